Background: an optimization exercise with open tools, aiming at small area, a short achievable clock period and few clock cycles per item. Do not read the settings as production practice.
RTL that was checked went through simulation tests only; none was proved equivalent to the original.
The runs stand in the order in which they began. Some may have run side by side, so a run need not build on the results above it, and the first need not be the original design.
Not every run is shown, and edits may drop behaviour that the tests do not exercise.
The RTL of runs 6, 7, 12 to 16, 21 and 22 was laid out without a check of its function.

## design/flow/design.v

```verilog
module nr_div (
    input rstn,
    input clk,
    input [MANTISSA_W+EXP_W-1:0] d,
    input in_valid,
    output reg in_ready,
    output reg [MANTISSA_W+EXP_W-1:0] out,
    output reg out_valid,
    input out_ready
);
    localparam MANTISSA_W = 16;
    localparam EXP_W = 8;
    localparam ITERATION_COUNT = 4;
    localparam ITERATION_CNT_W = 2;
    localparam MANTISSA_W_CLOG2 = 4;
    localparam STATE_W = 2;
    localparam STATE_IDLE = 0;
    localparam STATE_APPROXIMATE = 1;
    localparam STATE_ITTERATING = 2;
    localparam STATE_DONE = 3;
    localparam FIX_POINT_LOCATION = 15;
    localparam CONST_48_OVER_17 = 32'd3031741621;  
    localparam CONST_32_OVER_17 = 16'd61681;  
    localparam CONST_2 = 32'h80000000;  
    reg [MANTISSA_W-1:0] d_man;  
    reg [31:FIX_POINT_LOCATION] z;  
    reg [31:FIX_POINT_LOCATION] ztemp;  
    wire [31:0] z_approx = CONST_48_OVER_17 - (CONST_32_OVER_17 * d_man);
    wire [31:0] ztemp_next = CONST_2-(d_man * z);
    wire [31:0] z_next = z * ztemp;
    reg signed [EXP_W-1:0] d_exp;  
    reg d_sign;
    reg [ITERATION_CNT_W-1:0] i;
    reg [STATE_W-1:0] state;
    always @(posedge clk) begin
        if (!rstn) begin
            i <= 0;
            state <= STATE_IDLE;
            in_ready <= 1;
            out_valid <= 0;
        end else begin
            if (state == STATE_IDLE) begin
                if (in_ready && in_valid) begin
                    d_man <= ({(MANTISSA_W){d[MANTISSA_W+EXP_W-1]}} ^ d[MANTISSA_W+EXP_W-1:EXP_W]) + d[MANTISSA_W+EXP_W-1];
                    d_exp <= d[EXP_W-1:0];
                    d_sign <= d[MANTISSA_W+EXP_W-1];
                    state <= STATE_APPROXIMATE;
                    in_ready <= 0;
                end
            end else if (state == STATE_APPROXIMATE) begin
                z <= z_approx[31:FIX_POINT_LOCATION];
                state <= STATE_ITTERATING;
            end else if (state == STATE_ITTERATING) begin
                i <= i+1;
                if (i[0] == 1'b0) begin
                    ztemp <= ztemp_next[31:FIX_POINT_LOCATION];
                end else begin
                    z <= z_next[31:FIX_POINT_LOCATION];
                end
                if (i == ITERATION_COUNT-1) begin
                    i <= 0;
                    state <= STATE_DONE;
                end
            end else if (state == STATE_DONE) begin
                if (!out_valid) begin
                    out_valid <= 1;
                    out[MANTISSA_W+EXP_W-1:EXP_W] <= ({MANTISSA_W{d_sign}} ^ (z[31:31-MANTISSA_W+1])) + d_sign;
                    out[EXP_W-1:0] <= -d_exp + 1'b1;
                end else if (out_ready) begin
                    out_valid <= 0;
                    state <= STATE_IDLE;
                    in_ready <= 1;
                end
            end
        end
    end
endmodule
```

## design/flow/run.sh

```bash
#!/bin/bash
# synth_recipe.tcl (not shown) runs the flow's synth.tcl, then flattens the netlist and writes it again
# the make line also repeats each setting of config.mk as NAME=value (left out here)
make -C /OpenROAD-flow-scripts/flow DESIGN_CONFIG=/design/flow/config.mk WORK_HOME=/design/flow/orfs CLKGATE_MAP_FILE= SYNTH_SCRIPT=/design/flow/synth_recipe.tcl finish
```

## design/flow/constraint.sdc

```tcl
create_clock -name core_clock -period 8.0 [get_ports {clk}]
set_input_delay 1.6000 -clock core_clock [delete_from_list [all_inputs] [get_ports {clk}]]
set_output_delay 1.6000 -clock core_clock [all_outputs]
set_load 0.01 [all_outputs]
```

## design/flow/config.mk

```make
export PLATFORM = sky130hd
export DESIGN_NAME = nr_div
export DESIGN_NICKNAME = nr_div
export VERILOG_FILES = /design/flow/design.v
export SDC_FILE = /design/flow/constraint.sdc
export NUM_CORES = 4
export LEC_CHECK = 0
export CAP_MARGIN = 20
export CORE_MARGIN = 2
export CORE_UTILIZATION = 40
export SLEW_MARGIN = 20
```

==> results of run 1 <==
-- metal layers --
layer / global-route usage, % / share of wire, % / vias to the layer above
met5: 0 / 0 / -
met4: 4.77 / 2.4 / 0
met3: 1.98 / 4.9 / 67
met2: 35.3 / 48 / 477
met1: 28.4 / 45 / 9480
li1: - / - / 8768
-- stage by stage --
step | utilization (%) | cells | setup WS (ns)
floorplan | - | 2923 | 1.68
global placement | 42.9 | 3781 | 1.04
detailed placement | 42.9 | 3781 | 0.978
CTS | 43.3 | 3797 | 0.946
global route | 43.3 | 3797 | 0.602
finish | 43.3 | 3797 | 0.939
-- registers in the layout, summed over array words and instances (netlist names) --
| register | flops |
|---|---|
| d_exp | 8 |
| d_man | 16 |
| d_sign | 1 |
| i | 2 |
| in_ready | 1 |
| out | 24 |
| out_valid | 1 |
| state | 2 |
| z | 17 |
| ztemp | 17 |
-- worst max-delay path: cells and delay by family (launching register included) --
kind	cells	cell delay (ns)
AO/OA/AOI/OAI	6	1.67
XOR/XNOR	1	0.14
adder cells (fa/ha/maj)	7	3.27
buffers and inverters	4	0.52
flip-flops	1	0.78
multiplexers	1	0.10
AND/OR/NAND/NOR	2	0.31
-- logic make-up after synthesis --
| family | after synthesis |
|---|---|
| AO/OA/AOI/OAI | 226 |
| XOR/XNOR | 109 |
| adder cells (fa/ha/maj) | 853 |
| buffers and inverters | 860 |
| flip-flops | 89 |
| multiplexers | 7 |
| AND/OR/NAND/NOR | 779 |
-- layout make-up --
class	instances	area (um^2)
Inverter	748	2810
Sequential cell	89	2610
Clock buffer	11	254
Tap cell	864	1080
Multi-Input combinational cell	1974	20800
Timing Repair Buffer	106	941
Clock inverter	5	35.0
Fill cell	6495	37300
-- how the worst min path moves through the flow --
stage	start	end	slack, ns	depth (start not counted)
2_1_floorplan	d_exp[1]$_DFFE_PP_	out[1]$_DFFE_PP_	0.45	0
3_3_place_gp	d_exp[1]$_DFFE_PP_	out[1]$_DFFE_PP_	0.49	0
3_5_place_dp	d_exp[1]$_DFFE_PP_	out[1]$_DFFE_PP_	0.51	0
4_1_cts	d_exp[0]$_DFFE_PP_	out[0]$_DFFE_PP_	0.52	1
5_1_grt	d_exp[0]$_DFFE_PP_	out[0]$_DFFE_PP_	0.53	1
6_report	d_exp[1]$_DFFE_PP_	out[1]$_DFFE_PP_	0.51	0
-- cell usage after synthesis, types with 3 or more instances --
| cell | number |
|---|---|
| and2_1 | 225 |
| a21oi_2 | 4 |
| o22ai_1 | 3 |
| ha_1 | 337 |
| o21a_1 | 11 |
| nand3_1 | 14 |
| xor2_1 | 46 |
| nand2_1 | 325 |
| and4_1 | 4 |
| mux2i_1 | 7 |
| a221oi_1 | 3 |
| nor2b_1 | 8 |
| nor4_1 | 4 |
| dfxtp_1 | 6 |
| buf_1 | 5 |
| nand4_1 | 13 |
| o21ai_1 | 10 |
| fa_1 | 516 |
| edfxtp_1 | 83 |
| inv_1 | 747 |
| a31oi_1 | 11 |
| o221ai_1 | 3 |
| a21oi_1 | 69 |
| xnor2_1 | 63 |
| a21o_1 | 18 |
| or3_1 | 3 |
| nor3_1 | 19 |
| o21bai_1 | 5 |
| and3_1 | 7 |
| a211oi_1 | 9 |
| o21ai_0 | 42 |
| or4b_1 | 4 |
| o211ai_1 | 7 |
| clkbuf_1 | 104 |
| o31ai_1 | 6 |
| nand2b_1 | 14 |
| nor2_1 | 126 |
==> impl_results.md, run 1 <==
* Crit-path max FO at 17
* Startpoint Class: register
* Setup TNS Final at 0 ns
* # Max-Cap Violations at 0
* DIE HEIGHT at 262 um
* I/O pins at 54
* Vias in the first global route at 19.9k
* DR DRC count at 0
* DR vias/cell at 4.95
* Worst Setup End Kind: register
* Worst reg2reg path startpoint: z[23]$_DFFE_PP_
* Sink Count at 89
* Diode count at 0
* Commonest register cell after synthesis: edfxtp_1
* Final instance area at 28500 um^2
* Num CTS Buffers at 9
* Root buf cell: clkbuf_16
* Initial antenna violation count at 1
* Pin count of the biggest net entering global routing at 37
* XOR/XNOR Fraction of Synth Area at 3.58%
* EDFF count, synth at 83
* Final period utilization at 88.3%
* Simple-Gate Fraction of Synth Area at 14.1%
* CP arrival at 7.16 ns
* Area growth syn-to-layout at 7.09%
* HPWL after DPL at 54100 um
* Ranking of synthesized cells by area: fa_1 39%, ha_1 16%, inv_1 11%, edfxtp_1 9.4%, and2_1 5.3%
* Combinational family with the most area after synthesis: adder cells
* Hold Crit Class: reg -> reg
* Critical path's most frequent cell: fa_1
* CTS tree: built
* Yosys top cell by area: fa_1
* Maximum clock frequency at 142 MHz
* Post-synthesis adder-cell area fraction at 54.6%
* Max Root-Sink Buffers at 2
* Reg2reg path depth at 21
* Final setup fails at 0
* Port bufs at 53
* Skew-Pair Late Insertion Delay at 0.38 ns
* Worst-margin pin slew at 0.994 ns
* Compound-cell area share of the yosys netlist at 5.49%
* Reg2Reg Setup Slack at 0.94 ns
* Global route total overflow at 0
* Cell area after synthesis at 26600 um^2
* Initial Util at 40.4%
* RSZ-0062 raised after global routing: no
* Kind of critical path: reg -> reg
* Hold_buf cts at 0
* Mean Syn Cell Area at 9.11 um^2
* Final ANT Viol Nets at 0
* Worst Path Required at 8.10 ns
* Synth Register Bits at 89
* Post-synthesis sequential area ratio at 9.81%
* Reg clk slew, reported paths at 0.07 ns
* Std-Cell Rows at 94
* Post-CTS Setup Inserts at 0
* Post_cts resized at 0
* Via Count at 18.8k
* Gr usage total at 20.7%
* Final wirelength at 66800 um
* Hold Slack at 0.510 ns
* Final Hold Fails at 0
* CTS H-tree depth at 3
* Post-layout min period at 7.06 ns
* Drt wl/cell at 17.6 um
* First-pass GRT wire length at 109000 um
* Ys async rst share at 0%
* DR iter-0 viols at 887
* Layout cells sized above 1 at 3.00%
* Max-slew violations at 0
* GP Congestion at 0.865
* Commonest non-fill, non-tap cell in the layout: inv_1
* Core outline area at 65900 um^2
* Endpoint of the worst register-to-register path: z[30]$_DFFE_PP_
* Drt first pass iters at 7
* Ys Warns at 1
* Synth top area share at 38.8%
* Full die area at 68700 um^2
* CP peak stage delay at 0.78 ns
* Relative slew slack at 33.7%
* Worst setup path endpoint: z[30]$_DFFE_PP_
* Mux share of post-synthesis cell area at 0.263%
* Commonest non-fill, non-tap cells in the layout: 747 x inv_1, 516 x fa_1, 337 x ha_1, 325 x nand2_1, 225 x and2_1
* Final Skew at 0.0180 ns
* Worst path cell trace: buf_4 > nand2_1 > fa_1 > inv_1 > fa_1 > fa_1 > fa_1 > fa_1 > inv_1 > fa_1 > inv_1 > ha_1 > and2_1 > a221oi_1 > o21ai_0 > a31oi_1 > o211ai_1 > a21oi_1 > o221a_2 > xor2_1 > mux2i_1
* Outcome: finished clean
* Post-DP Area at 28200 um^2
* Synth unique cells at 70
* CP max-delay cell: edfxtp_1
* Syn Inst Count at 2923
* CP Launch Point: z[23]$_DFFE_PP_
* Nets at 3809
* Width of the die at 262 um
* Synthesized Nets at 3804
Testbench counts, summed over its fixed seeds: cycles 16,384, items 2,048.
Power of run 1 is not shown: default switching activity piles up to over one toggle a cycle in this logic, so the estimate is an artifact.
==> run 2: changes to the inputs <==
==> design/flow/design.v (replaced) <==
module nr_div (
    input rstn,
    input clk,
    input [23:0] d,
    input in_valid,
    output reg in_ready,
    output reg [23:0] out,
    output reg out_valid,
    input out_ready
);
    localparam [31:0] C48 = 32'd3031741621;
    localparam [31:0] C32 = 32'd61681;
    localparam [31:0] C2  = 32'h80000000;
    wire en = in_ready;              
    reg        v1;
    reg [23:0] d1;
    reg        v2, s2;
    reg [7:0]  e2;
    reg [15:0] m2;
    reg [16:0] z2;
    reg        v3, s3;
    reg [7:0]  e3;
    reg [15:0] m3;
    reg [16:0] z3, t3;
    reg        v4, s4;
    reg [7:0]  e4;
    reg [15:0] m4;
    reg [16:0] z4;
    reg        v5, s5;
    reg [7:0]  e5;
    reg [16:0] z5, t5;
    reg [23:0] sk;
    wire        s1 = d1[23];
    wire [15:0] m1 = s1 ? (~d1[23:8] + 16'd1) : d1[23:8];
    wire [31:0] za = C48 - C32 * m1;
    wire [31:0] ta = C2 - m2 * z2;
    wire [31:0] zb = z3 * t3;
    wire [31:0] tb = C2 - m4 * z4;
    wire [31:0] zc = z5 * t5;
    wire [15:0] om = s5 ? (~zc[31:16] + 16'd1) : zc[31:16];
    wire [23:0] r5 = {om, e5};
    always @(posedge clk) begin
        if (en) begin
            d1 <= d;
            s2 <= s1; e2 <= 8'd1 - d1[7:0]; m2 <= m1; z2 <= za[31:15];
            s3 <= s2; e3 <= e2; m3 <= m2; z3 <= z2; t3 <= ta[31:15];
            s4 <= s3; e4 <= e3; m4 <= m3; z4 <= zb[31:15];
            s5 <= s4; e5 <= e4; z5 <= z4; t5 <= tb[31:15];
        end
    end
    wire push = en & v5;
    wire pop  = out_valid & out_ready;
    always @(posedge clk) begin
        if (!rstn) begin
            v1 <= 0; v2 <= 0; v3 <= 0; v4 <= 0; v5 <= 0;
            out_valid <= 0;
            in_ready <= 1;
        end else begin
            if (en) begin
                v1 <= in_valid; v2 <= v1; v3 <= v2; v4 <= v3; v5 <= v4;
            end
            if (pop) begin
                out_valid <= !in_ready | push;
                in_ready <= 1;
            end else if (push) begin
                out_valid <= 1;
                in_ready <= !out_valid;
            end
        end
    end
    always @(posedge clk) begin
        if (pop) begin
            out <= in_ready ? r5 : sk;
        end else if (push & !out_valid) begin
            out <= r5;
        end
        if (push & (pop ? !in_ready : out_valid)) sk <= r5;
    end
endmodule
==> run 2 against run 1 <==
  * Still clean
  * Sequential cell count rose by 176
  * Global-route usage fell by 2.2 points
  * Wire length rose by 63%
  * Sequential share of layout area rose by 5.8 points
  * Non-clock buffer count rose by 4
  * Critical path depth rose by 4
  * Via count rose by 69%
  * Worst setup slack got worse by 0.40 ns
  * First-iteration DRC count rose by 69%
  * Clock-buffer cell count rose by 31
  * Core utilization fell by 0.096 points
  * Critical path type unchanged
  * Largest cell class unchanged
==> impl_results.md, run 2 <==
* Final setup fails at 0 (unchanged)
* Kind of critical path: reg -> reg
* DR iter-0 viols at 1496 (+69%)
* Via Count at 31.8k (+69%)
* Final Skew at 0.0305 ns (+0.0125 ns)
* First-pass GRT wire length at 186000 um (+70%)
* Core outline area at 122000 um^2 (+85%)
* CTS H-tree depth at 2 (-1)
* Cell area after synthesis at 49100 um^2 (+84%)
* Nets at 6459 (+70%)
* CP arrival at 7.79 ns (+0.63 ns)
* CP max-delay cell: fa_1
* Syn Inst Count at 4968 (+70%)
* Worst-margin pin slew at 1.05 ns (+0.0597 ns)
* Max Root-Sink Buffers at 3 (+1)
* DIE HEIGHT at 354 um (+35%)
* Max-slew violations at 0 (unchanged)
* Vias in the first global route at 35.5k (+79%)
* HPWL after DPL at 88000 um (+63%)
* Ys Warns at 1 (unchanged)
* Std-Cell Rows at 128 (+36%)
* Num CTS Buffers at 36 (+27)
* Relative slew slack at 29.7% (-4.0 points)
* Setup TNS Final at 0 ns (unchanged)
* EDFF count, synth at 258 (+210%)
* Outcome: finished clean
* CTS tree: built
* # Max-Cap Violations at 0 (unchanged)
* RSZ-0062 raised after global routing: no
* DR vias/cell at 4.82 (-2.5%)
* Width of the die at 354 um (+35%)
* Worst Setup End Kind: register
* Commonest non-fill, non-tap cell in the layout: inv_1
* Gr usage total at 18.4% (-2.2 points)
* Sink Count at 265 (+200%)
* Critical path's most frequent cell: fa_1
* Final ANT Viol Nets at 0 (unchanged)
* Top-count cell post-synth: inv_1
* Worst Path Required at 8.33 ns (+0.23 ns)
* Layout cells sized above 1 at 3.30% (+0.30 points)
* Initial Util at 40.3% (-0.13 points)
* I/O pins at 54 (unchanged)
* Ys async rst share at 0% (unchanged)
* Hold Crit Class: reg -> reg
* Commonest register cell after synthesis: edfxtp_1
* Post-synth top cells: 1240 x inv_1, 951 x fa_1, 606 x nand2_1
* Pin count of the biggest net entering global routing at 74 (+100%)
* Initial antenna violation count at 1 (unchanged)
* Synth unique cells at 75 (+7.1%)
* Crit-path max FO at 8 (-9)
* Port bufs at 53 (unchanged)
* Synthesized Nets at 6476 (+70%)
* Final wirelength at 109000 um (+63%)
* Synth top area share at 38.7% (about the same)
* Root buf cell: clkbuf_16
* CP peak stage delay at 0.50 ns (-0.28 ns)
* Startpoint Class: register
* Post-synthesis sequential area ratio at 16.1% (+6.2 points)
* Global route total overflow at 0 (unchanged)
* Full die area at 126000 um^2 (+83%)
* GP Congestion at 0.894 (+3.3%)
* Post-layout min period at 7.46 ns (+0.398 ns)
* Mean Syn Cell Area at 9.89 um^2 (+8.5%)
* Post-layout util at 43.2% (-0.096 points)
* Bufs and invs on worst path at 4 (unchanged)
* Final period utilization at 93.2% (+5.0 points)
* Drt wl/cell at 16.5 um (-6.1%)
* DR DRC count at 0 (unchanged)
* Skew-Pair Late Insertion Delay at 0.59 ns (+0.21 ns)
* Final Hold Fails at 0 (unchanged)
* Drt first pass iters at 5 (-2)
* Yosys top cell by area: fa_1
* Diode count at 0 (unchanged)
* Commonest non-fill, non-tap cells in the layout: 1240 x inv_1, 951 x fa_1, 606 x nand2_1, 599 x and2_1, 529 x ha_1
* Area growth syn-to-layout at 7.21%
* Synth Register Bits at 265 (+200%)
* Reg clk slew, reported paths at 0.07 ns (about the same)
* Maximum clock frequency at 134 MHz (-5.3%)
* Post-CTS Setup Inserts at 0 (unchanged)
* Ranking of synthesized cells by area: fa_1 39%, edfxtp_1 16%, ha_1 13%, inv_1 9.5%, and2_1 7.6%
* Top flop regs: d1 (24), out (24), sk (24)
* Crit path max-delay family: adder cells
-- run 2: final timing paths --
check,from,to,slack [ns],cells past startpoint
max reg2reg,d1[8]$_DFFE_PP_,z2[16]$_DFFE_PP_,0.54,25
min reg2reg,m3[3]$_DFFE_PP_,m4[3]$_DFFE_PP_,0.41,0
min,m3[3]$_DFFE_PP_,m4[3]$_DFFE_PP_,0.41,0
max,d1[8]$_DFFE_PP_,z2[16]$_DFFE_PP_,0.54,25
-- run 2: area by class of cell --
cell class	count	area (um^2)
Clock buffer	42	923
Clock inverter	21	226
Fill cell	11800	69200
Inverter	1240	4650
Multi-Input combinational cell	3298	36000
Sequential cell	265	7890
Tap cell	1625	2030
Timing Repair Buffer	110	958
-- run 2: metal layers --
metal / GRT usage (%) / share of wire (%) / vias to the layer above
li1: - / - / 14800
met1: 24.5 / 45 / 16400
met2: 31.7 / 48 / 551
met3: 2.83 / 4.6 / 119
met4: 3.85 / 1.8 / 0
met5: 0 / 0 / -
-- run 2: kinds of logic after synthesis --
logic type                 count (synthesis)  share of synthesized area, %
AOI/OAI and AO/OA                        245                          3.50
xor gates and xnor gates                 125                          2.24
adders and majority gates               1480                          52.2
buffers and inverters                   1405                          10.7
DFF                                      265                          16.1
muxes                                     21                         0.469
and+or+nand+nor                         1427                          14.8
-- run 2: worst register-to-register path, cell delays in order, from the launching register on --
cell and delay [ns]:
edfxtp_1 0.38, buf_4 0.19, or3_1 0.40, or4_1 0.48, o41ai_1 0.47, xnor2_2 0.25, inv_1 0.16, fa_1 0.50
inv_1 0.04, ha_1 0.29, fa_1 0.50, fa_1 0.43, fa_1 0.50, inv_1 0.05, fa_1 0.44, ha_1 0.34
o21a_1 0.13, o21ai_0 0.06, nand2b_1 0.10, nand2_1 0.08, o21ai_0 0.34, a31o_2 0.26, nand3_1 0.09, a21boi_1 0.30
nor4_1 0.10, a311o_1 0.33
-- run 2: timing repair --
action	in CTS	in global routing
endpoints found under the setup margin	0	1
hold buffers	0	0
resized for setup	0	2
-- run 2: stage by stage --
stage / instance area [um^2] / hold WS [ns] / std cells / setup slack (ns)
2_1_floorplan: 49100 / 0.400 / 4968 / 0.133
3_3_place_gp: 51500 / 0.402 / 6538 / 0.615
3_5_place_dp: 51500 / 0.405 / 6538 / 0.399
4_1_cts: 52700 / 0.406 / 6601 / 0.399
5_1_grt: 52700 / 0.422 / 6601 / 0.0518
6_report: 52700 / 0.412 / 6601 / 0.540
Testbench counts for the RTL of run 2, summed over its fixed seeds: cycles 2,096, items 2,048.
Power of run 2 is left out for the same reason.
==> run 3: too many edits to list; what changed since run 2 <==
design/flow/design.v: 79 -> 1557 lines; modules unchanged: 0
  nr_div: edited, 79 -> 1557 lines, shown in part
==> module nr_div, changes in run 3, first 56 of 1592 lines <==
@@ -9,71 +9,1549 @@
     input out_ready
 );
-    localparam [31:0] C48 = 32'd3031741621;
-    localparam [31:0] C32 = 32'd61681;
-    localparam [31:0] C2  = 32'h80000000;
-    wire en = in_ready;              
-    reg        v1;
+    wire in_norm = d[23] ? ((d[22] == 1'b0 && d[21:8] != 14'd0) || d[22:8] == 15'h4000)
+                         : d[22];
+    wire acc = in_valid & in_ready;
+    reg        v1, v2, v3, v4, v5;
+    reg        f1, f2, f3, f4, f5;       
     reg [23:0] d1;
-    reg        v2, s2;
-    reg [7:0]  e2;
-    reg [15:0] m2;
-    reg [16:0] z2;
-    reg        v3, s3;
-    reg [7:0]  e3;
-    reg [15:0] m3;
-    reg [16:0] z3, t3;
-    reg        v4, s4;
-    reg [7:0]  e4;
-    reg [15:0] m4;
-    reg [16:0] z4;
-    reg        v5, s5;
-    reg [7:0]  e5;
-    reg [16:0] z5, t5;
+    reg        s2, s3, s4, s5;
+    reg [7:0]  ex2, ex3, ex4, ex5;
+    reg [15:0] z2, z3, z4, z5;
+    reg [13:0] mp2, mp3, mp4;
+    reg [11:0] ea3;
+    reg [6:0]  eb5;
+    reg        skv;                      
     reg [23:0] sk;
+    reg        sbusy;                    
+    reg [2:0]  ph;                       
+    reg [4:0]  cnt;
+    reg [15:0] sM;
+    reg [16:0] sZ, sB, sA;
+    wire sdone = (ph == 3'd0);
+    wire en = !skv & !(v5 & f5 & !sdone);
     wire        s1 = d1[23];
-    wire [15:0] m1 = s1 ? (~d1[23:8] + 16'd1) : d1[23:8];
-    wire [31:0] za = C48 - C32 * m1;
-    wire [31:0] ta = C2 - m2 * z2;
-    wire [31:0] zb = z3 * t3;
-    wire [31:0] tb = C2 - m4 * z4;
-    wire [31:0] zc = z5 * t5;
-    wire [15:0] om = s5 ? (~zc[31:16] + 16'd1) : zc[31:16];
-    wire [23:0] r5 = {om, e5};
+    wire [15:0] x1 = d1[23:8] ^ {16{s1}};
+    wire [15:0] m1 = x1 + {15'd0, s1};
+    wire za_s1 = x1[0] ^ s1 ^ ~x1[4];
==> run 3 against run 2 <==
  * Register-to-register slack improved by 0.59 ns
  * Worst setup slack gained 0.59 ns
  * Area after synthesis decreased by 24%
  * Synthesized cell count is 24% lower
  * Core utilization grew 0.53 points
  * First-iteration DRC count increased by 5.9%
  * Final cell count shrank 23%
  * Die area fell by 23%
  * Global-route usage up 1.2 points
  * Highest routed layer is now met5
==> impl_results.md, run 3 <==
* Outcome: finished clean
* Diode count at 0 (unchanged)
* Final setup fails at 0 (unchanged)
* Ys Warns at 1 (unchanged)
* Max Root-Sink Buffers at 3 (unchanged)
* Final wirelength at 90800 um (-17%)
* M3 GR Usage at 1.69% (-1.1 points)
* Worst path cell trace: nand2_1 > fa_1 > fa_1 > inv_1 > fa_1 > fa_1 > fa_1 > fa_1 > ha_1 > a2111oi_0 > o21ai_0 > a211oi_1 > o31ai_1 > a211oi_1 > o311ai_0 > a31oi_1 > o21bai_1 > xnor2_1
* Full die area at 96200 um^2 (-23%)
* Crit-path max FO at 16 (+8)
* Routing usage on met2 at 34.4% (+2.6 points)
* Port bufs at 53 (unchanged)
* Vias in the first global route at 26.1k (-26%)
* Hold_buf cts at 0 (unchanged)
* Core outline area at 93200 um^2 (-24%)
* DIE HEIGHT at 310 um (-12%)
* Grt peak-use layer: met2
* First-pass GRT wire length at 146000 um (-21%)
* Syn Inst Count at 3776 (-24%)
* Gr usage total at 19.6% (+1.2 points)
* Initial antenna violation count at 1 (unchanged)
* Synthesized Nets at 4639 (-28%)
* Hold Crit Class: reg -> reg
* Pin count of the biggest net entering global routing at 74 (unchanged)
* Bufs and invs on worst path at 1 (-3)
* Worst-margin pin slew at 1.02 ns (-0.0367 ns)
* Via Count at 25.0k (-21%)
* Final Hold Fails at 0 (unchanged)
* Commonest register cell after synthesis: edfxtp_1
* Pre-CTS setup slack at 1.01 ns (+0.613 ns)
* Drt wl/cell at 17.9 um (+8.6%)
* DR vias/cell at 4.94 (+2.4%)
* Max-slew violations at 0 (unchanged)
* Mean Syn Cell Area at 9.93 um^2 (+0.43%)
* Maximum clock frequency at 145 MHz (+8.5%)
* Area growth syn-to-layout at 8.69%
* Worst Setup End Kind: register
* Root buf cell: clkbuf_16
* DR DRC count at 0 (unchanged)
* Routing usage on met1 at 26.4% (+1.9 points)
* Setup ws final at 1.13 ns (+0.586 ns)
* RSZ-0062 raised after global routing: no
* Synth top area share at 30.3% (-8.5 points)
* Setup TNS Final at 0 ns (unchanged)
* Post-layout min period at 6.87 ns (-0.586 ns)
* CTS tree: built
* Final period utilization at 85.9% (-7.3 points)
* HPWL after DPL at 70700 um (-20%)
* Layout fillers at 8977 (-24%)
* Top-count cell post-synth: inv_1
* I/O pins at 54 (unchanged)
* Hold Slack at 0.398 ns (-0.0137 ns)
* Sink Count at 322 (+22%)
* Synth unique cells at 77 (+2.7%)
* Cell area after synthesis at 37500 um^2 (-24%)
* Post-synthesis sequential area ratio at 24.8% (+8.8 points)
* CP peak stage delay at 0.65 ns (+0.15 ns)
* Yosys top cell by area: fa_1
* Final instance area at 40800 um^2 (-23%)
* Final Skew at 0.0281 ns (-0.00237 ns)
* Relative slew slack at 32.1% (+2.4 points)
* Worst Path Required at 8.28 ns (-0.05 ns)
* Kind of critical path: reg -> reg
* GP Congestion at 0.843 (-5.7%)
* Initial Util at 40.2% (-0.068 points)
* EDFF count, synth at 287 (+11%)
* Final ANT Viol Nets at 0 (unchanged)
* Std-Cell Rows at 112 (-13%)
* Startpoint Class: register
* Ranking of synthesized cells by area: fa_1 30%, edfxtp_1 23%, ha_1 8.9%, and2_1 8.6%, inv_1 8.0%
* CP max-delay cell: edfxtp_1
* CP arrival at 7.16 ns (-0.63 ns)
* Skew-Pair Late Insertion Delay at 0.56 ns (-0.03 ns)
* # Max-Cap Violations at 0 (unchanged)
* CTS H-tree depth at 2 (unchanged)
* Layout cells sized above 1 at 3.86% (+0.56 points)
* Post-DP Area at 39400 um^2 (-24%)
* Commonest non-fill, non-tap cells in the layout: 798 x inv_1, 567 x fa_1, 517 x and2_1, 356 x nand2_1, 287 x edfxtp_1
* Post_cts resized at 0 (unchanged)
* Post-synth top cells: 799 x inv_1, 567 x fa_1, 517 x and2_1
* Synth Register Bits at 322 (+22%)
* Top flop regs: d1 (24), out (24), sk (24)
* DR iter-0 viols at 1584 (+5.9%)
* Num CTS Buffers at 40 (+11%)
* Width of the die at 310 um (-12%)
* Nets at 4639 (-28%)
* Ys async rst share at 0% (unchanged)
* Commonest non-fill, non-tap cell in the layout: inv_1
* Global route total overflow at 0 (unchanged)
* Post-CTS Setup Inserts at 0 (unchanged)
* Reg clk slew, reported paths at 0.06 ns (about the same)
* Drt first pass iters at 8 (+3)
* Critical path's most frequent cell: fa_1
* Crit path max-delay family: adder cells
run 3: changes by cell type after synthesis, moves of 36 or more:
cell      delta
and2_1      -82
clkbuf_1    -36
fa_1       -384
ha_1       -261
inv_1      -441
nand2_1    -250
o21ai_0     +53
run 3: final timing paths:
path	slack, ns	startpoint	cells past startpoint	endpoint
worst max-delay path	1.13	z2[12]$_DFFE_PP_	18	ea3[11]$_DFFE_PP_
worst min-delay path	0.40	mp3[10]$_DFFE_PP_	0	mp4[10]$_DFFE_PP_
worst max register to register	1.13	z2[12]$_DFFE_PP_	18	ea3[11]$_DFFE_PP_
worst min register to register	0.40	mp3[10]$_DFFE_PP_	0	mp4[10]$_DFFE_PP_
run 3: through the flow:
stage / std cells / utilization (%)
3_5_place_dp: 4988 / 42.3
4_1_cts: 5062 / 43.7
3_3_place_gp: 4988 / 42.3
5_1_grt: 5062 / 43.7
6_report: 5062 / 43.7
2_1_floorplan: 3776 / -
run 3: logic make-up (layout without fill, tap and decap cells):
kind of cell / count (synthesis) / in the layout / synth area share (%)
flops: 322 / 322 / 24.8
compound gates: 331 / 331 / 5.75
fa+ha+maj: 835 / 835 / 39.2
mux: 35 / 35 / 0.997
buf+inv: 932 / 964 / 9.34
simple gates: 1170 / 1170 / 16.3
xor+xnor: 151 / 151 / 3.53
run 3: final cells by class:
class / count / area, um^2 / area share [%]
flip-flops and latches: 322 / 9320 / 22.9
clock buffers: 48 / 1070 / 2.63
repair buffers: 90 / 808 / 1.98
inverters: 800 / 3000 / 7.37
multi-input cells: 2522 / 24700 / 60.6
clock inverters: 26 / 288 / 0.706
well taps: 1254 / 1570 / 3.85
run 3: routing by layer:
layer	vias to the layer above	share of wire, %
met1	12700	45
li1	11700	-
met4	2	1.9
met5	-	0.014
met2	450	49
met3	98	3.4
Testbench counts for the RTL of run 3, summed over its fixed seeds: cycles 2,096, items 2,048.
Power of run 3 is left out for the same reason.
==> run 4: changes to the inputs <==
--- a/design/flow/config.mk
+++ b/design/flow/config.mk
@@ -9,3 +9,4 @@
 export CORE_MARGIN = 2
 export CORE_UTILIZATION = 40
+export SETUP_SLACK_MARGIN = 4.5
 export SLEW_MARGIN = 20
==> run 4 against run 3 <==
  * Area after synthesis unchanged
  * Clock-buffer cell count up 2
  * Core utilization up 5.8 points
  * Hold slack better by 0.013 ns
  * Largest cell class unchanged
  * Highest routed layer is now met4
==> impl_results.md, run 4 <==
* Ys async rst share at 0% (unchanged)
* EDFF count, synth at 287 (unchanged)
* Startpoint Class: register
* DR vias/cell at 4.97 (+0.61%)
* Synth Register Bits at 322 (unchanged)
* RSZ-0062 raised after global routing: yes
* Max-slew violations at 0 (unchanged)
* Maximum clock frequency at 168 MHz (+15%)
* Syn Inst Count at 3776 (unchanged)
* Worst Path Required at 8.41 ns (+0.13 ns)
* Skew-Pair Late Insertion Delay at 0.57 ns (about the same)
* Hold_buf cts at 0 (unchanged)
* Max Root-Sink Buffers at 3 (unchanged)
* DR iter-0 viols at 1423 (-10%)
* Post-synthesis sequential area ratio at 24.8% (unchanged)
* Post-layout min period at 5.96 ns (-0.919 ns)
* Kind of critical path: reg -> reg
* Final period utilization at 74.4% (-11 points)
* Global route total overflow at 0 (unchanged)
* CTS H-tree depth at 2 (unchanged)
* Crit path max-delay family: adder cells
* Worst-margin pin slew at 0.997 ns (-0.0206 ns)
* Mean Syn Cell Area at 9.93 um^2 (unchanged)
* Full die area at 96200 um^2 (unchanged)
* Ranking of synthesized cells by area: fa_1 30%, edfxtp_1 23%, ha_1 8.9%, and2_1 8.6%, inv_1 8.0%
* Commonest non-fill, non-tap cell in the layout: inv_1
* Port bufs at 53 (unchanged)
* GP Congestion at 0.854 (+1.3%)
* Worst path cell trace: buf_6 > and2_4 > fa_1 > inv_1 > fa_1 > inv_1 > fa_1 > inv_1 > fa_1 > inv_2 > ha_4 > or3_4 > o21ai_4 > a21oi_4 > o211a_4 > o31a_1 > or4_4 > a211oi_4 > nand4_1 > buf_4 > or4_1 > nand3_1
* HPWL after DPL at 64200 um (-9.2%)
* Initial Util at 40.2% (unchanged)
* Commonest register cell after synthesis: edfxtp_1
* Top flop regs: d1 (24), out (24), sk (24)
* First-pass GRT wire length at 153000 um (+4.5%)
* Std-Cell Rows at 112 (unchanged)
* Final setup fails at 0 (unchanged)
* Top-count cell post-synth: inv_1
* Gr usage total at 20.1% (+0.55 points)
* Initial antenna violation count at 2 (+1)
* Root buf cell: clkbuf_16
* Final Skew at 0.0293 ns (+0.00121 ns)
* Area growth syn-to-layout at 23.1%
* Synth unique cells at 77 (unchanged)
* Worst Setup End Kind: register
* DR DRC count at 0 (unchanged)
* Critical path's most frequent cell: fa_1
* Ys Warns at 1 (unchanged)
* Synth top area share at 30.3% (unchanged)
* Width of the die at 310 um (unchanged)
* Commonest non-fill, non-tap cells in the layout: 757 x inv_1, 518 x fa_1, 486 x and2_1, 346 x nand2_1, 287 x edfxtp_1
* Bufs and invs on worst path at 6 (+5)
* Relative slew slack at 32.7% (+0.56 points)
* Num CTS Buffers at 38 (-5.0%)
* Final Hold Fails at 0 (unchanged)
* Drt first pass iters at 7 (-1)
* CP peak stage delay at 0.52 ns (-0.13 ns)
* Final wirelength at 95300 um (+4.9%)
* Crit-path max FO at 5 (-11)
* Vias in the first global route at 28.0k (+7.2%)
* Nets at 4984 (+7.4%)
* DIE HEIGHT at 310 um (unchanged)
* Post-synth top cells: 799 x inv_1, 567 x fa_1, 517 x and2_1
* Synthesized Nets at 4639 (unchanged)
* CP arrival at 6.37 ns (-0.79 ns)
* I/O pins at 54 (unchanged)
* CP max-delay cell: fa_1
* Yosys top cell by area: fa_1
* Reg clk slew, reported paths at 0.06 ns (about the same)
* Final ANT Viol Nets at 0 (unchanged)
* Layout cells sized above 1 at 20.1% (+16 points)
* Hold Crit Class: reg -> reg
* Via Count at 26.9k (+7.4%)
* Outcome: finished clean
* Pin count of the biggest net entering global routing at 63 (-15%)
* Setup TNS Final at 0 ns (unchanged)
* Drt wl/cell at 17.6 um (-1.7%)
* Sink Count at 322 (unchanged)
* # Max-Cap Violations at 0 (unchanged)
* Cell area after synthesis at 37500 um^2 (unchanged)
* Diode count at 0 (unchanged)
* CTS tree: built
* Hold Slack at 0.411 ns (+0.0126 ns)
* Core outline area at 93200 um^2 (unchanged)
-- run 4: cell counts after synthesis --
Identical to the previous run, type by type.
-- run 4: worst paths after layout --
check                     from                 to  slack, ns  cells past startpoint
max           eb5[0]$_DFFE_PP_  out[20]$_DFFE_PP_       2.04                     22
min          mp3[13]$_DFFE_PP_  mp4[13]$_DFFE_PP_       0.41                      0
max reg2reg   eb5[0]$_DFFE_PP_  out[20]$_DFFE_PP_       2.04                     22
min reg2reg  mp3[13]$_DFFE_PP_  mp4[13]$_DFFE_PP_       0.41                      0
-- run 4: cell families after synthesis --
logic type | after synthesis | synth area share (%)
fa+ha+maj | 835 | 39.2
xor+xnor | 151 | 3.53
flops | 322 | 24.8
simple gates | 1170 | 16.3
compound gates | 331 | 5.75
mux | 35 | 0.997
buf+inv | 932 | 9.34
-- run 4: final cells by class --
cell class / count / area (um^2)
clock buffer: 50 / 1060
clock inverter: 18 / 170
fill: 8306 / 47000
inverter: 800 / 3020
multi-input combinational: 2523 / 27100
sequential: 322 / 9320
tap: 1254 / 1570
timing repair buffer: 436 / 3910
-- run 4: worst register-to-register path, cell delays in order (launching register included) --
cell	delay [ns]
edfxtp_1	0.40
buf_6	0.15
and2_4	0.15
fa_1	0.52
inv_1	0.05
fa_1	0.47
inv_1	0.05
fa_1	0.47
inv_1	0.05
fa_1	0.51
inv_2	0.05
ha_4	0.23
or3_4	0.40
o21ai_4	0.08
a21oi_4	0.06
o211a_4	0.25
o31a_1	0.31
or4_4	0.44
a211oi_4	0.26
nand4_1	0.22
buf_4	0.20
or4_1	0.40
nand3_1	0.10
-- run 4: through the flow --
stage,std cells,setup slack (ns),area (um^2),utilization [%]
5_1_grt,5403,1.88,46200,49.5
3_3_place_gp,4972,1.76,39900,42.8
3_5_place_dp,4972,1.71,39900,42.8
4_1_cts,5346,2.12,44900,48.1
6_report,5403,2.04,46200,49.5
2_1_floorplan,3776,2.25,38400,-
-- run 4: what timing repair did --
item | 4_1_cts | 5_1_grt
pin swaps | 146 | 130
hold endpoints to repair | 0 | 0
gates cloned | 3 | 0
endpoints found under the setup margin | 408 | 208
buffers inserted | 303 | 57
resized for setup | 257 | 182
-- run 4: routing by layer --
| layer | global-route usage, % | wire length (um) | vias up |
|---|---|---|---|
| met4 | 5.38 | 2810 | 0 |
| met3 | 1.66 | 3990 | 170 |
| met2 | 34.1 | 45900 | 576 |
| met1 | 27.9 | 42500 | 13700 |
| met5 | 0 | 0 | - |
| li1 | - | - | 12400 |
Power of run 4 is left out for the same reason.
==> run 5: changes to the inputs <==
--- a/design/flow/config.mk
+++ b/design/flow/config.mk
@@ -9,4 +9,4 @@
 export CORE_MARGIN = 2
 export CORE_UTILIZATION = 40
-export SETUP_SLACK_MARGIN = 4.5
+export SETUP_SLACK_MARGIN = 3
 export SLEW_MARGIN = 20
==> run 5 against run 4 <==
  * Clock-buffer cell count shrank 6
  * Register-to-register slack lost 0.099 ns
  * Wire length grew 4.4%
  * Sequential cell count is the same
  * Hold slack lost 0.0075 ns
  * Area after synthesis is the same
  * Highest routed layer unchanged
==> impl_results.md, run 5 <==
* Kind of critical path: reg -> reg
* Mean Syn Cell Area at 9.93 um^2 (unchanged)
* Final wirelength at 99400 um (+4.4%)
* DR iter-0 viols at 1612 (+13%)
* CTS tree: built
* Synth Register Bits at 322 (unchanged)
* Final setup fails at 0 (unchanged)
* Final Skew at 0.0380 ns (+0.00871 ns)
* Relative slew slack at 31.3% (-1.4 points)
* Reg clk slew, reported paths at 0.07 ns (about the same)
* EDFF count, synth at 287 (unchanged)
* Nets at 4927 (-1.1%)
* Std-Cell Rows at 112 (unchanged)
* Simple-Gate Fraction of Synth Area at 16.3% (unchanged)
* Final Hold Fails at 0 (unchanged)
* CTS H-tree depth at 2 (unchanged)
* Mux share of post-synthesis cell area at 0.997% (unchanged)
* Max Root-Sink Buffers at 3 (unchanged)
* Initial Util at 40.2% (unchanged)
* Commonest non-fill, non-tap cells in the layout: 763 x inv_1, 529 x fa_1, 493 x and2_1, 344 x nand2_1, 287 x edfxtp_1
* Worst Path Required at 8.32 ns (-0.09 ns)
* Crit-path max FO at 7 (+2)
* Num CTS Buffers at 37 (-2.6%)
* First-pass GRT wire length at 159000 um (+4.0%)
* Post-synthesis sequential area ratio at 24.8% (unchanged)
* Post-synth top cells: 799 x inv_1, 567 x fa_1, 517 x and2_1
* Gr usage total at 21.3% (+1.1 points)
* Initial antenna violation count at 1 (-1)
* Sink Count at 322 (unchanged)
* Compound-cell area share of the yosys netlist at 5.75% (unchanged)
* RSZ-0062 raised after global routing: yes
* Vias in the first global route at 28.2k (+0.70%)
* Skew-Pair Late Insertion Delay at 0.57 ns (about the same)
* Area growth syn-to-layout at 20.6%
* Register Area at 9320 um^2 (about the same)
* Outcome: finished clean
* CP arrival at 6.37 ns (about the same)
* Final instance area at 45200 um^2 (-2.0%)
* HPWL after DPL at 69400 um (+8.1%)
* Commonest non-fill, non-tap cell in the layout: inv_1
* Syn Inst Count at 3776 (unchanged)
* Core outline area at 93200 um^2 (unchanged)
* Synthesized Nets at 4639 (unchanged)
* XOR/XNOR Fraction of Synth Area at 3.53% (unchanged)
* Worst-margin pin slew at 1.03 ns (+0.0346 ns)
* # Max-Cap Violations at 0 (unchanged)
* DR vias/cell at 4.99 (+0.36%)
* Ys async rst share at 0% (unchanged)
* Ranking of synthesized cells by area: fa_1 30%, edfxtp_1 23%, ha_1 8.9%, and2_1 8.6%, inv_1 8.0%
* Cell area after synthesis at 37500 um^2 (unchanged)
* Worst Setup End Kind: register
* Final ANT Viol Nets at 0 (unchanged)
* Post-DP Area at 39700 um^2 (-0.40%)
* Port bufs at 53 (unchanged)
* DIE HEIGHT at 310 um (unchanged)
* Pin count of the biggest net entering global routing at 81 (+29%)
* Diode count at 0 (unchanged)
* Root buf cell: clkbuf_16
* Multi-input logic area at 26600 um^2 (-2.0%)
* Max-slew violations at 0 (unchanged)
* Drt wl/cell at 18.6 um (+5.5%)
* Startpoint Class: register
* Combinational family with the most area after synthesis: adder cells
* Top flop regs: d1 (24), out (24), sk (24)
* Hold Crit Class: reg -> reg
* Top-count cell post-synth: inv_1
* Reg2reg path depth at 23 (+4.5%)
* Final period utilization at 75.7% (+1.2 points)
* Hold Path Depth at 0 (unchanged)
* Via Count at 26.7k (-0.70%)
* Width of the die at 310 um (unchanged)
* Yosys top cell by area: fa_1
* Ys Warns at 1 (unchanged)
* Post-layout min period at 6.05 ns (+0.0986 ns)
* Global route total overflow at 0 (unchanged)
* I/O pins at 54 (unchanged)
* Full die area at 96200 um^2 (unchanged)
* Layout fillers at 8559 (+3.0%)
* GP Congestion at 0.858 (+0.48%)
* Drt first pass iters at 5 (-2)
* DR DRC count at 0 (unchanged)
* Post-synthesis adder-cell area fraction at 39.2% (unchanged)
* Synth unique cells at 77 (unchanged)
* Synth top area share at 30.3% (unchanged)
* Layout cells sized above 1 at 17.6% (-2.5 points)
* Maximum clock frequency at 165 MHz (-1.6%)
* Commonest register cell after synthesis: edfxtp_1
* Setup TNS Final at 0 ns (unchanged)
## run 5: final timing paths
path | start | end | slack, ns
worst max-delay path | eb5[1]$_DFFE_PP_ | out[18]$_DFFE_PP_ | 1.95
worst min-delay path | ex2[6]$_DFFE_PP_ | ex3[6]$_DFFE_PP_ | 0.40
worst min register to register | ex2[6]$_DFFE_PP_ | ex3[6]$_DFFE_PP_ | 0.40
worst max register to register | eb5[1]$_DFFE_PP_ | out[18]$_DFFE_PP_ | 1.95
## run 5: layout make-up
| type | instances | share of cell area, % |
|---|---|---|
| Multi-Input combinational cell | 2522 | 58.7 |
| Sequential cell | 322 | 20.6 |
| Timing Repair Buffer | 381 | 7.56 |
| Inverter | 800 | 6.64 |
| Tap cell | 1254 | 3.47 |
| Clock buffer | 44 | 2.20 |
| Clock inverter | 23 | 0.808 |
## run 5: logic make-up after synthesis
group	Yosys count
AND/OR/NAND/NOR	1170
buffers and inverters	932
adder cells (fa/ha/maj)	835
AO/OA/AOI/OAI	331
flip-flops	322
XOR/XNOR	151
multiplexers	35
## run 5: critical path, stage by stage, from the launching register on
cell	delay, ns
edfxtp_1	0.42
buf_6	0.16
and2_4	0.15
fa_1	0.49
inv_1	0.05
fa_1	0.49
inv_2	0.04
fa_1	0.47
inv_1	0.05
fa_1	0.51
inv_2	0.05
ha_4	0.24
or3_1	0.38
o21ai_2	0.09
a21oi_4	0.08
o211a_4	0.26
o31a_1	0.32
or4_4	0.44
a211oi_4	0.28
buf_6	0.15
buf_4	0.12
a31oi_1	0.10
xnor2_1	0.18
mux2_2	0.27
## run 5: repair_timing
item,CTS,global route
cloned,0,1
hold buffers,0,0
pin swaps,116,153
endpoints found under the hold margin,0,0
resized for setup,200,196
buffers inserted,225,63
setup endpoints to repair,98,90
## run 5: stage by stage
step           cells  hold slack (ns)  util [%]  setup WS [ns]
6_report        5346            0.403      48.5           1.95
3_5_place_dp    4990            0.405      42.6           1.52
2_1_floorplan   3776            0.400         -           2.25
4_1_cts         5282            0.405      47.1           2.08
5_1_grt         5346            0.409      48.5           1.76
3_3_place_gp    4989            0.400      42.6           1.69
## run 5: per-layer routing
| layer | track usage [%] | share of wire, % |
|---|---|---|
| met4 | 5.57 | 2.9 |
| met5 | 0 | 0 |
| met2 | 35.7 | 48 |
| met1 | 29.3 | 44 |
| met3 | 2.38 | 5.1 |
Power of run 5 is left out for the same reason.
--- run 6: outline of the changes from run 5 ---
design/flow/design.v: 1557 -> 1483 lines; modules unchanged: 0
  nr_div: edited, 1557 -> 1483 lines, shown in part
==> module nr_div, changes in run 6, first 45 of 2652 lines <==
@@ -12,13 +12,19 @@
                          : d[22];
     wire acc = in_valid & in_ready;
-    reg        v1, v2, v3, v4, v5;
-    reg        f1, f2, f3, f4, f5;       
+    reg        v1, v2, v3, v4, v5, v6, v7, v8, v9;
+    reg        f1, f2, f3, f4, f5, f6, f7, f8, f9;    
     reg [23:0] d1;
-    reg        s2, s3, s4, s5;
-    reg [7:0]  ex2, ex3, ex4, ex5;
-    reg [15:0] z2, z3, z4, z5;
-    reg [13:0] mp2, mp3, mp4;
-    reg [11:0] ea3;
-    reg [6:0]  eb5;
+    reg        s2, s3, s4, s5, s6, s7, s8, s9;
+    reg [7:0]  ex2, ex3, ex4, ex5, ex6, ex7, ex8, ex9;
+    reg [15:0] z2, z3, z4, z5, z6, z7, z8;
+    reg [13:0] mp2, mp3, mp4, mp5, mp6;
+    reg [19:0] pa3;
+    reg [11:0] ea4;
+    reg [5:0]  ea5h;
+    reg [24:0] qa5;
+    reg [6:0]  mp7h;
+    reg [14:0] pc7;
+    reg [6:0]  eb8;
+    reg [15:0] mg9;
     reg        skv;                      
     reg [23:0] sk;
@@ -29,5 +35,5 @@
     reg [16:0] sZ, sB, sA;
     wire sdone = (ph == 3'd0);
-    wire en = !skv & !(v5 & f5 & !sdone);
+    wire en = !skv & !(v9 & f9 & !sdone);
     wire        s1 = d1[23];
     wire [15:0] x1 = d1[23:8] ^ {16{s1}};
@@ -155,1345 +161,1265 @@
     wire [31:0] za = za_a + za_b;
     wire [16:0] z1 = za[31:15];
-    wire pa_s119 = (z2[12] & mp2[0]) ^ (z2[11] & mp2[1]);
-    wire pa_c120 = (z2[12] & mp2[0]) & (z2[11] & mp2[1]);
-    wire pa_s121 = (z2[13] & mp2[0]) ^ (z2[12] & mp2[1]) ^ (z2[11] & mp2[2]);
-    wire pa_c122 = ((z2[13] & mp2[0]) & (z2[12] & mp2[1])) | ((z2[13] & mp2[0]) & (z2[11] & mp2[2])) | ((z2[12] & mp2[1]) & (z2[11] & mp2[2]));
-    wire pa_s123 = (z2[10] & mp2[3]) ^ (z2[9] & mp2[4]);
-    wire pa_c124 = (z2[10] & mp2[3]) & (z2[9] & mp2[4]);
-    wire pa_s125 = (z2[14] & mp2[0]) ^ (z2[13] & mp2[1]) ^ (z2[12] & mp2[2]);
==> run 6 against run 5 <==
  * Register-to-register slack improved by 0.85 ns
  * Die area increased by 17%
  * First-iteration DRC count decreased by 11%
  * Critical path depth decreased by 1
  * Still clean
  * Worst setup slack improved by 0.85 ns
  * Sequential share of layout area increased by 10 points
  * Area after synthesis increased by 17%
  * Clock-buffer cell count increased by 28
  * Core utilization decreased by 2.6 points
  * Sequential cell count increased by 207
  * Synthesized cell count increased by 8.4%
==> impl_results.md, run 6 <==
* Skew-Pair Late Insertion Delay at 0.66 ns (+0.09 ns)
* CTS tree: built
* Commonest non-fill, non-tap cell in the layout: inv_1
* First-pass GRT wire length at 153000 um (-3.4%)
* Via Count at 28.0k (+4.9%)
* Routing usage on met2 at 28.7% (-7.0 points)
* Drt wl/cell at 16.5 um (-12%)
* Reg clk slew, reported paths at 0.06 ns (about the same)
* Post-synthesis sequential area ratio at 35.4% (+11 points)
* HPWL after DPL at 69700 um (+0.52%)
* Reg2reg path depth at 22 (-4.3%)
* Setup TNS Final at 0 ns (unchanged)
* Synth Register Bits at 529 (+64%)
* Startpoint Class: register
* GP Congestion at 0.822 (-4.2%)
* Yosys top cell by area: edfxtp_1
* Routing usage on met1 at 23.7% (-5.7 points)
* CTS H-tree depth at 2 (unchanged)
* Reg2Reg Setup Slack at 2.80 ns (+0.85 ns)
* Max-slew violations at 0 (unchanged)
* EDFF count, synth at 490 (+71%)
* Worst-margin pin slew at 1.05 ns (+0.0225 ns)
* Endpoint of the worst register-to-register path: z6[12]$_DFFE_PP_
* Crit path max-delay family: adder cells
* Port bufs at 53 (unchanged)
* Relative slew slack at 29.8% (-1.5 points)
* Maximum clock frequency at 192 MHz (+16%)
* Max Root-Sink Buffers at 3 (unchanged)
* RSZ-0062 raised after global routing: yes
* CP arrival at 5.61 ns (-0.76 ns)
* I/O pins at 54 (unchanged)
* M3 GR Usage at 1.89% (-0.49 points)
* DR DRC count at 0 (unchanged)
* Max FFs per register at 25
* Drt first pass iters at 5 (unchanged)
* Worst Setup End Kind: register
* Hold Crit Class: reg -> reg
* Final ANT Viol Nets at 0 (unchanged)
* Final Skew at 0.0800 ns (+0.0420 ns)
* Ys Warns at 1 (unchanged)
* Syn Inst Count at 4095 (+8.4%)
* Cell area after synthesis at 43800 um^2 (+17%)
* Core outline area at 109000 um^2 (+17%)
* Synthesized Nets at 4951 (+6.7%)
* Post-layout min period at 5.20 ns (-0.850 ns)
* Area growth syn-to-layout at 13.9%
* Final period utilization at 65.0% (-11 points)
* Bufs and invs on worst path at 7 (unchanged)
* Post-synth top cells: 831 x inv_1, 526 x fa_1, 490 x edfxtp_1
* Outcome: finished clean
* Crit-path max FO at 13 (+6)
* CP peak stage delay at 0.54 ns (+0.03 ns)
* Commonest register cell after synthesis: edfxtp_1
* Critical path's most frequent cell: fa_1
* Width of the die at 335 um (+8.0%)
* Pin count of the biggest net entering global routing at 164 (+100%)
* Top-count cell post-synth: inv_1
* Hold Path Sink: ex8[5]$_DFFE_PP_
* Mean Syn Cell Area at 10.7 um^2 (+7.7%)
* Gr usage total at 17.1% (-4.2 points)
* Worst path cell trace: buf_6 > and2_4 > fa_1 > inv_1 > fa_1 > inv_1 > fa_1 > inv_1 > fa_1 > inv_2 > ha_4 > a21o_1 > a21o_1 > a211oi_2 > o21ai_2 > o211ai_1 > a31oi_2 > buf_4 > o41ai_4 > o21bai_1 > buf_4 > xor2_1
* # Max-Cap Violations at 0 (unchanged)
* Num CTS Buffers at 57 (+54%)
* Vias in the first global route at 28.6k (+1.2%)
* CP max-delay cell: fa_1
* Root buf cell: clkbuf_16
* Synth top area share at 33.6% (+3.3 points)
* Worst reg2reg path startpoint: ea5h[0]$_DFFE_PP_
* Ys async rst share at 0% (unchanged)
* Initial Util at 40.3% (+0.064 points)
* Final wirelength at 94800 um (-4.6%)
* Kind of critical path: reg -> reg
* Hold Startpoint: ex7[5]$_DFFE_PP_
* Biggest register: qa5
* Std-Cell Rows at 121 (+8.0%)
* Final Hold Fails at 0 (unchanged)
* DIE HEIGHT at 335 um (+8.0%)
* Initial antenna violation count at 0 (-1)
* Grt peak-use layer: met2
* Final setup fails at 0 (unchanged)
* Global route total overflow at 0 (unchanged)
* Hold Path Depth at 0 (unchanged)
* Commonest non-fill, non-tap cells in the layout: 820 x inv_1, 523 x fa_1, 490 x edfxtp_1, 466 x nand2_1, 405 x and2_1
* Full die area at 112000 um^2 (+17%)
* DR vias/cell at 4.86 (-2.6%)
* Sink Count at 529 (+64%)
* Synth unique cells at 73 (-5.2%)
* Worst Path Required at 8.40 ns (+0.08 ns)
* Ranking of synthesized cells by area: edfxtp_1 34%, fa_1 24%, ha_1 8.6%, inv_1 7.1%, and2_1 5.9%
* Nets at 5157 (+4.7%)
* DR iter-0 viols at 1434 (-11%)
* Diode count at 0 (unchanged)
* Layout cells sized above 1 at 9.66% (-7.9 points)
* CP Launch Point: ea5h[0]$_DFFE_PP_
-- run 6: layout make-up --
class,instances,area (um^2)
well taps,1414,1770
repair buffers,240,2060
clock buffers,72,1500
fillers,10100,58800
flip-flops and latches,529,15500
multi-input cells,2641,25700
clock inverters,35,324
inverters,832,3120
-- run 6: cell families after synthesis --
group / after synthesis / synth area share, %
simple gates: 1225 / 13.9
buf+inv: 925 / 7.94
fa+ha+maj: 828 / 32.7
flops: 529 / 35.4
compound gates: 338 / 4.93
xor+xnor: 200 / 4.01
mux: 50 / 1.19
-- run 6: timing repair --
| item | 4_1_cts | 5_1_grt |
|---|---|---|
| gates resized for setup | 51 | 100 |
| gates cloned | 0 | 1 |
| pin swaps | 39 | 45 |
| buffers inserted | 113 | 55 |
| hold buffers | 0 | 0 |
| endpoints found under the setup margin | 87 | 156 |
-- run 6: worst max-delay path by stage --
stage,to,slack [ns],cells after the start
after global routing,z6[12]$_DFFE_PP_,2.53,22
after floorplan,z6[15]$_DFFE_PP_,2.93,21
final,z6[12]$_DFFE_PP_,2.80,22
after global placement,sZ[4]$_DFFE_PP_,2.43,19
after detailed placement,sZ[4]$_DFFE_PP_,2.33,19
after CTS,z6[15]$_DFFE_PP_,2.79,22
-- run 6: routing by layer --
layer	wire length (um)	share of wire [%]
met3	3390	3.6
met1	43200	46
met4	2180	2.3
met2	46100	49
met5	0	0
-- run 6: metrics by stage --
| step | instances | cell area, um^2 | setup slack (ns) | utilization [%] | hold WS [ns] |
|---|---|---|---|---|---|
| 2_1_floorplan | 4095 | 44000 | 2.93 | - | 0.400 |
| 3_3_place_gp | 5487 | 46000 | 2.43 | 42.3 | 0.400 |
| 3_5_place_dp | 5487 | 46000 | 2.33 | 42.3 | 0.405 |
| 4_1_cts | 5707 | 48900 | 2.79 | 45.0 | 0.402 |
| 5_1_grt | 5763 | 49900 | 2.53 | 45.9 | 0.413 |
| 6_report | 5763 | 49900 | 2.80 | 45.9 | 0.415 |
Power of run 6 is left out for the same reason.
==> run 7: changes to the inputs <==
--- a/design/flow/config.mk
+++ b/design/flow/config.mk
@@ -9,4 +9,3 @@
 export CORE_MARGIN = 2
 export CORE_UTILIZATION = 40
-export SETUP_SLACK_MARGIN = 3
 export SLEW_MARGIN = 20
==> run 7 against run 6 <==
  * Global-route usage shrank 0.21 points
  * Sequential share of layout area grew 1.3 points
  * Wire length shrank 2.8%
  * Via count shrank 3.0%
  * Non-clock buffer count shrank 172
  * Hold slack lost 0.0066 ns
  * Fmax shrank 13%
  * Synthesized cell count is the same
  * Sequential cell count is the same
  * Clock-buffer cell count shrank 8
==> impl_results.md, run 7 <==
* Commonest register cell after synthesis: edfxtp_1
* Biggest register: qa5
* CP Launch Point: mp2[2]$_DFFE_PP_
* Layout fillers at 10.2k (+0.88%)
* Via Count at 27.2k (-3.0%)
* Final Skew at 0.0773 ns (-0.00270 ns)
* Global route total overflow at 0 (unchanged)
* Hold Crit Class: reg -> reg
* Post-synth top cells: 831 x inv_1, 526 x fa_1, 490 x edfxtp_1
* Final setup fails at 0 (unchanged)
* Final period utilization at 75.1% (+10 points)
* CP peak stage delay at 0.79 ns (+0.25 ns)
* Initial Util at 40.3% (unchanged)
* DR DRC count at 0 (unchanged)
* GP Congestion at 0.837 (+1.8%)
* Worst Path Required at 8.38 ns (-0.02 ns)
* Critical path's most frequent cell: fa_1
* Std-Cell Rows at 121 (unchanged)
* Max Root-Sink Buffers at 3 (unchanged)
* Vias in the first global route at 28.1k (-1.7%)
* Outcome: finished clean
* Port bufs at 53 (unchanged)
* DIE HEIGHT at 335 um (unchanged)
* HPWL after DPL at 69900 um (+0.25%)
* Post-CTS Setup Inserts at 0 (-100%)
* Hold Startpoint: mp2[9]$_DFFE_PP_
* Post_cts resized at 0 (-100%)
* Final wirelength at 92200 um (-2.8%)
* Mean Syn Cell Area at 10.7 um^2 (unchanged)
* Core outline area at 109000 um^2 (unchanged)
* Post-layout min period at 6.01 ns (+0.804 ns)
* RSZ-0062 raised after global routing: no
* Final Hold Fails at 0 (unchanged)
* Nets at 4985 (-3.3%)
* Max FFs per register at 25 (unchanged)
* Worst reg2reg path startpoint: mp2[2]$_DFFE_PP_
* CP max-delay cell: edfxtp_1
* Worst-margin pin slew at 1.04 ns (-0.0125 ns)
* CP arrival at 6.38 ns (+0.77 ns)
* Num CTS Buffers at 57 (unchanged)
* Max-slew violations at 0 (unchanged)
* DR iter-0 viols at 1562 (+8.9%)
* Maximum clock frequency at 166 MHz (-13%)
* EDFF count, synth at 490 (unchanged)
* Top-count cell post-synth: inv_1
* Width of the die at 335 um (unchanged)
* DR vias/cell at 4.86 (about the same)
* Synth top area share at 33.6% (unchanged)
* Final ANT Viol Nets at 0 (unchanged)
* # Max-Cap Violations at 0 (unchanged)
* Gr usage total at 16.9% (-0.21 points)
* Synth unique cells at 73 (unchanged)
* Skew-Pair Late Insertion Delay at 0.66 ns (about the same)
* I/O pins at 54 (unchanged)
* Sink Count at 529 (unchanged)
* Worst path cell trace: nand2_1 > fa_1 > fa_1 > inv_1 > fa_1 > fa_1 > ha_1 > nor2_1 > a21oi_1 > a311oi_1 > o21bai_1 > a21oi_1 > o31ai_1 > o41ai_1 > o21ba_2 > and2_1
* Syn Inst Count at 4095 (unchanged)
* CTS tree: built
* Area growth syn-to-layout at 9.27%
* Worst Setup End Kind: register
* Commonest non-fill, non-tap cells in the layout: 830 x inv_1, 526 x fa_1, 490 x edfxtp_1, 470 x nand2_1, 414 x and2_1
* Yosys top cell by area: edfxtp_1
* Layout cells sized above 1 at 3.59% (-6.1 points)
* Crit-path max FO at 17 (+4)
* Diode count at 0 (unchanged)
* Synth Register Bits at 529 (unchanged)
* Startpoint Class: register
* Hold_buf cts at 0 (unchanged)
* Post-synthesis sequential area ratio at 35.4% (unchanged)
* Ys async rst share at 0% (unchanged)
* Reg clk slew, reported paths at 0.06 ns (about the same)
* Commonest non-fill, non-tap cell in the layout: inv_1
* Bufs and invs on worst path at 1 (-6)
* Root buf cell: clkbuf_16
* CTS H-tree depth at 2 (unchanged)
* Pin count of the biggest net entering global routing at 177 (+7.9%)
* First-pass GRT wire length at 151000 um (-1.4%)
* Drt first pass iters at 7 (+2)
* Full die area at 112000 um^2 (unchanged)
* Crit path max-delay family: adder cells
* Drt wl/cell at 16.5 um (+0.20%)
* Ys Warns at 1 (unchanged)
* Kind of critical path: reg -> reg
* Ranking of synthesized cells by area: edfxtp_1 34%, fa_1 24%, ha_1 8.6%, inv_1 7.1%, and2_1 5.9%
* Synthesized Nets at 4951 (unchanged)
* Setup TNS Final at 0 ns (unchanged)
* Initial antenna violation count at 0 (unchanged)
* Relative slew slack at 30.5% (+0.74 points)
* Cell area after synthesis at 43800 um^2 (unchanged)
-- run 7: metal layers --
| layer | track usage [%] | up-vias | share of wire, % |
|---|---|---|---|
| met2 | 28.1 | 387 | 48 |
| met3 | 1.90 | 108 | 3.2 |
| li1 | - | 13000 | - |
| met5 | 0 | - | 0 |
| met1 | 23.7 | 13600 | 46 |
| met4 | 4.01 | 0 | 2.2 |
-- run 7: per-stage QoR --
step | util [%] | instance area (um^2) | hold WS, ns | instances | setup slack, ns
after floorplan | - | 43800 | 0.400 | 4095 | 0.990
after global placement | 42.2 | 45900 | 0.401 | 5484 | 1.95
after CTS | 44.0 | 47900 | 0.407 | 5592 | 1.94
after detailed placement | 42.2 | 45900 | 0.405 | 5484 | 1.93
final | 44.0 | 47900 | 0.409 | 5592 | 1.99
after global routing | 44.0 | 47900 | 0.420 | 5592 | 1.47
-- run 7: worst paths after layout --
| check | end | slack, ns | depth (start not counted) |
|---|---|---|---|
| max | pa3[18]$_DFFE_PP_ | 1.99 | 16 |
| max reg2reg | pa3[18]$_DFFE_PP_ | 1.99 | 16 |
| min reg2reg | mp3[9]$_DFFE_PP_ | 0.41 | 0 |
| min | mp3[9]$_DFFE_PP_ | 0.41 | 0 |
-- run 7: layout make-up --
cell class              count  area [um^2]  share of cell area (%)
flip-flops and latches    529        15500                    32.4
clock buffers              64         1470                    3.08
inverters                 832         3120                    6.52
repair buffers             68          668                    1.40
multi-input cells        2641        24900                    51.9
well taps                1414         1770                    3.69
clock inverters            44          484                    1.01
-- run 7: cells by family (layout without fill, tap and decap cells) --
logic type / count (synthesis) / count (layout) / share of synthesized area (%)
buffers and inverters: 925 / 1008 / 7.94
and+or+nand+nor: 1225 / 1225 / 13.9
adders and majority gates: 828 / 828 / 32.7
AOI/OAI and AO/OA: 338 / 338 / 4.93
xor gates and xnor gates: 200 / 200 / 4.01
muxes: 50 / 50 / 1.19
DFF: 529 / 529 / 35.4
Power of run 7 is left out for the same reason.
--- run 8: outline of the changes from run 7 ---
design/flow/design.v: 1483 -> 1674 lines; modules unchanged: 0
  nr_div: edited, 1483 -> 1674 lines, shown in part
==> module nr_div, changes in run 8, first 43 of 2730 lines <==
@@ -14,17 +14,16 @@
     reg        v1, v2, v3, v4, v5, v6, v7, v8, v9;
     reg        f1, f2, f3, f4, f5, f6, f7, f8, f9;    
-    reg [23:0] d1;
-    reg        s2, s3, s4, s5, s6, s7, s8, s9;
+    reg        s1, s2, s3, s4, s5, s6, s7, s8, s9;
+    reg [15:0] x1;
+    reg [7:0]  dl1;
     reg [7:0]  ex2, ex3, ex4, ex5, ex6, ex7, ex8, ex9;
-    reg [15:0] z2, z3, z4, z5, z6, z7, z8;
+    reg [15:0] z2, z3, z4, z6, z7, zz8;
     reg [13:0] mp2, mp3, mp4, mp5, mp6;
-    reg [19:0] pa3;
+    reg [26:0] pa3_a, pa3_b;
     reg [11:0] ea4;
-    reg [5:0]  ea5h;
-    reg [24:0] qa5;
-    reg [6:0]  mp7h;
-    reg [14:0] pc7;
+    reg [30:0] qb5_a, qb5_b;
+    reg [21:0] pb7_a, pb7_b;
     reg [6:0]  eb8;
-    reg [15:0] mg9;
+    reg [31:0] zc9_a, zc9_b;
     reg        skv;                      
     reg [23:0] sk;
@@ -36,6 +35,4 @@
     wire sdone = (ph == 3'd0);
     wire en = !skv & !(v9 & f9 & !sdone);
-    wire        s1 = d1[23];
-    wire [15:0] x1 = d1[23:8] ^ {16{s1}};
     wire [15:0] m1 = x1 + {15'd0, s1};
     wire za_s1 = x1[0] ^ s1 ^ ~x1[4];
@@ -161,1256 +158,1450 @@
     wire [31:0] za = za_a + za_b;
     wire [16:0] z1 = za[31:15];
-    wire pa_s119 = (z2[5] & mp2[0]) ^ (z2[4] & mp2[1]);
-    wire pa_c120 = (z2[5] & mp2[0]) & (z2[4] & mp2[1]);
-    wire pa_s121 = (z2[6] & mp2[0]) ^ (z2[5] & mp2[1]) ^ (z2[4] & mp2[2]);
-    wire pa_c122 = ((z2[6] & mp2[0]) & (z2[5] & mp2[1])) | ((z2[6] & mp2[0]) & (z2[4] & mp2[2])) | ((z2[5] & mp2[1]) & (z2[4] & mp2[2]));
-    wire pa_s123 = (z2[3] & mp2[3]) ^ (z2[2] & mp2[4]);
-    wire pa_c124 = (z2[3] & mp2[3]) & (z2[2] & mp2[4]);
-    wire pa_s125 = (z2[7] & mp2[0]) ^ (z2[6] & mp2[1]) ^ (z2[5] & mp2[2]);
==> run 8 against run 7 <==
  * Non-clock buffer count up 6
  * Sequential cell count up 114
  * Clock skew down 0.031 ns
  * First-iteration DRC count down 6.4%
  * Critical path depth down 8
  * Core utilization up 0.49 points
  * Fmax up 8.8%
  * Final cell count up 4.4%
  * Worst setup slack better by 0.48 ns
  * Critical path type unchanged
  * Hold slack better by 0.0069 ns
  * Global-route usage up 0.053 points
  * Sequential share of layout area up 3.5 points
==> impl_results.md, run 8 <==
* Critical path's most frequent cell: buf_4
* Drt first pass iters at 5 (-2)
* Reg clk slew, reported paths at 0.06 ns (about the same)
* Width of the die at 350 um (+4.5%)
* Yosys top cell by area: edfxtp_1
* Final ANT Viol Nets at 0 (unchanged)
* Core outline area at 118000 um^2 (+8.9%)
* CP arrival at 5.76 ns (-0.62 ns)
* Endpoint of the worst register-to-register path: qb5_a[6]$_DFFE_PP_
* Commonest non-fill, non-tap cells in the layout: 885 x inv_1, 604 x edfxtp_1, 590 x fa_1, 486 x and2_1, 371 x nand2_1
* Final Hold Fails at 0 (unchanged)
* Hold Crit Class: reg -> reg
* EDFF count, synth at 604 (+23%)
* Setup ws final at 2.48 ns (+0.483 ns)
* Kind of critical path: reg -> reg
* CTS tree: built
* Full die area at 122000 um^2 (+9.1%)
* Worst path cell trace: clkinv_1 > ha_1 > nand2b_1 > a31oi_4 > buf_4 > buf_12 > buf_4 > buf_4
* Port bufs at 53 (unchanged)
* CP peak stage delay at 0.88 ns (+0.09 ns)
* CP Launch Point: ph[0]$_SDFFE_PN0P_
* Pre-CTS setup slack at 2.59 ns (+0.663 ns)
* Initial antenna violation count at 1 (+1)
* Initial Util at 40.4% (+0.12 points)
* Relative slew slack at 26.3% (-4.2 points)
* Final period utilization at 69.1% (-6.0 points)
* Startpoint Class: register
* Global route total overflow at 0 (unchanged)
* DR iter-0 viols at 1462 (-6.4%)
* # Max-Cap Violations at 0 (unchanged)
* Setup TNS Final at 0 ns (unchanged)
* Ranking of synthesized cells by area: edfxtp_1 38%, fa_1 25%, ha_1 7.6%, inv_1 6.9%, and2_1 6.4%
* Syn Inst Count at 4155 (+1.5%)
* GP Congestion at 0.835 (-0.24%)
* Worst-margin pin slew at 1.11 ns (+0.0648 ns)
* Biggest register: zc9_a
* Worst reg2reg path startpoint: ph[0]$_SDFFE_PN0P_
* HPWL after DPL at 73000 um (+4.3%)
* Max-slew violations at 0 (unchanged)
* Layout cells sized above 1 at 4.56% (+0.96 points)
* Post-synthesis sequential area ratio at 39.5% (+4.2 points)
* Num CTS Buffers at 73 (+28%)
* I/O pins at 54 (unchanged)
* Worst Path Required at 8.24 ns (-0.14 ns)
* Worst Setup End Kind: register
* Drt wl/cell at 17.1 um (+4.0%)
* Std-Cell Rows at 126 (+4.1%)
* Root buf cell: clkbuf_16
* Vias in the first global route at 29.9k (+6.3%)
* Top-count cell post-synth: inv_1
* Maximum clock frequency at 181 MHz (+8.8%)
* Sink Count at 643 (+22%)
* Commonest register cell after synthesis: edfxtp_1
* Worst setup path endpoint: qb5_a[6]$_DFFE_PP_
* Top flop regs: zc9_a (32), zc9_b (31)
* RSZ-0062 raised after global routing: no
* Post-layout min period at 5.52 ns (-0.483 ns)
* Reg2reg path depth at 8 (-8)
* Synth top area share at 37.9% (+4.3 points)
* Ys Warns at 1 (unchanged)
* Nets at 5089 (+2.1%)
* Mean Syn Cell Area at 11.5 um^2 (+7.7%)
* Skew-Pair Late Insertion Delay at 0.65 ns (about the same)
* First-pass GRT wire length at 163000 um (+7.7%)
* Synth Register Bits at 643 (+22%)
* Post-layout util at 44.5% (+0.49 points)
* Gr usage total at 16.9% (+0.053 points)
* Final setup fails at 0 (unchanged)
* Cells after DPL at 5705 (+4.0%)
* Commonest non-fill, non-tap cell in the layout: inv_1
* Post-CTS Setup Inserts at 0 (unchanged)
* DIE HEIGHT at 350 um (+4.5%)
* Synthesized Nets at 5064 (+2.3%)
* Outcome: finished clean
* Crit-path max FO at 181 (+164)
* Cell area after synthesis at 47900 um^2 (+9.2%)
* DR vias/cell at 4.79 (-1.4%)
* DR DRC count at 0 (unchanged)
* Reg2Reg Setup Slack at 2.48 ns (+0.48 ns)
* Post_cts resized at 0 (unchanged)
* Pin count of the biggest net entering global routing at 182 (+2.8%)
* Post-synth top cells: 886 x inv_1, 604 x edfxtp_1, 590 x fa_1
* Max FFs per register at 32 (+28%)
* Final Skew at 0.0467 ns (-0.0306 ns)
* Ys async rst share at 0% (unchanged)
* CP max-delay cell: buf_4
* Final Instance Count excl. Fillers at 5838 (+4.4%)
* Hold_buf cts at 0 (unchanged)
* Synth unique cells at 65 (-11%)
* Max Root-Sink Buffers at 3 (unchanged)
* Final wirelength at 100000 um (+8.6%)
* CTS H-tree depth at 3 (+1)
* Area growth syn-to-layout at 10.1%
* Via Count at 27.9k (+2.9%)
==> run 8: cell types whose count changed after synthesis, moves of 27 or more <==
cell,delta
clkbuf_1,+29
inv_1,+55
and2_1,+72
a21oi_1,-31
edfxtp_1,+114
nand2_1,-99
nor2_1,-64
xnor2_1,-27
fa_1,+64
==> run 8: critical path, delay by kind of cell, from the launching register on <==
family	cells	cell delay [ns]
AOI/OAI and AO/OA	1	0.26
adders and majority gates	1	0.24
buffers and inverters	5	3.37
DFF	1	0.62
and+or+nand+nor	1	0.23
==> run 8: worst min path at each step <==
stage,from,to,cells past startpoint
2_1_floorplan,ex2[0]$_DFFE_PP_,ex3[0]$_DFFE_PP_,0
5_1_grt,z3[6]$_DFFE_PP_,z4[6]$_DFFE_PP_,0
6_report,mp3[4]$_DFFE_PP_,mp4[4]$_DFFE_PP_,0
4_1_cts,mp3[12]$_DFFE_PP_,mp4[12]$_DFFE_PP_,0
3_3_place_gp,ex4[1]$_DFFE_PP_,ex5[1]$_DFFE_PP_,0
3_5_place_dp,ex2[1]$_DFFE_PP_,ex3[1]$_DFFE_PP_,0
==> run 8: per-stage QoR <==
step | hold slack (ns) | instance area [um^2]
after floorplan | 0.400 | 47900
after global placement | 0.400 | 50100
after detailed placement | 0.405 | 50100
after CTS | 0.409 | 52700
after global routing | 0.421 | 52700
final | 0.416 | 52700
==> run 8: final cells by class <==
type                            instances  area (um^2)
Inverter                              887         3330
Clock buffer                           83         1860
Timing Repair Buffer                   74          701
Tap cell                             1600         2000
Clock inverter                         49          723
Sequential cell                       643        18900
Fill cell                           10900        65700
Multi-Input combinational cell       2501        25200
Antenna cell                            1         2.50
==> run 8: routing by layer <==
| layer | track usage (%) | up-vias | share of wire (%) |
|---|---|---|---|
| li1 | - | 13100 | - |
| met1 | 23.4 | 14200 | 46 |
| met2 | 28.3 | 466 | 48 |
| met3 | 1.93 | 132 | 3.8 |
| met4 | 4.75 | 0 | 2.0 |
| met5 | 0 | - | 0 |
==> run 8: cell families (layout without fill, tap and decap cells) <==
family,Yosys count,after routing,share of synthesized area [%]
other,0,1,0
xor gates and xnor gates,181,181,3.31
muxes,52,52,1.17
adders and majority gates,881,881,32.3
buffers and inverters,1011,1093,7.94
and+or+nand+nor,1094,1094,11.9
AOI/OAI and AO/OA,293,293,3.93
DFF,643,643,39.5
Testbench counts for the RTL of run 8, summed over its fixed seeds: cycles 2,128, items 2,048.
Power of run 8 is left out for the same reason.
==> run 9: changes to the inputs <==
--- a/design/flow/config.mk
+++ b/design/flow/config.mk
@@ -9,3 +9,4 @@
 export CORE_MARGIN = 2
 export CORE_UTILIZATION = 40
+export SETUP_SLACK_MARGIN = 5
 export SLEW_MARGIN = 20
==> run 9 against run 8 <==
  * Still clean on timing, DRC and antenna
  * Core utilization increased by 5.5 points
  * Via count rose by 8.0%
  * Non-clock buffer count is 395 higher
  * Worst setup slack gained 1.4 ns
  * Clock skew rose by 0.0075 ns
  * Sequential share of layout area shrank 3.9 points
  * First-iteration DRC count up 31%
  * Hold slack worse by 0.0069 ns
  * Fmax is 33% higher
  * Final area increased by 12%
  * Register-to-register slack gained 1.4 ns
  * Highest routed layer unchanged
==> impl_results.md, run 9 <==
* Setup TNS Final at 0 ns (unchanged)
* Post-layout min period at 4.15 ns (-1.38 ns)
* # Max-Cap Violations at 0 (unchanged)
* Final setup fails at 0 (unchanged)
* Final Instance Count excl. Fillers at 6242 (+6.9%)
* Outcome: finished clean
* Pin count of the biggest net entering global routing at 84 (-54%)
* EDFF count, synth at 604 (unchanged)
* HPWL after DPL at 74400 um (+2.0%)
* Commonest non-fill, non-tap cells in the layout: 674 x inv_1, 604 x edfxtp_1, 392 x and2_1, 329 x nand2_1, 328 x fa_1
* Worst Setup End Kind: register
* Diode count at 0 (-1)
* Max-slew violations at 0 (unchanged)
* Final period utilization at 51.8% (-17 points)
* Final ANT Viol Nets at 0 (unchanged)
* Ranking of synthesized cells by area: edfxtp_1 38%, fa_1 25%, ha_1 7.6%, inv_1 6.9%, and2_1 6.4%
* Synth top area share at 37.9% (unchanged)
* Global route total overflow at 0 (unchanged)
* Maximum clock frequency at 241 MHz (+33%)
* GP Congestion at 0.855 (+2.4%)
* Simple-Gate Fraction of Synth Area at 11.9% (unchanged)
* Sink Count at 643 (unchanged)
* Width of the die at 350 um (unchanged)
* Mux share of post-synthesis cell area at 1.17% (unchanged)
* Root buf cell: clkbuf_16
* Mean Syn Cell Area at 11.5 um^2 (unchanged)
* Kind of critical path: reg -> reg
* Post-DP Area at 50500 um^2 (+0.78%)
* Max FFs per register at 32 (unchanged)
* Nets at 5489 (+7.9%)
* Port bufs at 53 (unchanged)
* Full die area at 122000 um^2 (unchanged)
* Std-Cell Rows at 126 (unchanged)
* Syn Inst Count at 4155 (unchanged)
* Startpoint Class: register
* Final Skew at 0.0543 ns (+0.00751 ns)
* RSZ-0062 raised after global routing: yes
* XOR/XNOR Fraction of Synth Area at 3.31% (unchanged)
* Cells after DPL at 5698 (-0.12%)
* Setup ws final at 3.85 ns (+1.38 ns)
* Synth unique cells at 65 (unchanged)
* Initial Util at 40.4% (unchanged)
* Synth Register Bits at 643 (unchanged)
* Vias in the first global route at 31.8k (+6.3%)
* DR DRC count at 0 (unchanged)
* Hold Crit Class: reg -> reg
* Top flop regs: zc9_a (32), zc9_b (31)
* Biggest register: zc9_a
* Initial antenna violation count at 3 (+2)
* CTS tree: built
* CP arrival at 4.60 ns (-1.16 ns)
* Post-synthesis adder-cell area fraction at 32.3% (unchanged)
* Commonest non-fill, non-tap cell in the layout: inv_1
* First-pass GRT wire length at 178000 um (+9.0%)
* Num CTS Buffers at 77 (+5.5%)
* Post-synth top cells: 886 x inv_1, 604 x edfxtp_1, 590 x fa_1
* Synthesized Nets at 5064 (unchanged)
* Commonest register cell after synthesis: edfxtp_1
* Final Hold Fails at 0 (unchanged)
* DR iter-0 viols at 1910 (+31%)
* Pre-CTS setup slack at 3.61 ns (+1.02 ns)
* Worst-margin pin slew at 0.942 ns (-0.163 ns)
* Final instance area at 59300 um^2 (+12%)
* Cell area after synthesis at 47900 um^2 (unchanged)
* Layout cells sized above 1 at 29.2% (+25 points)
* Drt first pass iters at 5 (unchanged)
* Ys async rst share at 0% (unchanged)
* DR vias/cell at 4.83 (+0.97%)
* Final wirelength at 112000 um (+12%)
* Skew-Pair Late Insertion Delay at 0.69 ns (+0.04 ns)
* Reg clk slew, reported paths at 0.07 ns (about the same)
* Relative slew slack at 37.2% (+11 points)
* Via Count at 30.2k (+8.0%)
* Compound-cell area share of the yosys netlist at 3.93% (unchanged)
* Yosys top cell by area: edfxtp_1
* DIE HEIGHT at 350 um (unchanged)
* CTS H-tree depth at 3 (unchanged)
* Area growth syn-to-layout at 23.8%
* Gr usage total at 18.7% (+1.7 points)
* Worst Path Required at 8.45 ns (+0.21 ns)
* Max Root-Sink Buffers at 3 (unchanged)
* I/O pins at 54 (unchanged)
* Drt wl/cell at 18.0 um (+5.1%)
* Combinational family with the most area after synthesis: adder cells
* Crit-path max FO at 5 (-97%)
* Top-count cell post-synth: inv_1
* Core outline area at 118000 um^2 (unchanged)
* Post-synthesis sequential area ratio at 39.5% (unchanged)
* Ys Warns at 1 (unchanged)
-- run 9: repair_timing --
item / 4_1_cts / 5_1_grt
setup buffers: 327 / 66
cloned: 8 / 2
pin swaps: 314 / 177
endpoints found under the setup margin: 781 / 394
hold buffers: 0 / 0
gates resized for setup: 575 / 296
-- run 9: worst paths after layout --
| kind | to | slack (ns) | from | cells past startpoint |
|---|---|---|---|---|
| hold reg to reg | mp6[7]$_DFFE_PP_ | 0.41 | mp5[7]$_DFFE_PP_ | 0 |
| hold / removal | mp6[7]$_DFFE_PP_ | 0.41 | mp5[7]$_DFFE_PP_ | 0 |
| setup / recovery | sZ[15]$_DFFE_PP_ | 3.85 | x1[0]$_DFFE_PP_ | 18 |
| setup reg to reg | sZ[15]$_DFFE_PP_ | 3.85 | x1[0]$_DFFE_PP_ | 18 |
-- run 9: layer usage --
metal,vias up,track usage [%],share of wire (%)
met5,-,0,0
met4,0,5.40,2.6
met3,160,2.27,4.1
met2,570,31.2,49
met1,15500,25.6,45
li1,13900,-,-
-- run 9: through the flow --
step | hold WS [ns] | util (%)
CTS | 0.404 | 48.7
global placement | 0.400 | 42.7
detailed placement | 0.405 | 42.7
floorplan | 0.400 | -
finish | 0.409 | 50.1
global route | 0.422 | 50.1
-- run 9: cell type report --
cell class                      count  area (um^2)
Clock inverter                     45          546
Timing Repair inverter              1         7.51
Sequential cell                   643        18900
Inverter                          887         3350
Fill cell                       10300        59100
Tap cell                         1600         2000
Timing Repair Buffer              469         4770
Clock buffer                       96         2040
Multi-Input combinational cell   2501        27600
-- run 9: worst max-delay path: stages, from the launching register on --
cell,delay [ns]
edfxtp_1,0.36
inv_2,0.06
fa_1,0.54
inv_2,0.05
fa_1,0.47
inv_1,0.04
ha_1,0.28
inv_2,0.04
ha_4,0.25
nand4_1,0.08
or3_1,0.38
a21oi_2,0.17
nor3_2,0.08
o21a_2,0.25
o211ai_1,0.17
buf_4,0.17
a31oi_2,0.09
xnor2_1,0.16
mux2_2,0.27
-- run 9: logic make-up (layout without fill, tap and decap cells) --
family,Yosys count,in the layout
buffers and inverters,1011,1498
AOI/OAI and AO/OA,293,293
DFF,643,643
and+or+nand+nor,1094,1094
muxes,52,52
xor gates and xnor gates,181,181
adders and majority gates,881,881
Power of run 9 is left out for the same reason.
==> run 10: changes to the inputs <==
--- a/design/flow/config.mk
+++ b/design/flow/config.mk
@@ -9,4 +9,4 @@
 export CORE_MARGIN = 2
 export CORE_UTILIZATION = 40
-export SETUP_SLACK_MARGIN = 5
+export SETUP_SLACK_MARGIN = 4.3
 export SLEW_MARGIN = 20
==> run 10 against run 9 <==
  * Worst setup slack got worse by 0.13 ns
  * Synthesized cell count unchanged
  * Global-route usage decreased by 0.79 points
  * Fmax decreased by 2.9%
  * Area after synthesis unchanged
  * Wire length decreased by 5.6%
  * Core utilization decreased by 3.1 points
  * Register-to-register slack got worse by 0.13 ns
  * Largest cell class unchanged
  * Highest routed layer is now met5
==> impl_results.md, run 10 <==
* Outcome: finished clean
* Syn Inst Count at 4155 (unchanged)
* Startpoint Class: register
* Synth Register Bits at 643 (unchanged)
* Global route total overflow at 0 (unchanged)
* Final period utilization at 53.4% (+1.6 points)
* EDFF count, synth at 604 (unchanged)
* Reg clk slew, reported paths at 0.06 ns (about the same)
* Post-synthesis sequential area ratio at 39.5% (unchanged)
* Commonest register cell after synthesis: edfxtp_1
* Endpoint of the worst register-to-register path: sZ[9]$_DFFE_PP_
* HPWL after DPL at 74700 um (+0.37%)
* Simple-Gate Fraction of Synth Area at 11.9% (unchanged)
* Post-synthesis adder-cell area fraction at 32.3% (unchanged)
* Hold Crit Class: reg -> reg
* Kind of critical path: reg -> reg
* Relative slew slack at 31.2% (-5.9 points)
* Via Count at 29.1k (-3.4%)
* CTS H-tree depth at 3 (unchanged)
* Mux share of post-synthesis cell area at 1.17% (unchanged)
* Post-synth top cells: 886 x inv_1, 604 x edfxtp_1, 590 x fa_1
* Vias in the first global route at 31.0k (-2.5%)
* Max FFs per register at 32 (unchanged)
* RSZ-0062 raised after global routing: yes
* Commonest non-fill, non-tap cells in the layout: 800 x inv_1, 604 x edfxtp_1, 493 x fa_1, 452 x and2_1, 362 x nand2_1
* Setup TNS Final at 0 ns (unchanged)
* Reg2reg path depth at 18 (unchanged)
* Skew-Pair Late Insertion Delay at 0.67 ns (-0.02 ns)
* Final wirelength at 106000 um (-5.6%)
* Commonest non-fill, non-tap cell in the layout: inv_1
* Final setup fails at 0 (unchanged)
* Hold Path Depth at 0 (unchanged)
* Final Skew at 0.0437 ns (-0.0105 ns)
* CTS tree: built
* Diode count at 0 (unchanged)
* Worst Path Required at 8.42 ns (-0.03 ns)
* Initial Util at 40.4% (unchanged)
* Hold Slack at 0.405 ns (-0.00392 ns)
* Pin count of the biggest net entering global routing at 169 (+100%)
* CP arrival at 4.69 ns (+0.09 ns)
* Initial antenna violation count at 2 (-1)
* Root buf cell: clkbuf_16
* Drt first pass iters at 5 (unchanged)
* # Max-Cap Violations at 0 (unchanged)
* Ys Warns at 1 (unchanged)
* Worst Setup End Kind: register
* DR vias/cell at 4.79 (-0.82%)
* DIE HEIGHT at 350 um (unchanged)
* Biggest register: zc9_a
* Setup ws final at 3.73 ns (-0.125 ns)
* Synth top area share at 37.9% (unchanged)
* Maximum clock frequency at 234 MHz (-2.9%)
* Port bufs at 53 (unchanged)
* I/O pins at 54 (unchanged)
* Worst-margin pin slew at 1.03 ns (+0.0889 ns)
* Synth unique cells at 65 (unchanged)
* Max Root-Sink Buffers at 3 (unchanged)
* Full die area at 122000 um^2 (unchanged)
* Layout cells sized above 1 at 15.6% (-14 points)
* Final instance area at 55600 um^2 (-6.2%)
* Final ANT Viol Nets at 0 (unchanged)
* Drt wl/cell at 17.5 um (-3.1%)
* Ys async rst share at 0% (unchanged)
* Nets at 5324 (-3.0%)
* First-pass GRT wire length at 171000 um (-3.9%)
* Hold Startpoint: mp3[6]$_DFFE_PP_
* GP Congestion at 0.847 (-0.96%)
* Synthesized Nets at 5064 (unchanged)
* Width of the die at 350 um (unchanged)
* Yosys top cell by area: edfxtp_1
* Crit-path max FO at 4 (-1)
* Std-Cell Rows at 126 (unchanged)
* Worst reg2reg path startpoint: x1[9]$_DFFE_PP_
* Compound-cell area share of the yosys netlist at 3.93% (unchanged)
* DR iter-0 viols at 1639 (-14%)
* Hold Path Sink: mp4[6]$_DFFE_PP_
* Core outline area at 118000 um^2 (unchanged)
* Final Hold Fails at 0 (unchanged)
* Post-DP Area at 50300 um^2 (-0.37%)
* Pre-CTS setup slack at 3.60 ns (-0.00256 ns)
* Top-count cell post-synth: inv_1
* Sink Count at 643 (unchanged)
* Num CTS Buffers at 77 (unchanged)
* Top flop regs: zc9_a (32), zc9_b (31)
* Ranking of synthesized cells by area: edfxtp_1 38%, fa_1 25%, ha_1 7.6%, inv_1 6.9%, and2_1 6.4%
* XOR/XNOR Fraction of Synth Area at 3.31% (unchanged)
* Max-slew violations at 0 (unchanged)
* Reg2Reg Setup Slack at 3.73 ns (-0.13 ns)
* DR DRC count at 0 (unchanged)
* Gr usage total at 17.9% (-0.79 points)
* Combinational family with the most area after synthesis: adder cells
* Area growth syn-to-layout at 16.2%
* Mean Syn Cell Area at 11.5 um^2 (unchanged)
* Cell area after synthesis at 47900 um^2 (unchanged)
* Post-layout min period at 4.27 ns (+0.125 ns)
==> run 10: stage by stage <==
stage	cells	util, %
2_1_floorplan	4155	-
3_5_place_dp	5699	42.5
6_report	6079	47.0
5_1_grt	6079	47.0
3_3_place_gp	5699	42.5
4_1_cts	6036	46.4
==> run 10: timing repair <==
action                     4_1_cts  5_1_grt
setup endpoints to repair      399      260
gates resized for setup        139      108
gates cloned                     2        1
setup buffers                  192       42
hold buffers                     0        0
pin swaps                       74       77
==> run 10: worst max-delay path, cell delays in order (launching register included) <==
cell	delay, ns
edfxtp_1	0.38
inv_2	0.06
fa_2	0.57
inv_2	0.05
fa_2	0.53
inv_2	0.05
ha_4	0.25
inv_2	0.04
ha_4	0.25
nand4_1	0.06
or3_4	0.38
a21oi_4	0.17
nor3_4	0.06
o21a_4	0.24
buf_4	0.14
nor3_4	0.21
o31ai_1	0.12
xnor2_1	0.17
mux2_2	0.28
==> run 10: routing by layer <==
layer | vias up | wire [um] | global-route usage [%]
met5 | - | 11 | 0
met4 | 2 | 2390 | 5.10
met3 | 139 | 4230 | 2.26
met2 | 489 | 51900 | 30.3
met1 | 14900 | 47500 | 24.1
li1 | 13600 | - | -
==> run 10: logic make-up (layout without fill, tap and decap cells) <==
kind of cell	count (synthesis)	count (layout)
buffers and inverters	1011	1335
adders and majority gates	881	881
muxes	52	52
DFF	643	643
xor gates and xnor gates	181	181
AOI/OAI and AO/OA	293	293
and+or+nand+nor	1094	1094
==> run 10: worst max path at each step <==
| stage | end | cells after the start | start |
|---|---|---|---|
| detailed placement | sB[3]$_DFFE_PP_ | 9 | ph[0]$_SDFFE_PN0P_ |
| CTS | sZ[14]$_DFFE_PP_ | 17 | x1[9]$_DFFE_PP_ |
| global placement | sZ[15]$_DFFE_PP_ | 17 | s1$_DFFE_PP_ |
| floorplan | sZ[15]$_DFFE_PP_ | 16 | x1[2]$_DFFE_PP_ |
| finish | sZ[9]$_DFFE_PP_ | 18 | x1[9]$_DFFE_PP_ |
| global route | sZ[9]$_DFFE_PP_ | 18 | x1[6]$_DFFE_PP_ |
==> run 10: cell type report <==
class	count	area [um^2]
fillers	10700	62800
multi-input cells	2501	26000
flip-flops and latches	643	18900
inverters	887	3350
repair buffers	304	2820
well taps	1600	2000
clock buffers	89	1970
clock inverters	54	608
repair inverters	1	7.51
Power of run 10 is left out for the same reason.
==> run 11: changes to the inputs <==
--- a/design/flow/config.mk
+++ b/design/flow/config.mk
@@ -9,4 +9,4 @@
 export CORE_MARGIN = 2
 export CORE_UTILIZATION = 40
-export SETUP_SLACK_MARGIN = 4.3
+export SETUP_SLACK_MARGIN = 3.7
 export SLEW_MARGIN = 20
==> run 11 against run 10 <==
  * Worst setup slack better by 0.026 ns
  * First-iteration DRC count is 4.9% lower
  * Core utilization is 1.6 points lower
  * Non-clock buffer count is 150 lower
  * Critical endpoint is now sZ[14]$_DFFE_PP_
==> impl_results.md, run 11 <==
* Synthesized Nets at 5064 (unchanged)
* Nets at 5173 (-2.8%)
* Worst-margin pin slew at 0.990 ns (-0.0410 ns)
* Worst path cell trace: inv_2 > fa_2 > inv_2 > fa_1 > inv_1 > ha_4 > inv_2 > ha_4 > nand4_1 > or3_1 > a21oi_2 > nor3_2 > o21a_2 > o211ai_1 > buf_4 > buf_6 > nand3_4 > xnor2_2 > mux2_4
* HPWL after DPL at 71700 um (-4.0%)
* Critical path's most frequent cell: inv_2
* Hold Path Depth at 0 (unchanged)
* Setup TNS Final at 0 ns (unchanged)
* Reg clk slew, reported paths at 0.06 ns (about the same)
* Initial antenna violation count at 3 (+1)
* Final Hold Fails at 0 (unchanged)
* Biggest register: zc9_a
* Core outline area at 118000 um^2 (unchanged)
* EDFF count, synth at 604 (unchanged)
* Final setup fails at 0 (unchanged)
* Ranking of synthesized cells by area: edfxtp_1 38%, fa_1 25%, ha_1 7.6%, inv_1 6.9%, and2_1 6.4%
* Yosys top cell by area: edfxtp_1
* Diode count at 0 (unchanged)
* Full die area at 122000 um^2 (unchanged)
* Final period utilization at 53.1% (-0.33 points)
* Global route total overflow at 0 (unchanged)
* DIE HEIGHT at 350 um (unchanged)
* Hold_buf cts at 0 (unchanged)
* Final ANT Viol Nets at 0 (unchanged)
* Worst Setup End Kind: register
* Ys Warns at 1 (unchanged)
* Drt first pass iters at 5 (unchanged)
* CP peak stage delay at 0.57 ns (about the same)
* Area growth syn-to-layout at 12.2%
* DR iter-0 viols at 1558 (-4.9%)
* Max Root-Sink Buffers at 3 (unchanged)
* RSZ-0062 raised after global routing: yes
* Post-synth top cells: 886 x inv_1, 604 x edfxtp_1, 590 x fa_1
* Final Skew at 0.0672 ns (+0.0235 ns)
* Initial Util at 40.4% (unchanged)
* Commonest non-fill, non-tap cells in the layout: 871 x inv_1, 604 x edfxtp_1, 589 x fa_1, 486 x and2_1, 371 x nand2_1
* Synth top area share at 37.9% (unchanged)
* Post-layout min period at 4.25 ns (-0.0261 ns)
* Pin count of the biggest net entering global routing at 200 (+18%)
* Relative slew slack at 34.0% (+2.7 points)
* First-pass GRT wire length at 161000 um (-5.4%)
* CP max-delay cell: fa_2
* Cell area after synthesis at 47900 um^2 (unchanged)
* Port bufs at 53 (unchanged)
* Via Count at 28.3k (-2.8%)
* CTS H-tree depth at 3 (unchanged)
* Top flop regs: zc9_a (32), zc9_b (31)
* Commonest non-fill, non-tap cell in the layout: inv_1
* Syn Inst Count at 4155 (unchanged)
* Crit-path max FO at 5 (+1)
* I/O pins at 54 (unchanged)
* Layout cells sized above 1 at 7.17% (-8.4 points)
* Kind of critical path: reg -> reg
* Synth Register Bits at 643 (unchanged)
* Skew-Pair Late Insertion Delay at 0.66 ns (about the same)
* Drt wl/cell at 16.7 um (-4.6%)
* Std-Cell Rows at 126 (unchanged)
* GP Congestion at 0.819 (-3.3%)
* Ys async rst share at 0% (unchanged)
* Worst Path Required at 8.41 ns (about the same)
* Post-synthesis sequential area ratio at 39.5% (unchanged)
* Sink Count at 643 (unchanged)
* Hold Crit Class: reg -> reg
* Width of the die at 350 um (unchanged)
* Commonest register cell after synthesis: edfxtp_1
* Outcome: finished clean
* Top-count cell post-synth: inv_1
* Final wirelength at 98700 um (-7.0%)
* Root buf cell: clkbuf_16
* DR vias/cell at 4.78 (-0.32%)
* Maximum clock frequency at 235 MHz (+0.61%)
* Synth unique cells at 65 (unchanged)
* Mean Syn Cell Area at 11.5 um^2 (unchanged)
* Num CTS Buffers at 77 (unchanged)
* Max-slew violations at 0 (unchanged)
* DR DRC count at 0 (unchanged)
* CP arrival at 4.66 ns (-0.03 ns)
* Reg2reg path depth at 19 (+1)
* # Max-Cap Violations at 0 (unchanged)
* CTS tree: built
* Startpoint Class: register
* Max FFs per register at 32 (unchanged)
* Gr usage total at 16.6% (-1.2 points)
* Vias in the first global route at 29.7k (-4.0%)
==> run 11: changes by cell type in the layout (fill, tap and decap cells not counted), moves of 34 or more <==
| cell | delta |
|---|---|
| buf_4 | -102 |
| fa_1 | +96 |
| fa_2 | -96 |
| inv_1 | +71 |
| inv_2 | -71 |
| and2_1 | +34 |
| and2_4 | -34 |
==> run 11: logic make-up (layout without fill, tap and decap cells) <==
logic type	after synthesis	after routing	share of synthesized area, %
AOI/OAI and AO/OA	293	293	3.93
xor gates and xnor gates	181	181	3.31
adders and majority gates	881	881	32.3
buffers and inverters	1011	1182	7.94
DFF	643	643	39.5
muxes	52	52	1.17
and+or+nand+nor	1094	1094	11.9
==> run 11: cell type report <==
class                   instances  area (um^2)
multi-input cells            2501        25400
clock inverters                45          692
fillers                     10800        64700
repair buffers                154         1410
clock buffers                  96         2020
well taps                    1600         2000
flip-flops and latches        643        18900
inverters                     887         3330
==> run 11: critical path: cells and delay by family, from the launching register on <==
kind | cells | cell delay [ns]
buf+inv | 6 | 0.50
fa+ha+maj | 4 | 1.57
mux | 1 | 0.26
flops | 1 | 0.37
simple gates | 4 | 0.55
compound gates | 3 | 0.59
xor+xnor | 1 | 0.16
==> run 11: final timing paths <==
kind	start	slack [ns]	to
max	x1[1]$_DFFE_PP_	3.75	sZ[14]$_DFFE_PP_
min	mp5[1]$_DFFE_PP_	0.41	mp6[1]$_DFFE_PP_
max reg2reg	x1[1]$_DFFE_PP_	3.75	sZ[14]$_DFFE_PP_
min reg2reg	mp5[1]$_DFFE_PP_	0.41	mp6[1]$_DFFE_PP_
==> run 11: through the flow <==
stage	instance area, um^2	instances	utilization, %	worst slack, ns	hold slack, ns
finish	53700	5926	45.4	3.75	0.408
global route	53700	5926	45.4	3.57	0.421
CTS	53100	5870	44.8	3.70	0.412
detailed placement	50100	5696	42.3	3.20	0.405
global placement	50100	5696	42.3	3.35	0.400
floorplan	47900	4155	-	3.88	0.400
==> run 11: per-layer routing <==
layer	GRT usage [%]	routed length (um)
met1	22.9	44900
met2	28.0	48000
met3	2.01	4040
met4	4.15	1800
met5	0	0
==> run 11: what timing repair did <==
item                       in CTS  in global routing
pin swaps                       1                 14
gates cloned                    0                  0
setup endpoints to repair      42                 29
setup buffers                  33                 54
gates resized for setup         7                 34
Power of run 11 is left out for the same reason.
==> run 12: too many edits to list; what changed since run 11 <==
design/flow/design.v: 1674 -> 1395 lines; modules unchanged: 0
  nr_div: edited, 1674 -> 1395 lines, shown in part
==> module nr_div as of run 12, first 51 of 1395 lines <==
module nr_div (
    input rstn,
    input clk,
    input [23:0] d,
    input in_valid,
    output reg in_ready,
    output reg [23:0] out,
    output reg out_valid,
    input out_ready
);
    wire in_norm = d[23] ? ((d[22] == 1'b0 && d[21:8] != 14'd0) || d[22:8] == 15'h4000)
                         : d[22];
    wire acc = in_valid & in_ready;
    reg        v1, v2, v3, v4, v5, v6, v7, v8, v9;
    reg        f1, f2, f3, f4, f5, f6, f7, f8, f9;    
    reg        s1, s2, s3, s4, s5, s6, s7, s8, s9;
    reg [15:0] x1;
    reg [7:0]  dl1;
    reg [7:0]  ex2, ex3, ex4, ex5, ex6, ex7, ex8, ex9;
    reg [15:0] z2, z3, z4, z6, z7, zz8;
    reg        z2h;                      
    reg [1:0]  m2h;
    reg [13:0] mp2, mp3, mp4, mp5, mp6;
    reg [26:0] pa3_a, pa3_b;
    reg [11:0] ea4;
    reg [30:0] qb5_a, qb5_b;
    reg [21:0] pb7_a, pb7_b;
    reg [6:0]  eb8;
    reg [31:0] zc9_a, zc9_b;
    reg        skv;                      
    reg [23:0] sk;
    reg        sbusy;                    
    reg [2:0]  ph;                       
    reg [4:0]  cnt;
    reg [15:0] sM;
    reg [16:0] sZ, sB, sA;
    wire sdone = (ph == 3'd0);
    wire en = !skv & !(v9 & f9 & !sdone);
    wire [15:0] m1 = x1 + {15'd0, s1};
    wire za_s1 = x1[0] ^ s1 ^ ~x1[4];
    wire za_c2 = (x1[0] & s1) | (x1[0] & ~x1[4]) | (s1 & ~x1[4]);
    wire za_s3 = x1[1] ^ ~x1[5] ^ x1[9];
    wire za_c4 = (x1[1] & ~x1[5]) | (x1[1] & x1[9]) | (~x1[5] & x1[9]);
    wire za_s5 = x1[2] ^ ~x1[6];
    wire za_c6 = x1[2] & ~x1[6];
    wire za_s7 = x1[3] ^ ~x1[7] ^ x1[11];
    wire za_c8 = (x1[3] & ~x1[7]) | (x1[3] & x1[11]) | (~x1[7] & x1[11]);
    wire za_s9 = ~x1[0] ^ ~s1 ^ x1[4];
    wire za_c10 = (~x1[0] & ~s1) | (~x1[0] & x1[4]) | (~s1 & x1[4]);
    wire za_s11 = ~x1[8] ^ x1[12];
    wire za_c12 = ~x1[8] & x1[12];
==> run 12 against run 11 <==
  * Core utilization down 0.96 points
  * Area after synthesis up 4.0%
  * Final cell count up 9.9%
  * Still clean on timing, DRC and antenna
  * Critical path type unchanged
==> impl_results.md, run 12 <==
* Sink Count at 648 (+0.78%)
* Area growth syn-to-layout at 10.3%
* First-pass GRT wire length at 188000 um (+16%)
* CP max-delay cell: fa_1
* DR iter-0 viols at 2780 (+78%)
* Relative slew slack at 28.8% (-5.2 points)
* Synth top area share at 36.7% (-1.2 points)
* Maximum clock frequency at 241 MHz (+2.4%)
* Initial Util at 40.3% (-0.15 points)
* EDFF count, synth at 609 (+0.83%)
* Via Count at 34.6k (+22%)
* Pin count of the biggest net entering global routing at 188 (-6.0%)
* Ys Warns at 1 (unchanged)
* Crit-path max FO at 29 (+24)
* Worst path cell trace: buf_4 > clkinv_1 > nor2_2 > nand2_1 > o211ai_1 > o21ai_0 > o21ai_0 > fa_1 > fa_1 > fa_1 > inv_1 > fa_1
* Hold Crit Class: reg -> reg
* Yosys top cell by area: edfxtp_1
* Diode count at 0 (unchanged)
* Worst Setup End Kind: register
* Startpoint Class: register
* Num CTS Buffers at 77 (unchanged)
* Full die area at 127000 um^2 (+4.0%)
* Reg clk slew, reported paths at 0.06 ns (about the same)
* Syn Inst Count at 4877 (+17%)
* DIE HEIGHT at 357 um (+2.0%)
* CTS tree: built
* Final Hold Fails at 0 (unchanged)
* Post-layout min period at 4.15 ns (-0.0977 ns)
* Global route total overflow at 0 (unchanged)
* CP arrival at 4.54 ns (-0.12 ns)
* Std-Cell Rows at 129 (+2.4%)
* Synthesized Nets at 5612 (+11%)
* Hold Path Depth at 0 (unchanged)
* Core outline area at 124000 um^2 (+4.4%)
* Crit path max-delay family: adder cells
* Skew-Pair Late Insertion Delay at 0.68 ns (+0.02 ns)
* Final Instance Count excl. Fillers at 6512 (+9.9%)
* Gr usage total at 18.5% (+1.9 points)
* Final wirelength at 118000 um (+20%)
* Commonest non-fill, non-tap cell in the layout: inv_1
* Final ANT Viol Nets at 0 (unchanged)
* DR DRC count at 0 (unchanged)
* Post-synth top cells: 640 x inv_1, 609 x edfxtp_1, 458 x nand2_1
* Reg2Reg Setup Slack at 3.85 ns (+0.10 ns)
* Drt wl/cell at 18.1 um (+8.8%)
* Max Root-Sink Buffers at 3 (unchanged)
* RSZ-0062 raised after global routing: yes
* Top-count cell post-synth: inv_1
* Final Skew at 0.0323 ns (-0.0350 ns)
* Synth unique cells at 69 (+6.2%)
* DR vias/cell at 5.31 (+11%)
* Mean Syn Cell Area at 10.2 um^2 (-11%)
* CP peak stage delay at 0.51 ns (-0.06 ns)
* Ranking of synthesized cells by area: edfxtp_1 37%, fa_1 17%, ha_1 7.0%, inv_1 4.8%, nand2_1 3.5%
* HPWL after DPL at 80900 um (+13%)
* Bufs and invs on worst path at 3 (-3)
* Synth Register Bits at 648 (+0.78%)
* Crit path depth at 12 (-7)
* Critical path's most frequent cell: fa_1
* Width of the die at 357 um (+2.0%)
* Biggest register: zc9_a
* Cells after DPL at 6319 (+11%)
* Cell area after synthesis at 49800 um^2 (+4.0%)
* Root buf cell: clkbuf_16
* Port bufs at 53 (unchanged)
* Pre-CTS setup slack at 3.30 ns (+0.103 ns)
* Setup ws final at 3.85 ns (+0.0977 ns)
* Vias in the first global route at 33.9k (+14%)
* Post-synthesis sequential area ratio at 38.3% (-1.2 points)
* Final setup fails at 0 (unchanged)
* Initial antenna violation count at 1 (-2)
* # Max-Cap Violations at 0 (unchanged)
* GP Congestion at 0.888 (+8.3%)
* Layout cells sized above 1 at 5.97% (-1.2 points)
* I/O pins at 54 (unchanged)
* Top flop regs: zc9_a (32), zc9_b (31)
* Final period utilization at 51.9% (-1.2 points)
* Drt first pass iters at 6 (+1)
* Worst-margin pin slew at 1.07 ns (+0.0775 ns)
* Worst Path Required at 8.39 ns (-0.02 ns)
* Commonest non-fill, non-tap cells in the layout: 633 x inv_1, 609 x edfxtp_1, 458 x nand2_1, 429 x fa_1, 295 x o21ai_0
* Reg2reg path depth at 12 (-7)
* Setup TNS Final at 0 ns (unchanged)
* Max-slew violations at 0 (unchanged)
* CTS H-tree depth at 3 (unchanged)
* Nets at 5551 (+7.3%)
* Commonest register cell after synthesis: edfxtp_1
* Kind of critical path: reg -> reg
* Ys async rst share at 0% (unchanged)
* Max FFs per register at 32 (unchanged)
* Outcome: finished clean
==> run 12: cell types whose count changed in the layout (fill, tap and decap cells not counted), sizes merged, moves of 68 or more <==
| cell | previous run | this run |
|---|---|---|
| and2 | 486 | 235 |
| inv | 890 | 639 |
| a21oi | 72 | 290 |
| o21ai | 91 | 301 |
| nor2 | 74 | 245 |
| fa | 590 | 429 |
| nand2 | 371 | 458 |
| o22ai | 4 | 75 |
| maj3 | 0 | 68 |
==> run 12: metrics by stage <==
| step | utilization (%) | hold WS [ns] | area, um^2 |
|---|---|---|---|
| final | 44.4 | 0.410 | 54900 |
| after global routing | 44.4 | 0.407 | 54900 |
| after CTS | 44.0 | 0.406 | 54400 |
| after detailed placement | 41.8 | 0.405 | 51700 |
| after global placement | 41.8 | 0.400 | 51700 |
| after floorplan | - | 0.400 | 49900 |
==> run 12: repair_timing <==
| item | CTS | global route |
|---|---|---|
| pin swaps | 1 | 5 |
| setup endpoints to repair | 152 | 141 |
| buffers inserted | 13 | 38 |
| hold endpoints to repair | 0 | 0 |
| hold buffers | 0 | 0 |
| gates resized for setup | 18 | 39 |
| gates cloned | 1 | 2 |
==> run 12: final cells by class <==
class,count,area [um^2]
repair buffers,161,1470
repair inverters,2,10.0
multi-input cells,3271,27300
fillers,11600,68700
well taps,1637,2050
flip-flops and latches,648,19100
inverters,655,2490
clock inverters,40,449
clock buffers,98,2090
==> run 12: per-layer routing <==
layer	wire, um	GRT usage [%]	vias to the layer above	share of wire [%]
li1	-	-	16500	-
met1	52900	25.7	17000	45
met2	55400	30.1	936	47
met3	6330	2.72	212	5.4
met4	3240	5.34	0	2.7
met5	0	0	-	0
==> run 12: cells by family (layout without fill, tap and decap cells) <==
logic type / after synthesis / after routing / share of synthesized area, %
AO/OA/AOI/OAI: 1034 / 1034 / 12.6
XOR/XNOR: 221 / 221 / 3.89
adder cells (fa/ha/maj): 775 / 775 / 25.6
buffers and inverters: 958 / 956 / 7.22
flip-flops: 648 / 648 / 38.3
multiplexers: 59 / 59 / 1.24
AND/OR/NAND/NOR: 1182 / 1182 / 11.1
==> run 12: path summary, 6_finish.rpt <==
check | start | end
max | mp6[9]$_DFFE_PP_ | pb7_b[17]$_DFFE_PP_
min | mp3[10]$_DFFE_PP_ | mp4[10]$_DFFE_PP_
max reg2reg | mp6[9]$_DFFE_PP_ | pb7_b[17]$_DFFE_PP_
min reg2reg | mp3[10]$_DFFE_PP_ | mp4[10]$_DFFE_PP_
Power of run 12 is left out for the same reason.
--- run 13: outline of the changes from run 12 ---
design/flow/design.v: 1395 -> 1666 lines; modules unchanged: 0
  nr_div: edited, 1395 -> 1666 lines, shown in part
==> module nr_div as of run 13, first 49 of 1666 lines <==
module nr_div (
    input rstn,
    input clk,
    input [23:0] d,
    input in_valid,
    output in_ready,
    output reg [23:0] out,
    output reg out_valid,
    input out_ready
);
    wire in_norm = d[23] ? ((d[22] == 1'b0 && d[21:8] != 14'd0) || d[22:8] == 15'h4000)
                         : d[22];
    wire acc = in_valid & in_ready;
    reg        v1, v2, v3, v4, v5, v6, v7, v8, v9;
    reg        f1, f2, f3, f4, f5, f6, f7, f8, f9;    
    reg        s1, s2, s3, s4, s5, s6, s7, s8, s9;
    reg [15:0] x1;
    reg [7:0]  dl1;
    reg [7:0]  ex2, ex3, ex4, ex5, ex6, ex7, ex8, ex9;
    reg [15:0] z2, z3, z4, z6, z7, zz8;
    reg        z2h;                      
    reg [1:0]  m2h;
    reg [13:0] mp2, mp3, mp4, mp5, mp6;
    reg [26:0] pa3_a, pa3_b;
    reg [11:0] ea4;
    reg [30:0] qb5_a, qb5_b;
    reg [21:0] pb7_a, pb7_b;
    reg [6:0]  eb8;
    reg [31:0] zc9_a, zc9_b;
    reg        sbusy;                    
    reg [2:0]  ph;                       
    reg [4:0]  cnt;
    reg [15:0] sM;
    reg [16:0] sZ, sB, sA;
    wire sdone = (ph == 3'd0);
    wire en = (!out_valid | out_ready) & !(v9 & f9 & !sdone);
    assign in_ready = (!out_valid | out_ready) & !sbusy;
    wire [15:0] m1 = x1 + {15'd0, s1};
    wire za_s1 = x1[0] ^ s1 ^ ~x1[4];
    wire za_c2 = (x1[0] & s1) | (x1[0] & ~x1[4]) | (s1 & ~x1[4]);
    wire za_s3 = x1[1] ^ ~x1[5] ^ x1[9];
    wire za_c4 = (x1[1] & ~x1[5]) | (x1[1] & x1[9]) | (~x1[5] & x1[9]);
    wire za_s5 = x1[2] ^ ~x1[6];
    wire za_c6 = x1[2] & ~x1[6];
    wire za_s7 = x1[3] ^ ~x1[7] ^ x1[11];
    wire za_c8 = (x1[3] & ~x1[7]) | (x1[3] & x1[11]) | (~x1[7] & x1[11]);
    wire za_s9 = ~x1[0] ^ ~s1 ^ x1[4];
    wire za_c10 = (~x1[0] & ~s1) | (~x1[0] & x1[4]) | (~s1 & x1[4]);
    wire za_s11 = ~x1[8] ^ x1[12];
==> run 13 against run 12 <==
  * Clock skew shrank 0.0074 ns
  * Global-route usage shrank 2.3 points
  * Still clean
  * Critical path depth grew 2
  * Final area shrank 4.8%
  * Synthesized cell count shrank 16%
  * Largest cell class unchanged
  * Via count shrank 20%
==> impl_results.md, run 13 <==
* CP peak stage delay at 0.55 ns (+0.04 ns)
* Met2 wire len at 45400 um (-18%)
* Drt wl/cell at 16.3 um (-10%)
* Final Skew at 0.0248 ns (-0.00743 ns)
* Hold Crit Class: reg -> reg
* Drt first pass iters at 5 (-1)
* Final period utilization at 52.8% (+0.89 points)
* Setup TNS Final at 0 ns (unchanged)
* Outcome: finished clean
* CTS tree: built
* Sink Count at 620 (-4.3%)
* Crit-path max FO at 3 (-90%)
* Worst reg2reg path startpoint: x1[6]$_DFFE_PP_
* Post-DP Area at 48800 um^2 (-5.6%)
* Maximum clock frequency at 237 MHz (-1.7%)
* Synth top area share at 37.5% (+0.79 points)
* CP max-delay cell: fa_1
* Ys async rst share at 0% (unchanged)
* HPWL after DPL at 67300 um (-17%)
* Post-synthesis sequential area ratio at 39.1% (+0.81 points)
* Relative slew slack at 29.7% (+0.92 points)
* Area growth syn-to-layout at 12.0%
* Mean Syn Cell Area at 11.4 um^2 (+12%)
* Met1 Routed Length at 42500 um (-20%)
* Top-count cell post-synth: inv_1
* Top flop regs: zc9_a (32), zc9_b (31)
* Commonest non-fill, non-tap cell in the layout: inv_1
* DR DRC count at 0 (unchanged)
* Hold_buf cts at 0 (unchanged)
* CTS H-tree depth at 3 (unchanged)
* Max-slew violations at 0 (unchanged)
* Via Count at 27.8k (-20%)
* Top layer in use: met4
* Diode count at 0 (unchanged)
* CP Launch Point: x1[6]$_DFFE_PP_
* Pin count of the biggest net entering global routing at 107 (-43%)
* Full die area at 119000 um^2 (-6.2%)
* Syn Inst Count at 4088 (-16%)
* Max Root-Sink Buffers at 3 (unchanged)
* Post-layout min period at 4.22 ns (+0.0715 ns)
* Final instance area at 52300 um^2 (-4.8%)
* Final ANT Viol Nets at 0 (unchanged)
* Num CTS Buffers at 73 (-5.2%)
* Commonest non-fill, non-tap cells in the layout: 818 x inv_1, 589 x fa_1, 583 x edfxtp_1, 465 x and2_1, 436 x nand2_1
* Synth unique cells at 71 (+2.9%)
* Biggest register: zc9_a
* GP Congestion at 0.819 (-7.7%)
* Vias in the first global route at 29.0k (-14%)
* # Max-Cap Violations at 0 (unchanged)
* CP arrival at 4.61 ns (+0.07 ns)
* EDFF count, synth at 583 (-4.3%)
* Final wirelength at 94500 um (-20%)
* Post-synth top cells: 828 x inv_1, 590 x fa_1, 583 x edfxtp_1
* Initial Util at 40.3% (about the same)
* Startpoint Class: register
* Ranking of synthesized cells by area: edfxtp_1 38%, fa_1 25%, ha_1 7.8%, inv_1 6.7%, and2_1 6.2%
* Reg clk slew, reported paths at 0.06 ns (about the same)
* Layout cells sized above 1 at 6.68% (+0.71 points)
* Core outline area at 116000 um^2 (-6.3%)
* DIE HEIGHT at 346 um (-3.2%)
* Std-Cell Rows at 125 (-3.1%)
* Ys Warns at 1 (unchanged)
* Width of the die at 346 um (-3.2%)
* First-pass GRT wire length at 156000 um (-17%)
* Worst Setup End Kind: register
* Port bufs at 53 (unchanged)
* Nets at 5133 (-7.5%)
* Root buf cell: clkbuf_16
* Cell area after synthesis at 46700 um^2 (-6.3%)
* Worst Path Required at 8.39 ns (about the same)
* I/O pins at 54 (unchanged)
* WL met3 at 4210 um (-33%)
* Skew-Pair Late Insertion Delay at 0.64 ns (-0.04 ns)
* Hold Startpoint: mp4[3]$_DFFE_PP_
* Final setup fails at 0 (unchanged)
* Gr usage total at 16.2% (-2.3 points)
* Kind of critical path: reg -> reg
* Initial antenna violation count at 1 (unchanged)
* Final Hold Fails at 0 (unchanged)
* Worst path cell trace: fa_1 > inv_2 > fa_1 > inv_1 > fa_1 > ha_4 > or4_4 > a21oi_4 > o21ai_2 > o211ai_1 > a31oi_2 > o21a_1 > o21ai_2 > xnor2_1
* Synthesized Nets at 4998 (-11%)
* DR iter-0 viols at 1439 (-48%)
* Critical path's most frequent cell: fa_1
* Yosys top cell by area: edfxtp_1
* Synth Register Bits at 620 (-4.3%)
* RSZ-0062 raised after global routing: yes
* DR vias/cell at 4.79 (-9.9%)
* Max FFs per register at 32 (unchanged)
* Worst-margin pin slew at 1.05 ns (-0.0138 ns)
* Global route total overflow at 0 (unchanged)
* Commonest register cell after synthesis: edfxtp_1
[run 13: cell count changes in the layout (fill, tap and decap cells not counted), sizes merged, moves of 68 or more]
cell,delta
inv,+193
nor2,-165
and2,+231
fa,+161
a21oi,-190
o22ai,-72
o21ai,-204
a211oi,-74
maj3,-68
[run 13: metal layers]
| layer | up-vias | GRT usage [%] |
|---|---|---|
| li1 | 13100 | - |
| met1 | 14000 | 21.7 |
| met2 | 477 | 27.2 |
| met3 | 153 | 2.82 |
| met4 | 0 | 4.43 |
| met5 | - | 0 |
[run 13: cell type report]
class,count,area [um^2]
clock inverters,49,587
multi-input cells,2521,25000
inverters,829,3120
clock buffers,84,1930
fillers,10700,63600
well taps,1524,1910
flip-flops and latches,620,18200
repair buffers,178,1490
[run 13: final timing paths]
kind,slack [ns],end,cells past startpoint
setup / recovery,3.78,z2[14]$_DFFE_PP_,14
hold / removal,0.41,mp5[3]$_DFFE_PP_,0
setup reg to reg,3.78,z2[14]$_DFFE_PP_,14
hold reg to reg,0.41,mp5[3]$_DFFE_PP_,0
[run 13: per-stage QoR]
stage	instances	util, %	setup WS (ns)	hold slack, ns
after floorplan	4088	-	3.76	0.400
after global placement	5566	42.1	2.57	0.400
after detailed placement	5566	42.1	2.47	0.405
after CTS	5759	44.7	3.70	0.410
after global routing	5805	45.1	3.62	0.419
final	5805	45.1	3.78	0.410
[run 13: critical path, delay by kind of cell, from the launching register on]
| kind | cells | cell delay [ns] |
|---|---|---|
| AO/OA/AOI/OAI | 6 | 1.11 |
| XOR/XNOR | 1 | 0.09 |
| flip-flops | 1 | 0.45 |
| buffers and inverters | 2 | 0.10 |
| AND/OR/NAND/NOR | 1 | 0.52 |
| adder cells (fa/ha/maj) | 4 | 1.71 |
[run 13: cell families after synthesis]
family	after synthesis	synth area share, %
simple gates	1129	12.3
buf+inv	947	7.64
fa+ha+maj	882	33.1
flops	620	39.1
compound gates	320	4.24
xor+xnor	176	3.30
mux	14	0.300
[run 13: timing repair]
item,in CTS,in global routing
setup buffers,60,46
setup endpoints to repair,156,119
resized for setup,12,19
pin swaps,3,20
Power of run 13 is left out for the same reason.
==> run 14: changes to the inputs <==
==> design/flow/flow/run.sh (new file) <==
#!/bin/bash
# Standard layout, with one extra step between synthesis and floorplan:
# invopt.py re-polarises full adders (a full adder is self-dual) so that the
# netlist needs fewer inverters around them.  Registers are untouched.
set -euo pipefail
R=orfs/results/${FLOW_PLATFORM}/nr_div/base
bash standard.sh synth > synth.log 2>&1
cp "$R/1_2_yosys.v" "$R/1_2_yosys.std.v"
python3 flow/invopt.py "$R/1_2_yosys.std.v" "$R/1_2_yosys.v" > invopt.log 2>&1
rm -f "$R/1_synth.odb" "$R/1_synth.sdc"
bash standard.sh > layout.log 2>&1
==> design/flow/flow/invopt.py (new file) <==
#!/usr/bin/env python3
"""Remove inverters around full adders in a Yosys gate netlist.
A full adder is self-dual: complementing its three inputs complements both
outputs.  Each fa cell may therefore be 'flipped' (fed complemented inputs,
its outputs read as complemented); this pass picks flips that need the
fewest inverters and rewrites the netlist.  Usage: invopt.py in.v out.v"""
import re, sys, random
from collections import defaultdict

src = open(sys.argv[1]).read()
INV = re.compile(r'sky130_fd_sc_hd__(inv|clkinv)_\d+$')
cell_re = re.compile(r'^(\s*)(sky130_fd_sc_hd__\w+)\s+(\S+)\s*\((.*?)\);', re.S | re.M)
pin_re = re.compile(r'\.(\w+)\(\s*(.*?)\s*\)\s*(?:,|$)', re.S)
OUTPINS = {'X', 'Y', 'Q', 'Q_N', 'SUM', 'COUT', 'HI', 'LO'}

cells = []
for m in cell_re.finditer(src):
    pins = [(p, n.strip()) for p, n in pin_re.findall(m.group(4))]
    cells.append(dict(span=m.span(), indent=m.group(1), type=m.group(2), name=m.group(3), pins=pins))

driver = {}
loads = defaultdict(list)           # net -> [(cell idx, pin)]
for i, c in enumerate(cells):
    for p, n in c['pins']:
        if p in OUTPINS:
            driver[n] = (i, p)
        else:
            loads[n].append((i, p))

def is_inv(i):
    return bool(INV.match(cells[i]['type']))
def is_fa(i):
    return re.match(r'sky130_fd_sc_hd__fa_\d+$', cells[i]['type']) is not None

# base signal of each net: follow inverter chains back to a non-inverter driver
def base(n):
    par = 0
    seen = 0
    while n in driver and is_inv(driver[n][0]) and seen < 50:
        i = driver[n][0]
        n = dict(cells[i]['pins'])['A']
        par ^= 1
        seen += 1
    return n, par

# groups: base net -> list of consumer pins with their polarity relative to base
groups = defaultdict(list)
inv_cells = set()
for i, c in enumerate(cells):
    if is_inv(i):
        inv_cells.add(i)
        continue
    for p, n in c['pins']:
        if p in OUTPINS:
            continue
        b, par = base(n)
        groups[b].append((i, p, par))
# nets used by module ports / assigns outside cells: keep their polarity fixed
other = src
for c in reversed(cells):
    s, e = c['span']
    other = other[:s] + other[e:]
extern = defaultdict(int)
for line in other.split(";"):
    l = line.strip()
    if l.startswith("assign") or l.startswith("output") or l.startswith("input"):
        for tok in re.findall(r'\\\S+|[A-Za-z_][\w$]*(?:\[\d+\])?', l):
            extern[tok] += 1
# inverter output nets referenced outside cells (e.g. output ports)
ext_need = defaultdict(set)
for n in list(driver):
    if n in extern and driver[n][0] in inv_cells:
        b, par = base(n)
        ext_need[b].add(par)
for n in extern:
    if n in driver and driver[n][0] not in inv_cells:
        ext_need[n].add(0)

fixed = set(driver[n][0] for n in extern if n in driver)
fa_idx = [i for i in range(len(cells)) if is_fa(i) and i not in fixed]
flip = defaultdict(int)
def drv_pol(b):
    if b in driver and is_fa(driver[b][0]):
        return flip[driver[b][0]]
    return 0
def group_cost(b):
    need = set(ext_need.get(b, ()))
    for i, p, par in groups[b]:
        need.add(par ^ (flip[i] if is_fa(i) else 0))
    dp = drv_pol(b)
    return 1 if any(x != dp for x in need) else 0

# groups touched by each fa
touch = defaultdict(set)
for b, lst in groups.items():
    for i, p, par in lst:
        if is_fa(i):
            touch[i].add(b)
    if b in driver and is_fa(driver[b][0]):
        touch[driver[b][0]].add(b)
for b in ext_need:
    if b in driver and is_fa(driver[b][0]):
        touch[driver[b][0]].add(b)

allg = set(groups) | set(ext_need)
before = sum(1 for b in allg if any(True for _ in [0]) and group_cost(b))
import math
random.seed(1)
cur = sum(group_cost(b) for b in allg)
best = cur; bestflip = dict(flip)
T = 2.0
steps = 400 * max(1, len(fa_idx))
for k in range(steps):
    i = random.choice(fa_idx)
    gs = touch[i]
    c0 = sum(group_cost(b) for b in gs)
    flip[i] ^= 1
    c1 = sum(group_cost(b) for b in gs)
    d = c1 - c0
    if d <= 0 or random.random() < math.exp(-d / T):
        cur += d
        if cur < best:
            best = cur; bestflip = dict(flip)
    else:
        flip[i] ^= 1
    T = max(0.05, 2.0 * (1 - k / steps))
flip.clear(); flip.update(bestflip)
after = sum(group_cost(b) for b in allg)
nflip = sum(flip[i] for i in fa_idx)
sys.stderr.write(f"inverters: {len(inv_cells)} cells; groups needing one before {before}, after {after}; flipped {nflip} of {len(fa_idx)} fa\n")

if len(sys.argv) < 3:
    sys.exit(0)

# rewrite: one inverter per group that needs the other polarity
newnets = []
edits = {}                          # cell idx -> new pin list
repl_inv = []
cnt = 0
def pin_set(i, p, n):
    pl = edits.get(i, list(cells[i]['pins']))
    pl = [(pp, n if pp == p else nn) for pp, nn in pl]
    edits[i] = pl
for b in allg:
    dp = drv_pol(b)
    consumers = groups.get(b, [])
    need_inv = any((par ^ (flip[i] if is_fa(i) else 0)) != dp for i, p, par in consumers) or any(x != dp for x in ext_need.get(b, ()))
    invnet = None
    if need_inv:
        cnt += 1
        invnet = f"_invopt_{cnt}_"
        newnets.append(invnet)
        repl_inv.append((b, invnet))
    for i, p, par in consumers:
        want = par ^ (flip[i] if is_fa(i) else 0)
        pin_set(i, p, b if want == dp else invnet)
    # external references to inverted copies: keep via assigns

# external nets that were inverter outputs: drive them from the new structure
assigns = []
for n in list(driver):
    if n in extern and driver[n][0] in inv_cells:
        b, par = base(n)
        dp = drv_pol(b)
        src_net = b if par == dp else [x for bb, x in repl_inv if bb == b][0]
        assigns.append((n, src_net))
for n in extern:
    if n in driver and driver[n][0] not in inv_cells and drv_pol(n) == 1:
        # a flipped fa output drives a port/assign directly: not handled
        raise SystemExit("flipped fa output referenced outside cells: " + n)

out = []
pos = 0
for i, c in enumerate(cells):
    s, e = c['span']
    out.append(src[pos:s])
    pos = e
    if i in inv_cells:
        continue
    pl = edits.get(i, c['pins'])
    body = ",\n".join(f"    .{p}({n}{' ' if n.startswith(chr(92)) else ''})" for p, n in pl)
    out.append(f"{c['indent']}{c['type']} {c['name']} (\n{body}\n  );")
out.append(src[pos:])
txt = "".join(out)
decl = "".join(f"  wire {n};\n" for n in newnets)
sp = lambda n: n + (' ' if n.startswith(chr(92)) else '')
insts = "".join(f"  sky130_fd_sc_hd__inv_1 _invopt_cell_{k}_ (\n    .A({sp(b)}),\n    .Y({x})\n  );\n" for k, (b, x) in enumerate(repl_inv))
asg = "".join(f"  assign {sp(n)} = {sp(s)};\n" for n, s in assigns)
# wires of removed inverter outputs stay declared (unused) - harmless
txt = txt.replace("endmodule", decl + insts + asg + "endmodule", 1)
open(sys.argv[2], "w").write(txt)
sys.stderr.write(f"wrote {sys.argv[2]}: {len(repl_inv)} inverters\n")
==> design/flow/standard.sh (new file) <==
#!/bin/bash
# synth_recipe.tcl (not shown) runs the flow's synth.tcl, then flattens the netlist and writes it again
# the make line also repeats each setting of config.mk as NAME=value (left out here)
make -C /OpenROAD-flow-scripts/flow DESIGN_CONFIG=/design/flow/config.mk WORK_HOME=/design/flow/orfs CLKGATE_MAP_FILE= SYNTH_SCRIPT=/design/flow/synth_recipe.tcl "${@:-finish}"
removed: design/flow/run.sh
==> run 14 against run 13 <==
  * Fmax down 0.33%
  * Wire length decreased by 1.6%
  * First-iteration DRC count grew 11%
  * Critical path depth decreased by 1
  * Core utilization down 0.073 points
  * Worst setup slack lost 0.014 ns
  * Sequential cell count is the same
  * Hold slack got worse by 0.0068 ns
  * Final cell count fell by 7.2%
  * Critical endpoint is now z2h$_DFFE_PP_
  * Largest cell class unchanged
==> impl_results.md, run 14 <==
* Outcome: finished clean
* Top flop regs: zc9_a (32), zc9_b (31)
* Synthesized Nets at 4627 (-7.4%)
* Skew-Pair Late Insertion Delay at 0.64 ns (about the same)
* Bufs and invs on worst path at 1 (-1)
* Port bufs at 53 (unchanged)
* Kind of critical path: reg -> reg
* Worst Setup End Kind: register
* Post-layout util at 45.0% (-0.073 points)
* Crit path depth at 13 (-1)
* Relative slew slack at 35.1% (+5.3 points)
* Commonest non-fill, non-tap cell in the layout: fa_1
* Startpoint Class: register
* Global route total overflow at 0 (unchanged)
* Width of the die at 340 um (-1.5%)
* Hold Crit Class: reg -> reg
* Vias in the first global route at 28.1k (-3.3%)
* Full die area at 116000 um^2 (-2.9%)
* Reg2reg path depth at 13 (-1)
* RSZ-0062 raised after global routing: yes
* Max-slew violations at 0 (unchanged)
* Ys Warns at 1 (unchanged)
* Gr usage total at 16.5% (+0.28 points)
* Max FFs per register at 32 (unchanged)
* Drt wl/cell at 17.3 um (+6.0%)
* Commonest non-fill, non-tap cells in the layout: 588 x fa_1, 583 x edfxtp_1, 465 x and2_1, 449 x inv_1, 436 x nand2_1
* Final wirelength at 93000 um (-1.6%)
* Sink Count at 620 (unchanged)
* Maximum clock frequency at 236 MHz (-0.33%)
* Final Instance Count excl. Fillers at 5386 (-7.2%)
* Mean Syn Cell Area at 12.2 um^2 (+6.7%)
* Core outline area at 112000 um^2 (-3.1%)
* Drt first pass iters at 5 (unchanged)
* Layout cells sized above 1 at 6.54% (-0.14 points)
* Cell area after synthesis at 45300 um^2 (-3.0%)
* Final Hold Fails at 0 (unchanged)
* DR iter-0 viols at 1601 (+11%)
* Via Count at 26.5k (-4.6%)
* CP max-delay cell: fa_1
* Critical path's most frequent cell: fa_1
* Pin count of the biggest net entering global routing at 178 (+66%)
* Setup ws final at 3.77 ns (-0.0141 ns)
* Worst Path Required at 8.39 ns (about the same)
* Final period utilization at 52.9% (+0.18 points)
* Initial Util at 40.3% (about the same)
* Crit-path max FO at 3 (unchanged)
* First-pass GRT wire length at 152000 um (-2.1%)
* GP Congestion at 0.831 (+1.5%)
* Syn Inst Count at 3717 (-9.1%)
* CP arrival at 4.62 ns (about the same)
* Final Skew at 0.0404 ns (+0.0156 ns)
* CTS tree: built
* CTS H-tree depth at 3 (unchanged)
* Root buf cell: clkbuf_16
* Post-layout min period at 4.23 ns (+0.0141 ns)
* Worst path cell trace: inv_2 > fa_1 > fa_1 > fa_1 > ha_2 > or4_4 > a21oi_4 > o21ai_2 > o211ai_1 > a31oi_2 > o21a_1 > o21ai_2 > o21ai_1
* Biggest register: zc9_a
* CP peak stage delay at 0.58 ns (+0.03 ns)
* Initial antenna violation count at 0 (-1)
* Crit path max-delay family: adder cells
* Cells after DPL at 5171 (-7.1%)
* Setup TNS Final at 0 ns (unchanged)
* HPWL after DPL at 65900 um (-2.1%)
* Final setup fails at 0 (unchanged)
* Area growth syn-to-layout at 11.7%
* Max Root-Sink Buffers at 3 (unchanged)
* Pre-CTS setup slack at 2.49 ns (+0.0144 ns)
* DIE HEIGHT at 340 um (-1.5%)
* Final ANT Viol Nets at 0 (unchanged)
* Std-Cell Rows at 123 (-1.6%)
* Hold Path Depth at 0 (unchanged)
* Nets at 4737 (-7.7%)
* Diode count at 0 (unchanged)
* DR vias/cell at 4.92 (+2.8%)
* Reg clk slew, reported paths at 0.06 ns (about the same)
* # Max-Cap Violations at 0 (unchanged)
* I/O pins at 54 (unchanged)
* Hold_buf cts at 0 (unchanged)
* Worst-margin pin slew at 0.974 ns (-0.0799 ns)
* Num CTS Buffers at 72 (-1.4%)
* DR DRC count at 0 (unchanged)
run 14: cell count changes in the layout (fill, tap and decap cells not counted), moves of 2 or more:
cell / delta
clkinv_1: +2
inv_1: -369
clkbuf_8: -5
clkbuf_1: +6
clkinv_8: -2
inv_6: -2
clkinv_4: -3
inv_16: +3
buf_4: -24
run 14: layer usage:
metal / share of wire, % / up-vias / global-route usage (%)
li1: - / 12400 / -
met1: 46 / 13600 / 22.7
met2: 48 / 426 / 27.4
met3: 3.7 / 130 / 2.53
met4: 2.2 / 0 / 4.10
met5: 0 / - / 0
run 14: stage by stage:
step	instance area [um^2]	hold WS, ns
after floorplan	45300	0.400
after global placement	47400	0.400
after detailed placement	47400	0.405
after CTS	50100	0.399
after global routing	50600	0.406
final	50600	0.403
run 14: worst paths after layout:
kind | startpoint | end | slack (ns)
setup / recovery | x1[10]$_DFFE_PP_ | z2h$_DFFE_PP_ | 3.77
hold / removal | z3[9]$_DFFE_PP_ | z4[9]$_DFFE_PP_ | 0.40
setup reg to reg | x1[10]$_DFFE_PP_ | z2h$_DFFE_PP_ | 3.77
hold reg to reg | z3[9]$_DFFE_PP_ | z4[9]$_DFFE_PP_ | 0.40
run 14: what timing repair did:
item / in CTS / in global routing
setup endpoints to repair: 330 / 77
pin swaps: 3 / 16
resized for setup: 17 / 14
buffers inserted: 32 / 50
endpoints found under the hold margin: 0 / 0
run 14: cell type report:
cell class | instances | area (um^2)
fillers | 10300 | 61800
multi-input cells | 2521 | 25000
flip-flops and latches | 620 | 18200
clock buffers | 85 | 1880
well taps | 1500 | 1880
inverters | 458 | 1730
repair buffers | 154 | 1330
clock inverters | 48 | 538
run 14: worst register-to-register path, stage by stage, from the launching register on:
cell and delay, ns:
edfxtp_1 0.41, inv_2 0.09, fa_1 0.58, fa_1 0.43
fa_1 0.47, ha_2 0.21, or4_4 0.54, a21oi_4 0.16
o21ai_2 0.08, o211ai_1 0.31, a31oi_2 0.18, o21a_1 0.26
o21ai_2 0.17, o21ai_1 0.10
Power of run 14 is left out for the same reason.
==> run 15: changes to the inputs <==
--- a/design/flow/design.v
+++ b/design/flow/design.v
@@ -31,5 +31,4 @@
     reg [2:0]  ph;                       
     reg [4:0]  cnt;
-    reg [15:0] sM;
     reg [16:0] sZ, sB, sA;
     wire sdone = (ph == 3'd0);
@@ -1595,6 +1594,10 @@
     wire [23:0] r9  = {om, ex9};
     always @(posedge clk) begin
-        if (en) begin
+        if (acc) begin
             s1 <= d[23]; x1 <= d[23:8] ^ {16{d[23]}}; dl1 <= d[7:0];
+        end
+    end
+    always @(posedge clk) begin
+        if (en) begin
             s2 <= s1; ex2 <= 8'd1 - dl1; z2 <= z1[15:0]; mp2 <= m1[13:0]; z2h <= z1[16]; m2h <= m1[15:14];
             s3 <= s2; ex3 <= ex2; z3 <= z2; mp3 <= mp2; pa3_a <= pa_a; pa3_b <= pa_b;
@@ -1646,5 +1649,5 @@
     always @(posedge clk) begin
         if (sstart) begin
-            sM <= m2; sZ <= {z2h, z2}; sB <= {1'b0, m2}; sA <= 0; cnt <= 0;
+            sZ <= {z2h, z2}; sB <= {1'b0, m2}; sA <= 0; cnt <= 0;
         end else if (ph != 0) begin
             if (cnt == 5'd17) begin
@@ -1655,5 +1658,5 @@
                 end else begin
                     sZ <= sH;
-                    sB <= {1'b0, sM};
+                    sB <= {1'b0, m2};
                 end
             end else begin
--- a/design/flow/config.mk
+++ b/design/flow/config.mk
@@ -9,4 +9,4 @@
 export CORE_MARGIN = 2
 export CORE_UTILIZATION = 40
-export SETUP_SLACK_MARGIN = 3.7
+export SETUP_SLACK_MARGIN = 4.0
 export SLEW_MARGIN = 20
==> run 15 against run 14 <==
  * Worst setup slack gained 0.28 ns
  * Still clean on timing, DRC and antenna
  * Sequential cell count shrank 16
  * Critical path depth shrank 3
  * Register-to-register slack gained 0.28 ns
  * Critical path type unchanged
  * Synthesized cell count shrank 0.13%
  * Final area grew 0.42%
  * Core utilization grew 0.31 points
  * Sequential share of layout area shrank 1.1 points
  * Final cell count grew 0.50%
  * Fmax grew 7.0%
  * Hold slack gained 0.0022 ns
  * Via count grew 1.6%
==> impl_results.md, run 15 <==
* Sink Count at 604 (-2.6%)
* Pre-CTS setup slack at 3.13 ns (+0.639 ns)
* Biggest register: zc9_a
* Ys Warns at 1 (unchanged)
* Kind of critical path: reg -> reg
* Diode count at 0 (unchanged)
* Commonest non-fill, non-tap cell in the layout: edfxtp_1
* Max Root-Sink Buffers at 3 (unchanged)
* GP Congestion at 0.838 (+0.83%)
* Final setup fails at 0 (unchanged)
* DR iter-0 viols at 1688 (+5.4%)
* Endpoint of the worst register-to-register path: z2[13]$_DFFE_PP_
* Worst setup path endpoint: z2[13]$_DFFE_PP_
* Maximum clock frequency at 253 MHz (+7.0%)
* Setup TNS Final at 0 ns (unchanged)
* CTS H-tree depth at 3 (unchanged)
* Final Skew at 0.0446 ns (+0.00424 ns)
* Via Count at 26.9k (+1.6%)
* Synthesized Nets at 4621 (-0.13%)
* Worst Path Required at 8.39 ns (about the same)
* Drt wl/cell at 17.6 um (+2.1%)
* CP Launch Point: x1[6]$_DFFE_PP_
* Reg2Reg Setup Slack at 4.04 ns (+0.28 ns)
* Pin count of the biggest net entering global routing at 166 (-6.7%)
* HPWL after DPL at 67400 um (+2.3%)
* # Max-Cap Violations at 0 (unchanged)
* First-pass GRT wire length at 156000 um (+2.2%)
* Initial antenna violation count at 1 (+1)
* Skew-Pair Late Insertion Delay at 0.65 ns (about the same)
* Final Hold Fails at 0 (unchanged)
* Top flop regs: zc9_a (32), zc9_b (31)
* Root buf cell: clkbuf_16
* Final wirelength at 95400 um (+2.6%)
* Reg clk slew, reported paths at 0.06 ns (about the same)
* Final period utilization at 49.5% (-3.5 points)
* Core outline area at 112000 um^2 (-0.27%)
* Std-Cell Rows at 123 (unchanged)
* Setup ws final at 4.04 ns (+0.278 ns)
* Width of the die at 339 um (-0.30%)
* Initial Util at 40.2% (-0.13 points)
* Mean Syn Cell Area at 12.1 um^2 (-0.46%)
* Post-layout util at 45.3% (+0.31 points)
* CP arrival at 4.35 ns (-0.27 ns)
* Max-slew violations at 0 (unchanged)
* DR DRC count at 0 (unchanged)
* Crit-path max FO at 4 (+1)
* Post-layout min period at 3.96 ns (-0.278 ns)
* DIE HEIGHT at 339 um (-0.30%)
* Worst Setup End Kind: register
* Full die area at 115000 um^2 (-0.59%)
* Gr usage total at 16.9% (+0.44 points)
* Final ANT Viol Nets at 0 (unchanged)
* CTS tree: built
* Outcome: finished clean
* Num CTS Buffers at 71 (-1.4%)
* Reg2reg path depth at 10 (-3)
* Global route total overflow at 0 (unchanged)
* Nets at 4763 (+0.55%)
* Commonest non-fill, non-tap cells in the layout: 567 x edfxtp_1, 526 x fa_1, 450 x and2_1, 436 x inv_1, 410 x nand2_1
* Worst reg2reg path startpoint: x1[6]$_DFFE_PP_
* DR vias/cell at 4.97 (+1.1%)
* Max FFs per register at 32 (unchanged)
* I/O pins at 54 (unchanged)
* RSZ-0062 raised after global routing: yes
* Startpoint Class: register
* Drt first pass iters at 5 (unchanged)
* Hold_buf cts at 0 (unchanged)
* Area growth syn-to-layout at 12.8%
* Relative slew slack at 36.6% (+1.5 points)
* Cell area after synthesis at 45000 um^2 (-0.60%)
* Layout cells sized above 1 at 10.1% (+3.5 points)
* Syn Inst Count at 3712 (-0.13%)
* Hold Slack at 0.405 ns (+0.00218 ns)
* Port bufs at 53 (unchanged)
* Vias in the first global route at 28.7k (+2.2%)
* Worst-margin pin slew at 0.952 ns (-0.0225 ns)
* Hold Crit Class: reg -> reg
run 15: changes by cell type in the layout (fill, tap and decap cells not counted), moves of 20 or more:
cell     change
fa_1        -62
buf_4       +31
a21o_1      +20
o21ai_0     -20
fa_2        +62
nand2_1     -26
run 15: area by class of cell:
| class | instances | area (um^2) |
|---|---|---|
| multi-input cells | 2538 | 25500 |
| clock buffers | 87 | 1890 |
| inverters | 450 | 1710 |
| repair buffers | 189 | 1600 |
| well taps | 1500 | 1880 |
| fillers | 10300 | 61300 |
| clock inverters | 45 | 489 |
| flip-flops and latches | 604 | 17800 |
run 15: through the flow:
| stage | area, um^2 | instances |
|---|---|---|
| floorplan | 45100 | 3712 |
| global placement | 47100 | 5157 |
| detailed placement | 47100 | 5157 |
| CTS | 50300 | 5379 |
| global route | 50800 | 5413 |
| finish | 50800 | 5413 |
run 15: worst min-delay path by stage:
stage	end	slack, ns	startpoint	cells past startpoint
after CTS	z4[15]$_DFFE_PP_	0.41	z3[15]$_DFFE_PP_	0
after detailed placement	ex3[3]$_DFFE_PP_	0.40	ex2[3]$_DFFE_PP_	0
final	z4[15]$_DFFE_PP_	0.40	z3[15]$_DFFE_PP_	0
after global placement	out[5]$_DFFE_PP_	0.40	ex9[5]$_DFFE_PP_	0
after global routing	z4[15]$_DFFE_PP_	0.41	z3[15]$_DFFE_PP_	0
after floorplan	ex3[0]$_DFFE_PP_	0.40	ex2[0]$_DFFE_PP_	0
run 15: metal layers:
layer,vias up,track usage [%],part of all wire [%]
li1,12500,-,-
met1,13700,22.3,44
met2,515,28.9,49
met3,181,2.56,4.0
met4,2,5.13,3.0
met5,-,0,0.021
run 15: repair_timing:
item,in CTS,in global routing
setup endpoints to repair,232,102
pin swaps,11,65
resized for setup,36,90
buffers inserted,90,34
run 15: critical path, stage by stage (launching register included):
cell and delay (ns):
edfxtp_1 0.43, buf_4 0.17, fa_1 0.57, fa_1 0.43, fa_1 0.40, ha_1 0.37
o211a_1 0.24, a221o_1 0.38, o2111ai_4 0.29, a31oi_4 0.14, o31a_1 0.29
Power of run 15 is left out for the same reason.
==> run 16: changes to the inputs <==
--- a/design/flow/config.mk
+++ b/design/flow/config.mk
@@ -9,4 +9,4 @@
 export CORE_MARGIN = 2
 export CORE_UTILIZATION = 40
-export SETUP_SLACK_MARGIN = 4.0
+export SETUP_SLACK_MARGIN = 3.7
 export SLEW_MARGIN = 20
==> run 16 against run 15 <==
  * Highest routed layer is now met4
  * Wire length down 1.1%
  * Still clean on timing, DRC and antenna
  * Die area unchanged
  * Critical path type unchanged
  * Clock skew up 0.012 ns
  * Sequential share of layout area up 0.39 points
==> impl_results.md, run 16 <==
* Outcome: finished clean
* CP max-delay cell: fa_1
* Hold_buf cts at 0 (unchanged)
* Initial Util at 40.2% (unchanged)
* DR DRC count at 0 (unchanged)
* Reg2Reg Setup Slack at 3.81 ns (-0.24 ns)
* Relative slew slack at 33.7% (-2.9 points)
* I/O pins at 54 (unchanged)
* Worst-margin pin slew at 0.995 ns (+0.0433 ns)
* DIE HEIGHT at 339 um (unchanged)
* Max Root-Sink Buffers at 3 (unchanged)
* CP arrival at 4.57 ns (+0.22 ns)
* Bufs and invs on worst path at 2 (+1)
* Vias in the first global route at 28.6k (-0.20%)
* Worst reg2reg path startpoint: x1[1]$_DFFE_PP_
* Initial antenna violation count at 0 (-1)
* Final period utilization at 52.4% (+3.0 points)
* Num CTS Buffers at 71 (unchanged)
* Final setup fails at 0 (unchanged)
* Diode count at 0 (unchanged)
* Worst Setup End Kind: register
* Final Skew at 0.0570 ns (+0.0123 ns)
* Ys Warns at 1 (unchanged)
* Max-slew violations at 0 (unchanged)
* Hold Startpoint: f4$_DFFE_PP_
* Top flop regs: zc9_a (32), zc9_b (31)
* Post-layout min period at 4.19 ns (+0.236 ns)
* Area growth syn-to-layout at 11.6%
* HPWL after DPL at 67500 um (+0.17%)
* Final ANT Viol Nets at 0 (unchanged)
* Pin count of the biggest net entering global routing at 117 (-30%)
* Port bufs at 53 (unchanged)
* First-pass GRT wire length at 155000 um (-0.22%)
* Full die area at 115000 um^2 (unchanged)
* Biggest register: zc9_a
* Max FFs per register at 32 (unchanged)
* Width of the die at 339 um (unchanged)
* Drt first pass iters at 7 (+2)
* Layout cells sized above 1 at 6.30% (-3.8 points)
* Crit-path max FO at 4 (unchanged)
* Gr usage total at 16.8% (-0.094 points)
* Sink Count at 604 (unchanged)
* CP peak stage delay at 0.49 ns (-0.08 ns)
* Cell area after synthesis at 45000 um^2 (unchanged)
* Startpoint Class: register
* Reg2reg path depth at 14 (+4)
* Crit path max-delay family: compound AO/OA/AOI/OAI gates
* Commonest non-fill, non-tap cell in the layout: fa_1
* Worst Path Required at 8.38 ns (about the same)
* Final wirelength at 94300 um (-1.1%)
* Worst path cell trace: inv_2 > fa_2 > fa_1 > fa_1 > inv_1 > ha_1 > a21o_1 > a21o_1 > a21oi_1 > o21ai_0 > a221o_1 > o2111ai_4 > a31oi_4 > o31a_1
* GP Congestion at 0.805 (-3.9%)
* Core outline area at 112000 um^2 (unchanged)
* Nets at 4708 (-1.2%)
* Setup TNS Final at 0 ns (unchanged)
* DR iter-0 viols at 1705 (+1.0%)
* CTS tree: built
* Kind of critical path: reg -> reg
* Commonest non-fill, non-tap cells in the layout: 588 x fa_1, 567 x edfxtp_1, 466 x and2_1, 445 x inv_1, 414 x nand2_1
* Root buf cell: clkbuf_16
* Mean Syn Cell Area at 12.1 um^2 (unchanged)
* Hold Path Sink: f5$_DFFE_PP_
* Drt wl/cell at 17.6 um (about the same)
* Final Hold Fails at 0 (unchanged)
* Skew-Pair Late Insertion Delay at 0.65 ns (about the same)
* Std-Cell Rows at 123 (unchanged)
* DR vias/cell at 5.01 (+0.83%)
* # Max-Cap Violations at 0 (unchanged)
* Maximum clock frequency at 238 MHz (-5.6%)
* Hold Crit Class: reg -> reg
* Via Count at 26.9k (-0.22%)
* Endpoint of the worst register-to-register path: z2[13]$_DFFE_PP_
* Syn Inst Count at 3712 (unchanged)
* Reg clk slew, reported paths at 0.06 ns (about the same)
* Hold Path Depth at 0 (unchanged)
* Global route total overflow at 0 (unchanged)
* RSZ-0062 raised after global routing: yes
* CTS H-tree depth at 3 (unchanged)
* Synthesized Nets at 4621 (unchanged)
==> run 16: cell types whose count changed in the layout (fill, tap and decap cells not counted), moves of 9 or more <==
cell    before  now
fa_1       526  588
fa_2        64    2
buf_4      128   79
and2_1     450  466
and2_4      16    0
inv_1      436  445
inv_2       12    3
==> run 16: worst max path at each step <==
| stage | startpoint | end | slack, ns | cells past startpoint |
|---|---|---|---|---|
| detailed placement | out_ready | sB[0]$_DFFE_PP_ | 2.78 | 7 |
| global route | x1[1]$_DFFE_PP_ | z2[13]$_DFFE_PP_ | 3.66 | 14 |
| finish | x1[1]$_DFFE_PP_ | z2[13]$_DFFE_PP_ | 3.81 | 14 |
| floorplan | out_ready | sZ[0]$_DFFE_PP_ | 3.72 | 8 |
| CTS | x1[9]$_DFFE_PP_ | z2h$_DFFE_PP_ | 3.70 | 14 |
| global placement | out_ready | sB[0]$_DFFE_PP_ | 2.88 | 7 |
==> run 16: final cells by class <==
cell class / count / area, um^2
Multi-Input combinational cell: 2538 / 25200
Tap cell: 1500 / 1880
Clock inverter: 43 / 598
Sequential cell: 604 / 17800
Inverter: 450 / 1710
Fill cell: 10300 / 61800
Clock buffer: 88 / 1940
Timing Repair Buffer: 134 / 1150
==> run 16: stage by stage <==
stage	hold slack (ns)	instances	area, um^2	setup slack, ns	utilization (%)
final	0.414	5357	50200	3.81	44.8
after CTS	0.416	5311	49800	3.70	44.5
after global placement	0.401	5153	47000	2.88	42.0
after detailed placement	0.405	5153	47000	2.78	42.0
after global routing	0.419	5357	50200	3.66	44.8
after floorplan	0.400	3712	45100	3.72	-
==> run 16: layer usage <==
| metal | GRT usage, % | wire length, um | vias to the layer above | part of all wire (%) |
|---|---|---|---|---|
| met5 | 0 | 0 | - | 0 |
| met1 | 22.8 | 42200 | 13700 | 45 |
| met4 | 4.11 | 2190 | 0 | 2.3 |
| met3 | 2.37 | 4130 | 163 | 4.4 |
| li1 | - | - | 12400 | - |
| met2 | 28.7 | 45900 | 603 | 49 |
==> run 16: what timing repair did <==
action | in CTS | in global routing
gates resized for setup | 9 | 9
pin swaps | 0 | 2
buffers inserted | 27 | 46
endpoints found under the setup margin | 91 | 45
Power of run 16 is left out for the same reason.
==> run 17: changes to the inputs <==
--- a/design/flow/design.v
+++ b/design/flow/design.v
@@ -1641,4 +1641,5 @@
         if (!rstn) begin
             ph <= 0;
+            cnt <= 0;
         end else if (sstart) begin
             ph <= 1;
@@ -1646,11 +1647,16 @@
             ph <= (ph == 3'd4) ? 3'd0 : ph + 3'd1;
         end
+        if (rstn) begin
+            if (sstart) cnt <= 0;
+            else if (ph != 0) cnt <= (cnt == 5'd17) ? 5'd0 : cnt + 5'd1;
+        end
     end
     always @(posedge clk) begin
-        if (sstart) begin
-            sZ <= {z2h, z2}; sB <= {1'b0, m2}; sA <= 0; cnt <= 0;
+        if (!rstn) begin
+            sA <= 0;                     
+        end else if (sstart) begin
+            sZ <= {z2h, z2}; sB <= {1'b0, m2}; sA <= 0;
         end else if (ph != 0) begin
             if (cnt == 5'd17) begin
-                cnt <= 0;
                 sA <= 0;
                 if (ph[0]) begin
@@ -1661,5 +1667,4 @@
                 end
             end else begin
-                cnt <= cnt + 5'd1;
                 sA <= ssum[17:1];
                 sB <= {ssum[0], sB[16:1]};
--- a/design/flow/flow/invopt.py
+++ b/design/flow/flow/invopt.py
@@ -32,4 +32,6 @@
 def is_fa(i):
     return re.match(r'sky130_fd_sc_hd__fa_\d+$', cells[i]['type']) is not None
+def is_ha(i):
+    return re.match(r'sky130_fd_sc_hd__ha_\d+$', cells[i]['type']) is not None
 
 # base signal of each net: follow inverter chains back to a non-inverter driver
@@ -80,12 +82,36 @@
 fa_idx = [i for i in range(len(cells)) if is_fa(i) and i not in fixed]
 flip = defaultdict(int)
+def drv_free(b):
+    return b in driver and is_ha(driver[b][0])
 def drv_pol(b):
     if b in driver and is_fa(driver[b][0]):
         return flip[driver[b][0]]
     return 0
-def group_cost(b):
+def needs(b):
     need = set(ext_need.get(b, ()))
     for i, p, par in groups[b]:
+        if is_ha(i):
+            continue
         need.add(par ^ (flip[i] if is_fa(i) else 0))
+    return need
+def out_pol(b):
+    """physical polarity of the driver's net after the rewrite"""
+    if drv_free(b):
+        need = needs(b)
+        if len(need) == 1:
+            return next(iter(need))
+        if not need:
+            return 0
+        # mixed: majority
+        cnt = [0, 0]
+        for i, p, par in groups[b]:
+            if not is_ha(i):
+                cnt[par ^ (flip[i] if is_fa(i) else 0)] += 1
+        return 0 if cnt[0] >= cnt[1] else 1
+    return drv_pol(b)
+def group_cost(b):
+    need = needs(b)
+    if drv_free(b):
+        return 1 if len(need) > 1 else 0
     dp = drv_pol(b)
     return 1 if any(x != dp for x in need) else 0
@@ -142,8 +168,9 @@
     pl = [(pp, n if pp == p else nn) for pp, nn in pl]
     edits[i] = pl
+hapol = {}                          # (ha idx, pin) -> physical polarity of the net it reads
 for b in allg:
-    dp = drv_pol(b)
+    dp = out_pol(b)
     consumers = groups.get(b, [])
-    need_inv = any((par ^ (flip[i] if is_fa(i) else 0)) != dp for i, p, par in consumers) or any(x != dp for x in ext_need.get(b, ()))
+    need_inv = any((par ^ (flip[i] if is_fa(i) else 0)) != dp for i, p, par in consumers if not is_ha(i)) or any(x != dp for x in ext_need.get(b, ()))
     invnet = None
     if need_inv:
@@ -153,7 +180,17 @@
         repl_inv.append((b, invnet))
     for i, p, par in consumers:
+        if is_ha(i):
+            # reads the driver's net as it is; the HA is rebuilt for that polarity
+            hapol[(i, p)] = dp ^ par
+            pin_set(i, p, b)
+            continue
         want = par ^ (flip[i] if is_fa(i) else 0)
         pin_set(i, p, b if want == dp else invnet)
-    # external references to inverted copies: keep via assigns
+# output polarity of each HA output net
+for i in range(len(cells)):
+    if is_ha(i):
+        for p, n in cells[i]['pins']:
+            if p in OUTPINS:
+                hapol[(i, p)] = out_pol(n) if n in allg else 0
 
 # external nets that were inverter outputs: drive them from the new structure
@@ -163,8 +200,9 @@
         b, par = base(n)
         dp = drv_pol(b)
+        dp = out_pol(b)
         src_net = b if par == dp else [x for bb, x in repl_inv if bb == b][0]
         assigns.append((n, src_net))
 for n in extern:
-    if n in driver and driver[n][0] not in inv_cells and drv_pol(n) == 1:
+    if n in driver and driver[n][0] not in inv_cells and out_pol(n) == 1:
         # a flipped fa output drives a port/assign directly: not handled
         raise SystemExit("flipped fa output referenced outside cells: " + n)
@@ -179,4 +217,25 @@
         continue
     pl = edits.get(i, c['pins'])
+    sp1 = lambda n: n + (' ' if n.startswith(chr(92)) else '')
+    if is_ha(i):
+        d = dict(pl)
+        pa, pb = hapol[(i, 'A')], hapol[(i, 'B')]
+        ps, pc = hapol[(i, 'SUM')], hapol[(i, 'COUT')]
+        a, bb = d['A'], d['B']
+        if 'SUM' in d:
+            t = 'xor2_1' if (pa ^ pb ^ ps) == 0 else 'xnor2_1'
+            o = 'X' if t == 'xor2_1' else 'Y'
+            out.append(f"{c['indent']}sky130_fd_sc_hd__{t} {c['name']}_s (\n    .A({sp1(a)}),\n    .B({sp1(bb)}),\n    .{o}({sp1(d['SUM'])})\n  );")
+        if 'COUT' in d:
+            if pa == 0 and pb == 0:
+                t, pins = ('and2_1', 'X') if pc == 0 else ('nand2_1', 'Y'), (('A', a), ('B', bb))
+            elif pa == 1 and pb == 1:
+                t, pins = ('nor2_1', 'Y') if pc == 0 else ('or2_1', 'X'), (('A', a), ('B', bb))
+            else:
+                an, bp = (a, bb) if pa == 1 else (bb, a)
+                t, pins = ('and2b_1', 'X') if pc == 0 else ('nand2b_1', 'Y'), (('A_N', an), ('B', bp))
+            body = "".join(f"    .{p}({sp1(n)}),\n" for p, n in pins)
+            out.append(f"\n{c['indent']}sky130_fd_sc_hd__{t[0]} {c['name']}_c (\n{body}    .{t[1]}({sp1(d['COUT'])})\n  );")
+        continue
     body = ",\n".join(f"    .{p}({n}{' ' if n.startswith(chr(92)) else ''})" for p, n in pl)
     out.append(f"{c['indent']}{c['type']} {c['name']} (\n{body}\n  );")
--- a/design/flow/config.mk
+++ b/design/flow/config.mk
@@ -9,4 +9,4 @@
 export CORE_MARGIN = 2
 export CORE_UTILIZATION = 40
-export SETUP_SLACK_MARGIN = 3.7
+export SETUP_SLACK_MARGIN = 4.0
 export SLEW_MARGIN = 20
==> run 17 against run 16 <==
  * Register-to-register slack gained 0.21 ns
  * Fmax grew 5.3%
  * Still clean
  * Non-clock buffer count grew 41
  * Clock-buffer cell count grew 1
  * Critical path type unchanged
  * Wire length grew 2.4%
  * Synthesized cell count grew 2.4%
  * Clock skew grew 0.0073 ns
==> impl_results.md, run 17 <==
* Diode count at 0 (unchanged)
* Skew-Pair Late Insertion Delay at 0.67 ns (+0.02 ns)
* Layout cells sized above 1 at 8.47% (+2.2 points)
* Core outline area at 111000 um^2 (-0.95%)
* Relative slew slack at 30.2% (-3.4 points)
* I/O pins at 54 (unchanged)
* HPWL after DPL at 66800 um (-1.1%)
* Vias in the first global route at 28.6k (-0.27%)
* Max FFs per register at 32 (unchanged)
* First-pass GRT wire length at 158000 um (+1.6%)
* Crit-path max FO at 4 (unchanged)
* Worst-margin pin slew at 1.05 ns (+0.0513 ns)
* Post-layout min period at 3.98 ns (-0.212 ns)
* # Max-Cap Violations at 0 (unchanged)
* Final ANT Viol Nets at 0 (unchanged)
* Startpoint Class: register
* Initial antenna violation count at 2 (+2)
* Drt first pass iters at 6 (-1)
* Hold_buf cts at 0 (unchanged)
* Final period utilization at 49.8% (-2.7 points)
* Kind of critical path: reg -> reg
* GP Congestion at 0.801 (-0.57%)
* Final wirelength at 96600 um (+2.4%)
* Area growth syn-to-layout at 12.7%
* Std-Cell Rows at 122 (-0.81%)
* Full die area at 115000 um^2 (-0.40%)
* Commonest non-fill, non-tap cell in the layout: and2_1
* Setup TNS Final at 0 ns (unchanged)
* Initial Util at 40.4% (+0.22 points)
* Worst Setup End Kind: register
* Drt wl/cell at 17.6 um (about the same)
* Num CTS Buffers at 74 (+4.2%)
* Gr usage total at 17.3% (+0.42 points)
* DR vias/cell at 4.98 (-0.74%)
* Final setup fails at 0 (unchanged)
* Final Skew at 0.0642 ns (+0.00726 ns)
* CTS tree: built
* Max Root-Sink Buffers at 3 (unchanged)
* Biggest register: zc9_a
* Commonest non-fill, non-tap cells in the layout: 630 x and2_1, 568 x edfxtp_1, 541 x fa_1, 439 x nand2_1, 281 x xor2_1
* Sink Count at 604 (unchanged)
* Ys Warns at 1 (unchanged)
* CTS H-tree depth at 3 (unchanged)
* Pin count of the biggest net entering global routing at 160 (+37%)
* Worst Path Required at 8.39 ns (about the same)
* Hold Crit Class: reg -> reg
* Cell area after synthesis at 44800 um^2 (-0.41%)
* Max-slew violations at 0 (unchanged)
* DIE HEIGHT at 339 um (-0.20%)
* Top flop regs: zc9_a (32), zc9_b (31)
* DR DRC count at 0 (unchanged)
* Nets at 4550 (-3.4%)
* Maximum clock frequency at 251 MHz (+5.3%)
* RSZ-0062 raised after global routing: yes
* Global route total overflow at 0 (unchanged)
* Width of the die at 339 um (-0.20%)
* Mean Syn Cell Area at 11.8 um^2 (-2.7%)
* Final Hold Fails at 0 (unchanged)
* Root buf cell: clkbuf_16
* Syn Inst Count at 3801 (+2.4%)
* Via Count at 27.3k (+1.5%)
* CP arrival at 4.37 ns (-0.20 ns)
* Reg clk slew, reported paths at 0.06 ns (about the same)
* DR iter-0 viols at 1556 (-8.7%)
* Port bufs at 53 (unchanged)
* Outcome: finished clean
* Synthesized Nets at 4419 (-4.4%)
## run 17: layout make-up
cell class / instances / area [um^2]
multi-input cells: 2843 / 26000
fillers: 10100 / 60400
flip-flops and latches: 604 / 17800
repair buffers: 175 / 1520
clock inverters: 46 / 562
inverters: 234 / 897
well taps: 1488 / 1860
clock buffers: 89 / 1940
## run 17: path summary, 6_finish.rpt
kind	slack [ns]	startpoint	depth (start not counted)	to
min reg2reg	0.41	ex8[0]$_DFFE_PP_	0	ex9[0]$_DFFE_PP_
min	0.41	ex8[0]$_DFFE_PP_	0	ex9[0]$_DFFE_PP_
max	4.02	z6[15]$_DFFE_PP_	10	pb7_b[16]$_DFFE_PP_
max reg2reg	4.02	z6[15]$_DFFE_PP_	10	pb7_b[16]$_DFFE_PP_
## run 17: metal layers
metal	global-route usage, %	routed length [um]	up-vias
met2	28.6	46600	558
met4	5.06	2260	2
met5	0	13	-
met1	23.8	43500	13800
met3	2.29	4180	147
li1	-	-	12700
## run 17: timing repair
| item | 4_1_cts | 5_1_grt |
|---|---|---|
| endpoints found under the setup margin | 212 | 36 |
| pin swaps | 6 | 36 |
| resized for setup | 30 | 71 |
| setup buffers | 75 | 25 |
## run 17: stage by stage
stage | setup slack, ns | hold slack (ns) | instances | util (%) | instance area [um^2]
finish | 4.02 | 0.414 | 5479 | 45.5 | 50500
global route | 3.89 | 0.421 | 5479 | 45.5 | 50500
CTS | 4.00 | 0.414 | 5454 | 45.2 | 50100
detailed placement | 2.78 | 0.405 | 5244 | 42.3 | 47000
global placement | 2.85 | 0.400 | 5244 | 42.3 | 47000
floorplan | 3.90 | 0.400 | 3801 | - | 44900
## run 17: critical path: stages (launching register included)
cell	delay, ns
edfxtp_1	0.44
buf_4	0.14
buf_4	0.10
nand2_1	0.07
fa_1	0.54
inv_1	0.06
fa_1	0.51
fa_2	0.46
fa_2	0.42
fa_2	0.56
fa_1	0.41
Testbench counts for the RTL of run 17, summed over its fixed seeds: cycles 2,128, items 2,048.
Power of run 17 is left out for the same reason.
==> run 18: changes to the inputs <==
--- a/design/flow/config.mk
+++ b/design/flow/config.mk
@@ -9,4 +9,4 @@
 export CORE_MARGIN = 2
 export CORE_UTILIZATION = 40
-export SETUP_SLACK_MARGIN = 4.0
+export SETUP_SLACK_MARGIN = 4.4
 export SLEW_MARGIN = 20
==> run 18 against run 17 <==
  * Still clean on timing, DRC and antenna
  * Final area is 4.3% higher
  * Wire length increased by 3.4%
  * Sequential share of layout area is 1.5 points lower
  * Critical path type unchanged
==> impl_results.md, run 18 <==
* Outcome: finished clean
* Startpoint Class: register
* I/O pins at 54 (unchanged)
* Biggest register: zc9_a
* DR iter-0 viols at 1685 (+8.3%)
* Final period utilization at 48.8% (-0.99 points)
* Reg clk slew, reported paths at 0.06 ns (about the same)
* Post-layout min period at 3.90 ns (-0.0788 ns)
* Synthesized Nets at 4419 (unchanged)
* Mean Syn Cell Area at 11.8 um^2 (unchanged)
* Maximum clock frequency at 256 MHz (+2.0%)
* CP arrival at 4.28 ns (-0.09 ns)
* RSZ-0062 raised after global routing: yes
* Final setup fails at 0 (unchanged)
* Via Count at 27.9k (+2.3%)
* Layout cells sized above 1 at 16.9% (+8.5 points)
* Pin count of the biggest net entering global routing at 92 (-43%)
* Vias in the first global route at 29.6k (+3.6%)
* Layout fillers at 9896 (-2.3%)
* Width of the die at 339 um (unchanged)
* Syn Inst Count at 3801 (unchanged)
* Commonest non-fill, non-tap cells in the layout: 606 x and2_1, 568 x edfxtp_1, 430 x nand2_1, 411 x fa_1, 279 x xor2_1
* GP Congestion at 0.815 (+1.8%)
* Initial Util at 40.4% (unchanged)
* Area growth syn-to-layout at 17.6%
* DR vias/cell at 4.94 (-0.71%)
* Max-slew violations at 0 (unchanged)
* Full die area at 115000 um^2 (unchanged)
* Final instance area at 52700 um^2 (+4.3%)
* Drt first pass iters at 8 (+2)
* Reg2Reg Setup Slack at 4.10 ns (+0.08 ns)
* Cell area after synthesis at 44800 um^2 (unchanged)
* CTS H-tree depth at 3 (unchanged)
* Global route total overflow at 0 (unchanged)
* Final wirelength at 99900 um (+3.4%)
* Gr usage total at 17.8% (+0.53 points)
* Post-DP Area at 47300 um^2 (+0.68%)
* Port bufs at 53 (unchanged)
* Num CTS Buffers at 73 (-1.4%)
* Final Skew at 0.0476 ns (-0.0166 ns)
* Post-layout util at 47.5% (+2.0 points)
* Ys Warns at 1 (unchanged)
* Max FFs per register at 32 (unchanged)
* Skew-Pair Late Insertion Delay at 0.66 ns (about the same)
* Root buf cell: clkbuf_16
* CTS tree: built
* Relative slew slack at 31.7% (+1.5 points)
* Kind of critical path: reg -> reg
* Worst Path Required at 8.38 ns (about the same)
* Worst Setup End Kind: register
* Top flop regs: zc9_a (32), zc9_b (31)
* Hold Crit Class: reg -> reg
* Final ANT Viol Nets at 0 (unchanged)
* First-pass GRT wire length at 162000 um (+2.7%)
* DR DRC count at 0 (unchanged)
* Commonest non-fill, non-tap cell in the layout: and2_1
* DIE HEIGHT at 339 um (unchanged)
* HPWL after DPL at 66600 um (-0.31%)
* Std-Cell Rows at 122 (unchanged)
* Sink Count at 604 (unchanged)
* Nets at 4716 (+3.6%)
* Core outline area at 111000 um^2 (unchanged)
* Setup TNS Final at 0 ns (unchanged)
* # Max-Cap Violations at 0 (unchanged)
* Crit-path max FO at 7 (+3)
* Initial antenna violation count at 1 (-1)
* Worst-margin pin slew at 1.02 ns (-0.0220 ns)
* Max Root-Sink Buffers at 3 (unchanged)
* Drt wl/cell at 17.7 um (+0.34%)
* Final Hold Fails at 0 (unchanged)
run 18: cell count changes in the layout (fill, tap and decap cells not counted), moves of 7 or more:
cell,previous run,this run
fa_1,541,411
fa_2,49,179
buf_4,110,208
buf_6,8,56
and2_1,630,606
and2_4,10,34
buf_12,3,20
inv_1,231,217
inv_2,1,15
nand2_1,439,430
clkinv_2,8,15
xnor2_1,173,166
run 18: repair_timing:
action	4_1_cts	5_1_grt
hold buffers	0	0
resized for setup	135	124
cloned	2	1
pin swaps	99	69
hold endpoints to repair	0	0
endpoints found under the setup margin	247	107
buffers inserted	230	39
run 18: final timing paths:
path | from | cells after the start | endpoint
max | z6[12]$_DFFE_PP_ | 7 | pb7_b[17]$_DFFE_PP_
min | mp5[13]$_DFFE_PP_ | 0 | mp6[13]$_DFFE_PP_
max reg2reg | z6[12]$_DFFE_PP_ | 7 | pb7_b[17]$_DFFE_PP_
min reg2reg | mp5[13]$_DFFE_PP_ | 0 | mp6[13]$_DFFE_PP_
run 18: metal layers:
metal	wire [um]	GRT usage, %	vias to the layer above
met5	11	0	-
met4	2500	5.27	2
met3	4340	2.52	173
met2	49300	30.4	558
met1	43700	23.6	14100
li1	-	-	13000
run 18: final cells by class:
class                      instances  area [um^2]  area share, %
sequential                       604        17800           33.7
clock inverter                    48          444          0.843
clock buffer                      87         1900           3.60
inverter                         234          898           1.70
timing repair inverter             1         8.76         0.0166
multi-input combinational       2843        26600           50.5
tap                             1488         1860           3.53
timing repair buffer             341         3220           6.11
antenna                            1         2.50        0.00475
run 18: through the flow:
stage	instances	worst slack (ns)	hold slack (ns)
floorplan	3801	3.90	0.400
global placement	5239	3.02	0.400
detailed placement	5239	2.96	0.405
CTS	5606	4.09	0.408
global route	5646	4.00	0.412
finish	5647	4.10	0.407
run 18: critical path, stage by stage, from the launching register on:
cell      delay [ns]
edfxtp_1        0.53
and2_4          0.23
fa_2            0.47
fa_2            0.56
fa_2            0.45
fa_2            0.40
fa_2            0.55
fa_2            0.43
Power of run 18 is left out for the same reason.
==> run 19: changes to the inputs <==
--- a/design/flow/flow/run.sh
+++ b/design/flow/flow/run.sh
@@ -1,5 +1,5 @@
 #!/bin/bash
 # Standard layout, with one extra step between synthesis and floorplan:
-# invopt.py re-polarises full adders (a full adder is self-dual) so that the
+# invopt.py re-polarises full and half adders so that the
 # netlist needs fewer inverters around them.  Registers are untouched.
 set -euo pipefail
--- a/design/flow/flow/invopt.py
+++ b/design/flow/flow/invopt.py
@@ -1,8 +1,11 @@
 #!/usr/bin/env python3
-"""Remove inverters around full adders in a Yosys gate netlist.
+"""Remove inverters around full and half adders in a Yosys gate netlist.
 A full adder is self-dual: complementing its three inputs complements both
 outputs.  Each fa cell may therefore be 'flipped' (fed complemented inputs,
-its outputs read as complemented); this pass picks flips that need the
-fewest inverters and rewrites the netlist.  Usage: invopt.py in.v out.v"""
+its outputs read as complemented).  A half adder is rebuilt from an xor/xnor
+and an and/nand/nor/or/and2b/nand2b cell of the same area, so it can read
+and produce either polarity.  This pass picks the flips that need the fewest
+inverters and rewrites the netlist; registers are untouched.
+Usage: invopt.py in.v out.v"""
 import re, sys, random
 from collections import defaultdict
--- a/design/flow/config.mk
+++ b/design/flow/config.mk
@@ -9,4 +9,4 @@
 export CORE_MARGIN = 2
 export CORE_UTILIZATION = 40
-export SETUP_SLACK_MARGIN = 4.4
+export SETUP_SLACK_MARGIN = 4.0
 export SLEW_MARGIN = 20
==> run 19 against run 18 <==
  * Clock-buffer cell count is 10 lower
  * Sequential share of layout area is 1.5 points higher
  * Hold slack lost 0.012 ns
  * Register-to-register slack got worse by 0.03 ns
  * Die area stayed put
  * Critical path depth is 1 higher
  * Wire length decreased by 3.4%
  * Final area shrank 4.4%
  * Area after synthesis stayed put
==> impl_results.md, run 19 <==
* Final Skew at 0.0425 ns (-0.00509 ns)
* Width of the die at 339 um (unchanged)
* Final Hold Fails at 0 (unchanged)
* Cell area after synthesis at 44800 um^2 (unchanged)
* Skew-Pair Late Insertion Delay at 0.66 ns (about the same)
* Final instance area at 50400 um^2 (-4.4%)
* Syn Inst Count at 3801 (unchanged)
* HPWL after DPL at 66600 um (about the same)
* Endpoint of the worst register-to-register path: pb7_b[14]$_DFFE_PP_
* Synthesized Nets at 4419 (unchanged)
* Initial antenna violation count at 0 (-1)
* Num CTS Buffers at 72 (-1.4%)
* Hold Startpoint: z3[6]$_DFFE_PP_
* Ys Warns at 1 (unchanged)
* RSZ-0062 raised after global routing: yes
* Top flop regs: zc9_a (32), zc9_b (31)
* Nets at 4552 (-3.5%)
* Area growth syn-to-layout at 12.5%
* Root buf cell: clkbuf_16
* Startpoint Class: register
* Worst reg2reg path startpoint: z6[12]$_DFFE_PP_
* Vias in the first global route at 28.6k (-3.2%)
* Layout cells sized above 1 at 8.39% (-8.5 points)
* DR vias/cell at 4.95 (+0.13%)
* DIE HEIGHT at 339 um (unchanged)
* Hold Slack at 0.395 ns (-0.0115 ns)
* Max-slew violations at 0 (unchanged)
* Post-layout min period at 3.93 ns (+0.0271 ns)
* Outcome: finished clean
* Gr usage total at 17.2% (-0.62 points)
* CP peak stage delay at 0.58 ns (+0.02 ns)
* Post-DP Area at 47000 um^2 (-0.66%)
* Reg2Reg Setup Slack at 4.07 ns (-0.03 ns)
* Max FFs per register at 32 (unchanged)
* CTS H-tree depth at 3 (unchanged)
* Biggest register: zc9_a
* CP max-delay cell: fa_2
* Worst path cell trace: buf_4 > and2_1 > fa_1 > fa_2 > fa_2 > fa_2 > fa_1 > fa_1
* Mean Syn Cell Area at 11.8 um^2 (unchanged)
* Global route total overflow at 0 (unchanged)
* DR DRC count at 0 (unchanged)
* Crit path max-delay family: adder cells
* Commonest non-fill, non-tap cells in the layout: 634 x and2_1, 568 x edfxtp_1, 546 x fa_1, 442 x nand2_1, 281 x xor2_1
* I/O pins at 54 (unchanged)
* Max Root-Sink Buffers at 3 (unchanged)
* Hold Crit Class: reg -> reg
* Relative slew slack at 27.9% (-3.9 points)
* DR iter-0 viols at 1612 (-4.3%)
* Worst Path Required at 8.39 ns (about the same)
* Pin count of the biggest net entering global routing at 179 (+95%)
* Std-Cell Rows at 122 (unchanged)
* Port bufs at 53 (unchanged)
* Drt first pass iters at 5 (-3)
* Hold Path Sink: z4[6]$_DFFE_PP_
* Final ANT Viol Nets at 0 (unchanged)
* Final wirelength at 96500 um (-3.4%)
* CTS tree: built
* Core outline area at 111000 um^2 (unchanged)
* CP arrival at 4.32 ns (+0.04 ns)
* Reg clk slew, reported paths at 0.07 ns (about the same)
* GP Congestion at 0.815 (about the same)
* Initial Util at 40.4% (unchanged)
* # Max-Cap Violations at 0 (unchanged)
* Maximum clock frequency at 255 MHz (-0.69%)
* Final setup fails at 0 (unchanged)
* Worst-margin pin slew at 1.08 ns (+0.0578 ns)
* Final period utilization at 49.1% (+0.34 points)
* Setup TNS Final at 0 ns (unchanged)
* Via Count at 27.1k (-2.8%)
* Hold Path Depth at 0 (unchanged)
* Layout fillers at 10.1k (+2.2%)
* Commonest non-fill, non-tap cell in the layout: and2_1
* Diode count at 0 (-1)
* Worst Setup End Kind: register
* First-pass GRT wire length at 157000 um (-3.1%)
* Drt wl/cell at 17.6 um (-0.49%)
* Reg2reg path depth at 8 (+1)
* Kind of critical path: reg -> reg
* Crit-path max FO at 6 (-1)
* Sink Count at 604 (unchanged)
* Bufs and invs on worst path at 1 (+1)
* Full die area at 115000 um^2 (unchanged)
[run 19: per-stage QoR]
stage	util, %	std cells	setup WS [ns]
5_1_grt	45.4	5481	3.94
4_1_cts	45.1	5456	4.00
2_1_floorplan	-	3801	3.90
6_report	45.4	5481	4.07
3_5_place_dp	42.3	5242	2.66
3_3_place_gp	42.3	5241	2.72
[run 19: metal layers]
metal	up-vias	GRT usage, %	wire length, um	part of all wire (%)
li1	12700	-	-	-
met1	13700	23.3	42900	44
met2	536	29.0	47300	49
met3	144	2.22	4190	4.3
met4	0	4.76	2080	2.2
met5	-	0	0	0
[run 19: repair_timing]
| item | CTS | global route |
|---|---|---|
| resized for setup | 26 | 58 |
| cloned | 0 | 0 |
| pin swaps | 4 | 28 |
| hold endpoints to repair | 0 | 0 |
| buffers inserted | 81 | 25 |
| endpoints found under the setup margin | 107 | 26 |
| hold buffers | 0 | 0 |
[run 19: worst register-to-register path: cells and delay by family, from the launching register on]
family	cells	cell delay (ns)
simple gates	1	0.16
flops	1	0.50
buf+inv	1	0.19
fa+ha+maj	6	2.82
[run 19: worst max path at each step]
stage / end / depth (start not counted) / slack, ns / from
after floorplan: out[0]$_DFFE_PP_ / 5 / 3.90 / out_ready
after global placement: sZ[11]$_DFFE_PP_ / 8 / 2.72 / out_ready
after detailed placement: sZ[11]$_DFFE_PP_ / 8 / 2.66 / out_ready
after CTS: pa3_b[15]$_DFFE_PP_ / 8 / 4.00 / mp2[0]$_DFFE_PP_
after global routing: z2[13]$_DFFE_PP_ / 11 / 3.94 / x1[0]$_DFFE_PP_
final: pb7_b[14]$_DFFE_PP_ / 8 / 4.07 / z6[12]$_DFFE_PP_
[run 19: cell type report]
class / instances / area, um^2 / share of cell area (%)
Multi-Input combinational cell: 2843 / 26000 / 51.5
Sequential cell: 604 / 17800 / 35.3
Tap cell: 1488 / 1860 / 3.69
Clock buffer: 77 / 1820 / 3.61
Timing Repair Buffer: 179 / 1530 / 3.04
Inverter: 234 / 897 / 1.78
Clock inverter: 56 / 559 / 1.11
Power of run 19 is left out for the same reason.
==> run 20: changes to the inputs <==
--- a/design/flow/config.mk
+++ b/design/flow/config.mk
@@ -9,4 +9,6 @@
 export CORE_MARGIN = 2
 export CORE_UTILIZATION = 40
+export CTS_BUF_LIST = sky130_fd_sc_hd__clkbuf_8
+export CTS_CLUSTER_SIZE = 30
 export SETUP_SLACK_MARGIN = 4.0
 export SLEW_MARGIN = 20
==> run 20 against run 19 <==
  * Global-route usage rose by 0.23 points
  * Critical path depth unchanged
  * Critical path type unchanged
  * Still clean
  * Worst setup slack got worse by 0.085 ns
  * Fmax fell by 2.1%
  * Area after synthesis unchanged
  * Final cell count rose by 1.4%
  * Clock skew increased by 0.018 ns
  * Non-clock buffer count increased by 15
==> impl_results.md, run 20 <==
* Cells after DPL at 5241 (-0.019%)
* Port bufs at 53 (unchanged)
* CTS H-tree depth at 3 (unchanged)
* Initial Util at 40.4% (unchanged)
* Maximum clock frequency at 249 MHz (-2.1%)
* Worst setup path endpoint: pa3_b[14]$_DFFE_PP_
* Area growth syn-to-layout at 12.3%
* Drt wl/cell at 17.6 um (-0.14%)
* First-pass GRT wire length at 160000 um (+1.6%)
* DR vias/cell at 4.93 (-0.43%)
* Max FFs per register at 32 (unchanged)
* Skew-Pair Late Insertion Delay at 0.79 ns (+0.13 ns)
* DIE HEIGHT at 339 um (unchanged)
* Sink Count at 604 (unchanged)
* Startpoint Class: register
* I/O pins at 54 (unchanged)
* Max Root-Sink Buffers at 3 (unchanged)
* Layout fillers at 10.2k (+0.70%)
* CP Launch Point: mp2[0]$_DFFE_PP_
* Register Area at 17800 um^2 (unchanged)
* Multi-input logic area at 26100 um^2 (+0.35%)
* Ys Warns at 1 (unchanged)
* Worst reg2reg path startpoint: mp2[0]$_DFFE_PP_
* Width of the die at 339 um (unchanged)
* Relative slew slack at 34.4% (+6.6 points)
* RSZ-0062 raised after global routing: yes
* Num CTS Buffers at 106 (+47%)
* CP arrival at 4.50 ns (+0.18 ns)
* Final Skew at 0.0604 ns (+0.0179 ns)
* Gr usage total at 17.4% (+0.23 points)
* Outcome: finished clean
* Syn Inst Count at 3801 (unchanged)
* Worst Path Required at 8.49 ns (+0.10 ns)
* DR iter-0 viols at 1733 (+7.5%)
* Kind of critical path: reg -> reg
* # Max-Cap Violations at 0 (unchanged)
* Reg2reg path depth at 8 (unchanged)
* Synthesized Nets at 4419 (unchanged)
* Pin count of the biggest net entering global routing at 147 (-18%)
* Initial antenna violation count at 2 (+2)
* Cell area after synthesis at 44800 um^2 (unchanged)
* Worst Setup End Kind: register
* Vias in the first global route at 29.3k (+2.2%)
* Full die area at 115000 um^2 (unchanged)
* Final wirelength at 97700 um (+1.3%)
* Commonest non-fill, non-tap cell in the layout: and2_1
* GP Congestion at 0.813 (-0.29%)
* Layout cells sized above 1 at 10.0% (+1.6 points)
* Setup ws final at 3.99 ns (-0.0849 ns)
* Reg2Reg Setup Slack at 3.99 ns (-0.08 ns)
* Setup TNS Final at 0 ns (unchanged)
* Mean Syn Cell Area at 11.8 um^2 (unchanged)
* Biggest register: zc9_a
* Core outline area at 111000 um^2 (unchanged)
* Std-Cell Rows at 122 (unchanged)
* Post-layout min period at 4.01 ns (+0.0849 ns)
* CTS tree: built
* Global route total overflow at 0 (unchanged)
* Max-slew violations at 0 (unchanged)
* HPWL after DPL at 67100 um (+0.74%)
* Top flop regs: zc9_a (32), zc9_b (31)
* Reg clk slew, reported paths at 0.06 ns (about the same)
* Commonest non-fill, non-tap cells in the layout: 629 x and2_1, 568 x edfxtp_1, 525 x fa_1, 440 x nand2_1, 280 x xor2_1
* Crit-path max FO at 3 (-3)
* Drt first pass iters at 5 (unchanged)
* Final period utilization at 50.2% (+1.1 points)
* Final Instance Count excl. Fillers at 5560 (+1.4%)
* Pre-CTS setup slack at 2.78 ns (+0.120 ns)
* Hold Crit Class: reg -> reg
* Final setup fails at 0 (unchanged)
* Worst-margin pin slew at 0.983 ns (-0.0988 ns)
* Endpoint of the worst register-to-register path: pa3_b[14]$_DFFE_PP_
* Hold Slack at 0.409 ns (+0.0141 ns)
* Nets at 4601 (+1.1%)
* Root buf cell: clkbuf_8
* Via Count at 27.4k (+1.0%)
* Final Hold Fails at 0 (unchanged)
* Final ANT Viol Nets at 0 (unchanged)
* DR DRC count at 0 (unchanged)
-- run 20: cell type report --
| class | count | area share [%] |
|---|---|---|
| sequential | 604 | 35.3 |
| tap | 1488 | 3.70 |
| timing repair buffer | 194 | 3.36 |
| multi-input combinational | 2843 | 51.8 |
| clock inverter | 90 | 1.18 |
| inverter | 234 | 1.78 |
| antenna | 1 | 0.00497 |
| clock buffer | 106 | 2.90 |
-- run 20: worst min-delay path by stage --
stage / slack (ns) / start / cells after the start / end
finish: 0.41 / ex8[1]$_DFFE_PP_ / 0 / ex9[1]$_DFFE_PP_
floorplan: 0.40 / ex2[0]$_DFFE_PP_ / 0 / ex3[0]$_DFFE_PP_
global placement: 0.40 / ex6[0]$_DFFE_PP_ / 0 / ex7[0]$_DFFE_PP_
detailed placement: 0.40 / ex2[7]$_DFFE_PP_ / 0 / ex3[7]$_DFFE_PP_
CTS: 0.41 / z3[0]$_DFFE_PP_ / 0 / z4[0]$_DFFE_PP_
global route: 0.42 / ex2[7]$_DFFE_PP_ / 0 / ex3[7]$_DFFE_PP_
-- run 20: per-stage QoR --
step                util [%]  cell area, um^2
CTS                     44.9            49800
global route            45.4            50300
floorplan                  -            44900
finish                  45.4            50300
global placement        42.3            47000
detailed placement      42.3            47000
-- run 20: layer usage --
| layer | track usage (%) | wire [um] | up-vias |
|---|---|---|---|
| li1 | - | - | 12800 |
| met1 | 23.5 | 43700 | 13900 |
| met2 | 29.4 | 47600 | 499 |
| met3 | 2.39 | 4160 | 142 |
| met4 | 4.69 | 2230 | 0 |
| met5 | 0 | 0 | - |
-- run 20: critical path, stage by stage (launching register included) --
cell,delay (ns)
edfxtp_1,0.53
buf_6,0.18
and2_1,0.15
fa_2,0.58
fa_2,0.45
fa_2,0.36
fa_2,0.55
fa_2,0.44
fa_1,0.46
-- run 20: what timing repair did --
item,in CTS,in global routing
endpoints found under the hold margin,0,0
setup buffers,92,30
resized for setup,33,91
hold buffers,0,0
pin swaps,12,48
setup endpoints to repair,265,273
Power of run 20 is left out for the same reason.
==> run 21: changes to the inputs <==
--- a/design/flow/design.v
+++ b/design/flow/design.v
@@ -22,10 +22,14 @@
     reg [1:0]  m2h;
     reg [13:0] mp2, mp3, mp4, mp5, mp6;
-    reg [26:0] pa3_a, pa3_b;
+    reg [26:8] pa3_a, pa3_b;
+    reg        pa3_c;
     reg [11:0] ea4;
-    reg [30:0] qb5_a, qb5_b;
-    reg [21:0] pb7_a, pb7_b;
+    reg [30:8] qb5_a, qb5_b;
+    reg        qb5_c;
+    reg [21:8] pb7_a, pb7_b;
+    reg        pb7_c;
     reg [6:0]  eb8;
-    reg [31:0] zc9_a, zc9_b;
+    reg [31:7] zc9_a, zc9_b;
+    reg        zc9_c;
     reg        sbusy;                    
     reg [2:0]  ph;                       
@@ -596,5 +600,6 @@
     wire [26:0] pa_a = {pa_c552, pa_c550, pa_c548, pa_c546, pa_c544, pa_c542, pa_c540, pa_c538, pa_c536, pa_c534, pa_c532, pa_c530, pa_c528, pa_c526, pa_c524, pa_c522, pa_c520, pa_c518, pa_c516, pa_c514, pa_c512, pa_c510, pa_c508, pa_c506, pa_c504, pa_s503, (z2[0] & mp2[0])};
     wire [26:0] pa_b = {pa_s553, pa_s551, pa_s549, pa_s547, pa_s545, pa_s543, pa_s541, pa_s539, pa_s537, pa_s535, pa_s533, pa_s531, pa_s529, pa_s527, pa_s525, pa_s523, pa_s521, pa_s519, pa_s517, pa_s515, pa_s513, pa_s511, pa_s509, pa_s507, pa_s505, 1'b1, 1'b1};
-    wire [26:0] pa3 = pa3_a + pa3_b;
+    wire [8:0]  pa_lo = pa_a[7:0] + pa_b[7:0];    
+    wire [26:8] pa3 = pa3_a + pa3_b + {18'd0, pa3_c};
     wire [11:0] e1n = ~pa3[26:15];
     wire qb_s555 = (z4[9] & ea4[0]) ^ (z4[8] & ea4[1]);
@@ -932,5 +937,6 @@
     wire [30:0] qb_a = {qb_c884, qb_c882, qb_c880, qb_c878, qb_c876, qb_c874, qb_c872, qb_c870, qb_c868, qb_c866, qb_c864, qb_c862, qb_c860, qb_c858, qb_c856, qb_c854, qb_c852, qb_c850, qb_c848, qb_c846, qb_c844, qb_c842, qb_c840, qb_c838, qb_c836, qb_c834, qb_c832, qb_c830, qb_s829, (z4[1] & ea4[0]), (z4[0] & ea4[0])};
     wire [30:0] qb_b = {qb_s885, qb_s883, qb_s881, qb_s879, qb_s877, qb_s875, qb_s873, qb_s871, qb_s869, qb_s867, qb_s865, qb_s863, qb_s861, qb_s859, qb_s857, qb_s855, qb_s853, qb_s851, qb_s849, qb_s847, qb_s845, qb_s843, qb_s841, qb_s839, qb_s837, qb_s835, qb_s833, qb_s831, (z4[0] & ea4[2]), (z4[0] & ea4[1]), 1'b0};
-    wire [30:0] qb5 = qb5_a + qb5_b;
+    wire [8:0]  qb_lo = qb_a[7:0] + qb_b[7:0];
+    wire [30:8] qb5 = qb5_a + qb5_b + {22'd0, qb5_c};
     wire pb_s887 = (z6[12] & mp6[0]) ^ (z6[11] & mp6[1]);
     wire pb_c888 = (z6[12] & mp6[0]) & (z6[11] & mp6[1]);
@@ -1311,5 +1317,6 @@
     wire [21:0] pb_a = {pb_c1260, pb_c1258, pb_c1256, pb_c1254, pb_c1252, pb_c1250, pb_c1248, pb_c1246, pb_c1244, pb_c1242, pb_c1240, pb_c1238, pb_c1236, pb_c1234, pb_c1232, pb_c1230, pb_c1228, pb_c1226, pb_c1224, pb_c1222, pb_s1221, (z6[0] & mp6[0])};
     wire [21:0] pb_b = {pb_s1261, pb_s1259, pb_s1257, pb_s1255, pb_s1253, pb_s1251, pb_s1249, pb_s1247, pb_s1245, pb_s1243, pb_s1241, pb_s1239, pb_s1237, pb_s1235, pb_s1233, pb_s1231, pb_s1229, pb_s1227, pb_s1225, pb_s1223, 1'b1, 1'b1};
-    wire [21:0] pb7 = pb7_a + pb7_b;
+    wire [8:0]  pb_lo = pb_a[7:0] + pb_b[7:0];
+    wire [21:8] pb7 = pb7_a + pb7_b + {13'd0, pb7_c};
     wire [6:0]  e2n = ~pb7[21:15];
     wire zc_s1263 = (zz8[15] & eb8[0]) ^ (zz8[14] & eb8[1]);
@@ -1589,5 +1596,6 @@
     wire [31:0] zc_a = {zc_c1534, zc_c1532, zc_c1530, zc_c1528, zc_c1526, zc_c1524, zc_c1522, zc_c1520, zc_c1518, zc_c1516, zc_c1514, zc_c1512, zc_c1510, zc_c1508, zc_c1506, zc_c1504, zc_c1502, zc_c1500, zc_c1498, zc_c1496, zc_c1494, zc_c1492, zc_c1490, zc_c1488, zc_c1486, zc_c1484, zc_c1482, zc_c1480, zc_c1478, zc_c1476, zc_c1474, zc_s1473};
     wire [31:0] zc_b = {zc_s1535, zc_s1533, zc_s1531, zc_s1529, zc_s1527, zc_s1525, zc_s1523, zc_s1521, zc_s1519, zc_s1517, zc_s1515, zc_s1513, zc_s1511, zc_s1509, zc_s1507, zc_s1505, zc_s1503, zc_s1501, zc_s1499, zc_s1497, zc_s1495, zc_s1493, zc_s1491, zc_s1489, zc_s1487, zc_s1485, zc_s1483, zc_s1481, zc_s1479, zc_s1477, zc_s1475, 1'b1};
-    wire [31:0] zc9 = zc9_a + zc9_b;
+    wire [7:0]  zc_lo = zc_a[6:0] + zc_b[6:0];
+    wire [31:7] zc9 = zc9_a + zc9_b + {24'd0, zc9_c};
     wire [15:0] sm  = s9 ? (~sZ[16:1] + 16'd1) : sZ[16:1];
     wire [15:0] om  = f9 ? sm : zc9[31:16];
@@ -1601,11 +1609,11 @@
         if (en) begin
             s2 <= s1; ex2 <= 8'd1 - dl1; z2 <= z1[15:0]; mp2 <= m1[13:0]; z2h <= z1[16]; m2h <= m1[15:14];
-            s3 <= s2; ex3 <= ex2; z3 <= z2; mp3 <= mp2; pa3_a <= pa_a; pa3_b <= pa_b;
+            s3 <= s2; ex3 <= ex2; z3 <= z2; mp3 <= mp2; pa3_a <= pa_a[26:8]; pa3_b <= pa_b[26:8]; pa3_c <= pa_lo[8];
             s4 <= s3; ex4 <= ex3; z4 <= z3; mp4 <= mp3; ea4 <= e1n;
-            s5 <= s4; ex5 <= ex4; mp5 <= mp4; qb5_a <= qb_a; qb5_b <= qb_b;
+            s5 <= s4; ex5 <= ex4; mp5 <= mp4; qb5_a <= qb_a[30:8]; qb5_b <= qb_b[30:8]; qb5_c <= qb_lo[8];
             s6 <= s5; ex6 <= ex5; z6 <= qb5[30:15]; mp6 <= mp5;
-            s7 <= s6; ex7 <= ex6; z7 <= z6; pb7_a <= pb_a; pb7_b <= pb_b;
+            s7 <= s6; ex7 <= ex6; z7 <= z6; pb7_a <= pb_a[21:8]; pb7_b <= pb_b[21:8]; pb7_c <= pb_lo[8];
             s8 <= s7; ex8 <= ex7; zz8 <= z7 ^ {16{s7}}; eb8 <= e2n;
-            s9 <= s8; ex9 <= ex8; zc9_a <= zc_a; zc9_b <= zc_b;
+            s9 <= s8; ex9 <= ex8; zc9_a <= zc_a[31:7]; zc9_b <= zc_b[31:7]; zc9_c <= zc_lo[7];
         end
     end
--- a/design/flow/config.mk
+++ b/design/flow/config.mk
@@ -9,6 +9,4 @@
 export CORE_MARGIN = 2
 export CORE_UTILIZATION = 40
-export CTS_BUF_LIST = sky130_fd_sc_hd__clkbuf_8
-export CTS_CLUSTER_SIZE = 30
 export SETUP_SLACK_MARGIN = 4.0
 export SLEW_MARGIN = 20
==> run 21 against run 20 <==
  * First-iteration DRC count fell by 14%
  * Register-to-register slack gained 0.02 ns
  * Non-clock buffer count grew 12
  * Final cell count decreased by 5.4%
  * Area after synthesis decreased by 4.3%
  * Clock-buffer cell count fell by 25
  * Clock skew shrank 0.023 ns
  * Sequential cell count down 51
  * Global-route usage decreased by 0.62 points
  * Wire length down 7.5%
  * Critical path depth up 1
  * Synthesized cell count shrank 4.1%
  * Highest routed layer is now met5
==> impl_results.md, run 21 <==
* Final Hold Fails at 0 (unchanged)
* Syn Inst Count at 3646 (-4.1%)
* Register Area at 16200 um^2 (-8.6%)
* Worst path cell trace: buf_4 > nand2_2 > fa_1 > inv_1 > fa_1 > fa_2 > fa_2 > fa_2 > fa_1
* Post-DP Area at 45000 um^2 (-4.1%)
* Gr usage total at 16.8% (-0.62 points)
* Layout fillers at 9666 (-5.1%)
* CP max-delay cell: edfxtp_1
* Maximum clock frequency at 250 MHz (+0.55%)
* Endpoint of the worst register-to-register path: pa3_b[17]$_DFFE_PP_
* Final Skew at 0.0372 ns (-0.0232 ns)
* Drt first pass iters at 7 (+2)
* Outcome: finished clean
* Drt wl/cell at 17.2 um (-2.2%)
* DR iter-0 viols at 1487 (-14%)
* Kind of critical path: reg -> reg
* Hold Slack at 0.407 ns (-0.00193 ns)
* Global route total overflow at 0 (unchanged)
* Reg2Reg Setup Slack at 4.01 ns (+0.02 ns)
* Max-slew violations at 0 (unchanged)
* Relative slew slack at 31.4% (-3.0 points)
* Final setup fails at 0 (unchanged)
* Final ANT Viol Nets at 0 (unchanged)
* CTS H-tree depth at 3 (unchanged)
* Initial Util at 40.2% (-0.19 points)
* Root buf cell: clkbuf_16
* DIE HEIGHT at 332 um (-2.1%)
* Width of the die at 332 um (-2.1%)
* Ys Warns at 1 (unchanged)
* Worst setup path endpoint: pa3_b[17]$_DFFE_PP_
* Startpoint Class: register
* Commonest non-fill, non-tap cell in the layout: and2_1
* Top flop regs: zc9_a (25), zc9_b (25), out (24)
* Mean Syn Cell Area at 11.8 um^2 (-0.18%)
* Nets at 4422 (-3.9%)
* CTS tree: built
* CP arrival at 4.34 ns (-0.16 ns)
* CP peak stage delay at 0.58 ns (about the same)
* Num CTS Buffers at 67 (-37%)
* Layout cells sized above 1 at 9.91% (-0.11 points)
* Initial antenna violation count at 2 (unchanged)
* Vias in the first global route at 27.6k (-5.9%)
* Synthesized Nets at 4264 (-3.5%)
* Pin count of the biggest net entering global routing at 191 (+30%)
* Area growth syn-to-layout at 13.4%
* HPWL after DPL at 62800 um (-6.4%)
* Full die area at 110000 um^2 (-4.2%)
* GP Congestion at 0.819 (+0.73%)
* CP Launch Point: z2[14]$_DFFE_PP_
* Post-layout min period at 3.99 ns (-0.0218 ns)
* Reg2reg path depth at 9 (+1)
* Worst-margin pin slew at 1.02 ns (+0.0321 ns)
* Final wirelength at 90400 um (-7.5%)
* Commonest non-fill, non-tap cells in the layout: 620 x and2_1, 545 x fa_1, 517 x edfxtp_1, 386 x nand2_1, 264 x xor2_1
* Worst Setup End Kind: register
* Hold_buf cts at 0 (unchanged)
* Crit-path max FO at 6 (+3)
* Std-Cell Rows at 120 (-1.6%)
* I/O pins at 54 (unchanged)
* Max Root-Sink Buffers at 3 (unchanged)
* Reg clk slew, reported paths at 0.06 ns (about the same)
* Skew-Pair Late Insertion Delay at 0.63 ns (-0.16 ns)
* Diode count at 0 (-1)
* Worst Path Required at 8.34 ns (-0.15 ns)
* First-pass GRT wire length at 148000 um (-7.1%)
* Core outline area at 107000 um^2 (-3.8%)
* Sink Count at 553 (-8.4%)
* Worst reg2reg path startpoint: z2[14]$_DFFE_PP_
* Via Count at 26.0k (-5.2%)
* Final instance area at 48700 um^2 (-3.4%)
* Hold Crit Class: reg -> reg
* # Max-Cap Violations at 0 (unchanged)
* DR DRC count at 0 (unchanged)
* Multi-input logic area at 25700 um^2 (-1.3%)
* Port bufs at 53 (unchanged)
* RSZ-0062 raised after global routing: yes
* DR vias/cell at 4.94 (+0.24%)
* Cell area after synthesis at 42900 um^2 (-4.3%)
* Final period utilization at 49.9% (-0.27 points)
run 21: metal layers:
layer,vias to the layer above,share of wire (%),GRT usage [%]
met1,13200,45,22.3
met2,429,49,28.6
met4,4,2.3,4.39
met5,-,0.034,0
li1,12200,-,-
met3,123,3.7,2.62
run 21: worst max-delay path: cells and delay by family (launching register included):
kind / cells / cell delay (ns)
buffers and inverters: 2 / 0.23
adders and majority gates: 6 / 2.84
and+or+nand+nor: 1 / 0.05
DFF: 1 / 0.58
run 21: what timing repair did:
action / CTS / global route
pin swaps: 1 / 50
gates resized for setup: 20 / 87
buffers inserted: 80 / 49
cloned: 1 / 3
endpoints found under the setup margin: 426 / 57
run 21: worst min-delay path by stage:
stage | startpoint | end | cells past startpoint
after global routing | z3[14]$_DFFE_PP_ | z4[14]$_DFFE_PP_ | 0
after detailed placement | ex2[6]$_DFFE_PP_ | ex3[6]$_DFFE_PP_ | 0
after global placement | f1$_DFFE_PP_ | f2$_DFFE_PP_ | 0
after floorplan | ex2[0]$_DFFE_PP_ | ex3[0]$_DFFE_PP_ | 0
final | z3[14]$_DFFE_PP_ | z4[14]$_DFFE_PP_ | 0
after CTS | z3[14]$_DFFE_PP_ | z4[14]$_DFFE_PP_ | 0
run 21: layout make-up:
type / count / share of cell area [%]
timing repair inverter: 1 / 0.0103
clock inverter: 39 / 0.885
tap: 1403 / 3.61
timing repair buffer: 206 / 3.86
clock buffer: 81 / 3.60
inverter: 230 / 1.78
multi-input combinational: 2745 / 52.9
sequential: 553 / 33.4
run 21: per-stage QoR:
stage	worst slack (ns)	instances	util [%]	TNS, ns
finish	4.01	5258	45.6	0
global route	3.95	5258	45.6	0
CTS	3.88	5206	44.9	0
detailed placement	3.01	5005	42.2	0
global placement	3.06	5005	42.2	0
floorplan	-1.63	3646	-	-543.45
Power of run 21 is left out for the same reason.
==> run 22: changes to the inputs <==
--- a/design/flow/config.mk
+++ b/design/flow/config.mk
@@ -8,5 +8,5 @@
 export CAP_MARGIN = 20
 export CORE_MARGIN = 2
-export CORE_UTILIZATION = 40
+export CORE_UTILIZATION = 60
 export SETUP_SLACK_MARGIN = 4.0
 export SLEW_MARGIN = 20
==> run 22 against run 21 <==
  * Non-clock buffer count shrank 12
  * Clock skew is 0.016 ns higher
  * Register-to-register slack improved by 0.06 ns
  * Clock-buffer cell count decreased by 1
  * Critical path depth fell by 1
  * Still clean on timing, DRC and antenna
  * Via count is 2.1% higher
  * Die area is 33% lower
  * Final cell count down 9.0%
==> impl_results.md, run 22 <==
* GP Congestion at 0.863 (+5.4%)
* Final wirelength at 92700 um (+2.6%)
* I/O pins at 54 (unchanged)
* DR iter-0 viols at 1738 (+17%)
* Drt first pass iters at 5 (-2)
* CP peak stage delay at 0.57 ns (about the same)
* Port bufs at 53 (unchanged)
* CTS H-tree depth at 2 (-1)
* Gr usage total at 26.2% (+9.5 points)
* Syn Inst Count at 3646 (unchanged)
* Pin count of the biggest net entering global routing at 189 (-1.0%)
* Commonest non-fill, non-tap cell in the layout: and2_1
* Worst-margin pin slew at 1.06 ns (+0.0403 ns)
* Crit path max-delay family: adder cells
* Ys Warns at 1 (unchanged)
* Num CTS Buffers at 61 (-9.0%)
* Max Root-Sink Buffers at 3 (unchanged)
* HPWL after DPL at 64600 um (+3.0%)
* RSZ-0062 raised after global routing: yes
* Worst Setup End Kind: register
* Outcome: finished clean
* Post-layout util at 67.1% (+22 points)
* DR DRC count at 0 (unchanged)
* Top flop regs: zc9_a (25), zc9_b (25), out (24)
* Std-Cell Rows at 98 (-18%)
* # Max-Cap Violations at 0 (unchanged)
* Skew-Pair Late Insertion Delay at 0.66 ns (+0.03 ns)
* Layout cells sized above 1 at 9.49% (-0.42 points)
* Area growth syn-to-layout at 11.2%
* CP arrival at 4.32 ns (-0.02 ns)
* Via Count at 26.5k (+2.1%)
* Startpoint Class: register
* Hold_buf cts at 0 (unchanged)
* Cell area after synthesis at 42900 um^2 (unchanged)
* Layout fillers at 5351 (-45%)
* Sink Count at 553 (unchanged)
* Initial Util at 60.4% (+20 points)
* Cells after DPL at 4545 (-9.2%)
* Synthesized Nets at 4264 (unchanged)
* CTS tree: built
* Bufs and invs on worst path at 1 (-1)
* Commonest non-fill, non-tap cells in the layout: 620 x and2_1, 548 x fa_1, 517 x edfxtp_1, 388 x nand2_1, 263 x xor2_1
* Post-layout min period at 3.93 ns (-0.0607 ns)
* Maximum clock frequency at 254 MHz (+1.5%)
* Max-slew violations at 0 (unchanged)
* Critical path's most frequent cell: fa_1
* Hold Crit Class: reg -> reg
* Final Hold Fails at 0 (unchanged)
* Full die area at 73700 um^2 (-33%)
* Crit-path max FO at 4 (-2)
* Root buf cell: clkbuf_16
* Final ANT Viol Nets at 0 (unchanged)
* Register Area at 16200 um^2 (unchanged)
* Initial antenna violation count at 3 (+1)
* Multi-input logic area at 25700 um^2 (-0.12%)
* Diode count at 0 (unchanged)
* Final Instance Count excl. Fillers at 4787 (-9.0%)
* DIE HEIGHT at 271 um (-18%)
* Final instance area at 47700 um^2 (-1.9%)
* Mean Syn Cell Area at 11.8 um^2 (unchanged)
* Hold Slack at 0.417 ns (+0.00966 ns)
* Worst Path Required at 8.39 ns (+0.05 ns)
* DR vias/cell at 5.54 (+12%)
* Worst path cell trace: buf_4 > and2_1 > fa_1 > fa_2 > fa_1 > fa_1 > fa_2 > fa_1
* Kind of critical path: reg -> reg
* Width of the die at 271 um (-18%)
* Final setup fails at 0 (unchanged)
* Relative slew slack at 29.6% (-1.8 points)
* First-pass GRT wire length at 152000 um (+2.7%)
* Final Skew at 0.0528 ns (+0.0156 ns)
* Reg clk slew, reported paths at 0.06 ns (about the same)
* Final period utilization at 49.1% (-0.76 points)
* Post-DP Area at 44400 um^2 (-1.4%)
* Core outline area at 71100 um^2 (-33%)
* Vias in the first global route at 29.0k (+5.2%)
* Global route total overflow at 0 (unchanged)
* Nets at 4404 (-0.41%)
* CP max-delay cell: fa_1
* Drt wl/cell at 19.4 um (+13%)
-- run 22: cell types whose count changed in the layout (fill, tap and decap cells not counted), sizes merged --
| cell | delta |
|---|---|
| clkinvlp | -4 |
| buf | -10 |
| inv | +3 |
| bufinv | +1 |
| clkbuf | -4 |
| clkdlybuf4s15 | +1 |
| clkinv | -5 |
-- run 22: final timing paths --
path / startpoint / to / slack, ns / cells past startpoint
max: z6[14]$_DFFE_PP_ / pb7_b[15]$_DFFE_PP_ / 4.07 / 8
min: f1$_DFFE_PP_ / f2$_DFFE_PP_ / 0.42 / 0
max reg2reg: z6[14]$_DFFE_PP_ / pb7_b[15]$_DFFE_PP_ / 4.07 / 8
min reg2reg: f1$_DFFE_PP_ / f2$_DFFE_PP_ / 0.42 / 0
-- run 22: metal layers --
metal	vias to the layer above	global-route usage, %	part of all wire, %
met5	-	0	0.024
li1	12100	-	-
met3	216	3.72	5.3
met4	4	9.30	3.4
met2	728	43.2	49
met1	13500	36.1	43
-- run 22: worst reg2reg max path, cell delays in order, from the launching register on --
cell	delay (ns)
edfxtp_1	0.46
buf_4	0.18
and2_1	0.16
fa_1	0.57
fa_2	0.48
fa_1	0.42
fa_1	0.48
fa_2	0.55
fa_1	0.41
-- run 22: what timing repair did --
action,CTS,global route
resized for setup,15,67
cloned,0,1
endpoints found under the setup margin,219,222
hold endpoints to repair,0,0
setup buffers,87,40
pin swaps,1,32
-- run 22: cell type report --
type,count,area share (%)
Clock inverter,34,0.892
Timing Repair Buffer,194,3.44
Tap cell,950,2.49
Timing Repair inverter,1,0.0105
Multi-Input combinational cell,2745,53.8
Inverter,230,1.82
Clock buffer,80,3.46
Sequential cell,553,34.0
-- run 22: per-stage QoR --
step           TNS, ns  worst slack (ns)
3_5_place_dp         0              3.19
3_3_place_gp         0              3.30
2_1_floorplan  -543.45             -1.63
6_report             0              4.07
4_1_cts              0              3.87
5_1_grt              0              3.96
Power of run 22 is left out for the same reason.
==> run 23: changes to the inputs <==
--- a/design/flow/design.v
+++ b/design/flow/design.v
@@ -35,6 +35,9 @@
     reg [2:0]  ph;                       
     reg [4:0]  cnt;
-    reg [16:0] sZ, sB, sA;
-    wire sdone = (ph == 3'd0);
+    wire [16:0] sZ = {mp3[0], z3};
+    wire [16:0] sB = {mp3[1], z4};
+    wire [16:0] sA = {mp3[4:2], mp4};
+    reg  [16:0] sZ_n, sB_n, sA_n;
+    wire sdone = (ph == 3'd5);
     wire en = (!out_valid | out_ready) & !(v9 & f9 & !sdone);
     assign in_ready = (!out_valid | out_ready) & !sbusy;
@@ -1616,4 +1619,8 @@
             s8 <= s7; ex8 <= ex7; zz8 <= z7 ^ {16{s7}}; eb8 <= e2n;
             s9 <= s8; ex9 <= ex8; zc9_a <= zc_a[31:7]; zc9_b <= zc_b[31:7]; zc9_c <= zc_lo[7];
+        end else if (srun) begin
+            {mp3[0], z3} <= sZ_n;
+            {mp3[1], z4} <= sB_n;
+            {mp3[4:2], mp4} <= sA_n;
         end
     end
@@ -1641,9 +1648,24 @@
         if (push) out <= r9;
     end
-    wire        sstart = en & v2 & f2;
+    wire        sstart = v9 & f9 & (ph == 3'd0);
+    wire        srun = sstart | (ph != 3'd0 && ph != 3'd5);
     wire [15:0] m2 = {m2h, mp2};
     wire [17:0] ssum = {1'b0, sA} + (sB[0] ? {1'b0, sZ} : 18'd0);
     wire [16:0] sH = {sA[14:0], sB[16:15]};
     wire [16:0] sT = (~sH + {16'd0, ~|sB[14:0]}) ^ 17'h10000;
+    always @(*) begin
+        sZ_n = sZ; sB_n = {ssum[0], sB[16:1]}; sA_n = ssum[17:1];
+        if (sstart) begin
+            sZ_n = {z2h, z2}; sB_n = {1'b0, m2}; sA_n = 17'd0;
+        end else if (cnt == 5'd17) begin
+            sA_n = 17'd0;
+            if (ph[0]) begin
+                sB_n = sT;
+            end else begin
+                sZ_n = sH;
+                sB_n = {1'b0, m2};
+            end
+        end
+    end
     always @(posedge clk) begin
         if (!rstn) begin
@@ -1652,30 +1674,10 @@
         end else if (sstart) begin
             ph <= 1;
-        end else if (ph != 0 && cnt == 5'd17) begin
-            ph <= (ph == 3'd4) ? 3'd0 : ph + 3'd1;
-        end
-        if (rstn) begin
-            if (sstart) cnt <= 0;
-            else if (ph != 0) cnt <= (cnt == 5'd17) ? 5'd0 : cnt + 5'd1;
-        end
-    end
-    always @(posedge clk) begin
-        if (!rstn) begin
-            sA <= 0;                     
-        end else if (sstart) begin
-            sZ <= {z2h, z2}; sB <= {1'b0, m2}; sA <= 0;
-        end else if (ph != 0) begin
-            if (cnt == 5'd17) begin
-                sA <= 0;
-                if (ph[0]) begin
-                    sB <= sT;
-                end else begin
-                    sZ <= sH;
-                    sB <= {1'b0, m2};
-                end
-            end else begin
-                sA <= ssum[17:1];
-                sB <= {ssum[0], sB[16:1]};
-            end
+            cnt <= 0;
+        end else if (srun) begin
+            cnt <= (cnt == 5'd17) ? 5'd0 : cnt + 5'd1;
+            if (cnt == 5'd17) ph <= ph + 3'd1;
+        end else if (sdone & push) begin
+            ph <= 0;
         end
     end
--- a/design/flow/config.mk
+++ b/design/flow/config.mk
@@ -8,5 +8,5 @@
 export CAP_MARGIN = 20
 export CORE_MARGIN = 2
-export CORE_UTILIZATION = 60
+export CORE_UTILIZATION = 72
 export SETUP_SLACK_MARGIN = 4.0
 export SLEW_MARGIN = 20
==> run 23 against run 22 <==
  * Synthesized cell count decreased by 0.71%
  * Register-to-register slack got worse by 0.18 ns
  * Worst setup slack got worse by 0.18 ns
  * Clock-buffer cell count decreased by 15
  * Final area decreased by 3.5%
  * Wire length increased by 5.6%
  * Clock skew decreased by 0.030 ns
  * Sequential cell count decreased by 51
  * Largest cell class unchanged
  * Highest routed layer is now met4
==> impl_results.md, run 23 <==
* Initial Util at 72.5% (+12 points)
* Via Count at 27.5k (+3.8%)
* Worst Setup End Kind: register
* Skew-Pair Late Insertion Delay at 0.62 ns (-0.04 ns)
* CTS tree: built
* Kind of critical path: reg -> reg
* Core outline area at 57400 um^2 (-19%)
* Final setup fails at 0 (unchanged)
* Hold Crit Class: reg -> reg
* Commonest non-fill, non-tap cell in the layout: and2_1
* Ys Warns at 1 (unchanged)
* I/O pins at 54 (unchanged)
* Worst-margin pin slew at 1.03 ns (-0.0306 ns)
* Outcome: finished clean
* Register Area at 14900 um^2 (-8.4%)
* DR iter-0 viols at 2369 (+36%)
* CP peak stage delay at 0.58 ns (about the same)
* Crit-path max FO at 3 (-1)
* Drt first pass iters at 7 (+2)
* Std-Cell Rows at 88 (-10%)
* Drt wl/cell at 21.5 um (+11%)
* Worst path cell trace: inv_2 > fa_2 > fa_2 > fa_2 > xor2_2 > nand4_1 > nor3_2 > nor2_2 > a41oi_2 > a21boi_2 > a21oi_2 > a221o_1 > nand2_2 > xnor2_1
* Layout fillers at 3328 (-38%)
* DIE HEIGHT at 244 um (-10%)
* DR DRC count at 0 (unchanged)
* CP max-delay cell: fa_2
* Cell area after synthesis at 41600 um^2 (-3.1%)
* Relative slew slack at 31.7% (+2.0 points)
* Final ANT Viol Nets at 0 (unchanged)
* Final Skew at 0.0231 ns (-0.0298 ns)
* GP Congestion at 0.937 (+8.6%)
* Synthesized Nets at 4238 (-0.61%)
* Final Hold Fails at 0 (unchanged)
* Root buf cell: clkbuf_16
* Setup ws final at 3.89 ns (-0.183 ns)
* Commonest non-fill, non-tap cells in the layout: 620 x and2_1, 542 x fa_1, 483 x edfxtp_1, 437 x nand2_1, 271 x xor2_1
* RSZ-0062 raised after global routing: yes
* Nets at 4370 (-0.77%)
* Mean Syn Cell Area at 11.5 um^2 (-2.4%)
* HPWL after DPL at 66500 um (+2.9%)
* CP arrival at 4.47 ns (+0.15 ns)
* First-pass GRT wire length at 154000 um (+1.3%)
* Global route total overflow at 0 (unchanged)
* Critical path's most frequent cell: fa_2
* Max Root-Sink Buffers at 3 (unchanged)
* Syn Inst Count at 3620 (-0.71%)
* Max-slew violations at 0 (unchanged)
* Maximum clock frequency at 243 MHz (-4.4%)
* Num CTS Buffers at 54 (-11%)
* Initial antenna violation count at 1 (-2)
* # Max-Cap Violations at 0 (unchanged)
* Pin count of the biggest net entering global routing at 175 (-7.4%)
* Setup TNS Final at 0 ns (unchanged)
* Worst Path Required at 8.36 ns (-0.03 ns)
* Reg clk slew, reported paths at 0.06 ns (about the same)
* CTS H-tree depth at 2 (unchanged)
* DR vias/cell at 6.03 (+8.8%)
* Startpoint Class: register
* Pre-CTS setup slack at 2.48 ns (-0.714 ns)
* Layout cells sized above 1 at 9.22% (-0.27 points)
* Full die area at 59700 um^2 (-19%)
* Post-layout min period at 4.11 ns (+0.183 ns)
* Multi-input logic area at 25700 um^2 (about the same)
* Area growth syn-to-layout at 10.7%
* Final period utilization at 51.4% (+2.3 points)
* Gr usage total at 33.3% (+7.0 points)
* Top flop regs: zc9_a (25), zc9_b (25), out (24)
* Port bufs at 53 (unchanged)
* Sink Count at 502 (-9.2%)
* Width of the die at 244 um (-10%)
* Final wirelength at 97900 um (+5.6%)
* Vias in the first global route at 29.9k (+3.3%)
-- run 23: path summary, 6_finish.rpt --
| kind | start | endpoint | slack (ns) | cells past startpoint |
|---|---|---|---|---|
| worst max register to register | x1[9]$_DFFE_PP_ | z2[14]$_DFFE_PP_ | 3.89 | 14 |
| worst max-delay path | x1[9]$_DFFE_PP_ | z2[14]$_DFFE_PP_ | 3.89 | 14 |
| worst min-delay path | mp5[8]$_DFFE_PP_ | mp6[8]$_DFFE_PP_ | 0.40 | 0 |
| worst min register to register | mp5[8]$_DFFE_PP_ | mp6[8]$_DFFE_PP_ | 0.40 | 0 |
-- run 23: worst max-delay path, delay by kind of cell (launching register included) --
family / cells / cell delay [ns]
adders and majority gates: 3 / 1.43
and+or+nand+nor: 4 / 0.71
DFF: 1 / 0.41
buffers and inverters: 1 / 0.11
AOI/OAI and AO/OA: 4 / 0.88
xor gates and xnor gates: 2 / 0.33
-- run 23: metrics by stage --
| stage | std cells | utilization [%] | hold WS (ns) | cell area (um^2) |
|---|---|---|---|---|
| 2_1_floorplan | 3620 | - | 0.400 | 41600 |
| 3_3_place_gp | 4331 | 74.6 | 0.400 | 42800 |
| 3_5_place_dp | 4332 | 74.6 | 0.405 | 42800 |
| 4_1_cts | 4527 | 79.3 | 0.395 | 45500 |
| 5_1_grt | 4563 | 80.3 | 0.419 | 46100 |
| 6_report | 4564 | 80.3 | 0.401 | 46100 |
-- run 23: layer usage --
layer / share of wire [%] / GRT usage, %
met1: 37 / 41.7
met2: 51 / 58.0
met3: 7.6 / 5.20
met4: 4.7 / 14.0
met5: 0 / 0
-- run 23: what timing repair did --
action,in CTS,in global routing
setup endpoints to repair,429,71
hold buffers,0,0
hold endpoints to repair,0,0
cloned,1,0
pin swaps,13,49
setup buffers,92,36
gates resized for setup,36,80
-- run 23: cell type report --
type | count | share of cell area, %
multi-input combinational | 2766 | 55.8
sequential | 502 | 32.3
timing repair buffer | 197 | 3.74
clock buffer | 65 | 3.09
tap | 765 | 2.08
inverter | 230 | 1.94
clock inverter | 37 | 1.05
timing repair inverter | 1 | 0.0190
antenna | 1 | 0.00543
Testbench counts for the RTL of run 23, summed over its fixed seeds: cycles 2,128, items 2,048.
Power of run 23 is left out for the same reason.
==> run 24: changes to the inputs <==
--- a/design/flow/config.mk
+++ b/design/flow/config.mk
@@ -8,5 +8,5 @@
 export CAP_MARGIN = 20
 export CORE_MARGIN = 2
-export CORE_UTILIZATION = 72
+export CORE_UTILIZATION = 60
 export SETUP_SLACK_MARGIN = 4.0
 export SLEW_MARGIN = 20
==> run 24 against run 23 <==
  * Core utilization decreased by 13 points
  * Die area is 20% higher
  * Highest routed layer unchanged
  * Fmax increased by 1.6%
==> impl_results.md, run 24 <==
* Syn Inst Count at 3620 (unchanged)
* Diode count at 0 (-1)
* Layout cells sized above 1 at 10.3% (+1.1 points)
* Startpoint Class: register
* Hold Crit Class: reg -> reg
* Core outline area at 68600 um^2 (+20%)
* Nets at 4389 (+0.43%)
* Final period utilization at 50.6% (-0.83 points)
* Grt peak-use layer: met2
* Width of the die at 267 um (+9.4%)
* Global route total overflow at 0 (unchanged)
* Crit-path max FO at 4 (+1)
* Num CTS Buffers at 55 (+1.9%)
* I/O pins at 54 (unchanged)
* Gr usage total at 27.9% (-5.3 points)
* Top flop regs: zc9_a (25), zc9_b (25), out (24)
* Final wirelength at 97000 um (-0.92%)
* DR DRC count at 0 (unchanged)
* Routing usage on met2 at 49.0% (-9.0 points)
* Kind of critical path: reg -> reg
* Pin count of the biggest net entering global routing at 164 (-6.3%)
* Port bufs at 53 (unchanged)
* CTS tree: built
* Max-slew violations at 0 (unchanged)
* Ys Warns at 1 (unchanged)
* DR vias/cell at 5.62 (-6.8%)
* Setup TNS Final at 0 ns (unchanged)
* Final Hold Fails at 0 (unchanged)
* HPWL after DPL at 67300 um (+1.2%)
* Vias in the first global route at 28.5k (-4.7%)
* Root buf cell: clkbuf_16
* Commonest non-fill, non-tap cells in the layout: 617 x and2_1, 519 x fa_1, 483 x edfxtp_1, 437 x nand2_1, 270 x xor2_1
* Mean Syn Cell Area at 11.5 um^2 (unchanged)
* First-pass GRT wire length at 154000 um (-0.37%)
* Layout fillers at 5207 (+56%)
* Final Skew at 0.0521 ns (+0.0291 ns)
* CP arrival at 4.45 ns (-0.02 ns)
* Initial antenna violation count at 1 (unchanged)
* Drt wl/cell at 20.4 um (-4.7%)
* DIE HEIGHT at 267 um (+9.4%)
* Hold_buf cts at 0 (unchanged)
* Relative slew slack at 33.1% (+1.4 points)
* Worst-margin pin slew at 0.978 ns (-0.0466 ns)
* Reg clk slew, reported paths at 0.06 ns (about the same)
* Via Count at 26.7k (-3.1%)
* Area growth syn-to-layout at 11.7%
* Sink Count at 502 (unchanged)
* Max Root-Sink Buffers at 3 (unchanged)
* Initial Util at 60.7% (-12 points)
* Maximum clock frequency at 247 MHz (+1.6%)
* Final setup fails at 0 (unchanged)
* CTS H-tree depth at 2 (unchanged)
* DR iter-0 viols at 1820 (-23%)
* Commonest non-fill, non-tap cell in the layout: and2_1
* Full die area at 71500 um^2 (+20%)
* Cell area after synthesis at 41600 um^2 (unchanged)
* Post-layout min period at 4.05 ns (-0.0661 ns)
* M3 GR Usage at 3.52% (-1.7 points)
* GP Congestion at 0.889 (-5.1%)
* Routing usage on met1 at 36.1% (-5.5 points)
* Final ANT Viol Nets at 0 (unchanged)
* Std-Cell Rows at 96 (+9.1%)
* Synthesized Nets at 4238 (unchanged)
* Post-layout util at 67.7% (-13 points)
* Worst Setup End Kind: register
* # Max-Cap Violations at 0 (unchanged)
* RSZ-0062 raised after global routing: yes
* Outcome: finished clean
* Worst Path Required at 8.40 ns (+0.04 ns)
* Drt first pass iters at 5 (-2)
* Skew-Pair Late Insertion Delay at 0.66 ns (+0.04 ns)
==> run 24: cell type report <==
class,count,area [um^2],area share [%]
timing repair inverter,1,8.76,0.0189
tap,931,1160,2.51
clock inverter,38,445,0.959
sequential,502,14900,32.0
timing repair buffer,215,1880,4.05
inverter,230,892,1.92
multi-input combinational,2766,25800,55.5
clock buffer,63,1410,3.03
==> run 24: final timing paths <==
path,start,end,slack [ns],cells past startpoint
hold reg to reg,mp5[11]$_DFFE_PP_,mp6[11]$_DFFE_PP_,0.41,0
hold / removal,mp5[11]$_DFFE_PP_,mp6[11]$_DFFE_PP_,0.41,0
setup reg to reg,x1[4]$_DFFE_PP_,z2[15]$_DFFE_PP_,3.95,14
setup / recovery,x1[4]$_DFFE_PP_,z2[15]$_DFFE_PP_,3.95,14
==> run 24: timing repair <==
action	in CTS	in global routing
gates resized for setup	42	107
buffers inserted	92	52
pin swaps	10	82
cloned	1	1
setup endpoints to repair	438	265
==> run 24: critical path, cell delays in order (launching register included) <==
cell and delay (ns):
edfxtp_1 0.41, inv_2 0.08, fa_1 0.59, fa_1 0.48, xor2_2 0.18, xnor2_1 0.17, a211oi_1 0.35, o22ai_2 0.15
nor2_2 0.18, a41oi_4 0.18, a21boi_2 0.21, a21oi_2 0.08, a221o_1 0.46, a21oi_2 0.19, xnor2_1 0.09
==> run 24: metal layers <==
metal | up-vias | share of wire [%]
met4 | 0 | 2.7
met5 | - | 0
met3 | 174 | 5.1
li1 | 12000 | -
met2 | 762 | 52
met1 | 13700 | 40
==> run 24: through the flow <==
| stage | worst slack (ns) | hold slack [ns] | instance area (um^2) | std cells |
|---|---|---|---|---|
| 5_1_grt | 3.79 | 0.422 | 46500 | 4746 |
| 4_1_cts | 3.97 | 0.413 | 45700 | 4693 |
| 6_report | 3.95 | 0.413 | 46500 | 4746 |
| 3_3_place_gp | 2.73 | 0.401 | 43000 | 4499 |
| 2_1_floorplan | 4.02 | 0.400 | 41600 | 3620 |
| 3_5_place_dp | 2.61 | 0.405 | 43000 | 4499 |
Power of run 24 is left out for the same reason.
==> run 25: changes to the inputs <==
--- a/design/flow/flow/run.sh
+++ b/design/flow/flow/run.sh
@@ -1,5 +1,5 @@
 #!/bin/bash
 # Standard layout, with one extra step between synthesis and floorplan:
-# invopt.py re-polarises full and half adders so that the
+# invopt.py re-polarises full and half adders and simple gates so that the
 # netlist needs fewer inverters around them.  Registers are untouched.
 set -euo pipefail
--- a/design/flow/flow/invopt.py
+++ b/design/flow/flow/invopt.py
@@ -5,6 +5,7 @@
 its outputs read as complemented).  A half adder is rebuilt from an xor/xnor
 and an and/nand/nor/or/and2b/nand2b cell of the same area, so it can read
-and produce either polarity.  This pass picks the flips that need the fewest
-inverters and rewrites the netlist; registers are untouched.
+and produce either polarity, and a two-input and/nand/or/nor/xor/xnor gate
+may be swapped for its complement.  This pass picks the flips that need the
+least inverter and gate area and rewrites the netlist; registers are untouched.
 Usage: invopt.py in.v out.v"""
 import re, sys, random
@@ -85,6 +86,16 @@
 fa_idx = [i for i in range(len(cells)) if is_fa(i) and i not in fixed]
 flip = defaultdict(int)
+COMPL = {'and2_1': ('nand2_1', 'X', 'Y'), 'nand2_1': ('and2_1', 'Y', 'X'),
+         'or2_1': ('nor2_1', 'X', 'Y'), 'nor2_1': ('or2_1', 'Y', 'X'),
+         'xor2_1': ('xnor2_1', 'X', 'Y'), 'xnor2_1': ('xor2_1', 'Y', 'X')}
+AREA = {'and2_1': 6.256, 'nand2_1': 3.7536, 'or2_1': 6.256, 'nor2_1': 3.7536,
+        'xor2_1': 8.7584, 'xnor2_1': 8.7584}
+INVA = 3.7536
+def gtype(i):
+    return cells[i]['type'][len('sky130_fd_sc_hd__'):]
+def is_g2(i):
+    return gtype(i) in COMPL and i not in fixed
 def drv_free(b):
-    return b in driver and is_ha(driver[b][0])
+    return b in driver and (is_ha(driver[b][0]) or is_g2(driver[b][0]))
 def drv_pol(b):
     if b in driver and is_fa(driver[b][0]):
@@ -98,25 +109,24 @@
         need.add(par ^ (flip[i] if is_fa(i) else 0))
     return need
+def free_cost(b, q, need):
+    c = INVA if any(x != q for x in need) else 0.0
+    i = driver[b][0]
+    if is_g2(i):
+        t = gtype(i)
+        c += AREA[t] if q == 0 else AREA[COMPL[t][0]]
+    return c
 def out_pol(b):
     """physical polarity of the driver's net after the rewrite"""
     if drv_free(b):
         need = needs(b)
-        if len(need) == 1:
-            return next(iter(need))
-        if not need:
-            return 0
-        # mixed: majority
-        cnt = [0, 0]
-        for i, p, par in groups[b]:
-            if not is_ha(i):
-                cnt[par ^ (flip[i] if is_fa(i) else 0)] += 1
-        return 0 if cnt[0] >= cnt[1] else 1
+        c0, c1 = free_cost(b, 0, need), free_cost(b, 1, need)
+        return 0 if c0 <= c1 else 1
     return drv_pol(b)
 def group_cost(b):
     need = needs(b)
     if drv_free(b):
-        return 1 if len(need) > 1 else 0
+        return min(free_cost(b, 0, need), free_cost(b, 1, need))
     dp = drv_pol(b)
-    return 1 if any(x != dp for x in need) else 0
+    return INVA if any(x != dp for x in need) else 0.0
 
 # groups touched by each fa
@@ -133,5 +143,5 @@
 
 allg = set(groups) | set(ext_need)
-before = sum(1 for b in allg if any(True for _ in [0]) and group_cost(b))
+before = sum(group_cost(b) for b in allg)
 import math
 random.seed(1)
@@ -147,5 +157,5 @@
     c1 = sum(group_cost(b) for b in gs)
     d = c1 - c0
-    if d <= 0 or random.random() < math.exp(-d / T):
+    if d <= 0 or random.random() < math.exp(-d / (INVA * T)):
         cur += d
         if cur < best:
@@ -157,5 +167,5 @@
 after = sum(group_cost(b) for b in allg)
 nflip = sum(flip[i] for i in fa_idx)
-sys.stderr.write(f"inverters: {len(inv_cells)} cells; groups needing one before {before}, after {after}; flipped {nflip} of {len(fa_idx)} fa\n")
+sys.stderr.write(f"inverters: {len(inv_cells)} cells; cost before {before:.1f}, after {after:.1f}; flipped {nflip} of {len(fa_idx)} fa\n")
 
 if len(sys.argv) < 3:
@@ -241,6 +251,13 @@
             out.append(f"\n{c['indent']}sky130_fd_sc_hd__{t[0]} {c['name']}_c (\n{body}    .{t[1]}({sp1(d['COUT'])})\n  );")
         continue
+    ctype = c['type']
+    if is_g2(i):
+        onet = [n for p, n in pl if p in OUTPINS][0]
+        if onet in allg and out_pol(onet) == 1:
+            t2, op, np_ = COMPL[gtype(i)]
+            ctype = 'sky130_fd_sc_hd__' + t2
+            pl = [(np_ if p == op else p, n) for p, n in pl]
     body = ",\n".join(f"    .{p}({n}{' ' if n.startswith(chr(92)) else ''})" for p, n in pl)
-    out.append(f"{c['indent']}{c['type']} {c['name']} (\n{body}\n  );")
+    out.append(f"{c['indent']}{ctype} {c['name']} (\n{body}\n  );")
 out.append(src[pos:])
 txt = "".join(out)
--- a/design/flow/config.mk
+++ b/design/flow/config.mk
@@ -8,5 +8,5 @@
 export CAP_MARGIN = 20
 export CORE_MARGIN = 2
-export CORE_UTILIZATION = 60
+export CORE_UTILIZATION = 40
 export SETUP_SLACK_MARGIN = 4.0
 export SLEW_MARGIN = 20
==> run 25 against run 24 <==
  * Critical path depth is 1 lower
  * Core utilization down 22 points
  * Sequential cell count unchanged
  * Wire length is 4.9% lower
  * Global-route usage decreased by 9.7 points
  * Clock skew down 0.026 ns
  * Non-clock buffer count grew 19
==> impl_results.md, run 25 <==
* Sink Count at 502 (unchanged)
* Gr usage total at 18.2% (-9.7 points)
* Global route total overflow at 0 (unchanged)
* DR DRC count at 0 (unchanged)
* Outcome: finished clean
* Final ANT Viol Nets at 0 (unchanged)
* Area growth syn-to-layout at 14.0%
* Final Hold Fails at 0 (unchanged)
* Via Count at 26.1k (-2.2%)
* Layout fillers at 9226 (+77%)
* Hold Crit Class: reg -> reg
* Final Skew at 0.0266 ns (-0.0255 ns)
* Final setup fails at 0 (unchanged)
* Final instance area at 46200 um^2 (-0.63%)
* Skew-Pair Late Insertion Delay at 0.65 ns (about the same)
* CP arrival at 4.45 ns (about the same)
* Final wirelength at 92200 um (-4.9%)
* Width of the die at 322 um (+21%)
* Final period utilization at 50.8% (+0.20 points)
* Commonest non-fill, non-tap cell in the layout: nand2_1
* Kind of critical path: reg -> reg
* Relative slew slack at 27.9% (-5.2 points)
* First-pass GRT wire length at 149000 um (-3.0%)
* Setup TNS Final at 0 ns (unchanged)
* Worst Setup End Kind: register
* Post-layout min period at 4.06 ns (+0.0156 ns)
* Full die area at 104000 um^2 (+45%)
* DIE HEIGHT at 322 um (+21%)
* Core outline area at 100000 um^2 (+46%)
* Reg2reg path depth at 13 (-1)
* Worst setup path endpoint: z2[13]$_DFFE_PP_
* Worst Path Required at 8.39 ns (about the same)
* DR vias/cell at 5.09 (-9.4%)
* Worst reg2reg path startpoint: s1$_DFFE_PP_
* Drt first pass iters at 5 (unchanged)
* I/O pins at 54 (unchanged)
* Root buf cell: clkbuf_16
* Startpoint Class: register
* Syn Inst Count at 3607 (-0.36%)
* # Max-Cap Violations at 0 (unchanged)
* Max-slew violations at 0 (unchanged)
* Maximum clock frequency at 246 MHz (-0.38%)
* DR iter-0 viols at 1643 (-9.7%)
* Initial Util at 40.4% (-20 points)
* Port bufs at 53 (unchanged)
* Mean Syn Cell Area at 11.2 um^2 (-2.3%)
* Nets at 4397 (+0.18%)
* Post-layout util at 46.1% (-22 points)
* Ys Warns at 1 (unchanged)
* Pin count of the biggest net entering global routing at 198 (+21%)
* Crit-path max FO at 4 (unchanged)
* Endpoint of the worst register-to-register path: z2[13]$_DFFE_PP_
* GP Congestion at 0.835 (-6.1%)
* Reg clk slew, reported paths at 0.06 ns (about the same)
* Reg2Reg Setup Slack at 3.94 ns (-0.02 ns)
* Worst-margin pin slew at 1.05 ns (+0.0755 ns)
* RSZ-0062 raised after global routing: yes
* CTS H-tree depth at 2 (unchanged)
* Cell area after synthesis at 40500 um^2 (-2.7%)
* Commonest non-fill, non-tap cells in the layout: 859 x nand2_1, 552 x fa_1, 483 x edfxtp_1, 249 x xor2_1, 213 x inv_1
* Std-Cell Rows at 116 (+21%)
* Post-DP Area at 42400 um^2 (-1.4%)
* CTS tree: built
* Num CTS Buffers at 58 (+5.5%)
* Initial antenna violation count at 0 (-1)
* Drt wl/cell at 18.0 um (-12%)
* CP Launch Point: s1$_DFFE_PP_
* Top flop regs: zc9_a (25), zc9_b (25), out (24)
* Max Root-Sink Buffers at 3 (unchanged)
* HPWL after DPL at 64800 um (-3.8%)
* Layout cells sized above 1 at 9.67% (-0.64 points)
* Hold_buf cts at 0 (unchanged)
* Vias in the first global route at 27.4k (-3.9%)
* Diode count at 0 (unchanged)
* Synthesized Nets at 4225 (-0.31%)
-- run 25: changes by cell type in the layout (fill, tap and decap cells not counted), moves of 10 or more --
cell / before / now
nor2_1: 93 / 111
buf_4: 145 / 155
fa_1: 519 / 552
xor2_1: 270 / 249
or2_1: 19 / 44
fa_2: 71 / 38
and2_1: 617 / 153
xnor2_1: 185 / 204
and2_4: 13 / 0
and2b_1: 42 / 65
nand2_1: 437 / 859
buf_12: 7 / 21
-- run 25: worst min path at each step --
| stage | start | endpoint | slack, ns | cells after the start |
|---|---|---|---|---|
| after floorplan | ex2[0]$_DFFE_PP_ | ex3[0]$_DFFE_PP_ | 0.40 | 0 |
| after global placement | ex6[5]$_DFFE_PP_ | ex7[5]$_DFFE_PP_ | 0.40 | 0 |
| after detailed placement | ex2[0]$_DFFE_PP_ | ex3[0]$_DFFE_PP_ | 0.40 | 0 |
| after CTS | ex4[4]$_DFFE_PP_ | ex5[4]$_DFFE_PP_ | 0.42 | 0 |
| after global routing | ex2[0]$_DFFE_PP_ | ex3[0]$_DFFE_PP_ | 0.42 | 0 |
| final | ex3[1]$_DFFE_PP_ | ex4[1]$_DFFE_PP_ | 0.42 | 0 |
-- run 25: area by class of cell --
type	count	area (um^2)	share of cell area [%]
Clock inverter	44	568	1.23
Clock buffer	65	1480	3.20
Sequential cell	502	14900	32.2
Inverter	217	827	1.79
Timing Repair Buffer	234	2180	4.73
Tap cell	1298	1620	3.52
Multi-Input combinational cell	2766	24600	53.3
-- run 25: per-stage QoR --
step                      setup slack, ns  cells  hold WS, ns
after detailed placement             2.93   4865        0.405
final                                3.94   5126        0.416
after floorplan                      4.01   3607        0.400
after global placement               2.99   4865        0.401
after CTS                            3.98   5051        0.418
after global routing                 3.77   5126        0.423
-- run 25: critical path, stage by stage, from the launching register on --
cell	delay, ns
edfxtp_1	0.42
fa_2	0.67
fa_2	0.49
xor2_2	0.17
xor2_1	0.21
a211oi_2	0.28
o22ai_2	0.13
nor2_2	0.18
a41oi_4	0.19
a21boi_2	0.23
a21oi_2	0.09
a221o_1	0.46
buf_6	0.16
xnor2_2	0.11
-- run 25: metal layers --
layer  track usage [%]  wire, um  up-vias
met5                 0         0        -
met4              4.99      2170        0
met3              2.24      4330      133
met2              30.6     45100      598
met1              24.9     40700    13300
li1                  -         -    12000
-- run 25: timing repair --
action,4_1_cts,5_1_grt
pin swaps,6,38
resized for setup,30,87
setup endpoints to repair,52,48
setup buffers,77,75
Power of run 25 is left out for the same reason.
==> run 26: changes to the inputs <==
--- a/design/flow/flow/run.sh
+++ b/design/flow/flow/run.sh
@@ -1,5 +1,5 @@
 #!/bin/bash
 # Standard layout, with one extra step between synthesis and floorplan:
-# invopt.py re-polarises full and half adders and simple gates so that the
+# invopt.py re-polarises full and half adders so that the
 # netlist needs fewer inverters around them.  Registers are untouched.
 set -euo pipefail
==> design/flow/flow/invopt.py: back to that of run 19 <==
==> run 26 against run 25 <==
  * Final area grew 1.7%
  * Die area grew 2.7%
  * Hold slack lost 0.0033 ns
  * First-iteration DRC count shrank 6.0%
  * Global-route usage shrank 0.47 points
  * Synthesized cell count grew 0.36%
  * Register-to-register slack gained 0.03 ns
  * Non-clock buffer count shrank 37
  * Core utilization shrank 0.65 points
==> impl_results.md, run 26 <==
* First-pass GRT wire length at 150000 um (+0.69%)
* Syn Inst Count at 3620 (+0.36%)
* CTS tree: built
* Via Count at 25.8k (-1.1%)
* Vias in the first global route at 27.1k (-1.3%)
* Worst-margin pin slew at 0.978 ns (-0.0757 ns)
* DR DRC count at 0 (unchanged)
* RSZ-0062 raised after global routing: yes
* Synthesized Nets at 4238 (+0.31%)
* DR iter-0 viols at 1545 (-6.0%)
* Final setup fails at 0 (unchanged)
* Drt wl/cell at 18.0 um (-0.16%)
* Hold Crit Class: reg -> reg
* Max-slew violations at 0 (unchanged)
* Cell area after synthesis at 41600 um^2 (+2.8%)
* I/O pins at 54 (unchanged)
* Final period utilization at 50.4% (-0.35 points)
* Initial Util at 40.3% (-0.17 points)
* Port bufs at 53 (unchanged)
* Gr usage total at 17.7% (-0.47 points)
* Startpoint Class: register
* Skew-Pair Late Insertion Delay at 0.65 ns (about the same)
* Sink Count at 502 (unchanged)
* Diode count at 0 (unchanged)
* Worst Setup End Kind: register
* Global route total overflow at 0 (unchanged)
* Pin count of the biggest net entering global routing at 101 (-49%)
* Post-layout min period at 4.04 ns (-0.0283 ns)
* # Max-Cap Violations at 0 (unchanged)
* Full die area at 107000 um^2 (+2.7%)
* Final Hold Fails at 0 (unchanged)
* Nets at 4374 (-0.52%)
* Ys Warns at 1 (unchanged)
* Crit-path max FO at 5 (+1)
* GP Congestion at 0.820 (-1.7%)
* Reg clk slew, reported paths at 0.06 ns (about the same)
* Width of the die at 326 um (+1.4%)
* Relative slew slack at 34.8% (+6.9 points)
* Max Root-Sink Buffers at 3 (unchanged)
* Area growth syn-to-layout at 12.9%
* Std-Cell Rows at 118 (+1.7%)
* Commonest non-fill, non-tap cells in the layout: 619 x and2_1, 542 x fa_1, 483 x edfxtp_1, 439 x nand2_1, 272 x xor2_1
* CP arrival at 4.43 ns (-0.02 ns)
* Core outline area at 103000 um^2 (+3.2%)
* CTS H-tree depth at 2 (unchanged)
* DR vias/cell at 4.97 (-2.3%)
* Worst Path Required at 8.40 ns (about the same)
* Num CTS Buffers at 59 (+1.7%)
* Final ANT Viol Nets at 0 (unchanged)
* Top flop regs: zc9_a (25), zc9_b (25), out (24)
* DIE HEIGHT at 326 um (+1.4%)
* Maximum clock frequency at 248 MHz (+0.70%)
* Initial antenna violation count at 0 (unchanged)
* Commonest non-fill, non-tap cell in the layout: and2_1
* Final Skew at 0.0422 ns (+0.0156 ns)
* Layout cells sized above 1 at 8.85% (-0.81 points)
* HPWL after DPL at 65300 um (+0.85%)
* Mean Syn Cell Area at 11.5 um^2 (+2.4%)
* Drt first pass iters at 5 (unchanged)
* Setup TNS Final at 0 ns (unchanged)
* Final wirelength at 93200 um (+1.0%)
* Outcome: finished clean
* Kind of critical path: reg -> reg
* Root buf cell: clkbuf_16
[run 26: repair_timing]
item | CTS | global route
hold buffers | 0 | 0
setup buffers | 81 | 37
pin swaps | 12 | 56
resized for setup | 39 | 74
setup endpoints to repair | 299 | 42
cloned | 1 | 1
[run 26: worst paths after layout]
kind / to / slack, ns / start / depth (start not counted)
max: z2[13]$_DFFE_PP_ / 3.96 / x1[10]$_DFFE_PP_ / 14
min reg2reg: mp6[5]$_DFFE_PP_ / 0.41 / mp5[5]$_DFFE_PP_ / 0
max reg2reg: z2[13]$_DFFE_PP_ / 3.96 / x1[10]$_DFFE_PP_ / 14
min: mp6[5]$_DFFE_PP_ / 0.41 / mp5[5]$_DFFE_PP_ / 0
[run 26: metal layers]
| metal | GRT usage (%) | routed length, um |
|---|---|---|
| met1 | 24.5 | 42200 |
| met2 | 29.8 | 44800 |
| met3 | 2.19 | 4110 |
| met4 | 4.38 | 2090 |
| met5 | 0 | 0 |
[run 26: area by class of cell]
| type | instances | area [um^2] |
|---|---|---|
| timing repair buffer | 197 | 1800 |
| sequential | 502 | 14900 |
| clock buffer | 73 | 1540 |
| clock inverter | 38 | 444 |
| multi-input combinational | 2766 | 25700 |
| fill | 9552 | 56400 |
| tap | 1380 | 1730 |
| inverter | 230 | 881 |
[run 26: critical path: stages (launching register included)]
cell	delay, ns
edfxtp_1	0.45
inv_4	0.14
fa_2	0.48
fa_1	0.50
fa_1	0.46
and2_1	0.17
a21o_1	0.17
a21oi_1	0.20
nor2_1	0.07
a21oi_1	0.12
a21boi_4	0.22
a21oi_2	0.09
a221o_1	0.43
buf_4	0.17
xnor2_2	0.12
[run 26: stage by stage]
step	cell area [um^2]	utilization [%]	cells	setup WS [ns]	hold WS (ns)
after floorplan	41600	-	3620	4.02	0.400
after global placement	43600	42.2	4955	2.47	0.400
after detailed placement	43600	42.2	4955	2.38	0.405
after CTS	46400	44.9	5148	4.00	0.415
after global routing	47000	45.4	5186	3.77	0.419
final	47000	45.4	5186	3.96	0.413
Power of run 26 is left out for the same reason.
==> run 27: changes to the inputs <==
--- a/design/flow/flow/run.sh
+++ b/design/flow/flow/run.sh
@@ -1,5 +1,5 @@
 #!/bin/bash
 # Standard layout, with one extra step between synthesis and floorplan:
-# invopt.py re-polarises full and half adders so that the
+# invopt.py re-polarises full and half adders and simple gates so that the
 # netlist needs fewer inverters around them.  Registers are untouched.
 set -euo pipefail
==> design/flow/flow/invopt.py: back to that of run 25 <==
--- a/design/flow/config.mk
+++ b/design/flow/config.mk
@@ -9,4 +9,4 @@
 export CORE_MARGIN = 2
 export CORE_UTILIZATION = 40
-export SETUP_SLACK_MARGIN = 4.0
+export SETUP_SLACK_MARGIN = 4.2
 export SLEW_MARGIN = 20
==> run 27 against run 26 <==
  * Highest routed layer unchanged
  * First-iteration DRC count rose by 11%
  * Sequential share of layout area fell by 0.12 points
  * Core utilization rose by 1.6 points
  * Wire length rose by 1.5%
  * Worst setup slack improved by 0.089 ns
  * Global-route usage rose by 0.92 points
==> impl_results.md, run 27 <==
* Outcome: finished clean
* Drt first pass iters at 5 (unchanged)
* Global route total overflow at 0 (unchanged)
* Nets at 4486 (+2.6%)
* Kind of critical path: reg -> reg
* Final ANT Viol Nets at 0 (unchanged)
* Worst path cell trace: inv_2 > fa_2 > fa_2 > fa_1 > xnor2_2 > nand4_1 > buf_4 > nor3_2 > nor2_2 > a41oi_4 > buf_4 > o21ai_4 > o21ai_2 > o41ai_2 > o21bai_1 > xor2_1
* Synthesized Nets at 4225 (-0.31%)
* Full die area at 104000 um^2 (-2.6%)
* Max Root-Sink Buffers at 3 (unchanged)
* CP peak stage delay at 0.52 ns (+0.02 ns)
* Layout cells sized above 1 at 13.4% (+4.6 points)
* Drt wl/cell at 18.1 um (+0.96%)
* Hold Crit Class: reg -> reg
* Post-DP Area at 42500 um^2 (-2.5%)
* Post-layout util at 47.1% (+1.6 points)
* DIE HEIGHT at 322 um (-1.3%)
* Cells after DPL at 4865 (-1.8%)
* Core outline area at 100000 um^2 (-3.1%)
* CTS H-tree depth at 2 (unchanged)
* Final wirelength at 94600 um (+1.5%)
* CTS tree: built
* I/O pins at 54 (unchanged)
* Final setup fails at 0 (unchanged)
* Worst Path Required at 8.40 ns (about the same)
* Post-layout min period at 3.95 ns (-0.0892 ns)
* Area growth syn-to-layout at 16.4%
* Std-Cell Rows at 116 (-1.7%)
* Skew-Pair Late Insertion Delay at 0.66 ns (about the same)
* CP max-delay cell: fa_1
* Port bufs at 53 (unchanged)
* # Max-Cap Violations at 0 (unchanged)
* Mean Syn Cell Area at 11.2 um^2 (-2.3%)
* Diode count at 0 (unchanged)
* First-pass GRT wire length at 152000 um (+1.4%)
* Vias in the first global route at 27.6k (+2.0%)
* Final instance area at 47100 um^2 (+0.38%)
* Final period utilization at 49.3% (-1.1 points)
* Relative slew slack at 30.2% (-4.6 points)
* DR iter-0 viols at 1711 (+11%)
* Via Count at 26.7k (+3.4%)
* Maximum clock frequency at 253 MHz (+2.3%)
* Syn Inst Count at 3607 (-0.36%)
* Commonest non-fill, non-tap cells in the layout: 844 x nand2_1, 495 x fa_1, 483 x edfxtp_1, 250 x xor2_1, 213 x inv_1
* RSZ-0062 raised after global routing: yes
* Bufs and invs on worst path at 3 (+1)
* Layout fillers at 9081 (-4.9%)
* Width of the die at 322 um (-1.3%)
* Crit path max-delay family: adder cells
* GP Congestion at 0.829 (+1.1%)
* Final Skew at 0.0471 ns (+0.00491 ns)
* Commonest non-fill, non-tap cell in the layout: nand2_1
* DR DRC count at 0 (unchanged)
* Final Instance Count excl. Fillers at 5214 (+0.54%)
* Max-slew violations at 0 (unchanged)
* DR vias/cell at 5.12 (+2.9%)
* Setup TNS Final at 0 ns (unchanged)
* Gr usage total at 18.6% (+0.92 points)
* Startpoint Class: register
* Sink Count at 502 (unchanged)
* Final Hold Fails at 0 (unchanged)
* Num CTS Buffers at 57 (-3.4%)
* Root buf cell: clkbuf_16
* Pin count of the biggest net entering global routing at 126 (+25%)
* Worst Setup End Kind: register
* Cell area after synthesis at 40500 um^2 (-2.7%)
* Top flop regs: zc9_a (25), zc9_b (25), out (24)
* Reg clk slew, reported paths at 0.06 ns (about the same)
* Initial antenna violation count at 1 (+1)
* HPWL after DPL at 65100 um (-0.38%)
* Ys Warns at 1 (unchanged)
* Crit-path max FO at 3 (-2)
* CP arrival at 4.34 ns (-0.09 ns)
* Initial Util at 40.4% (+0.17 points)
* Worst-margin pin slew at 1.05 ns (+0.0693 ns)
-- run 27: repair_timing --
action,in CTS,in global routing
pin swaps,76,79
hold buffers,0,0
gates resized for setup,113,59
setup buffers,192,50
endpoints found under the hold margin,0,0
setup endpoints to repair,196,105
-- run 27: area by class of cell --
class | count | area, um^2 | area share (%)
clock buffers | 62 | 1450 | 3.07
clock inverters | 45 | 437 | 0.926
inverters | 217 | 827 | 1.75
multi-input cells | 2766 | 24800 | 52.6
flip-flops and latches | 502 | 14900 | 31.6
well taps | 1298 | 1620 | 3.45
repair buffers | 324 | 3110 | 6.60
-- run 27: worst reg2reg max path: stages, from the launching register on --
cell and delay, ns:
edfxtp_1 0.41, inv_2 0.10, fa_2 0.46, fa_2 0.36, fa_1 0.52, xnor2_2 0.17, nand4_1 0.13, buf_4 0.14
nor3_2 0.03, nor2_2 0.17, a41oi_4 0.17, buf_4 0.18, o21ai_4 0.16, o21ai_2 0.10, o41ai_2 0.33, o21bai_1 0.11
xor2_1 0.15
-- run 27: metrics by stage --
step | setup slack (ns) | hold slack (ns)
6_report | 4.05 | 0.412
5_1_grt | 3.87 | 0.417
4_1_cts | 4.11 | 0.415
3_5_place_dp | 3.04 | 0.405
3_3_place_gp | 3.10 | 0.401
2_1_floorplan | 4.19 | 0.400
-- run 27: worst paths after layout --
path                                       start               end  slack [ns]  depth (start not counted)
worst max-delay path             x1[5]$_DFFE_PP_  z2[12]$_DFFE_PP_        4.05                         16
worst max register to register   x1[5]$_DFFE_PP_  z2[12]$_DFFE_PP_        4.05                         16
worst min register to register  mp5[7]$_DFFE_PP_  mp6[7]$_DFFE_PP_        0.41                          0
worst min-delay path            mp5[7]$_DFFE_PP_  mp6[7]$_DFFE_PP_        0.41                          0
-- run 27: per-layer routing --
layer | track usage (%) | vias up | share of wire (%)
li1 | - | 12200 | -
met1 | 25.4 | 13600 | 44
met2 | 31.4 | 705 | 49
met3 | 2.25 | 175 | 5.0
met4 | 5.40 | 0 | 2.8
met5 | 0 | - | 0
Power of run 27 is left out for the same reason.
==> run 28: changes to the inputs <==
--- a/design/flow/config.mk
+++ b/design/flow/config.mk
@@ -6,7 +6,8 @@
 export NUM_CORES = 4
 export LEC_CHECK = 0
+export ABC_AREA = 1
 export CAP_MARGIN = 20
 export CORE_MARGIN = 2
 export CORE_UTILIZATION = 40
-export SETUP_SLACK_MARGIN = 4.2
+export SETUP_SLACK_MARGIN = 4.0
 export SLEW_MARGIN = 20
==> run 28 against run 27 <==
  * Hold slack lost 0.0029 ns
  * Global-route usage up 2.2 points
  * Area after synthesis increased by 7.8%
  * Non-clock buffer count fell by 112
  * First-iteration DRC count up 46%
  * Clock-buffer cell count up 1
  * Fmax about the same
  * Die area grew 7.7%
  * Critical path type unchanged
  * Largest cell class unchanged
==> impl_results.md, run 28 <==
* Crit-path max FO at 7 (+4)
* Width of the die at 334 um (+3.8%)
* DR iter-0 viols at 2496 (+46%)
* DR vias/cell at 5.19 (+1.5%)
* Mean Syn Cell Area at 9.60 um^2 (-15%)
* Initial antenna violation count at 4 (+3)
* Sink Count at 502 (unchanged)
* Nets at 5260 (+17%)
* Reg clk slew, reported paths at 0.06 ns (about the same)
* Initial Util at 40.2% (-0.21 points)
* First-pass GRT wire length at 182000 um (+20%)
* Pin count of the biggest net entering global routing at 181 (+44%)
* CP arrival at 4.33 ns (about the same)
* Global route total overflow at 0 (unchanged)
* Reg2Reg Setup Slack at 4.06 ns (about the same)
* Core outline area at 109000 um^2 (+8.4%)
* Commonest non-fill, non-tap cell in the layout: nand2_1
* Hold Startpoint: s6$_DFFE_PP_
* Layout cells sized above 1 at 6.64% (-6.8 points)
* Gr usage total at 20.8% (+2.2 points)
* Worst Path Required at 8.39 ns (about the same)
* Kind of critical path: reg -> reg
* I/O pins at 54 (unchanged)
* Final Hold Fails at 0 (unchanged)
* Vias in the first global route at 32.5k (+18%)
* Relative slew slack at 29.7% (-0.46 points)
* Root buf cell: clkbuf_16
* Diode count at 0 (unchanged)
* Post-layout min period at 3.94 ns (-0.00292 ns)
* Outcome: finished clean
* Syn Inst Count at 4549 (+26%)
* Max Root-Sink Buffers at 3 (unchanged)
* Worst setup path endpoint: pa3_b[16]$_DFFE_PP_
* HPWL after DPL at 83500 um (+28%)
* Hold Crit Class: reg -> reg
* Worst Setup End Kind: register
* Post-layout util at 44.8% (-2.3 points)
* DIE HEIGHT at 334 um (+3.8%)
* Setup TNS Final at 0 ns (unchanged)
* Full die area at 112000 um^2 (+7.7%)
* Std-Cell Rows at 121 (+4.3%)
* Commonest non-fill, non-tap cells in the layout: 1295 x nand2_1, 563 x fa_1, 483 x edfxtp_1, 390 x inv_1, 247 x nor2_1
* Via Count at 31.7k (+19%)
* GP Congestion at 0.913 (+10%)
* Skew-Pair Late Insertion Delay at 0.64 ns (-0.02 ns)
* CP Launch Point: z2[14]$_DFFE_PP_
* Area growth syn-to-layout at 11.4%
* Ys Warns at 1 (unchanged)
* Drt first pass iters at 7 (+2)
* Drt wl/cell at 18.8 um (+3.8%)
* Worst-margin pin slew at 1.05 ns (+0.00442 ns)
* CTS H-tree depth at 2 (unchanged)
* Final ANT Viol Nets at 0 (unchanged)
* Cell area after synthesis at 43600 um^2 (+7.8%)
* CTS tree: built
* Final wirelength at 115000 um (+21%)
* Port bufs at 53 (unchanged)
* Top flop regs: zc9_a (25), zc9_b (25), out (24)
* Worst reg2reg path startpoint: z2[14]$_DFFE_PP_
* RSZ-0062 raised after global routing: yes
* Final Skew at 0.0245 ns (-0.0226 ns)
* Final period utilization at 49.3% (about the same)
* DR DRC count at 0 (unchanged)
* Startpoint Class: register
* Synthesized Nets at 5167 (+22%)
* Maximum clock frequency at 254 MHz (about the same)
* Num CTS Buffers at 55 (-3.5%)
* Endpoint of the worst register-to-register path: pa3_b[16]$_DFFE_PP_
* # Max-Cap Violations at 0 (unchanged)
* Final setup fails at 0 (unchanged)
* Reg2reg path depth at 8 (-8)
* Max-slew violations at 0 (unchanged)
[run 28: how the worst min path moves through the flow]
| stage | end | slack (ns) | depth (start not counted) |
|---|---|---|---|
| final | s7$_DFFE_PP_ | 0.41 | 0 |
| after global placement | ex5[0]$_DFFE_PP_ | 0.40 | 0 |
| after global routing | ex8[2]$_DFFE_PP_ | 0.41 | 0 |
| after floorplan | ex3[0]$_DFFE_PP_ | 0.40 | 0 |
| after CTS | ex6[5]$_DFFE_PP_ | 0.41 | 0 |
| after detailed placement | ex3[3]$_DFFE_PP_ | 0.40 | 0 |
[run 28: worst max-delay path: stages, from the launching register on]
cell and delay, ns:
edfxtp_1 0.61, nand2_2 0.10, fa_1 0.48, fa_2 0.59, fa_1 0.45, fa_1 0.45
fa_2 0.47, fa_1 0.51, inv_1 0.04
[run 28: metal layers]
metal	track usage, %	part of all wire, %
met1	28.2	43
met2	34.6	48
met3	2.91	5.8
met4	6.34	3.1
met5	0	0.024
[run 28: layout make-up]
type | instances | area, um^2
clock buffers | 63 | 1410
clock inverters | 37 | 409
fillers | 10300 | 59900
inverters | 392 | 1490
multi-input cells | 3479 | 26700
flip-flops and latches | 502 | 14900
well taps | 1414 | 1770
repair buffers | 212 | 1940
[run 28: repair_timing]
item,in CTS,in global routing
setup buffers,106,36
pin swaps,0,14
gates cloned,0,1
hold endpoints to repair,0,0
hold buffers,0,0
endpoints found under the setup margin,313,160
resized for setup,17,45
[run 28: per-stage QoR]
step | cells | instance area [um^2] | hold WS, ns | setup slack [ns]
floorplan | 4549 | 43700 | 0.400 | 4.01
global placement | 5856 | 45400 | 0.401 | 2.99
detailed placement | 5856 | 45400 | 0.405 | 2.98
CTS | 6062 | 48200 | 0.415 | 3.94
global route | 6099 | 48600 | 0.414 | 3.84
finish | 6099 | 48600 | 0.409 | 4.06
Power of run 28 is left out for the same reason.
==> run 29: changes to the inputs <==
--- a/design/flow/config.mk
+++ b/design/flow/config.mk
@@ -6,8 +6,8 @@
 export NUM_CORES = 4
 export LEC_CHECK = 0
-export ABC_AREA = 1
 export CAP_MARGIN = 20
 export CORE_MARGIN = 2
 export CORE_UTILIZATION = 40
+export PLACE_DENSITY = 0.75
 export SETUP_SLACK_MARGIN = 4.0
 export SLEW_MARGIN = 20
==> run 29 against run 28 <==
  * Still clean
  * Clock-buffer cell count up 3
  * First-iteration DRC count down 5.9%
  * Critical path depth up 4
  * Hold slack better by 0.0049 ns
  * Sequential share of layout area up 1.9 points
  * Via count down 15%
  * Final area down 5.9%
  * Sequential cell count unchanged
  * Synthesized cell count down 21%
  * Wire length down 20%
  * Non-clock buffer count up 6
  * Core utilization up 0.88 points
==> impl_results.md, run 29 <==
* Outcome: finished clean
* Nets at 4374 (-17%)
* Final wirelength at 91700 um (-20%)
* Final period utilization at 50.6% (+1.3 points)
* Reg2Reg Setup Slack at 3.95 ns (-0.10 ns)
* Std-Cell Rows at 116 (-4.1%)
* Reg2reg path depth at 12 (+4)
* DR vias/cell at 5.29 (+1.8%)
* Cell area after synthesis at 40500 um^2 (-7.2%)
* Final Skew at 0.0166 ns (-0.00795 ns)
* Full die area at 104000 um^2 (-7.2%)
* Worst-margin pin slew at 1.06 ns (+0.00686 ns)
* DR DRC count at 0 (unchanged)
* Worst Path Required at 8.36 ns (-0.03 ns)
* Mean Syn Cell Area at 11.2 um^2 (+17%)
* Vias in the first global route at 27.9k (-14%)
* Skew-Pair Late Insertion Delay at 0.62 ns (-0.02 ns)
* HPWL after DPL at 63400 um (-24%)
* Pin count of the biggest net entering global routing at 171 (-5.5%)
* Startpoint Class: register
* Initial Util at 40.4% (+0.21 points)
* Setup TNS Final at 0 ns (unchanged)
* Commonest non-fill, non-tap cells in the layout: 854 x nand2_1, 546 x fa_1, 483 x edfxtp_1, 251 x xor2_1, 214 x inv_1
* DR iter-0 viols at 2349 (-5.9%)
* Via Count at 26.9k (-15%)
* Relative slew slack at 29.4% (-0.29 points)
* Area growth syn-to-layout at 13.0%
* Endpoint of the worst register-to-register path: z2[14]$_DFFE_PP_
* Hold Path Depth at 0 (unchanged)
* Width of the die at 322 um (-3.6%)
* Ys Warns at 1 (unchanged)
* Crit-path max FO at 6 (-1)
* Sink Count at 502 (unchanged)
* Reg clk slew, reported paths at 0.06 ns (about the same)
* Hold Crit Class: reg -> reg
* Global route total overflow at 0 (unchanged)
* CTS H-tree depth at 2 (unchanged)
* Worst reg2reg path startpoint: x1[10]$_DFFE_PP_
* RSZ-0062 raised after global routing: yes
* Initial antenna violation count at 0 (-4)
* I/O pins at 54 (unchanged)
* Num CTS Buffers at 51 (-7.3%)
* Maximum clock frequency at 247 MHz (-2.6%)
* DIE HEIGHT at 322 um (-3.6%)
* CTS tree: built
* GP Congestion at 0.895 (-2.0%)
* Hold Path Sink: ex3[7]$_DFFE_PP_
* Synthesized Nets at 4225 (-18%)
* Core outline area at 100000 um^2 (-7.7%)
* CP arrival at 4.41 ns (+0.08 ns)
* Final ANT Viol Nets at 0 (unchanged)
* Root buf cell: clkbuf_16
* Drt first pass iters at 5 (-2)
* Post-layout min period at 4.05 ns (+0.104 ns)
* Port bufs at 53 (unchanged)
* # Max-Cap Violations at 0 (unchanged)
* Layout fillers at 8767 (-15%)
* Max Root-Sink Buffers at 3 (unchanged)
* Kind of critical path: reg -> reg
* Diode count at 0 (unchanged)
* Top flop regs: zc9_a (25), zc9_b (25), out (24)
* First-pass GRT wire length at 147000 um (-19%)
* Final setup fails at 0 (unchanged)
* Drt wl/cell at 18.0 um (-4.4%)
* Syn Inst Count at 3607 (-21%)
* Max-slew violations at 0 (unchanged)
* Layout cells sized above 1 at 8.90% (+2.3 points)
* Worst Setup End Kind: register
* Commonest non-fill, non-tap cell in the layout: nand2_1
* Gr usage total at 17.7% (-3.1 points)
* Final Hold Fails at 0 (unchanged)
* Hold Startpoint: ex2[7]$_DFFE_PP_
==> run 29: cell type report <==
class                           instances  area (um^2)  share of cell area (%)
Multi-Input combinational cell       2766        24600                    53.7
Tap cell                             1298         1620                    3.55
Clock inverter                         30          408                   0.892
Timing Repair Buffer                  218         2080                    4.54
Clock buffer                           66         1370                    3.00
Inverter                              217          822                    1.80
Sequential cell                       502        14900                    32.5
==> run 29: layer usage <==
layer	global-route usage (%)	part of all wire, %
met3	3.37	8.5
met4	5.62	3.6
met5	0	0
met2	29.7	49
met1	23.2	39
==> run 29: worst max-delay path by stage <==
stage                      from                  end  slack (ns)  cells after the start
2_1_floorplan  mp2[3]$_DFFE_PP_  pa3_b[18]$_DFFE_PP_        4.01                      9
3_3_place_gp          out_ready   ph[0]$_SDFFE_PN0P_        3.19                     10
3_5_place_dp          out_ready   ph[0]$_SDFFE_PN0P_        3.08                     10
4_1_cts         x1[4]$_DFFE_PP_     z2[12]$_DFFE_PP_        3.92                     14
5_1_grt        x1[10]$_DFFE_PP_     z2[13]$_DFFE_PP_        3.80                     13
6_report       x1[10]$_DFFE_PP_     z2[14]$_DFFE_PP_        3.95                     12
==> run 29: metrics by stage <==
step | hold slack, ns | cells | utilization (%) | instance area, um^2 | setup WS (ns)
global route | 0.422 | 5097 | 45.7 | 45800 | 3.80
detailed placement | 0.405 | 4859 | 42.3 | 42400 | 3.08
global placement | 0.400 | 4859 | 42.3 | 42400 | 3.19
finish | 0.414 | 5097 | 45.7 | 45800 | 3.95
CTS | 0.417 | 5030 | 44.7 | 44800 | 3.92
floorplan | 0.400 | 3607 | - | 40500 | 4.01
==> run 29: timing repair <==
item	CTS	global route
endpoints found under the setup margin	63	37
pin swaps	8	53
gates resized for setup	25	82
hold buffers	0	0
buffers inserted	75	65
==> run 29: worst max-delay path, stage by stage, from the launching register on <==
cell      delay [ns]
edfxtp_1        0.55
fa_1            0.63
fa_1            0.46
fa_1            0.46
xnor2_1         0.34
nand2_1         0.09
nor2_1          0.26
a21oi_1         0.14
a21boi_4        0.17
a21oi_2         0.17
a221o_1         0.25
nand2_2         0.10
xnor2_1         0.16
Power of run 29 is left out for the same reason.
==> run 30: changes to the inputs <==
--- a/design/flow/config.mk
+++ b/design/flow/config.mk
@@ -9,5 +9,6 @@
 export CORE_MARGIN = 2
 export CORE_UTILIZATION = 40
-export PLACE_DENSITY = 0.75
+export CTS_BUF_LIST = sky130_fd_sc_hd__clkbuf_8
+export CTS_CLUSTER_SIZE = 30
 export SETUP_SLACK_MARGIN = 4.0
 export SLEW_MARGIN = 20
==> run 30 against run 29 <==
  * Wire length rose by 0.79%
  * Hold slack worse by 0.0073 ns
  * Final cell count increased by 1.5%
  * Area after synthesis did not move
  * Via count decreased by 2.4%
  * Final area fell by 0.10%
  * Global-route usage grew 0.53 points
  * Fmax about the same
  * Clock skew up 0.034 ns
  * Register-to-register slack barely moved
  * Critical path type unchanged
  * Critical endpoint is now z2[13]$_DFFE_PP_
  * Highest routed layer unchanged
==> impl_results.md, run 30 <==
* Outcome: finished clean
* Commonest non-fill, non-tap cell in the layout: nand2_1
* Max-slew violations at 0 (unchanged)
* CTS tree: built
* Top flop regs: zc9_a (25), zc9_b (25), out (24)
* Pin count of the biggest net entering global routing at 141 (-18%)
* Maximum clock frequency at 247 MHz (about the same)
* Max Root-Sink Buffers at 3 (unchanged)
* Full die area at 104000 um^2 (unchanged)
* Final Hold Fails at 0 (unchanged)
* Nets at 4427 (+1.2%)
* Global route total overflow at 0 (unchanged)
* Ys Warns at 1 (unchanged)
* Root buf cell: clkbuf_8
* Startpoint Class: register
* Core outline area at 100000 um^2 (unchanged)
* Hold Crit Class: reg -> reg
* Sink Count at 502 (unchanged)
* Worst-margin pin slew at 1.09 ns (+0.0298 ns)
* DR vias/cell at 5.08 (-3.9%)
* Worst Path Required at 8.44 ns (+0.08 ns)
* RSZ-0062 raised after global routing: yes
* Kind of critical path: reg -> reg
* DIE HEIGHT at 322 um (unchanged)
* Relative slew slack at 27.4% (-2.0 points)
* Final ANT Viol Nets at 0 (unchanged)
* I/O pins at 54 (unchanged)
* Drt wl/cell at 17.9 um (-0.75%)
* Mean Syn Cell Area at 11.2 um^2 (unchanged)
* Cell area after synthesis at 40500 um^2 (unchanged)
* Port bufs at 53 (unchanged)
* HPWL after DPL at 65000 um (+2.5%)
* Syn Inst Count at 3607 (unchanged)
* Final period utilization at 50.6% (about the same)
* Gr usage total at 18.2% (+0.53 points)
* Width of the die at 322 um (unchanged)
* Worst Setup End Kind: register
* Initial antenna violation count at 1 (+1)
* Final Skew at 0.0503 ns (+0.0337 ns)
* Skew-Pair Late Insertion Delay at 0.71 ns (+0.09 ns)
* Drt first pass iters at 7 (+2)
* Crit-path max FO at 3 (-3)
* Area growth syn-to-layout at 12.9%
* Hold Path Depth at 0 (unchanged)
* Post-layout min period at 4.05 ns (+0.000650 ns)
* Final wirelength at 92500 um (+0.79%)
* CP arrival at 4.48 ns (+0.07 ns)
* DR DRC count at 0 (unchanged)
* Std-Cell Rows at 116 (unchanged)
* Vias in the first global route at 27.4k (-2.0%)
* # Max-Cap Violations at 0 (unchanged)
* DR iter-0 viols at 1665 (-29%)
* Reg2reg path depth at 15 (+3)
* Layout cells sized above 1 at 9.57% (+0.67 points)
* First-pass GRT wire length at 149000 um (+1.2%)
* Setup TNS Final at 0 ns (unchanged)
* Commonest non-fill, non-tap cells in the layout: 855 x nand2_1, 565 x fa_1, 483 x edfxtp_1, 251 x xor2_1, 240 x inv_1
* Synthesized Nets at 4225 (unchanged)
* Initial Util at 40.4% (unchanged)
* CTS H-tree depth at 3 (+1)
* Final setup fails at 0 (unchanged)
* Hold_buf cts at 0 (unchanged)
* Num CTS Buffers at 86 (+69%)
* Via Count at 26.3k (-2.4%)
* GP Congestion at 0.842 (-5.9%)
* Reg clk slew, reported paths at 0.06 ns (about the same)
-- run 30: cell count changes in the layout (fill, tap and decap cells not counted), sizes merged --
cell and delta:
buf +18, bufinv -5, clkbuf +23, clkinv +15, diode +1, inv +27
-- run 30: per-stage QoR --
stage | util [%] | instance area (um^2) | instances | hold WS (ns) | worst slack, ns
after global placement | 42.3 | 42400 | 4864 | 0.400 | 2.82
final | 45.6 | 45700 | 5176 | 0.407 | 3.95
after floorplan | - | 40500 | 3607 | 0.400 | 4.01
after CTS | 44.8 | 44800 | 5106 | 0.405 | 3.95
after detailed placement | 42.3 | 42400 | 4864 | 0.405 | 2.78
after global routing | 45.6 | 45700 | 5176 | 0.415 | 3.72
-- run 30: layout make-up --
type / count / area (um^2)
clock buffer: 89 / 1220
fill: 9183 / 54400
sequential: 502 / 14900
timing repair buffer: 236 / 2220
clock inverter: 67 / 378
antenna: 1 / 2.50
multi-input combinational: 2766 / 24500
tap: 1298 / 1620
inverter: 217 / 822
-- run 30: final timing paths --
kind,endpoint,slack (ns),startpoint
min,mp6[9]$_DFFE_PP_,0.41,mp5[9]$_DFFE_PP_
max,z2[13]$_DFFE_PP_,3.95,x1[5]$_DFFE_PP_
min reg2reg,mp6[9]$_DFFE_PP_,0.41,mp5[9]$_DFFE_PP_
max reg2reg,z2[13]$_DFFE_PP_,3.95,x1[5]$_DFFE_PP_
-- run 30: worst max-delay path: stages, from the launching register on --
cell      delay [ns]
edfxtp_1        0.41
inv_2           0.10
fa_2            0.46
fa_2            0.37
fa_1            0.52
xnor2_2         0.16
nand4_1         0.19
nor3_1          0.08
o21ai_1         0.17
a41oi_2         0.21
buf_4           0.19
a21boi_4        0.15
a21oi_2         0.08
a221o_1         0.43
buf_4           0.16
xnor2_1         0.11
-- run 30: per-layer routing --
layer | vias to the layer above | wire length [um] | GRT usage, %
met5 | - | 0 | 0
met4 | 0 | 2650 | 5.57
met3 | 177 | 5460 | 3.30
met2 | 714 | 44500 | 30.3
met1 | 13300 | 39800 | 24.3
li1 | 12100 | - | -
-- run 30: what timing repair did --
action,CTS,global route
endpoints found under the hold margin,0,0
pin swaps,8,25
gates resized for setup,37,64
endpoints found under the setup margin,217,156
setup buffers,86,69
Power of run 30 is left out for the same reason.
==> run 31: changes to the inputs <==
--- a/design/flow/config.mk
+++ b/design/flow/config.mk
@@ -11,4 +11,5 @@
 export CTS_BUF_LIST = sky130_fd_sc_hd__clkbuf_8
 export CTS_CLUSTER_SIZE = 30
+export PLACE_DENSITY = 0.75
 export SETUP_SLACK_MARGIN = 4.0
 export SLEW_MARGIN = 20
==> run 31 against run 30 <==
  * Still clean
  * Hold slack improved by 0.00055 ns
  * Wire length grew 0.16%
  * Fmax shrank 0.41%
  * Sequential share of layout area is essentially flat
  * Critical path depth down 1
  * Via count increased by 3.8%
  * Area after synthesis unchanged
  * Highest routed layer unchanged
==> impl_results.md, run 31 <==
* Endpoint of the worst register-to-register path: z2[14]$_DFFE_PP_
* Relative slew slack at 34.5% (+7.1 points)
* Hold Crit Class: reg -> reg
* Global route total overflow at 0 (unchanged)
* Kind of critical path: reg -> reg
* Final period utilization at 50.8% (+0.21 points)
* Commonest non-fill, non-tap cell in the layout: nand2_1
* Via Count at 27.3k (+3.8%)
* HPWL after DPL at 63200 um (-2.7%)
* Cell area after synthesis at 40500 um^2 (unchanged)
* Area growth syn-to-layout at 12.9% (about the same)
* Commonest non-fill, non-tap cells in the layout: 858 x nand2_1, 564 x fa_1, 483 x edfxtp_1, 248 x xor2_1, 243 x inv_1
* Gr usage total at 17.8% (-0.39 points)
* Sink Count at 502 (unchanged)
* Outcome: finished clean
* Multi-input logic area at 24600 um^2 (+0.28%)
* Layout fillers at 8752 (-4.7%)
* Layout cells sized above 1 at 9.60% (+0.031 points)
* I/O pins at 54 (unchanged)
* Diode count at 0 (-1)
* Max Root-Sink Buffers at 3 (unchanged)
* CTS H-tree depth at 3 (unchanged)
* Final Skew at 0.0369 ns (-0.0134 ns)
* Post-layout min period at 4.07 ns (+0.0168 ns)
* Max-slew violations at 0 (unchanged)
* Reg2reg path depth at 14 (-1)
* Top flop regs: zc9_a (25), zc9_b (25), out (24)
* Register Area at 14900 um^2 (unchanged)
* Ys Warns at 1 (unchanged)
* CP arrival at 4.51 ns (+0.03 ns)
* Port bufs at 53 (unchanged)
* Core outline area at 100000 um^2 (unchanged)
* Syn Inst Count at 3607 (unchanged)
* Drt wl/cell at 17.9 um (+0.22%)
* Setup ws final at 3.93 ns (-0.0168 ns)
* Post-layout util at 45.7% (about the same)
* Root buf cell: clkbuf_8
* Final setup fails at 0 (unchanged)
* Vias in the first global route at 27.9k (+1.9%)
* Skew-Pair Late Insertion Delay at 0.69 ns (-0.02 ns)
* Num CTS Buffers at 84 (-2.3%)
* Synthesized Nets at 4225 (unchanged)
* Startpoint Class: register
* Nets at 4423 (-0.090%)
* CP Launch Point: x1[5]$_DFFE_PP_
* Worst path cell trace: inv_2 > fa_2 > fa_2 > xor2_1 > xor2_1 > nand4_1 > nor3_2 > nor2_4 > a41oi_4 > a21boi_2 > a21oi_2 > a221o_1 > nand2_2 > xnor2_1
* Worst Path Required at 8.44 ns (about the same)
* CTS tree: built
* Worst reg2reg path startpoint: x1[5]$_DFFE_PP_
* Setup TNS Final at 0 ns (unchanged)
* First-pass GRT wire length at 147000 um (-1.2%)
* Worst setup path endpoint: z2[14]$_DFFE_PP_
* # Max-Cap Violations at 0 (unchanged)
* Full die area at 104000 um^2 (unchanged)
* CP max-delay cell: fa_2
* Hold_buf cts at 0 (unchanged)
* Final Hold Fails at 0 (unchanged)
* Pre-CTS setup slack at 2.39 ns (-0.386 ns)
* Initial Util at 40.4% (unchanged)
* Worst-margin pin slew at 0.980 ns (-0.109 ns)
* CP peak stage delay at 0.58 ns (+0.06 ns)
* Drt first pass iters at 7 (unchanged)
* Maximum clock frequency at 246 MHz (-0.41%)
* Pin count of the biggest net entering global routing at 171 (+21%)
* Width of the die at 322 um (unchanged)
* RSZ-0062 raised after global routing: yes
* Reg clk slew, reported paths at 0.06 ns (about the same)
* Reg2Reg Setup Slack at 3.93 ns (-0.02 ns)
* DR vias/cell at 5.28 (+3.9%)
* Final wirelength at 92600 um (+0.16%)
* Initial antenna violation count at 0 (-1)
* Worst Setup End Kind: register
* Crit-path max FO at 4 (+1)
* Mean Syn Cell Area at 11.2 um^2 (unchanged)
* Std-Cell Rows at 116 (unchanged)
* DR DRC count at 0 (unchanged)
* Final ANT Viol Nets at 0 (unchanged)
* DIE HEIGHT at 322 um (unchanged)
* GP Congestion at 0.870 (+3.3%)
* DR iter-0 viols at 2426 (+46%)
-- run 31: through the flow --
stage	hold slack, ns	std cells	cell area (um^2)
5_1_grt	0.416	5173	45700
6_report	0.407	5173	45700
3_3_place_gp	0.401	4854	42300
2_1_floorplan	0.400	3607	40500
3_5_place_dp	0.405	4854	42300
4_1_cts	0.412	5107	44900
-- run 31: layout make-up --
type | instances | area share [%]
well taps | 1298 | 3.55
repair inverters | 1 | 0.0192
clock inverters | 69 | 0.985
inverters | 217 | 1.84
repair buffers | 233 | 4.60
clock buffers | 87 | 2.62
flip-flops and latches | 502 | 32.6
multi-input cells | 2766 | 53.8
-- run 31: per-layer routing --
layer  vias to the layer above  GRT usage (%)  routed length, um
met4                         0           6.23               3510
met1                     13700           22.8              35600
met3                       262           3.46               7730
met2                      1269           30.2              45800
met5                         -              0                  0
li1                      12100              -                  -
-- run 31: how the worst min path moves through the flow --
| stage | slack, ns | cells past startpoint | from | to |
|---|---|---|---|---|
| 2_1_floorplan | 0.40 | 0 | ex2[0]$_DFFE_PP_ | ex3[0]$_DFFE_PP_ |
| 3_3_place_gp | 0.40 | 0 | mp5[10]$_DFFE_PP_ | mp6[10]$_DFFE_PP_ |
| 3_5_place_dp | 0.40 | 0 | ex5[3]$_DFFE_PP_ | ex6[3]$_DFFE_PP_ |
| 4_1_cts | 0.41 | 0 | mp5[7]$_DFFE_PP_ | mp6[7]$_DFFE_PP_ |
| 5_1_grt | 0.42 | 0 | ex9[2]$_DFFE_PP_ | out[2]$_DFFE_PP_ |
| 6_report | 0.41 | 0 | ex9[1]$_DFFE_PP_ | out[1]$_DFFE_PP_ |
-- run 31: critical path: cells and delay by family (launching register included) --
kind	cells	cell delay, ns
simple gates	4	0.72
fa+ha+maj	2	1.04
buf+inv	1	0.11
flops	1	0.44
xor+xnor	3	0.67
compound gates	4	0.83
-- run 31: repair_timing --
item	CTS	global route
setup endpoints to repair	199	285
setup buffers	97	65
pin swaps	8	32
endpoints found under the hold margin	0	0
resized for setup	33	66
cloned	0	1
Power of run 31 is left out for the same reason.
==> run 32: changes to the inputs <==
--- a/design/flow/flow/run.sh
+++ b/design/flow/flow/run.sh
@@ -5,4 +5,5 @@
 set -euo pipefail
 R=orfs/results/${FLOW_PLATFORM}/nr_div/base
+export PYTHONHASHSEED=0
 bash standard.sh synth > synth.log 2>&1
 cp "$R/1_2_yosys.v" "$R/1_2_yosys.std.v"
--- a/design/flow/config.mk
+++ b/design/flow/config.mk
@@ -11,5 +11,4 @@
 export CTS_BUF_LIST = sky130_fd_sc_hd__clkbuf_8
 export CTS_CLUSTER_SIZE = 30
-export PLACE_DENSITY = 0.75
-export SETUP_SLACK_MARGIN = 4.0
+export SETUP_SLACK_MARGIN = 4.1
 export SLEW_MARGIN = 20
==> run 32 against run 31 <==
  * Still clean
  * Area after synthesis stayed put
  * Wire length is 1.6% higher
  * First-iteration DRC count is 25% lower
  * Hold slack worse by 0.015 ns
  * Global-route usage is 0.73 points higher
  * Highest routed layer unchanged
==> impl_results.md, run 32 <==
* Outcome: finished clean
* Nets at 4464 (+0.93%)
* Sink Count at 502 (unchanged)
* CTS H-tree depth at 3 (unchanged)
* Maximum clock frequency at 254 MHz (+3.2%)
* Skew-Pair Late Insertion Delay at 0.74 ns (+0.05 ns)
* Startpoint Class: register
* GP Congestion at 0.864 (-0.78%)
* Final setup fails at 0 (unchanged)
* Via Count at 26.4k (-3.2%)
* Core outline area at 100000 um^2 (unchanged)
* Root buf cell: clkbuf_8
* Hold_buf cts at 0 (unchanged)
* I/O pins at 54 (unchanged)
* Cell area after synthesis at 40500 um^2 (unchanged)
* Routing usage on met2 at 30.7% (+0.55 points)
* Drt wl/cell at 18.0 um (+0.76%)
* Initial Util at 40.4% (unchanged)
* M3 GR Usage at 2.85% (-0.61 points)
* Width of the die at 322 um (unchanged)
* DIE HEIGHT at 322 um (unchanged)
* Commonest non-fill, non-tap cells in the layout: 839 x nand2_1, 514 x fa_1, 483 x edfxtp_1, 250 x xor2_1, 235 x inv_1
* Final period utilization at 49.2% (-1.6 points)
* Drt first pass iters at 5 (-2)
* Num CTS Buffers at 89 (+6.0%)
* Setup TNS Final at 0 ns (unchanged)
* Kind of critical path: reg -> reg
* Final Hold Fails at 0 (unchanged)
* Ys Warns at 1 (unchanged)
* # Max-Cap Violations at 0 (unchanged)
* Worst Setup End Kind: register
* Worst-margin pin slew at 1.05 ns (+0.0743 ns)
* Vias in the first global route at 27.6k (-0.86%)
* Synthesized Nets at 4225 (unchanged)
* Full die area at 104000 um^2 (unchanged)
* CTS tree: built
* Global route total overflow at 0 (unchanged)
* Final wirelength at 94100 um (+1.6%)
* Layout cells sized above 1 at 12.2% (+2.6 points)
* Mean Syn Cell Area at 11.2 um^2 (unchanged)
* Area growth syn-to-layout at 15.0%
* Reg clk slew, reported paths at 0.06 ns (about the same)
* Top flop regs: zc9_a (25), zc9_b (25), out (24)
* DR iter-0 viols at 1819 (-25%)
* Grt peak-use layer: met2
* Max-slew violations at 0 (unchanged)
* Gr usage total at 18.5% (+0.73 points)
* Max Root-Sink Buffers at 3 (unchanged)
* Syn Inst Count at 3607 (unchanged)
* RSZ-0062 raised after global routing: yes
* Routing usage on met1 at 24.7% (+1.9 points)
* Crit-path max FO at 4 (unchanged)
* Initial antenna violation count at 1 (+1)
* Commonest non-fill, non-tap cell in the layout: nand2_1
* Pin count of the biggest net entering global routing at 93 (-46%)
* DR DRC count at 0 (unchanged)
* DR vias/cell at 5.07 (-4.0%)
* Hold Crit Class: reg -> reg
* Std-Cell Rows at 116 (unchanged)
* First-pass GRT wire length at 151000 um (+2.8%)
* Worst Path Required at 8.47 ns (+0.03 ns)
* HPWL after DPL at 65300 um (+3.3%)
* Port bufs at 53 (unchanged)
* Final ANT Viol Nets at 0 (unchanged)
* Final Skew at 0.0534 ns (+0.0166 ns)
* Relative slew slack at 27.9% (-6.6 points)
* Post-layout min period at 3.94 ns (-0.127 ns)
* CP arrival at 4.41 ns (-0.10 ns)
run 32: final cells by class:
class / count / area [um^2]
timing repair buffer: 270 / 2620
inverter: 217 / 822
clock inverter: 72 / 647
tap: 1298 / 1620
sequential: 502 / 14900
fill: 9179 / 53600
multi-input combinational: 2766 / 24700
antenna: 1 / 2.50
clock buffer: 90 / 1240
run 32: stage by stage:
step | utilization [%] | setup WS [ns] | instance area [um^2] | cells | hold slack (ns)
2_1_floorplan | - | 4.10 | 40600 | 3607 | 0.400
3_3_place_gp | 42.4 | 3.07 | 42400 | 4866 | 0.400
3_5_place_dp | 42.4 | 3.06 | 42400 | 4866 | 0.405
4_1_cts | 45.5 | 3.85 | 45500 | 5142 | 0.410
5_1_grt | 46.5 | 3.89 | 46500 | 5216 | 0.414
6_report | 46.5 | 4.06 | 46500 | 5216 | 0.392
run 32: path summary, 6_finish.rpt:
path / depth (start not counted) / endpoint / slack, ns / from
setup / recovery: 14 / z2[13]$_DFFE_PP_ / 4.06 / x1[9]$_DFFE_PP_
hold / removal: 0 / f4$_DFFE_PP_ / 0.39 / f3$_DFFE_PP_
hold reg to reg: 0 / f4$_DFFE_PP_ / 0.39 / f3$_DFFE_PP_
setup reg to reg: 14 / z2[13]$_DFFE_PP_ / 4.06 / x1[9]$_DFFE_PP_
run 32: routing by layer:
metal | up-vias | wire length, um
li1 | 12200 | -
met2 | 738 | 45500
met1 | 13300 | 40400
met4 | 0 | 3020
met3 | 179 | 5170
met5 | - | 0
run 32: repair_timing:
item	in CTS	in global routing
gates resized for setup	77	98
setup endpoints to repair	107	95
pin swaps	28	95
buffers inserted	114	73
run 32: worst max-delay path, cell delays in order (launching register included):
cell and delay, ns:
edfxtp_1 0.45, fa_2 0.39, fa_1 0.49, fa_1 0.53
xnor2_2 0.16, nand4_1 0.15, nor3_1 0.06, o21ai_1 0.17
a41oi_2 0.17, buf_6 0.16, a21boi_4 0.16, a21oi_2 0.08
a221o_1 0.43, buf_4 0.17, xnor2_2 0.12
Power of run 32 is left out for the same reason.
==> run 33: changes to the inputs <==
--- a/design/flow/config.mk
+++ b/design/flow/config.mk
@@ -11,4 +11,4 @@
 export CTS_BUF_LIST = sky130_fd_sc_hd__clkbuf_8
 export CTS_CLUSTER_SIZE = 30
-export SETUP_SLACK_MARGIN = 4.1
+export SETUP_SLACK_MARGIN = 4.25
 export SLEW_MARGIN = 20
==> run 33 against run 32 <==
  * Critical path type unchanged
  * Hold slack better by 0.018 ns
  * Clock-buffer cell count up 1
  * Sequential share of layout area shrank 0.36 points
  * Sequential cell count unchanged
  * Global-route usage rose by 0.45 points
  * Wire length grew 2.2%
  * Non-clock buffer count is 43 higher
  * Final area is 1.1% higher
  * First-iteration DRC count increased by 3.2%
  * Die area unchanged
  * Still clean on timing, DRC and antenna
  * Core utilization is 0.53 points higher
  * Area after synthesis unchanged
==> impl_results.md, run 33 <==
* Outcome: finished clean
* CTS tree: built
* Final period utilization at 49.2% (about the same)
* Worst Path Required at 8.48 ns (about the same)
* Endpoint of the worst register-to-register path: z2[11]$_DFFE_PP_
* Worst setup path endpoint: z2[11]$_DFFE_PP_
* Initial Util at 40.4% (unchanged)
* Sink Count at 502 (unchanged)
* Drt first pass iters at 5 (unchanged)
* Register Area at 14900 um^2 (about the same)
* Worst path cell trace: inv_2 > fa_2 > fa_1 > fa_1 > xnor2_2 > nand4_1 > nor3_1 > nor2_1 > a41oi_2 > buf_4 > o21ai_4 > o21ai_4 > o41ai_4 > buf_4 > xnor2_1
* Final setup fails at 0 (unchanged)
* CP arrival at 4.42 ns (about the same)
* Synthesized Nets at 4225 (unchanged)
* # Max-Cap Violations at 0 (unchanged)
* CP Launch Point: x1[5]$_DFFE_PP_
* Ys Warns at 1 (unchanged)
* Bufs and invs on worst path at 3 (+1)
* Pin count of the biggest net entering global routing at 107 (+15%)
* DR DRC count at 0 (unchanged)
* Cell area after synthesis at 40500 um^2 (unchanged)
* Multi-input logic area at 24800 um^2 (+0.55%)
* Std-Cell Rows at 116 (unchanged)
* Core outline area at 100000 um^2 (unchanged)
* DR vias/cell at 5.10 (+0.70%)
* Relative slew slack at 35.0% (+7.1 points)
* Max Root-Sink Buffers at 3 (unchanged)
* First-pass GRT wire length at 154000 um (+2.2%)
* CP max-delay cell: fa_1
* Via Count at 26.8k (+1.5%)
* CP peak stage delay at 0.58 ns (+0.05 ns)
* Skew-Pair Late Insertion Delay at 0.73 ns (about the same)
* Gr usage total at 19.0% (+0.45 points)
* Commonest non-fill, non-tap cell in the layout: nand2_1
* RSZ-0062 raised after global routing: yes
* Port bufs at 53 (unchanged)
* GP Congestion at 0.835 (-3.4%)
* Final ANT Viol Nets at 0 (unchanged)
* DR iter-0 viols at 1878 (+3.2%)
* Syn Inst Count at 3607 (unchanged)
* Worst Setup End Kind: register
* Final Skew at 0.0430 ns (-0.0105 ns)
* Crit path max-delay family: adder cells
* Startpoint Class: register
* Initial antenna violation count at 1 (unchanged)
* Final Hold Fails at 0 (unchanged)
* Worst reg2reg path startpoint: x1[5]$_DFFE_PP_
* Root buf cell: clkbuf_8
* Reg2reg path depth at 15 (+1)
* CTS H-tree depth at 3 (unchanged)
* Crit-path max FO at 3 (-1)
* Final wirelength at 96100 um (+2.2%)
* Num CTS Buffers at 89 (unchanged)
* Kind of critical path: reg -> reg
* Global route total overflow at 0 (unchanged)
* Post-layout min period at 3.94 ns (-0.00191 ns)
* Full die area at 104000 um^2 (unchanged)
* Max-slew violations at 0 (unchanged)
* Reg2Reg Setup Slack at 4.06 ns (about the same)
* Mean Syn Cell Area at 11.2 um^2 (unchanged)
* Setup TNS Final at 0 ns (unchanged)
* Nets at 4507 (+0.96%)
* Commonest non-fill, non-tap cells in the layout: 843 x nand2_1, 485 x fa_1, 483 x edfxtp_1, 250 x xor2_1, 238 x inv_1
* Layout cells sized above 1 at 13.8% (+1.6 points)
* Reg clk slew, reported paths at 0.06 ns (about the same)
* I/O pins at 54 (unchanged)
* Worst-margin pin slew at 0.975 ns (-0.0786 ns)
* Hold Crit Class: reg -> reg
* Maximum clock frequency at 254 MHz (about the same)
* DIE HEIGHT at 322 um (unchanged)
* HPWL after DPL at 65100 um (-0.33%)
* Crit path depth at 15 (+1)
* Vias in the first global route at 28.2k (+1.9%)
* Area growth syn-to-layout at 16.3%
* Drt wl/cell at 18.3 um (+1.3%)
* Width of the die at 322 um (unchanged)
* Top flop regs: zc9_a (25), zc9_b (25), out (24)
* Layout fillers at 9125 (-0.59%)
run 33: through the flow:
stage | setup WS, ns | area, um^2 | std cells | hold WS (ns) | util (%)
after global routing | 3.91 | 47100 | 5258 | 0.419 | 47.0
final | 4.06 | 47100 | 5259 | 0.411 | 47.0
after global placement | 3.04 | 42600 | 4866 | 0.401 | 42.5
after CTS | 3.99 | 46500 | 5224 | 0.415 | 46.4
after detailed placement | 2.98 | 42600 | 4866 | 0.405 | 42.5
after floorplan | 4.20 | 40900 | 3607 | 0.400 | -
run 33: final cells by class:
type | count | area share [%]
flip-flops and latches | 502 | 31.6
clock inverters | 69 | 1.01
repair buffers | 313 | 6.71
multi-input cells | 2766 | 52.8
diodes | 3 | 0.0159
clock buffers | 91 | 2.66
well taps | 1298 | 3.45
inverters | 217 | 1.76
run 33: timing repair:
item                                    CTS  global route
pin swaps                                81            66
buffers inserted                        197            32
endpoints found under the setup margin  163            75
gates resized for setup                  88            74
gates cloned                              1             0
hold buffers                              0             0
run 33: how the worst min path moves through the flow:
stage,slack (ns),endpoint,cells after the start,from
after floorplan,0.40,ex3[0]$_DFFE_PP_,0,ex2[0]$_DFFE_PP_
after global placement,0.40,ex4[2]$_DFFE_PP_,0,ex3[2]$_DFFE_PP_
after detailed placement,0.40,ex6[6]$_DFFE_PP_,0,ex5[6]$_DFFE_PP_
after CTS,0.41,ex6[6]$_DFFE_PP_,0,ex5[6]$_DFFE_PP_
after global routing,0.42,ex6[6]$_DFFE_PP_,0,ex5[6]$_DFFE_PP_
final,0.41,mp6[5]$_DFFE_PP_,0,mp5[5]$_DFFE_PP_
run 33: metal layers:
metal  routed length, um  vias to the layer above  track usage, %
li1                    -                    12300               -
met1               40800                    13600            25.2
met2               46900                      772            32.0
met3                5310                      175            2.77
met4                3130                        0            6.58
met5                   0                        -               0
Power of run 33 is left out for the same reason.
==> run 34: too many edits to list; what changed since run 33 <==
design/flow/design.v: 1684 -> 1673 lines; modules unchanged: 0
  nr_div: edited, 1684 -> 1673 lines, shown in part
==> module nr_div as of run 34, first 52 of 1673 lines <==
module nr_div (
    input rstn,
    input clk,
    input [23:0] d,
    input in_valid,
    output in_ready,
    output reg [23:0] out,
    output reg out_valid,
    input out_ready
);
    wire in_norm = d[23] ? ((d[22] == 1'b0 && d[21:8] != 14'd0) || d[22:8] == 15'h4000)
                         : d[22];
    wire acc = in_valid & in_ready;
    reg        v1, v2, v3, v4, v5, v6, v7, v8, v9;
    reg        f1, f2, f3, f4, f5, f6, f7, f8, f9;    
    reg        s1, s2, s3, s4, s5, s6, s7, s8, s9;
    reg [15:0] m1;
    reg [7:0]  dl1;
    reg [7:0]  ex2, ex3, ex4, ex5, ex6, ex7, ex8, ex9;
    reg [15:0] z2, z3, z4, z6, z7, zz8;
    reg        z2h;                      
    reg [1:0]  m2h;
    reg [13:0] mp2, mp3, mp4, mp5, mp6;
    reg [26:8] pa3_a, pa3_b;
    reg        pa3_c;
    reg [11:0] ea4;
    reg [30:8] qb5_a, qb5_b;
    reg        qb5_c;
    reg [21:8] pb7_a, pb7_b;
    reg        pb7_c;
    reg [6:0]  eb8;
    reg [31:7] zc9_a, zc9_b;
    reg        zc9_c;
    reg        sbusy;                    
    reg [2:0]  ph;                       
    reg [4:0]  cnt;
    wire [16:0] sZ = {mp3[0], z3};
    wire [16:0] sB = {mp3[1], z4};
    wire [16:0] sA = {mp3[4:2], mp4};
    reg  [16:0] sZ_n, sB_n, sA_n;
    wire sdone = (ph == 3'd5);
    wire en = (!out_valid | out_ready) & !(v9 & f9 & !sdone);
    assign in_ready = (!out_valid | out_ready) & !sbusy;
    wire za_s1 = m1[0] ^ ~m1[4];
    wire za_c2 = m1[0] & ~m1[4];
    wire za_s3 = m1[1] ^ ~m1[5] ^ m1[9];
    wire za_c4 = (m1[1] & ~m1[5]) | (m1[1] & m1[9]) | (~m1[5] & m1[9]);
    wire za_s5 = m1[2] ^ ~m1[6];
    wire za_c6 = m1[2] & ~m1[6];
    wire za_s7 = m1[3] ^ ~m1[7] ^ m1[11];
    wire za_c8 = (m1[3] & ~m1[7]) | (m1[3] & m1[11]) | (~m1[7] & m1[11]);
    wire za_s9 = ~m1[0] ^ m1[4];
--- a/design/flow/config.mk
+++ b/design/flow/config.mk
@@ -11,4 +11,4 @@
 export CTS_BUF_LIST = sky130_fd_sc_hd__clkbuf_8
 export CTS_CLUSTER_SIZE = 30
-export SETUP_SLACK_MARGIN = 4.25
+export SETUP_SLACK_MARGIN = 4.1
 export SLEW_MARGIN = 20
==> run 34 against run 33 <==
  * Still clean on timing, DRC and antenna
  * First-iteration DRC count increased by 5.2%
  * Fmax increased by 0.85%
  * Area after synthesis increased by 0.18%
  * Wire length decreased by 0.71%
  * Register-to-register slack improved by 0.03 ns
  * Critical path depth decreased by 6
  * Via count decreased by 0.53%
  * Final cell count increased by 0.61%
  * Sequential share of layout area increased by 0.46 points
  * Die area increased by 0.18%
  * Sequential cell count increased by 1
  * Core utilization decreased by 0.65 points
  * Highest routed layer unchanged
==> impl_results.md, run 34 <==
* Outcome: finished clean
* Reg2Reg Setup Slack at 4.10 ns (+0.03 ns)
* Commonest non-fill, non-tap cells in the layout: 838 x nand2_1, 540 x fa_1, 484 x edfxtp_1, 240 x xor2_1, 220 x inv_1
* Full die area at 104000 um^2 (+0.18%)
* Crit-path max FO at 6 (+3)
* Core outline area at 100000 um^2 (+0.14%)
* Maximum clock frequency at 256 MHz (+0.85%)
* Endpoint of the worst register-to-register path: pb7_b[18]$_DFFE_PP_
* Mean Syn Cell Area at 11.2 um^2 (about the same)
* Reg clk slew, reported paths at 0.06 ns (about the same)
* Hold Path Depth at 0 (unchanged)
* Final setup fails at 0 (unchanged)
* Final Skew at 0.0395 ns (-0.00349 ns)
* DR iter-0 viols at 1976 (+5.2%)
* Relative slew slack at 33.5% (-1.5 points)
* Skew-Pair Late Insertion Delay at 0.72 ns (about the same)
* Pin count of the biggest net entering global routing at 136 (+27%)
* DIE HEIGHT at 322 um (about the same)
* Max Root-Sink Buffers at 3 (unchanged)
* GP Congestion at 0.844 (+1.1%)
* Final Hold Fails at 0 (unchanged)
* Width of the die at 322 um (about the same)
* Commonest non-fill, non-tap cell in the layout: nand2_1
* Setup TNS Final at 0 ns (unchanged)
* Cell area after synthesis at 40600 um^2 (+0.18%)
* First-pass GRT wire length at 151000 um (-2.0%)
* Area growth syn-to-layout at 14.6%
* Post-layout util at 46.3% (-0.65 points)
* RSZ-0062 raised after global routing: yes
* Port bufs at 53 (unchanged)
* CTS tree: built
* Reg2reg path depth at 9 (-6)
* Global route total overflow at 0 (unchanged)
* # Max-Cap Violations at 0 (unchanged)
* Nets at 4482 (-0.55%)
* I/O pins at 54 (unchanged)
* CTS H-tree depth at 3 (unchanged)
* HPWL after DPL at 66200 um (+1.7%)
* Worst Setup End Kind: register
* Final ANT Viol Nets at 0 (unchanged)
* Final wirelength at 95500 um (-0.71%)
* Root buf cell: clkbuf_8
* Worst-margin pin slew at 0.998 ns (+0.0222 ns)
* Via Count at 26.7k (-0.53%)
* Kind of critical path: reg -> reg
* Initial Util at 40.4% (about the same)
* Max-slew violations at 0 (unchanged)
* Sink Count at 503 (+0.20%)
* Gr usage total at 18.6% (-0.37 points)
* Startpoint Class: register
* Pre-CTS setup slack at 3.31 ns (+0.325 ns)
* Layout cells sized above 1 at 11.7% (-2.1 points)
* CP arrival at 4.39 ns (-0.03 ns)
* Setup ws final at 4.10 ns (+0.0332 ns)
* Initial antenna violation count at 2 (+1)
* Vias in the first global route at 27.4k (-2.9%)
* DR vias/cell at 5.04 (-1.1%)
* Top flop regs: zc9_a (25), zc9_b (25), out (24)
* Num CTS Buffers at 87 (-2.2%)
* DR DRC count at 0 (unchanged)
* Std-Cell Rows at 116 (unchanged)
* Final period utilization at 48.8% (-0.41 points)
* Hold Crit Class: reg -> reg
* Synthesized Nets at 4233 (+0.19%)
* Post-layout min period at 3.90 ns (-0.0332 ns)
* Syn Inst Count at 3616 (+0.25%)
* Worst reg2reg path startpoint: z6[12]$_DFFE_PP_
* Ys Warns at 1 (unchanged)
* Drt wl/cell at 18.0 um (-1.3%)
* Worst Path Required at 8.48 ns (about the same)
* Hold Path Sink: mp6[8]$_DFFE_PP_
* Hold Startpoint: mp5[8]$_DFFE_PP_
* Drt first pass iters at 5 (unchanged)
-- run 34: what timing repair did --
item | 4_1_cts | 5_1_grt
pin swaps | 18 | 49
hold buffers | 0 | 0
hold endpoints to repair | 0 | 0
buffers inserted | 99 | 109
endpoints found under the setup margin | 56 | 49
gates resized for setup | 34 | 89
-- run 34: worst max-delay path by stage --
| stage | slack [ns] | to | start |
|---|---|---|---|
| finish | 4.10 | pb7_b[18]$_DFFE_PP_ | z6[12]$_DFFE_PP_ |
| global route | 3.97 | z2h$_DFFE_PP_ | m1[9]$_DFFE_PP_ |
| CTS | 4.10 | pb7_b[15]$_DFFE_PP_ | z6[12]$_DFFE_PP_ |
| detailed placement | 3.31 | ph[0]$_SDFFE_PN0P_ | out_ready |
| global placement | 3.30 | ph[0]$_SDFFE_PN0P_ | out_ready |
| floorplan | 4.10 | pb7_b[15]$_DFFE_PP_ | z6[11]$_DFFE_PP_ |
-- run 34: stage by stage --
step | hold slack, ns | instance area (um^2) | cells
after global routing | 0.421 | 46500 | 5291
final | 0.404 | 46500 | 5291
after global placement | 0.401 | 42500 | 4925
after detailed placement | 0.405 | 42500 | 4925
after CTS | 0.413 | 45100 | 5181
after floorplan | 0.400 | 40700 | 3616
-- run 34: layer usage --
layer / wire length [um] / vias to the layer above / global-route usage (%)
met4: 3290 / 0 / 6.40
met2: 45200 / 837 / 30.4
met5: 0 / - / 0
met3: 6190 / 195 / 3.20
li1: - / 12300 / -
met1: 40700 / 13400 / 25.2
-- run 34: layout make-up --
| class | count | area, um^2 |
|---|---|---|
| fill | 9190 | 53800 |
| multi-input combinational | 2783 | 24700 |
| sequential | 503 | 14900 |
| timing repair buffer | 285 | 2690 |
| tap | 1357 | 1700 |
| clock buffer | 88 | 1210 |
| inverter | 205 | 777 |
| clock inverter | 69 | 449 |
| antenna | 1 | 2.50 |
-- run 34: worst max-delay path: stages (launching register included) --
cell and delay, ns:
edfxtp_1 0.55, buf_4 0.19, nand2_2 0.05, fa_2 0.54, fa_2 0.47, fa_2 0.37, fa_1 0.52, fa_2 0.46
fa_1 0.51, inv_1 0.03
Testbench counts for the RTL of run 34, summed over its fixed seeds: cycles 2,128, items 2,048.
Power of run 34 is left out for the same reason.

-- what the ideal ports hide --
The results above use ideal ports. As a check the final layouts listed here were re-extracted and re-timed, cells and wires unchanged. Step 1, drivers: a clkbuf_16 drives clk and a buf_2 each remaining input, both assumed. Step 2 also shifts input and output timing later by t, the mid clock arrival at the registers, as if the neighbouring blocks saw the same clock. a / b / c = no drivers / after step 1 / after step 2; a / b = the first two.
run	t, ns	setup WS [ns]	clock arrival spread, ns
run 1	0.416	0.939 / 0.939 / 0.939	0.023 / 0.023
run 2	0.647	0.540 / 0.540 / 0.540	0.042 / 0.041
run 3	0.614	1.126 / 1.126 / 1.126	0.028 / 0.028
run 4	0.615	2.045 / 2.045 / 2.045	0.030 / 0.030
run 5	0.619	1.946 / 1.946 / 1.946	0.042 / 0.041
run 6	0.688	2.797 / 2.797 / 2.797	0.085 / 0.086
run 7	0.695	1.992 / 1.992 / 1.992	0.082 / 0.082
run 8	0.707	2.476 / 2.476 / 2.476	0.059 / 0.059
run 9	0.735	3.852 / 3.852 / 3.852	0.060 / 0.060
run 10	0.718	3.727 / 3.727 / 3.727	0.048 / 0.047
run 11	0.695	3.753 / 3.753 / 3.753	0.076 / 0.076
run 12	0.736	3.851 / 3.851 / 3.851	0.033 / 0.033
run 13	0.694	3.779 / 3.779 / 3.355	0.027 / 0.027
run 14	0.693	3.765 / 3.765 / 3.312	0.042 / 0.042
run 15	0.692	4.043 / 4.043 / 3.851	0.051 / 0.051
run 16	0.686	3.807 / 3.807 / 3.265	0.057 / 0.057
run 17	0.711	4.019 / 4.019 / 3.657	0.066 / 0.066
run 18	0.702	4.098 / 4.098 / 4.098	0.049 / 0.049
run 19	0.717	4.071 / 4.071 / 3.672	0.046 / 0.046
run 20	0.819	3.986 / 3.986 / 3.746	0.065 / 0.065
run 21	0.673	4.008 / 4.008 / 4.008	0.042 / 0.042
run 22	0.701	4.068 / 4.068 / 3.842	0.056 / 0.056
run 23	0.673	3.886 / 3.886 / 3.720	0.023 / 0.023
run 24	0.699	3.952 / 3.952 / 3.865	0.057 / 0.057
run 25	0.702	3.936 / 3.936 / 3.698	0.033 / 0.033
run 26	0.700	3.964 / 3.964 / 3.570	0.050 / 0.050
run 27	0.705	4.054 / 4.054 / 3.920	0.047 / 0.047
run 28	0.688	4.056 / 4.056 / 3.913	0.030 / 0.029
run 29	0.674	3.952 / 3.952 / 3.616	0.020 / 0.020
run 30	0.756	3.952 / 3.952 / 3.399	0.055 / 0.055
run 31	0.736	3.935 / 3.935 / 3.811	0.041 / 0.041
run 32	0.782	4.062 / 4.062 / 3.882	0.060 / 0.060
run 33	0.782	4.064 / 4.064 / 3.863	0.052 / 0.053
run 34	0.766	4.097 / 4.097 / 3.677	0.045 / 0.045
After both steps every run listed still meets setup and hold. For run 30, which loses most, drivers alone change the setup slack by 0.000 ns; drivers and shift together by -0.553 ns.
